Source: an optimization exercise on an open RTL-to-GDS flow (aim: small area and a short achievable clock period). Production flows keep margins and buffers that such runs may drop. Where RTL was checked, it was by simulation tests only, not by an equivalence proof against the original. Runs are listed by start time; runs that overlapped did not see each other's results, and the first one shown may already differ from the original design. Not every run is shown, and edits may drop behaviour that the tests do not exercise. Function not checked in runs 7 to 26, 28, 30, 31 and 33: the RTL went through the layout flow alone. No activity file was given, so power comes from the tool's default toggle rates.

File: flow/config.mk
export PLATFORM = sky130hd
export DESIGN_NAME = ALU
export DESIGN_NICKNAME = ALU
export VERILOG_FILES = /design/flow/design.v
export SDC_FILE = /design/flow/constraint.sdc
export NUM_CORES = 4
export LEC_CHECK = 0
export CAP_MARGIN = 20
export CORE_MARGIN = 2
export CORE_UTILIZATION = 40
export SLEW_MARGIN = 20
File: flow/constraint.sdc
create_clock -name core_clock -period 28.0 [get_ports {clk}]
set_input_delay 5.6000 -clock core_clock [delete_from_list [all_inputs] [get_ports {clk}]]
set_output_delay 5.6000 -clock core_clock [all_outputs]
set_load 0.01 [all_outputs]
File: flow/design.v
`timescale 1ns / 1ps
module logical(
input [15:0] a,b,
input [3*8:0] sel,
output reg [15:0] x
    );
 always@(*)
begin
    case(sel)
    "~": 
            x=~a;
    "|": 
            x=a|b;
    "&": 
            x=a&b;
    "~&": 
            x=~(a&b);
    "~|": 
            x=~(a|b);
    "^": 
            x=a^b;
    "~^": 
            x=~(a^b);
    "<<": 
            x=a<<1;
    ">>": 
            x=a>>1;
    "asl": 
            x={a[14:0],1'b0};
    "asr": 
            x={a[15],a[15:1]};
    "rol": 
            x={a[14:0],a[15]};
    "ror": 
            x={a[0],a[15:1]};  
    "cmp": 
            if(a>b)
                x=1;
             else if(a<b)
                x=16'hffff;
             else
                x=0;  
     default:
            x=0;
     endcase
end
endmodule
`timescale 1ns / 1ps
module arithmetic(
input [15:0] A,
input [15:0] B,
input [8:0] sel,
output reg [15:0] Sum,
output reg Cout
    );
wire [15:0] B_comp;
twos_comp TC(B,B_comp);
reg [15:0] b;
wire [15:0] S1;
wire c1;
adder A1( A, b, S1, c1);
always @(*)
case(sel)
"+" : begin
        b = B;
        Sum = S1;
        Cout = c1;
      end
"-" : begin
        b = B_comp;
        Sum = S1;
        Cout = 0;
      end       
default : begin
        b = B;
        Sum = 0;
        Cout = 0;
        end       
endcase 
endmodule
module adder(
input [15:0] A,
input [15:0] B,
output [15:0] Sum,
output Cout
    );
wire [2:0] cout_cla;
wire Cin;
assign Cin = 0;
carry_look_ahead CLA1(A[3:0],B[3:0], Cin, cout_cla[0]);
carry_look_ahead CLA2(A[7:4],B[7:4], cout_cla[0], cout_cla[1]);
carry_look_ahead CLA3(A[11:8],B[11:8], cout_cla[1], cout_cla[2] );  
carry_look_ahead CLA4(A[15:12],B[15:12], cout_cla[2], Cout );
ripple_carry_adder RCA1(A[3:0], B[3:0], Cin, Sum[3:0]);
ripple_carry_adder RCA2(A[7:4], B[7:4],cout_cla[0], Sum[7:4]);
ripple_carry_adder RCA3(A[11:8], B[11:8], cout_cla[1], Sum[11:8]);
ripple_carry_adder RCA4(A[15:12], B[15:12], cout_cla[2], Sum[15:12]);  
endmodule
module full_adder(
input a, b, cin,
output sum, cout
);
    assign sum = a ^ b ^ cin;
    assign cout = (a & b) | (b & cin) | (cin & a);
endmodule
module ripple_carry_adder(
    input [3:0] a, b,
    input cin,
    output [3:0] sum
);
    wire [3:0] c;
    full_adder FA1(a[0], b[0], cin, sum[0], c[0]);
    full_adder FA2(a[1], b[1], c[0], sum[1], c[1]);
    full_adder FA3(a[2], b[2], c[1], sum[2], c[2]);
    full_adder FA4(a[3], b[3], c[2], sum[3], c[3]);
endmodule
module carry_look_ahead(
input [3:0]a,b,
input Cin,
output Cout1);
wire [3:0]p,g;
assign p = a^b;
assign g = a&b;
assign Cout1 =  g[3] | (p[3] & g[2]) | (p[3] & p[2] & g[1]) | (p[3] & p[2] & p[1] & g[0]) | (p[3] & p[2] & p[1] & p[0] & Cin);
endmodule
module twos_comp(
input [15:0]B,
output [15:0]B_comp
);
assign B_comp = ~B + 1'b1;
endmodule
`timescale 1ns / 1ps
module multiplier( input clk, input[15:0]A1, B1, output reg [31:0] C);
integer i;
reg [31:0]A2;
reg [15:0]B2;
always@(posedge clk )
begin
		C=0;
		A2[15:0]=A1;
		A2[31:16]=0;
		B2=B1;
        for (i=0;i<16;i=i+1)
        begin
			if(B1[i]==1'b0)
			begin
				C=C+0;
			end
			else
			begin
				C=C+(A1<<i);
			end
		end
end
endmodule
`timescale 1ns / 1ps
module ALU(
input clk,
input [15:0]a,b,
input [3*8:0] op,
output  reg [31:0]out
    );
wire [15:0]z1,z2;
wire [31:0]z3;
reg [15:0] a1, a2, a3, b1, b2, b3;
reg [1:0] sel;
wire Cout;
always @(*)
if(  op == "" || op == "~" || op == "|" || op == "&" || op == "~&" || op == "~|" ||
     op == "^" || op == "~^" || op == ">>" || op == "<<" || op == "asr" || 
     op == "asl" || op == "ror" || op == "rol" || op == "cmp" )
 sel = 2'b00;
else if(op == "+" || op == "-")
    sel = 2'b01;
else if( op == "*" )
    sel = 2'b10;
else
    sel = 2'b00;
logical L(a1, b1, op, z1);
arithmetic AA1( a2,b2,op,z2,Cout);
multiplier M( clk,a3, b3, z3);
always @(*)
case(sel)
2'b00 : begin
        a1 = a;
        a2 = 0;
        a3 = 0;
        b1 = b;
        b2 = 0;
        b3 = 0;
        out[15:0] = z1;
        out[31:16] = 0;
        end
2'b01  : begin
        a1 = 0;
        a2 = a;
        a3 = 0;
        b1 = 0;
        b2 = b;
        b3 = 0;
        out[15:0] = z2;
        out[16] = Cout;
        out[31:17] = 0;
        end     
default :  begin
        a1 = 0;
        a2 = 0;
        a3 = a;
        b1 = 0;
        b2 = 0;
        b3 = b;
       out = z3;
        end            
endcase
endmodule
File: flow/run.sh
#!/bin/bash
# synth_recipe.tcl (not shown) runs the flow's synth.tcl, then flattens the netlist and writes it again
# the make line also repeats each setting of config.mk as NAME=value (left out here)
make -C /OpenROAD-flow-scripts/flow DESIGN_CONFIG=/design/flow/config.mk WORK_HOME=/design/flow/orfs CLKGATE_MAP_FILE= SYNTH_SCRIPT=/design/flow/synth_recipe.tcl finish
==> summary.txt, run 1 <==
Route
  – Vias: slightly above 20,000
  – Wirelength per Cell: 20.6 µm
  – DR vias/cell: ~6.1
  – # DRC: 0
  – Initial DRC Count: around 1,700
  – Post-Route WL: 67,900 µm
  – Drt pass-1 iters: 9
  – Antenna viol nets, final: 0

Clock tree
  – Max H-tree Level: 2
  – TritonCTS clock tree: yes
  – CTS buffer count: 5
  – Clock root cell: clkbuf_16
  – Clk pin slew, worst setup/hold paths: approximately 60 ps
  – CTS Sinks: 32
  – CTS Buffer Depth: 2
  – Hold-fix buffers, CTS: 0

GRT
  – GR Util All Layers: between 20% and 30%
  – Largest net degree at the start of global routing: 46
  – Grt ovf: 0
  – First-pass GRT wire length: ~110,000 µm
  – Vias in the first global route: 19,300
  – Initial antenna violation count: 0

Die
  – Core Area: about 0.045 mm²
  – Vert. Die Dim: 218 µm
  – Std cell rows: 78
  – Die footprint: between 0.04 and 0.05 mm²
  – Ports: 90
  – Starting Density: between 40% and 50%
  – Die span in x: about 220 µm

STA
  – Final setup fails: 0
  – Worst rel slew slack: 39.1%
  – Post-route minimum period: around 27,000 ps
  – Pins Over Slew Limit: 0
  – Final period util: a little over nine tenths
  – Post-Route Setup TNS: 0 ps
  – Minimum hold slack: 6020 ps
  – Final hold violations: 0
  – Worst Tran Pin Value: ~910 ps
  – Fmax: between 0.03 and 0.04 GHz

Power and ir drop
  – Switching share of power: 35.3%
  – Comb pwr share: around 28%
  – Net Sw Power: approximately 0.051 mW
  – Leak pwr: about 10 nW
  – Clk network pwr share: 40.7%
  – Internal power: 0.0939 mW
  – Register share of total power: a little under a third
  – Power density over the cells: 7.00 mW/mm²
  – VDD IR max: 0.0168 mV

Outcome
  – Status: complete, no violations

Critical path
  – Crit path required time: 28,190 ps
  – Crit-path max cell delay: 510 ps
  – Cell at the slowest stage of the critical path: or4_1
  – Critical-path maximum fanout: 13
  – Crit path capture type: flip-flop
  – WS Path Type: in2reg
  – Worst Path Arrival: about 27,000 ps
  – Top cell by count, worst path: ha_1
  – CP Launch Type: primary input

Synthesis
  – Post-Syn Area per Cell: 6.97 µm²
  – Share of the synthesized area in the top cell type: 21.6%
  – Cells after Synth: roughly 2,600
  – Top cells by count, synth: ha_1, nand2_1, nor2_1, a21oi_1, o21ai_0
  – Synthesized Nets: 3,031
  – Synthesized cell area: approximately 0.018 mm²
  – Post-synth EDFFs: 0
  – Register area share after synthesis: under 10%
  – Most common cell in the netlist: ha_1
  – Synth async-reset ratio: 0%
  – Number of warnings issued by yosys: 5
  – Synth Flop Type: dfxtp_1
  – Area contributors post-synth: ha_1, a21oi_1, nand2_1
  – #FFs+latches synth: 32
  – Yosys cell types: 86
  – Post-synth top area cell: ha_1

Place
  – DP Cell Count: about 3,300
  – Port Buffer Count: 89
  – Final GP Congestion: around 0.95
  – DP Wirelength: between 50,000 and 60,000 µm

Cells and area
  – Final Util: a little under half
  – Fill count: between 4,000 and 5,000
  – Nets: just over 3,000
  – Largest register FFs: 32
  – Share of cells above drive strength 1: 8.89%
  – Area growth from synthesis to layout: 13.2%
  – Non-Filler Instances: around 3,300
  – Antenna diode count: 0

Hold path
  – Hold Path Origin: b[15]
  – Hold Crit Endpoint: M.C[29]$_DFF_P_
  – HP Class: in2reg
  – Hold depth: 2

Job
  – Max-cap violations: 0
[stage by stage]
step                setup slack, ps  power [mW]  area, µm²
finish                         1380       0.145      20700
detailed placement              132      0.0855      20000
global route                  -84.7       0.151      20700
global placement                743      0.0853      20000
floorplan                      1250      0.0648      18300
CTS                             337       0.145      20200
[metal layers]
layer	track usage [%]	wire length, µm
met3	2.41	4420
met4	7.12	1640
met2	45.9	30900
met1	37.8	30900
met5	0	0
[cells in the final DEF, fill, tap and decap left out, types with 32 or more instances in the layout]
| cell | instances |
|---|---|
| ha_1 | 304 |
| nand2_1 | 298 |
| nor2_1 | 256 |
| a21oi_1 | 214 |
| o21ai_0 | 147 |
| inv_1 | 117 |
| xnor2_1 | 115 |
| clkdlybuf4s50_1 | 88 |
| a21o_1 | 78 |
| xor2_1 | 70 |
| buf_4 | 68 |
| and2_1 | 65 |
| nand3_1 | 52 |
| nor3_1 | 48 |
| mux2_2 | 48 |
| o21a_1 | 48 |
| and3_1 | 44 |
| a211oi_1 | 37 |
| a31oi_1 | 33 |
| dfxtp_1 | 32 |
[how the worst max path moves through the flow]
| stage | start | end | slack (ps) |
|---|---|---|---|
| 2_1_floorplan | op[23] | M.C[30]$_DFF_P_ | 1250 |
| 3_3_place_gp | op[4] | M.C[31]$_SDFF_PN0_ | 740 |
| 3_5_place_dp | op[4] | M.C[31]$_SDFF_PN0_ | 130 |
| 4_1_cts | op[4] | M.C[31]$_SDFF_PN0_ | 340 |
| 5_1_grt | op[23] | M.C[30]$_DFF_P_ | -80 |
| 6_report | op[8] | M.C[30]$_DFF_P_ | 1380 |
[cell type report]
type	count	area (µm²)	share of cell area [%]
clock buffers	5	125	0.603
clock inverters	3	18.8	0.0905
inverters	117	439	2.12
multi-input cells	2385	17300	83.6
flip-flops and latches	32	641	3.09
well taps	600	751	3.62
repair buffers	159	1420	6.85
[power by group through the flow]
stage,Combinational (mW),Clock (mW),Sequential (mW)
5_1_grt,0.0436,0.0617,0.0455
6_report,0.0406,0.0591,0.0455
3_5_place_dp,0.0389,0,0.0465
2_1_floorplan,0.0183,0,0.0465
4_1_cts,0.0391,0.0601,0.0455
3_3_place_gp,0.0388,0,0.0465
[kinds of logic (layout without fill, tap and decap cells)]
logic type / Yosys count / in the layout / synth area share [%]
simple gates: 936 / 936 / 24.0
compound gates: 857 / 857 / 30.9
fa+ha+maj: 342 / 342 / 24.4
buf+inv: 214 / 284 / 4.45
xor+xnor: 188 / 188 / 8.98
mux: 62 / 62 / 3.78
flops: 32 / 32 / 3.50
[repair_timing]
action | CTS | global route
buffers inserted | 0 | 14
resized for setup | 0 | 97
setup endpoints to repair | 0 | 10
[worst max-delay path: cells and delay by family]
kind            cells  cell delay [ps]
compound gates     37             6660
fa+ha+maj          16             5320
simple gates       28             4780
xor+xnor           13             2010
mux                 6             1540
buf+inv             4              800
==> inputs of run 2 (changes only) <==
==> flow/design.v (replaced) <==
module logical(
input [15:0] a, b,
input k_and, k_xor, k_a, inv,
input shl, rol, shr, asr, ror,
output [15:0] x
    );
wire [15:0] f = ({16{k_and}} & a & b) | ({16{k_xor}} & (a ^ b)) | ({16{k_a}} & a);
wire [15:0] bw = f ^ {16{inv}};
wire left = shl | rol;
wire right = shr | asr | ror;
wire [15:0] sl = {a[14:0], rol & a[15]};
wire [15:0] sr = {(asr & a[15]) | (ror & a[0]), a[15:1]};
assign x = bw | ({16{left}} & sl) | ({16{right}} & sr);
endmodule
module arithmetic(input [15:0] A, input [15:0] B, input sub, output [15:0] S, output Cout);
wire [15:0] y = B ^ {16{sub}};
wire [15:0] x = A;
wire [15:0] S_g, S_p;
wire S_G0, S_G1, S_G2, S_P2, S_G3, S_P3, S_G4, S_P4, S_G5, S_P5, S_G6, S_P6, S_G7, S_P7, S_G8, S_P8, S_G9, S_G10, S_G11, S_P11, S_G12, S_P12, S_G13, S_P13, S_G14, S_P14, S_G15, S_P15, S_G16, S_P16, S_G17, S_G18, S_G19, S_G20, S_G21, S_P21, S_G22, S_P22, S_G23, S_P23, S_G24, S_P24, S_G25, S_G26, S_G27, S_G28, S_G29, S_G30, S_G31, S_G32;
assign S_g = x[15:0] & y[15:0];
assign S_p = x[15:0] ^ y[15:0];
assign S_G0 = S_g[0] | (S_p[0] & sub);
assign S_G1 = S_g[1] | (S_p[1] & S_G0);
assign S_G2 = S_g[3] | (S_p[3] & S_g[2]);
assign S_P2 = S_p[3] & S_p[2];
assign S_G3 = S_g[5] | (S_p[5] & S_g[4]);
assign S_P3 = S_p[5] & S_p[4];
assign S_G4 = S_g[7] | (S_p[7] & S_g[6]);
assign S_P4 = S_p[7] & S_p[6];
assign S_G5 = S_g[9] | (S_p[9] & S_g[8]);
assign S_P5 = S_p[9] & S_p[8];
assign S_G6 = S_g[11] | (S_p[11] & S_g[10]);
assign S_P6 = S_p[11] & S_p[10];
assign S_G7 = S_g[13] | (S_p[13] & S_g[12]);
assign S_P7 = S_p[13] & S_p[12];
assign S_G8 = S_g[15] | (S_p[15] & S_g[14]);
assign S_P8 = S_p[15] & S_p[14];
assign S_G9 = S_g[2] | (S_p[2] & S_G1);
assign S_G10 = S_G2 | (S_P2 & S_G1);
assign S_G11 = S_g[6] | (S_p[6] & S_G3);
assign S_P11 = S_p[6] & S_P3;
assign S_G12 = S_G4 | (S_P4 & S_G3);
assign S_P12 = S_P4 & S_P3;
assign S_G13 = S_g[10] | (S_p[10] & S_G5);
assign S_P13 = S_p[10] & S_P5;
assign S_G14 = S_G6 | (S_P6 & S_G5);
assign S_P14 = S_P6 & S_P5;
assign S_G15 = S_g[14] | (S_p[14] & S_G7);
assign S_P15 = S_p[14] & S_P7;
assign S_G16 = S_G8 | (S_P8 & S_G7);
assign S_P16 = S_P8 & S_P7;
assign S_G17 = S_g[4] | (S_p[4] & S_G10);
assign S_G18 = S_G3 | (S_P3 & S_G10);
assign S_G19 = S_G11 | (S_P11 & S_G10);
assign S_G20 = S_G12 | (S_P12 & S_G10);
assign S_G21 = S_g[12] | (S_p[12] & S_G14);
assign S_P21 = S_p[12] & S_P14;
assign S_G22 = S_G7 | (S_P7 & S_G14);
assign S_P22 = S_P7 & S_P14;
assign S_G23 = S_G15 | (S_P15 & S_G14);
assign S_P23 = S_P15 & S_P14;
assign S_G24 = S_G16 | (S_P16 & S_G14);
assign S_P24 = S_P16 & S_P14;
assign S_G25 = S_g[8] | (S_p[8] & S_G20);
assign S_G26 = S_G5 | (S_P5 & S_G20);
assign S_G27 = S_G13 | (S_P13 & S_G20);
assign S_G28 = S_G14 | (S_P14 & S_G20);
assign S_G29 = S_G21 | (S_P21 & S_G20);
assign S_G30 = S_G22 | (S_P22 & S_G20);
assign S_G31 = S_G23 | (S_P23 & S_G20);
assign S_G32 = S_G24 | (S_P24 & S_G20);
assign S[0] = S_p[0] ^ sub;
assign S[1] = S_p[1] ^ S_G0;
assign S[2] = S_p[2] ^ S_G1;
assign S[3] = S_p[3] ^ S_G9;
assign S[4] = S_p[4] ^ S_G10;
assign S[5] = S_p[5] ^ S_G17;
assign S[6] = S_p[6] ^ S_G18;
assign S[7] = S_p[7] ^ S_G19;
assign S[8] = S_p[8] ^ S_G20;
assign S[9] = S_p[9] ^ S_G25;
assign S[10] = S_p[10] ^ S_G26;
assign S[11] = S_p[11] ^ S_G27;
assign S[12] = S_p[12] ^ S_G28;
assign S[13] = S_p[13] ^ S_G29;
assign S[14] = S_p[14] ^ S_G30;
assign S[15] = S_p[15] ^ S_G31;
assign Cout = S_G32;
endmodule
module multiplier(input clk, input [15:0] A1, input [15:0] B1, output reg [31:0] C);
wire [255:0] pp;
genvar gi, gj;
generate for (gi = 0; gi < 16; gi = gi + 1) begin : g_pp
  for (gj = 0; gj < 16; gj = gj + 1) begin : g_ppj
    assign pp[gi*16+gj] = A1[gi] & B1[gj];
  end
end endgenerate
wire [194:0] fs, fc;
wire [14:0] hs, hc;
assign hc[0] = pp[2] & pp[17];
assign hs[0] = pp[2] ^ pp[17];
assign fs[0] = pp[3] ^ pp[18] ^ pp[33];
assign fc[0] = (pp[3] & pp[18]) | (pp[3] & pp[33]) | (pp[18] & pp[33]);
assign hc[1] = pp[48] & hc[0];
assign hs[1] = pp[48] ^ hc[0];
assign fs[1] = pp[4] ^ pp[19] ^ pp[34];
assign fc[1] = (pp[4] & pp[19]) | (pp[4] & pp[34]) | (pp[19] & pp[34]);
assign fs[2] = pp[49] ^ pp[64] ^ fc[0];
assign fc[2] = (pp[49] & pp[64]) | (pp[49] & fc[0]) | (pp[64] & fc[0]);
assign hc[2] = hc[1] & fs[1];
assign hs[2] = hc[1] ^ fs[1];
assign fs[3] = pp[5] ^ pp[20] ^ pp[35];
assign fc[3] = (pp[5] & pp[20]) | (pp[5] & pp[35]) | (pp[20] & pp[35]);
assign fs[4] = pp[50] ^ pp[65] ^ pp[80];
assign fc[4] = (pp[50] & pp[65]) | (pp[50] & pp[80]) | (pp[65] & pp[80]);
assign fs[5] = fc[1] ^ fs[3] ^ fs[4];
assign fc[5] = (fc[1] & fs[3]) | (fc[1] & fs[4]) | (fs[3] & fs[4]);
assign hc[3] = hc[2] & fc[2];
assign hs[3] = hc[2] ^ fc[2];
assign fs[6] = pp[6] ^ pp[21] ^ pp[36];
assign fc[6] = (pp[6] & pp[21]) | (pp[6] & pp[36]) | (pp[21] & pp[36]);
assign fs[7] = pp[51] ^ pp[66] ^ pp[81];
assign fc[7] = (pp[51] & pp[66]) | (pp[51] & pp[81]) | (pp[66] & pp[81]);
assign fs[8] = pp[96] ^ fc[3] ^ fc[4];
assign fc[8] = (pp[96] & fc[3]) | (pp[96] & fc[4]) | (fc[3] & fc[4]);
assign fs[9] = fs[6] ^ fs[7] ^ fc[5];
assign fc[9] = (fs[6] & fs[7]) | (fs[6] & fc[5]) | (fs[7] & fc[5]);
assign hc[4] = fs[8] & hc[3];
assign hs[4] = fs[8] ^ hc[3];
assign fs[10] = pp[7] ^ pp[22] ^ pp[37];
assign fc[10] = (pp[7] & pp[22]) | (pp[7] & pp[37]) | (pp[22] & pp[37]);
assign fs[11] = pp[52] ^ pp[67] ^ pp[82];
assign fc[11] = (pp[52] & pp[67]) | (pp[52] & pp[82]) | (pp[67] & pp[82]);
assign fs[12] = pp[97] ^ pp[112] ^ fc[6];
assign fc[12] = (pp[97] & pp[112]) | (pp[97] & fc[6]) | (pp[112] & fc[6]);
assign fs[13] = fc[7] ^ fs[10] ^ fs[11];
assign fc[13] = (fc[7] & fs[10]) | (fc[7] & fs[11]) | (fs[10] & fs[11]);
assign fs[14] = fc[8] ^ fs[12] ^ fs[13];
assign fc[14] = (fc[8] & fs[12]) | (fc[8] & fs[13]) | (fs[12] & fs[13]);
assign hc[5] = fc[9] & hc[4];
assign hs[5] = fc[9] ^ hc[4];
assign fs[15] = pp[8] ^ pp[23] ^ pp[38];
assign fc[15] = (pp[8] & pp[23]) | (pp[8] & pp[38]) | (pp[23] & pp[38]);
assign fs[16] = pp[53] ^ pp[68] ^ pp[83];
assign fc[16] = (pp[53] & pp[68]) | (pp[53] & pp[83]) | (pp[68] & pp[83]);
assign fs[17] = pp[98] ^ pp[113] ^ pp[128];
assign fc[17] = (pp[98] & pp[113]) | (pp[98] & pp[128]) | (pp[113] & pp[128]);
assign fs[18] = fc[10] ^ fc[11] ^ fs[15];
assign fc[18] = (fc[10] & fc[11]) | (fc[10] & fs[15]) | (fc[11] & fs[15]);
assign fs[19] = fs[16] ^ fs[17] ^ fc[12];
assign fc[19] = (fs[16] & fs[17]) | (fs[16] & fc[12]) | (fs[17] & fc[12]);
assign fs[20] = fc[13] ^ fs[18] ^ fs[19];
assign fc[20] = (fc[13] & fs[18]) | (fc[13] & fs[19]) | (fs[18] & fs[19]);
assign hc[6] = fc[14] & hc[5];
assign hs[6] = fc[14] ^ hc[5];
assign fs[21] = pp[9] ^ pp[24] ^ pp[39];
assign fc[21] = (pp[9] & pp[24]) | (pp[9] & pp[39]) | (pp[24] & pp[39]);
assign fs[22] = pp[54] ^ pp[69] ^ pp[84];
assign fc[22] = (pp[54] & pp[69]) | (pp[54] & pp[84]) | (pp[69] & pp[84]);
assign fs[23] = pp[99] ^ pp[114] ^ pp[129];
assign fc[23] = (pp[99] & pp[114]) | (pp[99] & pp[129]) | (pp[114] & pp[129]);
assign fs[24] = pp[144] ^ fc[15] ^ fc[16];
assign fc[24] = (pp[144] & fc[15]) | (pp[144] & fc[16]) | (fc[15] & fc[16]);
assign fs[25] = fc[17] ^ fs[21] ^ fs[22];
assign fc[25] = (fc[17] & fs[21]) | (fc[17] & fs[22]) | (fs[21] & fs[22]);
assign fs[26] = fs[23] ^ fc[18] ^ fs[24];
assign fc[26] = (fs[23] & fc[18]) | (fs[23] & fs[24]) | (fc[18] & fs[24]);
assign fs[27] = fs[25] ^ fc[19] ^ fs[26];
assign fc[27] = (fs[25] & fc[19]) | (fs[25] & fs[26]) | (fc[19] & fs[26]);
assign hc[7] = fc[20] & hc[6];
assign hs[7] = fc[20] ^ hc[6];
assign fs[28] = pp[10] ^ pp[25] ^ pp[40];
assign fc[28] = (pp[10] & pp[25]) | (pp[10] & pp[40]) | (pp[25] & pp[40]);
assign fs[29] = pp[55] ^ pp[70] ^ pp[85];
assign fc[29] = (pp[55] & pp[70]) | (pp[55] & pp[85]) | (pp[70] & pp[85]);
assign fs[30] = pp[100] ^ pp[115] ^ pp[130];
assign fc[30] = (pp[100] & pp[115]) | (pp[100] & pp[130]) | (pp[115] & pp[130]);
assign fs[31] = pp[145] ^ pp[160] ^ fc[21];
assign fc[31] = (pp[145] & pp[160]) | (pp[145] & fc[21]) | (pp[160] & fc[21]);
assign fs[32] = fc[22] ^ fc[23] ^ fs[28];
assign fc[32] = (fc[22] & fc[23]) | (fc[22] & fs[28]) | (fc[23] & fs[28]);
assign fs[33] = fs[29] ^ fs[30] ^ fc[24];
assign fc[33] = (fs[29] & fs[30]) | (fs[29] & fc[24]) | (fs[30] & fc[24]);
assign fs[34] = fc[25] ^ fs[31] ^ fs[32];
assign fc[34] = (fc[25] & fs[31]) | (fc[25] & fs[32]) | (fs[31] & fs[32]);
assign fs[35] = fc[26] ^ fs[33] ^ fs[34];
assign fc[35] = (fc[26] & fs[33]) | (fc[26] & fs[34]) | (fs[33] & fs[34]);
assign hc[8] = fc[27] & fs[35];
assign hs[8] = fc[27] ^ fs[35];
assign fs[36] = pp[11] ^ pp[26] ^ pp[41];
assign fc[36] = (pp[11] & pp[26]) | (pp[11] & pp[41]) | (pp[26] & pp[41]);
assign fs[37] = pp[56] ^ pp[71] ^ pp[86];
assign fc[37] = (pp[56] & pp[71]) | (pp[56] & pp[86]) | (pp[71] & pp[86]);
assign fs[38] = pp[101] ^ pp[116] ^ pp[131];
assign fc[38] = (pp[101] & pp[116]) | (pp[101] & pp[131]) | (pp[116] & pp[131]);
assign fs[39] = pp[146] ^ pp[161] ^ pp[176];
assign fc[39] = (pp[146] & pp[161]) | (pp[146] & pp[176]) | (pp[161] & pp[176]);
assign fs[40] = fc[28] ^ fc[29] ^ fc[30];
assign fc[40] = (fc[28] & fc[29]) | (fc[28] & fc[30]) | (fc[29] & fc[30]);
assign fs[41] = fs[36] ^ fs[37] ^ fs[38];
assign fc[41] = (fs[36] & fs[37]) | (fs[36] & fs[38]) | (fs[37] & fs[38]);
assign fs[42] = fs[39] ^ fc[31] ^ fc[32];
assign fc[42] = (fs[39] & fc[31]) | (fs[39] & fc[32]) | (fc[31] & fc[32]);
assign fs[43] = fs[40] ^ fs[41] ^ fc[33];
assign fc[43] = (fs[40] & fs[41]) | (fs[40] & fc[33]) | (fs[41] & fc[33]);
assign fs[44] = fc[34] ^ fs[42] ^ fs[43];
assign fc[44] = (fc[34] & fs[42]) | (fc[34] & fs[43]) | (fs[42] & fs[43]);
assign hc[9] = fc[35] & hc[8];
assign hs[9] = fc[35] ^ hc[8];
assign fs[45] = pp[12] ^ pp[27] ^ pp[42];
assign fc[45] = (pp[12] & pp[27]) | (pp[12] & pp[42]) | (pp[27] & pp[42]);
assign fs[46] = pp[57] ^ pp[72] ^ pp[87];
assign fc[46] = (pp[57] & pp[72]) | (pp[57] & pp[87]) | (pp[72] & pp[87]);
assign fs[47] = pp[102] ^ pp[117] ^ pp[132];
assign fc[47] = (pp[102] & pp[117]) | (pp[102] & pp[132]) | (pp[117] & pp[132]);
assign fs[48] = pp[147] ^ pp[162] ^ pp[177];
assign fc[48] = (pp[147] & pp[162]) | (pp[147] & pp[177]) | (pp[162] & pp[177]);
assign fs[49] = pp[192] ^ fc[36] ^ fc[37];
assign fc[49] = (pp[192] & fc[36]) | (pp[192] & fc[37]) | (fc[36] & fc[37]);
assign fs[50] = fc[38] ^ fc[39] ^ fs[45];
assign fc[50] = (fc[38] & fc[39]) | (fc[38] & fs[45]) | (fc[39] & fs[45]);
assign fs[51] = fs[46] ^ fs[47] ^ fs[48];
assign fc[51] = (fs[46] & fs[47]) | (fs[46] & fs[48]) | (fs[47] & fs[48]);
assign fs[52] = fc[40] ^ fc[41] ^ fs[49];
assign fc[52] = (fc[40] & fc[41]) | (fc[40] & fs[49]) | (fc[41] & fs[49]);
assign fs[53] = fs[50] ^ fs[51] ^ fc[42];
assign fc[53] = (fs[50] & fs[51]) | (fs[50] & fc[42]) | (fs[51] & fc[42]);
assign fs[54] = fs[52] ^ fc[43] ^ fs[53];
assign fc[54] = (fs[52] & fc[43]) | (fs[52] & fs[53]) | (fc[43] & fs[53]);
assign hc[10] = fc[44] & fs[54];
assign hs[10] = fc[44] ^ fs[54];
assign fs[55] = pp[13] ^ pp[28] ^ pp[43];
assign fc[55] = (pp[13] & pp[28]) | (pp[13] & pp[43]) | (pp[28] & pp[43]);
assign fs[56] = pp[58] ^ pp[73] ^ pp[88];
assign fc[56] = (pp[58] & pp[73]) | (pp[58] & pp[88]) | (pp[73] & pp[88]);
assign fs[57] = pp[103] ^ pp[118] ^ pp[133];
assign fc[57] = (pp[103] & pp[118]) | (pp[103] & pp[133]) | (pp[118] & pp[133]);
assign fs[58] = pp[148] ^ pp[163] ^ pp[178];
assign fc[58] = (pp[148] & pp[163]) | (pp[148] & pp[178]) | (pp[163] & pp[178]);
assign fs[59] = pp[193] ^ pp[208] ^ fc[45];
assign fc[59] = (pp[193] & pp[208]) | (pp[193] & fc[45]) | (pp[208] & fc[45]);
assign fs[60] = fc[46] ^ fc[47] ^ fc[48];
assign fc[60] = (fc[46] & fc[47]) | (fc[46] & fc[48]) | (fc[47] & fc[48]);
assign fs[61] = fs[55] ^ fs[56] ^ fs[57];
assign fc[61] = (fs[55] & fs[56]) | (fs[55] & fs[57]) | (fs[56] & fs[57]);
assign fs[62] = fs[58] ^ fc[49] ^ fc[50];
assign fc[62] = (fs[58] & fc[49]) | (fs[58] & fc[50]) | (fc[49] & fc[50]);
assign fs[63] = fc[51] ^ fs[59] ^ fs[60];
assign fc[63] = (fc[51] & fs[59]) | (fc[51] & fs[60]) | (fs[59] & fs[60]);
assign fs[64] = fs[61] ^ fc[52] ^ fs[62];
assign fc[64] = (fs[61] & fc[52]) | (fs[61] & fs[62]) | (fc[52] & fs[62]);
assign fs[65] = fs[63] ^ fc[53] ^ fs[64];
assign fc[65] = (fs[63] & fc[53]) | (fs[63] & fs[64]) | (fc[53] & fs[64]);
assign hc[11] = fc[54] & fs[65];
assign hs[11] = fc[54] ^ fs[65];
assign fs[66] = pp[14] ^ pp[29] ^ pp[44];
assign fc[66] = (pp[14] & pp[29]) | (pp[14] & pp[44]) | (pp[29] & pp[44]);
assign fs[67] = pp[59] ^ pp[74] ^ pp[89];
assign fc[67] = (pp[59] & pp[74]) | (pp[59] & pp[89]) | (pp[74] & pp[89]);
assign fs[68] = pp[104] ^ pp[119] ^ pp[134];
assign fc[68] = (pp[104] & pp[119]) | (pp[104] & pp[134]) | (pp[119] & pp[134]);
assign fs[69] = pp[149] ^ pp[164] ^ pp[179];
assign fc[69] = (pp[149] & pp[164]) | (pp[149] & pp[179]) | (pp[164] & pp[179]);
assign fs[70] = pp[194] ^ pp[209] ^ pp[224];
assign fc[70] = (pp[194] & pp[209]) | (pp[194] & pp[224]) | (pp[209] & pp[224]);
assign fs[71] = fc[55] ^ fc[56] ^ fc[57];
assign fc[71] = (fc[55] & fc[56]) | (fc[55] & fc[57]) | (fc[56] & fc[57]);
assign fs[72] = fc[58] ^ fs[66] ^ fs[67];
assign fc[72] = (fc[58] & fs[66]) | (fc[58] & fs[67]) | (fs[66] & fs[67]);
assign fs[73] = fs[68] ^ fs[69] ^ fs[70];
assign fc[73] = (fs[68] & fs[69]) | (fs[68] & fs[70]) | (fs[69] & fs[70]);
assign fs[74] = fc[59] ^ fc[60] ^ fc[61];
assign fc[74] = (fc[59] & fc[60]) | (fc[59] & fc[61]) | (fc[60] & fc[61]);
assign fs[75] = fs[71] ^ fs[72] ^ fs[73];
assign fc[75] = (fs[71] & fs[72]) | (fs[71] & fs[73]) | (fs[72] & fs[73]);
assign fs[76] = fc[62] ^ fc[63] ^ fs[74];
assign fc[76] = (fc[62] & fc[63]) | (fc[62] & fs[74]) | (fc[63] & fs[74]);
assign fs[77] = fs[75] ^ fc[64] ^ fs[76];
assign fc[77] = (fs[75] & fc[64]) | (fs[75] & fs[76]) | (fc[64] & fs[76]);
assign hc[12] = fc[65] & fs[77];
assign hs[12] = fc[65] ^ fs[77];
assign fs[78] = pp[15] ^ pp[30] ^ pp[45];
assign fc[78] = (pp[15] & pp[30]) | (pp[15] & pp[45]) | (pp[30] & pp[45]);
assign fs[79] = pp[60] ^ pp[75] ^ pp[90];
assign fc[79] = (pp[60] & pp[75]) | (pp[60] & pp[90]) | (pp[75] & pp[90]);
assign fs[80] = pp[105] ^ pp[120] ^ pp[135];
assign fc[80] = (pp[105] & pp[120]) | (pp[105] & pp[135]) | (pp[120] & pp[135]);
assign fs[81] = pp[150] ^ pp[165] ^ pp[180];
assign fc[81] = (pp[150] & pp[165]) | (pp[150] & pp[180]) | (pp[165] & pp[180]);
assign fs[82] = pp[195] ^ pp[210] ^ pp[225];
assign fc[82] = (pp[195] & pp[210]) | (pp[195] & pp[225]) | (pp[210] & pp[225]);
assign fs[83] = pp[240] ^ fc[66] ^ fc[67];
assign fc[83] = (pp[240] & fc[66]) | (pp[240] & fc[67]) | (fc[66] & fc[67]);
assign fs[84] = fc[68] ^ fc[69] ^ fc[70];
assign fc[84] = (fc[68] & fc[69]) | (fc[68] & fc[70]) | (fc[69] & fc[70]);
assign fs[85] = fs[78] ^ fs[79] ^ fs[80];
assign fc[85] = (fs[78] & fs[79]) | (fs[78] & fs[80]) | (fs[79] & fs[80]);
assign fs[86] = fs[81] ^ fs[82] ^ fc[71];
assign fc[86] = (fs[81] & fs[82]) | (fs[81] & fc[71]) | (fs[82] & fc[71]);
assign fs[87] = fc[72] ^ fc[73] ^ fs[83];
assign fc[87] = (fc[72] & fc[73]) | (fc[72] & fs[83]) | (fc[73] & fs[83]);
assign fs[88] = fs[84] ^ fs[85] ^ fc[74];
assign fc[88] = (fs[84] & fs[85]) | (fs[84] & fc[74]) | (fs[85] & fc[74]);
assign fs[89] = fs[86] ^ fc[75] ^ fs[87];
assign fc[89] = (fs[86] & fc[75]) | (fs[86] & fs[87]) | (fc[75] & fs[87]);
assign fs[90] = fc[76] ^ fs[88] ^ fs[89];
assign fc[90] = (fc[76] & fs[88]) | (fc[76] & fs[89]) | (fs[88] & fs[89]);
assign hc[13] = fc[77] & fs[90];
assign hs[13] = fc[77] ^ fs[90];
assign fs[91] = pp[31] ^ pp[46] ^ pp[61];
assign fc[91] = (pp[31] & pp[46]) | (pp[31] & pp[61]) | (pp[46] & pp[61]);
assign fs[92] = pp[76] ^ pp[91] ^ pp[106];
assign fc[92] = (pp[76] & pp[91]) | (pp[76] & pp[106]) | (pp[91] & pp[106]);
assign fs[93] = pp[121] ^ pp[136] ^ pp[151];
assign fc[93] = (pp[121] & pp[136]) | (pp[121] & pp[151]) | (pp[136] & pp[151]);
assign fs[94] = pp[166] ^ pp[181] ^ pp[196];
assign fc[94] = (pp[166] & pp[181]) | (pp[166] & pp[196]) | (pp[181] & pp[196]);
assign fs[95] = pp[211] ^ pp[226] ^ pp[241];
assign fc[95] = (pp[211] & pp[226]) | (pp[211] & pp[241]) | (pp[226] & pp[241]);
assign fs[96] = fc[78] ^ fc[79] ^ fc[80];
assign fc[96] = (fc[78] & fc[79]) | (fc[78] & fc[80]) | (fc[79] & fc[80]);
assign fs[97] = fc[81] ^ fc[82] ^ fs[91];
assign fc[97] = (fc[81] & fc[82]) | (fc[81] & fs[91]) | (fc[82] & fs[91]);
assign fs[98] = fs[92] ^ fs[93] ^ fs[94];
assign fc[98] = (fs[92] & fs[93]) | (fs[92] & fs[94]) | (fs[93] & fs[94]);
assign fs[99] = fs[95] ^ fc[83] ^ fc[84];
assign fc[99] = (fs[95] & fc[83]) | (fs[95] & fc[84]) | (fc[83] & fc[84]);
assign fs[100] = fc[85] ^ fs[96] ^ fs[97];
assign fc[100] = (fc[85] & fs[96]) | (fc[85] & fs[97]) | (fs[96] & fs[97]);
assign fs[101] = fs[98] ^ fc[86] ^ fc[87];
assign fc[101] = (fs[98] & fc[86]) | (fs[98] & fc[87]) | (fc[86] & fc[87]);
assign fs[102] = fs[99] ^ fs[100] ^ fc[88];
assign fc[102] = (fs[99] & fs[100]) | (fs[99] & fc[88]) | (fs[100] & fc[88]);
assign fs[103] = fc[89] ^ fs[101] ^ fs[102];
assign fc[103] = (fc[89] & fs[101]) | (fc[89] & fs[102]) | (fs[101] & fs[102]);
assign hc[14] = fc[90] & hc[13];
assign hs[14] = fc[90] ^ hc[13];
assign fs[104] = pp[47] ^ pp[62] ^ pp[77];
assign fc[104] = (pp[47] & pp[62]) | (pp[47] & pp[77]) | (pp[62] & pp[77]);
assign fs[105] = pp[92] ^ pp[107] ^ pp[122];
assign fc[105] = (pp[92] & pp[107]) | (pp[92] & pp[122]) | (pp[107] & pp[122]);
assign fs[106] = pp[137] ^ pp[152] ^ pp[167];
assign fc[106] = (pp[137] & pp[152]) | (pp[137] & pp[167]) | (pp[152] & pp[167]);
assign fs[107] = pp[182] ^ pp[197] ^ pp[212];
assign fc[107] = (pp[182] & pp[197]) | (pp[182] & pp[212]) | (pp[197] & pp[212]);
assign fs[108] = pp[227] ^ pp[242] ^ fc[91];
assign fc[108] = (pp[227] & pp[242]) | (pp[227] & fc[91]) | (pp[242] & fc[91]);
assign fs[109] = fc[92] ^ fc[93] ^ fc[94];
assign fc[109] = (fc[92] & fc[93]) | (fc[92] & fc[94]) | (fc[93] & fc[94]);
assign fs[110] = fc[95] ^ fs[104] ^ fs[105];
assign fc[110] = (fc[95] & fs[104]) | (fc[95] & fs[105]) | (fs[104] & fs[105]);
assign fs[111] = fs[106] ^ fs[107] ^ fc[96];
assign fc[111] = (fs[106] & fs[107]) | (fs[106] & fc[96]) | (fs[107] & fc[96]);
assign fs[112] = fc[97] ^ fc[98] ^ fs[108];
assign fc[112] = (fc[97] & fc[98]) | (fc[97] & fs[108]) | (fc[98] & fs[108]);
assign fs[113] = fs[109] ^ fs[110] ^ fc[99];
assign fc[113] = (fs[109] & fs[110]) | (fs[109] & fc[99]) | (fs[110] & fc[99]);
assign fs[114] = fs[111] ^ fc[100] ^ fs[112];
assign fc[114] = (fs[111] & fc[100]) | (fs[111] & fs[112]) | (fc[100] & fs[112]);
assign fs[115] = fc[101] ^ fs[113] ^ fs[114];
assign fc[115] = (fc[101] & fs[113]) | (fc[101] & fs[114]) | (fs[113] & fs[114]);
assign fs[116] = fc[102] ^ fs[115] ^ fc[103];
assign fc[116] = (fc[102] & fs[115]) | (fc[102] & fc[103]) | (fs[115] & fc[103]);
assign fs[117] = pp[63] ^ pp[78] ^ pp[93];
assign fc[117] = (pp[63] & pp[78]) | (pp[63] & pp[93]) | (pp[78] & pp[93]);
assign fs[118] = pp[108] ^ pp[123] ^ pp[138];
assign fc[118] = (pp[108] & pp[123]) | (pp[108] & pp[138]) | (pp[123] & pp[138]);
assign fs[119] = pp[153] ^ pp[168] ^ pp[183];
assign fc[119] = (pp[153] & pp[168]) | (pp[153] & pp[183]) | (pp[168] & pp[183]);
assign fs[120] = pp[198] ^ pp[213] ^ pp[228];
assign fc[120] = (pp[198] & pp[213]) | (pp[198] & pp[228]) | (pp[213] & pp[228]);
assign fs[121] = pp[243] ^ fc[104] ^ fc[105];
assign fc[121] = (pp[243] & fc[104]) | (pp[243] & fc[105]) | (fc[104] & fc[105]);
assign fs[122] = fc[106] ^ fc[107] ^ fs[117];
assign fc[122] = (fc[106] & fc[107]) | (fc[106] & fs[117]) | (fc[107] & fs[117]);
assign fs[123] = fs[118] ^ fs[119] ^ fs[120];
assign fc[123] = (fs[118] & fs[119]) | (fs[118] & fs[120]) | (fs[119] & fs[120]);
assign fs[124] = fc[108] ^ fc[109] ^ fc[110];
assign fc[124] = (fc[108] & fc[109]) | (fc[108] & fc[110]) | (fc[109] & fc[110]);
assign fs[125] = fs[121] ^ fs[122] ^ fs[123];
assign fc[125] = (fs[121] & fs[122]) | (fs[121] & fs[123]) | (fs[122] & fs[123]);
assign fs[126] = fc[111] ^ fc[112] ^ fs[124];
assign fc[126] = (fc[111] & fc[112]) | (fc[111] & fs[124]) | (fc[112] & fs[124]);
assign fs[127] = fs[125] ^ fc[113] ^ fc[114];
assign fc[127] = (fs[125] & fc[113]) | (fs[125] & fc[114]) | (fc[113] & fc[114]);
assign fs[128] = fs[126] ^ fc[115] ^ fs[127];
assign fc[128] = (fs[126] & fc[115]) | (fs[126] & fs[127]) | (fc[115] & fs[127]);
assign fs[129] = pp[79] ^ pp[94] ^ pp[109];
assign fc[129] = (pp[79] & pp[94]) | (pp[79] & pp[109]) | (pp[94] & pp[109]);
assign fs[130] = pp[124] ^ pp[139] ^ pp[154];
assign fc[130] = (pp[124] & pp[139]) | (pp[124] & pp[154]) | (pp[139] & pp[154]);
assign fs[131] = pp[169] ^ pp[184] ^ pp[199];
assign fc[131] = (pp[169] & pp[184]) | (pp[169] & pp[199]) | (pp[184] & pp[199]);
assign fs[132] = pp[214] ^ pp[229] ^ pp[244];
assign fc[132] = (pp[214] & pp[229]) | (pp[214] & pp[244]) | (pp[229] & pp[244]);
assign fs[133] = fc[117] ^ fc[118] ^ fc[119];
assign fc[133] = (fc[117] & fc[118]) | (fc[117] & fc[119]) | (fc[118] & fc[119]);
assign fs[134] = fc[120] ^ fs[129] ^ fs[130];
assign fc[134] = (fc[120] & fs[129]) | (fc[120] & fs[130]) | (fs[129] & fs[130]);
assign fs[135] = fs[131] ^ fs[132] ^ fc[121];
assign fc[135] = (fs[131] & fs[132]) | (fs[131] & fc[121]) | (fs[132] & fc[121]);
assign fs[136] = fc[122] ^ fc[123] ^ fs[133];
assign fc[136] = (fc[122] & fc[123]) | (fc[122] & fs[133]) | (fc[123] & fs[133]);
assign fs[137] = fs[134] ^ fc[124] ^ fs[135];
assign fc[137] = (fs[134] & fc[124]) | (fs[134] & fs[135]) | (fc[124] & fs[135]);
assign fs[138] = fc[125] ^ fs[136] ^ fc[126];
assign fc[138] = (fc[125] & fs[136]) | (fc[125] & fc[126]) | (fs[136] & fc[126]);
assign fs[139] = fs[137] ^ fc[127] ^ fs[138];
assign fc[139] = (fs[137] & fc[127]) | (fs[137] & fs[138]) | (fc[127] & fs[138]);
assign fs[140] = pp[95] ^ pp[110] ^ pp[125];
assign fc[140] = (pp[95] & pp[110]) | (pp[95] & pp[125]) | (pp[110] & pp[125]);
assign fs[141] = pp[140] ^ pp[155] ^ pp[170];
assign fc[141] = (pp[140] & pp[155]) | (pp[140] & pp[170]) | (pp[155] & pp[170]);
assign fs[142] = pp[185] ^ pp[200] ^ pp[215];
assign fc[142] = (pp[185] & pp[200]) | (pp[185] & pp[215]) | (pp[200] & pp[215]);
assign fs[143] = pp[230] ^ pp[245] ^ fc[129];
assign fc[143] = (pp[230] & pp[245]) | (pp[230] & fc[129]) | (pp[245] & fc[129]);
assign fs[144] = fc[130] ^ fc[131] ^ fc[132];
assign fc[144] = (fc[130] & fc[131]) | (fc[130] & fc[132]) | (fc[131] & fc[132]);
assign fs[145] = fs[140] ^ fs[141] ^ fs[142];
assign fc[145] = (fs[140] & fs[141]) | (fs[140] & fs[142]) | (fs[141] & fs[142]);
assign fs[146] = fc[133] ^ fc[134] ^ fs[143];
assign fc[146] = (fc[133] & fc[134]) | (fc[133] & fs[143]) | (fc[134] & fs[143]);
assign fs[147] = fs[144] ^ fs[145] ^ fc[135];
assign fc[147] = (fs[144] & fs[145]) | (fs[144] & fc[135]) | (fs[145] & fc[135]);
assign fs[148] = fc[136] ^ fs[146] ^ fc[137];
assign fc[148] = (fc[136] & fs[146]) | (fc[136] & fc[137]) | (fs[146] & fc[137]);
assign fs[149] = fs[147] ^ fs[148] ^ fc[138];
assign fc[149] = (fs[147] & fs[148]) | (fs[147] & fc[138]) | (fs[148] & fc[138]);
assign fs[150] = pp[111] ^ pp[126] ^ pp[141];
assign fc[150] = (pp[111] & pp[126]) | (pp[111] & pp[141]) | (pp[126] & pp[141]);
assign fs[151] = pp[156] ^ pp[171] ^ pp[186];
assign fc[151] = (pp[156] & pp[171]) | (pp[156] & pp[186]) | (pp[171] & pp[186]);
assign fs[152] = pp[201] ^ pp[216] ^ pp[231];
assign fc[152] = (pp[201] & pp[216]) | (pp[201] & pp[231]) | (pp[216] & pp[231]);
assign fs[153] = pp[246] ^ fc[140] ^ fc[141];
assign fc[153] = (pp[246] & fc[140]) | (pp[246] & fc[141]) | (fc[140] & fc[141]);
assign fs[154] = fc[142] ^ fs[150] ^ fs[151];
assign fc[154] = (fc[142] & fs[150]) | (fc[142] & fs[151]) | (fs[150] & fs[151]);
assign fs[155] = fs[152] ^ fc[143] ^ fc[144];
assign fc[155] = (fs[152] & fc[143]) | (fs[152] & fc[144]) | (fc[143] & fc[144]);
assign fs[156] = fc[145] ^ fs[153] ^ fs[154];
assign fc[156] = (fc[145] & fs[153]) | (fc[145] & fs[154]) | (fs[153] & fs[154]);
assign fs[157] = fc[146] ^ fs[155] ^ fs[156];
assign fc[157] = (fc[146] & fs[155]) | (fc[146] & fs[156]) | (fs[155] & fs[156]);
assign fs[158] = fc[147] ^ fs[157] ^ fc[148];
assign fc[158] = (fc[147] & fs[157]) | (fc[147] & fc[148]) | (fs[157] & fc[148]);
assign fs[159] = pp[127] ^ pp[142] ^ pp[157];
assign fc[159] = (pp[127] & pp[142]) | (pp[127] & pp[157]) | (pp[142] & pp[157]);
assign fs[160] = pp[172] ^ pp[187] ^ pp[202];
assign fc[160] = (pp[172] & pp[187]) | (pp[172] & pp[202]) | (pp[187] & pp[202]);
assign fs[161] = pp[217] ^ pp[232] ^ pp[247];
assign fc[161] = (pp[217] & pp[232]) | (pp[217] & pp[247]) | (pp[232] & pp[247]);
assign fs[162] = fc[150] ^ fc[151] ^ fc[152];
assign fc[162] = (fc[150] & fc[151]) | (fc[150] & fc[152]) | (fc[151] & fc[152]);
assign fs[163] = fs[159] ^ fs[160] ^ fs[161];
assign fc[163] = (fs[159] & fs[160]) | (fs[159] & fs[161]) | (fs[160] & fs[161]);
assign fs[164] = fc[153] ^ fc[154] ^ fs[162];
assign fc[164] = (fc[153] & fc[154]) | (fc[153] & fs[162]) | (fc[154] & fs[162]);
assign fs[165] = fs[163] ^ fc[155] ^ fc[156];
assign fc[165] = (fs[163] & fc[155]) | (fs[163] & fc[156]) | (fc[155] & fc[156]);
assign fs[166] = fs[164] ^ fc[157] ^ fs[165];
assign fc[166] = (fs[164] & fc[157]) | (fs[164] & fs[165]) | (fc[157] & fs[165]);
assign fs[167] = pp[143] ^ pp[158] ^ pp[173];
assign fc[167] = (pp[143] & pp[158]) | (pp[143] & pp[173]) | (pp[158] & pp[173]);
assign fs[168] = pp[188] ^ pp[203] ^ pp[218];
assign fc[168] = (pp[188] & pp[203]) | (pp[188] & pp[218]) | (pp[203] & pp[218]);
assign fs[169] = pp[233] ^ pp[248] ^ fc[159];
assign fc[169] = (pp[233] & pp[248]) | (pp[233] & fc[159]) | (pp[248] & fc[159]);
assign fs[170] = fc[160] ^ fc[161] ^ fs[167];
assign fc[170] = (fc[160] & fc[161]) | (fc[160] & fs[167]) | (fc[161] & fs[167]);
assign fs[171] = fs[168] ^ fc[162] ^ fc[163];
assign fc[171] = (fs[168] & fc[162]) | (fs[168] & fc[163]) | (fc[162] & fc[163]);
assign fs[172] = fs[169] ^ fs[170] ^ fc[164];
assign fc[172] = (fs[169] & fs[170]) | (fs[169] & fc[164]) | (fs[170] & fc[164]);
assign fs[173] = fs[171] ^ fc[165] ^ fs[172];
assign fc[173] = (fs[171] & fc[165]) | (fs[171] & fs[172]) | (fc[165] & fs[172]);
assign fs[174] = pp[159] ^ pp[174] ^ pp[189];
assign fc[174] = (pp[159] & pp[174]) | (pp[159] & pp[189]) | (pp[174] & pp[189]);
assign fs[175] = pp[204] ^ pp[219] ^ pp[234];
assign fc[175] = (pp[204] & pp[219]) | (pp[204] & pp[234]) | (pp[219] & pp[234]);
assign fs[176] = pp[249] ^ fc[167] ^ fc[168];
assign fc[176] = (pp[249] & fc[167]) | (pp[249] & fc[168]) | (fc[167] & fc[168]);
assign fs[177] = fs[174] ^ fs[175] ^ fc[169];
assign fc[177] = (fs[174] & fs[175]) | (fs[174] & fc[169]) | (fs[175] & fc[169]);
assign fs[178] = fc[170] ^ fs[176] ^ fc[171];
assign fc[178] = (fc[170] & fs[176]) | (fc[170] & fc[171]) | (fs[176] & fc[171]);
assign fs[179] = fs[177] ^ fc[172] ^ fs[178];
assign fc[179] = (fs[177] & fc[172]) | (fs[177] & fs[178]) | (fc[172] & fs[178]);
assign fs[180] = pp[175] ^ pp[190] ^ pp[205];
assign fc[180] = (pp[175] & pp[190]) | (pp[175] & pp[205]) | (pp[190] & pp[205]);
assign fs[181] = pp[220] ^ pp[235] ^ pp[250];
assign fc[181] = (pp[220] & pp[235]) | (pp[220] & pp[250]) | (pp[235] & pp[250]);
assign fs[182] = fc[174] ^ fc[175] ^ fs[180];
assign fc[182] = (fc[174] & fc[175]) | (fc[174] & fs[180]) | (fc[175] & fs[180]);
assign fs[183] = fs[181] ^ fc[176] ^ fs[182];
assign fc[183] = (fs[181] & fc[176]) | (fs[181] & fs[182]) | (fc[176] & fs[182]);
assign fs[184] = fc[177] ^ fs[183] ^ fc[178];
assign fc[184] = (fc[177] & fs[183]) | (fc[177] & fc[178]) | (fs[183] & fc[178]);
assign fs[185] = pp[191] ^ pp[206] ^ pp[221];
assign fc[185] = (pp[191] & pp[206]) | (pp[191] & pp[221]) | (pp[206] & pp[221]);
assign fs[186] = pp[236] ^ pp[251] ^ fc[180];
assign fc[186] = (pp[236] & pp[251]) | (pp[236] & fc[180]) | (pp[251] & fc[180]);
assign fs[187] = fc[181] ^ fs[185] ^ fc[182];
assign fc[187] = (fc[181] & fs[185]) | (fc[181] & fc[182]) | (fs[185] & fc[182]);
assign fs[188] = fs[186] ^ fc[183] ^ fs[187];
assign fc[188] = (fs[186] & fc[183]) | (fs[186] & fs[187]) | (fc[183] & fs[187]);
assign fs[189] = pp[207] ^ pp[222] ^ pp[237];
assign fc[189] = (pp[207] & pp[222]) | (pp[207] & pp[237]) | (pp[222] & pp[237]);
assign fs[190] = pp[252] ^ fc[185] ^ fs[189];
assign fc[190] = (pp[252] & fc[185]) | (pp[252] & fs[189]) | (fc[185] & fs[189]);
assign fs[191] = fc[186] ^ fs[190] ^ fc[187];
assign fc[191] = (fc[186] & fs[190]) | (fc[186] & fc[187]) | (fs[190] & fc[187]);
assign fs[192] = pp[223] ^ pp[238] ^ pp[253];
assign fc[192] = (pp[223] & pp[238]) | (pp[223] & pp[253]) | (pp[238] & pp[253]);
assign fs[193] = fc[189] ^ fs[192] ^ fc[190];
assign fc[193] = (fc[189] & fs[192]) | (fc[189] & fc[190]) | (fs[192] & fc[190]);
assign fs[194] = pp[239] ^ pp[254] ^ fc[192];
assign fc[194] = (pp[239] & pp[254]) | (pp[239] & fc[192]) | (pp[254] & fc[192]);
wire [31:0] rx, ry, prod;
assign rx[0] = pp[0]; assign ry[0] = 1'b0;
assign rx[1] = pp[1]; assign ry[1] = pp[16];
assign rx[2] = pp[32]; assign ry[2] = hs[0];
assign rx[3] = fs[0]; assign ry[3] = hs[1];
assign rx[4] = fs[2]; assign ry[4] = hs[2];
assign rx[5] = fs[5]; assign ry[5] = hs[3];
assign rx[6] = fs[9]; assign ry[6] = hs[4];
assign rx[7] = fs[14]; assign ry[7] = hs[5];
assign rx[8] = fs[20]; assign ry[8] = hs[6];
assign rx[9] = fs[27]; assign ry[9] = hs[7];
assign rx[10] = hc[7]; assign ry[10] = hs[8];
assign rx[11] = fs[44]; assign ry[11] = hs[9];
assign rx[12] = hc[9]; assign ry[12] = hs[10];
assign rx[13] = hc[10]; assign ry[13] = hs[11];
assign rx[14] = hc[11]; assign ry[14] = hs[12];
assign rx[15] = hc[12]; assign ry[15] = hs[13];
assign rx[16] = fs[103]; assign ry[16] = hs[14];
assign rx[17] = hc[14]; assign ry[17] = fs[116];
assign rx[18] = fc[116]; assign ry[18] = fs[128];
assign rx[19] = fc[128]; assign ry[19] = fs[139];
assign rx[20] = fc[139]; assign ry[20] = fs[149];
assign rx[21] = fc[149]; assign ry[21] = fs[158];
assign rx[22] = fc[158]; assign ry[22] = fs[166];
assign rx[23] = fc[166]; assign ry[23] = fs[173];
assign rx[24] = fc[173]; assign ry[24] = fs[179];
assign rx[25] = fc[179]; assign ry[25] = fs[184];
assign rx[26] = fc[184]; assign ry[26] = fs[188];
assign rx[27] = fc[188]; assign ry[27] = fs[191];
assign rx[28] = fc[191]; assign ry[28] = fs[193];
assign rx[29] = fc[193]; assign ry[29] = fs[194];
assign rx[30] = pp[255]; assign ry[30] = fc[194];
assign rx[31] = 1'b0; assign ry[31] = 1'b0;
wire [31:1] prod_g, prod_p;
wire prod_G0, prod_G1, prod_P1, prod_G2, prod_P2, prod_G3, prod_P3, prod_G4, prod_P4, prod_G5, prod_P5, prod_G6, prod_P6, prod_G7, prod_P7, prod_G8, prod_P8, prod_G9, prod_P9, prod_G10, prod_P10, prod_G11, prod_P11, prod_G12, prod_P12, prod_G13, prod_P13, prod_G14, prod_P14, prod_G15, prod_G16, prod_G17, prod_P17, prod_G18, prod_P18, prod_G19, prod_P19, prod_G20, prod_P20, prod_G21, prod_P21, prod_G22, prod_P22, prod_G23, prod_P23, prod_G24, prod_P24, prod_G25, prod_P25, prod_G26, prod_P26, prod_G27, prod_P27, prod_G28, prod_P28, prod_G29, prod_P29, prod_G30, prod_G31, prod_G32, prod_G33, prod_G34, prod_P34, prod_G35, prod_P35, prod_G36, prod_P36, prod_G37, prod_P37, prod_G38, prod_P38, prod_G39, prod_P39, prod_G40, prod_P40, prod_G41, prod_P41, prod_G42, prod_P42, prod_G43, prod_P43, prod_G44, prod_P44, prod_G45, prod_G46, prod_G47, prod_G48, prod_G49, prod_G50, prod_G51, prod_G52, prod_G53, prod_P53, prod_G54, prod_P54, prod_G55, prod_P55, prod_G56, prod_P56, prod_G57, prod_P57, prod_G58, prod_P58, prod_G59, prod_P59, prod_G60, prod_G61, prod_G62, prod_G63, prod_G64, prod_G65, prod_G66, prod_G67, prod_G68, prod_G69, prod_G70, prod_G71, prod_G72, prod_G73, prod_G74;
assign prod_g = rx[31:1] & ry[31:1];
assign prod_p = rx[31:1] ^ ry[31:1];
assign prod_G0 = prod_g[2] | (prod_p[2] & prod_g[1]);
assign prod_G1 = prod_g[4] | (prod_p[4] & prod_g[3]);
assign prod_P1 = prod_p[4] & prod_p[3];
assign prod_G2 = prod_g[6] | (prod_p[6] & prod_g[5]);
assign prod_P2 = prod_p[6] & prod_p[5];
assign prod_G3 = prod_g[8] | (prod_p[8] & prod_g[7]);
assign prod_P3 = prod_p[8] & prod_p[7];
assign prod_G4 = prod_g[10] | (prod_p[10] & prod_g[9]);
assign prod_P4 = prod_p[10] & prod_p[9];
assign prod_G5 = prod_g[12] | (prod_p[12] & prod_g[11]);
assign prod_P5 = prod_p[12] & prod_p[11];
assign prod_G6 = prod_g[14] | (prod_p[14] & prod_g[13]);
assign prod_P6 = prod_p[14] & prod_p[13];
assign prod_G7 = prod_g[16] | (prod_p[16] & prod_g[15]);
assign prod_P7 = prod_p[16] & prod_p[15];
assign prod_G8 = prod_g[18] | (prod_p[18] & prod_g[17]);
assign prod_P8 = prod_p[18] & prod_p[17];
assign prod_G9 = prod_g[20] | (prod_p[20] & prod_g[19]);
assign prod_P9 = prod_p[20] & prod_p[19];
assign prod_G10 = prod_g[22] | (prod_p[22] & prod_g[21]);
assign prod_P10 = prod_p[22] & prod_p[21];
assign prod_G11 = prod_g[24] | (prod_p[24] & prod_g[23]);
assign prod_P11 = prod_p[24] & prod_p[23];
assign prod_G12 = prod_g[26] | (prod_p[26] & prod_g[25]);
assign prod_P12 = prod_p[26] & prod_p[25];
assign prod_G13 = prod_g[28] | (prod_p[28] & prod_g[27]);
assign prod_P13 = prod_p[28] & prod_p[27];
assign prod_G14 = prod_g[30] | (prod_p[30] & prod_g[29]);
assign prod_P14 = prod_p[30] & prod_p[29];
assign prod_G15 = prod_g[3] | (prod_p[3] & prod_G0);
assign prod_G16 = prod_G1 | (prod_P1 & prod_G0);
assign prod_G17 = prod_g[7] | (prod_p[7] & prod_G2);
assign prod_P17 = prod_p[7] & prod_P2;
assign prod_G18 = prod_G3 | (prod_P3 & prod_G2);
assign prod_P18 = prod_P3 & prod_P2;
assign prod_G19 = prod_g[11] | (prod_p[11] & prod_G4);
assign prod_P19 = prod_p[11] & prod_P4;
assign prod_G20 = prod_G5 | (prod_P5 & prod_G4);
assign prod_P20 = prod_P5 & prod_P4;
assign prod_G21 = prod_g[15] | (prod_p[15] & prod_G6);
assign prod_P21 = prod_p[15] & prod_P6;
assign prod_G22 = prod_G7 | (prod_P7 & prod_G6);
assign prod_P22 = prod_P7 & prod_P6;
assign prod_G23 = prod_g[19] | (prod_p[19] & prod_G8);
assign prod_P23 = prod_p[19] & prod_P8;
assign prod_G24 = prod_G9 | (prod_P9 & prod_G8);
assign prod_P24 = prod_P9 & prod_P8;
assign prod_G25 = prod_g[23] | (prod_p[23] & prod_G10);
assign prod_P25 = prod_p[23] & prod_P10;
assign prod_G26 = prod_G11 | (prod_P11 & prod_G10);
assign prod_P26 = prod_P11 & prod_P10;
assign prod_G27 = prod_g[27] | (prod_p[27] & prod_G12);
assign prod_P27 = prod_p[27] & prod_P12;
assign prod_G28 = prod_G13 | (prod_P13 & prod_G12);
assign prod_P28 = prod_P13 & prod_P12;
assign prod_G29 = prod_g[31] | (prod_p[31] & prod_G14);
assign prod_P29 = prod_p[31] & prod_P14;
assign prod_G30 = prod_g[5] | (prod_p[5] & prod_G16);
assign prod_G31 = prod_G2 | (prod_P2 & prod_G16);
assign prod_G32 = prod_G17 | (prod_P17 & prod_G16);
assign prod_G33 = prod_G18 | (prod_P18 & prod_G16);
assign prod_G34 = prod_g[13] | (prod_p[13] & prod_G20);
assign prod_P34 = prod_p[13] & prod_P20;
assign prod_G35 = prod_G6 | (prod_P6 & prod_G20);
assign prod_P35 = prod_P6 & prod_P20;
assign prod_G36 = prod_G21 | (prod_P21 & prod_G20);
assign prod_P36 = prod_P21 & prod_P20;
assign prod_G37 = prod_G22 | (prod_P22 & prod_G20);
assign prod_P37 = prod_P22 & prod_P20;
assign prod_G38 = prod_g[21] | (prod_p[21] & prod_G24);
assign prod_P38 = prod_p[21] & prod_P24;
assign prod_G39 = prod_G10 | (prod_P10 & prod_G24);
assign prod_P39 = prod_P10 & prod_P24;
assign prod_G40 = prod_G25 | (prod_P25 & prod_G24);
assign prod_P40 = prod_P25 & prod_P24;
assign prod_G41 = prod_G26 | (prod_P26 & prod_G24);
assign prod_P41 = prod_P26 & prod_P24;
assign prod_G42 = prod_g[29] | (prod_p[29] & prod_G28);
assign prod_P42 = prod_p[29] & prod_P28;
assign prod_G43 = prod_G14 | (prod_P14 & prod_G28);
assign prod_P43 = prod_P14 & prod_P28;
assign prod_G44 = prod_G29 | (prod_P29 & prod_G28);
assign prod_P44 = prod_P29 & prod_P28;
assign prod_G45 = prod_g[9] | (prod_p[9] & prod_G33);
assign prod_G46 = prod_G4 | (prod_P4 & prod_G33);
assign prod_G47 = prod_G19 | (prod_P19 & prod_G33);
assign prod_G48 = prod_G20 | (prod_P20 & prod_G33);
assign prod_G49 = prod_G34 | (prod_P34 & prod_G33);
assign prod_G50 = prod_G35 | (prod_P35 & prod_G33);
assign prod_G51 = prod_G36 | (prod_P36 & prod_G33);
assign prod_G52 = prod_G37 | (prod_P37 & prod_G33);
assign prod_G53 = prod_g[25] | (prod_p[25] & prod_G41);
assign prod_P53 = prod_p[25] & prod_P41;
assign prod_G54 = prod_G12 | (prod_P12 & prod_G41);
assign prod_P54 = prod_P12 & prod_P41;
assign prod_G55 = prod_G27 | (prod_P27 & prod_G41);
assign prod_P55 = prod_P27 & prod_P41;
assign prod_G56 = prod_G28 | (prod_P28 & prod_G41);
assign prod_P56 = prod_P28 & prod_P41;
assign prod_G57 = prod_G42 | (prod_P42 & prod_G41);
assign prod_P57 = prod_P42 & prod_P41;
assign prod_G58 = prod_G43 | (prod_P43 & prod_G41);
assign prod_P58 = prod_P43 & prod_P41;
assign prod_G59 = prod_G44 | (prod_P44 & prod_G41);
assign prod_P59 = prod_P44 & prod_P41;
assign prod_G60 = prod_g[17] | (prod_p[17] & prod_G52);
assign prod_G61 = prod_G8 | (prod_P8 & prod_G52);
assign prod_G62 = prod_G23 | (prod_P23 & prod_G52);
assign prod_G63 = prod_G24 | (prod_P24 & prod_G52);
assign prod_G64 = prod_G38 | (prod_P38 & prod_G52);
assign prod_G65 = prod_G39 | (prod_P39 & prod_G52);
assign prod_G66 = prod_G40 | (prod_P40 & prod_G52);
assign prod_G67 = prod_G41 | (prod_P41 & prod_G52);
assign prod_G68 = prod_G53 | (prod_P53 & prod_G52);
assign prod_G69 = prod_G54 | (prod_P54 & prod_G52);
assign prod_G70 = prod_G55 | (prod_P55 & prod_G52);
assign prod_G71 = prod_G56 | (prod_P56 & prod_G52);
assign prod_G72 = prod_G57 | (prod_P57 & prod_G52);
assign prod_G73 = prod_G58 | (prod_P58 & prod_G52);
assign prod_G74 = prod_G59 | (prod_P59 & prod_G52);
assign prod[1] = prod_p[1];
assign prod[2] = prod_p[2] ^ prod_g[1];
assign prod[3] = prod_p[3] ^ prod_G0;
assign prod[4] = prod_p[4] ^ prod_G15;
assign prod[5] = prod_p[5] ^ prod_G16;
assign prod[6] = prod_p[6] ^ prod_G30;
assign prod[7] = prod_p[7] ^ prod_G31;
assign prod[8] = prod_p[8] ^ prod_G32;
assign prod[9] = prod_p[9] ^ prod_G33;
assign prod[10] = prod_p[10] ^ prod_G45;
assign prod[11] = prod_p[11] ^ prod_G46;
assign prod[12] = prod_p[12] ^ prod_G47;
assign prod[13] = prod_p[13] ^ prod_G48;
assign prod[14] = prod_p[14] ^ prod_G49;
assign prod[15] = prod_p[15] ^ prod_G50;
assign prod[16] = prod_p[16] ^ prod_G51;
assign prod[17] = prod_p[17] ^ prod_G52;
assign prod[18] = prod_p[18] ^ prod_G60;
assign prod[19] = prod_p[19] ^ prod_G61;
assign prod[20] = prod_p[20] ^ prod_G62;
assign prod[21] = prod_p[21] ^ prod_G63;
assign prod[22] = prod_p[22] ^ prod_G64;
assign prod[23] = prod_p[23] ^ prod_G65;
assign prod[24] = prod_p[24] ^ prod_G66;
assign prod[25] = prod_p[25] ^ prod_G67;
assign prod[26] = prod_p[26] ^ prod_G68;
assign prod[27] = prod_p[27] ^ prod_G69;
assign prod[28] = prod_p[28] ^ prod_G70;
assign prod[29] = prod_p[29] ^ prod_G71;
assign prod[30] = prod_p[30] ^ prod_G72;
assign prod[31] = prod_p[31] ^ prod_G73;
assign prod[0] = rx[0];
always @(posedge clk) C <= prod;
endmodule
module ALU(
input clk,
input [15:0] a, b,
input [3*8:0] op,
output [31:0] out
    );
wire [7:0] c0 = op[7:0], c1 = op[15:8], c2 = op[23:16];
wire z2  = (op[24:16] == 9'd0);          
wire z1  = z2 & (c1 == 8'd0);            
wire t3  = ~op[24];                      
wire is_mul  = z1 & (c0 == "*");
wire is_add  = z1 & (c0 == "+");
wire is_sub  = z1 & (c0 == "-");
wire is_not  = z1 & (c0 == "~");
wire is_or   = z1 & (c0 == "|");
wire is_and  = z1 & (c0 == "&");
wire is_xor  = z1 & (c0 == "^");
wire tl      = z2 & (c1 == "~");
wire is_nand = tl & (c0 == "&");
wire is_nor  = tl & (c0 == "|");
wire is_xnor = tl & (c0 == "^");
wire is_shl  = z2 & (c1 == "<") & (c0 == "<");
wire is_shr  = z2 & (c1 == ">") & (c0 == ">");
wire as_     = t3 & (c2 == "a") & (c1 == "s");
wire ro_     = t3 & (c2 == "r") & (c1 == "o");
wire is_asl  = as_ & (c0 == "l");
wire is_asr  = as_ & (c0 == "r");
wire is_rol  = ro_ & (c0 == "l");
wire is_ror  = ro_ & (c0 == "r");
wire is_cmp  = t3 & (c2 == "c") & (c1 == "m") & (c0 == "p");
wire [15:0] zl;
logical L(.a(a), .b(b),
  .k_and(is_and | is_or | is_nand | is_nor),
  .k_xor(is_or | is_xor | is_nor | is_xnor),
  .k_a(is_not),
  .inv(is_not | is_nand | is_nor | is_xnor),
  .shl(is_shl | is_asl), .rol(is_rol),
  .shr(is_shr), .asr(is_asr), .ror(is_ror),
  .x(zl));
wire [15:0] s;
wire co;
arithmetic AA1(.A(a), .B(b), .sub(~op[1]), .S(s), .Cout(co));
wire ne = |(a ^ b);
wire lt = ~co;
wire [31:0] p;
multiplier M(.clk(clk), .A1(a), .B1(b & {16{is_mul}}), .C(p));
wire as = is_add | is_sub;
assign out[15:0]  = zl | ({16{as}} & s) | ({16{is_mul}} & p[15:0])
                  | {{15{is_cmp & lt}}, is_cmp & ne};
assign out[16]    = (is_add & co) | (is_mul & p[16]);
assign out[31:17] = {15{is_mul}} & p[31:17];
endmodule
--- a/flow/config.mk
+++ b/flow/config.mk
@@ -5,6 +5,7 @@
 export SDC_FILE = /design/flow/constraint.sdc
 export NUM_CORES = 4
 export LEC_CHECK = 0
+export ABC_AREA = 1
 export CAP_MARGIN = 20
 export CORE_MARGIN = 2
 export CORE_UTILIZATION = 40
==> summary.txt, run 2 <==
STA
  – Worst rel slew slack: 39.2%
  – Pins Over Slew Limit: 0
  – Post-route minimum period: 14,840 ps
  – Unrepaired setup endpoints after global routing: no
  – Worst Tran Pin Value: 908 ps
  – Final hold violations: 0
  – Fmax: about 0.067 GHz
  – Final period util: a little over half
  – Post-Route Setup TNS: 0 ps
  – Final setup fails: 0

Route
  – Post-Route WL: approximately 34,000 µm
  – # DRC: 0
  – DR vias/cell: around 5
  – Antenna viol nets, final: 0
  – Drt pass-1 iters: 8
  – Vias: a little under 10,000
  – Initial DRC Count: 828
  – Wirelength per Cell: 17.7 µm

Cells and area
  – Nets: 1,906
  – Share of cells above drive strength 1: under 10%
  – Area growth from synthesis to layout: 11.8%
  – Antenna diode count: 0
  – Largest register FFs: 32
  – Final Instance Area: ~0.012 mm²
  – Final Util: a little under half
  – Commonest non-fill, non-tap cell in the layout: nand2_1
  – Commonest non-fill, non-tap cells in the layout: nand2_1, inv_1, nor2_1, fa_1, clkdlybuf4s50_1

Synthesis
  – Synthesized cell area: around 0.011 mm²
  – Largest family of logic cells by synthesized area: adder cells
  – Synth async-reset ratio: 0%
  – Register area share after synthesis: 5.80%
  – Cells after Synth: around 1,500
  – Area contributors post-synth: fa_1, nand2_1, inv_1
  – Synth Area in Adders: 43.5%
  – Synthesized Nets: 1,848
  – Most common cell in the netlist: nand2_1
  – Simple-Gate Fraction of Synth Area: a little under a third
  – Post-Syn Area per Cell: ~7.2 µm²
  – Number of warnings issued by yosys: 1
  – Synth Flop Type: dfxtp_1
  – Post-synth top area cell: fa_1
  – Compound-Gate Fraction of Synth Area: 3.94%
  – Top cells by count, synth: nand2_1, inv_1, nor2_1, fa_1, nand3_1
  – Post-synth EDFFs: 0
  – Share of the synthesized area in the top cell type: 37.0%
  – Multiplexer area fraction after synthesis: 0%
  – XOR/XNOR Fraction of Synth Area: roughly 2.9%
  – #FFs+latches synth: 32
  – Yosys cell types: 36

Critical path
  – Worst Path Arrival: between 9000 and 10,000 ps
  – Crit path capture type: primary output
  – Critical-path maximum fanout: 21
  – CP Launch Type: primary input
  – Crit path required time: about 22,000 ps
  – WS Path Type: in2out

Clock tree
  – Post-CTS resize count: 0
  – Post-CTS Setup Bufs: 0
  – CTS buffer count: 5
  – TritonCTS clock tree: yes
  – Clock root cell: clkbuf_16
  – Clk pin slew, worst setup/hold paths: 70 ps
  – CTS Buffer Depth: 2
  – Hold-fix buffers, CTS: 0
  – Max H-tree Level: 2
  – CTS Sinks: 32

Place
  – Port Buffer Count: 89
  – Post-DP Area: about 0.012 mm²
  – Final GP Congestion: around 0.95
  – DP Wirelength: ~28,000 µm

Outcome
  – Status: complete, no violations

Die
  – Die footprint: 0.0290 mm²
  – Std cell rows: 60
  – Starting Density: about two fifths
  – Core Area: between 0.02 and 0.03 mm²
  – Vert. Die Dim: between 150 and 200 µm
  – Ports: 90
  – Die span in x: approximately 170 µm

GRT
  – Grt ovf: 0
  – Largest net degree at the start of global routing: 29
  – Vias in the first global route: 10,100
  – GR Util All Layers: between 20% and 30%
  – Initial antenna violation count: 0
  – First-pass GRT wire length: between 50,000 and 60,000 µm

Hold path
  – HP Class: in2reg

Job
  – Max-cap violations: 0

Power and ir drop
  – Power density over the cells: between 10 and 15 mW/mm²
  – Leak pwr: between 6 and 7 nW
  – VDD IR max: about 0.018 mV
-- run 2: cell type report --
| type | instances | area [µm²] |
|---|---|---|
| fill | 2782 | 14700 |
| multi-input combinational | 1115 | 8900 |
| inverter | 339 | 1270 |
| timing repair buffer | 93 | 921 |
| sequential | 32 | 641 |
| tap | 341 | 427 |
| clock buffer | 7 | 153 |
| clock inverter | 1 | 30.0 |
-- run 2: path summary, 6_finish.rpt --
check | startpoint | to | slack [ps] | cells after the start
min | b[0] | M.C[0]$_DFF_P_ | 6010 | 3
max | op[1] | out[15] | 13160 | 13
-- run 2: logic make-up (layout without fill, tap and decap cells) --
kind of cell | after synthesis | in the layout
AND/OR/NAND/NOR | 740 | 740
buffers and inverters | 381 | 440
adder cells (fa/ha/maj) | 262 | 262
AO/OA/AOI/OAI | 77 | 77
XOR/XNOR | 36 | 36
flip-flops | 32 | 32
-- run 2: critical path, stage by stage --
cell             delay (ps)
clkdlybuf4s50_1         450
buf_4                   300
nand2_1                 160
nor2_1                  200
nand2_1                  80
nor2_1                  700
inv_1                   310
nand2_2                 370
inv_2                   230
nor2_1                  150
nor2_1                   50
nand4_1                  70
clkdlybuf4s50_1         570
-- run 2: metrics by stage --
step	setup WS [ps]	hold slack (ps)	total power, mW	instances
floorplan	14670	5760	0.0766	1528
global placement	13290	6340	0.0983	1920
detailed placement	13170	6310	0.0984	1920
CTS	13160	5990	0.174	1928
global route	12820	6040	0.180	1928
finish	13160	6010	0.174	1928
-- run 2: metal layers --
metal	vias up	track usage, %	part of all wire, %
met5	-	0	0
li1	4698	-	-
met1	4727	34.1	43
met2	420	40.0	45
met3	66	3.84	8.1
met4	0	8.66	3.7
-- run 2: report_power, final --
group	internal [mW]	switching [mW]	total [mW]	leakage, nW
Combinational	0.0181	0.0350	0.0531	6.10
Clock	0.0471	0.0281	0.0752	0.0901
Sequential	0.0455	0.00000000319	0.0455	0.258
==> inputs of run 3 (changes only) <==
==> flow/flow/run.sh (new file) <==
#!/bin/bash
# Standard ORFS layout with small port buffers and a timing-repair slack target.
set -euo pipefail
MARGIN=$(cat flow/margin.txt 2>/dev/null || echo 0)
BUF=$(cat flow/portbuf.txt 2>/dev/null || echo sky130_fd_sc_hd__buf_2)
bash standard.sh "BUFFER_PORTS_ARGS=-buffer_cell $BUF" "SETUP_SLACK_MARGIN=$MARGIN" finish > standard.log 2>&1
==> flow/flow/margin.txt (new file) <==
14
==> flow/standard.sh (new file) <==
#!/bin/bash
# synth_recipe.tcl (not shown) runs the flow's synth.tcl, then flattens the netlist and writes it again
# the make line also repeats each setting of config.mk as NAME=value (left out here)
make -C /OpenROAD-flow-scripts/flow DESIGN_CONFIG=/design/flow/config.mk WORK_HOME=/design/flow/orfs CLKGATE_MAP_FILE= SYNTH_SCRIPT=/design/flow/synth_recipe.tcl "${@:-finish}"
removed: flow/run.sh
==> summary.txt, run 3 <==
Critical path
  – Critical-path maximum fanout: 21
  – CP Launch Type: primary input
  – Crit path capture type: primary output
  – Worst Path Arrival: just over 8000 ps
  – Crit path required time: approximately 22,000 ps
  – WS Path Type: in2out

Die
  – Core Area: approximately 0.027 mm²
  – Starting Density: roughly two fifths
  – Ports: 90
  – Vert. Die Dim: approximately 170 µm
  – Die span in x: 170 µm
  – Die footprint: just under 0.03 mm²
  – Std cell rows: 60

Cells and area
  – Commonest non-fill, non-tap cell in the layout: nand2_1
  – Storage element area: ~640 µm²
  – Area growth from synthesis to layout: 7.42%
  – Antenna diode count: 0
  – Fill count: between 2,000 and 3,000
  – Area of the multi-input gates: slightly below 0.009 mm²
  – Final Util: 43.9%
  – Commonest non-fill, non-tap cells in the layout: nand2_1, inv_1, nor2_1, fa_1, buf_2
  – Nets: roughly 1,900
  – Share of cells above drive strength 1: under 10%
  – Largest register FFs: 32

Place
  – Port Buffer Count: between 80 and 90
  – Post-Place Worst Slack: about 14,000 ps
  – DP Wirelength: roughly 27,000 µm
  – Final GP Congestion: ~0.90

Clock tree
  – CTS Buffer Depth: 2
  – Max H-tree Level: 2
  – Clk pin slew, worst setup/hold paths: roughly 70 ps
  – CTS buffer count: 5
  – Clock root cell: clkbuf_16
  – Post-CTS Setup Bufs: 0
  – Hold-fix buffers, CTS: 0
  – TritonCTS clock tree: yes
  – CTS Sinks: 32

GRT
  – Vias in the first global route: 10,100
  – Grt ovf: 0
  – Largest net degree at the start of global routing: 36
  – Initial antenna violation count: 0
  – First-pass GRT wire length: 54,400 µm
  – GR Util All Layers: 24.3%

STA
  – Minimum hold slack: 5690 ps
  – Final hold violations: 0
  – Unrepaired setup endpoints after global routing: no
  – Final period util: about half
  – Worst Tran Pin Value: 847 ps
  – Final setup margin: around 14,000 ps
  – Fmax: 0.0729 GHz
  – Post-Route Setup TNS: 0 ps
  – Post-route minimum period: ~14,000 ps
  – Pins Over Slew Limit: 0
  – Final setup fails: 0
  – Worst rel slew slack: a little over two fifths

Route
  – Initial DRC Count: roughly 740
  – Post-Route WL: approximately 34,000 µm
  – Vias: 10,100
  – Antenna viol nets, final: 0
  – Drt pass-1 iters: 5
  – # DRC: 0
  – DR vias/cell: 5.25
  – Wirelength per Cell: between 15 and 20 µm

Power and ir drop
  – Switching share of power: 39.0%
  – VDD IR max: roughly 0.016 mV
  – Register share of total power: approximately 29%
  – Net Sw Power: 0.0619 mW
  – Internal power: a little under 0.1 mW
  – Leak pwr: approximately 6.5 nW
  – Comb pwr share: 30.5%
  – Clk network pwr share: between 40 and 50%
  – Power, Total: 0.159 mW
  – Power density over the cells: 13.4 mW/mm²

Job
  – Max-cap violations: 0

Synthesis
  – Cells after Synth: between 1,500 and 2,000
  – Synthesized cell area: between 0.01 and 0.015 mm²
  – Share of the synthesized area in the top cell type: between 30% and 40%
  – Synth async-reset ratio: 0%
  – Synth Flop Type: dfxtp_1
  – Post-synth EDFFs: 0
  – #FFs+latches synth: 32
  – Top cells by count, synth: nand2_1, inv_1, nor2_1, fa_1, nand3_1
  – Post-Syn Area per Cell: just over 7 µm²
  – Register area share after synthesis: between 5 and 6%
  – Yosys cell types: 36
  – Synthesized Nets: roughly 1,800
  – Most common cell in the netlist: nand2_1
  – Post-synth top area cell: fa_1
  – Number of warnings issued by yosys: 1
  – Area contributors post-synth: fa_1, nand2_1, inv_1

Outcome
  – Status: complete, no violations

Hold path
  – Hold depth: 3
  – HP Class: in2reg
[run 3: path summary, 6_finish.rpt]
| path | startpoint | end | slack [ps] |
|---|---|---|---|
| worst min-delay path | b[0] | M.C[0]$_DFF_P_ | 5690 |
| worst max-delay path | op[1] | out[8] | 14270 |
[run 3: layer usage]
layer | routed length [µm] | GRT usage [%] | part of all wire (%) | vias up
met1 | 14600 | 33.5 | 43 | 4925
li1 | - | - | - | 4681
met4 | 1320 | 9.22 | 3.9 | 0
met2 | 15400 | 39.0 | 46 | 429
met3 | 2410 | 3.30 | 7.1 | 70
met5 | 0 | 0 | 0 | -
[run 3: cell families (layout without fill, tap and decap cells)]
group	count (synthesis)	count (layout)	share of synthesized area [%]
compound gates	77	77	3.94
xor+xnor	36	36	2.85
fa+ha+maj	262	262	43.5
buf+inv	381	436	13.6
flops	32	32	5.80
simple gates	740	740	30.3
[run 3: timing repair]
item | 4_1_cts | 5_1_grt
pin swaps | 0 | 0
resized for setup | 1 | 3
endpoints found under the setup margin | 16 | 16
[run 3: power groups by stage]
stage	combinational, mW	sequential (mW)	clock, mW
finish	0.0485	0.0455	0.0648
global route	0.0534	0.0455	0.0669
CTS	0.0471	0.0455	0.0664
detailed placement	0.0469	0.0465	0
global placement	0.0464	0.0465	0
floorplan	0.0301	0.0465	0
[run 3: worst max-delay path, cell delays in order]
cell      delay [ps]
clkbuf_4         280
o21ai_0          280
fa_1             270
nand3_1           90
nand3_1          150
nand3_1          100
nand2_1          200
inv_1             80
fa_1             490
o21ai_0           90
nor3b_1          200
nand4_1          110
buf_2            160
[run 3: layout make-up]
cell class | count | share of cell area, %
Multi-Input combinational cell | 1115 | 75.2
Inverter | 339 | 10.7
Sequential cell | 32 | 5.40
Timing Repair Buffer | 90 | 3.84
Tap cell | 341 | 3.60
Clock buffer | 7 | 1.29
[run 3: stage by stage]
step           instance area (µm²)  std cells
4_1_cts                      11900       1924
6_report                     11900       1924
5_1_grt                      11900       1924
3_5_place_dp                 11700       1917
3_3_place_gp                 11700       1917
2_1_floorplan                11000       1528
==> inputs of run 4 (changes only) <==
==> flow/flow/margin.txt (replaced) <==
0
==> summary.txt, run 4 <==
Synthesis
  – Area contributors post-synth: fa_1, nand2_1, inv_1
  – Post-synth top area cell: fa_1
  – Synth Flop Type: dfxtp_1
  – Register area share after synthesis: under 10%
  – Synthesized cell area: between 0.01 and 0.015 mm²
  – #FFs+latches synth: 32
  – Most common cell in the netlist: nand2_1
  – Yosys cell types: 36
  – Share of the synthesized area in the top cell type: around 37%
  – Post-Syn Area per Cell: between 7 and 8 µm²
  – Cells after Synth: around 1,500
  – Top cells by count, synth: nand2_1, inv_1, nor2_1, fa_1, nand3_1
  – Synthesized Nets: 1,848
  – Synth async-reset ratio: 0%
  – Number of warnings issued by yosys: 1
  – Post-synth EDFFs: 0

Hold path
  – Hold Crit Endpoint: M.C[0]$_DFF_P_
  – Hold depth: 3
  – HP Class: in2reg
  – Hold Path Origin: b[0]

Clock tree
  – CTS Sinks: 32
  – Post-CTS resize count: 0
  – Clk pin slew, worst setup/hold paths: 60 ps
  – CTS Buffer Depth: 2
  – Max H-tree Level: 2
  – TritonCTS clock tree: yes
  – Clock root cell: clkbuf_16
  – Post-CTS Setup Bufs: 0
  – CTS buffer count: 5
  – Hold-fix buffers, CTS: 0

STA
  – Final setup margin: 13,800 ps
  – Pins Over Slew Limit: 0
  – Final setup fails: 0
  – Worst rel slew slack: roughly 43%
  – Worst Tran Pin Value: ~850 ps
  – Final hold violations: 0
  – Unrepaired setup endpoints after global routing: no
  – Minimum hold slack: roughly 5700 ps
  – Post-route minimum period: between 10,000 and 15,000 ps
  – Post-Route Setup TNS: 0 ps
  – Final period util: between 50 and 60%
  – Fmax: slightly above 0.07 GHz

Power and ir drop
  – VDD IR max: 0.0162 mV
  – Power, Total: between 0.15 and 0.2 mW
  – Power density over the cells: about 13 mW/mm²
  – Leak pwr: 6.49 nW

GRT
  – Vias in the first global route: between 10,000 and 15,000
  – GR Util All Layers: 24.3%
  – Largest net degree at the start of global routing: 36
  – First-pass GRT wire length: around 54,000 µm
  – Grt ovf: 0
  – Initial antenna violation count: 0

Place
  – Final GP Congestion: approximately 0.9
  – Post-DP Area: between 0.01 and 0.015 mm²
  – Post-Place Worst Slack: 13,840 ps
  – DP Cell Count: ~1,900
  – Port Buffer Count: a little under 90
  – DP Wirelength: roughly 27,000 µm

Cells and area
  – Antenna diode count: 0
  – Largest register FFs: 32
  – Fill count: 2,852
  – Final Instance Area: about 0.012 mm²
  – Commonest non-fill, non-tap cells in the layout: nand2_1, inv_1, nor2_1, fa_1, buf_2
  – Nets: around 1,900
  – Final Util: a little over two fifths
  – Share of cells above drive strength 1: 9.29%
  – Area growth from synthesis to layout: 7.28%
  – Non-Filler Instances: between 1,500 and 2,000
  – Commonest non-fill, non-tap cell in the layout: nand2_1

Route
  – Initial DRC Count: between 700 and 800
  – DR vias/cell: ~5.3
  – Post-Route WL: 33,700 µm
  – # DRC: 0
  – Vias: slightly above 10,000
  – Wirelength per Cell: 17.5 µm
  – Antenna viol nets, final: 0
  – Drt pass-1 iters: 6

Die
  – Std cell rows: 60
  – Vert. Die Dim: between 150 and 200 µm
  – Core Area: 0.0270 mm²
  – Starting Density: about 40%
  – Die footprint: between 0.02 and 0.03 mm²
  – Die span in x: between 150 and 200 µm
  – Ports: 90

Critical path
  – Crit-path max cell delay: around 630 ps
  – Crit path capture type: primary output
  – CP Launch Point: op[1]
  – Crit path required time: approximately 22,000 ps
  – Critical-path maximum fanout: 21
  – Worst Path Arrival: between 8000 and 9000 ps
  – Cell at the slowest stage of the critical path: nor2_1
  – WS Path Type: in2out
  – Worst path cell trace: buf_2 -> nand2_1 -> nor2_1 -> nand2_1 -> nor2_1 -> inv_1 -> nand2_2 -> inv_2 -> a21oi_1 -> nand4_1 -> buf_2
  – CP Launch Type: primary input

Job
  – Max-cap violations: 0

Outcome
  – Status: complete, no violations
## run 4: cell count changes in the layout (fill, tap and decap cells not counted)
cell	change
nand3_1	+1
nand3_2	-1
nor2_1	+1
buf_2	+1
clkbuf_4	-1
nor2_4	-1
## run 4: worst max-delay path, delay by kind of cell
| kind | cells | cell delay, ps |
|---|---|---|
| compound gates | 1 | 170 |
| buf+inv | 4 | 1200 |
| simple gates | 6 | 1620 |
## run 4: how the worst max path moves through the flow
stage | endpoint | slack (ps) | cells past startpoint
finish | out[11] | 13800 | 11
global route | out[11] | 13510 | 11
CTS | out[11] | 13830 | 11
detailed placement | out[11] | 13840 | 11
global placement | out[11] | 13980 | 11
floorplan | out[8] | 14670 | 13
## run 4: power breakdown
group / total (mW) / internal (mW) / leakage [nW] / switching, mW
clock network: 0.0650 / 0.0376 / 0.0760 / 0.0274
registers: 0.0455 / 0.0455 / 0.258 / 0.00000000413
logic: 0.0484 / 0.0138 / 6.15 / 0.0345
## run 4: area by class of cell
class | count | area [µm²] | share of cell area [%]
clock buffer | 7 | 153 | 1.29
sequential | 32 | 641 | 5.41
tap | 341 | 427 | 3.60
inverter | 339 | 1270 | 10.7
multi-input combinational | 1115 | 8900 | 75.1
timing repair buffer | 90 | 453 | 3.82
## run 4: per-layer routing
metal,GRT usage (%),routed length [µm],up-vias
li1,-,-,4683
met2,39.0,15300,462
met3,3.30,2550,74
met4,9.22,1350,0
met1,33.5,14500,4915
met5,0,0,-
## run 4: logic make-up after synthesis
| group | Yosys count | synth area share, % |
|---|---|---|
| AND/OR/NAND/NOR | 740 | 30.3 |
| flip-flops | 32 | 5.80 |
| AO/OA/AOI/OAI | 77 | 3.94 |
| XOR/XNOR | 36 | 2.85 |
| buffers and inverters | 381 | 13.6 |
| adder cells (fa/ha/maj) | 262 | 43.5 |
==> inputs of run 5 (changes only) <==
==> flow/flow/margin.txt (replaced) <==
17
==> summary.txt, run 5 <==
Clock tree
  – Clock root cell: clkbuf_16
  – Max H-tree Level: 2
  – CTS buffer count: 5
  – TritonCTS clock tree: yes
  – Hold-fix buffers, CTS: 0
  – CTS Sinks: 32
  – Clk pin slew, worst setup/hold paths: 60 ps
  – CTS Buffer Depth: 2

Synthesis
  – Synth async-reset ratio: 0%
  – Post-synth top area cell: fa_1
  – Most common cell in the netlist: nand2_1
  – Synth Flop Type: dfxtp_1
  – Post-synth EDFFs: 0
  – Synthesized Nets: between 1,500 and 2,000
  – Post-Syn Area per Cell: approximately 7.2 µm²
  – Cells after Synth: roughly 1,500
  – Yosys cell types: 36
  – Synthesized cell area: ~0.011 mm²
  – Register area share after synthesis: ~5.8%
  – Top cells by count, synth: nand2_1, inv_1, nor2_1, fa_1, nand3_1
  – #FFs+latches synth: 32
  – Number of warnings issued by yosys: 1
  – Share of the synthesized area in the top cell type: a little under two fifths
  – Area contributors post-synth: fa_1, nand2_1, inv_1

Cells and area
  – Storage element area: 641 µm²
  – Final Util: between 50 and 60%
  – Area of the multi-input gates: about 0.010 mm²
  – Area growth from synthesis to layout: 31.6%
  – Share of cells above drive strength 1: 27.8%
  – Fill count: approximately 2,500
  – Largest register FFs: 32
  – Antenna diode count: 0
  – Commonest non-fill, non-tap cell in the layout: nand2_1
  – Nets: approximately 2,000
  – Commonest non-fill, non-tap cells in the layout: nand2_1, inv_1, fa_1, nor2_1, buf_4
  – Final Instance Area: 0.0145 mm²

Die
  – Vert. Die Dim: between 150 and 200 µm
  – Std cell rows: 60
  – Core Area: approximately 0.027 mm²
  – Ports: 90
  – Starting Density: between 40% and 50%
  – Die span in x: between 150 and 200 µm
  – Die footprint: 0.0290 mm²

STA
  – Final setup fails: 0
  – Post-route minimum period: approximately 13,000 ps
  – Unrepaired setup endpoints after global routing: yes
  – Worst Tran Pin Value: 662 ps
  – Final setup margin: about 15,000 ps
  – Final period util: a little under half
  – Fmax: 0.0759 GHz
  – Post-Route Setup TNS: 0 ps
  – Final hold violations: 0
  – Pins Over Slew Limit: 0
  – Worst rel slew slack: 55.8%

Power and ir drop
  – VDD IR max: ~0.016 mV
  – Switching share of power: 39.0%
  – Power density over the cells: roughly 12 mW/mm²
  – Internal power: 0.109 mW
  – Leak pwr: roughly 7.4 nW
  – Register share of total power: about a quarter
  – Clk network pwr share: between 30% and 40%
  – Comb pwr share: approximately two fifths
  – Net Sw Power: between 0.06 and 0.07 mW
  – Power, Total: about 0.18 mW

GRT
  – GR Util All Layers: roughly 27%
  – Grt ovf: 0
  – Initial antenna violation count: 0
  – Vias in the first global route: about 11,000
  – Largest net degree at the start of global routing: 23
  – First-pass GRT wire length: roughly 60,000 µm

Place
  – DP Wirelength: roughly 29,000 µm
  – Final GP Congestion: 0.979
  – Post-Place Worst Slack: roughly 14,000 ps
  – Port Buffer Count: around 90
  – Post-DP Area: ~0.012 mm²

Route
  – Wirelength per Cell: roughly 19 µm
  – Antenna viol nets, final: 0
  – Drt pass-1 iters: 6
  – Post-Route WL: around 39,000 µm
  – DR vias/cell: 5.36
  – # DRC: 0
  – Vias: 10,900
  – Initial DRC Count: about 1,100

Critical path
  – Critical-path maximum fanout: 11
  – CP Launch Type: primary input
  – Crit path capture type: primary output
  – Worst Path Arrival: 7570 ps
  – WS Path Type: in2out
  – Crit path required time: between 20,000 and 25,000 ps

Outcome
  – Status: complete, no violations

Job
  – Max-cap violations: 0

Hold path
  – HP Class: in2reg
-- run 5: what timing repair did --
| item | 4_1_cts | 5_1_grt |
|---|---|---|
| setup endpoints to repair | 51 | 51 |
| pin swaps | 62 | 68 |
| gates resized for setup | 178 | 160 |
| buffers inserted | 57 | 48 |
| cloned | 7 | 0 |
-- run 5: kinds of logic (layout without fill, tap and decap cells) --
group                      after synthesis  in the layout  share of synthesized area [%]
AOI/OAI and AO/OA                       77             77                           3.94
xor gates and xnor gates                36             36                           2.85
adders and majority gates              262            262                           43.5
buffers and inverters                  381            544                           13.6
DFF                                     32             32                           5.80
and+or+nand+nor                        740            744                           30.3
-- run 5: critical path, cell delays in order --
cell and delay, ps:
buf_2 230, inv_1 520, nand2_1 170, nand2_1 110, nand2_1 50, inv_1 50, nand4_1 110, o21ai_0 220
nand2_1 80, nor3_1 170, nand3_2 110, buf_2 150
-- run 5: layout make-up --
class | count | area share [%]
Multi-Input combinational cell | 1119 | 70.0
Timing Repair Buffer | 198 | 12.1
Inverter | 339 | 9.50
Sequential cell | 32 | 4.41
Tap cell | 341 | 2.94
Clock buffer | 7 | 1.05
-- run 5: per-layer routing --
layer  vias to the layer above  wire (µm)  GRT usage (%)
met5                         -          0              0
met3                       110       3450           3.60
met2                       583      17800           43.5
met1                      5309      15700           36.7
met4                         0       2130           13.8
li1                       4912          -              -
-- run 5: worst paths after layout --
path | from | end | slack (ps) | cells after the start
worst min-delay path | b[0] | M.C[0]$_DFF_P_ | 5680 | 4
worst max-delay path | a[11] | out[0] | 14830 | 12
-- run 5: metrics by stage --
step | cells | hold slack, ps
floorplan | 1528 | 5760
finish | 2036 | 5680
global route | 2036 | 5690
CTS | 1988 | 5670
detailed placement | 1917 | 5920
global placement | 1917 | 5930
-- run 5: power by group through the flow --
stage / Clock (mW) / Combinational, mW / Sequential [mW]
4_1_cts: 0.0630 / 0.0641 / 0.0455
3_3_place_gp: 0 / 0.0499 / 0.0465
5_1_grt: 0.0642 / 0.0762 / 0.0455
6_report: 0.0616 / 0.0721 / 0.0455
2_1_floorplan: 0 / 0.0324 / 0.0465
3_5_place_dp: 0 / 0.0499 / 0.0465
==> run 6: too many edits to list; what changed since run 5 <==
flow/design.v: 762 -> 1042 lines; modules unchanged: 2
  multiplier: edited, 621 -> 901 lines, shown in part
  ALU: edited, 52 -> 52 lines
==> module multiplier as of run 6, first 7 of 901 lines <==
module multiplier(input clk, input [15:0] A1, input [15:0] B1, input en, output reg [31:0] C);
wire inv_1, inv_2, inv_3, inv_4, inv_5, inv_6, inv_7, inv_8, inv_9, inv_10, inv_11, inv_12, inv_13, inv_14, inv_15, inv_16;
wire nand2_17, nand2_18, nand2_19, nand2_20, nand2_21, nand2_22, nand2_23, nand2_24, nand2_25, nand2_26, nand2_27, nand2_28, nand2_29, nand2_30, nand2_31, nand2_32;
wire nor2_33, nor2_34, nor2_35, nor2_36, nor2_37, nor2_38, nor2_39, nor2_40, nor2_41, nor2_42, nor2_43, nor2_44, nor2_45, nor2_46, nor2_47, nor2_48;
wire nor2_49, nor2_50, nor2_51, nor2_52, nor2_53, nor2_54, nor2_55, nor2_56, nor2_57, nor2_58, nor2_59, nor2_60, nor2_61, nor2_62, nor2_63, nor2_64;
wire nor2_65, nor2_66, nor2_67, nor2_68, nor2_69, nor2_70, nor2_71, nor2_72, nor2_73, nor2_74, nor2_75, nor2_76, nor2_77, nor2_78, nor2_79, nor2_80;
wire nor2_81, nor2_82, nor2_83, nor2_84, nor2_85, nor2_86, nor2_87, nor2_88, nor2_89, nor2_90, nor2_91, nor2_92, nor2_93, nor2_94, nor2_95, nor2_96;
==> module ALU, changes in run 6 <==
@@ -43,7 +43,7 @@
 wire ne = |(a ^ b);
 wire lt = ~co;
 wire [31:0] p;
-multiplier M(.clk(clk), .A1(a), .B1(b & {16{is_mul}}), .C(p));
+multiplier M(.clk(clk), .A1(a), .B1(b), .en(is_mul), .C(p));
 wire as = is_add | is_sub;
 assign out[15:0]  = zl | ({16{as}} & s) | ({16{is_mul}} & p[15:0])
                   | {{15{is_cmp & lt}}, is_cmp & ne};
new, not shown: flow/flow/map_mult.py
==> flow/flow/run.sh (replaced) <==
#!/bin/bash
# Layout flow: the standard ORFS flow, with
#  - the generated multiplier module mapped gate for gate onto cells (flow/map_mult.py)
#    before synthesis, so Yosys keeps its full-adder tree as written;
#  - small port buffers and a timing-repair slack target.
set -euo pipefail
MARGIN=$(cat flow/margin.txt 2>/dev/null || echo 0)
BUF=$(cat flow/portbuf.txt 2>/dev/null || echo sky130_fd_sc_hd__buf_2)
python3 flow/map_mult.py design.v design_mapped.v > map_mult.log 2>&1
bash standard.sh "VERILOG_FILES=$PWD/design_mapped.v" "BUFFER_PORTS_ARGS=-buffer_cell $BUF" "SETUP_SLACK_MARGIN=$MARGIN" finish > standard.log 2>&1
==> flow/flow/margin.txt (replaced) <==
14
==> summary.txt, run 6 <==
Synthesis
  – Register area share after synthesis: between 6 and 7%
  – Simple-Gate Fraction of Synth Area: a little under a third
  – Synthesized cell area: about 0.0096 mm²
  – Yosys cell types: 40
  – #FFs+latches synth: 32
  – Post-synth EDFFs: 0
  – Most common cell in the netlist: nor2_1
  – Synth Area in Adders: 50.0%
  – Post-Syn Area per Cell: about 8 µm²
  – Share of the synthesized area in the top cell type: a little over two fifths
  – Compound-Gate Fraction of Synth Area: approximately 3.2%
  – Synth Flop Type: dfxtp_1
  – Synth async-reset ratio: 0%
  – XOR/XNOR Fraction of Synth Area: under 10%
  – Multiplexer area fraction after synthesis: 0%
  – Largest family of logic cells by synthesized area: adder cells
  – Synthesized Nets: 1,498
  – Post-synth top area cell: fa_1
  – Cells after Synth: between 1,000 and 1,500
  – Number of warnings issued by yosys: 0
  – Top cells by count, synth: nor2_1, fa_1, nand2_1, inv_1, nand3_1
  – Area contributors post-synth: fa_1, nor2_1, dfxtp_1

Critical path
  – Crit path max-delay family: buffers and inverters
  – Crit path required time: 22,400 ps
  – Crit path capture type: primary output
  – Top cell by count, worst path: nor2_1
  – Worst path cell trace: clkbuf_4 -> xor2_1 -> inv_1 -> ha_1 -> nand2_1 -> nor2_1 -> nand3_1 -> nand2_1 -> inv_1 -> fa_1 -> xor2_1 -> nor2_1 -> nor2_1 -> nand4_1 -> buf_2
  – Critical-path maximum fanout: 19
  – Crit-path max cell delay: just under 400 ps
  – Buffers plus inverters on the worst setup path: 4
  – Cell at the slowest stage of the critical path: fa_1
  – Worst Path Arrival: slightly above 8000 ps
  – WS Path Type: in2out
  – CP Launch Type: primary input

Route
  – Antenna viol nets, final: 0
  – DR vias/cell: roughly 5.3
  – # DRC: 0
  – Post-Route WL: 28,300 µm
  – Initial DRC Count: 609
  – Vias: ~8,500
  – Wirelength per Cell: ~18 µm
  – Drt pass-1 iters: 5

STA
  – Unrepaired setup endpoints after global routing: no
  – Final period util: 49.0%
  – Post-route minimum period: around 14,000 ps
  – Fmax: about 0.073 GHz
  – Post-Route Setup TNS: 0 ps
  – Worst Tran Pin Value: roughly 1100 ps
  – Final setup fails: 0
  – Pins Over Slew Limit: 0
  – Worst rel slew slack: 26.0%
  – Final hold violations: 0

Place
  – Final GP Congestion: approximately 0.86
  – DP Wirelength: ~21,000 µm
  – Port Buffer Count: 89

Clock tree
  – CTS Sinks: 32
  – Post-CTS Setup Bufs: 0
  – CTS buffer count: 5
  – Clk pin slew, worst setup/hold paths: 50 ps
  – CTS Buffer Depth: 2
  – Post-CTS resize count: 0
  – Hold-fix buffers, CTS: 0
  – Max H-tree Level: 2
  – TritonCTS clock tree: yes
  – Clock root cell: clkbuf_16

Hold path
  – Hold Path Origin: a[0]
  – Hold Crit Endpoint: M.C[0]$_DFF_P_
  – HP Class: in2reg
  – Hold depth: 3

GRT
  – Largest net degree at the start of global routing: 35
  – Grt ovf: 0
  – First-pass GRT wire length: 46,300 µm
  – Initial antenna violation count: 0
  – Vias in the first global route: between 8,000 and 9,000
  – GR Util All Layers: 23.0%

Power and ir drop
  – Power density over the cells: between 10 and 15 mW/mm²
  – Power, Total: 0.152 mW
  – Leak pwr: 5.89 nW
  – VDD IR max: roughly 0.016 mV

Cells and area
  – Antenna diode count: 0
  – Area growth from synthesis to layout: 9.36%
  – Commonest non-fill, non-tap cell in the layout: nor2_1
  – Nets: between 1,500 and 2,000
  – Largest register FFs: 32
  – Commonest non-fill, non-tap cells in the layout: nor2_1, fa_1, nand2_1, inv_1, buf_2
  – Share of cells above drive strength 1: 10.8%

Die
  – Ports: 90
  – Vert. Die Dim: ~160 µm
  – Die span in x: approximately 160 µm
  – Die footprint: roughly 0.025 mm²
  – Core Area: about 0.023 mm²
  – Starting Density: roughly two fifths
  – Std cell rows: between 50 and 60

Job
  – Max-cap violations: 0

Outcome
  – Status: complete, no violations
run 6: power breakdown:
| group | leakage, nW | switching, mW | internal [mW] |
|---|---|---|---|
| sequential | 0.258 | 0.00000000184 | 0.0455 |
| clock | 0.0736 | 0.0249 | 0.0329 |
| combinational | 5.56 | 0.0327 | 0.0156 |
run 6: per-layer routing:
metal	GRT usage (%)	part of all wire, %	wire length (µm)
met1	31.0	42	11800
met2	38.2	47	13400
met3	3.81	8.2	2320
met4	6.80	2.7	773
met5	0	0	0
run 6: worst max-delay path by stage:
stage                   to  depth (start not counted)  start  slack (ps)
floorplan           out[9]                         14  op[1]       14560
global placement    out[1]                         13  op[1]       14150
detailed placement  out[1]                         13  op[1]       14040
CTS                 out[1]                         13  op[1]       14060
global route        out[9]                         15  op[1]       14050
finish              out[9]                         15  op[1]       14280
run 6: stage by stage:
step,setup slack [ps],util [%],cell area (µm²),cells,hold WS (ps)
after floorplan,14560,-,9570,1182,5900
after global placement,14150,44.0,10300,1576,6070
after detailed placement,14040,44.0,10300,1576,6070
after CTS,14060,44.6,10500,1584,6070
after global routing,14050,44.6,10500,1584,6120
final,14280,44.6,10500,1584,6120
run 6: cell type report:
class	count	area, µm²
Timing Repair Buffer	90	455
Clock inverter	3	18.8
Tap cell	319	399
Clock buffer	5	125
Fill cell	2349	13000
Sequential cell	32	641
Multi-Input combinational cell	1034	8450
Inverter	101	379
run 6: cells by family (layout without fill, tap and decap cells):
family / count (synthesis) / after routing
xor gates and xnor gates: 53 / 53
and+or+nand+nor: 666 / 666
DFF: 32 / 32
buffers and inverters: 116 / 199
AOI/OAI and AO/OA: 57 / 57
adders and majority gates: 258 / 258
## Run 7: large edit since run 6, in outline
flow/design.v: 1042 -> 1141 lines; modules unchanged: 0
  logical: edited, 14 -> 14 lines
  arithmetic: edited, 75 -> 147 lines, not shown
  multiplier: edited, 901 -> 927 lines, not shown
  ALU: edited, 52 -> 53 lines, not shown
==> module logical as of run 7 <==
module logical(
input [15:0] a, p, g,
input k_g, k_p, k_a, inv,
input shl, rol, shr, asr, ror,
output [15:0] x
    );
wire [15:0] f = ({16{k_g}} & g) | ({16{k_p}} & p) | ({16{k_a}} & a);
wire [15:0] bw = f ^ {16{inv}};
wire left = shl | rol;
wire right = shr | asr | ror;
wire [15:0] sl = {a[14:0], rol & a[15]};
wire [15:0] sr = {(asr & a[15]) | (ror & a[0]), a[15:1]};
assign x = bw | ({16{left}} & sl) | ({16{right}} & sr);
endmodule
new, not shown: flow/flow/map_cells.py
removed: flow/flow/map_mult.py
==> flow/flow/run.sh (replaced) <==
#!/bin/bash
# Layout flow: the standard ORFS flow, with
#  - the generated multiplier and adder modules mapped gate for gate onto cells (flow/map_cells.py)
#    before synthesis, so Yosys keeps their adder structure as written;
#  - small port buffers and a timing-repair slack target.
set -euo pipefail
MARGIN=$(cat flow/margin.txt 2>/dev/null || echo 0)
BUF=$(cat flow/portbuf.txt 2>/dev/null || echo sky130_fd_sc_hd__buf_2)
python3 flow/map_cells.py design.v design_mapped.v > map_cells.log 2>&1
bash standard.sh "VERILOG_FILES=$PWD/design_mapped.v" "BUFFER_PORTS_ARGS=-buffer_cell $BUF" "SETUP_SLACK_MARGIN=$MARGIN" finish > standard.log 2>&1
==> flow/flow/margin.txt (replaced) <==
15
--- a/flow/config.mk
+++ b/flow/config.mk
@@ -5,7 +5,6 @@
 export SDC_FILE = /design/flow/constraint.sdc
 export NUM_CORES = 4
 export LEC_CHECK = 0
-export ABC_AREA = 1
 export CAP_MARGIN = 20
 export CORE_MARGIN = 2
 export CORE_UTILIZATION = 40
==> summary.txt, run 7 <==
STA
  – Final setup fails: 0
  – Final setup margin: 14,200 ps
  – Final hold violations: 0
  – Post-Route Setup TNS: 0 ps
  – Final period util: 49.3%
  – Worst rel slew slack: 39.8%
  – Unrepaired setup endpoints after global routing: yes
  – Fmax: about 0.072 GHz
  – Worst Tran Pin Value: roughly 900 ps
  – Minimum hold slack: around 5900 ps
  – Post-route minimum period: around 14,000 ps
  – Pins Over Slew Limit: 0

Place
  – Port Buffer Count: 89
  – Final GP Congestion: 0.905
  – DP Wirelength: 21,500 µm
  – DP Cell Count: 1,376
  – Post-DP Area: around 0.010 mm²
  – Post-Place Worst Slack: 13,230 ps

Synthesis
  – Register area share after synthesis: 6.98%
  – Synth Flop Type: dfxtp_1
  – Cells after Synth: 1,011
  – Synthesized Nets: about 1,300
  – Post-Syn Area per Cell: between 9 and 10 µm²
  – Area contributors post-synth: fa_1, nor2_1, ha_1
  – Most common cell in the netlist: nor2_1
  – Post-synth EDFFs: 0
  – Synth async-reset ratio: 0%
  – Share of the synthesized area in the top cell type: a little over two fifths
  – Yosys cell types: 52
  – #FFs+latches synth: 32
  – Synthesized cell area: between 0.009 and 0.01 mm²
  – Post-synth top area cell: fa_1
  – Top cells by count, synth: nor2_1, fa_1, inv_1, ha_1
  – Number of warnings issued by yosys: 0

Critical path
  – Crit path required time: around 22,000 ps
  – Critical-path maximum fanout: 8
  – Crit-path max cell delay: 390 ps
  – Crit path capture type: primary output
  – WS Path Type: in2out
  – CP endpoint: out[2]
  – CP Launch Type: primary input
  – CP Launch Point: op[0]
  – Worst path cell trace: buf_12 -> inv_6 -> a21oi_4 -> buf_12 -> buf_4 -> xor2_1 -> ha_2 -> nand2_1 -> nor2_4 -> nand2_1 -> o21ai_4 -> a21oi_2 -> inv_2 -> or2_4 -> o221ai_1 -> a221o_1 -> buf_2
  – Cell at the slowest stage of the critical path: ha_2
  – Worst Path Arrival: 8200 ps

Route
  – DR vias/cell: 6.04
  – Initial DRC Count: 694
  – Drt pass-1 iters: 5
  – Vias: 8,647
  – Wirelength per Cell: roughly 22 µm
  – # DRC: 0
  – Antenna viol nets, final: 0
  – Post-Route WL: about 31,000 µm

Cells and area
  – Antenna diode count: 0
  – Commonest non-fill, non-tap cell in the layout: nor2_1
  – Final Instance Area: approximately 0.011 mm²
  – Commonest non-fill, non-tap cells in the layout: nor2_1, fa_1, buf_2, inv_1, ha_1
  – Area growth from synthesis to layout: 21.4%
  – Share of cells above drive strength 1: approximately 22%
  – Largest register FFs: 32
  – Non-Filler Instances: between 1,000 and 1,500
  – Storage element area: 641 µm²
  – Area of the multi-input gates: 0.00878 mm²
  – Fill count: 2,104
  – Nets: 1,460

Clock tree
  – TritonCTS clock tree: yes
  – Max H-tree Level: 2
  – CTS Sinks: 32
  – Clk pin slew, worst setup/hold paths: 60 ps
  – Hold-fix buffers, CTS: 0
  – Clock root cell: clkbuf_16
  – CTS buffer count: 5
  – CTS Buffer Depth: 2

GRT
  – Vias in the first global route: between 9,000 and 10,000
  – GR Util All Layers: between 20% and 30%
  – Largest net degree at the start of global routing: 21
  – First-pass GRT wire length: around 50,000 µm
  – Grt ovf: 0
  – Initial antenna violation count: 0

Die
  – Vert. Die Dim: 156 µm
  – Std cell rows: 55
  – Core Area: ~0.023 mm²
  – Die span in x: roughly 160 µm
  – Ports: 90
  – Starting Density: ~41%
  – Die footprint: between 0.02 and 0.025 mm²

Power and ir drop
  – Power density over the cells: 17.0 mW/mm²
  – VDD IR max: between 0.015 and 0.02 mV
  – Leak pwr: about 6.1 nW

Hold path
  – HP Class: in2reg
  – Hold Path Origin: b[0]

Outcome
  – Status: complete, no violations

Job
  – Max-cap violations: 0
[run 7: cell types whose count changed in the layout (fill, tap and decap cells not counted), moves of 12 or more]
cell	delta
nand2_1	-134
a22oi_1	+12
xor2_1	+28
buf_4	+42
nand3_1	-47
xnor2_1	-19
nor2_1	-72
inv_1	-35
nand4_1	-43
o21ai_0	+14
[run 7: worst min path at each step]
stage / to / depth (start not counted)
floorplan: M.C[0]$_DFF_P_ / 2
global placement: out[31] / 2
detailed placement: out[31] / 2
CTS: M.C[0]$_DFF_P_ / 3
global route: M.C[0]$_DFF_P_ / 3
finish: M.C[0]$_DFF_P_ / 3
[run 7: metal layers]
layer,vias to the layer above,wire [µm],global-route usage [%]
met5,-,0,0
met4,0,1220,9.26
met3,104,2770,4.54
met2,468,14800,44.2
met1,4401,12500,34.9
li1,3674,-,-
[run 7: kinds of logic after synthesis]
| kind of cell | synth area share (%) |
|---|---|
| and+or+nand+nor | 19.6 |
| xor gates and xnor gates | 6.10 |
| AOI/OAI and AO/OA | 12.8 |
| buffers and inverters | 3.45 |
| adders and majority gates | 51.1 |
| muxes | 0.109 |
| DFF | 6.98 |
[run 7: layout make-up]
class                      count  share of cell area, %
multi-input combinational    905                   78.8
timing repair buffer         142                   8.87
sequential                    32                   5.74
tap                          285                   3.20
inverter                      60                   2.06
clock buffer                   7                   1.37
[run 7: critical path: cells and delay by family]
kind,cells,cell delay (ps)
adder cells (fa/ha/maj),1,390
AND/OR/NAND/NOR,4,660
AO/OA/AOI/OAI,5,730
buffers and inverters,6,670
XOR/XNOR,1,140
[run 7: where the power goes]
part / switching (mW) / internal [mW]
registers: 0.00000000363 / 0.0455
logic: 0.0498 / 0.0330
clock network: 0.0237 / 0.0374
[run 7: per-stage QoR]
step | utilization [%] | power, mW
after floorplan | - | 0.0823
after global placement | 44.5 | 0.103
after detailed placement | 44.5 | 0.103
after CTS | 48.7 | 0.182
after global routing | 49.4 | 0.196
final | 49.4 | 0.190
[run 7: what timing repair did]
| item | CTS | global route |
|---|---|---|
| cloned | 4 | 0 |
| setup buffers | 40 | 4 |
| pin swaps | 41 | 22 |
| endpoints found under the setup margin | 45 | 39 |
| gates resized for setup | 108 | 33 |
==> inputs of run 8 (changes only) <==
==> flow/flow/margin.txt (replaced) <==
14
==> summary.txt, run 8 <==
Critical path
  – WS Path Type: in2out
  – Critical-path maximum fanout: 7
  – Worst Path Arrival: between 8000 and 9000 ps
  – Top cell by count, worst path: a21oi_4
  – CP Launch Type: primary input
  – Cell at the slowest stage of the critical path: a211o_1
  – Crit path required time: roughly 22,000 ps
  – Crit path max-delay family: compound AO/OA/AOI/OAI gates
  – Crit path capture type: primary output
  – Buffers plus inverters on the worst setup path: 6
  – Crit-path max cell delay: approximately 290 ps
  – Worst path cell trace: buf_4 -> inv_2 -> a21oi_4 -> buf_12 -> xor2_2 -> ha_4 -> a21oi_2 -> o21ai_4 -> a21oi_4 -> buf_6 -> inv_1 -> a21oi_1 -> xnor2_1 -> a22oi_1 -> o221ai_1 -> a211o_1 -> buf_2

Cells and area
  – Area growth from synthesis to layout: 16.7%
  – Commonest non-fill, non-tap cells in the layout: nor2_1, fa_1, buf_2, inv_1, ha_1
  – Antenna diode count: 0
  – Nets: around 1,400
  – Commonest non-fill, non-tap cell in the layout: nor2_1
  – Share of cells above drive strength 1: 17.5%
  – Largest register FFs: 32

STA
  – Fmax: a little over 0.07 GHz
  – Minimum hold slack: around 6000 ps
  – Final period util: between 40% and 50%
  – Worst rel slew slack: between 40% and 50%
  – Post-route minimum period: 13,980 ps
  – Final setup margin: ~14,000 ps
  – Post-Route Setup TNS: 0 ps
  – Unrepaired setup endpoints after global routing: no
  – Pins Over Slew Limit: 0
  – Worst Tran Pin Value: 875 ps
  – Final setup fails: 0
  – Final hold violations: 0

GRT
  – Vias in the first global route: between 8,000 and 9,000
  – Grt ovf: 0
  – First-pass GRT wire length: 47,100 µm
  – Largest net degree at the start of global routing: 32
  – Initial antenna violation count: 0
  – GR Util All Layers: between 20 and 30%

Synthesis
  – Cells after Synth: 1,011
  – Post-synth top area cell: fa_1
  – Share of the synthesized area in the top cell type: a little over two fifths
  – Synth Flop Type: dfxtp_1
  – Most common cell in the netlist: nor2_1
  – Synth async-reset ratio: 0%
  – Top cells by count, synth: nor2_1, fa_1, inv_1, ha_1
  – Register area share after synthesis: approximately 7%
  – Synthesized Nets: 1,325
  – Number of warnings issued by yosys: 0
  – Synthesized cell area: ~0.0092 mm²
  – Post-Syn Area per Cell: between 9 and 10 µm²
  – Area contributors post-synth: fa_1, nor2_1, ha_1
  – Yosys cell types: 52
  – Post-synth EDFFs: 0
  – #FFs+latches synth: 32

Die
  – Starting Density: 40.7%
  – Std cell rows: 55
  – Vert. Die Dim: between 150 and 200 µm
  – Die footprint: between 0.02 and 0.025 mm²
  – Core Area: around 0.023 mm²
  – Die span in x: between 150 and 200 µm
  – Ports: 90

Place
  – DP Wirelength: 21,100 µm
  – Final GP Congestion: slightly above 0.9
  – Port Buffer Count: around 90
  – Post-Place Worst Slack: 13,210 ps

Route
  – Drt pass-1 iters: 6
  – # DRC: 0
  – Antenna viol nets, final: 0
  – DR vias/cell: 5.94
  – Vias: roughly 8,300
  – Wirelength per Cell: about 21 µm
  – Post-Route WL: about 30,000 µm
  – Initial DRC Count: ~800

Clock tree
  – Max H-tree Level: 2
  – CTS Buffer Depth: 2
  – CTS Sinks: 32
  – Clk pin slew, worst setup/hold paths: 60 ps
  – Hold-fix buffers, CTS: 0
  – CTS buffer count: 5
  – TritonCTS clock tree: yes
  – Clock root cell: clkbuf_16

Hold path
  – HP Class: in2reg

Power and ir drop
  – Leak pwr: ~5.8 nW
  – Power, Total: between 0.15 and 0.2 mW
  – VDD IR max: ~0.018 mV
  – Power density over the cells: 17.2 mW/mm²

Job
  – Max-cap violations: 0

Outcome
  – Status: complete, no violations
-- run 8: cell count changes in the layout (fill, tap and decap cells not counted), sizes merged --
cell    before  now
nand2       56   55
buf        142  113
clkbuf       7    8
-- run 8: logic make-up after synthesis --
group                      synth area share (%)
and+or+nand+nor                            19.6
muxes                                     0.109
xor gates and xnor gates                   6.10
AOI/OAI and AO/OA                          12.8
adders and majority gates                  51.1
buffers and inverters                      3.45
DFF                                        6.98
-- run 8: area by class of cell --
cell class	instances	area, µm²
fill	2152	11900
sequential	32	641
tap	285	357
timing repair buffer	114	694
clock buffer	7	153
inverter	60	225
multi-input combinational	904	8640
-- run 8: through the flow --
stage / instances / instance area, µm² / util [%]
after global routing: 1402 / 10700 / 47.5
after floorplan: 1011 / 9220 / -
after CTS: 1388 / 10300 / 45.4
after detailed placement: 1375 / 9990 / 44.2
after global placement: 1375 / 9990 / 44.2
final: 1402 / 10700 / 47.5
-- run 8: worst paths after layout --
check / startpoint / end / cells past startpoint
max: op[0] / out[8] / 17
min: b[15] / M.C[31]$_DFF_P_ / 7
-- run 8: per-layer routing --
layer  vias up  global-route usage (%)  share of wire (%)
met4         0                    7.30                2.5
met5         -                       0                  0
met2       455                    40.9                 48
met3        74                    3.93                8.2
met1      4188                    34.4                 41
li1       3604                       -                  -
-- run 8: report_power, final --
part	leakage, nW	internal, mW	switching [mW]	total [mW]
logic	5.48	0.0312	0.0472	0.0784
clock network	0.0760	0.0374	0.0233	0.0607
registers	0.258	0.0455	0.00000000341	0.0455
-- run 8: repair_timing --
action / 4_1_cts / 5_1_grt
setup endpoints to repair: 35 / 38
cloned: 0 / 3
resized for setup: 11 / 76
pin swaps: 3 / 24
buffers inserted: 6 / 11
==> inputs of run 9 (changes only) <==
--- a/flow/design.v
+++ b/flow/design.v
@@ -1,16 +1,90 @@
-module logical(
-input [15:0] a, p, g,
-input k_g, k_p, k_a, inv,
-input shl, rol, shr, asr, ror,
-output [15:0] x
-    );
-wire [15:0] f = ({16{k_g}} & g) | ({16{k_p}} & p) | ({16{k_a}} & a);
-wire [15:0] bw = f ^ {16{inv}};
-wire left = shl | rol;
-wire right = shr | asr | ror;
-wire [15:0] sl = {a[14:0], rol & a[15]};
-wire [15:0] sr = {(asr & a[15]) | (ror & a[0]), a[15:1]};
-assign x = bw | ({16{left}} & sl) | ({16{right}} & sr);
+module logical(input [15:0] a, p, g, s, m, input k_g, k_p, k_a, inv, as, left, rol, right, asr, ror, mul, cmp, lt, ne, output [15:0] x);
+wire a222oi_20001, xor2_20002, a222oi_20003, a22oi_20004, nand3_20005, a222oi_20006, xor2_20007, a222oi_20008, a22oi_20009, nand3_20010, a222oi_20011, xor2_20012, a222oi_20013, a22oi_20014, nand3_20015, a222oi_20016;
+wire xor2_20017, a222oi_20018, a22oi_20019, nand3_20020, a222oi_20021, xor2_20022, a222oi_20023, a22oi_20024, nand3_20025, a222oi_20026, xor2_20027, a222oi_20028, a22oi_20029, nand3_20030, a222oi_20031, xor2_20032;
+wire a222oi_20033, a22oi_20034, nand3_20035, a222oi_20036, xor2_20037, a222oi_20038, a22oi_20039, nand3_20040, a222oi_20041, xor2_20042, a222oi_20043, a22oi_20044, nand3_20045, a222oi_20046, xor2_20047, a222oi_20048;
+wire a22oi_20049, nand3_20050, a222oi_20051, xor2_20052, a222oi_20053, a22oi_20054, nand3_20055, a222oi_20056, xor2_20057, a222oi_20058, a22oi_20059, nand3_20060, a222oi_20061, xor2_20062, a222oi_20063, a22oi_20064;
+wire nand3_20065, a222oi_20066, xor2_20067, a222oi_20068, a22oi_20069, nand3_20070, a222oi_20071, xor2_20072, a222oi_20073, a22oi_20074, nand3_20075, a222oi_20076, xor2_20077, a222oi_20078, a222oi_20079, nand3_20080;
+assign a222oi_20001 = ~((k_g & g[0]) | (k_p & p[0]) | (k_a & a[0]));
+assign xor2_20002 = a222oi_20001 ^ inv;
+assign a222oi_20003 = ~((as & s[0]) | (rol & a[15]) | (right & a[1]));
+assign a22oi_20004 = ~((mul & m[0]) | (cmp & ne));
+assign nand3_20005 = ~(a222oi_20003 & a22oi_20004 & xor2_20002);
+assign a222oi_20006 = ~((k_g & g[1]) | (k_p & p[1]) | (k_a & a[1]));
+assign xor2_20007 = a222oi_20006 ^ inv;
+assign a222oi_20008 = ~((as & s[1]) | (left & a[0]) | (right & a[2]));
+assign a22oi_20009 = ~((mul & m[1]) | (cmp & lt));
+assign nand3_20010 = ~(a222oi_20008 & a22oi_20009 & xor2_20007);
+assign a222oi_20011 = ~((k_g & g[2]) | (k_p & p[2]) | (k_a & a[2]));
+assign xor2_20012 = a222oi_20011 ^ inv;
+assign a222oi_20013 = ~((as & s[2]) | (left & a[1]) | (right & a[3]));
+assign a22oi_20014 = ~((mul & m[2]) | (cmp & lt));
+assign nand3_20015 = ~(a222oi_20013 & a22oi_20014 & xor2_20012);
+assign a222oi_20016 = ~((k_g & g[3]) | (k_p & p[3]) | (k_a & a[3]));
+assign xor2_20017 = a222oi_20016 ^ inv;
+assign a222oi_20018 = ~((as & s[3]) | (left & a[2]) | (right & a[4]));
+assign a22oi_20019 = ~((mul & m[3]) | (cmp & lt));
+assign nand3_20020 = ~(a222oi_20018 & a22oi_20019 & xor2_20017);
+assign a222oi_20021 = ~((k_g & g[4]) | (k_p & p[4]) | (k_a & a[4]));
+assign xor2_20022 = a222oi_20021 ^ inv;
+assign a222oi_20023 = ~((as & s[4]) | (left & a[3]) | (right & a[5]));
+assign a22oi_20024 = ~((mul & m[4]) | (cmp & lt));
+assign nand3_20025 = ~(a222oi_20023 & a22oi_20024 & xor2_20022);
+assign a222oi_20026 = ~((k_g & g[5]) | (k_p & p[5]) | (k_a & a[5]));
+assign xor2_20027 = a222oi_20026 ^ inv;
+assign a222oi_20028 = ~((as & s[5]) | (left & a[4]) | (right & a[6]));
+assign a22oi_20029 = ~((mul & m[5]) | (cmp & lt));
+assign nand3_20030 = ~(a222oi_20028 & a22oi_20029 & xor2_20027);
+assign a222oi_20031 = ~((k_g & g[6]) | (k_p & p[6]) | (k_a & a[6]));
+assign xor2_20032 = a222oi_20031 ^ inv;
+assign a222oi_20033 = ~((as & s[6]) | (left & a[5]) | (right & a[7]));
+assign a22oi_20034 = ~((mul & m[6]) | (cmp & lt));
+assign nand3_20035 = ~(a222oi_20033 & a22oi_20034 & xor2_20032);
+assign a222oi_20036 = ~((k_g & g[7]) | (k_p & p[7]) | (k_a & a[7]));
+assign xor2_20037 = a222oi_20036 ^ inv;
+assign a222oi_20038 = ~((as & s[7]) | (left & a[6]) | (right & a[8]));
+assign a22oi_20039 = ~((mul & m[7]) | (cmp & lt));
+assign nand3_20040 = ~(a222oi_20038 & a22oi_20039 & xor2_20037);
+assign a222oi_20041 = ~((k_g & g[8]) | (k_p & p[8]) | (k_a & a[8]));
+assign xor2_20042 = a222oi_20041 ^ inv;
+assign a222oi_20043 = ~((as & s[8]) | (left & a[7]) | (right & a[9]));
+assign a22oi_20044 = ~((mul & m[8]) | (cmp & lt));
+assign nand3_20045 = ~(a222oi_20043 & a22oi_20044 & xor2_20042);
+assign a222oi_20046 = ~((k_g & g[9]) | (k_p & p[9]) | (k_a & a[9]));
+assign xor2_20047 = a222oi_20046 ^ inv;
+assign a222oi_20048 = ~((as & s[9]) | (left & a[8]) | (right & a[10]));
+assign a22oi_20049 = ~((mul & m[9]) | (cmp & lt));
+assign nand3_20050 = ~(a222oi_20048 & a22oi_20049 & xor2_20047);
+assign a222oi_20051 = ~((k_g & g[10]) | (k_p & p[10]) | (k_a & a[10]));
+assign xor2_20052 = a222oi_20051 ^ inv;
+assign a222oi_20053 = ~((as & s[10]) | (left & a[9]) | (right & a[11]));
+assign a22oi_20054 = ~((mul & m[10]) | (cmp & lt));
+assign nand3_20055 = ~(a222oi_20053 & a22oi_20054 & xor2_20052);
+assign a222oi_20056 = ~((k_g & g[11]) | (k_p & p[11]) | (k_a & a[11]));
+assign xor2_20057 = a222oi_20056 ^ inv;
+assign a222oi_20058 = ~((as & s[11]) | (left & a[10]) | (right & a[12]));
+assign a22oi_20059 = ~((mul & m[11]) | (cmp & lt));
+assign nand3_20060 = ~(a222oi_20058 & a22oi_20059 & xor2_20057);
+assign a222oi_20061 = ~((k_g & g[12]) | (k_p & p[12]) | (k_a & a[12]));
+assign xor2_20062 = a222oi_20061 ^ inv;
+assign a222oi_20063 = ~((as & s[12]) | (left & a[11]) | (right & a[13]));
+assign a22oi_20064 = ~((mul & m[12]) | (cmp & lt));
+assign nand3_20065 = ~(a222oi_20063 & a22oi_20064 & xor2_20062);
+assign a222oi_20066 = ~((k_g & g[13]) | (k_p & p[13]) | (k_a & a[13]));
+assign xor2_20067 = a222oi_20066 ^ inv;
+assign a222oi_20068 = ~((as & s[13]) | (left & a[12]) | (right & a[14]));
+assign a22oi_20069 = ~((mul & m[13]) | (cmp & lt));
+assign nand3_20070 = ~(a222oi_20068 & a22oi_20069 & xor2_20067);
+assign a222oi_20071 = ~((k_g & g[14]) | (k_p & p[14]) | (k_a & a[14]));
+assign xor2_20072 = a222oi_20071 ^ inv;
+assign a222oi_20073 = ~((as & s[14]) | (left & a[13]) | (right & a[15]));
+assign a22oi_20074 = ~((mul & m[14]) | (cmp & lt));
+assign nand3_20075 = ~(a222oi_20073 & a22oi_20074 & xor2_20072);
+assign a222oi_20076 = ~((k_g & g[15]) | (k_p & p[15]) | (k_a & a[15]));
+assign xor2_20077 = a222oi_20076 ^ inv;
+assign a222oi_20078 = ~((as & s[15]) | (left & a[14]) | (asr & a[15]));
+assign a222oi_20079 = ~((mul & m[15]) | (cmp & lt) | (ror & a[0]));
+assign nand3_20080 = ~(a222oi_20078 & a222oi_20079 & xor2_20077);
+assign x = {nand3_20080, nand3_20075, nand3_20070, nand3_20065, nand3_20060, nand3_20055, nand3_20050, nand3_20045, nand3_20040, nand3_20035, nand3_20030, nand3_20025, nand3_20020, nand3_20015, nand3_20010, nand3_20005};
 endmodule
 module arithmetic(input [15:0] A, input [15:0] B, input sub, output [15:0] S, output Cout, output [15:0] p, output [15:0] g);
 wire xor2_10001, ha_10002_s, ha_10002_c, xor2_10003, ha_10004_s, ha_10004_c, xor2_10005, ha_10006_s, ha_10006_c, xor2_10007, ha_10008_s, ha_10008_c, xor2_10009, ha_10010_s, ha_10010_c, xor2_10011;
@@ -1122,20 +1196,19 @@
 arithmetic AA1(.A(a), .B(b), .sub(sub), .S(s), .Cout(co), .p(p), .g(g));
 wire lt = ~co;                           
 wire ne = ~&p;                           
-wire [15:0] zl;
-logical L(.a(a), .p(p), .g(g),
+wire [31:0] m;
+multiplier M(.clk(clk), .A1(a), .B1(b), .en(is_mul), .C(m));
+wire as = is_add | is_sub;
+logical L(.a(a), .p(p), .g(g), .s(s), .m(m[15:0]),
   .k_g(is_and | is_or | is_nand | is_nor),
   .k_p(is_or | is_xor | is_nor | is_xnor),
   .k_a(is_not),
   .inv(is_not | is_nand | is_nor | is_xnor),
-  .shl(is_shl | is_asl), .rol(is_rol),
-  .shr(is_shr), .asr(is_asr), .ror(is_ror),
-  .x(zl));
-wire [31:0] m;
-multiplier M(.clk(clk), .A1(a), .B1(b), .en(is_mul), .C(m));
-wire as = is_add | is_sub;
-assign out[15:0]  = zl | ({16{as}} & s) | ({16{is_mul}} & m[15:0])
-                  | {{15{is_cmp & lt}}, is_cmp & ne};
+  .as(as),
+  .left(is_shl | is_asl | is_rol), .rol(is_rol),
+  .right(is_shr | is_asr | is_ror), .asr(is_asr), .ror(is_ror),
+  .mul(is_mul), .cmp(is_cmp), .lt(lt), .ne(ne),
+  .x(out[15:0]));
 assign out[16]    = (is_add & co) | (is_mul & m[16]);
 assign out[31:17] = {15{is_mul}} & m[31:17];
 endmodule
--- a/flow/flow/map_cells.py
+++ b/flow/flow/map_cells.py
@@ -1,5 +1,5 @@
 #!/usr/bin/env python3
-"""Maps the generated modules of design.v (multiplier, arithmetic) gate for gate onto sky130
+"""Maps the generated modules of design.v (multiplier, arithmetic, logical) gate for gate onto sky130
 cells before synthesis. In those modules each gate is one assign driving a net named KIND_N
 (KIND_N_s / KIND_N_c for the sum and carry of an adder); KIND names the cell. Other lines are
 kept; the multiplier's product register becomes dfxtp cells named as Yosys names them.
@@ -16,6 +16,9 @@
     'xnor2': ('xnor2_1', ['A', 'B'], ['Y']),
     'a21oi': ('a21oi_1', ['A1', 'A2', 'B1'], ['Y']),
     'o21ai': ('o21ai_0', ['A1', 'A2', 'B1'], ['Y']),
+    'a222oi': ('a222oi_1', ['A1', 'A2', 'B1', 'B2', 'C1', 'C2'], ['Y']),
+    'a22oi': ('a22oi_1', ['A1', 'A2', 'B1', 'B2'], ['Y']),
+    'nand3': ('nand3_1', ['A', 'B', 'C'], ['Y']),
 }
 IDENT = r'[A-Za-z_][A-Za-z0-9_]*(?:\s*\[\s*\d+\s*\])?'
 GATE = re.compile(r'\s*assign\s+((' + '|'.join(CELL) + r')_(\d+)(?:_([sc]))?)\s*=\s*([^;]*);\s*$')
@@ -61,7 +64,7 @@
 
 src = open(sys.argv[1]).read()
 total = 0
-for name in ('multiplier', 'arithmetic'):
+for name in ('multiplier', 'arithmetic', 'logical'):
     m = re.search(r'module\s+' + name + r'\s*\(.*?\bendmodule\b', src, re.S)
     if m:
         text, n = map_module(m.group(0))
==> flow/flow/margin.txt (replaced) <==
0
==> summary.txt, run 9 <==
Critical path
  – Crit path capture type: primary output
  – Critical-path maximum fanout: 18
  – Crit path max-delay family: compound AO/OA/AOI/OAI gates
  – Top cell by count, worst path: a21oi_1
  – Buffers plus inverters on the worst setup path: 5
  – CP Launch Type: primary input
  – WS Path Type: in2out
  – Crit-path max cell delay: 690 ps
  – Cell at the slowest stage of the critical path: a21oi_1
  – Worst Path Arrival: ~9400 ps
  – Crit path required time: between 20,000 and 25,000 ps
  – CP Launch Point: op[2]
  – Worst path cell trace: buf_2 -> nor2b_1 -> nor2_2 -> buf_4 -> xor2_1 -> ha_1 -> a21oi_1 -> o21ai_0 -> a21oi_1 -> o21ai_0 -> a21oi_1 -> inv_1 -> inv_1 -> a22oi_1 -> nand3_1 -> buf_2

Route
  – Initial DRC Count: roughly 870
  – Antenna viol nets, final: 0
  – Wirelength per Cell: roughly 21 µm
  – DR vias/cell: between 5 and 6
  – Drt pass-1 iters: 10
  – # DRC: 0
  – Post-Route WL: around 28,000 µm
  – Vias: 7,850

STA
  – Pins Over Slew Limit: 0
  – Post-Route Setup TNS: 0 ps
  – Final period util: between 50% and 60%
  – Unrepaired setup endpoints after global routing: no
  – Worst Tran Pin Value: 957 ps
  – Minimum hold slack: 5840 ps
  – Final setup margin: between 10,000 and 15,000 ps
  – Worst rel slew slack: between 30 and 40%
  – Post-route minimum period: about 15,000 ps
  – Final hold violations: 0
  – Fmax: between 0.06 and 0.07 GHz
  – Final setup fails: 0

Clock tree
  – Clock root cell: clkbuf_16
  – Hold-fix buffers, CTS: 0
  – Post-CTS resize count: 0
  – CTS buffer count: 5
  – CTS Sinks: 32
  – Post-CTS Setup Bufs: 0
  – CTS Buffer Depth: 2
  – Max H-tree Level: 2
  – Clk pin slew, worst setup/hold paths: 60 ps
  – TritonCTS clock tree: yes

Synthesis
  – Post-synth top area cell: fa_1
  – Area contributors post-synth: fa_1, nor2_1, ha_1
  – Top cells by count, synth: nor2_1, fa_1, ha_1, a21oi_1, xor2_1
  – Register area share after synthesis: 7.15%
  – Synth Flop Type: dfxtp_1
  – Most common cell in the netlist: nor2_1
  – Synth async-reset ratio: 0%
  – Post-synth EDFFs: 0
  – Synthesized cell area: 0.00896 mm²
  – Number of warnings issued by yosys: 0
  – Post-Syn Area per Cell: 9.25 µm²
  – #FFs+latches synth: 32
  – Yosys cell types: 42
  – Synthesized Nets: roughly 1,300
  – Share of the synthesized area in the top cell type: 44.2%
  – Cells after Synth: 968

Place
  – DP Wirelength: approximately 20,000 µm
  – Final GP Congestion: about 0.87
  – Post-DP Area: between 0.009 and 0.01 mm²
  – Port Buffer Count: between 80 and 90
  – Post-Place Worst Slack: about 13,000 ps
  – DP Cell Count: about 1,300

Hold path
  – HP Class: in2reg
  – Hold Path Origin: b[0]

Cells and area
  – Nets: 1,367
  – Area growth from synthesis to layout: 10.2%
  – Largest register FFs: 32
  – Share of cells above drive strength 1: 10.9%
  – Commonest non-fill, non-tap cells in the layout: nor2_1, fa_1, buf_2, ha_1, xor2_1
  – Non-Filler Instances: 1,336
  – Commonest non-fill, non-tap cell in the layout: nor2_1
  – Final Instance Area: 0.00987 mm²
  – Final Util: a little under half

Die
  – Die span in x: roughly 150 µm
  – Std cell rows: 54
  – Starting Density: around two fifths
  – Vert. Die Dim: roughly 150 µm
  – Core Area: ~0.022 mm²
  – Ports: 90
  – Die footprint: between 0.02 and 0.025 mm²

GRT
  – Initial antenna violation count: 3
  – Grt ovf: 0
  – First-pass GRT wire length: between 40,000 and 50,000 µm
  – Largest net degree at the start of global routing: 48
  – GR Util met1: between 30% and 40%
  – GR Util All Layers: roughly 24%
  – Vias in the first global route: between 8,000 and 9,000
  – GRT met3 Usage: roughly 4%
  – Met2 Use GR: about two fifths
  – Busiest layer in global routing: met2

Power and ir drop
  – Comb pwr share: 32.2%
  – Internal power: approximately 0.10 mW
  – Power density over the cells: around 17 mW/mm²
  – Clk network pwr share: 39.9%
  – Leak pwr: roughly 5.4 nW
  – Switching share of power: approximately 36%
  – Register share of total power: roughly 28%
  – Power, Total: between 0.15 and 0.2 mW
  – Net Sw Power: between 0.05 and 0.06 mW
  – VDD IR max: ~0.019 mV

Outcome
  – Status: complete, no violations

Job
  – Max-cap violations: 0
[run 9: changes by cell type after synthesis, sizes merged, moves of 10 or more]
cell,before,now
a221o,10,0
a222oi,0,33
inv,60,46
o21ai,43,28
o221ai,17,0
xor2,41,53
[run 9: cell type report]
type | count | area [µm²]
antenna | 2 | 5.00
clock buffer | 6 | 129
clock inverter | 2 | 35.0
fill | 2155 | 12000
inverter | 46 | 173
multi-input combinational | 872 | 8040
sequential | 32 | 641
tap | 280 | 350
timing repair buffer | 96 | 498
[run 9: worst paths after layout]
check	endpoint	slack [ps]	depth (start not counted)
hold / removal	M.C[0]$_DFF_P_	5840	4
setup / recovery	out[10]	13000	16
[run 9: tightest hold or removal path, stage by stage]
cell,delay (ps)
buf_2,110
nand2_1,50
buf_4,200
nor2_1,120
[run 9: power groups by stage]
stage	sequential (mW)	clock, mW	combinational, mW
floorplan	0.0465	0	0.0314
detailed placement	0.0465	0	0.0509
finish	0.0455	0.0651	0.0525
global route	0.0455	0.0679	0.0577
global placement	0.0465	0	0.0507
CTS	0.0455	0.0658	0.0513
[run 9: cells by family after synthesis]
kind of cell | after synthesis | synth area share, %
AO/OA/AOI/OAI | 133 | 9.83
XOR/XNOR | 76 | 7.43
adder cells (fa/ha/maj) | 256 | 52.3
buffers and inverters | 64 | 3.44
flip-flops | 32 | 7.15
multiplexers | 1 | 0.112
AND/OR/NAND/NOR | 406 | 19.7
[run 9: routing by layer]
metal	up-vias	part of all wire, %
li1	3422	-
met5	-	0.047
met4	2	3.8
met2	399	47
met3	87	7.9
met1	3940	41
==> inputs of run 10 (changes only) <==
==> flow/flow/margin.txt (replaced) <==
13
==> summary.txt, run 10 <==
Power and ir drop
  – Power, Total: between 0.15 and 0.2 mW
  – Power density over the cells: between 15 and 20 mW/mm²
  – Leak pwr: between 5 and 6 nW
  – VDD IR max: 0.0191 mV

GRT
  – Grt ovf: 0
  – Largest net degree at the start of global routing: 48
  – Vias in the first global route: 8,352
  – First-pass GRT wire length: roughly 45,000 µm
  – Initial antenna violation count: 3
  – GR Util All Layers: between 20% and 30%

Cells and area
  – Non-Filler Instances: approximately 1,300
  – Final Util: 45.1%
  – Nets: 1,367
  – Area growth from synthesis to layout: 10.3%
  – Final Instance Area: 0.00988 mm²
  – Share of cells above drive strength 1: 11.0%
  – Largest register FFs: 32
  – Commonest non-fill, non-tap cell in the layout: nor2_1
  – Commonest non-fill, non-tap cells in the layout: nor2_1, fa_1, buf_2, ha_1, xor2_1

STA
  – Final setup fails: 0
  – Worst Tran Pin Value: 952 ps
  – Final hold violations: 0
  – Pins Over Slew Limit: 0
  – Minimum hold slack: between 5000 and 6000 ps
  – Post-Route Setup TNS: 0 ps
  – Post-route minimum period: 14,640 ps
  – Worst rel slew slack: roughly 36%
  – Fmax: between 0.06 and 0.07 GHz
  – Final period util: around 52%
  – Final setup margin: 13,360 ps
  – Unrepaired setup endpoints after global routing: no

Clock tree
  – Clk pin slew, worst setup/hold paths: 60 ps
  – Max H-tree Level: 2
  – CTS Buffer Depth: 2
  – Post-CTS resize count: 0
  – Post-CTS Setup Bufs: 0
  – Hold-fix buffers, CTS: 0
  – Clock root cell: clkbuf_16
  – CTS buffer count: 5
  – CTS Sinks: 32
  – TritonCTS clock tree: yes

Job
  – Max-cap violations: 0

Synthesis
  – Synth async-reset ratio: 0%
  – Cells after Synth: 968
  – Most common cell in the netlist: nor2_1
  – Yosys cell types: 42
  – Synthesized cell area: between 0.008 and 0.009 mm²
  – Post-synth top area cell: fa_1
  – Area contributors post-synth: fa_1, nor2_1, ha_1
  – Post-Syn Area per Cell: approximately 9.3 µm²
  – Synth Flop Type: dfxtp_1
  – Number of warnings issued by yosys: 0
  – Register area share after synthesis: 7.15%
  – Post-synth EDFFs: 0
  – Top cells by count, synth: nor2_1, fa_1, ha_1, a21oi_1, xor2_1
  – Share of the synthesized area in the top cell type: 44.2%
  – Synthesized Nets: approximately 1,300
  – #FFs+latches synth: 32

Critical path
  – Critical-path maximum fanout: 18
  – CP Launch Type: primary input
  – Crit path required time: roughly 22,000 ps
  – Crit path capture type: primary output
  – Worst Path Arrival: between 9000 and 10,000 ps
  – WS Path Type: in2out

Route
  – DR vias/cell: 5.86
  – Vias: around 8,000
  – Post-Route WL: 27,600 µm
  – Antenna viol nets, final: 0
  – # DRC: 0
  – Wirelength per Cell: slightly above 20 µm
  – Initial DRC Count: 882
  – Drt pass-1 iters: 9

Hold path
  – Hold Crit Endpoint: M.C[0]$_DFF_P_
  – Hold Path Origin: b[0]
  – HP Class: in2reg
  – Hold depth: 4

Die
  – Die span in x: 154 µm
  – Std cell rows: 54
  – Vert. Die Dim: around 150 µm
  – Core Area: 0.0219 mm²
  – Ports: 90
  – Die footprint: about 0.024 mm²
  – Starting Density: 40.9%

Place
  – DP Wirelength: roughly 20,000 µm
  – Final GP Congestion: 0.873
  – DP Cell Count: between 1,000 and 1,500
  – Post-Place Worst Slack: 13,000 ps
  – Post-DP Area: 0.00969 mm²
  – Port Buffer Count: 89

Outcome
  – Status: complete, no violations
==> run 10: cell counts after synthesis <==
Identical to the previous run, type by type.
==> run 10: logic make-up (layout without fill, tap and decap cells) <==
family / count (synthesis) / in the layout / share of synthesized area (%)
simple gates: 406 / 406 / 19.7
fa+ha+maj: 256 / 256 / 52.3
compound gates: 133 / 133 / 9.83
xor+xnor: 76 / 76 / 7.43
buf+inv: 64 / 150 / 3.44
flops: 32 / 32 / 7.15
mux: 1 / 1 / 0.112
other cells: 0 / 2 / 0
==> run 10: worst max-delay path by stage <==
stage                      from       to  slack, ps  cells after the start
after floorplan           op[1]  out[15]      13080                     14
after global placement    op[2]  out[15]      13190                     16
final                     op[2]  out[10]      13360                     16
after global routing      op[2]  out[14]      13090                     16
after CTS                 op[2]  out[15]      13000                     16
after detailed placement  op[2]  out[15]      13000                     16
==> run 10: area by class of cell <==
class | count | area (µm²)
diodes | 2 | 5.00
clock buffers | 6 | 129
clock inverters | 2 | 35.0
fillers | 2154 | 12000
inverters | 46 | 173
multi-input cells | 872 | 8050
flip-flops and latches | 32 | 641
well taps | 280 | 350
repair buffers | 96 | 498
==> run 10: routing by layer <==
| layer | vias to the layer above | global-route usage [%] | share of wire, % |
|---|---|---|---|
| met5 | - | 0 | 0.047 |
| met4 | 2 | 8.39 | 3.7 |
| met3 | 86 | 3.92 | 8.3 |
| met2 | 399 | 39.5 | 47 |
| met1 | 3919 | 32.8 | 41 |
| li1 | 3423 | - | - |
==> run 10: where the power goes <==
group	switching, mW	internal, mW	total [mW]
Sequential	0.00000000255	0.0455	0.0455
Combinational	0.0365	0.0163	0.0528
Clock	0.0231	0.0419	0.0650
Total	0.0596	0.104	0.163
==> run 10: critical path: stages <==
cell,delay [ps]
buf_2,140
nor2b_1,250
nor2_2,50
buf_4,230
xor2_1,170
ha_1,350
a21oi_1,270
o21ai_1,210
a21oi_2,440
o21ai_0,210
a21oi_1,180
inv_1,70
inv_1,410
a22oi_1,130
nand3_1,170
buf_2,150
==> run 11: too many edits to list; what changed since run 10 <==
flow/design.v: 1214 -> 1215 lines; modules unchanged: 0
  logical: edited, 88 -> 90 lines, not shown
  arithmetic: edited, 147 -> 147 lines, not shown
  multiplier: edited, 927 -> 927 lines, not shown
  ALU: edited, 52 -> 51 lines, not shown
--- a/flow/flow/map_cells.py
+++ b/flow/flow/map_cells.py
@@ -19,6 +19,16 @@
     'a222oi': ('a222oi_1', ['A1', 'A2', 'B1', 'B2', 'C1', 'C2'], ['Y']),
     'a22oi': ('a22oi_1', ['A1', 'A2', 'B1', 'B2'], ['Y']),
     'nand3': ('nand3_1', ['A', 'B', 'C'], ['Y']),
+    'and2': ('and2_1', ['A', 'B'], ['X']),
+}
+# drive strength by fanout inside the module: (fanout at least, cell)
+SIZES = {
+    'inv': [(4, 'inv_2'), (8, 'inv_4')],
+    'nand2': [(4, 'nand2_2'), (8, 'nand2_4')],
+    'nor2': [(4, 'nor2_2'), (8, 'nor2_4')],
+    'a21oi': [(4, 'a21oi_2'), (8, 'a21oi_4')],
+    'o21ai': [(3, 'o21ai_1'), (5, 'o21ai_2'), (9, 'o21ai_4')],
+    'and2': [(4, 'and2_2'), (8, 'and2_4')],
 }
 IDENT = r'[A-Za-z_][A-Za-z0-9_]*(?:\s*\[\s*\d+\s*\])?'
 GATE = re.compile(r'\s*assign\s+((' + '|'.join(CELL) + r')_(\d+)(?:_([sc]))?)\s*=\s*([^;]*);\s*$')
@@ -45,8 +55,21 @@
         if part in (None, 's'):
             e['ins'] = ins
         e['outs'][part] = lhs
+    fanout = {}
+    for e in gates.values():
+        for s in e['ins']:
+            fanout[s] = fanout.get(s, 0) + 1
+    for line in out:
+        if line is not None and not line.lstrip().startswith('sky130'):
+            for t in re.findall(IDENT, line):
+                fanout[t] = fanout.get(t, 0) + 1
     for idx, e in gates.items():
         cell, ip, op = CELL[e['kind']]
+        outs0 = list(e['outs'].values())
+        fo = max(fanout.get(o, 0) for o in outs0)
+        for lim, big in SIZES.get(e['kind'], []):
+            if fo >= lim:
+                cell = big
         assert len(e['ins']) == len(ip), (idx, e)
         outs = [e['outs'][None]] if None in e['outs'] else [e['outs']['s'], e['outs']['c']]
         pins = [f'.{p}({s})' for p, s in zip(ip, e['ins'])] + \
==> flow/flow/margin.txt (replaced) <==
14
==> summary.txt, run 11 <==
Die
  – Core Area: between 0.02 and 0.025 mm²
  – Ports: 90
  – Std cell rows: between 50 and 60
  – Die footprint: between 0.02 and 0.025 mm²
  – Die span in x: approximately 160 µm
  – Starting Density: 40.8%
  – Vert. Die Dim: approximately 160 µm

Power and ir drop
  – VDD IR max: 0.0173 mV
  – Internal power: between 0.1 and 0.15 mW
  – Switching share of power: just over 40%
  – Comb pwr share: between 40% and 50%
  – Power density over the cells: about 17 mW/mm²
  – Net Sw Power: about 0.077 mW
  – Leak pwr: between 5 and 6 nW
  – Register share of total power: about a quarter
  – Clk network pwr share: between 30% and 40%

Critical path
  – Crit path capture type: primary output
  – Worst path cell trace: buf_2 -> nand2b_4 -> nor2b_4 -> buf_12 -> xor2_4 -> xor2_2 -> buf_4 -> a21oi_2 -> o21ai_4 -> a21oi_2 -> o21ai_0 -> xor2_1 -> a222oi_1 -> nand3_1 -> buf_2
  – Crit-path max cell delay: about 350 ps
  – Critical-path maximum fanout: 7
  – WS Path Type: in2out
  – Worst Path Arrival: between 8000 and 9000 ps
  – CP Launch Type: primary input
  – Cell at the slowest stage of the critical path: a222oi_1
  – Crit path required time: between 20,000 and 25,000 ps

Clock tree
  – TritonCTS clock tree: yes
  – Max H-tree Level: 2
  – Clock root cell: clkbuf_16
  – Clk pin slew, worst setup/hold paths: about 50 ps
  – CTS Sinks: 32
  – CTS Buffer Depth: 2
  – CTS buffer count: 5

Route
  – # DRC: 0
  – DR vias/cell: between 5 and 6
  – Vias: 8,250
  – Post-Route WL: between 20,000 and 30,000 µm
  – Antenna viol nets, final: 0
  – Initial DRC Count: about 850
  – Wirelength per Cell: about 21 µm
  – Drt pass-1 iters: 10

STA
  – Unrepaired setup endpoints after global routing: no
  – Post-Route Setup TNS: 0 ps
  – Final period util: approximately half
  – Post-route minimum period: about 14,000 ps
  – Worst rel slew slack: approximately 44%
  – Final hold violations: 0
  – Final setup fails: 0
  – Minimum hold slack: 5770 ps
  – Fmax: just over 0.07 GHz
  – Pins Over Slew Limit: 0
  – Final setup margin: about 14,000 ps
  – Worst Tran Pin Value: approximately 840 ps

Synthesis
  – Synthesized Nets: around 1,300
  – Post-synth top area cell: fa_1
  – Share of the synthesized area in the top cell type: a little over two fifths
  – Yosys cell types: between 50 and 60
  – Post-Syn Area per Cell: slightly above 9 µm²
  – Post-synth EDFFs: 0
  – Number of warnings issued by yosys: 0
  – Synth async-reset ratio: 0%
  – Top cells by count, synth: nor2_1, fa_1, xor2_1, nand2_1, xnor2_1
  – #FFs+latches synth: 32
  – Synthesized cell area: roughly 0.0092 mm²
  – Most common cell in the netlist: nor2_1
  – Cells after Synth: between 1,000 and 1,500
  – Register area share after synthesis: between 6 and 7%
  – Synth Flop Type: dfxtp_1
  – Area contributors post-synth: fa_1, nor2_1, dfxtp_1

Cells and area
  – Share of cells above drive strength 1: between 20 and 25%
  – Final Util: between 40% and 50%
  – Antenna diode count: 0
  – Commonest non-fill, non-tap cell in the layout: nor2_1
  – Nets: 1,401
  – Largest register FFs: 32
  – Non-Filler Instances: about 1,400
  – Area growth from synthesis to layout: 17.8%
  – Commonest non-fill, non-tap cells in the layout: nor2_1, fa_1, buf_2, xnor2_1, nand2_1

Job
  – Max-cap violations: 0

Place
  – Port Buffer Count: 89
  – Final GP Congestion: 0.897
  – Post-Place Worst Slack: 13,390 ps
  – DP Wirelength: between 20,000 and 25,000 µm
  – DP Cell Count: 1,371

GRT
  – Grt ovf: 0
  – Largest net degree at the start of global routing: 36
  – Initial antenna violation count: 0
  – GR Util All Layers: about 25%
  – Vias in the first global route: ~8,600
  – First-pass GRT wire length: 46,900 µm

Hold path
  – HP Class: in2reg

Outcome
  – Status: complete, no violations
==> run 11: path summary, 6_finish.rpt <==
kind / endpoint / cells after the start / slack (ps) / startpoint
max: out[13] / 15 / 14010 / op[2]
min: M.C[0]$_DFF_P_ / 3 / 5770 / b[0]
==> run 11: repair_timing <==
item	CTS	global route
setup buffers	21	13
pin swaps	15	18
endpoints found under the hold margin	0	0
hold buffers	0	0
cloned	0	2
gates resized for setup	26	45
setup endpoints to repair	17	16
==> run 11: final cells by class <==
type	instances	area [µm²]
clock buffer	5	125
clock inverter	2	12.5
fill	2098	11800
inverter	45	216
multi-input combinational	915	8710
sequential	32	641
tap	285	357
timing repair buffer	130	822
==> run 11: power by group through the flow <==
stage / Combinational, mW / Clock, mW / Sequential [mW]
after floorplan: 0.0347 / 0 / 0.0465
after global placement: 0.0553 / 0 / 0.0465
after detailed placement: 0.0550 / 0 / 0.0465
after CTS: 0.0666 / 0.0584 / 0.0455
after global routing: 0.0869 / 0.0599 / 0.0455
final: 0.0824 / 0.0576 / 0.0455
==> run 11: cell families after synthesis <==
family / synth area share [%]
flip-flops: 6.93
AND/OR/NAND/NOR: 22.8
AO/OA/AOI/OAI: 10.3
multiplexers: 0.108
adder cells (fa/ha/maj): 45.1
buffers and inverters: 3.70
XOR/XNOR: 11.1
==> run 11: routing by layer <==
metal | vias up | part of all wire [%] | track usage [%]
met5 | - | 0 | 0
met1 | 4196 | 40 | 33.3
li1 | 3556 | - | -
met4 | 0 | 2.8 | 7.56
met3 | 69 | 8.2 | 3.56
met2 | 429 | 49 | 41.9
==> run 11: critical path: cells and delay by family <==
family	cells	cell delay [ps]
xor+xnor	3	470
buf+inv	4	710
simple gates	3	520
compound gates	5	1090
==> run 11: metrics by stage <==
step	power, mW	cell area, µm²
after floorplan	0.0812	9250
after detailed placement	0.102	9990
final	0.186	10900
after global placement	0.102	9990
after CTS	0.171	10500
after global routing	0.192	10900
==> inputs of run 12 (changes only) <==
==> flow/flow/margin.txt (replaced) <==
0
==> summary.txt, run 12 <==
Outcome
  – Status: complete, no violations

GRT
  – Grt ovf: 0
  – GR Util All Layers: ~25%
  – Vias in the first global route: ~8,600
  – Initial antenna violation count: 0
  – Largest net degree at the start of global routing: 36
  – First-pass GRT wire length: roughly 46,000 µm

Hold path
  – HP Class: in2reg

Critical path
  – Worst Path Arrival: 9070 ps
  – Crit path capture type: primary output
  – WS Path Type: in2out
  – Worst path cell trace: buf_2 -> nand2b_1 -> nor2b_4 -> xor2_1 -> xor2_1 -> nand2_1 -> o21ai_0 -> a21oi_4 -> o21ai_1 -> a21oi_1 -> inv_1 -> inv_4 -> a222oi_1 -> nand3_1 -> buf_2
  – CP Launch Type: primary input
  – Crit-path max cell delay: approximately 620 ps
  – Critical-path maximum fanout: 18
  – Crit path required time: 22,400 ps
  – Cell at the slowest stage of the critical path: nor2b_4

Synthesis
  – Synth async-reset ratio: 0%
  – #FFs+latches synth: 32
  – Most common cell in the netlist: nor2_1
  – Multiplexer area fraction after synthesis: less than 1%
  – Post-synth top area cell: fa_1
  – XOR/XNOR Fraction of Synth Area: between 10 and 15%
  – Area contributors post-synth: fa_1, nor2_1, dfxtp_1
  – Compound-Gate Fraction of Synth Area: about a tenth
  – Top cells by count, synth: nor2_1, fa_1, xor2_1, nand2_1, xnor2_1
  – Register area share after synthesis: roughly 6.9%
  – Synth Flop Type: dfxtp_1
  – Synthesized Nets: 1,281
  – Post-Syn Area per Cell: between 9 and 10 µm²
  – Cells after Synth: ~1,000
  – Number of warnings issued by yosys: 0
  – Largest family of logic cells by synthesized area: adder cells
  – Simple-Gate Fraction of Synth Area: between 20 and 25%
  – Yosys cell types: 51
  – Share of the synthesized area in the top cell type: between 40% and 50%
  – Synth Area in Adders: a little under half
  – Synthesized cell area: a little over 0.009 mm²
  – Post-synth EDFFs: 0

Clock tree
  – Post-CTS resize count: 0
  – CTS Sinks: 32
  – Post-CTS Setup Bufs: 0
  – Clock root cell: clkbuf_16
  – CTS buffer count: 5
  – TritonCTS clock tree: yes
  – CTS Buffer Depth: 2
  – Hold-fix buffers, CTS: 0
  – Max H-tree Level: 2
  – Clk pin slew, worst setup/hold paths: 50 ps

STA
  – Final setup fails: 0
  – Minimum hold slack: ~5800 ps
  – Pins Over Slew Limit: 0
  – Post-Route Setup TNS: 0 ps
  – Worst Tran Pin Value: slightly below 800 ps
  – Fmax: around 0.07 GHz
  – Post-route minimum period: 14,670 ps
  – Unrepaired setup endpoints after global routing: no
  – Worst rel slew slack: a little under half
  – Final hold violations: 0
  – Final period util: 52.4%

Route
  – Post-Route WL: roughly 28,000 µm
  – DR vias/cell: 5.79
  – Initial DRC Count: between 700 and 800
  – Wirelength per Cell: around 21 µm
  – Drt pass-1 iters: 8
  – Antenna viol nets, final: 0
  – # DRC: 0
  – Vias: approximately 8,000

Cells and area
  – Commonest non-fill, non-tap cells in the layout: nor2_1, fa_1, buf_2, xor2_1
  – Share of cells above drive strength 1: about 16%
  – Commonest non-fill, non-tap cell in the layout: nor2_1
  – Largest register FFs: 32
  – Nets: around 1,400
  – Area growth from synthesis to layout: 10.0%
  – Non-Filler Instances: between 1,000 and 1,500
  – Antenna diode count: 0

Job
  – Max-cap violations: 0

Power and ir drop
  – Power, Total: approximately 0.17 mW
  – VDD IR max: about 0.019 mV
  – Power density over the cells: between 15 and 20 mW/mm²
  – Leak pwr: about 5.2 nW

Die
  – Die span in x: 156 µm
  – Ports: 90
  – Core Area: between 0.02 and 0.025 mm²
  – Starting Density: around 40%
  – Vert. Die Dim: 156 µm
  – Std cell rows: 55
  – Die footprint: approximately 0.024 mm²

Place
  – DP Cell Count: ~1,400
  – Port Buffer Count: between 80 and 90
  – DP Wirelength: between 20,000 and 25,000 µm
  – Final GP Congestion: ~0.90
-- run 12: per-layer routing --
metal,wire length [µm],global-route usage (%)
met5,0,0
met4,703,7.99
met3,2480,4.33
met2,13500,39.9
met1,11600,33.3
-- run 12: power by group --
part | internal, mW | leakage [nW] | switching (mW) | total [mW]
Clock | 0.0419 | 0.0798 | 0.0245 | 0.0664
Combinational | 0.0165 | 4.84 | 0.0402 | 0.0568
Sequential | 0.0455 | 0.258 | 0.00000000325 | 0.0455
-- run 12: cells by family (layout without fill, tap and decap cells) --
| kind of cell | Yosys count | count (layout) |
|---|---|---|
| xor+xnor | 117 | 117 |
| simple gates | 447 | 447 |
| flops | 32 | 32 |
| compound gates | 135 | 135 |
| fa+ha+maj | 214 | 214 |
| mux | 1 | 1 |
| buf+inv | 63 | 148 |
-- run 12: cell type report --
| cell class | count | area [µm²] |
|---|---|---|
| fillers | 2232 | 12500 |
| clock buffers | 5 | 125 |
| well taps | 285 | 357 |
| multi-input cells | 914 | 8300 |
| inverters | 45 | 211 |
| repair buffers | 95 | 490 |
| clock inverters | 3 | 42.5 |
| flip-flops and latches | 32 | 641 |
-- run 12: worst paths after layout --
kind  startpoint              to  slack, ps  cells after the start
max        op[0]         out[15]      13340                     15
min         b[0]  M.C[0]$_DFF_P_       5770                      3
-- run 12: through the flow --
step	cell area, µm²	utilization [%]	worst slack [ps]
floorplan	9240	-	13430
global placement	9980	44.1	13130
detailed placement	9990	44.1	13390
CTS	10200	44.9	13350
global route	10200	44.9	12980
finish	10200	44.9	13340
-- run 12: worst max-delay path, delay by kind of cell --
kind                   cells  cell delay, ps
XOR/XNOR                   2             680
buffers and inverters      4             560
AND/OR/NAND/NOR            4            1070
AO/OA/AOI/OAI              5            1150
==> inputs of run 13 (changes only) <==
--- a/flow/design.v
+++ b/flow/design.v
@@ -88,152 +88,154 @@
 assign nand3_20081 = ~(a222oi_20079 & a222oi_20080 & xor2_20078);
 assign x = {nand3_20081, nand3_20076, nand3_20071, nand3_20066, nand3_20061, nand3_20056, nand3_20051, nand3_20046, nand3_20041, nand3_20036, nand3_20031, nand3_20026, nand3_20021, nand3_20016, nand3_20011, nand3_20006};
 endmodule
-module arithmetic(input [15:0] A, input [15:0] B, input sub, output [15:0] S, output Cout, output [15:0] p, output [15:0] g);
-wire xor2_10001, xor2_10002, and2_10003, xor2_10004, xor2_10005, and2_10006, xor2_10007, xor2_10008, and2_10009, xor2_10010, xor2_10011, and2_10012, xor2_10013, xor2_10014, and2_10015, xor2_10016;
-wire xor2_10017, and2_10018, xor2_10019, xor2_10020, and2_10021, xor2_10022, xor2_10023, and2_10024, xor2_10025, xor2_10026, and2_10027, xor2_10028, xor2_10029, and2_10030, xor2_10031, xor2_10032;
-wire and2_10033, xor2_10034, xor2_10035, and2_10036, xor2_10037, xor2_10038, and2_10039, xor2_10040, xor2_10041, and2_10042, xor2_10043, xor2_10044, and2_10045, xor2_10046, xor2_10047, and2_10048;
-wire a21oi_10049, a21oi_10050, nand2_10051, a21oi_10052, nand2_10053, a21oi_10054, nand2_10055, a21oi_10056, nand2_10057, a21oi_10058, nand2_10059, a21oi_10060, nand2_10061, a21oi_10062, nand2_10063, inv_10064;
-wire a21oi_10065, o21ai_10066, inv_10067, a21oi_10068, inv_10069, nand2_10070, o21ai_10071, nor2_10072, inv_10073, a21oi_10074, inv_10075, nand2_10076, o21ai_10077, nor2_10078, inv_10079, a21oi_10080;
-wire inv_10081, nand2_10082, o21ai_10083, nor2_10084, a21oi_10085, inv_10086, o21ai_10087, inv_10088, o21ai_10089, a21oi_10090, a21oi_10091, nand2_10092, inv_10093, o21ai_10094, inv_10095, nand2_10096;
-wire inv_10097, o21ai_10098, inv_10099, nand2_10100, a21oi_10101, nand2_10102, inv_10103, a21oi_10104, o21ai_10105, o21ai_10106, inv_10107, a21oi_10108, o21ai_10109, inv_10110, o21ai_10111, inv_10112;
-wire o21ai_10113, o21ai_10114, a21oi_10115, xor2_10116, xnor2_10117, xnor2_10118, xor2_10119, xnor2_10120, xor2_10121, xor2_10122, xnor2_10123, xnor2_10124, xor2_10125, xor2_10126, xnor2_10127, xor2_10128;
-wire xor2_10129, xor2_10130, xor2_10131, inv_10132;
-assign xor2_10001 = B[0] ^ sub;
-assign xor2_10002 = A[0] ^ xor2_10001;
-assign and2_10003 = A[0] & xor2_10001;
-assign xor2_10004 = B[1] ^ sub;
-assign xor2_10005 = A[1] ^ xor2_10004;
-assign and2_10006 = A[1] & xor2_10004;
-assign xor2_10007 = B[2] ^ sub;
-assign xor2_10008 = A[2] ^ xor2_10007;
-assign and2_10009 = A[2] & xor2_10007;
-assign xor2_10010 = B[3] ^ sub;
-assign xor2_10011 = A[3] ^ xor2_10010;
-assign and2_10012 = A[3] & xor2_10010;
-assign xor2_10013 = B[4] ^ sub;
-assign xor2_10014 = A[4] ^ xor2_10013;
-assign and2_10015 = A[4] & xor2_10013;
-assign xor2_10016 = B[5] ^ sub;
-assign xor2_10017 = A[5] ^ xor2_10016;
-assign and2_10018 = A[5] & xor2_10016;
-assign xor2_10019 = B[6] ^ sub;
-assign xor2_10020 = A[6] ^ xor2_10019;
-assign and2_10021 = A[6] & xor2_10019;
-assign xor2_10022 = B[7] ^ sub;
-assign xor2_10023 = A[7] ^ xor2_10022;
-assign and2_10024 = A[7] & xor2_10022;
-assign xor2_10025 = B[8] ^ sub;
-assign xor2_10026 = A[8] ^ xor2_10025;
-assign and2_10027 = A[8] & xor2_10025;
-assign xor2_10028 = B[9] ^ sub;
-assign xor2_10029 = A[9] ^ xor2_10028;
-assign and2_10030 = A[9] & xor2_10028;
-assign xor2_10031 = B[10] ^ sub;
-assign xor2_10032 = A[10] ^ xor2_10031;
-assign and2_10033 = A[10] & xor2_10031;
-assign xor2_10034 = B[11] ^ sub;
-assign xor2_10035 = A[11] ^ xor2_10034;
-assign and2_10036 = A[11] & xor2_10034;
-assign xor2_10037 = B[12] ^ sub;
-assign xor2_10038 = A[12] ^ xor2_10037;
-assign and2_10039 = A[12] & xor2_10037;
-assign xor2_10040 = B[13] ^ sub;
-assign xor2_10041 = A[13] ^ xor2_10040;
-assign and2_10042 = A[13] & xor2_10040;
-assign xor2_10043 = B[14] ^ sub;
-assign xor2_10044 = A[14] ^ xor2_10043;
-assign and2_10045 = A[14] & xor2_10043;
-assign xor2_10046 = B[15] ^ sub;
-assign xor2_10047 = A[15] ^ xor2_10046;
-assign and2_10048 = A[15] & xor2_10046;
-assign a21oi_10049 = ~((xor2_10002 & sub) | and2_10003);
-assign a21oi_10050 = ~((xor2_10008 & and2_10006) | and2_10009);
-assign nand2_10051 = ~(xor2_10008 & xor2_10005);
-assign a21oi_10052 = ~((xor2_10014 & and2_10012) | and2_10015);
-assign nand2_10053 = ~(xor2_10014 & xor2_10011);
-assign a21oi_10054 = ~((xor2_10020 & and2_10018) | and2_10021);
-assign nand2_10055 = ~(xor2_10020 & xor2_10017);
-assign a21oi_10056 = ~((xor2_10026 & and2_10024) | and2_10027);
-assign nand2_10057 = ~(xor2_10026 & xor2_10023);
-assign a21oi_10058 = ~((xor2_10032 & and2_10030) | and2_10033);
-assign nand2_10059 = ~(xor2_10032 & xor2_10029);
-assign a21oi_10060 = ~((xor2_10038 & and2_10036) | and2_10039);
-assign nand2_10061 = ~(xor2_10038 & xor2_10035);
-assign a21oi_10062 = ~((xor2_10044 & and2_10042) | and2_10045);
-assign nand2_10063 = ~(xor2_10044 & xor2_10041);
-assign inv_10064 = ~a21oi_10049;
-assign a21oi_10065 = ~((xor2_10005 & inv_10064) | and2_10006);
-assign o21ai_10066 = ~((nand2_10051 | a21oi_10049) & a21oi_10050);
-assign inv_10067 = ~a21oi_10052;
-assign a21oi_10068 = ~((xor2_10017 & inv_10067) | and2_10018);
-assign inv_10069 = ~nand2_10053;
-assign nand2_10070 = ~(xor2_10017 & inv_10069);
-assign o21ai_10071 = ~((nand2_10055 | a21oi_10052) & a21oi_10054);
-assign nor2_10072 = ~(nand2_10055 | nand2_10053);
-assign inv_10073 = ~a21oi_10056;
-assign a21oi_10074 = ~((xor2_10029 & inv_10073) | and2_10030);
-assign inv_10075 = ~nand2_10057;
-assign nand2_10076 = ~(xor2_10029 & inv_10075);
-assign o21ai_10077 = ~((nand2_10059 | a21oi_10056) & a21oi_10058);
-assign nor2_10078 = ~(nand2_10059 | nand2_10057);
-assign inv_10079 = ~a21oi_10060;
-assign a21oi_10080 = ~((xor2_10041 & inv_10079) | and2_10042);
-assign inv_10081 = ~nand2_10061;
-assign nand2_10082 = ~(xor2_10041 & inv_10081);
-assign o21ai_10083 = ~((nand2_10063 | a21oi_10060) & a21oi_10062);
-assign nor2_10084 = ~(nand2_10063 | nand2_10061);
-assign a21oi_10085 = ~((xor2_10011 & o21ai_10066) | and2_10012);
-assign inv_10086 = ~o21ai_10066;
-assign o21ai_10087 = ~((nand2_10053 | inv_10086) & a21oi_10052);
-assign inv_10088 = ~o21ai_10066;
-assign o21ai_10089 = ~((nand2_10070 | inv_10088) & a21oi_10068);
-assign a21oi_10090 = ~((nor2_10072 & o21ai_10066) | o21ai_10071);
-assign a21oi_10091 = ~((xor2_10035 & o21ai_10077) | and2_10036);
-assign nand2_10092 = ~(xor2_10035 & nor2_10078);
-assign inv_10093 = ~o21ai_10077;
-assign o21ai_10094 = ~((nand2_10061 | inv_10093) & a21oi_10060);
-assign inv_10095 = ~nand2_10061;
-assign nand2_10096 = ~(inv_10095 & nor2_10078);
-assign inv_10097 = ~o21ai_10077;
-assign o21ai_10098 = ~((nand2_10082 | inv_10097) & a21oi_10080);
-assign inv_10099 = ~nand2_10082;
-assign nand2_10100 = ~(inv_10099 & nor2_10078);
-assign a21oi_10101 = ~((nor2_10084 & o21ai_10077) | o21ai_10083);
-assign nand2_10102 = ~(nor2_10084 & nor2_10078);
-assign inv_10103 = ~a21oi_10090;
-assign a21oi_10104 = ~((xor2_10023 & inv_10103) | and2_10024);
-assign o21ai_10105 = ~((nand2_10057 | a21oi_10090) & a21oi_10056);
-assign o21ai_10106 = ~((nand2_10076 | a21oi_10090) & a21oi_10074);
-assign inv_10107 = ~a21oi_10090;
-assign a21oi_10108 = ~((nor2_10078 & inv_10107) | o21ai_10077);
-assign o21ai_10109 = ~((nand2_10092 | a21oi_10090) & a21oi_10091);
-assign inv_10110 = ~o21ai_10094;
-assign o21ai_10111 = ~((nand2_10096 | a21oi_10090) & inv_10110);
-assign inv_10112 = ~o21ai_10098;
-assign o21ai_10113 = ~((nand2_10100 | a21oi_10090) & inv_10112);
-assign o21ai_10114 = ~((nand2_10102 | a21oi_10090) & a21oi_10101);
-assign a21oi_10115 = ~((xor2_10047 & o21ai_10114) | and2_10048);
-assign xor2_10116 = xor2_10002 ^ sub;
-assign xnor2_10117 = ~(xor2_10005 ^ a21oi_10049);
-assign xnor2_10118 = ~(xor2_10008 ^ a21oi_10065);
-assign xor2_10119 = xor2_10011 ^ o21ai_10066;
-assign xnor2_10120 = ~(xor2_10014 ^ a21oi_10085);
-assign xor2_10121 = xor2_10017 ^ o21ai_10087;
-assign xor2_10122 = xor2_10020 ^ o21ai_10089;
-assign xnor2_10123 = ~(xor2_10023 ^ a21oi_10090);
-assign xnor2_10124 = ~(xor2_10026 ^ a21oi_10104);
-assign xor2_10125 = xor2_10029 ^ o21ai_10105;
-assign xor2_10126 = xor2_10032 ^ o21ai_10106;
-assign xnor2_10127 = ~(xor2_10035 ^ a21oi_10108);
-assign xor2_10128 = xor2_10038 ^ o21ai_10109;
-assign xor2_10129 = xor2_10041 ^ o21ai_10111;
-assign xor2_10130 = xor2_10044 ^ o21ai_10113;
-assign xor2_10131 = xor2_10047 ^ o21ai_10114;
-assign inv_10132 = ~a21oi_10115;
-assign S = {xor2_10131, xor2_10130, xor2_10129, xor2_10128, xnor2_10127, xor2_10126, xor2_10125, xnor2_10124, xnor2_10123, xor2_10122, xor2_10121, xnor2_10120, xor2_10119, xnor2_10118, xnor2_10117, xor2_10116};
-assign Cout = inv_10132;
-assign p = {xor2_10047, xor2_10044, xor2_10041, xor2_10038, xor2_10035, xor2_10032, xor2_10029, xor2_10026, xor2_10023, xor2_10020, xor2_10017, xor2_10014, xor2_10011, xor2_10008, xor2_10005, xor2_10002};
-assign g = {and2_10048, and2_10045, and2_10042, and2_10039, and2_10036, and2_10033, and2_10030, and2_10027, and2_10024, and2_10021, and2_10018, and2_10015, and2_10012, and2_10009, and2_10006, and2_10003};
+module arithmetic(input [15:0] A, input [15:0] B, input [2:0] o, output [15:0] S, output Cout, output [15:0] p, output [15:0] g);
+wire inv_10001, a21oi_10002, xor2_10003, xor2_10004, and2_10005, xor2_10006, xor2_10007, and2_10008, xor2_10009, xor2_10010, and2_10011, xor2_10012, xor2_10013, and2_10014, xor2_10015, xor2_10016;
+wire and2_10017, xor2_10018, xor2_10019, and2_10020, xor2_10021, xor2_10022, and2_10023, xor2_10024, xor2_10025, and2_10026, xor2_10027, xor2_10028, and2_10029, xor2_10030, xor2_10031, and2_10032;
+wire xor2_10033, xor2_10034, and2_10035, xor2_10036, xor2_10037, and2_10038, xor2_10039, xor2_10040, and2_10041, xor2_10042, xor2_10043, and2_10044, xor2_10045, xor2_10046, and2_10047, xor2_10048;
+wire xor2_10049, and2_10050, a21oi_10051, a21oi_10052, nand2_10053, a21oi_10054, nand2_10055, a21oi_10056, nand2_10057, a21oi_10058, nand2_10059, a21oi_10060, nand2_10061, a21oi_10062, nand2_10063, a21oi_10064;
+wire nand2_10065, inv_10066, a21oi_10067, o21ai_10068, inv_10069, a21oi_10070, inv_10071, nand2_10072, o21ai_10073, nor2_10074, inv_10075, a21oi_10076, inv_10077, nand2_10078, o21ai_10079, nor2_10080;
+wire inv_10081, a21oi_10082, inv_10083, nand2_10084, o21ai_10085, nor2_10086, a21oi_10087, inv_10088, o21ai_10089, inv_10090, o21ai_10091, a21oi_10092, a21oi_10093, nand2_10094, inv_10095, o21ai_10096;
+wire inv_10097, nand2_10098, inv_10099, o21ai_10100, inv_10101, nand2_10102, a21oi_10103, nand2_10104, inv_10105, a21oi_10106, o21ai_10107, o21ai_10108, inv_10109, a21oi_10110, o21ai_10111, inv_10112;
+wire o21ai_10113, inv_10114, o21ai_10115, o21ai_10116, a21oi_10117, xor2_10118, xnor2_10119, xnor2_10120, xor2_10121, xnor2_10122, xor2_10123, xor2_10124, xnor2_10125, xnor2_10126, xor2_10127, xor2_10128;
+wire xnor2_10129, xor2_10130, xor2_10131, xor2_10132, xor2_10133, inv_10134;
+assign inv_10001 = ~o[0];
+assign a21oi_10002 = ~((inv_10001 & o[2]) | o[1]);
+assign xor2_10003 = B[0] ^ a21oi_10002;
+assign xor2_10004 = A[0] ^ xor2_10003;
+assign and2_10005 = A[0] & xor2_10003;
+assign xor2_10006 = B[1] ^ a21oi_10002;
+assign xor2_10007 = A[1] ^ xor2_10006;
+assign and2_10008 = A[1] & xor2_10006;
+assign xor2_10009 = B[2] ^ a21oi_10002;
+assign xor2_10010 = A[2] ^ xor2_10009;
+assign and2_10011 = A[2] & xor2_10009;
+assign xor2_10012 = B[3] ^ a21oi_10002;
+assign xor2_10013 = A[3] ^ xor2_10012;
+assign and2_10014 = A[3] & xor2_10012;
+assign xor2_10015 = B[4] ^ a21oi_10002;
+assign xor2_10016 = A[4] ^ xor2_10015;
+assign and2_10017 = A[4] & xor2_10015;
+assign xor2_10018 = B[5] ^ a21oi_10002;
+assign xor2_10019 = A[5] ^ xor2_10018;
+assign and2_10020 = A[5] & xor2_10018;
+assign xor2_10021 = B[6] ^ a21oi_10002;
+assign xor2_10022 = A[6] ^ xor2_10021;
+assign and2_10023 = A[6] & xor2_10021;
+assign xor2_10024 = B[7] ^ a21oi_10002;
+assign xor2_10025 = A[7] ^ xor2_10024;
+assign and2_10026 = A[7] & xor2_10024;
+assign xor2_10027 = B[8] ^ a21oi_10002;
+assign xor2_10028 = A[8] ^ xor2_10027;
+assign and2_10029 = A[8] & xor2_10027;
+assign xor2_10030 = B[9] ^ a21oi_10002;
+assign xor2_10031 = A[9] ^ xor2_10030;
+assign and2_10032 = A[9] & xor2_10030;
+assign xor2_10033 = B[10] ^ a21oi_10002;
+assign xor2_10034 = A[10] ^ xor2_10033;
+assign and2_10035 = A[10] & xor2_10033;
+assign xor2_10036 = B[11] ^ a21oi_10002;
+assign xor2_10037 = A[11] ^ xor2_10036;
+assign and2_10038 = A[11] & xor2_10036;
+assign xor2_10039 = B[12] ^ a21oi_10002;
+assign xor2_10040 = A[12] ^ xor2_10039;
+assign and2_10041 = A[12] & xor2_10039;
+assign xor2_10042 = B[13] ^ a21oi_10002;
+assign xor2_10043 = A[13] ^ xor2_10042;
+assign and2_10044 = A[13] & xor2_10042;
+assign xor2_10045 = B[14] ^ a21oi_10002;
+assign xor2_10046 = A[14] ^ xor2_10045;
+assign and2_10047 = A[14] & xor2_10045;
+assign xor2_10048 = B[15] ^ a21oi_10002;
+assign xor2_10049 = A[15] ^ xor2_10048;
+assign and2_10050 = A[15] & xor2_10048;
+assign a21oi_10051 = ~((xor2_10004 & a21oi_10002) | and2_10005);
+assign a21oi_10052 = ~((xor2_10010 & and2_10008) | and2_10011);
+assign nand2_10053 = ~(xor2_10010 & xor2_10007);
+assign a21oi_10054 = ~((xor2_10016 & and2_10014) | and2_10017);
+assign nand2_10055 = ~(xor2_10016 & xor2_10013);
+assign a21oi_10056 = ~((xor2_10022 & and2_10020) | and2_10023);
+assign nand2_10057 = ~(xor2_10022 & xor2_10019);
+assign a21oi_10058 = ~((xor2_10028 & and2_10026) | and2_10029);
+assign nand2_10059 = ~(xor2_10028 & xor2_10025);
+assign a21oi_10060 = ~((xor2_10034 & and2_10032) | and2_10035);
+assign nand2_10061 = ~(xor2_10034 & xor2_10031);
+assign a21oi_10062 = ~((xor2_10040 & and2_10038) | and2_10041);
+assign nand2_10063 = ~(xor2_10040 & xor2_10037);
+assign a21oi_10064 = ~((xor2_10046 & and2_10044) | and2_10047);
+assign nand2_10065 = ~(xor2_10046 & xor2_10043);
+assign inv_10066 = ~a21oi_10051;
+assign a21oi_10067 = ~((xor2_10007 & inv_10066) | and2_10008);
+assign o21ai_10068 = ~((nand2_10053 | a21oi_10051) & a21oi_10052);
+assign inv_10069 = ~a21oi_10054;
+assign a21oi_10070 = ~((xor2_10019 & inv_10069) | and2_10020);
+assign inv_10071 = ~nand2_10055;
+assign nand2_10072 = ~(xor2_10019 & inv_10071);
+assign o21ai_10073 = ~((nand2_10057 | a21oi_10054) & a21oi_10056);
+assign nor2_10074 = ~(nand2_10057 | nand2_10055);
+assign inv_10075 = ~a21oi_10058;
+assign a21oi_10076 = ~((xor2_10031 & inv_10075) | and2_10032);
+assign inv_10077 = ~nand2_10059;
+assign nand2_10078 = ~(xor2_10031 & inv_10077);
+assign o21ai_10079 = ~((nand2_10061 | a21oi_10058) & a21oi_10060);
+assign nor2_10080 = ~(nand2_10061 | nand2_10059);
+assign inv_10081 = ~a21oi_10062;
+assign a21oi_10082 = ~((xor2_10043 & inv_10081) | and2_10044);
+assign inv_10083 = ~nand2_10063;
+assign nand2_10084 = ~(xor2_10043 & inv_10083);
+assign o21ai_10085 = ~((nand2_10065 | a21oi_10062) & a21oi_10064);
+assign nor2_10086 = ~(nand2_10065 | nand2_10063);
+assign a21oi_10087 = ~((xor2_10013 & o21ai_10068) | and2_10014);
+assign inv_10088 = ~o21ai_10068;
+assign o21ai_10089 = ~((nand2_10055 | inv_10088) & a21oi_10054);
+assign inv_10090 = ~o21ai_10068;
+assign o21ai_10091 = ~((nand2_10072 | inv_10090) & a21oi_10070);
+assign a21oi_10092 = ~((nor2_10074 & o21ai_10068) | o21ai_10073);
+assign a21oi_10093 = ~((xor2_10037 & o21ai_10079) | and2_10038);
+assign nand2_10094 = ~(xor2_10037 & nor2_10080);
+assign inv_10095 = ~o21ai_10079;
+assign o21ai_10096 = ~((nand2_10063 | inv_10095) & a21oi_10062);
+assign inv_10097 = ~nand2_10063;
+assign nand2_10098 = ~(inv_10097 & nor2_10080);
+assign inv_10099 = ~o21ai_10079;
+assign o21ai_10100 = ~((nand2_10084 | inv_10099) & a21oi_10082);
+assign inv_10101 = ~nand2_10084;
+assign nand2_10102 = ~(inv_10101 & nor2_10080);
+assign a21oi_10103 = ~((nor2_10086 & o21ai_10079) | o21ai_10085);
+assign nand2_10104 = ~(nor2_10086 & nor2_10080);
+assign inv_10105 = ~a21oi_10092;
+assign a21oi_10106 = ~((xor2_10025 & inv_10105) | and2_10026);
+assign o21ai_10107 = ~((nand2_10059 | a21oi_10092) & a21oi_10058);
+assign o21ai_10108 = ~((nand2_10078 | a21oi_10092) & a21oi_10076);
+assign inv_10109 = ~a21oi_10092;
+assign a21oi_10110 = ~((nor2_10080 & inv_10109) | o21ai_10079);
+assign o21ai_10111 = ~((nand2_10094 | a21oi_10092) & a21oi_10093);
+assign inv_10112 = ~o21ai_10096;
+assign o21ai_10113 = ~((nand2_10098 | a21oi_10092) & inv_10112);
+assign inv_10114 = ~o21ai_10100;
+assign o21ai_10115 = ~((nand2_10102 | a21oi_10092) & inv_10114);
+assign o21ai_10116 = ~((nand2_10104 | a21oi_10092) & a21oi_10103);
+assign a21oi_10117 = ~((xor2_10049 & o21ai_10116) | and2_10050);
+assign xor2_10118 = xor2_10004 ^ a21oi_10002;
+assign xnor2_10119 = ~(xor2_10007 ^ a21oi_10051);
+assign xnor2_10120 = ~(xor2_10010 ^ a21oi_10067);
+assign xor2_10121 = xor2_10013 ^ o21ai_10068;
+assign xnor2_10122 = ~(xor2_10016 ^ a21oi_10087);
+assign xor2_10123 = xor2_10019 ^ o21ai_10089;
+assign xor2_10124 = xor2_10022 ^ o21ai_10091;
+assign xnor2_10125 = ~(xor2_10025 ^ a21oi_10092);
+assign xnor2_10126 = ~(xor2_10028 ^ a21oi_10106);
+assign xor2_10127 = xor2_10031 ^ o21ai_10107;
+assign xor2_10128 = xor2_10034 ^ o21ai_10108;
+assign xnor2_10129 = ~(xor2_10037 ^ a21oi_10110);
+assign xor2_10130 = xor2_10040 ^ o21ai_10111;
+assign xor2_10131 = xor2_10043 ^ o21ai_10113;
+assign xor2_10132 = xor2_10046 ^ o21ai_10115;
+assign xor2_10133 = xor2_10049 ^ o21ai_10116;
+assign inv_10134 = ~a21oi_10117;
+assign S = {xor2_10133, xor2_10132, xor2_10131, xor2_10130, xnor2_10129, xor2_10128, xor2_10127, xnor2_10126, xnor2_10125, xor2_10124, xor2_10123, xnor2_10122, xor2_10121, xnor2_10120, xnor2_10119, xor2_10118};
+assign Cout = inv_10134;
+assign p = {xor2_10049, xor2_10046, xor2_10043, xor2_10040, xor2_10037, xor2_10034, xor2_10031, xor2_10028, xor2_10025, xor2_10022, xor2_10019, xor2_10016, xor2_10013, xor2_10010, xor2_10007, xor2_10004};
+assign g = {and2_10050, and2_10047, and2_10044, and2_10041, and2_10038, and2_10035, and2_10032, and2_10029, and2_10026, and2_10023, and2_10020, and2_10017, and2_10014, and2_10011, and2_10008, and2_10005};
 endmodule
 module multiplier(input clk, input [15:0] A1, input [15:0] B1, input en, output reg [31:0] C);
 wire inv_1, inv_2, inv_3, inv_4, inv_5, inv_6, inv_7, inv_8, inv_9, inv_10, inv_11, inv_12, inv_13, inv_14, inv_15, inv_16;
@@ -1192,10 +1194,9 @@
 wire is_rol  = ro_ & (c0 == "l");
 wire is_ror  = ro_ & (c0 == "r");
 wire is_cmp  = t3 & (c2 == "c") & (c1 == "m") & (c0 == "p");
-wire sub = ~op[1] & (op[0] | ~op[2]);
 wire [15:0] s, p, g;
 wire co;
-arithmetic AA1(.A(a), .B(b), .sub(sub), .S(s), .Cout(co), .p(p), .g(g));
+arithmetic AA1(.A(a), .B(b), .o(op[2:0]), .S(s), .Cout(co), .p(p), .g(g));
 wire ne = ~&p;                           
 wire [31:0] m;
 multiplier M(.clk(clk), .A1(a), .B1(b), .en(is_mul), .C(m));
--- a/flow/flow/map_cells.py
+++ b/flow/flow/map_cells.py
@@ -24,7 +24,7 @@
 # drive strength by fanout inside the module: (fanout at least, cell)
 SIZES = {
     'inv': [(4, 'inv_2'), (8, 'inv_4')],
-    'nand2': [(4, 'nand2_2'), (8, 'nand2_4')],
+    'nand2': [(4, 'nand2_2')],
     'nor2': [(4, 'nor2_2'), (8, 'nor2_4')],
     'a21oi': [(4, 'a21oi_2'), (8, 'a21oi_4')],
     'o21ai': [(3, 'o21ai_1'), (5, 'o21ai_2'), (9, 'o21ai_4')],
--- a/flow/config.mk
+++ b/flow/config.mk
@@ -5,6 +5,7 @@
 export SDC_FILE = /design/flow/constraint.sdc
 export NUM_CORES = 4
 export LEC_CHECK = 0
+export ABC_AREA = 1
 export CAP_MARGIN = 20
 export CORE_MARGIN = 2
 export CORE_UTILIZATION = 40
removed: flow/flow/margin.txt
==> summary.txt, run 13 <==
STA
  – Pins Over Slew Limit: 0
  – Final period util: 51.7%
  – Worst rel slew slack: 36.4%
  – Fmax: slightly below 0.07 GHz
  – Post-route minimum period: between 10,000 and 15,000 ps
  – Final hold violations: 0
  – Unrepaired setup endpoints after global routing: no
  – Post-Route Setup TNS: 0 ps
  – Worst Tran Pin Value: around 950 ps
  – Final setup fails: 0
  – Final setup margin: 13,520 ps
  – Minimum hold slack: ~5800 ps

Clock tree
  – Clk pin slew, worst setup/hold paths: 60 ps
  – Post-CTS Setup Bufs: 0
  – Clock root cell: clkbuf_16
  – Hold-fix buffers, CTS: 0
  – Max H-tree Level: 2
  – CTS buffer count: 5
  – TritonCTS clock tree: yes
  – CTS Sinks: 32
  – CTS Buffer Depth: 2
  – Post-CTS resize count: 0

Critical path
  – Crit path capture type: primary output
  – Worst Path Arrival: just under 9000 ps
  – Crit path required time: roughly 22,000 ps
  – CP Launch Point: op[0]
  – WS Path Type: in2out
  – Critical-path maximum fanout: 18
  – CP Launch Type: primary input

Synthesis
  – Cells after Synth: approximately 1,100
  – Top cells by count, synth: nor2_1, fa_1, inv_1, nand2_1, xor2_1
  – Synth Flop Type: dfxtp_1
  – Post-synth EDFFs: 0
  – Number of warnings issued by yosys: 0
  – Share of the synthesized area in the top cell type: ~42%
  – Yosys cell types: 32
  – Synthesized Nets: 1,361
  – Most common cell in the netlist: nor2_1
  – Post-Syn Area per Cell: approximately 8.6 µm²
  – Post-synth top area cell: fa_1
  – Register area share after synthesis: 6.84%
  – Area contributors post-synth: fa_1, nor2_1, dfxtp_1
  – Synthesized cell area: between 0.009 and 0.01 mm²
  – Synth async-reset ratio: 0%
  – #FFs+latches synth: 32

Outcome
  – Status: complete, no violations

Cells and area
  – Area growth from synthesis to layout: 9.72%
  – Commonest non-fill, non-tap cell in the layout: nor2_1
  – Final Util: ~45%
  – Antenna diode count: 0
  – Nets: around 1,400
  – Largest register FFs: 32
  – Share of cells above drive strength 1: 15.2%
  – Commonest non-fill, non-tap cells in the layout: nor2_1, fa_1, buf_2, inv_1, nand2_1
  – Fill count: 2,285

GRT
  – GR Util All Layers: between 20% and 30%
  – Largest net degree at the start of global routing: 33
  – Vias in the first global route: about 8,600
  – Initial antenna violation count: 0
  – Grt ovf: 0
  – First-pass GRT wire length: ~46,000 µm

Route
  – Initial DRC Count: ~1,000
  – Drt pass-1 iters: 8
  – Antenna viol nets, final: 0
  – # DRC: 0
  – Post-Route WL: around 28,000 µm
  – Wirelength per Cell: 18.9 µm
  – Vias: just over 8,000
  – DR vias/cell: roughly 5.6

Place
  – Port Buffer Count: 89
  – Post-Place Worst Slack: around 14,000 ps
  – DP Wirelength: 20,400 µm
  – Final GP Congestion: 0.909

Die
  – Starting Density: roughly two fifths
  – Ports: 90
  – Die span in x: roughly 160 µm
  – Std cell rows: 55
  – Core Area: around 0.023 mm²
  – Die footprint: between 0.02 and 0.025 mm²
  – Vert. Die Dim: 157 µm

Power and ir drop
  – Power, Total: 0.169 mW
  – Power density over the cells: 16.5 mW/mm²
  – Leak pwr: roughly 5.2 nW
  – VDD IR max: 0.0170 mV

Hold path
  – Hold Path Origin: a[0]
  – HP Class: in2reg

Job
  – Max-cap violations: 0
run 13: cells by family (layout without fill, tap and decap cells):
group	count (synthesis)	in the layout	share of synthesized area, %
buffers and inverters	109	194	5.54
adders and majority gates	214	214	44.5
AOI/OAI and AO/OA	130	130	9.75
xor gates and xnor gates	116	116	10.8
DFF	32	32	6.84
and+or+nand+nor	488	488	22.6
run 13: final cells by class:
class | instances | area [µm²] | share of cell area, %
tap | 313 | 392 | 3.81
sequential | 32 | 641 | 6.23
timing repair buffer | 94 | 483 | 4.70
inverter | 92 | 388 | 3.77
clock buffer | 5 | 125 | 1.22
multi-input combinational | 948 | 8210 | 79.9
clock inverter | 3 | 42.5 | 0.414
run 13: final timing paths:
check / endpoint / slack, ps / cells past startpoint
setup / recovery: out[15] / 13520 / 15
hold / removal: M.C[0]$_DFF_P_ / 5830 / 3
run 13: report_power, final:
part           switching (mW)  internal, mW
Sequential      0.00000000263        0.0455
Clock                  0.0248        0.0419
Combinational          0.0406        0.0165
Total                  0.0654         0.104
run 13: per-layer routing:
metal	global-route usage, %	vias to the layer above	part of all wire [%]
li1	-	3676	-
met1	32.6	4149	42
met2	39.6	393	48
met3	3.85	48	8.1
met4	6.10	0	2.2
met5	0	-	0
run 13: per-stage QoR:
stage               instance area [µm²]  instances
global route                      10300       1487
global placement                  10100       1479
detailed placement                10100       1479
CTS                               10300       1487
floorplan                          9370       1089
finish                            10300       1487
run 13: worst max-delay path, cell delays in order:
cell and delay (ps):
buf_2 130, inv_1 70, a21oi_4 630, xor2_1 260, xor2_1 440, a21oi_2 130, o21ai_0 320, a21oi_4 110
o21ai_1 220, a21oi_1 100, inv_1 130, inv_4 110, a222oi_1 300, nand3_1 140, buf_2 160
==> inputs of run 14 (changes only) <==
--- a/flow/config.mk
+++ b/flow/config.mk
@@ -5,7 +5,6 @@
 export SDC_FILE = /design/flow/constraint.sdc
 export NUM_CORES = 4
 export LEC_CHECK = 0
-export ABC_AREA = 1
 export CAP_MARGIN = 20
 export CORE_MARGIN = 2
 export CORE_UTILIZATION = 40
==> summary.txt, run 14 <==
Outcome
  – Status: complete, no violations

Place
  – Port Buffer Count: 89
  – DP Cell Count: around 1,400
  – Post-DP Area: around 0.01 mm²
  – Post-Place Worst Slack: roughly 13,000 ps
  – DP Wirelength: 20,700 µm
  – Final GP Congestion: a little over 0.9

Cells and area
  – Area of the multi-input gates: around 0.008 mm²
  – Commonest non-fill, non-tap cells in the layout: nor2_1, fa_1, buf_2, xor2_1, xnor2_1
  – Largest register FFs: 32
  – Commonest non-fill, non-tap cell in the layout: nor2_1
  – Final Instance Area: 0.0101 mm²
  – Non-Filler Instances: 1,378
  – Fill count: roughly 2,200
  – Antenna diode count: 0
  – Nets: approximately 1,400
  – Storage element area: 641 µm²
  – Share of cells above drive strength 1: between 10% and 20%
  – Area growth from synthesis to layout: 9.87%

Synthesis
  – Number of warnings issued by yosys: 0
  – Post-synth top area cell: fa_1
  – Cells after Synth: about 1,000
  – Synthesized cell area: between 0.009 and 0.01 mm²
  – Register area share after synthesis: around 7.0%
  – Post-synth EDFFs: 0
  – Synth async-reset ratio: 0%
  – #FFs+latches synth: 32
  – Share of the synthesized area in the top cell type: a little over two fifths
  – Area contributors post-synth: fa_1, nor2_1, dfxtp_1
  – Yosys cell types: 49
  – Top cells by count, synth: nor2_1, fa_1, xor2_1, xnor2_1, nand2_1
  – Synth Flop Type: dfxtp_1
  – Synthesized Nets: around 1,300
  – Post-Syn Area per Cell: 9.08 µm²
  – Most common cell in the netlist: nor2_1

Route
  – DR vias/cell: approximately 5.8
  – Initial DRC Count: a little over 800
  – Vias: between 8,000 and 9,000
  – Antenna viol nets, final: 0
  – # DRC: 0
  – Wirelength per Cell: slightly above 20 µm
  – Drt pass-1 iters: 7
  – Post-Route WL: 28,500 µm

Power and ir drop
  – Power density over the cells: ~16 mW/mm²
  – Leak pwr: roughly 5 nW
  – Power, Total: around 0.17 mW
  – VDD IR max: roughly 0.02 mV

Die
  – Die footprint: between 0.02 and 0.025 mm²
  – Starting Density: between 40% and 50%
  – Std cell rows: 55
  – Ports: 90
  – Core Area: ~0.023 mm²
  – Vert. Die Dim: 155 µm
  – Die span in x: about 160 µm

STA
  – Post-route minimum period: roughly 15,000 ps
  – Final period util: a little over half
  – Worst rel slew slack: between 30% and 40%
  – Worst Tran Pin Value: about 1000 ps
  – Final setup margin: between 10,000 and 15,000 ps
  – Fmax: 0.0684 GHz
  – Unrepaired setup endpoints after global routing: no
  – Final setup fails: 0
  – Pins Over Slew Limit: 0
  – Final hold violations: 0
  – Post-Route Setup TNS: 0 ps

Critical path
  – Crit path required time: around 22,000 ps
  – Crit-path max cell delay: between 600 and 700 ps
  – Cell at the slowest stage of the critical path: a21oi_4
  – Critical-path maximum fanout: 18
  – CP Launch Type: primary input
  – Worst Path Arrival: 9010 ps
  – Crit path capture type: primary output
  – WS Path Type: in2out
  – Worst path cell trace: buf_2 -> inv_1 -> a21oi_4 -> xor2_1 -> xor2_1 -> nand2_1 -> o21ai_0 -> a21oi_4 -> o21ai_1 -> a21oi_1 -> inv_1 -> inv_4 -> a222oi_1 -> nand3_1 -> buf_2

Clock tree
  – CTS Buffer Depth: 2
  – CTS buffer count: 5
  – Post-CTS resize count: 0
  – TritonCTS clock tree: yes
  – Hold-fix buffers, CTS: 0
  – Clock root cell: clkbuf_16
  – Post-CTS Setup Bufs: 0
  – Max H-tree Level: 2
  – Clk pin slew, worst setup/hold paths: 50 ps
  – CTS Sinks: 32

GRT
  – Initial antenna violation count: 0
  – Largest net degree at the start of global routing: 33
  – First-pass GRT wire length: 46,400 µm
  – Grt ovf: 0
  – Busiest layer in global routing: met2
  – GR Util All Layers: around 25%
  – Met2 Use GR: 40.7%
  – GR Util met1: 34.4%
  – GRT met3 Usage: under 10%
  – Vias in the first global route: around 8,600

Job
  – Max-cap violations: 0

Hold path
  – Hold Path Origin: a[0]
  – Hold depth: 3
  – HP Class: in2reg
  – Hold Crit Endpoint: M.C[0]$_DFF_P_
==> run 14: cell count changes in the layout (fill, tap and decap cells not counted), sizes merged, moves of 6 or more <==
cell,before,now
nor2,326,279
nand3,42,23
nand2,87,65
inv,92,46
and3,0,16
nor4,0,6
==> run 14: power by group <==
part	total (mW)	switching, mW	internal (mW)
combinational	0.0563	0.0398	0.0165
clock	0.0632	0.0215	0.0418
sequential	0.0456	0.00000000334	0.0456
total	0.165	0.0613	0.104
==> run 14: area by class of cell <==
| class | instances | share of cell area [%] |
|---|---|---|
| Clock buffer | 5 | 1.24 |
| Clock inverter | 3 | 0.423 |
| Inverter | 46 | 2.14 |
| Multi-Input combinational cell | 912 | 81.4 |
| Sequential cell | 32 | 6.37 |
| Tap cell | 285 | 3.54 |
| Timing Repair Buffer | 95 | 4.88 |
==> run 14: worst max path at each step <==
stage / start / end / cells past startpoint
2_1_floorplan: op[10] / out[0] / 7
3_3_place_gp: op[0] / out[15] / 15
3_5_place_dp: op[0] / out[15] / 15
4_1_cts: op[0] / out[15] / 15
5_1_grt: op[0] / out[15] / 15
6_report: op[0] / out[15] / 15
==> run 14: through the flow <==
step	utilization, %	hold WS [ps]
2_1_floorplan	-	5760
3_3_place_gp	43.8	6070
3_5_place_dp	43.8	6080
4_1_cts	44.6	5790
5_1_grt	44.6	5840
6_report	44.6	5800
==> run 14: logic make-up after synthesis <==
family	after synthesis	share of synthesized area, %
AND/OR/NAND/NOR	445	22.1
adder cells (fa/ha/maj)	214	45.5
AO/OA/AOI/OAI	135	10.3
XOR/XNOR	117	11.2
buffers and inverters	64	3.83
flip-flops	32	7.00
multiplexers	1	0.109
==> run 14: critical path, delay by kind of cell <==
| kind | cells | cell delay (ps) |
|---|---|---|
| buffers and inverters | 5 | 650 |
| AO/OA/AOI/OAI | 6 | 1770 |
| XOR/XNOR | 2 | 720 |
| AND/OR/NAND/NOR | 2 | 250 |
==> run 14: per-layer routing <==
metal  up-vias  part of all wire [%]
met5         -                     0
li1       3522                     -
met3        44                   6.8
met4         0                   2.0
met1      4098                    43
met2       357                    48
==> run 15: too many edits to list; what changed since run 14 <==
flow/design.v: 1216 -> 1216 lines; modules unchanged: 1
  logical: edited, 90 -> 88 lines, not shown
  arithmetic: edited, 149 -> 151 lines, shown in part
  ALU: edited, 50 -> 50 lines, not shown
==> module arithmetic as of run 15, first 3 of 151 lines <==
module arithmetic(input [15:0] A, input [15:0] B, input [2:0] o, output [15:0] S, output Cout, output lt, output [15:0] p, output [15:0] g);
wire inv_10001, a21oiX4_10002, a21oiX4_10003, xor2_10004, xor2_10005, and2_10006, xor2_10007, xor2_10008, and2_10009, xor2_10010, xor2_10011, and2_10012, xor2_10013, xor2_10014, and2_10015, xor2_10016;
wire xor2_10017, and2_10018, xor2_10019, xor2_10020, and2_10021, xor2_10022, xor2_10023, and2_10024, xor2_10025, xor2_10026, and2_10027, xor2_10028, xor2_10029, and2_10030, xor2_10031, xor2_10032;
--- a/flow/flow/map_cells.py
+++ b/flow/flow/map_cells.py
@@ -31,7 +31,7 @@
     'and2': [(4, 'and2_2'), (8, 'and2_4')],
 }
 IDENT = r'[A-Za-z_][A-Za-z0-9_]*(?:\s*\[\s*\d+\s*\])?'
-GATE = re.compile(r'\s*assign\s+((' + '|'.join(CELL) + r')_(\d+)(?:_([sc]))?)\s*=\s*([^;]*);\s*$')
+GATE = re.compile(r'\s*assign\s+((' + '|'.join(CELL) + r')(?:X(\d+))?_(\d+)(?:_([sc]))?)\s*=\s*([^;]*);\s*$')
 
 
 def map_module(mod):
@@ -42,7 +42,7 @@
         if not m:
             out.append(line)
             continue
-        lhs, kind, idx, part, rhs = m.groups()
+        lhs, kind, size, idx, part, rhs = m.groups()
         ins = []
         for t in re.findall(IDENT, rhs):
             t = re.sub(r'\s+', '', t)
@@ -50,7 +50,7 @@
                 ins.append(t)
         e = gates.get(idx)
         if e is None:
-            e = gates[idx] = {'kind': kind, 'ins': None, 'outs': {}, 'pos': len(out)}
+            e = gates[idx] = {'kind': kind, 'size': size, 'ins': None, 'outs': {}, 'pos': len(out)}
             out.append(None)
         if part in (None, 's'):
             e['ins'] = ins
@@ -70,6 +70,8 @@
         for lim, big in SIZES.get(e['kind'], []):
             if fo >= lim:
                 cell = big
+        if e['size']:
+            cell = cell.rsplit('_', 1)[0] + '_' + e['size']
         assert len(e['ins']) == len(ip), (idx, e)
         outs = [e['outs'][None]] if None in e['outs'] else [e['outs']['s'], e['outs']['c']]
         pins = [f'.{p}({s})' for p, s in zip(ip, e['ins'])] + \
==> flow/flow/margin.txt (new file) <==
13.9
==> summary.txt, run 15 <==
Cells and area
  – Commonest non-fill, non-tap cells in the layout: nor2_1, fa_1, buf_2, xnor2_1, nand2_1
  – Largest register FFs: 32
  – Commonest non-fill, non-tap cell in the layout: nor2_1
  – Share of cells above drive strength 1: about a fifth
  – Non-Filler Instances: 1,411
  – Antenna diode count: 0
  – Area growth from synthesis to layout: 15.0%
  – Nets: approximately 1,400

Synthesis
  – Post-Syn Area per Cell: 9.10 µm²
  – Post-synth EDFFs: 0
  – Register area share after synthesis: approximately 7.0%
  – Synthesized Nets: 1,280
  – #FFs+latches synth: 32
  – Area contributors post-synth: fa_1, nor2_1, dfxtp_1
  – Number of warnings issued by yosys: 0
  – Cells after Synth: around 1,000
  – Share of the synthesized area in the top cell type: a little over two fifths
  – Synthesized cell area: around 0.0092 mm²
  – Top cells by count, synth: nor2_1, fa_1, xor2_1, xnor2_1, nand2_1
  – Yosys cell types: 49
  – Synth Flop Type: dfxtp_1
  – Synth async-reset ratio: 0%
  – Most common cell in the netlist: nor2_1
  – Post-synth top area cell: fa_1

Critical path
  – Crit path max-delay family: compound AO/OA/AOI/OAI gates
  – Cell at the slowest stage of the critical path: a222oi_1
  – Crit path required time: 22,400 ps
  – Buffers plus inverters on the worst setup path: 5
  – WS Path Type: in2out
  – Worst path cell trace: buf_2 -> inv_1 -> a21oi_4 -> buf_12 -> xor2_1 -> xor2_2 -> a21oi_1 -> o21ai_1 -> a21oi_4 -> inv_1 -> a21oi_1 -> xnor2_1 -> a222oi_1 -> nand3_1 -> buf_2
  – Crit-path max cell delay: between 300 and 400 ps
  – CP Launch Type: primary input
  – Crit path capture type: primary output
  – Worst Path Arrival: 8430 ps
  – Critical-path maximum fanout: 10

GRT
  – Initial antenna violation count: 0
  – Grt ovf: 0
  – Vias in the first global route: between 8,000 and 9,000
  – First-pass GRT wire length: ~47,000 µm
  – Largest net degree at the start of global routing: 33
  – GR Util All Layers: about 25%

Hold path
  – HP Class: in2reg

Power and ir drop
  – Power, Total: about 0.18 mW
  – Leak pwr: 5.28 nW
  – Power density over the cells: between 15 and 20 mW/mm²
  – VDD IR max: between 0.015 and 0.02 mV

Outcome
  – Status: complete, no violations

Die
  – Die span in x: ~160 µm
  – Die footprint: 0.0242 mm²
  – Std cell rows: 55
  – Vert. Die Dim: between 150 and 200 µm
  – Starting Density: 40.7%
  – Core Area: about 0.023 mm²
  – Ports: 90

Place
  – Post-Place Worst Slack: around 14,000 ps
  – Final GP Congestion: a little over 0.9
  – Port Buffer Count: approximately 90
  – DP Wirelength: just over 20,000 µm
  – DP Cell Count: 1,371

Clock tree
  – Clk pin slew, worst setup/hold paths: about 50 ps
  – Max H-tree Level: 2
  – CTS Buffer Depth: 2
  – CTS Sinks: 32
  – CTS buffer count: 5
  – Hold-fix buffers, CTS: 0
  – TritonCTS clock tree: yes
  – Clock root cell: clkbuf_16

STA
  – Worst Tran Pin Value: between 1000 and 1500 ps
  – Final period util: roughly 50%
  – Worst rel slew slack: ~33%
  – Minimum hold slack: 5830 ps
  – Final setup margin: around 14,000 ps
  – Final hold violations: 0
  – Fmax: between 0.07 and 0.08 GHz
  – Unrepaired setup endpoints after global routing: yes
  – Pins Over Slew Limit: 0
  – Post-route minimum period: 14,030 ps
  – Final setup fails: 0
  – Post-Route Setup TNS: 0 ps

Route
  – Wirelength per Cell: ~21 µm
  – Initial DRC Count: 877
  – Post-Route WL: 29,500 µm
  – Antenna viol nets, final: 0
  – Drt pass-1 iters: 9
  – Vias: around 8,000
  – # DRC: 0
  – DR vias/cell: just under 6

Job
  – Max-cap violations: 0
[run 15: kinds of logic (layout without fill, tap and decap cells)]
kind of cell               Yosys count  in the layout  share of synthesized area, %
AOI/OAI and AO/OA                  136            136                          10.6
xor gates and xnor gates           117            117                          11.2
adders and majority gates          214            214                          45.4
buffers and inverters               63            181                          3.75
DFF                                 32             32                          6.98
muxes                                1              1                         0.109
and+or+nand+nor                    445            445                          22.0
[run 15: where the power goes]
group / internal [mW] / switching, mW / total, mW
Combinational: 0.0279 / 0.0465 / 0.0744
Sequential: 0.0455 / 0.00000000350 / 0.0455
Clock: 0.0374 / 0.0220 / 0.0594
[run 15: routing by layer]
metal  wire (µm)  up-vias  GRT usage (%)
met2       14200      404           41.2
li1            -     3577              -
met3        2570       45           4.57
met1       12100     4176           34.4
met5           0        -              0
met4         579        0           4.67
[run 15: timing repair]
action / 4_1_cts / 5_1_grt
setup endpoints to repair: 17 / 16
buffers inserted: 4 / 29
hold endpoints to repair: 0 / 0
pin swaps: 3 / 16
gates resized for setup: 5 / 24
[run 15: final timing paths]
check,from,end,slack (ps),cells after the start
hold / removal,a[0],M.C[0]$_DFF_P_,5830,3
setup / recovery,op[0],out[11],13970,15
[run 15: metrics by stage]
step                util, %  instance area [µm²]
floorplan                 -                 9180
global placement       43.9                 9920
detailed placement     43.9                 9920
CTS                    45.0                10200
global route           46.7                10600
finish                 46.7                10600
[run 15: final cells by class]
type | instances | area [µm²]
fill | 2208 | 12000
multi-input combinational | 913 | 8410
timing repair buffer | 129 | 783
sequential | 32 | 641
tap | 285 | 357
inverter | 45 | 209
clock buffer | 7 | 153
[run 15: worst min-delay path, stage by stage]
cell	delay (ps)
buf_2	200
inv_4	140
nor2_1	120
==> inputs of run 16 (changes only) <==
removed: flow/flow/margin.txt
==> summary.txt, run 16 <==
Power and ir drop
  – VDD IR max: between 0.015 and 0.02 mV
  – Leak pwr: 5.08 nW
  – Comb pwr share: a little over a third
  – Power density over the cells: 16.1 mW/mm²
  – Net Sw Power: 0.0624 mW
  – Clk network pwr share: 36.7%
  – Internal power: 0.0996 mW
  – Switching share of power: between 30% and 40%
  – Register share of total power: 28.1%

Critical path
  – WS Path Type: in2out
  – Crit path capture type: primary output
  – Crit-path max cell delay: 450 ps
  – Critical-path maximum fanout: 16
  – Worst path cell trace: buf_2 -> inv_1 -> a21oi_4 -> xor2_1 -> xor2_1 -> a21oi_2 -> o21ai_0 -> a21oi_4 -> o21ai_1 -> a21oi_4 -> a222oi_1 -> nand3_1 -> buf_2
  – CP Launch Type: primary input
  – Top cell by count, worst path: a21oi_4
  – Crit path required time: 22,400 ps
  – CP Launch Point: op[0]
  – Cell at the slowest stage of the critical path: xor2_1
  – Worst Path Arrival: approximately 9000 ps

Hold path
  – Hold Path Origin: a[0]
  – Hold depth: 3
  – HP Class: in2reg

STA
  – Final setup fails: 0
  – Minimum hold slack: a little under 6000 ps
  – Worst Tran Pin Value: a little under 1000 ps
  – Worst rel slew slack: 33.8%
  – Post-Route Setup TNS: 0 ps
  – Post-route minimum period: between 10,000 and 15,000 ps
  – Unrepaired setup endpoints after global routing: no
  – Final hold violations: 0
  – Pins Over Slew Limit: 0
  – Fmax: 0.0696 GHz
  – Final period util: between 50% and 60%

Synthesis
  – Post-Syn Area per Cell: about 9.1 µm²
  – Share of the synthesized area in the top cell type: between 40% and 50%
  – Simple-Gate Fraction of Synth Area: between 20 and 25%
  – Most common cell in the netlist: nor2_1
  – Synth async-reset ratio: 0%
  – Area contributors post-synth: fa_1, nor2_1, dfxtp_1
  – Multiplexer area fraction after synthesis: less than 1%
  – Compound-Gate Fraction of Synth Area: a little over a tenth
  – Cells after Synth: 1,008
  – Post-synth top area cell: fa_1
  – XOR/XNOR Fraction of Synth Area: roughly 11%
  – #FFs+latches synth: 32
  – Number of warnings issued by yosys: 0
  – Top cells by count, synth: nor2_1, fa_1, xor2_1, xnor2_1, nand2_1
  – Synthesized Nets: between 1,000 and 1,500
  – Synthesized cell area: ~0.0092 mm²
  – Synth Flop Type: dfxtp_1
  – Register area share after synthesis: between 6 and 7%
  – Synth Area in Adders: 45.4%
  – Post-synth EDFFs: 0
  – Largest family of logic cells by synthesized area: adder cells
  – Yosys cell types: 49

Place
  – Final GP Congestion: around 0.93
  – DP Wirelength: about 21,000 µm
  – Port Buffer Count: just under 90

Clock tree
  – Post-CTS resize count: 0
  – Clock root cell: clkbuf_16
  – CTS Buffer Depth: 2
  – CTS buffer count: 5
  – Post-CTS Setup Bufs: 0
  – Clk pin slew, worst setup/hold paths: 60 ps
  – Max H-tree Level: 2
  – Hold-fix buffers, CTS: 0
  – TritonCTS clock tree: yes
  – CTS Sinks: 32

GRT
  – Vias in the first global route: 8,488
  – Largest net degree at the start of global routing: 33
  – First-pass GRT wire length: 46,600 µm
  – Initial antenna violation count: 0
  – Grt ovf: 0
  – GR Util All Layers: around a quarter

Job
  – Max-cap violations: 0

Die
  – Die footprint: 0.0242 mm²
  – Starting Density: a little over 40%
  – Vert. Die Dim: between 150 and 200 µm
  – Core Area: ~0.023 mm²
  – Std cell rows: 55
  – Ports: 90
  – Die span in x: 155 µm

Cells and area
  – Fill count: approximately 2,300
  – Nets: about 1,400
  – Largest register FFs: 32
  – Share of cells above drive strength 1: around 16%
  – Commonest non-fill, non-tap cells in the layout: nor2_1, fa_1, buf_2, xor2_1, xnor2_1
  – Antenna diode count: 0
  – Area growth from synthesis to layout: 9.73%
  – Final Util: between 40% and 50%
  – Commonest non-fill, non-tap cell in the layout: nor2_1

Route
  – DR vias/cell: ~6
  – # DRC: 0
  – Antenna viol nets, final: 0
  – Wirelength per Cell: roughly 21 µm
  – Initial DRC Count: around 860
  – Post-Route WL: 28,800 µm
  – Vias: just over 8,000
  – Drt pass-1 iters: 13

Outcome
  – Status: complete, no violations
[run 16: worst paths after layout]
kind                        endpoint  slack (ps)
worst min-delay path  M.C[0]$_DFF_P_        5820
worst max-delay path         out[15]       13630
[run 16: metal layers]
| metal | share of wire [%] | wire length, µm | vias up | GRT usage, % |
|---|---|---|---|---|
| li1 | - | - | 3526 | - |
| met1 | 41 | 11800 | 4035 | 34.4 |
| met2 | 47 | 13700 | 433 | 40.6 |
| met3 | 9.5 | 2730 | 47 | 4.68 |
| met4 | 2.1 | 600 | 0 | 4.94 |
| met5 | 0 | 0 | - | 0 |
[run 16: final cells by class]
class | instances | area (µm²) | share of cell area, %
repair buffers | 96 | 498 | 4.94
well taps | 285 | 357 | 3.54
multi-input cells | 913 | 8210 | 81.6
flip-flops and latches | 32 | 641 | 6.36
clock buffers | 7 | 153 | 1.52
inverters | 45 | 209 | 2.07
[run 16: logic make-up (layout without fill, tap and decap cells)]
family | count (synthesis) | after routing
mux | 1 | 1
simple gates | 445 | 445
flops | 32 | 32
fa+ha+maj | 214 | 214
buf+inv | 63 | 148
xor+xnor | 117 | 117
compound gates | 136 | 136
[run 16: metrics by stage]
step / setup slack, ps / instance area, µm² / power, mW / std cells
after floorplan: 13980 / 9180 / 0.0813 / 1008
after global placement: 13750 / 9920 / 0.102 / 1371
after detailed placement: 13660 / 9920 / 0.102 / 1371
after CTS: 13660 / 10100 / 0.162 / 1378
after global routing: 13390 / 10100 / 0.170 / 1378
final: 13630 / 10100 / 0.162 / 1378
[run 16: worst max-delay path: cells and delay by family]
kind / cells / cell delay (ps)
compound gates: 7 / 1840
xor+xnor: 2 / 700
buf+inv: 3 / 480
simple gates: 1 / 130
[run 16: power by group through the flow]
stage	registers, mW	logic [mW]	clock network, mW
2_1_floorplan	0.0465	0.0348	0
3_3_place_gp	0.0465	0.0558	0
3_5_place_dp	0.0465	0.0554	0
4_1_cts	0.0455	0.0559	0.0609
5_1_grt	0.0455	0.0619	0.0622
6_report	0.0455	0.0571	0.0594
## Run 17: large edit since run 16, in outline
flow/design.v: 1216 -> 1230 lines; modules unchanged: 0
  logical: edited, 88 -> 90 lines, not shown
  arithmetic: edited, 151 -> 153 lines, not shown
  multiplier: edited, 927 -> 937 lines, shown in part
  ALU: edited, 50 -> 50 lines, not shown
==> module multiplier, changes in run 17, first 5 of 1838 lines <==
@@ -1,7 +1,7 @@
-module multiplier(input clk, input [15:0] A1, input [15:0] B1, input en, output reg [31:0] C);
-wire inv_1, inv_2, inv_3, inv_4, inv_5, inv_6, inv_7, inv_8, inv_9, inv_10, inv_11, inv_12, inv_13, inv_14, inv_15, inv_16;
-wire nand2_17, nand2_18, nand2_19, nand2_20, nand2_21, nand2_22, nand2_23, nand2_24, nand2_25, nand2_26, nand2_27, nand2_28, nand2_29, nand2_30, nand2_31, nand2_32;
-wire nor2_33, nor2_34, nor2_35, nor2_36, nor2_37, nor2_38, nor2_39, nor2_40, nor2_41, nor2_42, nor2_43, nor2_44, nor2_45, nor2_46, nor2_47, nor2_48;
--- a/flow/flow/map_cells.py
+++ b/flow/flow/map_cells.py
@@ -15,11 +15,15 @@
     'xor2': ('xor2_1', ['A', 'B'], ['X']),
     'xnor2': ('xnor2_1', ['A', 'B'], ['Y']),
     'a21oi': ('a21oi_1', ['A1', 'A2', 'B1'], ['Y']),
-    'o21ai': ('o21ai_0', ['A1', 'A2', 'B1'], ['Y']),
+    'o21ai': ('o21ai_1', ['A1', 'A2', 'B1'], ['Y']),
     'a222oi': ('a222oi_1', ['A1', 'A2', 'B1', 'B2', 'C1', 'C2'], ['Y']),
     'a22oi': ('a22oi_1', ['A1', 'A2', 'B1', 'B2'], ['Y']),
     'nand3': ('nand3_1', ['A', 'B', 'C'], ['Y']),
     'and2': ('and2_1', ['A', 'B'], ['X']),
+    'and2b': ('and2b_1', ['A_N', 'B'], ['X']),
+    'nor3': ('nor3_1', ['A', 'B', 'C'], ['Y']),
+    'nor4': ('nor4_1', ['A', 'B', 'C', 'D'], ['Y']),
+    'nand4': ('nand4_1', ['A', 'B', 'C', 'D'], ['Y']),
 }
 # drive strength by fanout inside the module: (fanout at least, cell)
 SIZES = {
@@ -27,7 +31,8 @@
     'nand2': [(4, 'nand2_2')],
     'nor2': [(4, 'nor2_2'), (8, 'nor2_4')],
     'a21oi': [(4, 'a21oi_2'), (8, 'a21oi_4')],
-    'o21ai': [(3, 'o21ai_1'), (5, 'o21ai_2'), (9, 'o21ai_4')],
+    'o21ai': [(5, 'o21ai_2'), (9, 'o21ai_4')],
+    'nor3': [(4, 'nor3_2'), (8, 'nor3_4')],
     'and2': [(4, 'and2_2'), (8, 'and2_4')],
 }
 IDENT = r'[A-Za-z_][A-Za-z0-9_]*(?:\s*\[\s*\d+\s*\])?'
==> summary.txt, run 17 <==
Cells and area
  – Antenna diode count: 0
  – Non-Filler Instances: 1,394
  – Share of cells above drive strength 1: 15.1%
  – Commonest non-fill, non-tap cell in the layout: nor2_1
  – Commonest non-fill, non-tap cells in the layout: nor2_1, fa_1, buf_2, xor2_1, xnor2_1
  – Final Instance Area: about 0.01 mm²
  – Fill count: 2,261
  – Storage element area: about 640 µm²
  – Nets: ~1,400
  – Area of the multi-input gates: between 0.008 and 0.009 mm²
  – Area growth from synthesis to layout: 9.35%
  – Largest register FFs: 32

Clock tree
  – Post-CTS resize count: 0
  – CTS Sinks: 32
  – Hold-fix buffers, CTS: 0
  – CTS Buffer Depth: 2
  – CTS buffer count: 5
  – TritonCTS clock tree: yes
  – Clock root cell: clkbuf_16
  – Clk pin slew, worst setup/hold paths: about 60 ps
  – Post-CTS Setup Bufs: 0
  – Max H-tree Level: 2

GRT
  – Initial antenna violation count: 0
  – Vias in the first global route: 8,446
  – Busiest layer in global routing: met2
  – GRT met3 Usage: around 4.2%
  – Grt ovf: 0
  – First-pass GRT wire length: ~46,000 µm
  – Met2 Use GR: around two fifths
  – Largest net degree at the start of global routing: 20
  – GR Util met1: between 30 and 40%
  – GR Util All Layers: 24.5%

Critical path
  – Critical-path maximum fanout: 16
  – CP Launch Type: primary input
  – Buffers plus inverters on the worst setup path: 4
  – Worst Path Arrival: roughly 8900 ps
  – Cell at the slowest stage of the critical path: a21oi_4
  – Crit-path max cell delay: approximately 480 ps
  – Crit path max-delay family: compound AO/OA/AOI/OAI gates
  – Crit path required time: roughly 22,000 ps
  – Worst path cell trace: buf_2 -> inv_2 -> a21oi_2 -> xor2_1 -> and2b_1 -> a21oi_1 -> o21ai_2 -> a21oi_4 -> o21ai_1 -> a21oi_4 -> inv_1 -> mux2_2 -> nand2_1 -> nor4_1 -> buf_2
  – WS Path Type: in2out
  – Crit path capture type: primary output

STA
  – Final hold violations: 0
  – Fmax: between 0.06 and 0.07 GHz
  – Post-route minimum period: ~15,000 ps
  – Final setup fails: 0
  – Worst Tran Pin Value: slightly above 800 ps
  – Unrepaired setup endpoints after global routing: no
  – Post-Route Setup TNS: 0 ps
  – Pins Over Slew Limit: 0
  – Final period util: between 50% and 60%
  – Worst rel slew slack: roughly 46%
  – Final setup margin: around 13,000 ps

Synthesis
  – Area contributors post-synth: fa_1, nor2_1, dfxtp_1
  – Synthesized cell area: around 0.0093 mm²
  – Multiplexer area fraction after synthesis: less than 1%
  – Register area share after synthesis: 6.91%
  – Post-Syn Area per Cell: about 9 µm²
  – Synthesized Nets: approximately 1,300
  – Synth Area in Adders: roughly 45%
  – Share of the synthesized area in the top cell type: 42.7%
  – Synth Flop Type: dfxtp_1
  – Simple-Gate Fraction of Synth Area: between 20% and 30%
  – Number of warnings issued by yosys: 0
  – Most common cell in the netlist: nor2_1
  – Compound-Gate Fraction of Synth Area: between 10% and 20%
  – Top cells by count, synth: nor2_1, fa_1, xor2_1, xnor2_1, nand2_1
  – Synth async-reset ratio: 0%
  – XOR/XNOR Fraction of Synth Area: between 10% and 20%
  – Post-synth EDFFs: 0
  – #FFs+latches synth: 32
  – Largest family of logic cells by synthesized area: adder cells
  – Yosys cell types: 49
  – Cells after Synth: 1,026
  – Post-synth top area cell: fa_1

Die
  – Die span in x: around 160 µm
  – Die footprint: 0.0244 mm²
  – Vert. Die Dim: about 160 µm
  – Core Area: about 0.023 mm²
  – Starting Density: about two fifths
  – Ports: 90
  – Std cell rows: 55

Place
  – Post-Place Worst Slack: about 14,000 ps
  – Final GP Congestion: a little over 0.9
  – DP Wirelength: approximately 21,000 µm
  – Post-DP Area: 0.00999 mm²
  – Port Buffer Count: 89
  – DP Cell Count: 1,386

Route
  – # DRC: 0
  – Antenna viol nets, final: 0
  – Wirelength per Cell: ~20 µm
  – Initial DRC Count: roughly 800
  – Post-Route WL: ~29,000 µm
  – Drt pass-1 iters: 10
  – DR vias/cell: ~5.7
  – Vias: roughly 8,000

Power and ir drop
  – Leak pwr: 5.06 nW
  – Power, Total: approximately 0.17 mW
  – Power density over the cells: 16.7 mW/mm²
  – VDD IR max: 0.0162 mV

Job
  – Max-cap violations: 0

Hold path
  – Hold depth: 3
  – Hold Path Origin: a[0]
  – HP Class: in2reg
  – Hold Crit Endpoint: M.C[0]$_DFF_P_

Outcome
  – Status: complete, no violations
[run 17: worst max path at each step]
stage               startpoint      end  slack [ps]  cells after the start
CTS                      op[0]  out[16]       13520                     15
global placement         op[0]  out[16]       13610                     15
finish                   op[0]  out[16]       13490                     15
global route             op[0]  out[16]       13210                     15
floorplan                op[2]  out[15]       14170                      8
detailed placement       op[0]  out[16]       13540                     15
[run 17: stage by stage]
step	hold slack [ps]	utilization [%]
6_report	5750	44.7
5_1_grt	5790	44.7
4_1_cts	5750	44.7
3_5_place_dp	6060	44.0
3_3_place_gp	6050	44.0
2_1_floorplan	5760	-
[run 17: kinds of logic (layout without fill, tap and decap cells)]
| group | Yosys count | after routing |
|---|---|---|
| AOI/OAI and AO/OA | 138 | 138 |
| adders and majority gates | 214 | 214 |
| xor gates and xnor gates | 118 | 118 |
| buffers and inverters | 68 | 151 |
| and+or+nand+nor | 455 | 455 |
| DFF | 32 | 32 |
| muxes | 1 | 1 |
[run 17: tightest hold or removal path: stages]
cell and delay [ps]:
buf_2 180, inv_4 120, nor2_1 110
[run 17: per-layer routing]
layer / part of all wire [%] / up-vias
li1: - / 3571
met1: 40 / 3995
met2: 48 / 366
met3: 8.9 / 53
met4: 3.0 / 0
met5: 0 / -
[run 17: area by class of cell]
| type | count | share of cell area, % |
|---|---|---|
| multi-input cells | 926 | 81.7 |
| flip-flops and latches | 32 | 6.32 |
| repair buffers | 96 | 4.91 |
| well taps | 285 | 3.52 |
| inverters | 47 | 2.13 |
| clock buffers | 6 | 1.37 |
| clock inverters | 2 | 0.0987 |
[run 17: power breakdown]
group / internal, mW / total, mW / switching [mW]
clock: 0.0353 / 0.0621 / 0.0269
sequential: 0.0455 / 0.0455 / 0.00000000385
combinational: 0.0188 / 0.0613 / 0.0425
total: 0.0996 / 0.169 / 0.0693
==> inputs of run 18 (changes only) <==
==> flow/flow/portbuf.txt (new file) <==
sky130_fd_sc_hd__buf_1
==> summary.txt, run 18 <==
STA
  – Worst rel slew slack: about a third
  – Post-route minimum period: about 15,000 ps
  – Pins Over Slew Limit: 0
  – Post-Route Setup TNS: 0 ps
  – Final hold violations: 0
  – Worst Tran Pin Value: around 1000 ps
  – Final setup margin: roughly 13,000 ps
  – Final period util: between 50% and 60%
  – Unrepaired setup endpoints after global routing: no
  – Fmax: a little under 0.07 GHz
  – Minimum hold slack: ~5800 ps
  – Final setup fails: 0

Synthesis
  – Synthesized Nets: 1,298
  – Post-synth EDFFs: 0
  – Area contributors post-synth: fa_1, nor2_1, dfxtp_1
  – Post-synth top area cell: fa_1
  – Synthesized cell area: 0.00928 mm²
  – Synth async-reset ratio: 0%
  – Register area share after synthesis: 6.91%
  – Share of the synthesized area in the top cell type: a little over two fifths
  – Most common cell in the netlist: nor2_1
  – Number of warnings issued by yosys: 0
  – Synth Flop Type: dfxtp_1
  – Top cells by count, synth: nor2_1, fa_1, xor2_1, xnor2_1, nand2_1
  – Yosys cell types: 49
  – Cells after Synth: 1,026
  – Post-Syn Area per Cell: 9.04 µm²
  – #FFs+latches synth: 32

Route
  – Initial DRC Count: 825
  – Drt pass-1 iters: 9
  – Wirelength per Cell: just over 20 µm
  – Antenna viol nets, final: 0
  – DR vias/cell: 5.79
  – Vias: roughly 8,100
  – # DRC: 0
  – Post-Route WL: 28,100 µm

Clock tree
  – Max H-tree Level: 2
  – Post-CTS Setup Bufs: 0
  – Clk pin slew, worst setup/hold paths: 60 ps
  – Post-CTS resize count: 0
  – TritonCTS clock tree: yes
  – Hold-fix buffers, CTS: 0
  – Clock root cell: clkbuf_16
  – CTS buffer count: 5
  – CTS Buffer Depth: 2
  – CTS Sinks: 32

Critical path
  – Buffers plus inverters on the worst setup path: 3
  – Critical-path maximum fanout: 16
  – WS Path Type: in2out
  – Crit path required time: 22,400 ps
  – Crit path max-delay family: compound AO/OA/AOI/OAI gates
  – Crit-path max cell delay: between 600 and 700 ps
  – CP Launch Type: primary input
  – Crit path capture type: primary output
  – Worst Path Arrival: roughly 9000 ps
  – Cell at the slowest stage of the critical path: buf_1
  – Worst path cell trace: buf_1 -> a21oi_2 -> xor2_1 -> and2b_1 -> a21oi_1 -> o21ai_2 -> a21oi_4 -> o21ai_1 -> a21oi_4 -> inv_1 -> mux2_2 -> nand2_1 -> nor4_1 -> buf_1

Power and ir drop
  – Leak pwr: roughly 4.7 nW
  – Power, Total: 0.168 mW
  – Power density over the cells: about 17 mW/mm²
  – VDD IR max: roughly 0.016 mV

Die
  – Starting Density: 40.8%
  – Die span in x: roughly 160 µm
  – Std cell rows: 55
  – Core Area: between 0.02 and 0.025 mm²
  – Die footprint: roughly 0.024 mm²
  – Vert. Die Dim: roughly 160 µm
  – Ports: 90

GRT
  – Largest net degree at the start of global routing: 20
  – Initial antenna violation count: 0
  – First-pass GRT wire length: 45,100 µm
  – GR Util All Layers: between 20% and 30%
  – Grt ovf: 0
  – Vias in the first global route: slightly above 8,000

Cells and area
  – Nets: approximately 1,400
  – Commonest non-fill, non-tap cells in the layout: nor2_1, fa_1, buf_1, xor2_1, xnor2_1
  – Share of cells above drive strength 1: between 6 and 7%
  – Area growth from synthesis to layout: 8.01%
  – Largest register FFs: 32
  – Antenna diode count: 0
  – Commonest non-fill, non-tap cell in the layout: nor2_1
  – Final Util: approximately 44%

Place
  – DP Wirelength: ~20,000 µm
  – Port Buffer Count: 89
  – Post-Place Worst Slack: approximately 13,000 ps
  – Final GP Congestion: about 0.9

Hold path
  – HP Class: in2reg

Outcome
  – Status: complete, no violations

Job
  – Max-cap violations: 0
-- run 18: cell types whose count changed in the layout (fill, tap and decap cells not counted) --
cell	delta
nor2_1	-1
buf_4	-2
nor2_2	+1
buf_2	-89
buf_1	+89
-- run 18: report_power, final --
group	leakage [nW]	internal, mW	total, mW	switching [mW]
registers	0.258	0.0455	0.0455	0.00000000393
clock network	0.0766	0.0352	0.0619	0.0267
logic	4.41	0.0176	0.0605	0.0429
total	4.75	0.0983	0.168	0.0695
-- run 18: final timing paths --
kind                  start              to  slack, ps  cells past startpoint
worst min-delay path   a[0]  M.C[0]$_DFF_P_       5830                      3
worst max-delay path  op[2]         out[16]      13210                     14
-- run 18: tightest hold or removal path, stage by stage --
cell,delay (ps)
buf_1,190
inv_4,220
nor2_1,70
-- run 18: cell families after synthesis --
logic type	share of synthesized area, %
simple gates	22.4
fa+ha+maj	44.9
compound gates	10.6
xor+xnor	11.1
buf+inv	3.94
flops	6.91
mux	0.121
-- run 18: layer usage --
metal / part of all wire, % / GRT usage, %
met1: 41 / 33.3
met2: 48 / 38.7
met3: 8.1 / 3.60
met4: 3.1 / 6.99
met5: 0 / 0
-- run 18: final cells by class --
class	instances	area [µm²]
flip-flops and latches	32	641
clock buffers	6	139
well taps	285	357
repair buffers	94	372
clock inverters	2	10.0
fillers	2265	12700
multi-input cells	926	8290
inverters	47	216
-- run 18: through the flow --
step,instance area (µm²),cells
2_1_floorplan,9280,1026
3_3_place_gp,9870,1384
3_5_place_dp,9870,1384
4_1_cts,10000,1392
5_1_grt,10000,1392
6_report,10000,1392
==> inputs of run 19 (changes only) <==
--- a/flow/design.v
+++ b/flow/design.v
@@ -1,10 +1,10 @@
-module logical(input [15:0] a, p, g, s, m, input k_g, k_p, k_a, inv, as, left, rol, right, asr, ror, mul, cmp, lt, ne, output [15:0] x);
+module logical(input [15:0] a, p, g, s, input [16:0] m, input k_g, k_p, k_a, inv, as, add, left, rol, right, asr, ror, mul, cmp, lt, ne, output [16:0] x);
 wire a222oi_20001, xor2_20002, a222oi_20003, a22oi_20004, nand3_20005, a222oi_20006, xor2_20007, a222oi_20008, a22oi_20009, nand3_20010, a222oi_20011, xor2_20012, a222oi_20013, a22oi_20014, nand3_20015, a222oi_20016;
 wire xor2_20017, a222oi_20018, a22oi_20019, nand3_20020, a222oi_20021, xor2_20022, a222oi_20023, a22oi_20024, nand3_20025, a222oi_20026, xor2_20027, a222oi_20028, a22oi_20029, nand3_20030, a222oi_20031, xor2_20032;
 wire a222oi_20033, a22oi_20034, nand3_20035, a222oi_20036, xor2_20037, a222oi_20038, a22oi_20039, nand3_20040, a222oi_20041, xor2_20042, a222oi_20043, a22oi_20044, nand3_20045, a222oi_20046, xor2_20047, a222oi_20048;
 wire a22oi_20049, nand3_20050, a222oi_20051, xor2_20052, a222oi_20053, a22oi_20054, nand3_20055, a222oi_20056, xor2_20057, a222oi_20058, a22oi_20059, nand3_20060, a222oi_20061, xor2_20062, a222oi_20063, a22oi_20064;
 wire nand3_20065, a222oi_20066, xor2_20067, a222oi_20068, a22oi_20069, nand3_20070, a222oi_20071, xor2_20072, a222oi_20073, a22oi_20074, nand3_20075, a222oi_20076, xor2_20077, a22oi_20078, a22oi_20079, a22oi_20080;
-wire nand4_20081;
+wire nand4_20081, and2b_20082, a21o_20083;
 assign a222oi_20001 = ~((k_g & g[0]) | (k_p & p[0]) | (k_a & a[0]));
 assign xor2_20002 = a222oi_20001 ^ inv;
 assign a222oi_20003 = ~((as & s[0]) | (rol & a[15]) | (right & a[1]));
@@ -86,9 +86,11 @@
 assign a22oi_20079 = ~((mul & m[15]) | (cmp & lt));
 assign a22oi_20080 = ~((asr & a[15]) | (ror & a[0]));
 assign nand4_20081 = ~(a22oi_20078 & a22oi_20079 & a22oi_20080 & xor2_20077);
-assign x = {nand4_20081, nand3_20075, nand3_20070, nand3_20065, nand3_20060, nand3_20055, nand3_20050, nand3_20045, nand3_20040, nand3_20035, nand3_20030, nand3_20025, nand3_20020, nand3_20015, nand3_20010, nand3_20005};
+assign and2b_20082 = ~lt & add;
+assign a21o_20083 = (mul & m[16]) | and2b_20082;
+assign x = {a21o_20083, nand4_20081, nand3_20075, nand3_20070, nand3_20065, nand3_20060, nand3_20055, nand3_20050, nand3_20045, nand3_20040, nand3_20035, nand3_20030, nand3_20025, nand3_20020, nand3_20015, nand3_20010, nand3_20005};
 endmodule
-module arithmetic(input [15:0] A, input [15:0] B, input [2:0] o, output [15:0] S, output Cout, output lt, output [15:0] p, output [15:0] g);
+module arithmetic(input [15:0] A, input [15:0] B, input [2:0] o, output [15:0] S, output lt, output [15:0] p, output [15:0] g);
 wire inv_10001, a21oiX2_10002, a21oiX2_10003, a21oiX2_10004, a21oiX2_10005, xor2_10006, xor2_10007, and2b_10008, xor2_10009, xor2_10010, and2b_10011, xor2_10012, xor2_10013, and2b_10014, xor2_10015, xor2_10016;
 wire and2b_10017, xor2_10018, xor2_10019, and2b_10020, xor2_10021, xor2_10022, and2b_10023, xor2_10024, xor2_10025, and2b_10026, xor2_10027, xor2_10028, and2b_10029, xor2_10030, xor2_10031, and2b_10032;
 wire xor2_10033, xor2_10034, and2b_10035, xor2_10036, xor2_10037, and2b_10038, xor2_10039, xor2_10040, and2b_10041, xor2_10042, xor2_10043, and2b_10044, xor2_10045, xor2_10046, and2b_10047, xor2_10048;
@@ -97,7 +99,7 @@
 wire nand2_10081, o21ai_10082, nor2_10083, inv_10084, a21oi_10085, inv_10086, nand2_10087, o21ai_10088, nor2_10089, a21oi_10090, inv_10091, o21ai_10092, inv_10093, o21ai_10094, a21oi_10095, a21oi_10096;
 wire nand2_10097, inv_10098, o21ai_10099, inv_10100, nand2_10101, inv_10102, o21ai_10103, inv_10104, nand2_10105, a21oi_10106, nand2_10107, inv_10108, a21oi_10109, o21ai_10110, o21ai_10111, inv_10112;
 wire a21oi_10113, o21ai_10114, inv_10115, o21ai_10116, inv_10117, o21ai_10118, o21ai_10119, a21oiX4_10120, xor2_10121, xnor2_10122, xnor2_10123, xor2_10124, xnor2_10125, xor2_10126, xor2_10127, xnor2_10128;
-wire xnor2_10129, xor2_10130, xor2_10131, xnor2_10132, xor2_10133, xor2_10134, xor2_10135, xor2_10136, inv_10137;
+wire xnor2_10129, xor2_10130, xor2_10131, xnor2_10132, xor2_10133, xor2_10134, xor2_10135, xor2_10136;
 assign inv_10001 = ~o[0];
 assign a21oiX2_10002 = ~((inv_10001 & o[2]) | o[1]);
 assign a21oiX2_10003 = ~((inv_10001 & o[2]) | o[1]);
@@ -234,9 +236,7 @@
 assign xor2_10134 = xor2_10046 ^ o21ai_10116;
 assign xor2_10135 = xor2_10049 ^ o21ai_10118;
 assign xor2_10136 = xor2_10052 ^ o21ai_10119;
-assign inv_10137 = ~a21oiX4_10120;
 assign S = {xor2_10136, xor2_10135, xor2_10134, xor2_10133, xnor2_10132, xor2_10131, xor2_10130, xnor2_10129, xnor2_10128, xor2_10127, xor2_10126, xnor2_10125, xor2_10124, xnor2_10123, xnor2_10122, xor2_10121};
-assign Cout = inv_10137;
 assign p = {xor2_10052, xor2_10049, xor2_10046, xor2_10043, xor2_10040, xor2_10037, xor2_10034, xor2_10031, xor2_10028, xor2_10025, xor2_10022, xor2_10019, xor2_10016, xor2_10013, xor2_10010, xor2_10007};
 assign g = {and2b_10053, and2b_10050, and2b_10047, and2b_10044, and2b_10041, and2b_10038, and2b_10035, and2b_10032, and2b_10029, and2b_10026, and2b_10023, and2b_10020, and2b_10017, and2b_10014, and2b_10011, and2b_10008};
 assign lt = a21oiX4_10120;
@@ -1209,22 +1209,21 @@
 wire is_ror  = ro_ & (c0 == "r");
 wire is_cmp  = t3 & (c2 == "c") & (c1 == "m") & (c0 == "p");
 wire [15:0] s, p, g;
-wire co, lt;
-arithmetic AA1(.A(a), .B(b), .o(op[2:0]), .S(s), .Cout(co), .lt(lt), .p(p), .g(g));
+wire lt;
+arithmetic AA1(.A(a), .B(b), .o(op[2:0]), .S(s), .lt(lt), .p(p), .g(g));
 wire ne = ~&p;                           
 wire [31:0] m;
 multiplier M(.clk(clk), .A1(a), .B1(b), .op(op), .C(m));
 wire as = is_add | is_sub;
-logical L(.a(a), .p(p), .g(g), .s(s), .m(m[15:0]),
+logical L(.a(a), .p(p), .g(g), .s(s), .m(m[16:0]),
   .k_g(is_and | is_or | is_nand | is_nor),
   .k_p(is_or | is_xor | is_nor | is_xnor),
   .k_a(is_not),
   .inv(is_not | is_nand | is_nor | is_xnor),
-  .as(as),
+  .as(as), .add(is_add),
   .left(is_shl | is_asl | is_rol), .rol(is_rol),
   .right(is_shr | is_asr | is_ror), .asr(is_asr), .ror(is_ror),
   .mul(is_mul), .cmp(is_cmp), .lt(lt), .ne(ne),
-  .x(out[15:0]));
-assign out[16]    = (is_add & co) | (is_mul & m[16]);
+  .x(out[16:0]));
 assign out[31:17] = {15{is_mul}} & m[31:17];
 endmodule
--- a/flow/flow/map_cells.py
+++ b/flow/flow/map_cells.py
@@ -24,6 +24,7 @@
     'nor3': ('nor3_1', ['A', 'B', 'C'], ['Y']),
     'nor4': ('nor4_1', ['A', 'B', 'C', 'D'], ['Y']),
     'nand4': ('nand4_1', ['A', 'B', 'C', 'D'], ['Y']),
+    'a21o': ('a21o_1', ['A1', 'A2', 'B1'], ['X']),
 }
 # drive strength by fanout inside the module: (fanout at least, cell)
 SIZES = {
removed: flow/flow/portbuf.txt
==> summary.txt, run 19 <==
Synthesis
  – Synthesized cell area: around 0.009 mm²
  – Cells after Synth: 1,023
  – Number of warnings issued by yosys: 0
  – #FFs+latches synth: 32
  – Most common cell in the netlist: nor2_1
  – Synth async-reset ratio: 0%
  – Post-synth EDFFs: 0
  – Area contributors post-synth: fa_1, nor2_1, dfxtp_1
  – Post-Syn Area per Cell: 9.07 µm²
  – Share of the synthesized area in the top cell type: a little over two fifths
  – Synth Flop Type: dfxtp_1
  – Top cells by count, synth: nor2_1, fa_1, xor2_1, nand2_1, xnor2_1
  – Synthesized Nets: about 1,300
  – Post-synth top area cell: fa_1
  – Yosys cell types: 49
  – Register area share after synthesis: about 6.9%

Clock tree
  – CTS Sinks: 32
  – Clock root cell: clkbuf_16
  – CTS buffer count: 5
  – Post-CTS resize count: 0
  – Max H-tree Level: 2
  – TritonCTS clock tree: yes
  – Hold-fix buffers, CTS: 0
  – Post-CTS Setup Bufs: 0
  – Clk pin slew, worst setup/hold paths: 50 ps
  – CTS Buffer Depth: 2

Cells and area
  – Commonest non-fill, non-tap cell in the layout: nor2_1
  – Share of cells above drive strength 1: 14.8%
  – Largest register FFs: 32
  – Non-Filler Instances: about 1,400
  – Commonest non-fill, non-tap cells in the layout: nor2_1, fa_1, buf_2, xor2_1
  – Antenna diode count: 0
  – Nets: roughly 1,400
  – Area growth from synthesis to layout: 9.04%

Critical path
  – Worst Path Arrival: about 8900 ps
  – Crit path required time: between 20,000 and 25,000 ps
  – Crit path capture type: primary output
  – WS Path Type: in2out
  – CP Launch Type: primary input
  – CP endpoint: out[16]
  – Critical-path maximum fanout: 16
  – CP Launch Point: op[0]

Route
  – # DRC: 0
  – DR vias/cell: between 5 and 6
  – Vias: about 8,100
  – Drt pass-1 iters: 7
  – Post-Route WL: roughly 28,000 µm
  – Antenna viol nets, final: 0
  – Wirelength per Cell: approximately 20 µm
  – Initial DRC Count: 640

Die
  – Starting Density: between 40% and 50%
  – Die footprint: roughly 0.024 mm²
  – Ports: 90
  – Vert. Die Dim: around 160 µm
  – Core Area: 0.0227 mm²
  – Std cell rows: 55
  – Die span in x: 156 µm

STA
  – Post-route minimum period: between 10,000 and 15,000 ps
  – Post-Route Setup TNS: 0 ps
  – Final hold violations: 0
  – Worst Tran Pin Value: about 1100 ps
  – Fmax: a little under 0.07 GHz
  – Minimum hold slack: 5800 ps
  – Final period util: roughly half
  – Worst rel slew slack: between 20% and 30%
  – Pins Over Slew Limit: 0
  – Unrepaired setup endpoints after global routing: no
  – Final setup fails: 0

GRT
  – GR Util All Layers: between 20% and 30%
  – Largest net degree at the start of global routing: 33
  – Initial antenna violation count: 0
  – Grt ovf: 0
  – First-pass GRT wire length: 45,800 µm
  – Vias in the first global route: approximately 8,500

Power and ir drop
  – Power, Total: ~0.16 mW
  – Power density over the cells: 16.0 mW/mm²
  – Leak pwr: 5.08 nW
  – VDD IR max: 0.0188 mV

Job
  – Max-cap violations: 0

Outcome
  – Status: complete, no violations

Hold path
  – HP Class: in2reg

Place
  – DP Cell Count: around 1,400
  – DP Wirelength: around 21,000 µm
  – Port Buffer Count: 89
  – Final GP Congestion: about 0.89
## run 19: changes by cell type after synthesis, sizes merged, moves of 2 or more
cell	change
and4	+2
buf	-2
nand2b	-2
nand3	-3
nor3	-5
o2bb2ai	+2
or4	+3
or4b	+2
## run 19: how the worst min path moves through the flow
stage          startpoint              to  slack [ps]  depth (start not counted)
3_5_place_dp         a[0]  M.C[0]$_DFF_P_        6070                          3
2_1_floorplan        a[0]  M.C[0]$_DFF_P_        5760                          2
6_report             a[0]  M.C[0]$_DFF_P_        5800                          3
4_1_cts              a[0]  M.C[0]$_DFF_P_        5790                          3
5_1_grt              a[0]  M.C[0]$_DFF_P_        5820                          3
3_3_place_gp         a[0]  M.C[0]$_DFF_P_        6070                          3
## run 19: final cells by class
cell class | count | area, µm²
inverter | 47 | 216
clock buffer | 5 | 125
clock inverter | 2 | 12.5
tap | 285 | 357
timing repair buffer | 93 | 475
fill | 2269 | 12600
multi-input combinational | 926 | 8290
sequential | 32 | 641
## run 19: critical path, stage by stage
cell and delay [ps]:
buf_2 180, inv_2 100, a21oi_2 390, xor2_1 490, and2b_1 270, a21oi_1 180, o21ai_2 140, a21oi_4 300
o21ai_1 180, a21oi_4 500, and2b_1 260, a21o_1 150, buf_2 130
## run 19: per-layer routing
| metal | track usage [%] | share of wire (%) | wire, µm |
|---|---|---|---|
| met5 | 0 | 0 | 0 |
| met4 | 5.55 | 2.2 | 613 |
| met3 | 3.49 | 7.7 | 2180 |
| met2 | 40.7 | 48 | 13600 |
| met1 | 33.0 | 42 | 11800 |
## run 19: per-stage QoR
step / area [µm²] / util (%) / worst slack [ps]
2_1_floorplan: 9280 / - / 14230
3_3_place_gp: 9970 / 43.9 / 13700
3_5_place_dp: 9980 / 43.9 / 13630
4_1_cts: 10100 / 44.5 / 13610
5_1_grt: 10100 / 44.5 / 13320
6_report: 10100 / 44.5 / 13520
## run 19: cell families (layout without fill, tap and decap cells)
family | after synthesis | count (layout) | share of synthesized area [%]
AND/OR/NAND/NOR | 455 | 455 | 22.4
adder cells (fa/ha/maj) | 214 | 214 | 44.9
AO/OA/AOI/OAI | 139 | 139 | 10.8
XOR/XNOR | 117 | 117 | 11.0
buffers and inverters | 65 | 147 | 3.79
flip-flops | 32 | 32 | 6.91
multiplexers | 1 | 1 | 0.108
## run 19: power by group
part	internal [mW]	leakage, nW	switching, mW
clock	0.0323	0.0657	0.0214
sequential	0.0455	0.258	0.00000000334
combinational	0.0185	4.76	0.0438
total	0.0963	5.08	0.0652
==> inputs of run 20 (changes only) <==
==> flow/design.v: back to that of run 17 <==
--- a/flow/flow/map_cells.py
+++ b/flow/flow/map_cells.py
@@ -24,7 +24,6 @@
     'nor3': ('nor3_1', ['A', 'B', 'C'], ['Y']),
     'nor4': ('nor4_1', ['A', 'B', 'C', 'D'], ['Y']),
     'nand4': ('nand4_1', ['A', 'B', 'C', 'D'], ['Y']),
-    'a21o': ('a21o_1', ['A1', 'A2', 'B1'], ['X']),
 }
 # drive strength by fanout inside the module: (fanout at least, cell)
 SIZES = {
--- a/flow/config.mk
+++ b/flow/config.mk
@@ -7,5 +7,5 @@
 export LEC_CHECK = 0
 export CAP_MARGIN = 20
 export CORE_MARGIN = 2
-export CORE_UTILIZATION = 40
+export CORE_UTILIZATION = 65
 export SLEW_MARGIN = 20
==> summary.txt, run 20 <==
Route
  – Vias: 8,109
  – # DRC: 0
  – Antenna viol nets, final: 0
  – Wirelength per Cell: approximately 21 µm
  – DR vias/cell: 6.31
  – Initial DRC Count: ~1,100
  – Post-Route WL: between 20,000 and 30,000 µm
  – Drt pass-1 iters: 7

STA
  – Post-Route Setup TNS: 0 ps
  – Fmax: slightly below 0.07 GHz
  – Final setup fails: 0
  – Post-route minimum period: between 10,000 and 15,000 ps
  – Unrepaired setup endpoints after global routing: no
  – Pins Over Slew Limit: 0
  – Worst rel slew slack: roughly 38%
  – Final hold violations: 0
  – Worst Tran Pin Value: 934 ps
  – Final setup margin: about 13,000 ps
  – Final period util: approximately 52%

GRT
  – Largest net degree at the start of global routing: 24
  – GRT met3 Usage: slightly above 7%
  – First-pass GRT wire length: around 43,000 µm
  – Met2 Use GR: roughly three fifths
  – Grt ovf: 0
  – GR Util All Layers: around 37%
  – Vias in the first global route: around 8,200
  – GR Util met1: 50.8%
  – Busiest layer in global routing: met2
  – Initial antenna violation count: 0

Critical path
  – Critical-path maximum fanout: 16
  – CP Launch Type: primary input
  – Worst Path Arrival: a little under 9000 ps
  – Crit path capture type: primary output
  – WS Path Type: in2out
  – Crit path required time: 22,400 ps

Synthesis
  – Post-synth EDFFs: 0
  – Number of warnings issued by yosys: 0
  – Synth async-reset ratio: 0%
  – Synthesized cell area: 0.00928 mm²
  – Share of the synthesized area in the top cell type: between 40% and 50%
  – Area contributors post-synth: fa_1, nor2_1, dfxtp_1
  – Synthesized Nets: approximately 1,300
  – Post-Syn Area per Cell: ~9.0 µm²
  – Register area share after synthesis: around 6.9%
  – Post-synth top area cell: fa_1
  – #FFs+latches synth: 32
  – Cells after Synth: a little over 1,000
  – Synth Flop Type: dfxtp_1
  – Yosys cell types: slightly below 50
  – Top cells by count, synth: nor2_1, fa_1, xor2_1, xnor2_1, nand2_1
  – Most common cell in the netlist: nor2_1

Cells and area
  – Commonest non-fill, non-tap cell in the layout: nor2_1
  – Final Instance Area: around 0.01 mm²
  – Share of cells above drive strength 1: around 15%
  – Final Util: a little under three quarters
  – Commonest non-fill, non-tap cells in the layout: nor2_1, fa_1, buf_2, xor2_1, xnor2_1
  – Largest register FFs: 32
  – Nets: approximately 1,400
  – Area growth from synthesis to layout: 7.74%
  – Antenna diode count: 0

Die
  – Die span in x: ~120 µm
  – Ports: 90
  – Std cell rows: 43
  – Die footprint: between 0.015 and 0.02 mm²
  – Vert. Die Dim: between 100 and 150 µm
  – Starting Density: 66.6%
  – Core Area: 0.0139 mm²

Clock tree
  – CTS Buffer Depth: 2
  – Clk pin slew, worst setup/hold paths: ~60 ps
  – Clock root cell: clkbuf_16
  – Hold-fix buffers, CTS: 0
  – CTS Sinks: 32
  – Max H-tree Level: 2
  – CTS buffer count: 5
  – Post-CTS Setup Bufs: 0
  – Post-CTS resize count: 0
  – TritonCTS clock tree: yes

Place
  – Port Buffer Count: 89
  – Final GP Congestion: ~0.94
  – Post-Place Worst Slack: 13,530 ps
  – DP Wirelength: 19,600 µm
  – Post-DP Area: slightly below 0.01 mm²

Outcome
  – Status: complete, no violations

Power and ir drop
  – VDD IR max: between 0.015 and 0.02 mV
  – Power density over the cells: between 15 and 20 mW/mm²
  – Leak pwr: 5.04 nW

Hold path
  – Hold depth: 3
  – HP Class: in2reg

Job
  – Max-cap violations: 0
-- run 20: changes by cell type in the layout (fill, tap and decap cells not counted), moves of 2 or more --
cell and change:
nor3_1 +6, nand3_1 +2, nor4_1 -2, nor2_1 -3
nor4_2 +2, nor2_2 +2, and4_1 -2, or4b_1 -2
or4_1 -2, nand2b_1 +2
-- run 20: final cells by class --
| type | instances | area [µm²] |
|---|---|---|
| clock buffers | 5 | 125 |
| well taps | 180 | 225 |
| clock inverters | 3 | 18.8 |
| multi-input cells | 926 | 8290 |
| inverters | 47 | 216 |
| repair buffers | 93 | 475 |
| flip-flops and latches | 32 | 641 |
| fillers | 1133 | 3940 |
-- run 20: logic make-up (layout without fill, tap and decap cells) --
family,Yosys count,count (layout),synth area share [%]
buffers and inverters,68,148,3.94
flip-flops,32,32,6.91
AND/OR/NAND/NOR,455,455,22.4
multiplexers,1,1,0.121
adder cells (fa/ha/maj),214,214,44.9
AO/OA/AOI/OAI,138,138,10.6
XOR/XNOR,118,118,11.1
-- run 20: critical path: stages --
cell     delay, ps
buf_2          220
inv_2          100
a21oi_2        370
xor2_1         440
and2b_1        270
a21oi_1        180
o21ai_2        140
a21oi_4        310
o21ai_1        190
a21oi_4        500
inv_1           80
mux2_2         270
nand2_1         60
nor4_1          50
buf_2          160
-- run 20: per-stage QoR --
step | hold WS (ps) | cells | total power, mW
final | 5750 | 1286 | 0.165
after global routing | 5800 | 1286 | 0.172
after CTS | 5750 | 1286 | 0.164
after detailed placement | 6040 | 1278 | 0.105
after global placement | 6050 | 1278 | 0.105
after floorplan | 5760 | 1026 | 0.0862
-- run 20: worst paths after layout --
| path | start | slack (ps) | end |
|---|---|---|---|
| max | op[0] | 13450 | out[16] |
| min | a[0] | 5750 | M.C[0]$_DFF_P_ |
-- run 20: routing by layer --
metal	vias to the layer above	wire length [µm]	share of wire (%)
met3	87	2820	11
met4	0	1260	4.7
li1	3560	-	-
met1	3976	10100	38
met5	-	0	0
met2	486	12600	47
-- run 20: power by group --
group	internal, mW	switching (mW)	leakage (nW)	total (mW)
registers	0.0455	0.00000000529	0.258	0.0455
clock network	0.0329	0.0256	0.0736	0.0585
logic	0.0188	0.0422	4.71	0.0610
total	0.0972	0.0678	5.04	0.165
--- run 21: outline of the changes from run 20 ---
flow/design.v: 1230 -> 1195 lines; modules unchanged: 0
  logical: edited, 90 -> 92 lines, not shown
  arithmetic: edited, 153 -> 152 lines, not shown
  multiplier: edited, 937 -> 902 lines, shown in part
  ALU: edited, 50 -> 49 lines, not shown
==> module multiplier, changes in run 21, first 8 of 304 lines <==
@@ -44,16 +44,14 @@
 wire fa_486_s, fa_486_c, fa_487_s, fa_487_c, fa_488_s, fa_488_c, fa_489_s, fa_489_c, fa_490_s, fa_490_c, fa_491_s, fa_491_c, fa_492_s, fa_492_c, fa_493_s, fa_493_c;
 wire fa_494_s, fa_494_c, fa_495_s, fa_495_c, fa_496_s, fa_496_c, fa_497_s, fa_497_c, fa_498_s, fa_498_c, fa_499_s, fa_499_c, fa_500_s, fa_500_c, fa_501_s, fa_501_c;
 wire fa_502_s, fa_502_c, fa_503_s, fa_503_c, fa_504_s, fa_504_c, fa_505_s, fa_505_c, fa_506_s, fa_506_c, fa_507_s, fa_507_c, fa_508_s, fa_508_c, ha_509_s, ha_509_c;
-wire fa_510_s, fa_510_c, fa_511_s, fa_511_c, fa_512_s, fa_512_c, nand2_513, xnor2_514, nand2_515, xnor2_516, nand2_517, xnor2_518, nand2_519, xnor2_520, nand2_521, xnor2_522;
-wire nand2_523, xnor2_524, nand2_525, xnor2_526, nand2_527, xnor2_528, nand2_529, xnor2_530, nand2_531, xnor2_532, nand2_533, xnor2_534, nand2_535, xnor2_536, nand2_537, xnor2_538;
-wire nand2_539, xnor2_540, nand2_541, xnor2_542, nand2_543, xnor2_544, nand2_545, xnor2_546, nand2_547, xnor2_548, nand2_549, xnor2_550, nand2_551, xnor2_552, nand2_553, xnor2_554;
-wire nand2_555, xnor2_556, nand2_557, xnor2_558, nand2_559, xnor2_560, nand2_561, xnor2_562, nand2_563, xnor2_564, inv_565, o21ai_566, o21ai_567, nor2_568, o21ai_569, nor2_570;
--- a/flow/flow/map_cells.py
+++ b/flow/flow/map_cells.py
@@ -24,6 +24,7 @@
     'nor3': ('nor3_1', ['A', 'B', 'C'], ['Y']),
     'nor4': ('nor4_1', ['A', 'B', 'C', 'D'], ['Y']),
     'nand4': ('nand4_1', ['A', 'B', 'C', 'D'], ['Y']),
+    'a21o': ('a21o_1', ['A1', 'A2', 'B1'], ['X']),
 }
 # drive strength by fanout inside the module: (fanout at least, cell)
 SIZES = {
--- a/flow/config.mk
+++ b/flow/config.mk
@@ -7,5 +7,5 @@
 export LEC_CHECK = 0
 export CAP_MARGIN = 20
 export CORE_MARGIN = 2
-export CORE_UTILIZATION = 65
+export CORE_UTILIZATION = 40
 export SLEW_MARGIN = 20
==> summary.txt, run 21 <==
Outcome
  – Status: complete, no violations

Synthesis
  – Number of warnings issued by yosys: 0
  – Area contributors post-synth: fa_1, nor2_1, dfxtp_1
  – Share of the synthesized area in the top cell type: 45.1%
  – Synth Flop Type: dfxtp_1
  – Post-synth EDFFs: 0
  – Post-synth top area cell: fa_1
  – Post-Syn Area per Cell: around 9.3 µm²
  – Synthesized cell area: around 0.0092 mm²
  – Synthesized Nets: ~1,300
  – #FFs+latches synth: 32
  – Top cells by count, synth: nor2_1, fa_1, xor2_1, nand2_1, xnor2_1
  – Cells after Synth: roughly 980
  – Most common cell in the netlist: nor2_1
  – Yosys cell types: 49
  – Register area share after synthesis: about 7%
  – Synth async-reset ratio: 0%

Power and ir drop
  – Comb pwr share: a little over a third
  – Power density over the cells: around 17 mW/mm²
  – Internal power: 0.106 mW
  – Leak pwr: around 5.1 nW
  – VDD IR max: between 0.015 and 0.02 mV
  – Switching share of power: between 30% and 40%
  – Net Sw Power: between 0.06 and 0.07 mW
  – Register share of total power: 26.4%
  – Clk network pwr share: 38.0%

STA
  – Minimum hold slack: roughly 5800 ps
  – Post-Route Setup TNS: 0 ps
  – Pins Over Slew Limit: 0
  – Worst Tran Pin Value: between 1000 and 1500 ps
  – Final setup fails: 0
  – Final period util: around 51%
  – Post-route minimum period: between 10,000 and 15,000 ps
  – Worst rel slew slack: roughly a third
  – Unrepaired setup endpoints after global routing: no
  – Fmax: between 0.06 and 0.07 GHz
  – Final hold violations: 0

GRT
  – Grt ovf: 0
  – Largest net degree at the start of global routing: 33
  – Vias in the first global route: ~7,900
  – Initial antenna violation count: 0
  – GR Util All Layers: 23.2%
  – First-pass GRT wire length: between 40,000 and 50,000 µm

Critical path
  – CP Launch Type: primary input
  – Worst path cell trace: buf_2 -> and2b_1 -> nor2_2 -> xor2_1 -> and2b_1 -> a21oi_1 -> o21ai_2 -> a21oi_4 -> o21ai_1 -> a21oi_2 -> and2b_1 -> a21o_1 -> buf_2
  – WS Path Type: in2out
  – Critical-path maximum fanout: 9
  – Crit path required time: roughly 22,000 ps
  – Crit-path max cell delay: 440 ps
  – Worst Path Arrival: 8810 ps
  – Cell at the slowest stage of the critical path: xor2_1
  – Crit path capture type: primary output
  – Top cell by count, worst path: and2b_1

Clock tree
  – Post-CTS Setup Bufs: 0
  – Clk pin slew, worst setup/hold paths: approximately 60 ps
  – CTS Buffer Depth: 2
  – CTS buffer count: 5
  – Post-CTS resize count: 0
  – TritonCTS clock tree: yes
  – Clock root cell: clkbuf_16
  – Max H-tree Level: 2
  – Hold-fix buffers, CTS: 0
  – CTS Sinks: 32

Route
  – Initial DRC Count: just over 800
  – Drt pass-1 iters: 9
  – DR vias/cell: between 5 and 6
  – # DRC: 0
  – Wirelength per Cell: 19.8 µm
  – Vias: between 7,000 and 8,000
  – Antenna viol nets, final: 0
  – Post-Route WL: about 27,000 µm

Cells and area
  – Nets: 1,342
  – Commonest non-fill, non-tap cells in the layout: nor2_1, fa_1, buf_2, xor2_1, nand2_1
  – Largest register FFs: 32
  – Area growth from synthesis to layout: 9.39%
  – Share of cells above drive strength 1: 15.0%
  – Antenna diode count: 0
  – Commonest non-fill, non-tap cell in the layout: nor2_1

Place
  – DP Wirelength: 20,100 µm
  – Final GP Congestion: roughly 0.94
  – Port Buffer Count: 89

Die
  – Die span in x: 155 µm
  – Vert. Die Dim: roughly 160 µm
  – Die footprint: roughly 0.024 mm²
  – Std cell rows: 55
  – Ports: 90
  – Core Area: roughly 0.023 mm²
  – Starting Density: 40.5%

Job
  – Max-cap violations: 0

Hold path
  – HP Class: in2reg
==> run 21: power by group through the flow <==
| stage | Combinational [mW] | Clock [mW] | Sequential (mW) |
|---|---|---|---|
| detailed placement | 0.0594 | 0 | 0.0465 |
| global route | 0.0661 | 0.0692 | 0.0455 |
| global placement | 0.0600 | 0 | 0.0465 |
| floorplan | 0.0386 | 0 | 0.0465 |
| finish | 0.0613 | 0.0654 | 0.0455 |
| CTS | 0.0599 | 0.0671 | 0.0455 |
==> run 21: kinds of logic after synthesis <==
kind of cell,synth area share [%]
XOR/XNOR,9.76
buffers and inverters,3.73
AND/OR/NAND/NOR,22.7
adder cells (fa/ha/maj),47.3
flip-flops,7.00
AO/OA/AOI/OAI,9.53
==> run 21: worst paths after layout <==
path,cells after the start,slack [ps],startpoint,to
max,13,13590,op[0],out[16]
min,3,5750,a[0],M.C[0]$_DFF_P_
==> run 21: layer usage <==
layer  vias up  wire length, µm  track usage (%)
met5         -                0                0
met4         0              512             5.33
met3        27             2090             3.45
met2       335            12400             37.2
met1      3898            11700             33.3
li1       3421                -                -
==> run 21: area by class of cell <==
cell class,instances,area [µm²]
Clock buffer,6,129
Tap cell,285,357
Clock inverter,2,35.0
Multi-Input combinational cell,889,8180
Sequential cell,32,641
Fill cell,2211,12600
Timing Repair Buffer,92,468
Inverter,42,198
==> run 21: worst max-delay path, delay by kind of cell <==
| kind | cells | cell delay, ps |
|---|---|---|
| AOI/OAI and AO/OA | 6 | 1340 |
| and+or+nand+nor | 4 | 1120 |
| xor gates and xnor gates | 1 | 440 |
| buffers and inverters | 2 | 300 |
==> run 21: metrics by stage <==
| step | cell area, µm² | utilization (%) | power, mW | setup slack, ps | std cells |
|---|---|---|---|---|---|
| 3_5_place_dp | 9850 | 43.6 | 0.106 | 13600 | 1340 |
| 4_1_cts | 10000 | 44.4 | 0.173 | 13590 | 1348 |
| 6_report | 10000 | 44.4 | 0.172 | 13590 | 1348 |
| 5_1_grt | 10000 | 44.4 | 0.181 | 13370 | 1348 |
| 3_3_place_gp | 9840 | 43.6 | 0.106 | 13660 | 1340 |
| 2_1_floorplan | 9150 | - | 0.0852 | 14190 | 982 |
==> inputs of run 22 (changes only) <==
==> flow/flow/run.sh (replaced) <==
#!/bin/bash
# Layout flow: the standard ORFS flow, with
#  - the generated multiplier, adder and result-select modules mapped gate for gate onto
#    cells (flow/map_cells.py) before synthesis, so Yosys keeps their structure as written;
#  - small port buffers, a small clock tree without dummy loads, and an optional
#    timing-repair slack target.
set -euo pipefail
MARGIN=$(cat flow/margin.txt 2>/dev/null || echo 0)
BUF=$(cat flow/portbuf.txt 2>/dev/null || echo sky130_fd_sc_hd__buf_2)
CTS=$(cat flow/cts_args.txt 2>/dev/null || echo "-sink_clustering_enable -repair_clock_nets")
python3 flow/map_cells.py design.v design_mapped.v > map_cells.log 2>&1
bash standard.sh "VERILOG_FILES=$PWD/design_mapped.v" "BUFFER_PORTS_ARGS=-buffer_cell $BUF" \
  "SETUP_SLACK_MARGIN=$MARGIN" "CTS_ARGS=$CTS" finish > standard.log 2>&1
==> flow/flow/cts_args.txt (new file) <==
-buf_list sky130_fd_sc_hd__clkbuf_4 -root_buf sky130_fd_sc_hd__clkbuf_4 -sink_clustering_enable -dont_use_dummy_load -repair_clock_nets
==> summary.txt, run 22 <==
Outcome
  – Status: complete, no violations

Clock tree
  – Hold-fix buffers, CTS: 0
  – CTS buffer count: 5
  – CTS Sinks: 32
  – CTS Buffer Depth: 2
  – TritonCTS clock tree: yes
  – Clock root cell: clkbuf_4
  – Clk pin slew, worst setup/hold paths: between 100 and 150 ps
  – Post-CTS resize count: 0
  – Post-CTS Setup Bufs: 0
  – Max H-tree Level: 2

Route
  – DR vias/cell: between 5 and 6
  – Vias: just under 8,000
  – # DRC: 0
  – Initial DRC Count: ~820
  – Post-Route WL: 26,700 µm
  – Antenna viol nets, final: 0
  – Drt pass-1 iters: 10
  – Wirelength per Cell: between 15 and 20 µm

GRT
  – Largest net degree at the start of global routing: 33
  – GR Util met1: around 33%
  – First-pass GRT wire length: 43,600 µm
  – Met2 Use GR: 37.0%
  – GR Util All Layers: 23.1%
  – Initial antenna violation count: 1
  – Busiest layer in global routing: met2
  – Vias in the first global route: 7,958
  – Grt ovf: 0
  – GRT met3 Usage: 4.09%

STA
  – Worst Tran Pin Value: 1010 ps
  – Final period util: around half
  – Post-Route Setup TNS: 0 ps
  – Minimum hold slack: between 5000 and 6000 ps
  – Post-route minimum period: between 10,000 and 15,000 ps
  – Final hold violations: 0
  – Unrepaired setup endpoints after global routing: no
  – Pins Over Slew Limit: 0
  – Final setup fails: 0
  – Fmax: about 0.07 GHz
  – Worst rel slew slack: roughly 33%

Power and ir drop
  – Net Sw Power: about 0.06 mW
  – Switching share of power: 46.0%
  – Register share of total power: about a third
  – Comb pwr share: 45.6%
  – Power density over the cells: about 14 mW/mm²
  – Clk network pwr share: between 20 and 25%
  – Internal power: ~0.073 mW
  – VDD IR max: between 0.008 and 0.009 mV
  – Leak pwr: 5.06 nW

Place
  – Final GP Congestion: about 0.94
  – DP Wirelength: between 20,000 and 25,000 µm
  – DP Cell Count: 1,340
  – Port Buffer Count: 89

Die
  – Std cell rows: 55
  – Die span in x: about 160 µm
  – Die footprint: ~0.024 mm²
  – Core Area: ~0.023 mm²
  – Vert. Die Dim: ~160 µm
  – Ports: 90
  – Starting Density: 40.5%

Cells and area
  – Non-Filler Instances: 1,346
  – Largest register FFs: 32
  – Commonest non-fill, non-tap cell in the layout: nor2_1
  – Area growth from synthesis to layout: 8.04%
  – Commonest non-fill, non-tap cells in the layout: nor2_1, fa_1, buf_2, xor2_1, nand2_1
  – Final Util: between 40% and 50%
  – Nets: roughly 1,300
  – Share of cells above drive strength 1: between 10% and 20%

Synthesis
  – Share of the synthesized area in the top cell type: between 40% and 50%
  – Synthesized cell area: about 0.0092 mm²
  – Most common cell in the netlist: nor2_1
  – Synthesized Nets: approximately 1,300
  – Synth async-reset ratio: 0%
  – Register area share after synthesis: between 7 and 8%
  – #FFs+latches synth: 32
  – Post-Syn Area per Cell: just over 9 µm²
  – Post-synth top area cell: fa_1
  – Area contributors post-synth: fa_1, nor2_1, dfxtp_1
  – Cells after Synth: around 1,000
  – Synth Flop Type: dfxtp_1
  – Top cells by count, synth: nor2_1, fa_1, xor2_1, nand2_1, xnor2_1
  – Yosys cell types: between 40 and 50
  – Post-synth EDFFs: 0
  – Number of warnings issued by yosys: 0

Hold path
  – Hold Crit Endpoint: M.C[0]$_DFF_P_
  – Hold Path Origin: a[0]
  – HP Class: in2reg
  – Hold depth: 3

Critical path
  – Crit path capture type: primary output
  – Crit path required time: ~22,000 ps
  – WS Path Type: in2out
  – Critical-path maximum fanout: 9
  – Worst Path Arrival: slightly below 9000 ps
  – CP Launch Type: primary input

Job
  – Max-cap violations: 0
[run 22: cell counts after synthesis]
Identical to the previous run, type by type.
[run 22: worst max path at each step]
stage | from | to | slack [ps] | depth (start not counted)
after floorplan | op[20] | out[15] | 14190 | 8
after CTS | op[0] | out[16] | 13590 | 13
after global placement | op[0] | out[16] | 13660 | 13
after global routing | op[0] | out[16] | 13370 | 13
final | op[0] | out[16] | 13600 | 13
after detailed placement | op[0] | out[16] | 13600 | 13
[run 22: metrics by stage]
step	setup WS, ps	instance area, µm²	total power, mW
after floorplan	14190	9150	0.0852
after global placement	13660	9840	0.106
after detailed placement	13600	9850	0.106
after CTS	13590	9880	0.135
after global routing	13370	9890	0.143
final	13600	9890	0.134
[run 22: power by group through the flow]
stage	Sequential (mW)	Clock [mW]	Combinational [mW]
6_report	0.0455	0.0276	0.0613
5_1_grt	0.0455	0.0314	0.0661
4_1_cts	0.0455	0.0294	0.0599
3_5_place_dp	0.0465	0	0.0594
3_3_place_gp	0.0465	0	0.0600
2_1_floorplan	0.0465	0	0.0386
[run 22: critical path, cell delays in order]
cell and delay, ps:
buf_2 160, and2b_1 280, nor2_2 310, xor2_1 430
and2b_1 270, a21oi_1 170, o21ai_2 130, a21oi_4 290
o21ai_1 180, a21oi_2 400, and2b_1 250, a21o_1 170
buf_2 140
[run 22: cells by family (layout without fill, tap and decap cells)]
group	count (synthesis)	after routing	synth area share (%)
adder cells (fa/ha/maj)	222	222	47.3
XOR/XNOR	102	102	9.76
AO/OA/AOI/OAI	120	120	9.53
buffers and inverters	61	139	3.73
AND/OR/NAND/NOR	445	445	22.7
other	0	1	0
flip-flops	32	32	7.00
[run 22: layout make-up]
cell class | instances | area [µm²]
fillers | 2228 | 12700
repair buffers | 92 | 468
inverters | 42 | 198
multi-input cells | 889 | 8180
diodes | 1 | 2.50
flip-flops and latches | 32 | 641
well taps | 285 | 357
clock buffers | 5 | 37.5
[run 22: routing by layer]
metal  vias to the layer above  wire length (µm)
li1                       3419                 -
met1                      3864             11500
met2                       373             12200
met3                        35              2370
met4                         0               584
met5                         -                 0
==> inputs of run 23 (changes only) <==
--- a/flow/design.v
+++ b/flow/design.v
@@ -4,7 +4,7 @@
 wire a222oi_20033, a22oi_20034, nand3_20035, a222oi_20036, xor2_20037, a222oi_20038, a22oi_20039, nand3_20040, a222oi_20041, xor2_20042, a222oi_20043, a22oi_20044, nand3_20045, a222oi_20046, xor2_20047, a222oi_20048;
 wire a22oi_20049, nand3_20050, a222oi_20051, xor2_20052, a222oi_20053, a22oi_20054, nand3_20055, a222oi_20056, xor2_20057, a222oi_20058, a22oi_20059, nand3_20060, a222oi_20061, xor2_20062, a222oi_20063, a22oi_20064;
 wire nand3_20065, a222oi_20066, xor2_20067, a222oi_20068, a22oi_20069, nand3_20070, a222oi_20071, xor2_20072, a222oi_20073, a22oi_20074, nand3_20075, a222oi_20076, xor2_20077, a22oi_20078, a22oi_20079, a22oi_20080;
-wire nand4_20081, and2b_20082, a21o_20083;
+wire nand4_20081, inv_20082, nor2_20083, a21o_20084;
 assign a222oi_20001 = ~((k_g & g[0]) | (k_p & p[0]) | (k_a & a[0]));
 assign xor2_20002 = a222oi_20001 ^ inv;
 assign a222oi_20003 = ~((as & s[0]) | (rol & a[15]) | (right & a[1]));
@@ -86,9 +86,10 @@
 assign a22oi_20079 = ~((mul & m[15]) | (cmp & lt[1]));
 assign a22oi_20080 = ~((asr & a[15]) | (ror & a[0]));
 assign nand4_20081 = ~(a22oi_20078 & a22oi_20079 & a22oi_20080 & xor2_20077);
-assign and2b_20082 = ~lt[0] & add;
-assign a21o_20083 = (mul & m[16]) | and2b_20082;
-assign x = {a21o_20083, nand4_20081, nand3_20075, nand3_20070, nand3_20065, nand3_20060, nand3_20055, nand3_20050, nand3_20045, nand3_20040, nand3_20035, nand3_20030, nand3_20025, nand3_20020, nand3_20015, nand3_20010, nand3_20005};
+assign inv_20082 = ~add;
+assign nor2_20083 = ~(inv_20082 | lt[0]);
+assign a21o_20084 = (mul & m[16]) | nor2_20083;
+assign x = {a21o_20084, nand4_20081, nand3_20075, nand3_20070, nand3_20065, nand3_20060, nand3_20055, nand3_20050, nand3_20045, nand3_20040, nand3_20035, nand3_20030, nand3_20025, nand3_20020, nand3_20015, nand3_20010, nand3_20005};
 endmodule
 module arithmetic(input [15:0] A, input [15:0] B, input [2:0] o, output [15:0] S, output [1:0] lt, output [15:0] p, output [15:0] g);
 wire and2b_10001, nor2X2_10002, nor2X2_10003, nor2X2_10004, nor2X2_10005, xor2_10006, xor2_10007, and2b_10008, xor2_10009, xor2_10010, and2b_10011, xor2_10012, xor2_10013, and2b_10014, xor2_10015, xor2_10016;
@@ -99,7 +100,7 @@
 wire nand2_10081, o21ai_10082, nor2_10083, inv_10084, a21oi_10085, inv_10086, nand2_10087, o21ai_10088, nor2_10089, a21oi_10090, inv_10091, o21ai_10092, inv_10093, o21ai_10094, a21oi_10095, a21oi_10096;
 wire nand2_10097, inv_10098, o21ai_10099, inv_10100, nand2_10101, inv_10102, o21ai_10103, inv_10104, nand2_10105, a21oi_10106, nand2_10107, inv_10108, a21oi_10109, o21ai_10110, o21ai_10111, inv_10112;
 wire a21oi_10113, o21ai_10114, inv_10115, o21ai_10116, inv_10117, o21ai_10118, o21ai_10119, xor2_10121, xnor2_10122, xnor2_10123, xor2_10124, xnor2_10125, xor2_10126, xor2_10127, xnor2_10128, xnor2_10129;
-wire xor2_10130, xor2_10131, xnor2_10132, xor2_10133, xor2_10134, xor2_10135, xor2_10136, a21oiX2_10137, a21oiX2_10138;
+wire xor2_10130, xor2_10131, xnor2_10132, xor2_10133, xor2_10134, xor2_10135, xor2_10136, a21oiX4_10137, a21oiX4_10138;
 assign and2b_10001 = ~o[0] & o[2];
 assign nor2X2_10002 = ~(o[1] | and2b_10001);
 assign nor2X2_10003 = ~(o[1] | and2b_10001);
@@ -235,12 +236,12 @@
 assign xor2_10134 = xor2_10046 ^ o21ai_10116;
 assign xor2_10135 = xor2_10049 ^ o21ai_10118;
 assign xor2_10136 = xor2_10052 ^ o21ai_10119;
-assign a21oiX2_10137 = ~((xor2_10052 & o21ai_10119) | and2b_10053);
-assign a21oiX2_10138 = ~((xor2_10052 & o21ai_10119) | and2b_10053);
+assign a21oiX4_10137 = ~((xor2_10052 & o21ai_10119) | and2b_10053);
+assign a21oiX4_10138 = ~((xor2_10052 & o21ai_10119) | and2b_10053);
 assign S = {xor2_10136, xor2_10135, xor2_10134, xor2_10133, xnor2_10132, xor2_10131, xor2_10130, xnor2_10129, xnor2_10128, xor2_10127, xor2_10126, xnor2_10125, xor2_10124, xnor2_10123, xnor2_10122, xor2_10121};
-assign p = {xor2_10052, xor2_10049, xor2_10046, xor2_10043, xor2_10040, xor2_10037, xor2_10034, xor2_10031, xor2_10028, xor2_10025, xor2_10022, xor2_10019, xor2_10016, xor2_10013, xor2_10010, xor2_10007};
+assign p = {xor2_10051, xor2_10048, xor2_10045, xor2_10042, xor2_10039, xor2_10036, xor2_10033, xor2_10030, xor2_10027, xor2_10024, xor2_10021, xor2_10018, xor2_10015, xor2_10012, xor2_10009, xor2_10006};
 assign g = {and2b_10053, and2b_10050, and2b_10047, and2b_10044, and2b_10041, and2b_10038, and2b_10035, and2b_10032, and2b_10029, and2b_10026, and2b_10023, and2b_10020, and2b_10017, and2b_10014, and2b_10011, and2b_10008};
-assign lt = {a21oiX2_10138, a21oiX2_10137};
+assign lt = {a21oiX4_10138, a21oiX4_10137};
 endmodule
 module multiplier(input clk, input [15:0] A1, input [15:0] B1, input [24:0] op, output reg [31:0] C);
 wire nor4_1, nor4_2, nor4_3, nor4_4, nor4_5, nor2_6, nand4_7, nand2_8, nand3_9, nor3_10, inv_11, inv_12, inv_13, inv_14, inv_15, inv_16;
@@ -1177,7 +1178,7 @@
 wire [15:0] s, p, g;
 wire [1:0] lt;                           
 arithmetic AA1(.A(a), .B(b), .o(op[2:0]), .S(s), .lt(lt), .p(p), .g(g));
-wire ne = ~&p;                           
+wire ne = |p;                            
 wire [31:0] m;
 multiplier M(.clk(clk), .A1(a), .B1(b), .op(op), .C(m));
 wire as = is_add | is_sub;
removed: flow/flow/cts_args.txt
==> summary.txt, run 23 <==
GRT
  – GR Util All Layers: between 20% and 30%
  – Grt ovf: 0
  – Largest net degree at the start of global routing: 33
  – Vias in the first global route: between 8,000 and 9,000
  – Initial antenna violation count: 0
  – First-pass GRT wire length: 47,100 µm

Synthesis
  – Area contributors post-synth: fa_1, nor2_1, dfxtp_1
  – Register area share after synthesis: ~7%
  – Number of warnings issued by yosys: 0
  – Cells after Synth: 985
  – Top cells by count, synth: nor2_1, fa_1, xor2_1, nand2_1, xnor2_1
  – Compound-Gate Fraction of Synth Area: 9.59%
  – Simple-Gate Fraction of Synth Area: 22.9%
  – XOR/XNOR Fraction of Synth Area: ~9.7%
  – Synth Area in Adders: 47.0%
  – Synth Flop Type: dfxtp_1
  – Post-synth top area cell: fa_1
  – #FFs+latches synth: 32
  – Post-synth EDFFs: 0
  – Post-Syn Area per Cell: 9.34 µm²
  – Synthesized cell area: between 0.009 and 0.01 mm²
  – Most common cell in the netlist: nor2_1
  – Synth async-reset ratio: 0%
  – Multiplexer area fraction after synthesis: 0%
  – Synthesized Nets: roughly 1,300
  – Share of the synthesized area in the top cell type: 44.8%
  – Yosys cell types: between 50 and 60
  – Largest family of logic cells by synthesized area: adder cells

Cells and area
  – Largest register FFs: 32
  – Antenna diode count: 0
  – Commonest non-fill, non-tap cell in the layout: nor2_1
  – Nets: 1,345
  – Commonest non-fill, non-tap cells in the layout: nor2_1, fa_1, buf_2, xor2_1, nand2_1
  – Fill count: about 2,200
  – Area growth from synthesis to layout: 9.33%
  – Share of cells above drive strength 1: approximately 17%
  – Non-Filler Instances: roughly 1,400

Route
  – Initial DRC Count: approximately 710
  – Vias: approximately 8,000
  – Drt pass-1 iters: 8
  – Antenna viol nets, final: 0
  – DR vias/cell: between 5 and 6
  – Wirelength per Cell: ~21 µm
  – Post-Route WL: a little under 30,000 µm
  – # DRC: 0

Critical path
  – CP Launch Point: op[0]
  – Worst Path Arrival: between 8000 and 9000 ps
  – CP Launch Type: primary input
  – Worst path cell trace: buf_2 -> and2b_1 -> nor2_2 -> xor2_1 -> and2b_1 -> a21oi_1 -> o21ai_2 -> a21oi_4 -> o21ai_1 -> a21oi_4 -> nor2_1 -> a21o_1 -> buf_2
  – Crit path required time: about 22,000 ps
  – Crit-path max cell delay: ~330 ps
  – WS Path Type: in2out
  – Cell at the slowest stage of the critical path: xor2_1
  – Crit path capture type: primary output
  – Critical-path maximum fanout: 9

Hold path
  – HP Class: in2reg
  – Hold Path Origin: a[0]

STA
  – Final period util: around half
  – Pins Over Slew Limit: 0
  – Final setup margin: 13,760 ps
  – Fmax: ~0.070 GHz
  – Final hold violations: 0
  – Post-Route Setup TNS: 0 ps
  – Worst rel slew slack: about a third
  – Final setup fails: 0
  – Post-route minimum period: around 14,000 ps
  – Unrepaired setup endpoints after global routing: no
  – Worst Tran Pin Value: between 900 and 1000 ps

Place
  – Post-Place Worst Slack: approximately 14,000 ps
  – DP Wirelength: 21,200 µm
  – Port Buffer Count: between 80 and 90
  – Final GP Congestion: 0.899
  – DP Cell Count: ~1,300

Power and ir drop
  – VDD IR max: 0.0187 mV
  – Leak pwr: 5.12 nW
  – Power density over the cells: ~17 mW/mm²

Clock tree
  – CTS Buffer Depth: 2
  – Post-CTS Setup Bufs: 0
  – Hold-fix buffers, CTS: 0
  – Post-CTS resize count: 0
  – CTS Sinks: 32
  – Clock root cell: clkbuf_16
  – TritonCTS clock tree: yes
  – Max H-tree Level: 2
  – Clk pin slew, worst setup/hold paths: 50 ps
  – CTS buffer count: 5

Die
  – Starting Density: a little over 40%
  – Std cell rows: 55
  – Die footprint: 0.0242 mm²
  – Ports: 90
  – Die span in x: between 150 and 200 µm
  – Vert. Die Dim: about 160 µm
  – Core Area: about 0.023 mm²

Job
  – Max-cap violations: 0

Outcome
  – Status: complete, no violations
run 23: worst max-delay path, delay by kind of cell:
family	cells	cell delay, ps
AO/OA/AOI/OAI	6	1400
AND/OR/NAND/NOR	4	990
buffers and inverters	2	300
XOR/XNOR	1	330
run 23: final timing paths:
kind,slack [ps],end,depth (start not counted)
max,13760,out[16],13
min,5780,M.C[0]$_DFF_P_,3
run 23: area by class of cell:
type                    instances  area (µm²)  share of cell area [%]
multi-input cells             892        8240                    81.9
repair buffers                 92         468                    4.65
clock buffers                   7         153                    1.52
inverters                      42         198                    1.97
flip-flops and latches         32         641                    6.37
well taps                     285         357                    3.55
run 23: logic make-up (layout without fill, tap and decap cells):
kind of cell    Yosys count  in the layout
simple gates            448            448
fa+ha+maj               222            222
compound gates          120            120
xor+xnor                102            102
buf+inv                  61            141
flops                    32             32
run 23: where the power goes:
group / total (mW) / switching [mW] / internal [mW]
Combinational: 0.0617 / 0.0426 / 0.0191
Sequential: 0.0456 / 0.00000000359 / 0.0456
Clock: 0.0592 / 0.0219 / 0.0374
run 23: metrics by stage:
step                total power [mW]  util (%)  hold slack (ps)  instance area, µm²
global route                   0.174      44.4             5790               10100
finish                         0.166      44.4             5780               10100
global placement               0.107      43.6             6050                9880
floorplan                     0.0858         -             5760                9200
detailed placement             0.106      43.7             6060                9900
CTS                            0.166      44.4             5770               10100
run 23: metal layers:
metal | part of all wire (%) | vias to the layer above | wire length (µm) | global-route usage (%)
li1 | - | 3424 | - | -
met1 | 41 | 3963 | 11800 | 34.4
met2 | 48 | 440 | 13800 | 41.5
met3 | 8.4 | 59 | 2420 | 3.50
met4 | 2.9 | 0 | 842 | 8.26
met5 | 0 | - | 0 | 0
==> inputs of run 24 (changes only) <==
--- a/flow/design.v
+++ b/flow/design.v
@@ -92,7 +92,7 @@
 assign x = {a21o_20084, nand4_20081, nand3_20075, nand3_20070, nand3_20065, nand3_20060, nand3_20055, nand3_20050, nand3_20045, nand3_20040, nand3_20035, nand3_20030, nand3_20025, nand3_20020, nand3_20015, nand3_20010, nand3_20005};
 endmodule
 module arithmetic(input [15:0] A, input [15:0] B, input [2:0] o, output [15:0] S, output [1:0] lt, output [15:0] p, output [15:0] g);
-wire and2b_10001, nor2X2_10002, nor2X2_10003, nor2X2_10004, nor2X2_10005, xor2_10006, xor2_10007, and2b_10008, xor2_10009, xor2_10010, and2b_10011, xor2_10012, xor2_10013, and2b_10014, xor2_10015, xor2_10016;
+wire nor2b_10001, nor2X2_10002, nor2X2_10003, nor2X2_10004, nor2X2_10005, xor2_10006, xor2_10007, and2b_10008, xor2_10009, xor2_10010, and2b_10011, xor2_10012, xor2_10013, and2b_10014, xor2_10015, xor2_10016;
 wire and2b_10017, xor2_10018, xor2_10019, and2b_10020, xor2_10021, xor2_10022, and2b_10023, xor2_10024, xor2_10025, and2b_10026, xor2_10027, xor2_10028, and2b_10029, xor2_10030, xor2_10031, and2b_10032;
 wire xor2_10033, xor2_10034, and2b_10035, xor2_10036, xor2_10037, and2b_10038, xor2_10039, xor2_10040, and2b_10041, xor2_10042, xor2_10043, and2b_10044, xor2_10045, xor2_10046, and2b_10047, xor2_10048;
 wire xor2_10049, and2b_10050, xor2_10051, xor2_10052, and2b_10053, a21oi_10054, a21oi_10055, nand2_10056, a21oi_10057, nand2_10058, a21oi_10059, nand2_10060, a21oi_10061, nand2_10062, a21oi_10063, nand2_10064;
@@ -101,11 +101,11 @@
 wire nand2_10097, inv_10098, o21ai_10099, inv_10100, nand2_10101, inv_10102, o21ai_10103, inv_10104, nand2_10105, a21oi_10106, nand2_10107, inv_10108, a21oi_10109, o21ai_10110, o21ai_10111, inv_10112;
 wire a21oi_10113, o21ai_10114, inv_10115, o21ai_10116, inv_10117, o21ai_10118, o21ai_10119, xor2_10121, xnor2_10122, xnor2_10123, xor2_10124, xnor2_10125, xor2_10126, xor2_10127, xnor2_10128, xnor2_10129;
 wire xor2_10130, xor2_10131, xnor2_10132, xor2_10133, xor2_10134, xor2_10135, xor2_10136, a21oiX4_10137, a21oiX4_10138;
-assign and2b_10001 = ~o[0] & o[2];
-assign nor2X2_10002 = ~(o[1] | and2b_10001);
-assign nor2X2_10003 = ~(o[1] | and2b_10001);
-assign nor2X2_10004 = ~(o[1] | and2b_10001);
-assign nor2X2_10005 = ~(o[1] | and2b_10001);
+assign nor2b_10001 = ~o[0] & o[2];
+assign nor2X2_10002 = ~(o[1] | nor2b_10001);
+assign nor2X2_10003 = ~(o[1] | nor2b_10001);
+assign nor2X2_10004 = ~(o[1] | nor2b_10001);
+assign nor2X2_10005 = ~(o[1] | nor2b_10001);
 assign xor2_10006 = A[0] ^ B[0];
 assign xor2_10007 = xor2_10006 ^ nor2X2_10002;
 assign and2b_10008 = ~xor2_10007 & A[0];
--- a/flow/flow/map_cells.py
+++ b/flow/flow/map_cells.py
@@ -21,6 +21,7 @@
     'nand3': ('nand3_1', ['A', 'B', 'C'], ['Y']),
     'and2': ('and2_1', ['A', 'B'], ['X']),
     'and2b': ('and2b_1', ['A_N', 'B'], ['X']),
+    'nor2b': ('nor2b_1', ['A', 'B_N'], ['Y']),
     'nor3': ('nor3_1', ['A', 'B', 'C'], ['Y']),
     'nor4': ('nor4_1', ['A', 'B', 'C', 'D'], ['Y']),
     'nand4': ('nand4_1', ['A', 'B', 'C', 'D'], ['Y']),
==> summary.txt, run 24 <==
Outcome
  – Status: complete, no violations

Critical path
  – Crit path capture type: primary output
  – WS Path Type: in2out
  – Worst Path Arrival: about 8700 ps
  – Crit path required time: ~22,000 ps
  – Critical-path maximum fanout: 9
  – CP Launch Type: primary input

STA
  – Worst Tran Pin Value: around 950 ps
  – Pins Over Slew Limit: 0
  – Worst rel slew slack: between 30 and 40%
  – Final setup fails: 0
  – Fmax: between 0.07 and 0.08 GHz
  – Final hold violations: 0
  – Final period util: around half
  – Unrepaired setup endpoints after global routing: no
  – Post-Route Setup TNS: 0 ps
  – Post-route minimum period: about 14,000 ps

GRT
  – Largest net degree at the start of global routing: 33
  – Grt ovf: 0
  – GR Util All Layers: roughly a quarter
  – First-pass GRT wire length: around 46,000 µm
  – Initial antenna violation count: 0
  – Vias in the first global route: 8,326

Cells and area
  – Commonest non-fill, non-tap cells in the layout: nor2_1, fa_1, buf_2, xor2_1, nand2_1
  – Commonest non-fill, non-tap cell in the layout: nor2_1
  – Antenna diode count: 0
  – Area growth from synthesis to layout: 9.37%
  – Area of the multi-input gates: ~0.0082 mm²
  – Nets: between 1,000 and 1,500
  – Largest register FFs: 32
  – Storage element area: between 600 and 700 µm²
  – Final Instance Area: between 0.01 and 0.015 mm²
  – Fill count: between 2,000 and 2,500
  – Share of cells above drive strength 1: between 15 and 20%

Power and ir drop
  – VDD IR max: roughly 0.023 mV
  – Leak pwr: about 5.1 nW
  – Internal power: around 0.10 mW
  – Switching share of power: between 30 and 40%
  – Power density over the cells: roughly 17 mW/mm²
  – Net Sw Power: between 0.06 and 0.07 mW
  – Clk network pwr share: between 30 and 40%
  – Comb pwr share: a little under two fifths
  – Power, Total: 0.166 mW
  – Register share of total power: 27.4%

Place
  – Final GP Congestion: ~0.93
  – DP Wirelength: roughly 21,000 µm
  – Port Buffer Count: 89
  – Post-DP Area: roughly 0.0099 mm²

Synthesis
  – Top cells by count, synth: nor2_1, fa_1, xor2_1, nand2_1, xnor2_1
  – Post-synth top area cell: fa_1
  – Cells after Synth: about 1,000
  – Post-synth EDFFs: 0
  – Yosys cell types: between 50 and 60
  – Most common cell in the netlist: nor2_1
  – Post-Syn Area per Cell: 9.34 µm²
  – Synth Flop Type: dfxtp_1
  – Register area share after synthesis: roughly 7%
  – Number of warnings issued by yosys: 0
  – Synthesized Nets: ~1,300
  – Synth async-reset ratio: 0%
  – Synthesized cell area: around 0.009 mm²
  – #FFs+latches synth: 32
  – Area contributors post-synth: fa_1, nor2_1, dfxtp_1
  – Share of the synthesized area in the top cell type: about 45%

Clock tree
  – Hold-fix buffers, CTS: 0
  – CTS Sinks: 32
  – Post-CTS resize count: 0
  – Post-CTS Setup Bufs: 0
  – TritonCTS clock tree: yes
  – Max H-tree Level: 2
  – Clk pin slew, worst setup/hold paths: about 50 ps
  – CTS Buffer Depth: 2
  – Clock root cell: clkbuf_16
  – CTS buffer count: 5

Route
  – Drt pass-1 iters: 8
  – # DRC: 0
  – Wirelength per Cell: approximately 21 µm
  – Initial DRC Count: just over 600
  – Post-Route WL: roughly 28,000 µm
  – Antenna viol nets, final: 0
  – DR vias/cell: between 5 and 6
  – Vias: roughly 7,900

Die
  – Vert. Die Dim: around 160 µm
  – Std cell rows: 55
  – Starting Density: 40.7%
  – Die footprint: approximately 0.024 mm²
  – Ports: 90
  – Die span in x: 156 µm
  – Core Area: roughly 0.023 mm²

Job
  – Max-cap violations: 0

Hold path
  – HP Class: in2reg
[run 24: through the flow]
stage	worst slack, ps	utilization [%]	hold WS [ps]	instances
2_1_floorplan	13870	-	5760	985
3_3_place_gp	13910	43.9	6050	1346
3_5_place_dp	13840	43.9	6050	1346
4_1_cts	13830	44.6	5770	1353
5_1_grt	13530	44.6	5830	1353
6_report	13750	44.6	5770	1353
[run 24: area by class of cell]
| cell class | instances | area share (%) |
|---|---|---|
| tap | 285 | 3.54 |
| inverter | 42 | 1.97 |
| multi-input combinational | 892 | 81.7 |
| sequential | 32 | 6.37 |
| clock buffer | 7 | 1.52 |
| timing repair buffer | 95 | 4.88 |
[run 24: critical path, stage by stage]
cell,delay [ps]
buf_2,160
nor2b_1,430
nor2_2,170
xor2_1,220
and2b_1,270
a21oi_2,70
o21ai_2,310
a21oi_4,160
o21ai_1,450
a21oi_4,170
nor2_1,360
a21o_1,130
buf_2,130
[run 24: cell families (layout without fill, tap and decap cells)]
kind of cell,after synthesis,after routing,share of synthesized area [%]
buf+inv,61,144,3.81
fa+ha+maj,222,222,47.0
simple gates,448,448,22.9
xor+xnor,102,102,9.71
flops,32,32,6.96
compound gates,120,120,9.59
[run 24: final timing paths]
check                         to   from  cells after the start  slack [ps]
setup / recovery         out[16]  op[2]                     13       13750
hold / removal    M.C[0]$_DFF_P_   a[0]                      3        5770
[run 24: per-layer routing]
| layer | up-vias | share of wire (%) | track usage (%) | wire length [µm] |
|---|---|---|---|---|
| met4 | 0 | 2.9 | 7.47 | 807 |
| met3 | 51 | 9.2 | 4.08 | 2600 |
| met2 | 399 | 47 | 40.3 | 13300 |
| met5 | - | 0 | 0 | 0 |
| met1 | 3981 | 41 | 33.3 | 11500 |
| li1 | 3429 | - | - | - |
[run 24: power by group through the flow]
stage	combinational, mW	clock (mW)	sequential, mW
2_1_floorplan	0.0392	0	0.0465
3_3_place_gp	0.0601	0	0.0465
3_5_place_dp	0.0597	0	0.0465
4_1_cts	0.0600	0.0603	0.0455
5_1_grt	0.0664	0.0620	0.0455
6_report	0.0612	0.0597	0.0455
==> inputs of run 25 (changes only) <==
==> flow/flow/cts_args.txt (new file) <==
-buf_list sky130_fd_sc_hd__clkbuf_4 -root_buf sky130_fd_sc_hd__clkbuf_8 -sink_clustering_enable -sink_clustering_size 8 -sink_clustering_max_diameter 60 -dont_use_dummy_load -repair_clock_nets
==> summary.txt, run 25 <==
Clock tree
  – Post-CTS Setup Bufs: 0
  – Post-CTS resize count: 0
  – CTS Sinks: 32
  – CTS buffer count: 5
  – Hold-fix buffers, CTS: 0
  – Clock root cell: clkbuf_8
  – Max H-tree Level: 2
  – CTS Buffer Depth: 2
  – Clk pin slew, worst setup/hold paths: roughly 60 ps
  – TritonCTS clock tree: yes

Synthesis
  – Top cells by count, synth: nor2_1, fa_1, xor2_1, nand2_1, xnor2_1
  – Post-synth top area cell: fa_1
  – Synth Flop Type: dfxtp_1
  – Post-synth EDFFs: 0
  – #FFs+latches synth: 32
  – Area contributors post-synth: fa_1, nor2_1, dfxtp_1
  – Register area share after synthesis: ~7%
  – Cells after Synth: between 900 and 1,000
  – Post-Syn Area per Cell: 9.34 µm²
  – Most common cell in the netlist: nor2_1
  – Number of warnings issued by yosys: 0
  – Share of the synthesized area in the top cell type: between 40% and 50%
  – Yosys cell types: 51
  – Synth async-reset ratio: 0%
  – Synthesized Nets: roughly 1,300
  – Synthesized cell area: 0.00920 mm²

GRT
  – Vias in the first global route: 8,303
  – Largest net degree at the start of global routing: 33
  – Grt ovf: 0
  – GR Util All Layers: 24.4%
  – First-pass GRT wire length: roughly 46,000 µm
  – Initial antenna violation count: 0

Cells and area
  – Commonest non-fill, non-tap cells in the layout: nor2_1, fa_1, buf_2, xor2_1, nand2_1
  – Antenna diode count: 0
  – Commonest non-fill, non-tap cell in the layout: nor2_1
  – Nets: 1,348
  – Area of the multi-input gates: 0.00822 mm²
  – Area growth from synthesis to layout: 8.46%
  – Share of cells above drive strength 1: between 10% and 20%
  – Largest register FFs: 32
  – Fill count: around 2,200
  – Storage element area: about 640 µm²

Route
  – # DRC: 0
  – Post-Route WL: approximately 28,000 µm
  – Vias: 7,838
  – DR vias/cell: 5.80
  – Wirelength per Cell: around 21 µm
  – Antenna viol nets, final: 0
  – Initial DRC Count: between 600 and 700
  – Drt pass-1 iters: 7

Critical path
  – Crit path max-delay family: compound AO/OA/AOI/OAI gates
  – Crit path required time: ~22,000 ps
  – Worst path cell trace: buf_2 -> nor2b_1 -> nor2_2 -> xor2_1 -> and2b_1 -> a21oi_2 -> o21ai_2 -> a21oi_4 -> o21ai_1 -> a21oi_4 -> nor2_1 -> a21o_1 -> buf_2
  – Crit-path max cell delay: between 400 and 500 ps
  – Buffers plus inverters on the worst setup path: 2
  – Worst Path Arrival: 8650 ps
  – Critical-path maximum fanout: 9
  – CP Launch Type: primary input
  – Cell at the slowest stage of the critical path: o21ai_1
  – WS Path Type: in2out
  – Crit path capture type: primary output

Die
  – Die span in x: about 160 µm
  – Ports: 90
  – Std cell rows: 55
  – Die footprint: between 0.02 and 0.025 mm²
  – Starting Density: between 40% and 50%
  – Vert. Die Dim: roughly 160 µm
  – Core Area: 0.0226 mm²

Power and ir drop
  – Clk network pwr share: between 20 and 25%
  – Register share of total power: between 30 and 40%
  – Comb pwr share: 43.1%
  – Power density over the cells: 14.2 mW/mm²
  – VDD IR max: about 0.013 mV
  – Leak pwr: 5.09 nW
  – Net Sw Power: 0.0613 mW
  – Internal power: 0.0806 mW
  – Switching share of power: between 40% and 50%

STA
  – Worst Tran Pin Value: between 900 and 1000 ps
  – Fmax: approximately 0.07 GHz
  – Final period util: 50.9%
  – Unrepaired setup endpoints after global routing: no
  – Final hold violations: 0
  – Pins Over Slew Limit: 0
  – Post-route minimum period: ~14,000 ps
  – Worst rel slew slack: 36.7%
  – Post-Route Setup TNS: 0 ps
  – Final setup margin: roughly 14,000 ps
  – Final setup fails: 0

Hold path
  – HP Class: in2reg

Place
  – Final GP Congestion: about 0.93
  – DP Wirelength: between 20,000 and 25,000 µm
  – Post-Place Worst Slack: about 14,000 ps
  – Port Buffer Count: slightly below 90

Job
  – Max-cap violations: 0

Outcome
  – Status: complete, no violations
-- run 25: cell counts after synthesis --
Identical to the previous run, type by type.
-- run 25: path summary, 6_finish.rpt --
kind,start,endpoint,slack (ps),cells after the start
max,op[2],out[16],13750,13
min,a[0],M.C[0]$_DFF_P_,5760,3
-- run 25: cell type report --
| cell class | instances | share of cell area [%] |
|---|---|---|
| flip-flops and latches | 32 | 6.42 |
| well taps | 285 | 3.57 |
| multi-input cells | 892 | 82.4 |
| inverters | 42 | 1.98 |
| repair buffers | 95 | 4.92 |
| clock buffers | 5 | 0.690 |
-- run 25: cells by family (layout without fill, tap and decap cells) --
family	Yosys count	count (layout)	synth area share, %
compound gates	120	120	9.59
xor+xnor	102	102	9.71
flops	32	32	6.96
simple gates	448	448	22.9
fa+ha+maj	222	222	47.0
buf+inv	61	142	3.81
-- run 25: power by group through the flow --
stage | registers (mW) | clock network [mW] | logic, mW
finish | 0.0455 | 0.0353 | 0.0612
global route | 0.0455 | 0.0375 | 0.0664
CTS | 0.0455 | 0.0360 | 0.0600
detailed placement | 0.0465 | 0 | 0.0597
global placement | 0.0465 | 0 | 0.0601
floorplan | 0.0465 | 0 | 0.0392
-- run 25: routing by layer --
layer,wire (µm),part of all wire [%],up-vias,GRT usage [%]
li1,-,-,3423,-
met1,11500,41,3990,33.1
met2,13400,48,380,40.6
met3,2550,9.0,45,4.17
met4,667,2.4,0,6.86
met5,0,0,-,0
-- run 25: stage by stage --
step	area, µm²	total power [mW]	std cells	util [%]	hold WS (ps)
floorplan	9200	0.0857	985	-	5760
global placement	9900	0.107	1346	43.9	6050
detailed placement	9900	0.106	1346	43.9	6050
CTS	9970	0.142	1351	44.2	5760
global route	9980	0.149	1351	44.2	5810
finish	9980	0.142	1351	44.2	5760
==> inputs of run 26 (changes only) <==
--- a/flow/design.v
+++ b/flow/design.v
@@ -91,157 +91,156 @@
 assign a21o_20084 = (mul & m[16]) | nor2_20083;
 assign x = {a21o_20084, nand4_20081, nand3_20075, nand3_20070, nand3_20065, nand3_20060, nand3_20055, nand3_20050, nand3_20045, nand3_20040, nand3_20035, nand3_20030, nand3_20025, nand3_20020, nand3_20015, nand3_20010, nand3_20005};
 endmodule
-module arithmetic(input [15:0] A, input [15:0] B, input [2:0] o, output [15:0] S, output [1:0] lt, output [15:0] p, output [15:0] g);
-wire nor2b_10001, nor2X2_10002, nor2X2_10003, nor2X2_10004, nor2X2_10005, xor2_10006, xor2_10007, and2b_10008, xor2_10009, xor2_10010, and2b_10011, xor2_10012, xor2_10013, and2b_10014, xor2_10015, xor2_10016;
-wire and2b_10017, xor2_10018, xor2_10019, and2b_10020, xor2_10021, xor2_10022, and2b_10023, xor2_10024, xor2_10025, and2b_10026, xor2_10027, xor2_10028, and2b_10029, xor2_10030, xor2_10031, and2b_10032;
-wire xor2_10033, xor2_10034, and2b_10035, xor2_10036, xor2_10037, and2b_10038, xor2_10039, xor2_10040, and2b_10041, xor2_10042, xor2_10043, and2b_10044, xor2_10045, xor2_10046, and2b_10047, xor2_10048;
-wire xor2_10049, and2b_10050, xor2_10051, xor2_10052, and2b_10053, a21oi_10054, a21oi_10055, nand2_10056, a21oi_10057, nand2_10058, a21oi_10059, nand2_10060, a21oi_10061, nand2_10062, a21oi_10063, nand2_10064;
-wire a21oi_10065, nand2_10066, a21oi_10067, nand2_10068, inv_10069, a21oi_10070, o21ai_10071, inv_10072, a21oi_10073, inv_10074, nand2_10075, o21ai_10076, nor2_10077, inv_10078, a21oi_10079, inv_10080;
-wire nand2_10081, o21ai_10082, nor2_10083, inv_10084, a21oi_10085, inv_10086, nand2_10087, o21ai_10088, nor2_10089, a21oi_10090, inv_10091, o21ai_10092, inv_10093, o21ai_10094, a21oi_10095, a21oi_10096;
-wire nand2_10097, inv_10098, o21ai_10099, inv_10100, nand2_10101, inv_10102, o21ai_10103, inv_10104, nand2_10105, a21oi_10106, nand2_10107, inv_10108, a21oi_10109, o21ai_10110, o21ai_10111, inv_10112;
-wire a21oi_10113, o21ai_10114, inv_10115, o21ai_10116, inv_10117, o21ai_10118, o21ai_10119, xor2_10121, xnor2_10122, xnor2_10123, xor2_10124, xnor2_10125, xor2_10126, xor2_10127, xnor2_10128, xnor2_10129;
-wire xor2_10130, xor2_10131, xnor2_10132, xor2_10133, xor2_10134, xor2_10135, xor2_10136, a21oiX4_10137, a21oiX4_10138;
-assign nor2b_10001 = ~o[0] & o[2];
-assign nor2X2_10002 = ~(o[1] | nor2b_10001);
-assign nor2X2_10003 = ~(o[1] | nor2b_10001);
-assign nor2X2_10004 = ~(o[1] | nor2b_10001);
-assign nor2X2_10005 = ~(o[1] | nor2b_10001);
-assign xor2_10006 = A[0] ^ B[0];
-assign xor2_10007 = xor2_10006 ^ nor2X2_10002;
-assign and2b_10008 = ~xor2_10007 & A[0];
-assign xor2_10009 = A[1] ^ B[1];
-assign xor2_10010 = xor2_10009 ^ nor2X2_10002;
-assign and2b_10011 = ~xor2_10010 & A[1];
-assign xor2_10012 = A[2] ^ B[2];
-assign xor2_10013 = xor2_10012 ^ nor2X2_10002;
-assign and2b_10014 = ~xor2_10013 & A[2];
-assign xor2_10015 = A[3] ^ B[3];
-assign xor2_10016 = xor2_10015 ^ nor2X2_10002;
-assign and2b_10017 = ~xor2_10016 & A[3];
-assign xor2_10018 = A[4] ^ B[4];
-assign xor2_10019 = xor2_10018 ^ nor2X2_10003;
-assign and2b_10020 = ~xor2_10019 & A[4];
-assign xor2_10021 = A[5] ^ B[5];
-assign xor2_10022 = xor2_10021 ^ nor2X2_10003;
-assign and2b_10023 = ~xor2_10022 & A[5];
-assign xor2_10024 = A[6] ^ B[6];
-assign xor2_10025 = xor2_10024 ^ nor2X2_10003;
-assign and2b_10026 = ~xor2_10025 & A[6];
-assign xor2_10027 = A[7] ^ B[7];
-assign xor2_10028 = xor2_10027 ^ nor2X2_10003;
-assign and2b_10029 = ~xor2_10028 & A[7];
-assign xor2_10030 = A[8] ^ B[8];
-assign xor2_10031 = xor2_10030 ^ nor2X2_10004;
-assign and2b_10032 = ~xor2_10031 & A[8];
-assign xor2_10033 = A[9] ^ B[9];
-assign xor2_10034 = xor2_10033 ^ nor2X2_10004;
-assign and2b_10035 = ~xor2_10034 & A[9];
-assign xor2_10036 = A[10] ^ B[10];
-assign xor2_10037 = xor2_10036 ^ nor2X2_10004;
-assign and2b_10038 = ~xor2_10037 & A[10];
-assign xor2_10039 = A[11] ^ B[11];
-assign xor2_10040 = xor2_10039 ^ nor2X2_10004;
-assign and2b_10041 = ~xor2_10040 & A[11];
-assign xor2_10042 = A[12] ^ B[12];
-assign xor2_10043 = xor2_10042 ^ nor2X2_10005;
-assign and2b_10044 = ~xor2_10043 & A[12];
-assign xor2_10045 = A[13] ^ B[13];
-assign xor2_10046 = xor2_10045 ^ nor2X2_10005;
-assign and2b_10047 = ~xor2_10046 & A[13];
-assign xor2_10048 = A[14] ^ B[14];
-assign xor2_10049 = xor2_10048 ^ nor2X2_10005;
-assign and2b_10050 = ~xor2_10049 & A[14];
-assign xor2_10051 = A[15] ^ B[15];
-assign xor2_10052 = xor2_10051 ^ nor2X2_10005;
-assign and2b_10053 = ~xor2_10052 & A[15];
-assign a21oi_10054 = ~((xor2_10007 & nor2X2_10002) | and2b_10008);
-assign a21oi_10055 = ~((xor2_10013 & and2b_10011) | and2b_10014);
-assign nand2_10056 = ~(xor2_10013 & xor2_10010);
-assign a21oi_10057 = ~((xor2_10019 & and2b_10017) | and2b_10020);
-assign nand2_10058 = ~(xor2_10019 & xor2_10016);
-assign a21oi_10059 = ~((xor2_10025 & and2b_10023) | and2b_10026);
-assign nand2_10060 = ~(xor2_10025 & xor2_10022);
-assign a21oi_10061 = ~((xor2_10031 & and2b_10029) | and2b_10032);
-assign nand2_10062 = ~(xor2_10031 & xor2_10028);
-assign a21oi_10063 = ~((xor2_10037 & and2b_10035) | and2b_10038);
-assign nand2_10064 = ~(xor2_10037 & xor2_10034);
-assign a21oi_10065 = ~((xor2_10043 & and2b_10041) | and2b_10044);
-assign nand2_10066 = ~(xor2_10043 & xor2_10040);
-assign a21oi_10067 = ~((xor2_10049 & and2b_10047) | and2b_10050);
-assign nand2_10068 = ~(xor2_10049 & xor2_10046);
-assign inv_10069 = ~a21oi_10054;
-assign a21oi_10070 = ~((xor2_10010 & inv_10069) | and2b_10011);
-assign o21ai_10071 = ~((nand2_10056 | a21oi_10054) & a21oi_10055);
-assign inv_10072 = ~a21oi_10057;
-assign a21oi_10073 = ~((xor2_10022 & inv_10072) | and2b_10023);
-assign inv_10074 = ~nand2_10058;
-assign nand2_10075 = ~(xor2_10022 & inv_10074);
-assign o21ai_10076 = ~((nand2_10060 | a21oi_10057) & a21oi_10059);
-assign nor2_10077 = ~(nand2_10060 | nand2_10058);
-assign inv_10078 = ~a21oi_10061;
-assign a21oi_10079 = ~((xor2_10034 & inv_10078) | and2b_10035);
-assign inv_10080 = ~nand2_10062;
-assign nand2_10081 = ~(xor2_10034 & inv_10080);
-assign o21ai_10082 = ~((nand2_10064 | a21oi_10061) & a21oi_10063);
-assign nor2_10083 = ~(nand2_10064 | nand2_10062);
-assign inv_10084 = ~a21oi_10065;
-assign a21oi_10085 = ~((xor2_10046 & inv_10084) | and2b_10047);
-assign inv_10086 = ~nand2_10066;
-assign nand2_10087 = ~(xor2_10046 & inv_10086);
-assign o21ai_10088 = ~((nand2_10068 | a21oi_10065) & a21oi_10067);
-assign nor2_10089 = ~(nand2_10068 | nand2_10066);
-assign a21oi_10090 = ~((xor2_10016 & o21ai_10071) | and2b_10017);
-assign inv_10091 = ~o21ai_10071;
-assign o21ai_10092 = ~((nand2_10058 | inv_10091) & a21oi_10057);
-assign inv_10093 = ~o21ai_10071;
-assign o21ai_10094 = ~((nand2_10075 | inv_10093) & a21oi_10073);
-assign a21oi_10095 = ~((nor2_10077 & o21ai_10071) | o21ai_10076);
-assign a21oi_10096 = ~((xor2_10040 & o21ai_10082) | and2b_10041);
-assign nand2_10097 = ~(xor2_10040 & nor2_10083);
-assign inv_10098 = ~o21ai_10082;
-assign o21ai_10099 = ~((nand2_10066 | inv_10098) & a21oi_10065);
-assign inv_10100 = ~nand2_10066;
-assign nand2_10101 = ~(inv_10100 & nor2_10083);
-assign inv_10102 = ~o21ai_10082;
-assign o21ai_10103 = ~((nand2_10087 | inv_10102) & a21oi_10085);
-assign inv_10104 = ~nand2_10087;
-assign nand2_10105 = ~(inv_10104 & nor2_10083);
-assign a21oi_10106 = ~((nor2_10089 & o21ai_10082) | o21ai_10088);
-assign nand2_10107 = ~(nor2_10089 & nor2_10083);
-assign inv_10108 = ~a21oi_10095;
-assign a21oi_10109 = ~((xor2_10028 & inv_10108) | and2b_10029);
-assign o21ai_10110 = ~((nand2_10062 | a21oi_10095) & a21oi_10061);
-assign o21ai_10111 = ~((nand2_10081 | a21oi_10095) & a21oi_10079);
-assign inv_10112 = ~a21oi_10095;
-assign a21oi_10113 = ~((nor2_10083 & inv_10112) | o21ai_10082);
-assign o21ai_10114 = ~((nand2_10097 | a21oi_10095) & a21oi_10096);
-assign inv_10115 = ~o21ai_10099;
-assign o21ai_10116 = ~((nand2_10101 | a21oi_10095) & inv_10115);
-assign inv_10117 = ~o21ai_10103;
-assign o21ai_10118 = ~((nand2_10105 | a21oi_10095) & inv_10117);
-assign o21ai_10119 = ~((nand2_10107 | a21oi_10095) & a21oi_10106);
-assign xor2_10121 = xor2_10007 ^ nor2X2_10002;
-assign xnor2_10122 = ~(xor2_10010 ^ a21oi_10054);
-assign xnor2_10123 = ~(xor2_10013 ^ a21oi_10070);
-assign xor2_10124 = xor2_10016 ^ o21ai_10071;
-assign xnor2_10125 = ~(xor2_10019 ^ a21oi_10090);
-assign xor2_10126 = xor2_10022 ^ o21ai_10092;
-assign xor2_10127 = xor2_10025 ^ o21ai_10094;
-assign xnor2_10128 = ~(xor2_10028 ^ a21oi_10095);
-assign xnor2_10129 = ~(xor2_10031 ^ a21oi_10109);
-assign xor2_10130 = xor2_10034 ^ o21ai_10110;
-assign xor2_10131 = xor2_10037 ^ o21ai_10111;
-assign xnor2_10132 = ~(xor2_10040 ^ a21oi_10113);
-assign xor2_10133 = xor2_10043 ^ o21ai_10114;
-assign xor2_10134 = xor2_10046 ^ o21ai_10116;
-assign xor2_10135 = xor2_10049 ^ o21ai_10118;
-assign xor2_10136 = xor2_10052 ^ o21ai_10119;
-assign a21oiX4_10137 = ~((xor2_10052 & o21ai_10119) | and2b_10053);
-assign a21oiX4_10138 = ~((xor2_10052 & o21ai_10119) | and2b_10053);
-assign S = {xor2_10136, xor2_10135, xor2_10134, xor2_10133, xnor2_10132, xor2_10131, xor2_10130, xnor2_10129, xnor2_10128, xor2_10127, xor2_10126, xnor2_10125, xor2_10124, xnor2_10123, xnor2_10122, xor2_10121};
-assign p = {xor2_10051, xor2_10048, xor2_10045, xor2_10042, xor2_10039, xor2_10036, xor2_10033, xor2_10030, xor2_10027, xor2_10024, xor2_10021, xor2_10018, xor2_10015, xor2_10012, xor2_10009, xor2_10006};
-assign g = {and2b_10053, and2b_10050, and2b_10047, and2b_10044, and2b_10041, and2b_10038, and2b_10035, and2b_10032, and2b_10029, and2b_10026, and2b_10023, and2b_10020, and2b_10017, and2b_10014, and2b_10011, and2b_10008};
-assign lt = {a21oiX4_10138, a21oiX4_10137};
+module arithmetic(input [15:0] A, input [15:0] B, input o1, output [15:0] S, output [1:0] lt, output [15:0] p, output [15:0] g);
+wire invX2_10001, invX2_10002, invX2_10003, invX2_10004, xor2_10005, xor2_10006, and2b_10007, xor2_10008, xor2_10009, and2b_10010, xor2_10011, xor2_10012, and2b_10013, xor2_10014, xor2_10015, and2b_10016;
+wire xor2_10017, xor2_10018, and2b_10019, xor2_10020, xor2_10021, and2b_10022, xor2_10023, xor2_10024, and2b_10025, xor2_10026, xor2_10027, and2b_10028, xor2_10029, xor2_10030, and2b_10031, xor2_10032;
+wire xor2_10033, and2b_10034, xor2_10035, xor2_10036, and2b_10037, xor2_10038, xor2_10039, and2b_10040, xor2_10041, xor2_10042, and2b_10043, xor2_10044, xor2_10045, and2b_10046, xor2_10047, xor2_10048;
+wire and2b_10049, xor2_10050, xor2_10051, and2b_10052, a21oi_10053, a21oi_10054, nand2_10055, a21oi_10056, nand2_10057, a21oi_10058, nand2_10059, a21oi_10060, nand2_10061, a21oi_10062, nand2_10063, a21oi_10064;
+wire nand2_10065, a21oi_10066, nand2_10067, inv_10068, a21oi_10069, o21ai_10070, inv_10071, a21oi_10072, inv_10073, nand2_10074, o21ai_10075, nor2_10076, inv_10077, a21oi_10078, inv_10079, nand2_10080;
+wire o21ai_10081, nor2_10082, inv_10083, a21oi_10084, inv_10085, nand2_10086, o21ai_10087, nor2_10088, a21oi_10089, inv_10090, o21ai_10091, inv_10092, o21ai_10093, a21oi_10094, a21oi_10095, nand2_10096;
+wire inv_10097, o21ai_10098, inv_10099, nand2_10100, inv_10101, o21ai_10102, inv_10103, nand2_10104, a21oi_10105, nand2_10106, inv_10107, a21oi_10108, o21ai_10109, o21ai_10110, inv_10111, a21oi_10112;
+wire o21ai_10113, inv_10114, o21ai_10115, inv_10116, o21ai_10117, o21ai_10118, xor2_10120, xnor2_10121, xnor2_10122, xor2_10123, xnor2_10124, xor2_10125, xor2_10126, xnor2_10127, xnor2_10128, xor2_10129;
+wire xor2_10130, xnor2_10131, xor2_10132, xor2_10133, xor2_10134, xor2_10135, a21oiX4_10136, a21oiX4_10137;
+assign invX2_10001 = ~o1;
+assign invX2_10002 = ~o1;
+assign invX2_10003 = ~o1;
+assign invX2_10004 = ~o1;
+assign xor2_10005 = A[0] ^ B[0];
+assign xor2_10006 = xor2_10005 ^ invX2_10001;
+assign and2b_10007 = ~xor2_10006 & A[0];
+assign xor2_10008 = A[1] ^ B[1];
+assign xor2_10009 = xor2_10008 ^ invX2_10001;
+assign and2b_10010 = ~xor2_10009 & A[1];
+assign xor2_10011 = A[2] ^ B[2];
+assign xor2_10012 = xor2_10011 ^ invX2_10001;
+assign and2b_10013 = ~xor2_10012 & A[2];
+assign xor2_10014 = A[3] ^ B[3];
+assign xor2_10015 = xor2_10014 ^ invX2_10001;
+assign and2b_10016 = ~xor2_10015 & A[3];
+assign xor2_10017 = A[4] ^ B[4];
+assign xor2_10018 = xor2_10017 ^ invX2_10002;
+assign and2b_10019 = ~xor2_10018 & A[4];
+assign xor2_10020 = A[5] ^ B[5];
+assign xor2_10021 = xor2_10020 ^ invX2_10002;
+assign and2b_10022 = ~xor2_10021 & A[5];
+assign xor2_10023 = A[6] ^ B[6];
+assign xor2_10024 = xor2_10023 ^ invX2_10002;
+assign and2b_10025 = ~xor2_10024 & A[6];
+assign xor2_10026 = A[7] ^ B[7];
+assign xor2_10027 = xor2_10026 ^ invX2_10002;
+assign and2b_10028 = ~xor2_10027 & A[7];
+assign xor2_10029 = A[8] ^ B[8];
+assign xor2_10030 = xor2_10029 ^ invX2_10003;
+assign and2b_10031 = ~xor2_10030 & A[8];
+assign xor2_10032 = A[9] ^ B[9];
+assign xor2_10033 = xor2_10032 ^ invX2_10003;
+assign and2b_10034 = ~xor2_10033 & A[9];
+assign xor2_10035 = A[10] ^ B[10];
+assign xor2_10036 = xor2_10035 ^ invX2_10003;
+assign and2b_10037 = ~xor2_10036 & A[10];
+assign xor2_10038 = A[11] ^ B[11];
+assign xor2_10039 = xor2_10038 ^ invX2_10003;
+assign and2b_10040 = ~xor2_10039 & A[11];
+assign xor2_10041 = A[12] ^ B[12];
+assign xor2_10042 = xor2_10041 ^ invX2_10004;
+assign and2b_10043 = ~xor2_10042 & A[12];
+assign xor2_10044 = A[13] ^ B[13];
+assign xor2_10045 = xor2_10044 ^ invX2_10004;
+assign and2b_10046 = ~xor2_10045 & A[13];
+assign xor2_10047 = A[14] ^ B[14];
+assign xor2_10048 = xor2_10047 ^ invX2_10004;
+assign and2b_10049 = ~xor2_10048 & A[14];
+assign xor2_10050 = A[15] ^ B[15];
+assign xor2_10051 = xor2_10050 ^ invX2_10004;
+assign and2b_10052 = ~xor2_10051 & A[15];
+assign a21oi_10053 = ~((xor2_10006 & invX2_10001) | and2b_10007);
+assign a21oi_10054 = ~((xor2_10012 & and2b_10010) | and2b_10013);
+assign nand2_10055 = ~(xor2_10012 & xor2_10009);
+assign a21oi_10056 = ~((xor2_10018 & and2b_10016) | and2b_10019);
+assign nand2_10057 = ~(xor2_10018 & xor2_10015);
+assign a21oi_10058 = ~((xor2_10024 & and2b_10022) | and2b_10025);
+assign nand2_10059 = ~(xor2_10024 & xor2_10021);
+assign a21oi_10060 = ~((xor2_10030 & and2b_10028) | and2b_10031);
+assign nand2_10061 = ~(xor2_10030 & xor2_10027);
+assign a21oi_10062 = ~((xor2_10036 & and2b_10034) | and2b_10037);
+assign nand2_10063 = ~(xor2_10036 & xor2_10033);
+assign a21oi_10064 = ~((xor2_10042 & and2b_10040) | and2b_10043);
+assign nand2_10065 = ~(xor2_10042 & xor2_10039);
+assign a21oi_10066 = ~((xor2_10048 & and2b_10046) | and2b_10049);
+assign nand2_10067 = ~(xor2_10048 & xor2_10045);
+assign inv_10068 = ~a21oi_10053;
+assign a21oi_10069 = ~((xor2_10009 & inv_10068) | and2b_10010);
+assign o21ai_10070 = ~((nand2_10055 | a21oi_10053) & a21oi_10054);
+assign inv_10071 = ~a21oi_10056;
+assign a21oi_10072 = ~((xor2_10021 & inv_10071) | and2b_10022);
+assign inv_10073 = ~nand2_10057;
+assign nand2_10074 = ~(xor2_10021 & inv_10073);
+assign o21ai_10075 = ~((nand2_10059 | a21oi_10056) & a21oi_10058);
+assign nor2_10076 = ~(nand2_10059 | nand2_10057);
+assign inv_10077 = ~a21oi_10060;
+assign a21oi_10078 = ~((xor2_10033 & inv_10077) | and2b_10034);
+assign inv_10079 = ~nand2_10061;
+assign nand2_10080 = ~(xor2_10033 & inv_10079);
+assign o21ai_10081 = ~((nand2_10063 | a21oi_10060) & a21oi_10062);
+assign nor2_10082 = ~(nand2_10063 | nand2_10061);
+assign inv_10083 = ~a21oi_10064;
+assign a21oi_10084 = ~((xor2_10045 & inv_10083) | and2b_10046);
+assign inv_10085 = ~nand2_10065;
+assign nand2_10086 = ~(xor2_10045 & inv_10085);
+assign o21ai_10087 = ~((nand2_10067 | a21oi_10064) & a21oi_10066);
+assign nor2_10088 = ~(nand2_10067 | nand2_10065);
+assign a21oi_10089 = ~((xor2_10015 & o21ai_10070) | and2b_10016);
+assign inv_10090 = ~o21ai_10070;
+assign o21ai_10091 = ~((nand2_10057 | inv_10090) & a21oi_10056);
+assign inv_10092 = ~o21ai_10070;
+assign o21ai_10093 = ~((nand2_10074 | inv_10092) & a21oi_10072);
+assign a21oi_10094 = ~((nor2_10076 & o21ai_10070) | o21ai_10075);
+assign a21oi_10095 = ~((xor2_10039 & o21ai_10081) | and2b_10040);
+assign nand2_10096 = ~(xor2_10039 & nor2_10082);
+assign inv_10097 = ~o21ai_10081;
+assign o21ai_10098 = ~((nand2_10065 | inv_10097) & a21oi_10064);
+assign inv_10099 = ~nand2_10065;
+assign nand2_10100 = ~(inv_10099 & nor2_10082);
+assign inv_10101 = ~o21ai_10081;
+assign o21ai_10102 = ~((nand2_10086 | inv_10101) & a21oi_10084);
+assign inv_10103 = ~nand2_10086;
+assign nand2_10104 = ~(inv_10103 & nor2_10082);
+assign a21oi_10105 = ~((nor2_10088 & o21ai_10081) | o21ai_10087);
+assign nand2_10106 = ~(nor2_10088 & nor2_10082);
+assign inv_10107 = ~a21oi_10094;
+assign a21oi_10108 = ~((xor2_10027 & inv_10107) | and2b_10028);
+assign o21ai_10109 = ~((nand2_10061 | a21oi_10094) & a21oi_10060);
+assign o21ai_10110 = ~((nand2_10080 | a21oi_10094) & a21oi_10078);
+assign inv_10111 = ~a21oi_10094;
+assign a21oi_10112 = ~((nor2_10082 & inv_10111) | o21ai_10081);
+assign o21ai_10113 = ~((nand2_10096 | a21oi_10094) & a21oi_10095);
+assign inv_10114 = ~o21ai_10098;
+assign o21ai_10115 = ~((nand2_10100 | a21oi_10094) & inv_10114);
+assign inv_10116 = ~o21ai_10102;
+assign o21ai_10117 = ~((nand2_10104 | a21oi_10094) & inv_10116);
+assign o21ai_10118 = ~((nand2_10106 | a21oi_10094) & a21oi_10105);
+assign xor2_10120 = xor2_10006 ^ invX2_10001;
+assign xnor2_10121 = ~(xor2_10009 ^ a21oi_10053);
+assign xnor2_10122 = ~(xor2_10012 ^ a21oi_10069);
+assign xor2_10123 = xor2_10015 ^ o21ai_10070;
+assign xnor2_10124 = ~(xor2_10018 ^ a21oi_10089);
+assign xor2_10125 = xor2_10021 ^ o21ai_10091;
+assign xor2_10126 = xor2_10024 ^ o21ai_10093;
+assign xnor2_10127 = ~(xor2_10027 ^ a21oi_10094);
+assign xnor2_10128 = ~(xor2_10030 ^ a21oi_10108);
+assign xor2_10129 = xor2_10033 ^ o21ai_10109;
+assign xor2_10130 = xor2_10036 ^ o21ai_10110;
+assign xnor2_10131 = ~(xor2_10039 ^ a21oi_10112);
+assign xor2_10132 = xor2_10042 ^ o21ai_10113;
+assign xor2_10133 = xor2_10045 ^ o21ai_10115;
+assign xor2_10134 = xor2_10048 ^ o21ai_10117;
+assign xor2_10135 = xor2_10051 ^ o21ai_10118;
+assign a21oiX4_10136 = ~((xor2_10051 & o21ai_10118) | and2b_10052);
+assign a21oiX4_10137 = ~((xor2_10051 & o21ai_10118) | and2b_10052);
+assign S = {xor2_10135, xor2_10134, xor2_10133, xor2_10132, xnor2_10131, xor2_10130, xor2_10129, xnor2_10128, xnor2_10127, xor2_10126, xor2_10125, xnor2_10124, xor2_10123, xnor2_10122, xnor2_10121, xor2_10120};
+assign p = {xor2_10050, xor2_10047, xor2_10044, xor2_10041, xor2_10038, xor2_10035, xor2_10032, xor2_10029, xor2_10026, xor2_10023, xor2_10020, xor2_10017, xor2_10014, xor2_10011, xor2_10008, xor2_10005};
+assign g = {and2b_10052, and2b_10049, and2b_10046, and2b_10043, and2b_10040, and2b_10037, and2b_10034, and2b_10031, and2b_10028, and2b_10025, and2b_10022, and2b_10019, and2b_10016, and2b_10013, and2b_10010, and2b_10007};
+assign lt = {a21oiX4_10137, a21oiX4_10136};
 endmodule
 module multiplier(input clk, input [15:0] A1, input [15:0] B1, input [24:0] op, output reg [31:0] C);
 wire nor4_1, nor4_2, nor4_3, nor4_4, nor4_5, nor2_6, nand4_7, nand2_8, nand3_9, nor3_10, inv_11, inv_12, inv_13, inv_14, inv_15, inv_16;
@@ -1177,15 +1176,15 @@
 wire is_cmp  = t3 & (c2 == "c") & (c1 == "m") & (c0 == "p");
 wire [15:0] s, p, g;
 wire [1:0] lt;                           
-arithmetic AA1(.A(a), .B(b), .o(op[2:0]), .S(s), .lt(lt), .p(p), .g(g));
+arithmetic AA1(.A(a), .B(b), .o1(op[1]), .S(s), .lt(lt), .p(p), .g(g));
 wire ne = |p;                            
 wire [31:0] m;
 multiplier M(.clk(clk), .A1(a), .B1(b), .op(op), .C(m));
 wire as = is_add | is_sub;
 logical L(.a(a), .p(p), .g(g), .s(s), .m(m[16:0]),
-  .k_g(is_and | is_or | is_nand | is_nor),
+  .k_g(is_and | is_nand),
   .k_p(is_or | is_xor | is_nor | is_xnor),
-  .k_a(is_not),
+  .k_a(is_not | is_or | is_nor),
   .inv(is_not | is_nand | is_nor | is_xnor),
   .as(as), .add(is_add),
   .left(is_shl | is_asl | is_rol), .rol(is_rol),
==> summary.txt, run 26 <==
Outcome
  – Status: complete, no violations

Clock tree
  – Clk pin slew, worst setup/hold paths: 60 ps
  – Post-CTS Setup Bufs: 0
  – Clock root cell: clkbuf_8
  – CTS Buffer Depth: 2
  – Hold-fix buffers, CTS: 0
  – Post-CTS resize count: 0
  – CTS Sinks: 32
  – TritonCTS clock tree: yes
  – CTS buffer count: 5
  – Max H-tree Level: 2

Critical path
  – CP Launch Type: primary input
  – WS Path Type: in2out
  – Worst Path Arrival: ~8300 ps
  – Critical-path maximum fanout: 9
  – Crit path capture type: primary output
  – Crit path required time: approximately 22,000 ps

Die
  – Ports: 90
  – Die footprint: 0.0240 mm²
  – Core Area: approximately 0.023 mm²
  – Die span in x: between 150 and 200 µm
  – Vert. Die Dim: ~160 µm
  – Starting Density: just over 40%
  – Std cell rows: 55

STA
  – Post-Route Setup TNS: 0 ps
  – Final hold violations: 0
  – Pins Over Slew Limit: 0
  – Final setup fails: 0
  – Final period util: between 40% and 50%
  – Unrepaired setup endpoints after global routing: no
  – Worst rel slew slack: a little over 50%
  – Minimum hold slack: between 5000 and 6000 ps
  – Fmax: 0.0718 GHz
  – Post-route minimum period: 13,930 ps
  – Final setup margin: roughly 14,000 ps
  – Worst Tran Pin Value: approximately 740 ps

Cells and area
  – Nets: between 1,000 and 1,500
  – Area of the multi-input gates: a little over 0.008 mm²
  – Fill count: ~2,200
  – Antenna diode count: 0
  – Storage element area: roughly 640 µm²
  – Share of cells above drive strength 1: approximately 17%
  – Largest register FFs: 32
  – Commonest non-fill, non-tap cell in the layout: nor2_1
  – Area growth from synthesis to layout: 8.73%
  – Final Util: around 44%
  – Commonest non-fill, non-tap cells in the layout: nor2_1, fa_1, buf_2, xor2_1, nand2_1

Synthesis
  – Area contributors post-synth: fa_1, nor2_1, dfxtp_1
  – Synthesized Nets: between 1,000 and 1,500
  – Share of the synthesized area in the top cell type: 45.2%
  – Register area share after synthesis: ~7.0%
  – Yosys cell types: 49
  – #FFs+latches synth: 32
  – Synthesized cell area: between 0.009 and 0.01 mm²
  – Cells after Synth: a little under 1,000
  – Post-Syn Area per Cell: ~9.3 µm²
  – Post-synth top area cell: fa_1
  – Most common cell in the netlist: nor2_1
  – Synth Flop Type: dfxtp_1
  – Top cells by count, synth: nor2_1, fa_1, xor2_1, nand2_1, xnor2_1
  – Number of warnings issued by yosys: 0
  – Post-synth EDFFs: 0
  – Synth async-reset ratio: 0%

GRT
  – Grt ovf: 0
  – GR Util All Layers: between 20% and 30%
  – Vias in the first global route: approximately 8,000
  – Initial antenna violation count: 0
  – Largest net degree at the start of global routing: 33
  – First-pass GRT wire length: 45,100 µm

Place
  – Final GP Congestion: 0.863
  – Port Buffer Count: about 90
  – Post-Place Worst Slack: 14,100 ps
  – DP Wirelength: 20,600 µm

Power and ir drop
  – Power, Total: between 0.1 and 0.15 mW
  – Comb pwr share: between 40% and 50%
  – Power density over the cells: between 10 and 15 mW/mm²
  – Register share of total power: 33.0%
  – Clk network pwr share: roughly 25%
  – Leak pwr: approximately 5 nW
  – Net Sw Power: 0.0587 mW
  – Switching share of power: around 43%
  – Internal power: about 0.079 mW
  – VDD IR max: roughly 0.014 mV

Route
  – DR vias/cell: 5.79
  – Drt pass-1 iters: 7
  – Wirelength per Cell: ~21 µm
  – Initial DRC Count: around 800
  – Antenna viol nets, final: 0
  – Vias: between 7,000 and 8,000
  – Post-Route WL: ~28,000 µm
  – # DRC: 0

Job
  – Max-cap violations: 0

Hold path
  – HP Class: in2reg
## run 26: cell count changes in the layout (fill, tap and decap cells not counted), moves of 3 or more
cell | before | now
nor2_2 | 7 | 1
nand3_1 | 22 | 17
inv_2 | 0 | 4
nor4b_1 | 4 | 0
and2b_2 | 3 | 0
and4_1 | 1 | 4
nor2_1 | 275 | 278
nor3_1 | 4 | 1
## run 26: logic make-up (layout without fill, tap and decap cells)
family / Yosys count / in the layout / share of synthesized area [%]
XOR/XNOR: 102 / 102 / 9.78
flip-flops: 32 / 32 / 7.02
buffers and inverters: 64 / 145 / 3.85
AO/OA/AOI/OAI: 121 / 121 / 9.65
AND/OR/NAND/NOR: 437 / 437 / 22.3
adder cells (fa/ha/maj): 222 / 222 / 47.4
## run 26: metal layers
layer | GRT usage (%) | routed length, µm
met5 | 0 | 0
met4 | 7.14 | 691
met1 | 32.3 | 11300
met3 | 2.62 | 2250
met2 | 41.5 | 13900
## run 26: final timing paths
kind	end	cells past startpoint	slack (ps)	from
worst max-delay path	out[8]	13	14070	a[2]
worst min-delay path	M.C[0]$_DFF_P_	3	5790	a[0]
## run 26: worst max-delay path, stage by stage
cell and delay [ps]:
buf_2 180, xor2_1 290, xor2_1 350, and2b_1 240
a21oi_1 170, o21ai_2 150, a21oi_4 340, inv_1 70
a21oi_1 180, xnor2_1 80, a222oi_1 350, nand3_1 160
buf_2 170
## run 26: power groups by stage
stage / clock network (mW) / logic, mW / registers, mW
6_report: 0.0341 / 0.0583 / 0.0455
5_1_grt: 0.0361 / 0.0627 / 0.0455
4_1_cts: 0.0352 / 0.0574 / 0.0455
3_5_place_dp: 0 / 0.0571 / 0.0465
3_3_place_gp: 0 / 0.0573 / 0.0465
2_1_floorplan: 0 / 0.0364 / 0.0465
## run 26: final cells by class
cell class / instances / share of cell area, %
inverters: 45 / 2.10
flip-flops and latches: 32 / 6.45
multi-input cells: 882 / 82.2
well taps: 285 / 3.59
clock buffers: 5 / 0.693
repair buffers: 95 / 4.94
## run 26: metrics by stage
step                      std cells  cell area, µm²
after floorplan                 978            9130
after global placement         1339            9850
after detailed placement       1339            9860
after CTS                      1344            9930
after global routing           1344            9930
final                          1344            9930
==> inputs of run 27 (changes only) <==
--- a/flow/design.v
+++ b/flow/design.v
@@ -91,11 +91,11 @@
 assign a21o_20084 = (mul & m[16]) | nor2_20083;
 assign x = {a21o_20084, nand4_20081, nand3_20075, nand3_20070, nand3_20065, nand3_20060, nand3_20055, nand3_20050, nand3_20045, nand3_20040, nand3_20035, nand3_20030, nand3_20025, nand3_20020, nand3_20015, nand3_20010, nand3_20005};
 endmodule
-module arithmetic(input [15:0] A, input [15:0] B, input o1, output [15:0] S, output [1:0] lt, output [15:0] p, output [15:0] g);
-wire invX2_10001, invX2_10002, invX2_10003, invX2_10004, xor2_10005, xor2_10006, and2b_10007, xor2_10008, xor2_10009, and2b_10010, xor2_10011, xor2_10012, and2b_10013, xor2_10014, xor2_10015, and2b_10016;
-wire xor2_10017, xor2_10018, and2b_10019, xor2_10020, xor2_10021, and2b_10022, xor2_10023, xor2_10024, and2b_10025, xor2_10026, xor2_10027, and2b_10028, xor2_10029, xor2_10030, and2b_10031, xor2_10032;
-wire xor2_10033, and2b_10034, xor2_10035, xor2_10036, and2b_10037, xor2_10038, xor2_10039, and2b_10040, xor2_10041, xor2_10042, and2b_10043, xor2_10044, xor2_10045, and2b_10046, xor2_10047, xor2_10048;
-wire and2b_10049, xor2_10050, xor2_10051, and2b_10052, a21oi_10053, a21oi_10054, nand2_10055, a21oi_10056, nand2_10057, a21oi_10058, nand2_10059, a21oi_10060, nand2_10061, a21oi_10062, nand2_10063, a21oi_10064;
+module arithmetic(input [15:0] A, input [15:0] nA, input [15:0] B, input o1, output [15:0] S, output [1:0] lt, output [15:0] p, output [15:0] g);
+wire invX2_10001, invX2_10002, invX2_10003, invX2_10004, xor2_10005, xor2_10006, nor2_10007, xor2_10008, xor2_10009, nor2_10010, xor2_10011, xor2_10012, nor2_10013, xor2_10014, xor2_10015, nor2_10016;
+wire xor2_10017, xor2_10018, nor2_10019, xor2_10020, xor2_10021, nor2_10022, xor2_10023, xor2_10024, nor2_10025, xor2_10026, xor2_10027, nor2_10028, xor2_10029, xor2_10030, nor2_10031, xor2_10032;
+wire xor2_10033, nor2_10034, xor2_10035, xor2_10036, nor2_10037, xor2_10038, xor2_10039, nor2_10040, xor2_10041, xor2_10042, nor2_10043, xor2_10044, xor2_10045, nor2_10046, xor2_10047, xor2_10048;
+wire nor2_10049, xor2_10050, xor2_10051, nor2_10052, a21oi_10053, a21oi_10054, nand2_10055, a21oi_10056, nand2_10057, a21oi_10058, nand2_10059, a21oi_10060, nand2_10061, a21oi_10062, nand2_10063, a21oi_10064;
 wire nand2_10065, a21oi_10066, nand2_10067, inv_10068, a21oi_10069, o21ai_10070, inv_10071, a21oi_10072, inv_10073, nand2_10074, o21ai_10075, nor2_10076, inv_10077, a21oi_10078, inv_10079, nand2_10080;
 wire o21ai_10081, nor2_10082, inv_10083, a21oi_10084, inv_10085, nand2_10086, o21ai_10087, nor2_10088, a21oi_10089, inv_10090, o21ai_10091, inv_10092, o21ai_10093, a21oi_10094, a21oi_10095, nand2_10096;
 wire inv_10097, o21ai_10098, inv_10099, nand2_10100, inv_10101, o21ai_10102, inv_10103, nand2_10104, a21oi_10105, nand2_10106, inv_10107, a21oi_10108, o21ai_10109, o21ai_10110, inv_10111, a21oi_10112;
@@ -107,95 +107,95 @@
 assign invX2_10004 = ~o1;
 assign xor2_10005 = A[0] ^ B[0];
 assign xor2_10006 = xor2_10005 ^ invX2_10001;
-assign and2b_10007 = ~xor2_10006 & A[0];
+assign nor2_10007 = ~(nA[0] | xor2_10006);
 assign xor2_10008 = A[1] ^ B[1];
 assign xor2_10009 = xor2_10008 ^ invX2_10001;
-assign and2b_10010 = ~xor2_10009 & A[1];
+assign nor2_10010 = ~(nA[1] | xor2_10009);
 assign xor2_10011 = A[2] ^ B[2];
 assign xor2_10012 = xor2_10011 ^ invX2_10001;
-assign and2b_10013 = ~xor2_10012 & A[2];
+assign nor2_10013 = ~(nA[2] | xor2_10012);
 assign xor2_10014 = A[3] ^ B[3];
 assign xor2_10015 = xor2_10014 ^ invX2_10001;
-assign and2b_10016 = ~xor2_10015 & A[3];
+assign nor2_10016 = ~(nA[3] | xor2_10015);
 assign xor2_10017 = A[4] ^ B[4];
 assign xor2_10018 = xor2_10017 ^ invX2_10002;
-assign and2b_10019 = ~xor2_10018 & A[4];
+assign nor2_10019 = ~(nA[4] | xor2_10018);
 assign xor2_10020 = A[5] ^ B[5];
 assign xor2_10021 = xor2_10020 ^ invX2_10002;
-assign and2b_10022 = ~xor2_10021 & A[5];
+assign nor2_10022 = ~(nA[5] | xor2_10021);
 assign xor2_10023 = A[6] ^ B[6];
 assign xor2_10024 = xor2_10023 ^ invX2_10002;
-assign and2b_10025 = ~xor2_10024 & A[6];
+assign nor2_10025 = ~(nA[6] | xor2_10024);
 assign xor2_10026 = A[7] ^ B[7];
 assign xor2_10027 = xor2_10026 ^ invX2_10002;
-assign and2b_10028 = ~xor2_10027 & A[7];
+assign nor2_10028 = ~(nA[7] | xor2_10027);
 assign xor2_10029 = A[8] ^ B[8];
 assign xor2_10030 = xor2_10029 ^ invX2_10003;
-assign and2b_10031 = ~xor2_10030 & A[8];
+assign nor2_10031 = ~(nA[8] | xor2_10030);
 assign xor2_10032 = A[9] ^ B[9];
 assign xor2_10033 = xor2_10032 ^ invX2_10003;
-assign and2b_10034 = ~xor2_10033 & A[9];
+assign nor2_10034 = ~(nA[9] | xor2_10033);
 assign xor2_10035 = A[10] ^ B[10];
 assign xor2_10036 = xor2_10035 ^ invX2_10003;
-assign and2b_10037 = ~xor2_10036 & A[10];
+assign nor2_10037 = ~(nA[10] | xor2_10036);
 assign xor2_10038 = A[11] ^ B[11];
 assign xor2_10039 = xor2_10038 ^ invX2_10003;
-assign and2b_10040 = ~xor2_10039 & A[11];
+assign nor2_10040 = ~(nA[11] | xor2_10039);
 assign xor2_10041 = A[12] ^ B[12];
 assign xor2_10042 = xor2_10041 ^ invX2_10004;
-assign and2b_10043 = ~xor2_10042 & A[12];
+assign nor2_10043 = ~(nA[12] | xor2_10042);
 assign xor2_10044 = A[13] ^ B[13];
 assign xor2_10045 = xor2_10044 ^ invX2_10004;
-assign and2b_10046 = ~xor2_10045 & A[13];
+assign nor2_10046 = ~(nA[13] | xor2_10045);
 assign xor2_10047 = A[14] ^ B[14];
 assign xor2_10048 = xor2_10047 ^ invX2_10004;
-assign and2b_10049 = ~xor2_10048 & A[14];
+assign nor2_10049 = ~(nA[14] | xor2_10048);
 assign xor2_10050 = A[15] ^ B[15];
 assign xor2_10051 = xor2_10050 ^ invX2_10004;
-assign and2b_10052 = ~xor2_10051 & A[15];
-assign a21oi_10053 = ~((xor2_10006 & invX2_10001) | and2b_10007);
-assign a21oi_10054 = ~((xor2_10012 & and2b_10010) | and2b_10013);
+assign nor2_10052 = ~(nA[15] | xor2_10051);
+assign a21oi_10053 = ~((xor2_10006 & invX2_10001) | nor2_10007);
+assign a21oi_10054 = ~((xor2_10012 & nor2_10010) | nor2_10013);
 assign nand2_10055 = ~(xor2_10012 & xor2_10009);
-assign a21oi_10056 = ~((xor2_10018 & and2b_10016) | and2b_10019);
+assign a21oi_10056 = ~((xor2_10018 & nor2_10016) | nor2_10019);
 assign nand2_10057 = ~(xor2_10018 & xor2_10015);
-assign a21oi_10058 = ~((xor2_10024 & and2b_10022) | and2b_10025);
+assign a21oi_10058 = ~((xor2_10024 & nor2_10022) | nor2_10025);
 assign nand2_10059 = ~(xor2_10024 & xor2_10021);
-assign a21oi_10060 = ~((xor2_10030 & and2b_10028) | and2b_10031);
+assign a21oi_10060 = ~((xor2_10030 & nor2_10028) | nor2_10031);
 assign nand2_10061 = ~(xor2_10030 & xor2_10027);
-assign a21oi_10062 = ~((xor2_10036 & and2b_10034) | and2b_10037);
+assign a21oi_10062 = ~((xor2_10036 & nor2_10034) | nor2_10037);
 assign nand2_10063 = ~(xor2_10036 & xor2_10033);
-assign a21oi_10064 = ~((xor2_10042 & and2b_10040) | and2b_10043);
+assign a21oi_10064 = ~((xor2_10042 & nor2_10040) | nor2_10043);
 assign nand2_10065 = ~(xor2_10042 & xor2_10039);
-assign a21oi_10066 = ~((xor2_10048 & and2b_10046) | and2b_10049);
+assign a21oi_10066 = ~((xor2_10048 & nor2_10046) | nor2_10049);
 assign nand2_10067 = ~(xor2_10048 & xor2_10045);
 assign inv_10068 = ~a21oi_10053;
-assign a21oi_10069 = ~((xor2_10009 & inv_10068) | and2b_10010);
+assign a21oi_10069 = ~((xor2_10009 & inv_10068) | nor2_10010);
 assign o21ai_10070 = ~((nand2_10055 | a21oi_10053) & a21oi_10054);
 assign inv_10071 = ~a21oi_10056;
-assign a21oi_10072 = ~((xor2_10021 & inv_10071) | and2b_10022);
+assign a21oi_10072 = ~((xor2_10021 & inv_10071) | nor2_10022);
 assign inv_10073 = ~nand2_10057;
 assign nand2_10074 = ~(xor2_10021 & inv_10073);
 assign o21ai_10075 = ~((nand2_10059 | a21oi_10056) & a21oi_10058);
 assign nor2_10076 = ~(nand2_10059 | nand2_10057);
 assign inv_10077 = ~a21oi_10060;
-assign a21oi_10078 = ~((xor2_10033 & inv_10077) | and2b_10034);
+assign a21oi_10078 = ~((xor2_10033 & inv_10077) | nor2_10034);
 assign inv_10079 = ~nand2_10061;
 assign nand2_10080 = ~(xor2_10033 & inv_10079);
 assign o21ai_10081 = ~((nand2_10063 | a21oi_10060) & a21oi_10062);
 assign nor2_10082 = ~(nand2_10063 | nand2_10061);
 assign inv_10083 = ~a21oi_10064;
-assign a21oi_10084 = ~((xor2_10045 & inv_10083) | and2b_10046);
+assign a21oi_10084 = ~((xor2_10045 & inv_10083) | nor2_10046);
 assign inv_10085 = ~nand2_10065;
 assign nand2_10086 = ~(xor2_10045 & inv_10085);
 assign o21ai_10087 = ~((nand2_10067 | a21oi_10064) & a21oi_10066);
 assign nor2_10088 = ~(nand2_10067 | nand2_10065);
-assign a21oi_10089 = ~((xor2_10015 & o21ai_10070) | and2b_10016);
+assign a21oi_10089 = ~((xor2_10015 & o21ai_10070) | nor2_10016);
 assign inv_10090 = ~o21ai_10070;
 assign o21ai_10091 = ~((nand2_10057 | inv_10090) & a21oi_10056);
 assign inv_10092 = ~o21ai_10070;
 assign o21ai_10093 = ~((nand2_10074 | inv_10092) & a21oi_10072);
 assign a21oi_10094 = ~((nor2_10076 & o21ai_10070) | o21ai_10075);
-assign a21oi_10095 = ~((xor2_10039 & o21ai_10081) | and2b_10040);
+assign a21oi_10095 = ~((xor2_10039 & o21ai_10081) | nor2_10040);
 assign nand2_10096 = ~(xor2_10039 & nor2_10082);
 assign inv_10097 = ~o21ai_10081;
 assign o21ai_10098 = ~((nand2_10065 | inv_10097) & a21oi_10064);
@@ -208,7 +208,7 @@
 assign a21oi_10105 = ~((nor2_10088 & o21ai_10081) | o21ai_10087);
 assign nand2_10106 = ~(nor2_10088 & nor2_10082);
 assign inv_10107 = ~a21oi_10094;
-assign a21oi_10108 = ~((xor2_10027 & inv_10107) | and2b_10028);
+assign a21oi_10108 = ~((xor2_10027 & inv_10107) | nor2_10028);
 assign o21ai_10109 = ~((nand2_10061 | a21oi_10094) & a21oi_10060);
 assign o21ai_10110 = ~((nand2_10080 | a21oi_10094) & a21oi_10078);
 assign inv_10111 = ~a21oi_10094;
@@ -235,14 +235,14 @@
 assign xor2_10133 = xor2_10045 ^ o21ai_10115;
 assign xor2_10134 = xor2_10048 ^ o21ai_10117;
 assign xor2_10135 = xor2_10051 ^ o21ai_10118;
-assign a21oiX4_10136 = ~((xor2_10051 & o21ai_10118) | and2b_10052);
-assign a21oiX4_10137 = ~((xor2_10051 & o21ai_10118) | and2b_10052);
+assign a21oiX4_10136 = ~((xor2_10051 & o21ai_10118) | nor2_10052);
+assign a21oiX4_10137 = ~((xor2_10051 & o21ai_10118) | nor2_10052);
 assign S = {xor2_10135, xor2_10134, xor2_10133, xor2_10132, xnor2_10131, xor2_10130, xor2_10129, xnor2_10128, xnor2_10127, xor2_10126, xor2_10125, xnor2_10124, xor2_10123, xnor2_10122, xnor2_10121, xor2_10120};
 assign p = {xor2_10050, xor2_10047, xor2_10044, xor2_10041, xor2_10038, xor2_10035, xor2_10032, xor2_10029, xor2_10026, xor2_10023, xor2_10020, xor2_10017, xor2_10014, xor2_10011, xor2_10008, xor2_10005};
-assign g = {and2b_10052, and2b_10049, and2b_10046, and2b_10043, and2b_10040, and2b_10037, and2b_10034, and2b_10031, and2b_10028, and2b_10025, and2b_10022, and2b_10019, and2b_10016, and2b_10013, and2b_10010, and2b_10007};
+assign g = {nor2_10052, nor2_10049, nor2_10046, nor2_10043, nor2_10040, nor2_10037, nor2_10034, nor2_10031, nor2_10028, nor2_10025, nor2_10022, nor2_10019, nor2_10016, nor2_10013, nor2_10010, nor2_10007};
 assign lt = {a21oiX4_10137, a21oiX4_10136};
 endmodule
-module multiplier(input clk, input [15:0] A1, input [15:0] B1, input [24:0] op, output reg [31:0] C);
+module multiplier(input clk, input [15:0] A1, input [15:0] B1, input [24:0] op, output reg [31:0] C, output [15:0] nA);
 wire nor4_1, nor4_2, nor4_3, nor4_4, nor4_5, nor2_6, nand4_7, nand2_8, nand3_9, nor3_10, inv_11, inv_12, inv_13, inv_14, inv_15, inv_16;
 wire inv_17, inv_18, inv_19, inv_20, inv_21, inv_22, inv_23, inv_24, inv_25, inv_26, nand2_27, nand2_28, nand2_29, nand2_30, nand2_31, nand2_32;
 wire nand2_33, nand2_34, nand2_35, nand2_36, nand2_37, nand2_38, nand2_39, nand2_40, nand2_41, nand2_42, nor2_43, nor2_44, nor2_45, nor2_46, nor2_47, nor2_48;
@@ -1143,6 +1143,7 @@
 assign xor2_623 = xnor2_556 ^ a21oi_593;
 wire [31:0] prod = {o21ai_605, xor2_623, xnor2_622, xor2_621, xnor2_620, xor2_619, xnor2_618, xnor2_617, xnor2_616, xor2_615, xnor2_614, xnor2_613, xnor2_612, xor2_611, xnor2_610, xor2_609, xnor2_608, xnor2_607, xnor2_606, fa_520_s, fa_519_s, fa_518_s, fa_517_s, fa_516_s, fa_515_s, fa_514_s, fa_513_s, fa_512_s, fa_511_s, fa_510_s, ha_509_s, nor2_43};
 always @(posedge clk) C <= prod;
+assign nA = {inv_26, inv_25, inv_24, inv_23, inv_22, inv_21, inv_20, inv_19, inv_18, inv_17, inv_16, inv_15, inv_14, inv_13, inv_12, inv_11};
 endmodule
 module ALU(
 input clk,
@@ -1174,12 +1175,12 @@
 wire is_rol  = ro_ & (c0 == "l");
 wire is_ror  = ro_ & (c0 == "r");
 wire is_cmp  = t3 & (c2 == "c") & (c1 == "m") & (c0 == "p");
-wire [15:0] s, p, g;
+wire [15:0] s, p, g, na;
 wire [1:0] lt;                           
-arithmetic AA1(.A(a), .B(b), .o1(op[1]), .S(s), .lt(lt), .p(p), .g(g));
+arithmetic AA1(.A(a), .nA(na), .B(b), .o1(op[1]), .S(s), .lt(lt), .p(p), .g(g));
 wire ne = |p;                            
 wire [31:0] m;
-multiplier M(.clk(clk), .A1(a), .B1(b), .op(op), .C(m));
+multiplier M(.clk(clk), .A1(a), .B1(b), .op(op), .C(m), .nA(na));
 wire as = is_add | is_sub;
 logical L(.a(a), .p(p), .g(g), .s(s), .m(m[16:0]),
   .k_g(is_and | is_nand),
==> summary.txt, run 27 <==
Outcome
  – Status: complete, no violations

Power and ir drop
  – Comb pwr share: 41.2%
  – Power density over the cells: between 10 and 15 mW/mm²
  – Switching share of power: a little over two fifths
  – Clk network pwr share: a little over a quarter
  – Internal power: around 0.078 mW
  – Power, Total: between 0.1 and 0.15 mW
  – VDD IR max: 0.0129 mV
  – Net Sw Power: ~0.06 mW
  – Register share of total power: about 33%
  – Leak pwr: 5.08 nW

STA
  – Final hold violations: 0
  – Post-Route Setup TNS: 0 ps
  – Pins Over Slew Limit: 0
  – Minimum hold slack: 5760 ps
  – Worst Tran Pin Value: ~960 ps
  – Worst rel slew slack: a little over a third
  – Post-route minimum period: between 10,000 and 15,000 ps
  – Unrepaired setup endpoints after global routing: no
  – Final setup fails: 0
  – Fmax: between 0.07 and 0.08 GHz
  – Final setup margin: between 10,000 and 15,000 ps
  – Final period util: about half

Hold path
  – HP Class: in2reg
  – Hold Crit Endpoint: M.C[0]$_DFF_P_
  – Hold depth: 3
  – Hold Path Origin: a[0]

Synthesis
  – Cells after Synth: between 900 and 1,000
  – Top cells by count, synth: nor2_1, fa_1, xor2_1, nand2_1, xnor2_1
  – Post-synth EDFFs: 0
  – Share of the synthesized area in the top cell type: 45.1%
  – Multiplexer area fraction after synthesis: 0%
  – Post-Syn Area per Cell: 9.31 µm²
  – Number of warnings issued by yosys: 0
  – Compound-Gate Fraction of Synth Area: slightly below 10%
  – Synth async-reset ratio: 0%
  – Most common cell in the netlist: nor2_1
  – Yosys cell types: between 40 and 50
  – Synth Area in Adders: 47.3%
  – Post-synth top area cell: fa_1
  – Largest family of logic cells by synthesized area: adder cells
  – Synthesized Nets: approximately 1,300
  – Register area share after synthesis: 7.01%
  – Area contributors post-synth: fa_1, nor2_1, dfxtp_1
  – XOR/XNOR Fraction of Synth Area: 9.78%
  – Synth Flop Type: dfxtp_1
  – Synthesized cell area: 0.00914 mm²
  – Simple-Gate Fraction of Synth Area: between 20 and 25%
  – #FFs+latches synth: 32

Cells and area
  – Commonest non-fill, non-tap cells in the layout: nor2_1, fa_1, buf_2, xor2_1, nand2_1
  – Largest register FFs: 32
  – Final Instance Area: just under 0.01 mm²
  – Commonest non-fill, non-tap cell in the layout: nor2_1
  – Final Util: 43.9%
  – Nets: approximately 1,300
  – Area growth from synthesis to layout: 8.17%
  – Share of cells above drive strength 1: 16.8%
  – Non-Filler Instances: around 1,300
  – Antenna diode count: 0

Clock tree
  – Post-CTS resize count: 0
  – Max H-tree Level: 2
  – Hold-fix buffers, CTS: 0
  – Clk pin slew, worst setup/hold paths: 80 ps
  – CTS Sinks: 32
  – CTS Buffer Depth: 2
  – TritonCTS clock tree: yes
  – Clock root cell: clkbuf_8
  – Post-CTS Setup Bufs: 0
  – CTS buffer count: 5

Die
  – Ports: 90
  – Die footprint: between 0.02 and 0.025 mm²
  – Core Area: between 0.02 and 0.025 mm²
  – Starting Density: about two fifths
  – Std cell rows: 55
  – Vert. Die Dim: about 160 µm
  – Die span in x: approximately 160 µm

Critical path
  – Worst path cell trace: buf_2 -> xor2_1 -> xor2_1 -> nand2_1 -> o21ai_2 -> a21oi_4 -> o21ai_1 -> a21oi_4 -> a22oi_1 -> nand3_1 -> buf_2
  – Critical-path maximum fanout: 9
  – Cell at the slowest stage of the critical path: o21ai_1
  – WS Path Type: in2out
  – Crit path required time: 22,400 ps
  – CP Launch Type: primary input
  – Crit path capture type: primary output
  – Crit-path max cell delay: about 450 ps
  – Worst Path Arrival: around 8300 ps

Place
  – Port Buffer Count: a little under 90
  – Post-Place Worst Slack: between 10,000 and 15,000 ps
  – DP Wirelength: approximately 21,000 µm
  – Final GP Congestion: 0.886
  – Post-DP Area: ~0.0098 mm²
  – DP Cell Count: roughly 1,300

GRT
  – First-pass GRT wire length: 43,900 µm
  – GR Util All Layers: around a quarter
  – Vias in the first global route: between 8,000 and 9,000
  – Grt ovf: 0
  – Largest net degree at the start of global routing: 22
  – Initial antenna violation count: 0

Route
  – Post-Route WL: about 28,000 µm
  – Antenna viol nets, final: 0
  – Drt pass-1 iters: 9
  – Vias: ~7,700
  – Initial DRC Count: around 700
  – # DRC: 0
  – Wirelength per Cell: between 20 and 25 µm
  – DR vias/cell: a little under 6

Job
  – Max-cap violations: 0
-- run 27: cell count changes after synthesis, sizes merged, moves of 3 or more --
cell and delta:
and3b +3, and2b -16, nor2 +17, nor4b +3, nor3 +3, or4 -3
-- run 27: cell type report --
cell class	instances	area, µm²
inverters	46	213
well taps	285	357
fillers	2239	12600
clock buffers	5	68.8
multi-input cells	884	8150
flip-flops and latches	32	641
repair buffers	91	460
-- run 27: power groups by stage --
stage / clock, mW / combinational (mW) / sequential (mW)
after floorplan: 0 / 0.0365 / 0.0465
after global placement: 0 / 0.0565 / 0.0465
after detailed placement: 0 / 0.0563 / 0.0465
after CTS: 0.0384 / 0.0567 / 0.0454
after global routing: 0.0405 / 0.0624 / 0.0455
final: 0.0369 / 0.0576 / 0.0455
-- run 27: metal layers --
metal	vias up	share of wire [%]	global-route usage, %
li1	3407	-	-
met1	3935	41	31.4
met2	362	49	40.0
met3	45	8.6	3.98
met4	0	1.5	6.31
met5	-	0	0
-- run 27: cell families (layout without fill, tap and decap cells) --
| kind of cell | count (synthesis) | in the layout |
|---|---|---|
| AO/OA/AOI/OAI | 121 | 121 |
| AND/OR/NAND/NOR | 439 | 439 |
| buffers and inverters | 65 | 142 |
| flip-flops | 32 | 32 |
| XOR/XNOR | 102 | 102 |
| adder cells (fa/ha/maj) | 222 | 222 |
-- run 27: how the worst max path moves through the flow --
stage	startpoint	to	slack, ps	cells after the start
3_3_place_gp	op[0]	M.C[27]$_DFF_P_	14090	27
5_1_grt	op[0]	M.C[27]$_DFF_P_	13800	27
6_report	a[1]	out[8]	14100	11
4_1_cts	a[1]	out[1]	14120	11
2_1_floorplan	op[8]	out[15]	14310	7
3_5_place_dp	op[0]	M.C[27]$_DFF_P_	13990	27
-- run 27: critical path: cells and delay by family --
kind / cells / cell delay [ps]
AO/OA/AOI/OAI: 5 / 1350
XOR/XNOR: 2 / 730
buffers and inverters: 2 / 340
AND/OR/NAND/NOR: 2 / 270
## Run 28: large edit since run 27, in outline
flow/design.v: 1196 -> 1206 lines; modules unchanged: 1
  logical: edited, 93 -> 93 lines, not shown
  arithmetic: edited, 151 -> 151 lines, not shown
  multiplier: edited, 903 -> 913 lines, shown in part
==> module multiplier, changes in run 28, first 11 of 254 lines <==
@@ -45,13 +45,14 @@
 wire fa_494_s, fa_494_c, fa_495_s, fa_495_c, fa_496_s, fa_496_c, fa_497_s, fa_497_c, fa_498_s, fa_498_c, fa_499_s, fa_499_c, fa_500_s, fa_500_c, fa_501_s, fa_501_c;
 wire fa_502_s, fa_502_c, fa_503_s, fa_503_c, fa_504_s, fa_504_c, fa_505_s, fa_505_c, fa_506_s, fa_506_c, fa_507_s, fa_507_c, fa_508_s, fa_508_c, ha_509_s, ha_509_c;
 wire fa_510_s, fa_510_c, fa_511_s, fa_511_c, fa_512_s, fa_512_c, fa_513_s, fa_513_c, fa_514_s, fa_514_c, fa_515_s, fa_515_c, fa_516_s, fa_516_c, fa_517_s, fa_517_c;
-wire fa_518_s, fa_518_c, fa_519_s, fa_519_c, fa_520_s, fa_520_c, nand2_521, xnor2_522, nand2_523, xnor2_524, nand2_525, xnor2_526, nand2_527, xnor2_528, nand2_529, xnor2_530;
-wire nand2_531, xnor2_532, nand2_533, xnor2_534, nand2_535, xnor2_536, nand2_537, xnor2_538, nand2_539, xnor2_540, nand2_541, xnor2_542, nand2_543, xnor2_544, nand2_545, xnor2_546;
-wire nand2_547, xnor2_548, nand2_549, xnor2_550, nand2_551, xnor2_552, nand2_553, xnor2_554, nand2_555, xnor2_556, inv_557, o21ai_558, o21ai_559, nor2_560, o21ai_561, nor2_562;
-wire o21ai_563, nor2_564, o21ai_565, nor2_566, o21ai_567, nor2_568, o21ai_569, nor2_570, o21ai_571, nor2_572, o21ai_573, nor2_574, a21oi_575, a21oi_576, nand2_577, a21oi_578;
-wire nand2_579, a21oi_580, nand2_581, o21ai_582, o21ai_583, nor2_584, a21oi_585, inv_586, o21ai_587, inv_588, a21oi_589, a21oi_590, a21oi_591, inv_592, a21oi_593, inv_594;
-wire o21ai_595, o21ai_596, o21ai_597, inv_598, o21ai_599, o21ai_600, inv_601, o21ai_602, o21ai_603, o21ai_604, o21ai_605, xnor2_606, xnor2_607, xnor2_608, xor2_609, xnor2_610;
-wire xor2_611, xnor2_612, xnor2_613, xnor2_614, xor2_615, xnor2_616, xnor2_617, xnor2_618, xor2_619, xnor2_620, xor2_621, xnor2_622, xor2_623;
==> summary.txt, run 28 <==
Cells and area
  – Non-Filler Instances: roughly 1,400
  – Nets: about 1,400
  – Largest register FFs: 32
  – Storage element area: 641 µm²
  – Antenna diode count: 0
  – Area of the multi-input gates: ~0.008 mm²
  – Commonest non-fill, non-tap cells in the layout: nor2_1, fa_1, buf_2, xor2_1, nand2_1
  – Fill count: 2,253
  – Area growth from synthesis to layout: 8.69%
  – Share of cells above drive strength 1: between 10% and 20%
  – Commonest non-fill, non-tap cell in the layout: nor2_1

Synthesis
  – Most common cell in the netlist: nor2_1
  – Area contributors post-synth: fa_1, nor2_1, dfxtp_1
  – Yosys cell types: approximately 50
  – Synth Flop Type: dfxtp_1
  – Post-Syn Area per Cell: just over 9 µm²
  – Share of the synthesized area in the top cell type: between 40 and 50%
  – #FFs+latches synth: 32
  – Synth async-reset ratio: 0%
  – Synthesized Nets: between 1,000 and 1,500
  – Register area share after synthesis: 6.97%
  – Cells after Synth: between 900 and 1,000
  – Post-synth EDFFs: 0
  – Post-synth top area cell: fa_1
  – Top cells by count, synth: nor2_1, fa_1, xor2_1, nand2_1, xnor2_1
  – Number of warnings issued by yosys: 0
  – Synthesized cell area: 0.00919 mm²

Hold path
  – HP Class: in2reg
  – Hold Path Origin: a[0]
  – Hold Crit Endpoint: M.C[0]$_DFF_P_
  – Hold depth: 3

Critical path
  – WS Path Type: in2out
  – CP Launch Type: primary input
  – Crit path capture type: primary output
  – Critical-path maximum fanout: 16
  – Worst Path Arrival: 8740 ps
  – Crit path required time: approximately 22,000 ps

Outcome
  – Status: complete, no violations

Job
  – Max-cap violations: 0

STA
  – Final hold violations: 0
  – Worst rel slew slack: between 30% and 40%
  – Worst Tran Pin Value: around 1000 ps
  – Unrepaired setup endpoints after global routing: no
  – Post-route minimum period: approximately 14,000 ps
  – Post-Route Setup TNS: 0 ps
  – Pins Over Slew Limit: 0
  – Final period util: 51.2%
  – Fmax: about 0.070 GHz
  – Final setup fails: 0

Clock tree
  – Clk pin slew, worst setup/hold paths: about 70 ps
  – CTS buffer count: 5
  – Post-CTS resize count: 0
  – Post-CTS Setup Bufs: 0
  – Max H-tree Level: 2
  – TritonCTS clock tree: yes
  – CTS Sinks: 32
  – Clock root cell: clkbuf_8
  – Hold-fix buffers, CTS: 0
  – CTS Buffer Depth: 2

GRT
  – GR Util All Layers: around 24%
  – Largest net degree at the start of global routing: 20
  – Grt ovf: 0
  – Initial antenna violation count: 0
  – First-pass GRT wire length: 45,600 µm
  – Vias in the first global route: between 8,000 and 9,000

Route
  – Wirelength per Cell: between 20 and 25 µm
  – DR vias/cell: ~5.9
  – Vias: approximately 8,000
  – Post-Route WL: 28,300 µm
  – Drt pass-1 iters: 7
  – # DRC: 0
  – Antenna viol nets, final: 0
  – Initial DRC Count: between 900 and 1,000

Power and ir drop
  – Power density over the cells: between 10 and 15 mW/mm²
  – Internal power: roughly 0.08 mW
  – Clk network pwr share: a little over a quarter
  – Net Sw Power: roughly 0.064 mW
  – Leak pwr: about 5 nW
  – Comb pwr share: between 40% and 50%
  – Switching share of power: roughly 45%
  – Register share of total power: 32.0%
  – VDD IR max: around 0.014 mV

Place
  – Final GP Congestion: ~0.9
  – DP Cell Count: 1,356
  – DP Wirelength: 21,500 µm
  – Port Buffer Count: 89

Die
  – Core Area: roughly 0.023 mm²
  – Starting Density: between 40% and 50%
  – Ports: 90
  – Std cell rows: between 50 and 60
  – Die footprint: ~0.024 mm²
  – Die span in x: between 150 and 200 µm
  – Vert. Die Dim: ~160 µm
-- run 28: cell types whose count changed after synthesis, sizes merged, moves of 3 or more --
cell   delta
xnor2     +3
nand3     +3
nand4     +5
nand2     +3
and2      -3
and3b     -3
and4b     +3
-- run 28: worst max-delay path by stage --
| stage | from | end | slack (ps) | cells past startpoint |
|---|---|---|---|---|
| final | op[24] | out[15] | 13660 | 9 |
| after global routing | op[24] | out[15] | 13600 | 9 |
| after CTS | op[24] | out[15] | 13710 | 9 |
| after detailed placement | op[24] | out[5] | 13730 | 9 |
| after global placement | op[24] | out[5] | 13470 | 9 |
| after floorplan | op[24] | out[15] | 13840 | 7 |
-- run 28: power groups by stage --
| stage | clock network, mW | registers (mW) | logic (mW) |
|---|---|---|---|
| after floorplan | 0 | 0.0465 | 0.0370 |
| after global placement | 0 | 0.0465 | 0.0574 |
| after detailed placement | 0 | 0.0465 | 0.0571 |
| after CTS | 0.0392 | 0.0455 | 0.0575 |
| after global routing | 0.0399 | 0.0455 | 0.0634 |
| final | 0.0380 | 0.0455 | 0.0588 |
-- run 28: cells by family after synthesis --
kind of cell	Yosys count	share of synthesized area (%)
AND/OR/NAND/NOR	450	22.4
XOR/XNOR	106	10.1
adder cells (fa/ha/maj)	220	46.6
flip-flops	32	6.97
buffers and inverters	67	3.88
AO/OA/AOI/OAI	124	10.0
-- run 28: metrics by stage --
step | hold slack, ps | setup slack (ps) | area, µm² | util (%) | power (mW)
5_1_grt | 5780 | 13600 | 9980 | 44.2 | 0.149
4_1_cts | 5740 | 13710 | 9970 | 44.2 | 0.142
3_5_place_dp | 6070 | 13730 | 9900 | 43.9 | 0.104
3_3_place_gp | 6060 | 13470 | 9890 | 43.8 | 0.104
2_1_floorplan | 5770 | 13840 | 9190 | - | 0.0835
6_report | 5730 | 13660 | 9980 | 44.2 | 0.142
-- run 28: cell type report --
| class | instances | area share (%) |
|---|---|---|
| tap | 285 | 3.57 |
| multi-input combinational | 900 | 82.5 |
| sequential | 32 | 6.42 |
| timing repair buffer | 92 | 4.69 |
| inverter | 47 | 2.17 |
| clock buffer | 5 | 0.689 |
-- run 28: routing by layer --
layer	GRT usage, %	wire, µm	part of all wire (%)
met5	0	0	0
met4	8.08	872	3.1
met3	4.25	2530	8.9
met2	38.9	13300	47
met1	33.3	11600	41
-- run 28: critical path, stage by stage --
cell and delay, ps:
buf_2 110, or3_4 400, or4b_4 560, or4_4 540, a211oi_4 780, a222oi_1 200
xor2_1 230, nand4_1 130, buf_2 170
==> inputs of run 29 (changes only) <==
--- a/flow/design.v
+++ b/flow/design.v
@@ -95,11 +95,11 @@
 wire invX2_10001, invX2_10002, invX2_10003, invX2_10004, xor2_10005, xor2_10006, nor2_10007, xor2_10008, xor2_10009, nor2_10010, xor2_10011, xor2_10012, nor2_10013, xor2_10014, xor2_10015, nor2_10016;
 wire xor2_10017, xor2_10018, nor2_10019, xor2_10020, xor2_10021, nor2_10022, xor2_10023, xor2_10024, nor2_10025, xor2_10026, xor2_10027, nor2_10028, xor2_10029, xor2_10030, nor2_10031, xor2_10032;
 wire xor2_10033, nor2_10034, xor2_10035, xor2_10036, nor2_10037, xor2_10038, xor2_10039, nor2_10040, xor2_10041, xor2_10042, nor2_10043, xor2_10044, xor2_10045, nor2_10046, xor2_10047, xor2_10048;
-wire nor2_10049, xor2_10050, xor2_10051, nor2X2_10052, a21oi_10053, a21oi_10054, nand2_10055, a21oi_10056, nand2_10057, a21oi_10058, nand2_10059, a21oi_10060, nand2_10061, a21oi_10062, nand2_10063, a21oi_10064;
+wire nor2_10049, xor2_10050, xor2_10051, nor2_10052, a21oi_10053, a21oi_10054, nand2_10055, a21oi_10056, nand2_10057, a21oi_10058, nand2_10059, a21oi_10060, nand2_10061, a21oi_10062, nand2_10063, a21oi_10064;
 wire nand2_10065, a21oi_10066, nand2_10067, inv_10068, a21oi_10069, o21ai_10070, inv_10071, a21oi_10072, inv_10073, nand2_10074, o21ai_10075, nor2_10076, inv_10077, a21oi_10078, inv_10079, nand2_10080;
 wire o21ai_10081, nor2_10082, inv_10083, a21oi_10084, inv_10085, nand2_10086, o21ai_10087, nor2_10088, a21oi_10089, inv_10090, o21ai_10091, inv_10092, o21ai_10093, a21oi_10094, a21oi_10095, nand2_10096;
 wire inv_10097, o21ai_10098, inv_10099, nand2_10100, inv_10101, o21ai_10102, inv_10103, nand2_10104, a21oi_10105, nand2_10106, inv_10107, a21oi_10108, o21ai_10109, o21ai_10110, inv_10111, a21oi_10112;
-wire o21ai_10113, inv_10114, o21ai_10115, inv_10116, o21ai_10117, o21aiX2_10118, xor2_10120, xnor2_10121, xnor2_10122, xor2_10123, xnor2_10124, xor2_10125, xor2_10126, xnor2_10127, xnor2_10128, xor2_10129;
+wire o21ai_10113, inv_10114, o21ai_10115, inv_10116, o21ai_10117, o21ai_10118, xor2_10120, xnor2_10121, xnor2_10122, xor2_10123, xnor2_10124, xor2_10125, xor2_10126, xnor2_10127, xnor2_10128, xor2_10129;
 wire xor2_10130, xnor2_10131, xor2_10132, xor2_10133, xor2_10134, xor2_10135, a21oiX4_10136, a21oiX4_10137;
 assign invX2_10001 = ~o1;
 assign invX2_10002 = ~o1;
@@ -152,7 +152,7 @@
 assign nor2_10049 = ~(nA[14] | xor2_10048);
 assign xor2_10050 = A[15] ^ B[15];
 assign xor2_10051 = xor2_10050 ^ invX2_10004;
-assign nor2X2_10052 = ~(nA[15] | xor2_10051);
+assign nor2_10052 = ~(nA[15] | xor2_10051);
 assign a21oi_10053 = ~((xor2_10006 & invX2_10001) | nor2_10007);
 assign a21oi_10054 = ~((xor2_10012 & nor2_10010) | nor2_10013);
 assign nand2_10055 = ~(xor2_10012 & xor2_10009);
@@ -218,7 +218,7 @@
 assign o21ai_10115 = ~((nand2_10100 | a21oi_10094) & inv_10114);
 assign inv_10116 = ~o21ai_10102;
 assign o21ai_10117 = ~((nand2_10104 | a21oi_10094) & inv_10116);
-assign o21aiX2_10118 = ~((nand2_10106 | a21oi_10094) & a21oi_10105);
+assign o21ai_10118 = ~((nand2_10106 | a21oi_10094) & a21oi_10105);
 assign xor2_10120 = xor2_10006 ^ invX2_10001;
 assign xnor2_10121 = ~(xor2_10009 ^ a21oi_10053);
 assign xnor2_10122 = ~(xor2_10012 ^ a21oi_10069);
@@ -234,12 +234,12 @@
 assign xor2_10132 = xor2_10042 ^ o21ai_10113;
 assign xor2_10133 = xor2_10045 ^ o21ai_10115;
 assign xor2_10134 = xor2_10048 ^ o21ai_10117;
-assign xor2_10135 = xor2_10051 ^ o21aiX2_10118;
-assign a21oiX4_10136 = ~((xor2_10051 & o21aiX2_10118) | nor2X2_10052);
-assign a21oiX4_10137 = ~((xor2_10051 & o21aiX2_10118) | nor2X2_10052);
+assign xor2_10135 = xor2_10051 ^ o21ai_10118;
+assign a21oiX4_10136 = ~((xor2_10051 & o21ai_10118) | nor2_10052);
+assign a21oiX4_10137 = ~((xor2_10051 & o21ai_10118) | nor2_10052);
 assign S = {xor2_10135, xor2_10134, xor2_10133, xor2_10132, xnor2_10131, xor2_10130, xor2_10129, xnor2_10128, xnor2_10127, xor2_10126, xor2_10125, xnor2_10124, xor2_10123, xnor2_10122, xnor2_10121, xor2_10120};
 assign p = {xor2_10050, xor2_10047, xor2_10044, xor2_10041, xor2_10038, xor2_10035, xor2_10032, xor2_10029, xor2_10026, xor2_10023, xor2_10020, xor2_10017, xor2_10014, xor2_10011, xor2_10008, xor2_10005};
-assign g = {nor2X2_10052, nor2_10049, nor2_10046, nor2_10043, nor2_10040, nor2_10037, nor2_10034, nor2_10031, nor2_10028, nor2_10025, nor2_10022, nor2_10019, nor2_10016, nor2_10013, nor2_10010, nor2_10007};
+assign g = {nor2_10052, nor2_10049, nor2_10046, nor2_10043, nor2_10040, nor2_10037, nor2_10034, nor2_10031, nor2_10028, nor2_10025, nor2_10022, nor2_10019, nor2_10016, nor2_10013, nor2_10010, nor2_10007};
 assign lt = {a21oiX4_10137, a21oiX4_10136};
 endmodule
 module multiplier(input clk, input [15:0] A1, input [15:0] B1, input [24:0] op, output reg [31:0] C, output [15:0] nA);
@@ -289,14 +289,13 @@
 wire fa_494_s, fa_494_c, fa_495_s, fa_495_c, fa_496_s, fa_496_c, fa_497_s, fa_497_c, fa_498_s, fa_498_c, fa_499_s, fa_499_c, fa_500_s, fa_500_c, fa_501_s, fa_501_c;
 wire fa_502_s, fa_502_c, fa_503_s, fa_503_c, fa_504_s, fa_504_c, fa_505_s, fa_505_c, fa_506_s, fa_506_c, fa_507_s, fa_507_c, fa_508_s, fa_508_c, ha_509_s, ha_509_c;
 wire fa_510_s, fa_510_c, fa_511_s, fa_511_c, fa_512_s, fa_512_c, fa_513_s, fa_513_c, fa_514_s, fa_514_c, fa_515_s, fa_515_c, fa_516_s, fa_516_c, fa_517_s, fa_517_c;
-wire fa_518_s, fa_518_c, nand2_519, xnor2_520, nand2_521, xnor2_522, nand2_523, xnor2_524, nand2_525, xnor2_526, nand2_527, xnor2_528, nand2_529, xnor2_530, nand2_531, xnor2_532;
-wire nand2_533, xnor2_534, nand2_535, xnor2_536, nand2_537, xnor2_538, nand2_539, xnor2_540, nand2_541, xnor2_542, nand2_543, xnor2_544, nand2_545, xnor2_546, nand2_547, xnor2_548;
-wire nand2_549, xnor2_550, nand2_551, xnor2_552, nand2_553, xnor2_554, nand2_555, xnor2_556, nand2_557, xnor2_558, inv_559, o21ai_560, o21ai_561, nor2_562, o21ai_563, nor2_564;
-wire o21ai_565, nor2_566, o21ai_567, nor2_568, o21ai_569, nor2_570, o21ai_571, nor2_572, o21ai_573, nor2_574, o21ai_575, nor2_576, o21ai_577, nor2_578, a21oi_579, a21oi_580;
-wire nand2_581, a21oi_582, nand2_583, a21oi_584, nand2_585, a21oi_586, nand2_587, o21ai_588, o21ai_589, nor2_590, a21oi_591, inv_592, o21ai_593, o21ai_594, inv_595, a21oi_596;
-wire a21oi_597, a21oi_598, inv_599, a21oi_600, inv_601, o21ai_602, o21ai_603, o21ai_604, inv_605, o21ai_606, o21ai_607, inv_608, o21ai_609, o21ai_610, o21ai_611, o21ai_612;
-wire inv_613, o21ai_614, xnor2_615, xnor2_616, xnor2_617, xor2_618, xnor2_619, xor2_620, xnor2_621, xnor2_622, xnor2_623, xor2_624, xnor2_625, xnor2_626, xnor2_627, xor2_628;
-wire xnor2_629, xor2_630, xnor2_631, xor2_632, xnor2_633, xnor2_634;
+wire fa_518_s, fa_518_c, fa_519_s, fa_519_c, fa_520_s, fa_520_c, nand2_521, xnor2_522, nand2_523, xnor2_524, nand2_525, xnor2_526, nand2_527, xnor2_528, nand2_529, xnor2_530;
+wire nand2_531, xnor2_532, nand2_533, xnor2_534, nand2_535, xnor2_536, nand2_537, xnor2_538, nand2_539, xnor2_540, nand2_541, xnor2_542, nand2_543, xnor2_544, nand2_545, xnor2_546;
+wire nand2_547, xnor2_548, nand2_549, xnor2_550, nand2_551, xnor2_552, nand2_553, xnor2_554, nand2_555, xnor2_556, inv_557, o21ai_558, o21ai_559, nor2_560, o21ai_561, nor2_562;
+wire o21ai_563, nor2_564, o21ai_565, nor2_566, o21ai_567, nor2_568, o21ai_569, nor2_570, o21ai_571, nor2_572, o21ai_573, nor2_574, a21oi_575, a21oi_576, nand2_577, a21oi_578;
+wire nand2_579, a21oi_580, nand2_581, o21ai_582, o21ai_583, nor2_584, a21oi_585, inv_586, o21ai_587, inv_588, a21oi_589, a21oi_590, a21oi_591, inv_592, a21oi_593, inv_594;
+wire o21ai_595, o21ai_596, o21ai_597, inv_598, o21ai_599, o21ai_600, inv_601, o21ai_602, o21ai_603, o21ai_604, o21ai_605, xnor2_606, xnor2_607, xnor2_608, xor2_609, xnor2_610;
+wire xor2_611, xnor2_612, xnor2_613, xnor2_614, xor2_615, xnor2_616, xnor2_617, xnor2_618, xor2_619, xnor2_620, xor2_621, xnor2_622, xor2_623;
 assign nor4_1 = ~(op[0] | op[2] | op[4] | op[6]);
 assign nor4_2 = ~(op[7] | op[8] | op[9] | op[10]);
 assign nor4_3 = ~(op[11] | op[12] | op[13] | op[14]);
@@ -1035,123 +1034,114 @@
 assign fa_517_c = (fa_333_s & ha_334_s) | (fa_333_s & fa_516_c) | (ha_334_s & fa_516_c);
 assign fa_518_s = ha_334_c ^ ha_343_s ^ fa_517_c;
 assign fa_518_c = (ha_334_c & ha_343_s) | (ha_334_c & fa_517_c) | (ha_343_s & fa_517_c);
-assign nand2_519 = ~(fa_352_s & ha_353_s);
-assign xnor2_520 = ~(fa_352_s ^ ha_353_s);
-assign nand2_521 = ~(ha_353_c & ha_364_s);
-assign xnor2_522 = ~(ha_353_c ^ ha_364_s);
-assign nand2_523 = ~(ha_364_c & ha_376_s);
-assign xnor2_524 = ~(ha_364_c ^ ha_376_s);
-assign nand2_525 = ~(ha_376_c & ha_389_s);
-assign xnor2_526 = ~(ha_376_c ^ ha_389_s);
-assign nand2_527 = ~(ha_389_c & ha_403_s);
-assign xnor2_528 = ~(ha_389_c ^ ha_403_s);
-assign nand2_529 = ~(fa_416_s & ha_417_s);
-assign xnor2_530 = ~(fa_416_s ^ ha_417_s);
-assign nand2_531 = ~(ha_417_c & fa_430_s);
-assign xnor2_532 = ~(ha_417_c ^ fa_430_s);
-assign nand2_533 = ~(fa_430_c & fa_442_s);
-assign xnor2_534 = ~(fa_430_c ^ fa_442_s);
-assign nand2_535 = ~(fa_442_c & fa_453_s);
-assign xnor2_536 = ~(fa_442_c ^ fa_453_s);
-assign nand2_537 = ~(fa_453_c & fa_463_s);
-assign xnor2_538 = ~(fa_453_c ^ fa_463_s);
-assign nand2_539 = ~(fa_463_c & fa_472_s);
-assign xnor2_540 = ~(fa_463_c ^ fa_472_s);
-assign nand2_541 = ~(fa_472_c & fa_480_s);
-assign xnor2_542 = ~(fa_472_c ^ fa_480_s);
-assign nand2_543 = ~(fa_480_c & fa_487_s);
-assign xnor2_544 = ~(fa_480_c ^ fa_487_s);
-assign nand2_545 = ~(fa_487_c & fa_493_s);
-assign xnor2_546 = ~(fa_487_c ^ fa_493_s);
-assign nand2_547 = ~(fa_493_c & fa_498_s);
-assign xnor2_548 = ~(fa_493_c ^ fa_498_s);
-assign nand2_549 = ~(fa_498_c & fa_502_s);
-assign xnor2_550 = ~(fa_498_c ^ fa_502_s);
-assign nand2_551 = ~(fa_502_c & fa_505_s);
-assign xnor2_552 = ~(fa_502_c ^ fa_505_s);
-assign nand2_553 = ~(fa_505_c & fa_507_s);
-assign xnor2_554 = ~(fa_505_c ^ fa_507_s);
-assign nand2_555 = ~(fa_507_c & fa_508_s);
-assign xnor2_556 = ~(fa_507_c ^ fa_508_s);
-assign nand2_557 = ~(nor2_298 & fa_508_c);
-assign xnor2_558 = ~(nor2_298 ^ fa_508_c);
-assign inv_559 = ~fa_518_c;
-assign o21ai_560 = ~((xnor2_520 | inv_559) & nand2_519);
-assign o21ai_561 = ~((xnor2_524 | nand2_521) & nand2_523);
-assign nor2_562 = ~(xnor2_524 | xnor2_522);
-assign o21ai_563 = ~((xnor2_528 | nand2_525) & nand2_527);
-assign nor2_564 = ~(xnor2_528 | xnor2_526);
-assign o21ai_565 = ~((xnor2_532 | nand2_529) & nand2_531);
-assign nor2_566 = ~(xnor2_532 | xnor2_530);
-assign o21ai_567 = ~((xnor2_536 | nand2_533) & nand2_535);
-assign nor2_568 = ~(xnor2_536 | xnor2_534);
-assign o21ai_569 = ~((xnor2_540 | nand2_537) & nand2_539);
-assign nor2_570 = ~(xnor2_540 | xnor2_538);
-assign o21ai_571 = ~((xnor2_544 | nand2_541) & nand2_543);
-assign nor2_572 = ~(xnor2_544 | xnor2_542);
-assign o21ai_573 = ~((xnor2_548 | nand2_545) & nand2_547);
-assign nor2_574 = ~(xnor2_548 | xnor2_546);
-assign o21ai_575 = ~((xnor2_552 | nand2_549) & nand2_551);
-assign nor2_576 = ~(xnor2_552 | xnor2_550);
-assign o21ai_577 = ~((xnor2_556 | nand2_553) & nand2_555);
-assign nor2_578 = ~(xnor2_556 | xnor2_554);
-assign a21oi_579 = ~((nor2_562 & o21ai_560) | o21ai_561);
-assign a21oi_580 = ~((nor2_566 & o21ai_563) | o21ai_565);
-assign nand2_581 = ~(nor2_566 & nor2_564);
-assign a21oi_582 = ~((nor2_570 & o21ai_567) | o21ai_569);
-assign nand2_583 = ~(nor2_570 & nor2_568);
-assign a21oi_584 = ~((nor2_574 & o21ai_571) | o21ai_573);
-assign nand2_585 = ~(nor2_574 & nor2_572);
-assign a21oi_586 = ~((nor2_578 & o21ai_575) | o21ai_577);
-assign nand2_587 = ~(nor2_578 & nor2_576);
-assign o21ai_588 = ~((nand2_581 | a21oi_579) & a21oi_580);
-assign o21ai_589 = ~((nand2_585 | a21oi_582) & a21oi_584);
-assign nor2_590 = ~(nand2_585 | nand2_583);
-assign a21oi_591 = ~((nor2_590 & o21ai_588) | o21ai_589);
-assign inv_592 = ~o21ai_588;
-assign o21ai_593 = ~((nand2_583 | inv_592) & a21oi_582);
-assign o21ai_594 = ~((nand2_587 | a21oi_591) & a21oi_586);
-assign inv_595 = ~a21oi_579;
-assign a21oi_596 = ~((nor2_564 & inv_595) | o21ai_563);
-assign a21oi_597 = ~((nor2_568 & o21ai_588) | o21ai_567);
-assign a21oi_598 = ~((nor2_572 & o21ai_593) | o21ai_571);
-assign inv_599 = ~a21oi_591;
-assign a21oi_600 = ~((nor2_576 & inv_599) | o21ai_575);
-assign inv_601 = ~o21ai_560;
-assign o21ai_602 = ~((xnor2_522 | inv_601) & nand2_521);
-assign o21ai_603 = ~((xnor2_526 | a21oi_579) & nand2_525);
-assign o21ai_604 = ~((xnor2_530 | a21oi_596) & nand2_529);
-assign inv_605 = ~o21ai_588;
-assign o21ai_606 = ~((xnor2_534 | inv_605) & nand2_533);
-assign o21ai_607 = ~((xnor2_538 | a21oi_597) & nand2_537);
-assign inv_608 = ~o21ai_593;
-assign o21ai_609 = ~((xnor2_542 | inv_608) & nand2_541);
-assign o21ai_610 = ~((xnor2_546 | a21oi_598) & nand2_545);
-assign o21ai_611 = ~((xnor2_550 | a21oi_591) & nand2_549);
-assign o21ai_612 = ~((xnor2_554 | a21oi_600) & nand2_553);
-assign inv_613 = ~o21ai_594;
-assign o21ai_614 = ~((xnor2_558 | inv_613) & nand2_557);
-assign xnor2_615 = ~(xnor2_520 ^ fa_518_c);
-assign xnor2_616 = ~(xnor2_522 ^ o21ai_560);
-assign xnor2_617 = ~(xnor2_524 ^ o21ai_602);
-assign xor2_618 = xnor2_526 ^ a21oi_579;
-assign xnor2_619 = ~(xnor2_528 ^ o21ai_603);
-assign xor2_620 = xnor2_530 ^ a21oi_596;
-assign xnor2_621 = ~(xnor2_532 ^ o21ai_604);
-assign xnor2_622 = ~(xnor2_534 ^ o21ai_588);
-assign xnor2_623 = ~(xnor2_536 ^ o21ai_606);
-assign xor2_624 = xnor2_538 ^ a21oi_597;
-assign xnor2_625 = ~(xnor2_540 ^ o21ai_607);
-assign xnor2_626 = ~(xnor2_542 ^ o21ai_593);
-assign xnor2_627 = ~(xnor2_544 ^ o21ai_609);
-assign xor2_628 = xnor2_546 ^ a21oi_598;
-assign xnor2_629 = ~(xnor2_548 ^ o21ai_610);
-assign xor2_630 = xnor2_550 ^ a21oi_591;
-assign xnor2_631 = ~(xnor2_552 ^ o21ai_611);
-assign xor2_632 = xnor2_554 ^ a21oi_600;
-assign xnor2_633 = ~(xnor2_556 ^ o21ai_612);
-assign xnor2_634 = ~(xnor2_558 ^ o21ai_594);
-wire [31:0] prod = {o21ai_614, xnor2_634, xnor2_633, xor2_632, xnor2_631, xor2_630, xnor2_629, xor2_628, xnor2_627, xnor2_626, xnor2_625, xor2_624, xnor2_623, xnor2_622, xnor2_621, xor2_620, xnor2_619, xor2_618, xnor2_617, xnor2_616, xnor2_615, fa_518_s, fa_517_s, fa_516_s, fa_515_s, fa_514_s, fa_513_s, fa_512_s, fa_511_s, fa_510_s, ha_509_s, nor2_43};
+assign fa_519_s = fa_352_s ^ ha_353_s ^ fa_518_c;
+assign fa_519_c = (fa_352_s & ha_353_s) | (fa_352_s & fa_518_c) | (ha_353_s & fa_518_c);
+assign fa_520_s = ha_353_c ^ ha_364_s ^ fa_519_c;
+assign fa_520_c = (ha_353_c & ha_364_s) | (ha_353_c & fa_519_c) | (ha_364_s & fa_519_c);
+assign nand2_521 = ~(ha_364_c & ha_376_s);
+assign xnor2_522 = ~(ha_364_c ^ ha_376_s);
+assign nand2_523 = ~(ha_376_c & ha_389_s);
+assign xnor2_524 = ~(ha_376_c ^ ha_389_s);
+assign nand2_525 = ~(ha_389_c & ha_403_s);
+assign xnor2_526 = ~(ha_389_c ^ ha_403_s);
+assign nand2_527 = ~(fa_416_s & ha_417_s);
+assign xnor2_528 = ~(fa_416_s ^ ha_417_s);
+assign nand2_529 = ~(ha_417_c & fa_430_s);
+assign xnor2_530 = ~(ha_417_c ^ fa_430_s);
+assign nand2_531 = ~(fa_430_c & fa_442_s);
+assign xnor2_532 = ~(fa_430_c ^ fa_442_s);
+assign nand2_533 = ~(fa_442_c & fa_453_s);
+assign xnor2_534 = ~(fa_442_c ^ fa_453_s);
+assign nand2_535 = ~(fa_453_c & fa_463_s);
+assign xnor2_536 = ~(fa_453_c ^ fa_463_s);
+assign nand2_537 = ~(fa_463_c & fa_472_s);
+assign xnor2_538 = ~(fa_463_c ^ fa_472_s);
+assign nand2_539 = ~(fa_472_c & fa_480_s);
+assign xnor2_540 = ~(fa_472_c ^ fa_480_s);
+assign nand2_541 = ~(fa_480_c & fa_487_s);
+assign xnor2_542 = ~(fa_480_c ^ fa_487_s);
+assign nand2_543 = ~(fa_487_c & fa_493_s);
+assign xnor2_544 = ~(fa_487_c ^ fa_493_s);
+assign nand2_545 = ~(fa_493_c & fa_498_s);
+assign xnor2_546 = ~(fa_493_c ^ fa_498_s);
+assign nand2_547 = ~(fa_498_c & fa_502_s);
+assign xnor2_548 = ~(fa_498_c ^ fa_502_s);
+assign nand2_549 = ~(fa_502_c & fa_505_s);
+assign xnor2_550 = ~(fa_502_c ^ fa_505_s);
+assign nand2_551 = ~(fa_505_c & fa_507_s);
+assign xnor2_552 = ~(fa_505_c ^ fa_507_s);
+assign nand2_553 = ~(fa_507_c & fa_508_s);
+assign xnor2_554 = ~(fa_507_c ^ fa_508_s);
+assign nand2_555 = ~(nor2_298 & fa_508_c);
+assign xnor2_556 = ~(nor2_298 ^ fa_508_c);
+assign inv_557 = ~fa_520_c;
+assign o21ai_558 = ~((xnor2_522 | inv_557) & nand2_521);
+assign o21ai_559 = ~((xnor2_526 | nand2_523) & nand2_525);
+assign nor2_560 = ~(xnor2_526 | xnor2_524);
+assign o21ai_561 = ~((xnor2_530 | nand2_527) & nand2_529);
+assign nor2_562 = ~(xnor2_530 | xnor2_528);
+assign o21ai_563 = ~((xnor2_534 | nand2_531) & nand2_533);
+assign nor2_564 = ~(xnor2_534 | xnor2_532);
+assign o21ai_565 = ~((xnor2_538 | nand2_535) & nand2_537);
+assign nor2_566 = ~(xnor2_538 | xnor2_536);
+assign o21ai_567 = ~((xnor2_542 | nand2_539) & nand2_541);
+assign nor2_568 = ~(xnor2_542 | xnor2_540);
+assign o21ai_569 = ~((xnor2_546 | nand2_543) & nand2_545);
+assign nor2_570 = ~(xnor2_546 | xnor2_544);
+assign o21ai_571 = ~((xnor2_550 | nand2_547) & nand2_549);
+assign nor2_572 = ~(xnor2_550 | xnor2_548);
+assign o21ai_573 = ~((xnor2_554 | nand2_551) & nand2_553);
+assign nor2_574 = ~(xnor2_554 | xnor2_552);
+assign a21oi_575 = ~((nor2_560 & o21ai_558) | o21ai_559);
+assign a21oi_576 = ~((nor2_564 & o21ai_561) | o21ai_563);
+assign nand2_577 = ~(nor2_564 & nor2_562);
+assign a21oi_578 = ~((nor2_568 & o21ai_565) | o21ai_567);
+assign nand2_579 = ~(nor2_568 & nor2_566);
+assign a21oi_580 = ~((nor2_572 & o21ai_569) | o21ai_571);
+assign nand2_581 = ~(nor2_572 & nor2_570);
+assign o21ai_582 = ~((nand2_577 | a21oi_575) & a21oi_576);
+assign o21ai_583 = ~((nand2_581 | a21oi_578) & a21oi_580);
+assign nor2_584 = ~(nand2_581 | nand2_579);
+assign a21oi_585 = ~((nor2_584 & o21ai_582) | o21ai_583);
+assign inv_586 = ~o21ai_582;
+assign o21ai_587 = ~((nand2_579 | inv_586) & a21oi_578);
+assign inv_588 = ~a21oi_575;
+assign a21oi_589 = ~((nor2_562 & inv_588) | o21ai_561);
+assign a21oi_590 = ~((nor2_566 & o21ai_582) | o21ai_565);
+assign a21oi_591 = ~((nor2_570 & o21ai_587) | o21ai_569);
+assign inv_592 = ~a21oi_585;
+assign a21oi_593 = ~((nor2_574 & inv_592) | o21ai_573);
+assign inv_594 = ~o21ai_558;
+assign o21ai_595 = ~((xnor2_524 | inv_594) & nand2_523);
+assign o21ai_596 = ~((xnor2_528 | a21oi_575) & nand2_527);
+assign o21ai_597 = ~((xnor2_532 | a21oi_589) & nand2_531);
+assign inv_598 = ~o21ai_582;
+assign o21ai_599 = ~((xnor2_536 | inv_598) & nand2_535);
+assign o21ai_600 = ~((xnor2_540 | a21oi_590) & nand2_539);
+assign inv_601 = ~o21ai_587;
+assign o21ai_602 = ~((xnor2_544 | inv_601) & nand2_543);
+assign o21ai_603 = ~((xnor2_548 | a21oi_591) & nand2_547);
+assign o21ai_604 = ~((xnor2_552 | a21oi_585) & nand2_551);
+assign o21ai_605 = ~((xnor2_556 | a21oi_593) & nand2_555);
+assign xnor2_606 = ~(xnor2_522 ^ fa_520_c);
+assign xnor2_607 = ~(xnor2_524 ^ o21ai_558);
+assign xnor2_608 = ~(xnor2_526 ^ o21ai_595);
+assign xor2_609 = xnor2_528 ^ a21oi_575;
+assign xnor2_610 = ~(xnor2_530 ^ o21ai_596);
+assign xor2_611 = xnor2_532 ^ a21oi_589;
+assign xnor2_612 = ~(xnor2_534 ^ o21ai_597);
+assign xnor2_613 = ~(xnor2_536 ^ o21ai_582);
+assign xnor2_614 = ~(xnor2_538 ^ o21ai_599);
+assign xor2_615 = xnor2_540 ^ a21oi_590;
+assign xnor2_616 = ~(xnor2_542 ^ o21ai_600);
+assign xnor2_617 = ~(xnor2_544 ^ o21ai_587);
+assign xnor2_618 = ~(xnor2_546 ^ o21ai_602);
+assign xor2_619 = xnor2_548 ^ a21oi_591;
+assign xnor2_620 = ~(xnor2_550 ^ o21ai_603);
+assign xor2_621 = xnor2_552 ^ a21oi_585;
+assign xnor2_622 = ~(xnor2_554 ^ o21ai_604);
+assign xor2_623 = xnor2_556 ^ a21oi_593;
+wire [31:0] prod = {o21ai_605, xor2_623, xnor2_622, xor2_621, xnor2_620, xor2_619, xnor2_618, xnor2_617, xnor2_616, xor2_615, xnor2_614, xnor2_613, xnor2_612, xor2_611, xnor2_610, xor2_609, xnor2_608, xnor2_607, xnor2_606, fa_520_s, fa_519_s, fa_518_s, fa_517_s, fa_516_s, fa_515_s, fa_514_s, fa_513_s, fa_512_s, fa_511_s, fa_510_s, ha_509_s, nor2_43};
 always @(posedge clk) C <= prod;
 assign nA = {inv_26, inv_25, inv_24, inv_23, inv_22, inv_21, inv_20, inv_19, inv_18, inv_17, inv_16, inv_15, inv_14, inv_13, inv_12, inv_11};
 endmodule
--- a/flow/config.mk
+++ b/flow/config.mk
@@ -5,6 +5,7 @@
 export SDC_FILE = /design/flow/constraint.sdc
 export NUM_CORES = 4
 export LEC_CHECK = 0
+export ABC_CLOCK_PERIOD_IN_PS = 1500
 export CAP_MARGIN = 20
 export CORE_MARGIN = 2
 export CORE_UTILIZATION = 40
==> summary.txt, run 29 <==
Place
  – Final GP Congestion: just under 0.9
  – DP Wirelength: 21,000 µm
  – DP Cell Count: ~1,300
  – Port Buffer Count: between 80 and 90

STA
  – Minimum hold slack: about 5700 ps
  – Post-route minimum period: around 14,000 ps
  – Fmax: between 0.07 and 0.08 GHz
  – Unrepaired setup endpoints after global routing: no
  – Final hold violations: 0
  – Worst Tran Pin Value: around 810 ps
  – Final period util: around half
  – Post-Route Setup TNS: 0 ps
  – Pins Over Slew Limit: 0
  – Final setup fails: 0
  – Worst rel slew slack: between 40% and 50%

Power and ir drop
  – Leak pwr: just over 5 nW
  – VDD IR max: about 0.013 mV
  – Power density over the cells: ~14 mW/mm²
  – Power, Total: 0.143 mW

Route
  – Initial DRC Count: 750
  – DR vias/cell: approximately 5.8
  – Antenna viol nets, final: 0
  – Vias: between 7,000 and 8,000
  – Post-Route WL: 28,500 µm
  – Wirelength per Cell: ~21 µm
  – # DRC: 0
  – Drt pass-1 iters: 9

Critical path
  – CP endpoint: out[16]
  – Crit path capture type: primary output
  – Crit path max-delay family: compound AO/OA/AOI/OAI gates
  – WS Path Type: in2out
  – CP Launch Point: a[1]
  – Cell depth of the worst setup path: 11
  – Worst path cell trace: buf_2 -> xor2_1 -> xor2_1 -> nand2_1 -> o21ai_2 -> a21oi_4 -> o21ai_1 -> a21oi_4 -> nor2_1 -> a21o_1 -> buf_2
  – Crit-path max cell delay: around 440 ps
  – Cell at the slowest stage of the critical path: o21ai_1
  – Crit path required time: ~22,000 ps
  – CP Launch Type: primary input
  – Worst Path Arrival: between 8000 and 9000 ps
  – Buffers plus inverters on the worst setup path: 2
  – Critical-path maximum fanout: 9

Synthesis
  – Register area share after synthesis: about 7.0%
  – Cells after Synth: 981
  – Post-synth EDFFs: 0
  – Area contributors post-synth: fa_1, nor2_1, dfxtp_1
  – Most common cell in the netlist: nor2_1
  – Synthesized cell area: ~0.009 mm²
  – Post-Syn Area per Cell: between 9 and 10 µm²
  – Synth async-reset ratio: 0%
  – Synth Flop Type: dfxtp_1
  – Share of the synthesized area in the top cell type: about 45%
  – Yosys cell types: 48
  – Top cells by count, synth: nor2_1, fa_1, xor2_1, nand2_1, xnor2_1
  – Synthesized Nets: roughly 1,300
  – Number of warnings issued by yosys: 0
  – #FFs+latches synth: 32
  – Post-synth top area cell: fa_1

Cells and area
  – Antenna diode count: 0
  – Area growth from synthesis to layout: 8.26%
  – Non-Filler Instances: approximately 1,300
  – Commonest non-fill, non-tap cell in the layout: nor2_1
  – Commonest non-fill, non-tap cells in the layout: nor2_1, fa_1, buf_2, xor2_1, nand2_1
  – Largest register FFs: 32
  – Share of cells above drive strength 1: about 17%
  – Nets: 1,341

GRT
  – First-pass GRT wire length: approximately 46,000 µm
  – GR Util All Layers: 24.8%
  – GRT met3 Usage: under 10%
  – GR Util met1: between 30% and 40%
  – Vias in the first global route: 8,117
  – Met2 Use GR: about two fifths
  – Largest net degree at the start of global routing: 33
  – Grt ovf: 0
  – Busiest layer in global routing: met2
  – Initial antenna violation count: 1

Hold path
  – Hold Path Origin: a[0]
  – HP Class: in2reg

Outcome
  – Status: complete, no violations

Die
  – Starting Density: between 40% and 50%
  – Std cell rows: 55
  – Die footprint: 0.0241 mm²
  – Vert. Die Dim: between 150 and 200 µm
  – Die span in x: between 150 and 200 µm
  – Ports: 90
  – Core Area: 0.0225 mm²

Clock tree
  – Clk pin slew, worst setup/hold paths: 90 ps
  – CTS buffer count: 5
  – Max H-tree Level: 2
  – Clock root cell: clkbuf_8
  – TritonCTS clock tree: yes
  – Post-CTS resize count: 0
  – CTS Buffer Depth: 2
  – Hold-fix buffers, CTS: 0
  – CTS Sinks: 32
  – Post-CTS Setup Bufs: 0

Job
  – Max-cap violations: 0
[run 29: changes by cell type after synthesis, sizes merged, moves of 3 or more]
cell,delta
nand3,-3
nand4,-5
and2,+3
and3b,+3
xnor2,-3
and4b,-3
[run 29: cells by family (layout without fill, tap and decap cells)]
family | Yosys count | count (layout) | synth area share (%)
compound gates | 120 | 120 | 9.67
buf+inv | 65 | 143 | 3.89
flops | 32 | 32 | 7.01
fa+ha+maj | 222 | 222 | 47.3
xor+xnor | 102 | 102 | 9.78
simple gates | 440 | 440 | 22.3
[run 29: power by group]
part / switching, mW / internal, mW
sequential: 0.00000000261 / 0.0455
combinational: 0.0412 / 0.0169
clock: 0.0229 / 0.0162
[run 29: how the worst min path moves through the flow]
stage,endpoint,slack (ps),cells after the start
2_1_floorplan,M.C[0]$_DFF_P_,5770,2
3_3_place_gp,M.C[0]$_DFF_P_,6060,3
3_5_place_dp,M.C[0]$_DFF_P_,6070,3
4_1_cts,M.C[0]$_DFF_P_,5720,3
5_1_grt,M.C[0]$_DFF_P_,5760,3
6_report,M.C[0]$_DFF_P_,5750,3
[run 29: final cells by class]
class	instances	area, µm²
Inverter	46	213
Tap cell	285	357
Timing Repair Buffer	92	468
Sequential cell	32	641
Fill cell	2207	12600
Clock buffer	5	68.8
Multi-Input combinational cell	884	8140
[run 29: routing by layer]
layer	up-vias	wire length, µm
li1	3411	-
met3	56	2360
met4	0	964
met1	3961	11700
met5	-	0
met2	375	13400
[run 29: through the flow]
step           setup slack, ps  utilization [%]  area (µm²)
2_1_floorplan            14300                -        9140
3_3_place_gp             14250             43.6        9820
3_5_place_dp             14210             43.6        9820
4_1_cts                  14190             44.0        9890
5_1_grt                  14040             44.0        9890
6_report                 14140             44.0        9890
==> inputs of run 30 (changes only) <==
==> flow/design.v: back to that of run 28 <==
==> summary.txt, run 30 <==
Outcome
  – Status: complete, no violations

Synthesis
  – Synth Flop Type: dfxtp_1
  – Register area share after synthesis: under 10%
  – Synth async-reset ratio: 0%
  – #FFs+latches synth: 32
  – Post-Syn Area per Cell: between 9 and 10 µm²
  – Cells after Synth: between 900 and 1,000
  – Synthesized Nets: about 1,300
  – Yosys cell types: between 50 and 60
  – Top cells by count, synth: nor2_1, fa_1, xor2_1, nand2_1, xnor2_1
  – Area contributors post-synth: fa_1, nor2_1, dfxtp_1
  – Post-synth EDFFs: 0
  – Most common cell in the netlist: nor2_1
  – Post-synth top area cell: fa_1
  – Synthesized cell area: around 0.0092 mm²
  – Number of warnings issued by yosys: 0
  – Share of the synthesized area in the top cell type: between 40% and 50%

Clock tree
  – Hold-fix buffers, CTS: 0
  – Max H-tree Level: 2
  – CTS Sinks: 32
  – Post-CTS Setup Bufs: 0
  – Clk pin slew, worst setup/hold paths: approximately 70 ps
  – Clock root cell: clkbuf_8
  – CTS buffer count: 5
  – TritonCTS clock tree: yes
  – Post-CTS resize count: 0
  – CTS Buffer Depth: 2

Place
  – DP Cell Count: between 1,000 and 1,500
  – DP Wirelength: about 21,000 µm
  – Final GP Congestion: slightly above 0.9
  – Post-Place Worst Slack: 13,730 ps
  – Port Buffer Count: 89

Die
  – Vert. Die Dim: roughly 160 µm
  – Core Area: ~0.023 mm²
  – Die footprint: between 0.02 and 0.025 mm²
  – Std cell rows: 55
  – Starting Density: between 40% and 50%
  – Ports: 90
  – Die span in x: about 160 µm

STA
  – Final hold violations: 0
  – Worst rel slew slack: 30.5%
  – Final setup fails: 0
  – Fmax: 0.0697 GHz
  – Unrepaired setup endpoints after global routing: no
  – Post-route minimum period: between 10,000 and 15,000 ps
  – Pins Over Slew Limit: 0
  – Final setup margin: ~14,000 ps
  – Post-Route Setup TNS: 0 ps
  – Final period util: 51.2%
  – Worst Tran Pin Value: slightly above 1000 ps

Cells and area
  – Share of cells above drive strength 1: ~16%
  – Largest register FFs: 32
  – Non-Filler Instances: approximately 1,400
  – Commonest non-fill, non-tap cells in the layout: nor2_1, fa_1, buf_2, xor2_1, nand2_1
  – Antenna diode count: 0
  – Nets: approximately 1,400
  – Commonest non-fill, non-tap cell in the layout: nor2_1
  – Area growth from synthesis to layout: 8.69%

GRT
  – GR Util All Layers: 24.2%
  – Largest net degree at the start of global routing: 20
  – Grt ovf: 0
  – Initial antenna violation count: 0
  – First-pass GRT wire length: 45,600 µm
  – Vias in the first global route: between 8,000 and 9,000

Critical path
  – Crit path capture type: primary output
  – Critical-path maximum fanout: 16
  – Crit-path max cell delay: between 700 and 800 ps
  – Crit path required time: 22,400 ps
  – Cell at the slowest stage of the critical path: a211oi_4
  – Worst path cell trace: buf_2 -> or3_4 -> or4b_4 -> or4_4 -> a211oi_4 -> a222oi_1 -> xor2_1 -> nand4_1 -> buf_2
  – Worst Path Arrival: between 8000 and 9000 ps
  – CP Launch Type: primary input
  – Top cell by count, worst path: buf_2
  – WS Path Type: in2out

Power and ir drop
  – Power density over the cells: between 10 and 15 mW/mm²
  – VDD IR max: ~0.014 mV
  – Power, Total: approximately 0.14 mW
  – Leak pwr: 5.03 nW

Route
  – Vias: 7,989
  – Antenna viol nets, final: 0
  – # DRC: 0
  – Post-Route WL: roughly 28,000 µm
  – Initial DRC Count: ~900
  – DR vias/cell: a little under 6
  – Drt pass-1 iters: 7
  – Wirelength per Cell: between 20 and 25 µm

Job
  – Max-cap violations: 0

Hold path
  – HP Class: in2reg
-- run 30: cell count changes after synthesis, moves of 3 or more --
cell     change
and2_1      +12
and2_2      -15
and3b_1      -3
and4b_1      +3
nand4_1      +5
nand3_1      +3
xnor2_1      +3
-- run 30: where the power goes --
part | internal (mW) | switching (mW)
Clock | 0.0161 | 0.0219
Combinational | 0.0169 | 0.0419
Sequential | 0.0455 | 0.00000000341
Total | 0.0785 | 0.0637
-- run 30: path summary, 6_finish.rpt --
check,to,depth (start not counted),slack (ps),start
setup / recovery,out[15],9,13660,op[24]
hold / removal,M.C[0]$_DFF_P_,3,5730,a[0]
-- run 30: worst max-delay path: cells and delay by family --
family                 cells  cell delay (ps)
XOR/XNOR                   1              230
buffers and inverters      2              280
AND/OR/NAND/NOR            4             1630
AO/OA/AOI/OAI              2              980
-- run 30: logic make-up (layout without fill, tap and decap cells) --
family | after synthesis | count (layout) | synth area share (%)
buffers and inverters | 67 | 144 | 3.88
and+or+nand+nor | 450 | 450 | 22.4
adders and majority gates | 220 | 220 | 46.6
AOI/OAI and AO/OA | 124 | 124 | 10.0
xor gates and xnor gates | 106 | 106 | 10.1
DFF | 32 | 32 | 6.97
-- run 30: final cells by class --
| cell class | instances | area (µm²) |
|---|---|---|
| Fill cell | 2253 | 12600 |
| Multi-Input combinational cell | 900 | 8230 |
| Sequential cell | 32 | 641 |
| Timing Repair Buffer | 92 | 468 |
| Tap cell | 285 | 357 |
| Inverter | 47 | 216 |
| Clock buffer | 5 | 68.8 |
-- run 30: metal layers --
metal	part of all wire, %	vias up	wire [µm]	track usage [%]
met3	8.9	64	2530	4.25
met1	41	4031	11600	33.3
met2	47	411	13300	38.9
met5	0	-	0	0
li1	-	3483	-	-
met4	3.1	0	872	8.08
-- run 30: through the flow --
step                util (%)  area [µm²]  hold WS (ps)
CTS                     44.2        9970          5740
detailed placement      43.9        9900          6070
finish                  44.2        9980          5730
global route            44.2        9980          5780
global placement        43.8        9890          6060
floorplan                  -        9190          5770
==> run 31: too many edits to list; what changed since run 30 <==
flow/design.v: 1206 -> 1203 lines; modules unchanged: 1
  logical: edited, 93 -> 100 lines, not shown
  arithmetic: edited, 151 -> 151 lines, not shown
  multiplier: edited, 913 -> 903 lines, shown in part
==> module multiplier, changes in run 31, first 10 of 254 lines <==
@@ -45,14 +45,13 @@
 wire fa_494_s, fa_494_c, fa_495_s, fa_495_c, fa_496_s, fa_496_c, fa_497_s, fa_497_c, fa_498_s, fa_498_c, fa_499_s, fa_499_c, fa_500_s, fa_500_c, fa_501_s, fa_501_c;
 wire fa_502_s, fa_502_c, fa_503_s, fa_503_c, fa_504_s, fa_504_c, fa_505_s, fa_505_c, fa_506_s, fa_506_c, fa_507_s, fa_507_c, fa_508_s, fa_508_c, ha_509_s, ha_509_c;
 wire fa_510_s, fa_510_c, fa_511_s, fa_511_c, fa_512_s, fa_512_c, fa_513_s, fa_513_c, fa_514_s, fa_514_c, fa_515_s, fa_515_c, fa_516_s, fa_516_c, fa_517_s, fa_517_c;
-wire fa_518_s, fa_518_c, nand2_519, xnor2_520, nand2_521, xnor2_522, nand2_523, xnor2_524, nand2_525, xnor2_526, nand2_527, xnor2_528, nand2_529, xnor2_530, nand2_531, xnor2_532;
-wire nand2_533, xnor2_534, nand2_535, xnor2_536, nand2_537, xnor2_538, nand2_539, xnor2_540, nand2_541, xnor2_542, nand2_543, xnor2_544, nand2_545, xnor2_546, nand2_547, xnor2_548;
-wire nand2_549, xnor2_550, nand2_551, xnor2_552, nand2_553, xnor2_554, nand2_555, xnor2_556, nand2_557, xnor2_558, inv_559, o21ai_560, o21ai_561, nor2_562, o21ai_563, nor2_564;
-wire o21ai_565, nor2_566, o21ai_567, nor2_568, o21ai_569, nor2_570, o21ai_571, nor2_572, o21ai_573, nor2_574, o21ai_575, nor2_576, o21ai_577, nor2_578, a21oi_579, a21oi_580;
-wire nand2_581, a21oi_582, nand2_583, a21oi_584, nand2_585, a21oi_586, nand2_587, o21ai_588, o21ai_589, nor2_590, a21oi_591, inv_592, o21ai_593, o21ai_594, inv_595, a21oi_596;
-wire a21oi_597, a21oi_598, inv_599, a21oi_600, inv_601, o21ai_602, o21ai_603, o21ai_604, inv_605, o21ai_606, o21ai_607, inv_608, o21ai_609, o21ai_610, o21ai_611, o21ai_612;
--- a/flow/config.mk
+++ b/flow/config.mk
@@ -5,7 +5,6 @@
 export SDC_FILE = /design/flow/constraint.sdc
 export NUM_CORES = 4
 export LEC_CHECK = 0
-export ABC_CLOCK_PERIOD_IN_PS = 1500
 export CAP_MARGIN = 20
 export CORE_MARGIN = 2
 export CORE_UTILIZATION = 40
==> summary.txt, run 31 <==
Synthesis
  – Synth async-reset ratio: 0%
  – Post-synth EDFFs: 0
  – Most common cell in the netlist: nor2_1
  – Synthesized cell area: 0.00918 mm²
  – Area contributors post-synth: fa_1, nor2_1, dfxtp_1
  – Yosys cell types: about 50
  – Share of the synthesized area in the top cell type: 44.9%
  – Compound-Gate Fraction of Synth Area: just under 10%
  – Register area share after synthesis: 6.98%
  – #FFs+latches synth: 32
  – Largest family of logic cells by synthesized area: adder cells
  – Synthesized Nets: around 1,300
  – Synth Area in Adders: between 40% and 50%
  – XOR/XNOR Fraction of Synth Area: about a tenth
  – Cells after Synth: roughly 1,000
  – Top cells by count, synth: nor2_1, fa_1, xnor2_1, xor2_1, nand2_1
  – Post-Syn Area per Cell: roughly 9.2 µm²
  – Synth Flop Type: dfxtp_1
  – Multiplexer area fraction after synthesis: 0%
  – Simple-Gate Fraction of Synth Area: between 20% and 30%
  – Number of warnings issued by yosys: 0
  – Post-synth top area cell: fa_1

Power and ir drop
  – Internal power: 0.0784 mW
  – Switching share of power: between 40 and 50%
  – Leak pwr: a little over 5 nW
  – Power density over the cells: approximately 14 mW/mm²
  – Clk network pwr share: 26.9%
  – Power, Total: about 0.14 mW
  – VDD IR max: 0.0125 mV
  – Net Sw Power: approximately 0.064 mW
  – Register share of total power: 32.0%
  – Comb pwr share: 41.1%

Die
  – Die span in x: between 150 and 200 µm
  – Die footprint: 0.0242 mm²
  – Ports: 90
  – Vert. Die Dim: around 160 µm
  – Starting Density: about two fifths
  – Std cell rows: 55
  – Core Area: approximately 0.023 mm²

Clock tree
  – Post-CTS Setup Bufs: 0
  – CTS Buffer Depth: 2
  – Max H-tree Level: 2
  – CTS Sinks: 32
  – Clock root cell: clkbuf_8
  – CTS buffer count: 5
  – Clk pin slew, worst setup/hold paths: ~80 ps
  – Post-CTS resize count: 0
  – TritonCTS clock tree: yes
  – Hold-fix buffers, CTS: 0

Critical path
  – Buffers plus inverters on the worst setup path: 2
  – Worst path cell trace: buf_2 -> xor2_1 -> xor2_1 -> nand2_1 -> o21ai_2 -> a21oi_4 -> o21ai_1 -> a21oi_4 -> nor2_1 -> a21o_1 -> buf_2
  – Crit path capture type: primary output
  – Critical-path maximum fanout: 9
  – CP Launch Type: primary input
  – WS Path Type: in2out
  – Crit path required time: 22,400 ps
  – Worst Path Arrival: approximately 8400 ps
  – Crit path max-delay family: compound AO/OA/AOI/OAI gates
  – Cell at the slowest stage of the critical path: o21ai_1
  – CP Launch Point: a[1]
  – Crit-path max cell delay: approximately 460 ps

Job
  – Max-cap violations: 0

STA
  – Post-Route Setup TNS: 0 ps
  – Worst rel slew slack: roughly 58%
  – Unrepaired setup endpoints after global routing: no
  – Minimum hold slack: ~5800 ps
  – Final period util: about half
  – Final setup fails: 0
  – Final hold violations: 0
  – Worst Tran Pin Value: ~630 ps
  – Pins Over Slew Limit: 0
  – Fmax: about 0.071 GHz
  – Post-route minimum period: around 14,000 ps

GRT
  – Largest net degree at the start of global routing: 33
  – Grt ovf: 0
  – First-pass GRT wire length: between 40,000 and 50,000 µm
  – GR Util All Layers: between 20% and 30%
  – Vias in the first global route: a little over 8,000
  – Initial antenna violation count: 2

Route
  – Wirelength per Cell: roughly 21 µm
  – # DRC: 0
  – Post-Route WL: around 28,000 µm
  – Vias: 7,922
  – DR vias/cell: 5.82
  – Antenna viol nets, final: 0
  – Initial DRC Count: 736
  – Drt pass-1 iters: 6

Cells and area
  – Commonest non-fill, non-tap cell in the layout: nor2_1
  – Commonest non-fill, non-tap cells in the layout: nor2_1, fa_1, buf_2, xnor2_1, xor2_1
  – Fill count: about 2,200
  – Final Util: between 40 and 50%
  – Area growth from synthesis to layout: 8.56%
  – Nets: 1,357
  – Largest register FFs: 32
  – Share of cells above drive strength 1: approximately 16%
  – Non-Filler Instances: approximately 1,400

Hold path
  – HP Class: in2reg
  – Hold Path Origin: a[0]

Outcome
  – Status: complete, no violations

Place
  – DP Wirelength: between 20,000 and 25,000 µm
  – Port Buffer Count: 89
  – Final GP Congestion: slightly above 0.9
  – DP Cell Count: ~1,400
run 31: cell count changes in the layout (fill, tap and decap cells not counted), sizes merged:
cell   before  now
a21oi      30   29
nor2      296  295
buf        92   95
nand2      61   58
o21ai      38   35
fa        204  206
xor2       66   50
diode       0    1
inv        47   53
xnor2      40   52
run 31: layer usage:
metal	GRT usage (%)	routed length (µm)	vias up
met1	33.3	11700	3963
met3	4.54	2540	50
met4	7.51	845	0
li1	-	-	3482
met2	39.3	13100	427
met5	0	0	-
run 31: cells by family after synthesis:
| group | after synthesis |
|---|---|
| AOI/OAI and AO/OA | 120 |
| buffers and inverters | 73 |
| adders and majority gates | 222 |
| DFF | 32 |
| and+or+nand+nor | 446 |
| xor gates and xnor gates | 102 |
run 31: power groups by stage:
stage                     Clock (mW)  Sequential, mW  Combinational, mW
final                         0.0381          0.0455             0.0584
after global routing          0.0409          0.0455             0.0634
after CTS                     0.0403          0.0455             0.0575
after detailed placement           0          0.0465             0.0572
after global placement             0          0.0465             0.0572
after floorplan                    0          0.0465             0.0368
run 31: tightest hold or removal path, cell delays in order:
cell and delay, ps:
buf_2 170, inv_4 120, nor2_1 140
run 31: final timing paths:
check	cells past startpoint	slack, ps	to
setup / recovery	11	14000	out[16]
hold / removal	3	5760	M.C[0]$_DFF_P_
run 31: stage by stage:
stage / setup WS [ps] / cell area (µm²)
after global placement: 14130 / 9900
after floorplan: 14200 / 9180
final: 14000 / 9970
after detailed placement: 14020 / 9900
after CTS: 14020 / 9970
after global routing: 13710 / 9970
run 31: layout make-up:
class	count	area (µm²)	share of cell area (%)
repair buffers	95	490	4.92
multi-input cells	890	8160	81.9
clock buffers	5	68.8	0.690
diodes	1	2.50	0.0251
flip-flops and latches	32	641	6.43
well taps	285	357	3.58
inverters	53	249	2.50
==> inputs of run 32 (changes only) <==
==> flow/design.v: back to that of run 29 <==
==> summary.txt, run 32 <==
STA
  – Final period util: 49.5%
  – Final hold violations: 0
  – Pins Over Slew Limit: 0
  – Unrepaired setup endpoints after global routing: no
  – Worst rel slew slack: a little under half
  – Fmax: about 0.072 GHz
  – Post-Route Setup TNS: 0 ps
  – Post-route minimum period: roughly 14,000 ps
  – Final setup margin: 14,140 ps
  – Worst Tran Pin Value: around 800 ps
  – Final setup fails: 0

Cells and area
  – Storage element area: about 640 µm²
  – Commonest non-fill, non-tap cell in the layout: nor2_1
  – Fill count: roughly 2,200
  – Commonest non-fill, non-tap cells in the layout: nor2_1, fa_1, buf_2, xor2_1, nand2_1
  – Largest register FFs: 32
  – Area growth from synthesis to layout: 8.26%
  – Share of cells above drive strength 1: 16.9%
  – Nets: approximately 1,300
  – Area of the multi-input gates: just over 0.008 mm²
  – Antenna diode count: 0
  – Final Util: a little over two fifths

Clock tree
  – Clock root cell: clkbuf_8
  – Max H-tree Level: 2
  – Post-CTS resize count: 0
  – Clk pin slew, worst setup/hold paths: around 90 ps
  – CTS Sinks: 32
  – TritonCTS clock tree: yes
  – Hold-fix buffers, CTS: 0
  – CTS buffer count: 5
  – CTS Buffer Depth: 2
  – Post-CTS Setup Bufs: 0

Synthesis
  – Post-synth EDFFs: 0
  – Top cells by count, synth: nor2_1, fa_1, xor2_1, nand2_1, xnor2_1
  – Synth Flop Type: dfxtp_1
  – Post-synth top area cell: fa_1
  – Cells after Synth: between 900 and 1,000
  – Post-Syn Area per Cell: a little over 9 µm²
  – #FFs+latches synth: 32
  – Synth async-reset ratio: 0%
  – Synthesized cell area: slightly above 0.009 mm²
  – Area contributors post-synth: fa_1, nor2_1, dfxtp_1
  – Most common cell in the netlist: nor2_1
  – Share of the synthesized area in the top cell type: between 40 and 50%
  – Number of warnings issued by yosys: 0
  – Register area share after synthesis: between 7 and 8%
  – Yosys cell types: 48
  – Synthesized Nets: 1,261

Route
  – DR vias/cell: slightly below 6
  – Wirelength per Cell: between 20 and 25 µm
  – Antenna viol nets, final: 0
  – Vias: around 8,000
  – # DRC: 0
  – Drt pass-1 iters: 9
  – Post-Route WL: roughly 29,000 µm
  – Initial DRC Count: 750

Die
  – Core Area: between 0.02 and 0.025 mm²
  – Std cell rows: 55
  – Starting Density: 40.6%
  – Vert. Die Dim: around 160 µm
  – Ports: 90
  – Die footprint: around 0.024 mm²
  – Die span in x: about 160 µm

Power and ir drop
  – Leak pwr: ~5 nW
  – Internal power: just under 0.08 mW
  – VDD IR max: roughly 0.013 mV
  – Clk network pwr share: 27.4%
  – Register share of total power: 31.9%
  – Net Sw Power: around 0.064 mW
  – Power density over the cells: approximately 14 mW/mm²
  – Switching share of power: between 40 and 50%
  – Comb pwr share: 40.7%

Hold path
  – HP Class: in2reg

Place
  – Port Buffer Count: 89
  – Post-Place Worst Slack: ~14,000 ps
  – Final GP Congestion: between 0.8 and 0.9
  – DP Wirelength: ~21,000 µm

GRT
  – Grt ovf: 0
  – First-pass GRT wire length: ~46,000 µm
  – GR Util All Layers: about a quarter
  – Vias in the first global route: ~8,100
  – Largest net degree at the start of global routing: 33
  – Initial antenna violation count: 1

Critical path
  – Worst Path Arrival: 8260 ps
  – Critical-path maximum fanout: 9
  – WS Path Type: in2out
  – CP Launch Type: primary input
  – Crit path required time: around 22,000 ps
  – Crit path capture type: primary output

Job
  – Max-cap violations: 0

Outcome
  – Status: complete, no violations
==> run 32: power by group through the flow <==
stage / sequential [mW] / clock (mW) / combinational (mW)
after floorplan: 0.0465 / 0 / 0.0366
after global placement: 0.0465 / 0 / 0.0572
after detailed placement: 0.0465 / 0 / 0.0568
after CTS: 0.0455 / 0.0405 / 0.0570
after global routing: 0.0455 / 0.0409 / 0.0628
final: 0.0455 / 0.0391 / 0.0581
==> run 32: area by class of cell <==
cell class | instances | share of cell area [%]
well taps | 285 | 3.61
flip-flops and latches | 32 | 6.48
clock buffers | 5 | 0.696
repair buffers | 92 | 4.73
inverters | 46 | 2.15
multi-input cells | 884 | 82.3
==> run 32: final timing paths <==
kind | from | to | slack (ps) | cells past startpoint
hold / removal | a[0] | M.C[0]$_DFF_P_ | 5750 | 3
setup / recovery | a[1] | out[16] | 14140 | 11
==> run 32: kinds of logic (layout without fill, tap and decap cells) <==
logic type	after synthesis	after routing	share of synthesized area (%)
adders and majority gates	222	222	47.3
DFF	32	32	7.01
AOI/OAI and AO/OA	120	120	9.67
buffers and inverters	65	143	3.89
and+or+nand+nor	440	440	22.3
xor gates and xnor gates	102	102	9.78
==> run 32: critical path, stage by stage <==
cell,delay [ps]
buf_2,150
xor2_1,340
xor2_1,380
nand2_1,120
o21ai_2,340
a21oi_4,160
o21ai_1,440
a21oi_4,180
nor2_1,250
a21o_1,150
buf_2,130
==> run 32: metrics by stage <==
stage | total power, mW | hold WS, ps | area, µm² | std cells
4_1_cts | 0.143 | 5720 | 9890 | 1344
3_3_place_gp | 0.104 | 6060 | 9820 | 1339
6_report | 0.143 | 5750 | 9890 | 1344
3_5_place_dp | 0.103 | 6070 | 9820 | 1339
5_1_grt | 0.149 | 5760 | 9890 | 1344
2_1_floorplan | 0.0832 | 5770 | 9140 | 981
==> run 32: per-layer routing <==
metal	global-route usage, %	part of all wire, %
met1	33.0	41
met5	0	0
met2	41.0	47
met3	4.12	8.3
met4	9.13	3.4
==> inputs of run 33 (changes only) <==
--- a/flow/design.v
+++ b/flow/design.v
@@ -97,10 +97,10 @@
 wire xor2_10033, nor2_10034, xor2_10035, xor2_10036, nor2_10037, xor2_10038, xor2_10039, nor2_10040, xor2_10041, xor2_10042, nor2_10043, xor2_10044, xor2_10045, nor2_10046, xor2_10047, xor2_10048;
 wire nor2_10049, xor2_10050, xor2_10051, nor2_10052, a21oi_10053, a21oi_10054, nand2_10055, a21oi_10056, nand2_10057, a21oi_10058, nand2_10059, a21oi_10060, nand2_10061, a21oi_10062, nand2_10063, a21oi_10064;
 wire nand2_10065, a21oi_10066, nand2_10067, inv_10068, a21oi_10069, o21ai_10070, inv_10071, a21oi_10072, inv_10073, nand2_10074, o21ai_10075, nor2_10076, inv_10077, a21oi_10078, inv_10079, nand2_10080;
-wire o21ai_10081, nor2_10082, inv_10083, a21oi_10084, inv_10085, nand2_10086, o21ai_10087, nor2_10088, a21oi_10089, inv_10090, o21ai_10091, inv_10092, o21ai_10093, a21oi_10094, a21oi_10095, nand2_10096;
-wire inv_10097, o21ai_10098, inv_10099, nand2_10100, inv_10101, o21ai_10102, inv_10103, nand2_10104, a21oi_10105, nand2_10106, inv_10107, a21oi_10108, o21ai_10109, o21ai_10110, inv_10111, a21oi_10112;
-wire o21ai_10113, inv_10114, o21ai_10115, inv_10116, o21ai_10117, o21ai_10118, xor2_10120, xnor2_10121, xnor2_10122, xor2_10123, xnor2_10124, xor2_10125, xor2_10126, xnor2_10127, xnor2_10128, xor2_10129;
-wire xor2_10130, xnor2_10131, xor2_10132, xor2_10133, xor2_10134, xor2_10135, a21oiX4_10136, a21oiX4_10137;
+wire o21ai_10081, nor2_10082, inv_10083, a21oi_10084, inv_10085, nand2_10086, o21ai_10087, nor2_10088, a21oi_10089, inv_10090, o21ai_10091, o21ai_10092, a21oi_10093, a21oi_10094, nand2_10095, inv_10096;
+wire o21ai_10097, nand2_10098, o21ai_10099, inv_10100, nand2_10101, a21oi_10102, nand2_10103, inv_10104, a21oi_10105, o21ai_10106, o21ai_10107, a21oi_10108, o21ai_10109, inv_10110, o21ai_10111, inv_10112;
+wire o21ai_10113, o21ai_10114, xor2_10116, xnor2_10117, xnor2_10118, xor2_10119, xnor2_10120, xor2_10121, xor2_10122, xnor2_10123, xnor2_10124, xor2_10125, xor2_10126, xnor2_10127, xor2_10128, xor2_10129;
+wire xor2_10130, xor2_10131, a21oiX4_10132, a21oiX4_10133;
 assign invX2_10001 = ~o1;
 assign invX2_10002 = ~o1;
 assign invX2_10003 = ~o1;
@@ -192,55 +192,51 @@
 assign a21oi_10089 = ~((xor2_10015 & o21ai_10070) | nor2_10016);
 assign inv_10090 = ~o21ai_10070;
 assign o21ai_10091 = ~((nand2_10057 | inv_10090) & a21oi_10056);
-assign inv_10092 = ~o21ai_10070;
-assign o21ai_10093 = ~((nand2_10074 | inv_10092) & a21oi_10072);
-assign a21oi_10094 = ~((nor2_10076 & o21ai_10070) | o21ai_10075);
-assign a21oi_10095 = ~((xor2_10039 & o21ai_10081) | nor2_10040);
-assign nand2_10096 = ~(xor2_10039 & nor2_10082);
-assign inv_10097 = ~o21ai_10081;
-assign o21ai_10098 = ~((nand2_10065 | inv_10097) & a21oi_10064);
-assign inv_10099 = ~nand2_10065;
-assign nand2_10100 = ~(inv_10099 & nor2_10082);
-assign inv_10101 = ~o21ai_10081;
-assign o21ai_10102 = ~((nand2_10086 | inv_10101) & a21oi_10084);
-assign inv_10103 = ~nand2_10086;
-assign nand2_10104 = ~(inv_10103 & nor2_10082);
-assign a21oi_10105 = ~((nor2_10088 & o21ai_10081) | o21ai_10087);
-assign nand2_10106 = ~(nor2_10088 & nor2_10082);
-assign inv_10107 = ~a21oi_10094;
-assign a21oi_10108 = ~((xor2_10027 & inv_10107) | nor2_10028);
-assign o21ai_10109 = ~((nand2_10061 | a21oi_10094) & a21oi_10060);
-assign o21ai_10110 = ~((nand2_10080 | a21oi_10094) & a21oi_10078);
-assign inv_10111 = ~a21oi_10094;
-assign a21oi_10112 = ~((nor2_10082 & inv_10111) | o21ai_10081);
-assign o21ai_10113 = ~((nand2_10096 | a21oi_10094) & a21oi_10095);
-assign inv_10114 = ~o21ai_10098;
-assign o21ai_10115 = ~((nand2_10100 | a21oi_10094) & inv_10114);
-assign inv_10116 = ~o21ai_10102;
-assign o21ai_10117 = ~((nand2_10104 | a21oi_10094) & inv_10116);
-assign o21ai_10118 = ~((nand2_10106 | a21oi_10094) & a21oi_10105);
-assign xor2_10120 = xor2_10006 ^ invX2_10001;
-assign xnor2_10121 = ~(xor2_10009 ^ a21oi_10053);
-assign xnor2_10122 = ~(xor2_10012 ^ a21oi_10069);
-assign xor2_10123 = xor2_10015 ^ o21ai_10070;
-assign xnor2_10124 = ~(xor2_10018 ^ a21oi_10089);
-assign xor2_10125 = xor2_10021 ^ o21ai_10091;
-assign xor2_10126 = xor2_10024 ^ o21ai_10093;
-assign xnor2_10127 = ~(xor2_10027 ^ a21oi_10094);
-assign xnor2_10128 = ~(xor2_10030 ^ a21oi_10108);
-assign xor2_10129 = xor2_10033 ^ o21ai_10109;
-assign xor2_10130 = xor2_10036 ^ o21ai_10110;
-assign xnor2_10131 = ~(xor2_10039 ^ a21oi_10112);
-assign xor2_10132 = xor2_10042 ^ o21ai_10113;
-assign xor2_10133 = xor2_10045 ^ o21ai_10115;
-assign xor2_10134 = xor2_10048 ^ o21ai_10117;
-assign xor2_10135 = xor2_10051 ^ o21ai_10118;
-assign a21oiX4_10136 = ~((xor2_10051 & o21ai_10118) | nor2_10052);
-assign a21oiX4_10137 = ~((xor2_10051 & o21ai_10118) | nor2_10052);
-assign S = {xor2_10135, xor2_10134, xor2_10133, xor2_10132, xnor2_10131, xor2_10130, xor2_10129, xnor2_10128, xnor2_10127, xor2_10126, xor2_10125, xnor2_10124, xor2_10123, xnor2_10122, xnor2_10121, xor2_10120};
+assign o21ai_10092 = ~((nand2_10074 | inv_10090) & a21oi_10072);
+assign a21oi_10093 = ~((nor2_10076 & o21ai_10070) | o21ai_10075);
+assign a21oi_10094 = ~((xor2_10039 & o21ai_10081) | nor2_10040);
+assign nand2_10095 = ~(xor2_10039 & nor2_10082);
+assign inv_10096 = ~o21ai_10081;
+assign o21ai_10097 = ~((nand2_10065 | inv_10096) & a21oi_10064);
+assign nand2_10098 = ~(inv_10085 & nor2_10082);
+assign o21ai_10099 = ~((nand2_10086 | inv_10096) & a21oi_10084);
+assign inv_10100 = ~nand2_10086;
+assign nand2_10101 = ~(inv_10100 & nor2_10082);
+assign a21oi_10102 = ~((nor2_10088 & o21ai_10081) | o21ai_10087);
+assign nand2_10103 = ~(nor2_10088 & nor2_10082);
+assign inv_10104 = ~a21oi_10093;
+assign a21oi_10105 = ~((xor2_10027 & inv_10104) | nor2_10028);
+assign o21ai_10106 = ~((nand2_10061 | a21oi_10093) & a21oi_10060);
+assign o21ai_10107 = ~((nand2_10080 | a21oi_10093) & a21oi_10078);
+assign a21oi_10108 = ~((nor2_10082 & inv_10104) | o21ai_10081);
+assign o21ai_10109 = ~((nand2_10095 | a21oi_10093) & a21oi_10094);
+assign inv_10110 = ~o21ai_10097;
+assign o21ai_10111 = ~((nand2_10098 | a21oi_10093) & inv_10110);
+assign inv_10112 = ~o21ai_10099;
+assign o21ai_10113 = ~((nand2_10101 | a21oi_10093) & inv_10112);
+assign o21ai_10114 = ~((nand2_10103 | a21oi_10093) & a21oi_10102);
+assign xor2_10116 = xor2_10006 ^ invX2_10001;
+assign xnor2_10117 = ~(xor2_10009 ^ a21oi_10053);
+assign xnor2_10118 = ~(xor2_10012 ^ a21oi_10069);
+assign xor2_10119 = xor2_10015 ^ o21ai_10070;
+assign xnor2_10120 = ~(xor2_10018 ^ a21oi_10089);
+assign xor2_10121 = xor2_10021 ^ o21ai_10091;
+assign xor2_10122 = xor2_10024 ^ o21ai_10092;
+assign xnor2_10123 = ~(xor2_10027 ^ a21oi_10093);
+assign xnor2_10124 = ~(xor2_10030 ^ a21oi_10105);
+assign xor2_10125 = xor2_10033 ^ o21ai_10106;
+assign xor2_10126 = xor2_10036 ^ o21ai_10107;
+assign xnor2_10127 = ~(xor2_10039 ^ a21oi_10108);
+assign xor2_10128 = xor2_10042 ^ o21ai_10109;
+assign xor2_10129 = xor2_10045 ^ o21ai_10111;
+assign xor2_10130 = xor2_10048 ^ o21ai_10113;
+assign xor2_10131 = xor2_10051 ^ o21ai_10114;
+assign a21oiX4_10132 = ~((xor2_10051 & o21ai_10114) | nor2_10052);
+assign a21oiX4_10133 = ~((xor2_10051 & o21ai_10114) | nor2_10052);
+assign S = {xor2_10131, xor2_10130, xor2_10129, xor2_10128, xnor2_10127, xor2_10126, xor2_10125, xnor2_10124, xnor2_10123, xor2_10122, xor2_10121, xnor2_10120, xor2_10119, xnor2_10118, xnor2_10117, xor2_10116};
 assign p = {xor2_10050, xor2_10047, xor2_10044, xor2_10041, xor2_10038, xor2_10035, xor2_10032, xor2_10029, xor2_10026, xor2_10023, xor2_10020, xor2_10017, xor2_10014, xor2_10011, xor2_10008, xor2_10005};
 assign g = {nor2_10052, nor2_10049, nor2_10046, nor2_10043, nor2_10040, nor2_10037, nor2_10034, nor2_10031, nor2_10028, nor2_10025, nor2_10022, nor2_10019, nor2_10016, nor2_10013, nor2_10010, nor2_10007};
-assign lt = {a21oiX4_10137, a21oiX4_10136};
+assign lt = {a21oiX4_10133, a21oiX4_10132};
 endmodule
 module multiplier(input clk, input [15:0] A1, input [15:0] B1, input [24:0] op, output reg [31:0] C, output [15:0] nA);
 wire nor4_1, nor4_2, nor4_3, nor4_4, nor4_5, nor2_6, nand4_7, nand2_8, nand3_9, nor3_10, inv_11, inv_12, inv_13, inv_14, inv_15, inv_16;
@@ -294,8 +290,8 @@
 wire nand2_547, xnor2_548, nand2_549, xnor2_550, nand2_551, xnor2_552, nand2_553, xnor2_554, nand2_555, xnor2_556, inv_557, o21ai_558, o21ai_559, nor2_560, o21ai_561, nor2_562;
 wire o21ai_563, nor2_564, o21ai_565, nor2_566, o21ai_567, nor2_568, o21ai_569, nor2_570, o21ai_571, nor2_572, o21ai_573, nor2_574, a21oi_575, a21oi_576, nand2_577, a21oi_578;
 wire nand2_579, a21oi_580, nand2_581, o21ai_582, o21ai_583, nor2_584, a21oi_585, inv_586, o21ai_587, inv_588, a21oi_589, a21oi_590, a21oi_591, inv_592, a21oi_593, inv_594;
-wire o21ai_595, o21ai_596, o21ai_597, inv_598, o21ai_599, o21ai_600, inv_601, o21ai_602, o21ai_603, o21ai_604, o21ai_605, xnor2_606, xnor2_607, xnor2_608, xor2_609, xnor2_610;
-wire xor2_611, xnor2_612, xnor2_613, xnor2_614, xor2_615, xnor2_616, xnor2_617, xnor2_618, xor2_619, xnor2_620, xor2_621, xnor2_622, xor2_623;
+wire o21ai_595, o21ai_596, o21ai_597, o21ai_598, o21ai_599, inv_600, o21ai_601, o21ai_602, o21ai_603, o21ai_604, xnor2_605, xnor2_606, xnor2_607, xor2_608, xnor2_609, xor2_610;
+wire xnor2_611, xnor2_612, xnor2_613, xor2_614, xnor2_615, xnor2_616, xnor2_617, xor2_618, xnor2_619, xor2_620, xnor2_621, xor2_622;
 assign nor4_1 = ~(op[0] | op[2] | op[4] | op[6]);
 assign nor4_2 = ~(op[7] | op[8] | op[9] | op[10]);
 assign nor4_3 = ~(op[11] | op[12] | op[13] | op[14]);
@@ -1115,33 +1111,32 @@
 assign o21ai_595 = ~((xnor2_524 | inv_594) & nand2_523);
 assign o21ai_596 = ~((xnor2_528 | a21oi_575) & nand2_527);
 assign o21ai_597 = ~((xnor2_532 | a21oi_589) & nand2_531);
-assign inv_598 = ~o21ai_582;
-assign o21ai_599 = ~((xnor2_536 | inv_598) & nand2_535);
-assign o21ai_600 = ~((xnor2_540 | a21oi_590) & nand2_539);
-assign inv_601 = ~o21ai_587;
-assign o21ai_602 = ~((xnor2_544 | inv_601) & nand2_543);
-assign o21ai_603 = ~((xnor2_548 | a21oi_591) & nand2_547);
-assign o21ai_604 = ~((xnor2_552 | a21oi_585) & nand2_551);
-assign o21ai_605 = ~((xnor2_556 | a21oi_593) & nand2_555);
-assign xnor2_606 = ~(xnor2_522 ^ fa_520_c);
-assign xnor2_607 = ~(xnor2_524 ^ o21ai_558);
-assign xnor2_608 = ~(xnor2_526 ^ o21ai_595);
-assign xor2_609 = xnor2_528 ^ a21oi_575;
-assign xnor2_610 = ~(xnor2_530 ^ o21ai_596);
-assign xor2_611 = xnor2_532 ^ a21oi_589;
-assign xnor2_612 = ~(xnor2_534 ^ o21ai_597);
-assign xnor2_613 = ~(xnor2_536 ^ o21ai_582);
-assign xnor2_614 = ~(xnor2_538 ^ o21ai_599);
-assign xor2_615 = xnor2_540 ^ a21oi_590;
-assign xnor2_616 = ~(xnor2_542 ^ o21ai_600);
-assign xnor2_617 = ~(xnor2_544 ^ o21ai_587);
-assign xnor2_618 = ~(xnor2_546 ^ o21ai_602);
-assign xor2_619 = xnor2_548 ^ a21oi_591;
-assign xnor2_620 = ~(xnor2_550 ^ o21ai_603);
-assign xor2_621 = xnor2_552 ^ a21oi_585;
-assign xnor2_622 = ~(xnor2_554 ^ o21ai_604);
-assign xor2_623 = xnor2_556 ^ a21oi_593;
-wire [31:0] prod = {o21ai_605, xor2_623, xnor2_622, xor2_621, xnor2_620, xor2_619, xnor2_618, xnor2_617, xnor2_616, xor2_615, xnor2_614, xnor2_613, xnor2_612, xor2_611, xnor2_610, xor2_609, xnor2_608, xnor2_607, xnor2_606, fa_520_s, fa_519_s, fa_518_s, fa_517_s, fa_516_s, fa_515_s, fa_514_s, fa_513_s, fa_512_s, fa_511_s, fa_510_s, ha_509_s, nor2_43};
+assign o21ai_598 = ~((xnor2_536 | inv_586) & nand2_535);
+assign o21ai_599 = ~((xnor2_540 | a21oi_590) & nand2_539);
+assign inv_600 = ~o21ai_587;
+assign o21ai_601 = ~((xnor2_544 | inv_600) & nand2_543);
+assign o21ai_602 = ~((xnor2_548 | a21oi_591) & nand2_547);
+assign o21ai_603 = ~((xnor2_552 | a21oi_585) & nand2_551);
+assign o21ai_604 = ~((xnor2_556 | a21oi_593) & nand2_555);
+assign xnor2_605 = ~(xnor2_522 ^ fa_520_c);
+assign xnor2_606 = ~(xnor2_524 ^ o21ai_558);
+assign xnor2_607 = ~(xnor2_526 ^ o21ai_595);
+assign xor2_608 = xnor2_528 ^ a21oi_575;
+assign xnor2_609 = ~(xnor2_530 ^ o21ai_596);
+assign xor2_610 = xnor2_532 ^ a21oi_589;
+assign xnor2_611 = ~(xnor2_534 ^ o21ai_597);
+assign xnor2_612 = ~(xnor2_536 ^ o21ai_582);
+assign xnor2_613 = ~(xnor2_538 ^ o21ai_598);
+assign xor2_614 = xnor2_540 ^ a21oi_590;
+assign xnor2_615 = ~(xnor2_542 ^ o21ai_599);
+assign xnor2_616 = ~(xnor2_544 ^ o21ai_587);
+assign xnor2_617 = ~(xnor2_546 ^ o21ai_601);
+assign xor2_618 = xnor2_548 ^ a21oi_591;
+assign xnor2_619 = ~(xnor2_550 ^ o21ai_602);
+assign xor2_620 = xnor2_552 ^ a21oi_585;
+assign xnor2_621 = ~(xnor2_554 ^ o21ai_603);
+assign xor2_622 = xnor2_556 ^ a21oi_593;
+wire [31:0] prod = {o21ai_604, xor2_622, xnor2_621, xor2_620, xnor2_619, xor2_618, xnor2_617, xnor2_616, xnor2_615, xor2_614, xnor2_613, xnor2_612, xnor2_611, xor2_610, xnor2_609, xor2_608, xnor2_607, xnor2_606, xnor2_605, fa_520_s, fa_519_s, fa_518_s, fa_517_s, fa_516_s, fa_515_s, fa_514_s, fa_513_s, fa_512_s, fa_511_s, fa_510_s, ha_509_s, nor2_43};
 always @(posedge clk) C <= prod;
 assign nA = {inv_26, inv_25, inv_24, inv_23, inv_22, inv_21, inv_20, inv_19, inv_18, inv_17, inv_16, inv_15, inv_14, inv_13, inv_12, inv_11};
 endmodule
==> summary.txt, run 33 <==
Critical path
  – WS Path Type: in2out
  – Worst Path Arrival: between 8000 and 9000 ps
  – Critical-path maximum fanout: 8
  – Cell at the slowest stage of the critical path: xor2_1
  – Worst path cell trace: buf_2 -> xor2_1 -> xor2_1 -> nor2_2 -> a21oi_1 -> o21ai_2 -> a21oi_4 -> o21ai_1 -> a21oi_4 -> nor2_1 -> a21o_1 -> buf_2
  – Crit path required time: 22,400 ps
  – Crit path max-delay family: compound AO/OA/AOI/OAI gates
  – CP Launch Type: primary input
  – Crit path capture type: primary output
  – Crit-path max cell delay: approximately 390 ps
  – Buffers plus inverters on the worst setup path: 2

GRT
  – Vias in the first global route: slightly above 8,000
  – Grt ovf: 0
  – First-pass GRT wire length: between 40,000 and 50,000 µm
  – Largest net degree at the start of global routing: 33
  – Initial antenna violation count: 0
  – GR Util All Layers: roughly 25%

Clock tree
  – Post-CTS Setup Bufs: 0
  – Max H-tree Level: 2
  – Hold-fix buffers, CTS: 0
  – CTS Sinks: 32
  – CTS buffer count: 5
  – Clock root cell: clkbuf_8
  – Post-CTS resize count: 0
  – CTS Buffer Depth: 2
  – Clk pin slew, worst setup/hold paths: roughly 50 ps
  – TritonCTS clock tree: yes

Route
  – Post-Route WL: around 28,000 µm
  – Met2 wire length: around 13,000 µm
  – # DRC: 0
  – Wl on met1: roughly 12,000 µm
  – Antenna viol nets, final: 0
  – Vias: just under 8,000
  – Top sig layer: met4
  – DR vias/cell: around 5.8
  – Drt pass-1 iters: 9
  – Wirelength per Cell: about 21 µm
  – Met3 WL: roughly 2500 µm
  – Initial DRC Count: between 700 and 800

Power and ir drop
  – Register share of total power: approximately a third
  – Power, Total: ~0.14 mW
  – Leak pwr: 5.01 nW
  – Internal power: 0.0782 mW
  – Net Sw Power: approximately 0.062 mW
  – Comb pwr share: between 40% and 50%
  – Switching share of power: between 40% and 50%
  – Clk network pwr share: about 26%
  – Power density over the cells: between 10 and 15 mW/mm²
  – VDD IR max: about 0.011 mV

STA
  – Worst Tran Pin Value: 794 ps
  – Final setup fails: 0
  – Post-route minimum period: roughly 14,000 ps
  – Fmax: about 0.072 GHz
  – Minimum hold slack: just under 6000 ps
  – Final setup margin: between 10,000 and 15,000 ps
  – Post-Route Setup TNS: 0 ps
  – Worst rel slew slack: 47.1%
  – Final hold violations: 0
  – Final period util: about half
  – Pins Over Slew Limit: 0
  – Unrepaired setup endpoints after global routing: no

Die
  – Ports: 90
  – Starting Density: around two fifths
  – Die footprint: between 0.02 and 0.025 mm²
  – Die span in x: roughly 150 µm
  – Std cell rows: between 50 and 60
  – Core Area: roughly 0.023 mm²
  – Vert. Die Dim: roughly 150 µm

Cells and area
  – Area growth from synthesis to layout: 8.98%
  – Largest register FFs: 32
  – Fill count: between 2,000 and 2,500
  – Commonest non-fill, non-tap cell in the layout: nor2_1
  – Non-Filler Instances: roughly 1,300
  – Final Util: 44.1%
  – Share of cells above drive strength 1: about 16%
  – Final Instance Area: just under 0.01 mm²
  – Commonest non-fill, non-tap cells in the layout: nor2_1, fa_1, buf_2, xor2_1, nand2_1
  – Nets: roughly 1,300

Synthesis
  – Post-synth EDFFs: 0
  – Share of the synthesized area in the top cell type: ~45%
  – Synth async-reset ratio: 0%
  – Synthesized Nets: approximately 1,300
  – Top cells by count, synth: nor2_1, fa_1, xor2_1, nand2_1, xnor2_1
  – Cells after Synth: 979
  – Post-synth top area cell: fa_1
  – Most common cell in the netlist: nor2_1
  – Post-Syn Area per Cell: approximately 9.3 µm²
  – #FFs+latches synth: 32
  – Number of warnings issued by yosys: 0
  – Synthesized cell area: between 0.009 and 0.01 mm²
  – Register area share after synthesis: approximately 7%
  – Area contributors post-synth: fa_1, nor2_1, dfxtp_1
  – Synth Flop Type: dfxtp_1
  – Yosys cell types: 50

Place
  – DP Wirelength: ~21,000 µm
  – Port Buffer Count: around 90
  – Final GP Congestion: 0.993
  – Post-DP Area: around 0.0098 mm²
  – Post-Place Worst Slack: approximately 14,000 ps
  – DP Cell Count: approximately 1,300

Hold path
  – HP Class: in2reg

Job
  – Max-cap violations: 0

Outcome
  – Status: complete, no violations
-- run 33: cell types whose count changed in the layout (fill, tap and decap cells not counted), moves of 4 or more --
cell     before  now
nor2_1      287  283
nand3_1      18   25
buf_4         3    7
and2_2       15    0
and2_1        4   16
inv_1        26   21
-- run 33: tightest hold or removal path, delay by kind of cell --
family	cells	cell delay, ps
AND/OR/NAND/NOR	1	110
buffers and inverters	2	350
-- run 33: logic make-up (layout without fill, tap and decap cells) --
family,Yosys count,after routing,synth area share [%]
simple gates,443,443,22.2
fa+ha+maj,222,222,47.5
compound gates,120,120,9.82
xor+xnor,102,102,9.81
buf+inv,60,142,3.70
flops,32,32,7.03
other cells,0,2,0
-- run 33: final timing paths --
path,start,to,slack [ps],cells after the start
max,a[1],out[16],14070,12
min,a[0],M.C[0]$_DFF_P_,5800,3
-- run 33: layout make-up --
| cell class | instances | area [µm²] | area share [%] |
|---|---|---|---|
| well taps | 285 | 357 | 3.59 |
| diodes | 2 | 5.00 | 0.0504 |
| clock buffers | 5 | 68.8 | 0.693 |
| repair buffers | 96 | 498 | 5.02 |
| flip-flops and latches | 32 | 641 | 6.45 |
| multi-input cells | 887 | 8160 | 82.2 |
| inverters | 41 | 194 | 1.95 |
-- run 33: metal layers --
metal,vias to the layer above,GRT usage [%]
met4,0,9.88
met1,3919,33.5
met2,399,40.0
met5,-,0
met3,58,3.84
li1,3433,-
-- run 33: power by group through the flow --
| stage | sequential (mW) | combinational (mW) | clock [mW] |
|---|---|---|---|
| 2_1_floorplan | 0.0465 | 0.0362 | 0 |
| 3_3_place_gp | 0.0465 | 0.0569 | 0 |
| 3_5_place_dp | 0.0465 | 0.0571 | 0 |
| 4_1_cts | 0.0455 | 0.0573 | 0.0381 |
| 5_1_grt | 0.0455 | 0.0630 | 0.0393 |
| 6_report | 0.0455 | 0.0584 | 0.0363 |

-- separate check: timing with driven ports --
No port has a modelled driver above. Below, the same layouts with a new extraction and two added sets of constraints.
Step 1 sets driving cells, clkbuf_16 on the clock port and buf_2 on the other inputs (assumed; they add their load-dependent delay and slew).
Step 2 times the ports against the registers' clock, not the clock port: input delays grow and output delays shrink by t, the midpoint of the rising clock arrivals with the driver on.
a / b / c = ideal / step 1 / step 2; a / b = the first two.
run	t (ns)	setup slack, ns	worst slew at a driven data input, ns	cell pins on the clock port's net
run 1	0.343	1.385 / 1.399 / 1.056	0.06	1
run 2	0.349	13.158 / 13.135 / 13.135	0.05	1
run 3	0.345	14.274 / 14.254 / 14.254	0.04	1
run 4	0.348	13.805 / 13.783 / 13.783	0.04	1
run 5	0.339	14.826 / 14.632 / 14.632	0.20	1
run 6	0.335	14.278 / 14.252 / 14.252	0.03	1
run 7	0.331	14.197 / 14.136 / 14.136	0.06	1
run 8	0.333	14.019 / 13.994 / 13.994	0.04	1
run 9	0.327	13.002 / 12.979 / 12.979	0.07	1
run 10	0.327	13.362 / 13.340 / 13.340	0.07	1
run 11	0.348	14.011 / 13.990 / 13.990	0.06	1
run 12	0.341	13.335 / 13.312 / 13.312	0.06	1
run 13	0.328	13.521 / 13.496 / 13.496	0.04	1
run 14	0.324	13.388 / 13.365 / 13.365	0.06	1
run 15	0.325	13.974 / 13.951 / 13.951	0.04	1
run 16	0.325	13.629 / 13.603 / 13.603	0.04	1
run 17	0.344	13.486 / 13.451 / 13.451	0.04	1
run 18	0.348	13.212 / 13.183 / 13.183	0.04	1
run 19	0.323	13.523 / 13.503 / 13.503	0.04	1
run 20	0.341	13.448 / 13.424 / 13.424	0.05	1
run 21	0.335	13.595 / 13.563 / 13.563	0.04	1
run 22	0.411	13.601 / 13.569 / 13.569	0.04	1
run 23	0.327	13.759 / 13.734 / 13.734	0.04	1
run 24	0.323	13.746 / 13.714 / 13.714	0.04	1
run 25	0.339	13.746 / 13.713 / 13.713	0.04	1
run 26	0.335	14.071 / 14.040 / 14.040	0.04	1
run 27	0.342	14.103 / 14.075 / 13.920	0.05	1
run 28	0.349	13.655 / 13.632 / 13.632	0.04	1
run 29	0.354	14.142 / 14.106 / 14.106	0.05	1
run 30	0.349	13.655 / 13.632 / 13.632	0.04	1
run 31	0.358	14.004 / 13.973 / 13.973	0.06	1
run 32	0.354	14.142 / 14.106 / 14.106	0.05	1
run 33	0.356	14.066 / 14.024 / 14.024	0.08	1
After both steps every run listed still meets setup and hold. For run 1, which loses most, drivers alone change the setup slack by +0.014 ns; drivers and shift together by -0.329 ns.
